Background: an optimization exercise with open tools, aiming at small area and a short achievable clock period. Do not read the settings as production practice. At most, simulation tests tie the RTL to the original design; equivalence was not proved. The runs stand in the order in which they began. Some may have run side by side, so a run need not build on the results above it, and the first need not be the original design. Not every run is shown, and edits may drop behaviour that the tests do not exercise. The RTL of runs 2 to 4, 6, 7, 9 to 15, 17 to 26, 30 and 42 was laid out without a check of its function. Power figures rest on the tool's default switching activity, not on a simulated workload.

File: flow/config.mk
export PLATFORM = sky130hd
export DESIGN_NAME = ChipLevel
export DESIGN_NICKNAME = ChipLevel
export VERILOG_FILES = /design/flow/design.v
export SDC_FILE = /design/flow/constraint.sdc
export NUM_CORES = 4
export LEC_CHECK = 0
export CAP_MARGIN = 20
export CORE_MARGIN = 2
export CORE_UTILIZATION = 40
export SLEW_MARGIN = 20
File: flow/constraint.sdc
create_clock -name core_clock -period 8.0 [get_ports {clk}]
set_input_delay 1.6000 -clock core_clock [delete_from_list [all_inputs] [get_ports {clk}]]
set_output_delay 1.6000 -clock core_clock [all_outputs]
set_load 0.01 [all_outputs]
File: flow/design.v
module Adder16 #(
  parameter DATA_WIDTH = 16
  ) (
  output logic [DATA_WIDTH-1:0] sout,
  output logic cout,
  input  logic [DATA_WIDTH-1:0] ain, bin,
  input  logic cin, clk
  );
  logic [DATA_WIDTH-1:0] s_ain,s_bin;
  logic s_cin;
  always_ff @(posedge clk) begin
    s_ain <= ain;
    s_bin <= bin;
    s_cin <= cin;
    {cout,sout} <= s_ain + s_bin + s_cin;
  end
endmodule
module Adder8 #(
  parameter DATA_WIDTH = 8
  ) (
  output logic [DATA_WIDTH-1:0] sout,
  output logic cout,
  input  logic [DATA_WIDTH-1:0] ain, bin,
  input  logic cin, clk
  );
  logic [DATA_WIDTH-1:0] s_ain,s_bin;
  logic s_cin;
  always_ff @(posedge clk) begin
    s_ain <= ain;
    s_bin <= bin;
    s_cin <= cin;
    {cout,sout} <= s_ain + s_bin + s_cin;
  end
endmodule
module Comparator (
  output logic cp_out,
  input  logic [15:0] ain, bin
  );
  assign cp_out = ain < bin;
endmodule
module Counter (
  input  logic clk,
  input  logic rst,
  input  logic start,
  output logic [15:0] count
);
  always_ff @(posedge clk) begin
    if (rst) begin
      count <= 16'd0;
    end else if (start) begin
      count <= 16'd1;
    end else begin
      count <= count + 1;
    end
  end
endmodule
module CascadeMod (
  input  logic [15:0] data1, data2,
  output logic [15:0] s, cnt,
  input  logic clk, cin, rst, start,
  output logic cout, comp_out
);
logic co;
Adder8 u10 (.ain(data1[7:0]), .bin(data2[7:0]), .cin(cin), .clk(clk), 
.sout(s[7:0]), .cout(co));
Adder8 u11 (.ain(data1[15:8]), .bin(data2[15:8]), .cin(co), .clk(clk), 
.sout(s[15:8]), .cout(cout));
Comparator u12 (.ain(s), .bin(cnt), .cp_out(comp_out));
Counter u13 (.count(cnt), .start(start), .clk(clk), .rst(rst));
endmodule
module Multiply8x8 #( 
  parameter DATA_WIDTH = 8
  ) (
  input  logic [DATA_WIDTH-1:0] op1, op2,
  input  logic clk,
  output logic [2*DATA_WIDTH-1:0] res
);
always_ff @(posedge clk) begin
  res <= op1*op2;
end
endmodule
module Multiply16x16 #( 
  parameter DATA_WIDTH = 16
  ) (
  input  logic [DATA_WIDTH-1:0] op1, op2,
  input  logic clk,
  output logic [2*DATA_WIDTH-1:0] res
);
always_ff @(posedge clk) begin
  res <= op1*op2;
end
endmodule
module  MuxMod (
   output logic [15:0] Y_IN,
   input  logic [ 1:0] MUX_CNT,
   input  logic [15:0] D, F, R, UPC
   );
   always_comb begin
    case(MUX_CNT)
      2'b00 : Y_IN = D;
      2'b01 : Y_IN = R;
      2'b10 : Y_IN = F;
      2'b11 : Y_IN = UPC;
    endcase
   end
endmodule
module PathSegment (
  input  logic [15:0] R1, R2, R3, R4,
  input  logic S2, S1, clk,
  input  logic OP,
  output logic [15:0] REGOUT
);
logic [15:0] ADATA, BDATA;
logic MODE;
logic [15:0] product;
always_ff @(posedge clk) begin
  case(S1)
    1'b0 : ADATA <= R1;
    1'b1 : BDATA <= R2;
  endcase
  case(S2)
    1'b0 : ADATA <= R3;
    1'b1 : BDATA <= R4;
  endcase
end
assign product = ADATA[7:0] * BDATA[7:0];
always_ff @(posedge clk) begin
  case(OP)
    1'b0 : REGOUT <= ADATA + BDATA;
    1'b1 : REGOUT <= product;
  endcase
end
endmodule
module ChipLevel (
   input  logic [15:0] data16_a, data16_b, data16_c, data16_d,
   input  logic [7:0] din_a, din_b,
   input  logic [1:0] sel,
   input  logic clk, cin, rst, start,
   input  logic s1, s2, op,
   output logic [15:0] mux_out, regout,
   output logic [31:0] m32_out,
   output logic cout1, cout2, comp_out1, comp_out2
);
logic [15:0] ad16_sout, ad8_sout, m16_out, cnt;
Adder16 u1 (.ain(data16_a), .bin(data16_b), .cin(cin), .cout(cout1),
            .sout(ad16_sout), .clk(clk));
CascadeMod u2 (.data1(data16_a), .data2(data16_b), .cin(cin), .s(ad8_sout),
               .cout(cout2), .clk(clk), .comp_out(comp_out1), .cnt(cnt),
               .rst(rst), .start(start) );
Comparator u3 (.ain(ad16_sout), .bin(ad8_sout), .cp_out(comp_out2));
Multiply8x8 u4 (.op1(din_a), .op2(din_b), .res(m16_out), .clk(clk));
Multiply16x16 u5 (.op1(data16_a), .op2(data16_b), .res(m32_out), .clk(clk));
MuxMod  u6 (.Y_IN(mux_out), .MUX_CNT(sel), .D(ad16_sout), .R(ad8_sout),
            .F(m16_out), .UPC(cnt));
PathSegment u7 (.R1(data16_a), .R2(data16_b), .R3(data16_c), .R4(data16_d),
                .S2(s2), .S1(s1), .OP(op), .REGOUT(regout), .clk(clk));
endmodule
File: flow/run.sh
#!/bin/bash
# synth_recipe.tcl (not shown) runs the flow's synth.tcl, then flattens the netlist and writes it again
# the make line also repeats each setting of config.mk as NAME=value (left out here)
make -C /OpenROAD-flow-scripts/flow DESIGN_CONFIG=/design/flow/config.mk WORK_HOME=/design/flow/orfs CLKGATE_MAP_FILE= SYNTH_SCRIPT=/design/flow/synth_recipe.tcl finish
==> impl_metrics.py, run 1 <==
metrics = {
    "timing": {
        "max_freq_mhz": 138.0,
        "worst_slew_pin_slew_ps": 1014,
        "finalCritPeriodShare": 0.9060,
        "timing.final.ws_setup_ps": 752.0,
        "layout_min_cycle_time_ps": 7248,
        "finalMaxSlewViolations": 0,
        "whs_ps": 331.8,
        "setup_viol": 0,
        "clock_skew_ps": 12.61,
        "rsz0062_at_grt": "no",
        "setup_tns_ps": 0,
        "relSlewSlack": 0.3218,
        "finalHoldViolations": 0,
    },
    "layout": {
        "instances_no_fill": 2945,
        "syn2layout_area_growth_pct": 15.77,
        "drive_gt1_frac": 0.05968,
        "nNetsFinal": 2856,
    },
    "logic_synthesis": {
        "ys.flop_type": "dfxtp_1",
        "synth-edff-count": 32,
        "synthesis.area_mm2": 0.01978,
        "avgSynthCellArea_um2": 9.434,
        "synth_common_cells": "370 x inv_1, 271 x fa_1, 245 x nand2_1",
        "synth_top_area_frac": 0.2742,
        "ys_seq_elements": 173,
        "synth_cell_type_count": 74,
        "synth_xor_area_frac": 0.03807,
        "synth_top_family_by_area": "adder cells",
        "synth_top_area_cell": "fa_1",
        "async_reset_ff_frac": 0,
        "synth.mux.area_fraction": 0.03453,
        "synth_fa_ha_area_frac": 0.4197,
        "yosys_warnings": 7,
        "synthTopCellsByArea": "fa_1 27%, ha_1 15%, dfxtp_1 14%, inv_1 7.0%, and2_1 6.2%",
        "post-synth-top-count-cell": "inv_1",
        "ys_seq_area_frac": 0.1912,
        "synth_compound_gate_area_share": 0.08361,
        "yosys.area_share.simple": 0.1509,
        "netlist_instances": 2097,
    },
    "floorplan": {
        "dieArea_mm2": 0.05125,
        "die_height_um": 226.4,
        "initial_core_util": 0.4050,
        "coreArea_mm2": 0.04885,
        "core.rowCount": 81,
        "die_x_um": 226.4,
        "num_io_pins": 157,
    },
    "clocking": {
        "insertion_delay_ps": 500,
        "ctsResizeCount": 0,
        "clkTransAtPathRegs_ps": 80,
        "cts_buffer_depth": 2,
        "cts_tree": "built",
        "cts_sinks": 173,
        "cts_setup_buffers": 0,
        "h-tree-depth": 4,
        "ctsHoldBuffers": 0,
        "cts_root_buf": "clkbuf_16",
        "cts_buffers": 17,
    },
    "worst_setup_path": {
        "reg2reg_from": "u7.ADATA[4]",
        "arrival_ps": 7640,
        "start_kind": "input port",
        "end_kind": "flop",
        "criticalPathCategory": "in2reg",
        "rr_endpoint": "u7.REGOUT[14]",
        "reg2reg_depth": 15,
        "critPathMaxFanout": 8,
        "r2r_setup_slack_ps": 2870,
        "critPathRequiredTime_ps": 8400,
    },
    "placed_design": {
        "place_ws_ps": 239.2,
        "hpwl_mm": 39.54,
        "gp_congestion": 0.8695,
        "io_buffers": 156,
        "dpl.cell_count": 2911,
    },
    "power": {
        "seq_power_share": 0.146,
        "p_sw_frac": 0.4847,
        "p_clk_frac": 0.095,
        "leakagePower_nw": 11.01,
        "p_switching_mw": 4.258,
        "p_int_mw": 4.528,
        "pwr-share-comb": 0.759,
        "p_per_area_mw_per_mm2": 383.6,
        "peakVddDrop_mv": 0.3791,
    },
    "grt": {
        "grt_usage": 0.1989,
        "antenna_found_initial": 2,
        "grt_max_degree": 35,
        "globalRoute.totalOverflow": 0,
        "grt_pass1_wl_mm": 79.93,
        "grt_pass1_vias": 15650,
    },
    "hold_path": {
        "min_to": "u2.u11.s_cin",
        "holdPathStages": 0,
        "min-delay-start": "u2.u10.cout",
        "min_path_type": "reg2reg",
    },
    "status": {
        "outcome": "no timing/DRC/antenna violations",
    },
    "route": {
        "viasPerCell": 4.875,
        "vias": 14360,
        "finalWirelength_mm": 47.13,
        "wl_per_cell_um": 16.00,
        "dr.first_iter.drc_count": 667,
        "firstDrtPassIters": 5,
        "drc": 0,
        "postRouteAntennaNets": 0,
    },
    "job": {
        "max-cap-violations": 0,
    },
}
[logic make-up after synthesis]
logic type      after synthesis
buf+inv                     427
xor+xnor                     86
fa+ha+maj                   501
compound gates              245
simple gates                611
flops                       173
mux                          54
[power by group through the flow]
stage / logic (mW) / clock network [mW] / registers (mW)
detailed placement: 6.64 / 0 / 1.30
CTS: 6.77 / 0.869 / 1.28
global placement: 6.62 / 0 / 1.30
floorplan: 4.96 / 0 / 1.32
finish: 6.67 / 0.839 / 1.28
global route: 7.65 / 0.907 / 1.30
[layout make-up]
cell class | count | area (um^2)
Multi-Input combinational cell | 1497 | 14380
Sequential cell | 173 | 3784
Clock buffer | 18 | 439.2
Clock inverter | 14 | 123.9
Fill cell | 4664 | 25950
Antenna cell | 2 | 5.005
Tap cell | 664 | 830.8
Inverter | 371 | 1393
Timing Repair Buffer | 206 | 1949
[registers in the layout, indices dropped and copies added (netlist names), 7 cells and up]
register	cells
u2.u10.s_ain	7
u2.u10.sout	7
u2.u11.sout	8
u2.u11.s_bin	7
u2.u13.count	16
u1.sout	9
u2.u11.s_ain	7
u2.u10.s_bin	7
u7.REGOUT	16
u7.BDATA	16
u7.ADATA	16
u4.res	16
u5.res	32
[critical path, stage by stage]
cell,delay (ps)
clkdlybuf4s50_1,650
and2_1,310
fa_1,530
inv_1,50
fa_1,450
fa_1,520
inv_1,60
fa_1,540
fa_1,500
inv_1,50
fa_1,470
inv_1,40
ha_1,360
and3_2,240
a221oi_2,250
o21a_2,170
a21oi_2,90
o311ai_4,290
mux2i_1,130
a2111oi_2,340
[through the flow]
step | instance area, um^2 | power [mW] | util
final | 22900 | 8.786 | 0.4689
after global routing | 22900 | 9.863 | 0.4689
after CTS | 22900 | 8.923 | 0.4688
after detailed placement | 22340 | 7.939 | 0.4572
after global placement | 22340 | 7.922 | 0.4572
after floorplan | 19780 | 6.282 | -
[worst max path at each step]
stage                  from          to  slack, ps  depth (start not counted)
2_1_floorplan  data16_a[12]  u5.res[31]       1120                         19
3_3_place_gp   data16_a[10]  u5.res[31]        310                         20
3_5_place_dp    data16_b[2]  u5.res[31]        240                         18
4_1_cts        data16_a[11]  u5.res[31]        760                         19
5_1_grt         data16_b[2]  u5.res[31]        450                         19
6_report       data16_a[10]  u5.res[31]        750                         20
[routing by layer]
layer	vias up	track usage	part of all wire
met3	56	0.03395	0.027
met5	-	0	0
li1	7019	-	-
met4	0	0.06685	0.025
met2	192	0.3380	0.49
met1	7091	0.2563	0.46
[cell usage in the layout (no fill, tap or decap), types with 12 or more instances in the layout]
cell type and instances:
clkbuf_16 17, dfxtp_1 141, a21o_1 39, and2_1 195, clkdlybuf4s50_1 156, buf_4 49
nor3_1 14, mux2_2 34, nand2_1 245, edfxtp_1 32, o21ai_0 35, xor2_1 21
mux2i_1 12, fa_1 271, inv_1 370, nor2_1 80, ha_1 230, xnor2_1 65
nand3_1 23, a21oi_1 73
==> run 2, diff against run 1 <==
==> flow/design.v (replaced) <==
module AdderPair (
  input  logic        clk,
  input  logic [15:0] ain, bin,
  input  logic        cin,
  output logic [15:0] ad16,    
  output logic        cout1,
  output logic [15:0] s,       
  output logic        cout2,
  output logic        lt       
);
  logic [8:0] lo1, hi1;        
  logic [7:0] lo2;             
  logic [8:0] hi2;
  logic       c1, c2, c3;      
  always_ff @(posedge clk) begin
    lo1 <= {1'b0, ain[7:0]}  + {1'b0, bin[7:0]} + {8'd0, cin};
    hi1 <= {1'b0, ain[15:8]} + {1'b0, bin[15:8]};
    lo2 <= lo1[7:0];
    hi2 <= hi1;
    c1  <= lo1[8];
    c2  <= c1;
    c3  <= c2;
  end
  assign {cout1, ad16} = {hi2 + {8'd0, c1}, lo2};
  assign {cout2, s}    = {hi2 + {8'd0, c3}, lo2};
  assign lt = (c3 & ~c1 & ~&hi2[7:0]) | (c1 & ~c3 & &hi2[7:0]);
endmodule
module Comparator (
  output logic cp_out,
  input  logic [15:0] ain, bin
  );
  assign cp_out = ain < bin;
endmodule
module Counter (
  input  logic clk,
  input  logic rst,
  input  logic start,
  output logic [15:0] count
);
  always_ff @(posedge clk) begin
    if (rst) begin
      count <= 16'd0;
    end else if (start) begin
      count <= 16'd1;
    end else begin
      count <= count + 1;
    end
  end
endmodule
module Multiply8x8 #(
  parameter DATA_WIDTH = 8
  ) (
  input  logic [DATA_WIDTH-1:0] op1, op2,
  input  logic clk,
  output logic [2*DATA_WIDTH-1:0] res
);
always_ff @(posedge clk) begin
  res <= op1*op2;
end
endmodule
module Multiply16x16 #(
  parameter DATA_WIDTH = 16
  ) (
  input  logic [DATA_WIDTH-1:0] op1, op2,
  input  logic clk,
  output logic [2*DATA_WIDTH-1:0] res
);
always_ff @(posedge clk) begin
  res <= op1*op2;
end
endmodule
module  MuxMod (
   output logic [15:0] Y_IN,
   input  logic [ 1:0] MUX_CNT,
   input  logic [15:0] D, F, R, UPC
   );
   always_comb begin
    case(MUX_CNT)
      2'b00 : Y_IN = D;
      2'b01 : Y_IN = R;
      2'b10 : Y_IN = F;
      2'b11 : Y_IN = UPC;
    endcase
   end
endmodule
module PathSegment (
  input  logic [15:0] R1, R2, R3, R4,
  input  logic S2, S1, clk,
  input  logic OP,
  output logic [15:0] REGOUT
);
logic [15:0] ADATA, BDATA;
always_ff @(posedge clk) begin
  if (!S2)      ADATA <= R3;
  else if (!S1) ADATA <= R1;
  if (S2)       BDATA <= R4;
  else if (S1)  BDATA <= R2;
end
always_ff @(posedge clk) begin
  if (OP) REGOUT <= ADATA[7:0] * BDATA[7:0];
  else    REGOUT <= ADATA + BDATA;
end
endmodule
module ChipLevel (
   input  logic [15:0] data16_a, data16_b, data16_c, data16_d,
   input  logic [7:0] din_a, din_b,
   input  logic [1:0] sel,
   input  logic clk, cin, rst, start,
   input  logic s1, s2, op,
   output logic [15:0] mux_out, regout,
   output logic [31:0] m32_out,
   output logic cout1, cout2, comp_out1, comp_out2
);
logic [15:0] ad16_sout, ad8_sout, m16_out, cnt;
AdderPair u1 (.clk(clk), .ain(data16_a), .bin(data16_b), .cin(cin),
              .ad16(ad16_sout), .cout1(cout1), .s(ad8_sout), .cout2(cout2),
              .lt(comp_out2));
Counter u13 (.count(cnt), .start(start), .clk(clk), .rst(rst));
Comparator u12 (.ain(ad8_sout), .bin(cnt), .cp_out(comp_out1));
Multiply8x8 u4 (.op1(din_a), .op2(din_b), .res(m16_out), .clk(clk));
Multiply16x16 u5 (.op1(data16_a), .op2(data16_b), .res(m32_out), .clk(clk));
MuxMod  u6 (.Y_IN(mux_out), .MUX_CNT(sel), .D(ad16_sout), .R(ad8_sout),
            .F(m16_out), .UPC(cnt));
PathSegment u7 (.R1(data16_a), .R2(data16_b), .R3(data16_c), .R4(data16_d),
                .S2(s2), .S1(s1), .OP(op), .REGOUT(regout), .clk(clk));
endmodule
==> impl_metrics.py, run 2 <==
metrics = {
    "clocking": {
        "cts_buffers": 17,
        "cts_tree": "built",
        "h-tree-depth": 4,
        "insertion_delay_ps": 480,
        "cts_sinks": 150,
        "cts_setup_buffers": 0,
        "cts_buffer_depth": 2,
        "ctsResizeCount": 0,
        "ctsHoldBuffers": 0,
        "cts_root_buf": "clkbuf_16",
        "clkTransAtPathRegs_ps": 70,
    },
    "placed_design": {
        "dpl-instance-area_mm2": 0.02147,
        "hpwl_mm": 39.97,
        "place_ws_ps": 247.3,
        "gp_congestion": 0.8774,
        "io_buffers": 156,
    },
    "layout": {
        "syn2layout_area_growth_pct": 16.38,
        "fillers": 4469,
        "multi_input_area_mm2": 0.01403,
        "drive_gt1_frac": 0.06149,
        "final_common_cell": "inv_1",
        "largest_reg_flops": 32,
        "register_area_mm2": 0.003323,
        "top_register": "u5.res",
        "final_cell_mix": "369 x inv_1, 270 x fa_1, 227 x ha_1, 226 x nand2_1, 183 x and2_1",
        "nNetsFinal": 2801,
        "stdcell_area_mm2": 0.02208,
    },
    "logic_synthesis": {
        "synthTopCellsByArea": "fa_1 28%, ha_1 15%, dfxtp_1 12%, inv_1 7.3%, and2_1 6.0%",
        "async_reset_ff_frac": 0,
        "yosys_warnings": 6,
        "ys_seq_area_frac": 0.1752,
        "post-synth-top-count-cell": "inv_1",
        "netlist_instances": 2044,
        "ys.flop_type": "dfxtp_1",
        "synth_cell_type_count": 64,
        "ys_seq_elements": 150,
        "synth_common_cells": "369 x inv_1, 270 x fa_1, 227 x ha_1",
        "synth-edff-count": 32,
        "avgSynthCellArea_um2": 9.281,
        "synth_top_area_frac": 0.2849,
        "synth_top_area_cell": "fa_1",
        "synthesis.area_mm2": 0.01897,
    },
    "floorplan": {
        "dieArea_mm2": 0.04918,
        "core.rowCount": 79,
        "num_io_pins": 157,
        "die_x_um": 221.8,
        "initial_core_util": 0.4066,
        "coreArea_mm2": 0.04665,
        "die_height_um": 221.8,
    },
    "timing": {
        "finalHoldViolations": 0,
        "setup_tns_ps": 0,
        "clock_skew_ps": 12.60,
        "timing.final.ws_setup_ps": 656.0,
        "finalMaxSlewViolations": 0,
        "whs_ps": 323.4,
        "rsz0062_at_grt": "no",
        "worst_slew_pin_slew_ps": 941.5,
        "setup_viol": 0,
        "relSlewSlack": 0.3704,
        "layout_min_cycle_time_ps": 7344,
        "finalCritPeriodShare": 0.9180,
        "max_freq_mhz": 136.2,
    },
    "route": {
        "wl_per_cell_um": 16.81,
        "firstDrtPassIters": 18,
        "dr.first_iter.drc_count": 647,
        "drc": 0,
        "vias": 14120,
        "postRouteAntennaNets": 0,
        "viasPerCell": 4.980,
        "finalWirelength_mm": 47.66,
    },
    "grt": {
        "use_met3": 0.04214,
        "grt_busiest_layer": "met2",
        "grt_use_met2": 0.3432,
        "grt_pass1_vias": 15300,
        "globalRoute.totalOverflow": 0,
        "grt_use_met1": 0.2710,
        "grt_pass1_wl_mm": 80.47,
        "antenna_found_initial": 1,
        "grt_usage": 0.2081,
        "grt_max_degree": 37,
    },
    "power": {
        "leakagePower_nw": 10.60,
        "p_per_area_mw_per_mm2": 404.0,
        "peakVddDrop_mv": 0.4838,
    },
    "worst_setup_path": {
        "critPathRequiredTime_ps": 8430,
        "arrival_ps": 7770,
        "reg2reg_depth": 15,
        "r2r_setup_slack_ps": 3360,
        "setup.worst_path.end": "u5.res[31]",
        "reg2reg_from": "u7.BDATA[4]",
        "critPathMaxFanout": 11,
        "start_kind": "input port",
        "end_kind": "flop",
        "crit_start": "data16_b[9]",
        "criticalPathCategory": "in2reg",
        "rr_endpoint": "u7.REGOUT[12]",
    },
    "job": {
        "max-cap-violations": 0,
    },
    "hold_path": {
        "min_path_type": "reg2reg",
    },
    "status": {
        "outcome": "no timing/DRC/antenna violations",
    },
}
## run 2: cell count changes in the layout (fill, tap and decap cells not counted), moves of 9 or more
cell	before	now
a21o_1	39	27
a21oi_1	73	90
and2_1	195	183
dfxtp_1	141	118
mux2i_1	12	22
nand2_1	245	226
o21ai_0	35	44
xor2_1	21	32
## run 2: kinds of logic after synthesis
family,count (synthesis),synth area share
buffers and inverters,428,0.08515
muxes,56,0.03298
adders and majority gates,497,0.4347
AOI/OAI and AO/OA,224,0.07229
and+or+nand+nor,590,0.1540
DFF,150,0.1752
xor gates and xnor gates,99,0.04571
## run 2: worst max-delay path, stage by stage
cell	delay [ps]
clkdlybuf4s50_1	900
nand2_1	150
fa_1	510
inv_1	60
fa_1	510
inv_1	60
fa_1	560
inv_1	70
fa_1	470
fa_1	500
inv_1	50
fa_1	480
inv_1	40
ha_1	290
a21oi_1	200
o21ai_0	170
a21oi_1	140
a21bo_2	260
o31ai_4	390
mux2i_1	220
and3_1	150
## run 2: layer usage
layer | wire length (um) | vias up | share of wire
met5 | 0 | - | 0
met4 | 1343 | 0 | 0.028
met3 | 2121 | 76 | 0.044
met2 | 22810 | 319 | 0.48
met1 | 21390 | 6958 | 0.45
li1 | - | 6770 | -
## run 2: layout make-up
cell class,count,share of cell area
antenna,1,0.0001134
clock buffer,21,0.02182
clock inverter,11,0.005724
sequential,150,0.1505
multi-input combinational,1466,0.6356
timing repair buffer,209,0.08876
tap,607,0.03440
inverter,371,0.06308
## run 2: power by group
group          switching, mW  internal [mW]  total, mW
registers              0.106           1.06       1.17
logic                   3.82           3.08       6.90
clock network          0.372          0.474      0.846
total                   4.30           4.62       8.92
## run 2: how the worst min path moves through the flow
stage / start / to / slack (ps) / depth (start not counted)
final: u1.c2 / u1.c3 / 320 / 0
after global placement: u1.c2 / u1.c3 / 310 / 0
after floorplan: u1.lo1[8] / u1.c1 / 310 / 0
after detailed placement: u1.hi1[7] / u1.hi2[7] / 310 / 0
after CTS: u1.c2 / u1.c3 / 330 / 0
after global routing: u1.hi1[7] / u1.hi2[7] / 340 / 0
## run 2: through the flow
stage	utilization	instances	total power, mW
finish	0.4732	2836	8.920
global route	0.4732	2836	9.961
CTS	0.4731	2835	9.074
detailed placement	0.4601	2803	8.116
global placement	0.4601	2803	8.109
floorplan	-	2044	6.132
==> run 3: too many edits to list; what changed since run 2 <==
flow/design.v: 126 -> 2074 lines; modules unchanged: 5
  Multiply16x16: edited, 11 -> 1565 lines, shown in part
  Multiply8x8: edited, 11 -> 405 lines, not shown
  ChipLevel: edited, 23 -> 23 lines
==> module Multiply16x16, changes in run 3, first 117 of 1572 lines <==
@@ -1,11 +1,1565 @@
-module Multiply16x16 #(
-  parameter DATA_WIDTH = 16
-  ) (
-  input  logic [DATA_WIDTH-1:0] op1, op2,
+module Multiply16x16 (
   input  logic clk,
-  output logic [2*DATA_WIDTH-1:0] res
+  input  logic [15:0] a,
+  input  logic [15:0] b,
+  output logic [31:0] p
 );
+logic pp0_0;
+logic pp0_1;
+logic pp0_2;
+logic pp0_3;
+logic pp0_4;
+logic pp0_5;
+logic pp0_6;
+logic pp0_7;
+logic pp0_8;
+logic pp0_9;
+logic pp0_10;
+logic pp0_11;
+logic pp0_12;
+logic pp0_13;
+logic pp0_14;
+logic pp0_15;
+logic pp1_0;
+logic pp1_1;
+logic pp1_2;
+logic pp1_3;
+logic pp1_4;
+logic pp1_5;
+logic pp1_6;
+logic pp1_7;
+logic pp1_8;
+logic pp1_9;
+logic pp1_10;
+logic pp1_11;
+logic pp1_12;
+logic pp1_13;
+logic pp1_14;
+logic pp1_15;
+logic pp2_0;
+logic pp2_1;
+logic pp2_2;
+logic pp2_3;
+logic pp2_4;
+logic pp2_5;
+logic pp2_6;
+logic pp2_7;
+logic pp2_8;
+logic pp2_9;
+logic pp2_10;
+logic pp2_11;
+logic pp2_12;
+logic pp2_13;
+logic pp2_14;
+logic pp2_15;
+logic pp3_0;
+logic pp3_1;
+logic pp3_2;
+logic pp3_3;
+logic pp3_4;
+logic pp3_5;
+logic pp3_6;
+logic pp3_7;
+logic pp3_8;
+logic pp3_9;
+logic pp3_10;
+logic pp3_11;
+logic pp3_12;
+logic pp3_13;
+logic pp3_14;
+logic pp3_15;
+logic pp4_0;
+logic pp4_1;
+logic pp4_2;
+logic pp4_3;
+logic pp4_4;
+logic pp4_5;
+logic pp4_6;
+logic pp4_7;
+logic pp4_8;
+logic pp4_9;
+logic pp4_10;
+logic pp4_11;
+logic pp4_12;
+logic pp4_13;
+logic pp4_14;
+logic pp4_15;
+logic pp5_0;
+logic pp5_1;
+logic pp5_2;
+logic pp5_3;
+logic pp5_4;
+logic pp5_5;
+logic pp5_6;
+logic pp5_7;
+logic pp5_8;
+logic pp5_9;
+logic pp5_10;
+logic pp5_11;
+logic pp5_12;
+logic pp5_13;
+logic pp5_14;
+logic pp5_15;
+logic pp6_0;
+logic pp6_1;
+logic pp6_2;
+logic pp6_3;
+logic pp6_4;
+logic pp6_5;
+logic pp6_6;
+logic pp6_7;
+logic pp6_8;
==> module ChipLevel, changes in run 3 <==
@@ -16,4 +16,4 @@
 Comparator u12 (.ain(ad8_sout), .bin(cnt), .cp_out(comp_out1));
-Multiply8x8 u4 (.op1(din_a), .op2(din_b), .res(m16_out), .clk(clk));
-Multiply16x16 u5 (.op1(data16_a), .op2(data16_b), .res(m32_out), .clk(clk));
+Multiply8x8 u4 (.a(din_a), .b(din_b), .p(m16_out), .clk(clk));
+Multiply16x16 u5 (.a(data16_a), .b(data16_b), .p(m32_out), .clk(clk));
 MuxMod  u6 (.Y_IN(mux_out), .MUX_CNT(sel), .D(ad16_sout), .R(ad8_sout),
--- a/flow/config.mk
+++ b/flow/config.mk
@@ -9,3 +9,4 @@
 export CORE_MARGIN = 2
-export CORE_UTILIZATION = 40
+export CORE_UTILIZATION = 60
+export SETUP_SLACK_MARGIN = 4.0
 export SLEW_MARGIN = 20
==> impl_metrics.py, run 3 <==
metrics = {
    "grt": {
        "grt_pass1_vias": 15500,
        "grt_max_degree": 37,
        "grt_usage": 0.3279,
        "grt_pass1_wl_mm": 79.13,
        "globalRoute.totalOverflow": 0,
        "antenna_found_initial": 1,
    },
    "route": {
        "finalWirelength_mm": 51.54,
        "firstDrtPassIters": 6,
        "drc": 0,
        "dr.first_iter.drc_count": 1222,
        "wl_per_cell_um": 20.17,
        "vias": 14730,
        "viasPerCell": 5.763,
        "postRouteAntennaNets": 0,
    },
    "logic_synthesis": {
        "synth_top_area_cell": "fa_1",
        "synth_cell_type_count": 73,
        "synth-edff-count": 32,
        "synthTopCellsByArea": "fa_1 31%, dfxtp_1 16%, ha_1 9.8%, inv_1 5.9%, and2_1 5.4%",
        "async_reset_ff_frac": 0,
        "ys_seq_area_frac": 0.2166,
        "ys.flop_type": "dfxtp_1",
        "synth_common_cells": "287 x inv_1, 282 x fa_1, 254 x nand2_1",
        "post-synth-top-count-cell": "inv_1",
        "netlist_instances": 1879,
        "synthesis.area_mm2": 0.01830,
        "ys_seq_elements": 182,
        "yosys_warnings": 6,
        "synth_top_area_frac": 0.3085,
        "avgSynthCellArea_um2": 9.739,
    },
    "timing": {
        "finalHoldViolations": 0,
        "clock_skew_ps": 10.94,
        "finalMaxSlewViolations": 0,
        "worst_slew_pin_slew_ps": 869.4,
        "layout_min_cycle_time_ps": 4579,
        "rsz0062_at_grt": "yes",
        "relSlewSlack": 0.4190,
        "setup_tns_ps": 0,
        "setup_viol": 0,
        "max_freq_mhz": 218.4,
        "finalCritPeriodShare": 0.5724,
    },
    "layout": {
        "fillers": 1898,
        "drive_gt1_frac": 0.3144,
        "final_common_cell": "inv_1",
        "nNetsFinal": 2667,
        "instances_no_fill": 2556,
        "syn2layout_area_growth_pct": 30.77,
        "final_cell_mix": "231 x inv_1, 212 x nand2_1, 177 x fa_1, 132 x dfxtp_1, 120 x and2_1",
        "n_antenna_cell": 0,
    },
    "power": {
        "peakVddDrop_mv": 0.3785,
        "p_switching_mw": 3.014,
        "p_per_area_mw_per_mm2": 292.8,
        "pwr-share-comb": 0.689,
        "p_clk_frac": 0.118,
        "leakagePower_nw": 10.48,
        "seq_power_share": 0.193,
        "p_int_mw": 3.992,
        "p_sw_frac": 0.4302,
    },
    "hold_path": {
        "min_path_type": "reg2reg",
        "holdPathStages": 0,
    },
    "floorplan": {
        "initial_core_util": 0.6141,
        "num_io_pins": 157,
        "coreArea_mm2": 0.02980,
        "core.rowCount": 63,
        "die_x_um": 178.6,
        "die_height_um": 178.6,
        "dieArea_mm2": 0.03191,
    },
    "worst_setup_path": {
        "critPathMaxFanout": 7,
        "r2r_setup_slack_ps": 3690,
        "reg2reg_from": "u7.ADATA[4]",
        "slowest_stage": "fa_1",
        "setup.worst_path.end": "u5.q1_17",
        "rr_endpoint": "u7.REGOUT[15]",
        "critPathRequiredTime_ps": 8340,
        "crit_path_max_incr_delay_ps": 500,
        "reg2reg_depth": 15,
        "cp_num_buf_inv": 7,
        "worstSetupPathDepth": 14,
        "crit_family": "adder cells",
        "end_kind": "flop",
        "criticalPathCategory": "in2reg",
        "crit_start": "data16_b[13]",
        "start_kind": "input port",
        "path_cells": "buf_6 > buf_12 > buf_8 > and2_4 > fa_2 > inv_2 > fa_2 > fa_2 > fa_1 > inv_1 > fa_1 > inv_1 > fa_1 > inv_1",
        "arrival_ps": 4920,
    },
    "clocking": {
        "cts_root_buf": "clkbuf_16",
        "cts_tree": "built",
        "ctsHoldBuffers": 0,
        "insertion_delay_ps": 440,
        "cts_buffers": 17,
        "cts_buffer_depth": 2,
        "cts_sinks": 182,
        "clkTransAtPathRegs_ps": 70,
        "h-tree-depth": 4,
    },
    "status": {
        "outcome": "no timing/DRC/antenna violations",
    },
    "placed_design": {
        "dpl.cell_count": 2380,
        "hpwl_mm": 35.93,
        "io_buffers": 156,
        "gp_congestion": 0.9477,
    },
    "job": {
        "max-cap-violations": 0,
    },
}
[run 3: cell types whose count changed in the layout (fill, tap and decap cells not counted), sizes merged, moves of 13 or more]
cell           previous run  this run
and2                    183       157
nand2                   226       254
buf                      53       222
inv                     378       293
a21oi                    91        64
nor2                     77        61
ha                      227       143
dfxtp                   118       150
xnor2                    67        54
clkdlybuf4s50           156        71
[run 3: cells by family (layout without fill, tap and decap cells)]
group,after synthesis,count (layout),synth area share
buffers and inverters,347,634,0.07309
AO/OA/AOI/OAI,216,216,0.07952
AND/OR/NAND/NOR,580,580,0.1547
XOR/XNOR,77,77,0.03685
flip-flops,182,182,0.2166
adder cells (fa/ha/maj),425,425,0.4063
multiplexers,52,52,0.03289
[run 3: final cells by class]
type,instances,area [um^2],share of cell area
clock inverter,14,136.4,0.005699
tap,390,488.0,0.02039
multi-input combinational,1350,14430,0.6030
inverter,287,1085,0.04533
sequential,182,3996,0.1670
clock buffer,18,439.2,0.01835
timing repair buffer,315,3354,0.1402
[run 3: timing repair]
action | CTS | global route
buffers inserted | 105 | 35
resized for setup | 657 | 134
pin swaps | 154 | 115
gates cloned | 2 | 2
endpoints found under the setup margin | 98 | 85
[run 3: how the worst min path moves through the flow]
stage	start	to	slack [ps]
after CTS	u1.hi1[3]	u1.hi2[3]	330
after global placement	u1.lo1[2]	u1.lo2[2]	310
final	u1.hi1[3]	u1.hi2[3]	320
after global routing	u1.lo1[0]	u1.lo2[0]	330
after floorplan	u1.lo1[8]	u1.c1	310
after detailed placement	u1.lo1[3]	u1.lo2[3]	310
[run 3: power by group through the flow]
| stage | clock network (mW) | registers, mW | logic [mW] |
|---|---|---|---|
| 6_report | 0.827 | 1.35 | 4.82 |
| 3_5_place_dp | 0 | 1.35 | 4.07 |
| 3_3_place_gp | 0 | 1.35 | 4.01 |
| 5_1_grt | 0.879 | 1.38 | 5.32 |
| 2_1_floorplan | 0 | 1.32 | 2.74 |
| 4_1_cts | 0.841 | 1.35 | 4.51 |
[run 3: worst register-to-register path, stage by stage, from the launching register on]
cell	delay (ps)
edfxtp_1	560
nand2_2	110
fa_1	490
fa_1	520
inv_2	50
fa_1	470
inv_1	50
fa_1	490
inv_2	50
ha_4	210
o21a_1	100
o31a_1	140
o31ai_4	320
a21oi_2	100
or4b_1	510
o221ai_1	90
[run 3: metal layers]
metal | vias to the layer above | share of wire | track usage
met5 | - | 0 | 0
met3 | 217 | 0.064 | 0.04284
li1 | 6529 | - | -
met1 | 7339 | 0.37 | 0.4012
met4 | 0 | 0.060 | 0.1792
met2 | 645 | 0.50 | 0.5634
[run 3: through the flow]
step | total power [mW] | worst slack, ps | hold WS, ps | util | area [um^2]
final | 7.007 | 3421 | 322.1 | 0.8031 | 23930
after global routing | 7.577 | 3361 | 332.8 | 0.8031 | 23930
after CTS | 6.699 | 3439 | 328.5 | 0.7769 | 23150
after detailed placement | 5.417 | 1952 | 312.1 | 0.6939 | 20680
after global placement | 5.356 | 2016 | 311.2 | 0.6939 | 20680
after floorplan | 4.063 | 3177 | 309.6 | - | 19280
==> run 4, diff against run 3 <==
--- a/flow/config.mk
+++ b/flow/config.mk
@@ -10,3 +10,2 @@
 export CORE_UTILIZATION = 60
-export SETUP_SLACK_MARGIN = 4.0
 export SLEW_MARGIN = 20
==> impl_metrics.py, run 4 <==
metrics = {
    "route": {
        "postRouteAntennaNets": 0,
        "viasPerCell": 5.614,
        "firstDrtPassIters": 5,
        "dr.first_iter.drc_count": 981,
        "wl_per_cell_um": 18.52,
        "finalWirelength_mm": 44.68,
        "vias": 13550,
        "drc": 0,
    },
    "layout": {
        "final_common_cell": "inv_1",
        "nNetsFinal": 2520,
        "syn2layout_area_growth_pct": 13.84,
        "fillers": 2371,
        "stdcell_area_mm2": 0.02083,
        "final_cell_mix": "287 x inv_1, 282 x fa_1, 254 x nand2_1, 157 x and2_1, 156 x clkdlybuf4s50_1",
        "drive_gt1_frac": 0.05052,
    },
    "grt": {
        "grt_pass1_wl_mm": 73.35,
        "grt_max_degree": 37,
        "globalRoute.totalOverflow": 0,
        "antenna_found_initial": 3,
        "grt_pass1_vias": 14190,
        "grt_usage": 0.3003,
    },
    "logic_synthesis": {
        "ys_seq_elements": 182,
        "ys_seq_area_frac": 0.2166,
        "async_reset_ff_frac": 0,
        "yosys_warnings": 6,
        "synth_top_area_cell": "fa_1",
        "ys.flop_type": "dfxtp_1",
        "synth-edff-count": 32,
        "synth_top_area_frac": 0.3085,
        "synthesis.area_mm2": 0.01830,
        "netlist_instances": 1879,
        "post-synth-top-count-cell": "inv_1",
        "avgSynthCellArea_um2": 9.739,
        "synth_common_cells": "287 x inv_1, 282 x fa_1, 254 x nand2_1",
        "synthTopCellsByArea": "fa_1 31%, dfxtp_1 16%, ha_1 9.8%, inv_1 5.9%, and2_1 5.4%",
        "synth_cell_type_count": 73,
    },
    "timing": {
        "setup_tns_ps": 0,
        "finalMaxSlewViolations": 0,
        "setup_viol": 0,
        "whs_ps": 330.6,
        "clock_skew_ps": 7.635,
        "finalCritPeriodShare": 0.7449,
        "finalHoldViolations": 0,
        "max_freq_mhz": 167.8,
        "relSlewSlack": 0.3012,
        "layout_min_cycle_time_ps": 5959,
        "rsz0062_at_grt": "no",
        "worst_slew_pin_slew_ps": 1045,
    },
    "placed_design": {
        "hpwl_mm": 34.39,
        "dpl-instance-area_mm2": 0.02018,
        "gp_congestion": 0.8661,
        "io_buffers": 156,
    },
    "clocking": {
        "cts_root_buf": "clkbuf_16",
        "cts_sinks": 182,
        "h-tree-depth": 4,
        "cts_setup_buffers": 0,
        "ctsResizeCount": 0,
        "ctsHoldBuffers": 0,
        "cts_buffer_depth": 2,
        "cts_buffers": 17,
        "clkTransAtPathRegs_ps": 80,
        "cts_tree": "built",
        "insertion_delay_ps": 460,
    },
    "worst_setup_path": {
        "arrival_ps": 4360,
        "end_kind": "output pin",
        "start_kind": "input port",
        "critPathRequiredTime_ps": 6400,
        "criticalPathCategory": "in2out",
        "reg2reg_depth": 14,
        "critPathMaxFanout": 21,
    },
    "hold_path": {
        "min_path_type": "reg2reg",
        "holdPathStages": 0,
    },
    "floorplan": {
        "die_height_um": 178.6,
        "initial_core_util": 0.6141,
        "dieArea_mm2": 0.03191,
        "die_x_um": 178.6,
        "coreArea_mm2": 0.02980,
        "num_io_pins": 157,
        "core.rowCount": 63,
    },
    "job": {
        "max-cap-violations": 0,
    },
    "status": {
        "outcome": "no timing/DRC/antenna violations",
    },
    "power": {
        "peakVddDrop_mv": 0.3273,
        "p_per_area_mw_per_mm2": 292.9,
        "leakagePower_nw": 9.250,
    },
}
-- run 4: cell types whose count changed in the layout (fill, tap and decap cells not counted), sizes merged --
| cell | change |
|---|---|
| buf | -210 |
| clkdlybuf4s50 | +85 |
| dlygate4sd2 | -10 |
| dlymetal6s2s | -9 |
| clkbuf | -4 |
| diode | +4 |
| clkinvlp | -2 |
| inv | +2 |
| clkinv | +1 |
-- run 4: cell families (layout without fill, tap and decap cells) --
family | count (synthesis) | count (layout) | synth area share
xor+xnor | 77 | 77 | 0.03685
compound gates | 216 | 216 | 0.07952
simple gates | 580 | 580 | 0.1547
buf+inv | 347 | 487 | 0.07309
other cells | 0 | 4 | 0
flops | 182 | 182 | 0.2166
mux | 52 | 52 | 0.03289
fa+ha+maj | 425 | 425 | 0.4063
-- run 4: final cells by class --
| cell class | count | area [um^2] | area share |
|---|---|---|---|
| clock buffer | 17 | 425.4 | 0.02042 |
| timing repair buffer | 168 | 1652 | 0.07928 |
| inverter | 287 | 1077 | 0.05171 |
| multi-input combinational | 1350 | 13000 | 0.6239 |
| clock inverter | 15 | 217.7 | 0.01045 |
| antenna | 4 | 10.01 | 0.0004805 |
| sequential | 182 | 3964 | 0.1903 |
| tap | 390 | 488.0 | 0.02342 |
-- run 4: worst paths after layout --
kind	slack (ps)	start	endpoint
max	2040	sel[0]	mux_out[13]
min reg2reg	330	u1.hi1[2]	u1.hi2[2]
max reg2reg	3300	u7.ADATA[2]	u7.REGOUT[15]
min	330	u1.hi1[2]	u1.hi2[2]
-- run 4: metal layers --
metal	global-route usage	vias to the layer above	wire length [um]
li1	-	6229	-
met1	0.4030	6731	19090
met2	0.4973	487	21790
met3	0.04476	100	2404
met4	0.1084	0	1406
met5	0	-	0
-- run 4: metrics by stage --
stage	power, mW	utilization	setup slack (ps)	std cells
2_1_floorplan	3.907	-	2707	1879
3_3_place_gp	5.130	0.6772	1900	2377
3_5_place_dp	5.170	0.6772	1834	2377
4_1_cts	6.149	0.6988	2038	2409
5_1_grt	6.675	0.6990	1847	2412
6_report	6.101	0.6991	2041	2413
-- run 4: critical path, stage by stage --
cell and delay [ps]:
clkdlybuf4s50_1 1160, mux2_2 420, nand3_1 100, xnor2_1 120, nor2_1 60, a31oi_1 190
o211a_1 190, clkdlybuf4s50_1 530
-- run 4: power breakdown --
part	leakage [nW]	switching, mW	internal (mW)	total (mW)
logic	7.36	2.04	1.84	3.87
registers	1.58	0.117	1.21	1.32
clock network	0.308	0.466	0.439	0.905
## Run 5: large edit since run 4, in outline
flow/design.v: 2074 -> 2141 lines; modules unchanged: 4
  AdderPair: edited, 27 -> 24 lines, not shown
  FA: new, 7 lines, not shown
  Multiply16x16: edited, 1565 -> 1363 lines, not shown
  Multiply8x8: edited, 405 -> 369 lines, not shown
  Tree8x8: new, 299 lines, not shown
  PathSegment: edited, 18 -> 20 lines, not shown
removed: flow/run.sh
==> flow/flow/run.sh (new file) <==
#!/bin/bash
# Layout flow: the standard one, except that synthesis keeps the design's FA
# modules as the library's full-adder cell (flow/synth_fa.tcl) and leaves the
# remaining logic to ABC without re-extracting adders from it.  The
# registers must come out exactly as in the standard synthesis (same names
# and cell types); if they do not, the standard synthesis is used instead.
set -uo pipefail
R=orfs/results/$FLOW_PLATFORM/ChipLevel/base

bash standard.sh synth > std_synth.log 2>&1 || exit 1
cp $R/1_2_yosys.v std_1_2_yosys.v

# 2. the synthesis with full-adder cells, in a work folder of its own
MK=$(sed -n 's/^make -C \S* \(.*\) "\${@:-finish}"$/\1/p' standard.sh | sed 's|WORK_HOME=\S*||; s|SYNTH_SCRIPT=\S*||')
eval make -C "$FLOW_HOME" $MK WORK_HOME="$PWD/orfs_fa" SYNTH_SCRIPT="$PWD/flow/synth_fa.tcl" \
  "SYNTH_KEEP_MODULES=FA" "ADDER_MAP_FILE=" synth > fa_synth.log 2>&1
ok=$?
if [[ $ok -eq 0 ]] && python3 flow/same_regs.py std_1_2_yosys.v orfs_fa/results/$FLOW_PLATFORM/ChipLevel/base/1_2_yosys.v > regs_check.log 2>&1; then
  echo "using the full-adder synthesis" > synth_choice.log
  cp orfs_fa/results/$FLOW_PLATFORM/ChipLevel/base/1_2_yosys.v $R/1_2_yosys.v
  rm -f $R/1_synth.odb $R/1_synth.sdc
else
  echo "using the standard synthesis (fa synth exit $ok)" > synth_choice.log
fi

# 3. the rest of the standard flow
bash standard.sh finish > std_finish.log 2>&1
==> flow/flow/same_regs.py (new file) <==
"""Exit 0 if two netlists have the same flip-flops (instance names and cell types)."""
import re, sys

def regs(path):
    txt = open(path).read()
    return sorted(re.findall(r'(sky130_fd_sc_hd__(?:df|edf|sdf|dl)\w*)\s+(\S+)\s*\(', txt))

a, b = regs(sys.argv[1]), regs(sys.argv[2])
print(len(a), "registers in the standard synthesis,", len(b), "in the other")
if a != b or not a:
    print("differ:", sorted(set(a) ^ set(b))[:20])
    sys.exit(1)
print("same")
==> flow/flow/synth_fa.tcl (new file) <==
# synth_recipe.tcl with one change: the FA (and HA) modules, kept as hierarchy
# through SYNTH_KEEP_MODULES, become the library's full (and half) adder
# cells instead of being flattened and re-extracted.
proc synth {args} { yosys synth -nofsm -noshare {*}$args }
source $::env(SCRIPTS_DIR)/synth.tcl
foreach {m c} {FA sky130_fd_sc_hd__fa_1 HA sky130_fd_sc_hd__ha_1} {
  if {[lsearch -exact $::env(SYNTH_KEEP_MODULES) $m] >= 0} {
    chtype -set $c t:$m
    delete $m
  }
}
# left out here: clear keep_hierarchy, flatten, clean up, hide names made inside functions
tee -o $::env(REPORTS_DIR)/synth_stat_fa.txt stat {*}$lib_args
# left out here: write 1_2_yosys.v
==> flow/standard.sh (new file) <==
#!/bin/bash
# synth_recipe.tcl (not shown) runs the flow's synth.tcl, then flattens the netlist and writes it again
# the make line also repeats each setting of config.mk as NAME=value (left out here)
make -C /OpenROAD-flow-scripts/flow DESIGN_CONFIG=/design/flow/config.mk WORK_HOME=/design/flow/orfs CLKGATE_MAP_FILE= SYNTH_SCRIPT=/design/flow/synth_recipe.tcl "${@:-finish}"
--- a/flow/config.mk
+++ b/flow/config.mk
@@ -10,2 +10,3 @@
 export CORE_UTILIZATION = 60
+export SETUP_SLACK_MARGIN = 4.0
 export SLEW_MARGIN = 20
==> impl_metrics.py, run 5 <==
metrics = {
    "status": {
        "outcome": "no timing/DRC/antenna violations",
    },
    "route": {
        "dr.first_iter.drc_count": 1255,
        "viasPerCell": 5.886,
        "finalWirelength_mm": 51.27,
        "drc": 0,
        "postRouteAntennaNets": 0,
        "vias": 14070,
        "firstDrtPassIters": 9,
        "wl_per_cell_um": 21.44,
    },
    "timing": {
        "setup_tns_ps": 0,
        "worst_slew_pin_slew_ps": 769.9,
        "finalHoldViolations": 0,
        "clock_skew_ps": 8.293,
        "rsz0062_at_grt": "yes",
        "max_freq_mhz": 189.2,
        "finalCritPeriodShare": 0.6608,
        "finalMaxSlewViolations": 0,
        "relSlewSlack": 0.4855,
        "layout_min_cycle_time_ps": 5286,
        "setup_viol": 0,
        "timing.final.ws_setup_ps": 2714,
    },
    "worst_setup_path": {
        "worst_path_most_repeated_cell": "maj3_2",
        "critPathMaxFanout": 2,
        "reg2reg_depth": 17,
        "rr_endpoint": "u7.REGOUT[14]",
        "cp_num_buf_inv": 1,
        "reg2reg_from": "u7.ADATA[2]",
        "critPathRequiredTime_ps": 6400,
        "crit_family": "adder cells",
        "start_kind": "flop",
        "criticalPathCategory": "reg2out",
        "arrival_ps": 3690,
        "crit_path_max_incr_delay_ps": 490,
        "r2r_setup_slack_ps": 3780,
        "path_cells": "nor2_4 > a21oi_2 > maj3_2 > maj3_2 > maj3_2 > maj3_2 > maj3_2 > maj3_2 > xnor2_2 > mux4_2 > buf_6",
        "slowest_stage": "mux4_2",
        "end_kind": "output pin",
    },
    "logic_synthesis": {
        "yosys_warnings": 6,
        "netlist_instances": 1691,
        "synthesis.area_mm2": 0.01671,
        "avgSynthCellArea_um2": 9.880,
    },
    "hold_path": {
        "holdPathStages": 0,
        "min-delay-start": "u1.lo1[6]",
        "min_path_type": "reg2reg",
        "min_to": "u1.ad16[6]",
    },
    "clocking": {
        "cts_buffer_depth": 2,
        "cts_tree": "built",
        "insertion_delay_ps": 450,
        "ctsHoldBuffers": 0,
        "clkTransAtPathRegs_ps": 70,
        "cts_buffers": 17,
        "h-tree-depth": 4,
        "cts_sinks": 189,
        "cts_root_buf": "clkbuf_16",
    },
    "power": {
        "peakVddDrop_mv": 0.3228,
        "p_per_area_mw_per_mm2": 307.0,
        "leakagePower_nw": 8.514,
    },
    "placed_design": {
        "gp_congestion": 0.8671,
        "place_ws_ps": 2000,
        "hpwl_mm": 30.59,
        "io_buffers": 156,
    },
    "grt": {
        "grt_pass1_vias": 14400,
        "grt_usage": 0.3495,
        "grt_max_degree": 35,
        "grt_pass1_wl_mm": 77.29,
        "globalRoute.totalOverflow": 0,
        "antenna_found_initial": 1,
    },
    "layout": {
        "syn2layout_area_growth_pct": 34.90,
        "final_cell_mix": "385 x nand2_1, 172 x buf_4, 152 x fa_1, 144 x dfxtp_1, 125 x fa_2",
        "drive_gt1_frac": 0.3583,
        "nNetsFinal": 2365,
        "final_common_cell": "nand2_1",
    },
    "floorplan": {
        "dieArea_mm2": 0.02920,
        "initial_core_util": 0.6047,
        "num_io_pins": 157,
        "die_height_um": 170.9,
        "die_x_um": 170.9,
        "core.rowCount": 61,
        "coreArea_mm2": 0.02763,
    },
    "job": {
        "max-cap-violations": 0,
    },
}
run 5: routing by layer:
metal	vias up	routed length [um]	global-route usage
li1	6078	-	-
met3	213	4418	0.06893
met2	790	25080	0.5756
met5	-	0	0
met1	6993	19050	0.4437
met4	0	2720	0.1750
run 5: through the flow:
step	utilization	instances	area [um^2]	power, mW	hold WS, ps
after CTS	0.7838	2336	21660	6.423	330.0
after detailed placement	0.6843	2124	18910	5.160	312.1
after floorplan	-	1691	18040	4.043	309.6
after global routing	0.8157	2391	22540	7.353	332.6
final	0.8157	2391	22540	6.919	330.8
after global placement	0.6843	2124	18910	5.079	311.5
run 5: worst max path at each step:
| stage | slack, ps | startpoint | end | cells after the start |
|---|---|---|---|---|
| after floorplan | 3190 | data16_b[12] | u5.q1_17 | 9 |
| after global placement | 2120 | data16_b[3] | u5.q1_17 | 8 |
| after detailed placement | 2000 | data16_b[3] | u5.q1_17 | 8 |
| after CTS | 2710 | u4.q1_6 | mux_out[14] | 11 |
| after global routing | 2620 | u4.q0_6 | mux_out[14] | 11 |
| final | 2710 | u4.q0_6 | mux_out[14] | 11 |
run 5: cell type report:
cell class,instances,area (um^2)
inverter,29,108.9
clock inverter,13,138.9
fill,1678,5091
tap,378,473.0
antenna,1,2.502
timing repair buffer,416,4134
clock buffer,19,452.9
sequential,189,4135
multi-input combinational,1346,13090
run 5: timing repair:
item,in CTS,in global routing
pin swaps,140,129
cloned,2,1
resized for setup,547,134
setup buffers,178,53
setup endpoints to repair,102,87
run 5: power breakdown:
| part | internal (mW) | total (mW) | switching [mW] |
|---|---|---|---|
| registers | 1.26 | 1.52 | 0.251 |
| clock network | 0.435 | 0.864 | 0.429 |
| logic | 2.36 | 4.54 | 2.18 |
| total | 4.06 | 6.92 | 2.86 |
==> run 6, diff against run 5 <==
--- a/flow/design.v
+++ b/flow/design.v
@@ -13,5 +13,9 @@
   logic [7:0] s_hi;
+  logic [7:0] lo_s, hi_s;
+  logic       lo_c, hi_c;
+  PAdd #(.W(8)) u_lo (.a(ain[7:0]),  .b(bin[7:0]),  .ci(cin),  .s(lo_s), .co(lo_c));
+  PAdd #(.W(8)) u_hi (.a(ain[15:8]), .b(bin[15:8]), .ci(1'b0), .s(hi_s), .co(hi_c));
   always_ff @(posedge clk) begin
-    lo1 <= {1'b0, ain[7:0]}  + {1'b0, bin[7:0]} + {8'd0, cin};
-    hi1 <= {1'b0, ain[15:8]} + {1'b0, bin[15:8]};
+    lo1 <= {lo_c, lo_s};
+    hi1 <= {hi_c, hi_s};
     c1  <= lo1[8];
@@ -30,2 +34,32 @@
 endmodule
+module PAdd #(
+  parameter int W = 16
+  ) (
+  input  logic [W-1:0] a, b,
+  input  logic         ci,
+  output logic [W-1:0] s,
+  output logic         co
+  );
+  localparam int N = W + 1;           
+  localparam int L = $clog2(N);
+  logic [N*(L+1)-1:0] g, p;
+  assign g[N-1:0] = {a & b, ci};
+  assign p[N-1:0] = {a ^ b, 1'b0};
+  for (genvar l = 0; l < L; l++) begin : lvl
+    for (genvar i = 0; i < N; i++) begin : bit_
+      if ((i >> l) & 1) begin : merge
+        localparam int J = ((i >> l) << l) - 1;
+        assign g[(l+1)*N+i] = g[l*N+i] | (p[l*N+i] & g[l*N+J]);
+        assign p[(l+1)*N+i] = p[l*N+i] & p[l*N+J];
+      end else begin : pass
+        assign g[(l+1)*N+i] = g[l*N+i];
+        assign p[(l+1)*N+i] = p[l*N+i];
+      end
+    end
+  end
+  for (genvar i = 1; i < N; i++) begin : sum
+    assign s[i-1] = p[i] ^ g[L*N+i-1];
+  end
+  assign co = g[L*N+N-1];
+endmodule
 module Counter (
@@ -1413,3 +1447,3 @@
 logic [31:0] sum;
-assign sum = x + y;
+PAdd #(.W(32)) u_add (.a(x), .b(y), .ci(1'b0), .s(sum), .co());
 assign p = sum[31:0];
@@ -1782,3 +1816,3 @@
 logic [15:0] sum;
-assign sum = x + y;
+PAdd #(.W(16)) u_add (.a(x), .b(y), .ci(1'b0), .s(sum), .co());
 assign p = sum[15:0];
@@ -2105,3 +2139,3 @@
 logic [15:0] ADATA, BDATA;
-logic [15:0] px, py;
+logic [15:0] px, py, sa, sb, sum;
 always_ff @(posedge clk) begin
@@ -2113,5 +2147,7 @@
 Tree8x8 u_tree (.a(ADATA[7:0]), .b(BDATA[7:0]), .x(px), .y(py));
+assign sa = OP ? px : ADATA;
+assign sb = OP ? py : BDATA;
+PAdd #(.W(16)) u_add (.a(sa), .b(sb), .ci(1'b0), .s(sum), .co());
 always_ff @(posedge clk) begin
-  if (OP) REGOUT <= px + py;
-  else    REGOUT <= ADATA + BDATA;
+  REGOUT <= sum;
 end
==> impl_metrics.py, run 6 <==
metrics = {
    "status": {
        "outcome": "no timing/DRC/antenna violations",
    },
    "timing": {
        "max_freq_mhz": 187.7,
        "setup_viol": 0,
        "setup_tns_ps": 0,
        "layout_min_cycle_time_ps": 5327,
        "relSlewSlack": 0.4870,
        "rsz0062_at_grt": "yes",
        "clock_skew_ps": 8.202,
        "finalMaxSlewViolations": 0,
        "finalCritPeriodShare": 0.6659,
        "finalHoldViolations": 0,
        "worst_slew_pin_slew_ps": 767.6,
    },
    "floorplan": {
        "dieArea_mm2": 0.02822,
        "num_io_pins": 157,
        "initial_core_util": 0.6055,
        "die_x_um": 168,
        "die_height_um": 168,
        "core.rowCount": 60,
        "coreArea_mm2": 0.02665,
    },
    "logic_synthesis": {
        "yosys_warnings": 6,
        "netlist_instances": 1600,
        "synthesis.area_mm2": 0.01614,
        "avgSynthCellArea_um2": 10.09,
    },
    "grt": {
        "grt_pass1_wl_mm": 80.23,
        "grt_use_met2": 0.6125,
        "grt_pass1_vias": 14490,
        "use_met3": 0.08275,
        "antenna_found_initial": 1,
        "grt_max_degree": 35,
        "grt_busiest_layer": "met2",
        "grt_use_met1": 0.4610,
        "globalRoute.totalOverflow": 0,
        "grt_usage": 0.3750,
    },
    "layout": {
        "fillers": 1307,
        "final_cell_mix": "377 x nand2_1, 160 x buf_4, 150 x fa_1, 137 x dfxtp_1, 127 x fa_2",
        "final_common_cell": "nand2_1",
        "syn2layout_area_growth_pct": 41.43,
        "nNetsFinal": 2308,
        "register_area_mm2": 0.004141,
        "drive_gt1_frac": 0.4000,
        "multi_input_area_mm2": 0.01272,
    },
    "worst_setup_path": {
        "crit_path_max_incr_delay_ps": 450,
        "critPathMaxFanout": 4,
        "arrival_ps": 3730,
        "criticalPathCategory": "reg2out",
        "start_kind": "flop",
        "slowest_stage": "dfxtp_1",
        "path_cells": "xor2_1 > nand3_1 > nor2_2 > a31oi_4 > maj3_2 > a2bb2oi_2 > nor3_4 > a311oi_4 > maj3_2 > o21ai_2 > clkdlybuf4s15_1",
        "end_kind": "output pin",
        "worst_path_most_repeated_cell": "maj3_2",
        "critPathRequiredTime_ps": 6400,
    },
    "clocking": {
        "h-tree-depth": 4,
        "cts_buffer_depth": 2,
        "cts_tree": "built",
        "insertion_delay_ps": 440,
        "cts_sinks": 189,
        "cts_buffers": 17,
        "cts_root_buf": "clkbuf_16",
        "clkTransAtPathRegs_ps": 90,
    },
    "placed_design": {
        "io_buffers": 156,
        "hpwl_mm": 30.21,
        "gp_congestion": 0.8900,
    },
    "route": {
        "wl_per_cell_um": 25.15,
        "dr.first_iter.drc_count": 1573,
        "drc": 0,
        "viasPerCell": 6.163,
        "finalWirelength_mm": 57.79,
        "vias": 14160,
        "firstDrtPassIters": 6,
        "postRouteAntennaNets": 0,
    },
    "power": {
        "p_total_mw": 6.846,
        "peakVddDrop_mv": 0.3353,
        "p_per_area_mw_per_mm2": 299.9,
        "leakagePower_nw": 8.725,
    },
    "hold_path": {
        "min_path_type": "reg2reg",
    },
    "job": {
        "max-cap-violations": 0,
    },
}
run 6: worst max-delay path: cells and delay by family (launching register included):
kind / cells / cell delay [ps]
fa+ha+maj: 2 / 770
xor+xnor: 1 / 350
flops: 1 / 450
simple gates: 3 / 800
buf+inv: 1 / 280
compound gates: 4 / 610
run 6: layout make-up:
class	count	area share
Multi-Input combinational cell	1264	0.5572
Sequential cell	189	0.1814
Clock buffer	17	0.01864
Tap cell	341	0.01869
Clock inverter	15	0.008661
Timing Repair Buffer	441	0.2086
Inverter	29	0.006469
Antenna cell	2	0.0002193
run 6: timing repair:
| item | 4_1_cts | 5_1_grt |
|---|---|---|
| gates cloned | 11 | 0 |
| pin swaps | 129 | 142 |
| hold buffers | 0 | 0 |
| setup buffers | 171 | 72 |
| resized for setup | 617 | 195 |
| setup endpoints to repair | 106 | 80 |
run 6: power by group:
group / total [mW] / leakage, nW / internal (mW) / switching (mW)
combinational: 4.42 / 6.78 / 2.28 / 2.14
sequential: 1.52 / 1.64 / 1.27 / 0.248
clock: 0.909 / 0.304 / 0.455 / 0.454
run 6: stage by stage:
step	utilization	worst slack, ps	area [um^2]	hold WS, ps	instances
5_1_grt	0.8564	2617	22820	332.3	2298
3_3_place_gp	0.6894	2135	18370	310.1	2010
4_1_cts	0.8089	2783	21560	323.3	2224
2_1_floorplan	-	3162	17550	309.6	1600
6_report	0.8564	2673	22820	324.4	2298
3_5_place_dp	0.6894	2097	18370	312.1	2010
run 6: worst paths after layout:
path | cells after the start | start | endpoint | slack, ps
worst max register to register | 13 | u7.BDATA[6] | u7.REGOUT[12] | 3940
worst max-delay path | 11 | u5.q0_19 | m32_out[31] | 2670
worst min register to register | 0 | u1.lo1[5] | u1.ad16[5] | 320
worst min-delay path | 0 | u1.lo1[5] | u1.ad16[5] | 320
run 6: routing by layer:
layer  up-vias  wire length, um
met1      6971            20080
met4         0             4584
met2      1033            27350
met3       365             5775
li1       5793                -
met5         -                0
## Run 7: large edit since run 6, in outline
flow/design.v: 2177 -> 2224 lines; modules unchanged: 8
  Multiply16x16: edited, 1363 -> 1410 lines, shown in part
  Multiply8x8: edited, 369 -> 369 lines, not shown
  Tree8x8: edited, 299 -> 299 lines, not shown
==> module Multiply16x16 as of run 7, first 131 of 1410 lines <==
module Multiply16x16 (
  input  logic clk,
  input  logic [15:0] a,
  input  logic [15:0] b,
  output logic [31:0] p
);
logic pp0_0;
logic pp0_1;
logic pp0_2;
logic pp0_3;
logic pp0_4;
logic pp0_5;
logic pp0_6;
logic pp0_7;
logic pp0_8;
logic pp0_9;
logic pp0_10;
logic pp0_11;
logic pp0_12;
logic pp0_13;
logic pp0_14;
logic pp0_15;
logic pp1_0;
logic pp1_1;
logic pp1_2;
logic pp1_3;
logic pp1_4;
logic pp1_5;
logic pp1_6;
logic pp1_7;
logic pp1_8;
logic pp1_9;
logic pp1_10;
logic pp1_11;
logic pp1_12;
logic pp1_13;
logic pp1_14;
logic pp1_15;
logic pp2_0;
logic pp2_1;
logic pp2_2;
logic pp2_3;
logic pp2_4;
logic pp2_5;
logic pp2_6;
logic pp2_7;
logic pp2_8;
logic pp2_9;
logic pp2_10;
logic pp2_11;
logic pp2_12;
logic pp2_13;
logic pp2_14;
logic pp2_15;
logic pp3_0;
logic pp3_1;
logic pp3_2;
logic pp3_3;
logic pp3_4;
logic pp3_5;
logic pp3_6;
logic pp3_7;
logic pp3_8;
logic pp3_9;
logic pp3_10;
logic pp3_11;
logic pp3_12;
logic pp3_13;
logic pp3_14;
logic pp3_15;
logic pp4_0;
logic pp4_1;
logic pp4_2;
logic pp4_3;
logic pp4_4;
logic pp4_5;
logic pp4_6;
logic pp4_7;
logic pp4_8;
logic pp4_9;
logic pp4_10;
logic pp4_11;
logic pp4_12;
logic pp4_13;
logic pp4_14;
logic pp4_15;
logic pp5_0;
logic pp5_1;
logic pp5_2;
logic pp5_3;
logic pp5_4;
logic pp5_5;
logic pp5_6;
logic pp5_7;
logic pp5_8;
logic pp5_9;
logic pp5_10;
logic pp5_11;
logic pp5_12;
logic pp5_13;
logic pp5_14;
logic pp5_15;
logic pp6_0;
logic pp6_1;
logic pp6_2;
logic pp6_3;
logic pp6_4;
logic pp6_5;
logic pp6_6;
logic pp6_7;
logic pp6_8;
logic pp6_9;
logic pp6_10;
logic pp6_11;
logic pp6_12;
logic pp6_13;
logic pp6_14;
logic pp6_15;
logic pp7_0;
logic pp7_1;
logic pp7_2;
logic pp7_3;
logic pp7_4;
logic pp7_5;
logic pp7_6;
logic pp7_7;
logic pp7_8;
logic pp7_9;
logic pp7_10;
logic pp7_11;
logic pp7_12;
==> impl_metrics.py, run 7 <==
metrics = {
    "timing": {
        "relSlewSlack": 0.4367,
        "setup_tns_ps": 0,
        "finalMaxSlewViolations": 0,
        "max_freq_mhz": 176.4,
        "rsz0062_at_grt": "yes",
        "whs_ps": 326.1,
        "setup_viol": 0,
        "clock_skew_ps": 7.686,
        "finalCritPeriodShare": 0.7085,
        "worst_slew_pin_slew_ps": 842.8,
        "finalHoldViolations": 0,
        "layout_min_cycle_time_ps": 5668,
    },
    "floorplan": {
        "dieArea_mm2": 0.02956,
        "die_x_um": 171.9,
        "num_io_pins": 157,
        "coreArea_mm2": 0.02778,
        "initial_core_util": 0.6091,
        "die_height_um": 171.9,
        "core.rowCount": 61,
    },
    "route": {
        "viasPerCell": 5.848,
        "dr.first_iter.drc_count": 980,
        "finalWirelength_mm": 51.02,
        "firstDrtPassIters": 8,
        "postRouteAntennaNets": 0,
        "wl_per_cell_um": 21.73,
        "vias": 13730,
        "drc": 0,
    },
    "worst_setup_path": {
        "criticalPathCategory": "reg2out",
        "critPathMaxFanout": 4,
        "end_kind": "output pin",
        "arrival_ps": 4070,
        "critPathRequiredTime_ps": 6400,
        "start_kind": "flop",
    },
    "clocking": {
        "insertion_delay_ps": 550,
        "cts_sinks": 214,
        "cts_root_buf": "clkbuf_16",
        "cts_tree": "built",
        "h-tree-depth": 1,
        "cts_buffer_depth": 3,
        "cts_buffers": 26,
        "clkTransAtPathRegs_ps": 60,
        "ctsHoldBuffers": 0,
    },
    "layout": {
        "instances_no_fill": 2348,
        "final_cell_mix": "417 x nand2_1, 203 x fa_1, 169 x dfxtp_1, 136 x buf_4, 107 x xnor2_1",
        "drive_gt1_frac": 0.3106,
        "nNetsFinal": 2312,
        "final_common_cell": "nand2_1",
        "syn2layout_area_growth_pct": 32.47,
    },
    "logic_synthesis": {
        "netlist_instances": 1669,
        "yosys_warnings": 6,
        "synthesis.area_mm2": 0.01692,
        "avgSynthCellArea_um2": 10.14,
    },
    "job": {
        "max-cap-violations": 0,
    },
    "power": {
        "p_per_area_mw_per_mm2": 378.7,
        "p_sw_frac": 0.4003,
        "leakagePower_nw": 8.550,
        "p_int_mw": 5.092,
        "p_switching_mw": 3.398,
        "seq_power_share": 0.188,
        "p_clk_frac": 0.155,
        "peakVddDrop_mv": 0.4771,
        "pwr-share-comb": 0.657,
    },
    "grt": {
        "grt_pass1_wl_mm": 75.16,
        "grt_usage": 0.3361,
        "grt_max_degree": 47,
        "grt_pass1_vias": 14030,
        "globalRoute.totalOverflow": 0,
        "antenna_found_initial": 2,
    },
    "placed_design": {
        "io_buffers": 156,
        "gp_congestion": 0.8295,
        "dpl.cell_count": 2106,
        "hpwl_mm": 30.72,
    },
    "hold_path": {
        "min_path_type": "reg2reg",
    },
    "status": {
        "outcome": "no timing/DRC/antenna violations",
    },
}
run 7: metal layers:
layer / global-route usage / share of wire
met5: 0 / 0
met4: 0.1604 / 0.056
met3: 0.05333 / 0.075
met2: 0.5766 / 0.50
met1: 0.4185 / 0.37
run 7: power by group through the flow:
stage | registers [mW] | logic (mW) | clock network, mW
6_report | 1.60 | 5.58 | 1.32
5_1_grt | 1.63 | 5.91 | 1.37
4_1_cts | 1.59 | 5.04 | 1.33
3_5_place_dp | 1.62 | 4.48 | 0
3_3_place_gp | 1.61 | 4.43 | 0
2_1_floorplan | 1.56 | 2.96 | 0
run 7: what timing repair did:
action	4_1_cts	5_1_grt
buffers inserted	141	43
setup endpoints to repair	107	48
pin swaps	74	85
cloned	7	0
endpoints found under the hold margin	0	0
resized for setup	410	148
run 7: path summary, 6_finish.rpt:
path                                  start       endpoint  slack, ps  depth (start not counted)
worst max-delay path               u5.q2_15    m32_out[25]       2330                         14
worst min-delay path                  u1.c1          u1.c2        330                          0
worst max register to register  u7.ADATA[4]  u7.REGOUT[14]       3730                         16
worst min register to register        u1.c1          u1.c2        330                          0
run 7: per-stage QoR:
| stage | util | power, mW | worst slack [ps] | instance area (um^2) |
|---|---|---|---|---|
| 6_report | 0.8069 | 8.490 | 2332 | 22420 |
| 5_1_grt | 0.8068 | 8.904 | 2234 | 22420 |
| 4_1_cts | 0.7832 | 7.961 | 2427 | 21760 |
| 3_5_place_dp | 0.6860 | 6.103 | 2452 | 19060 |
| 3_3_place_gp | 0.6860 | 6.043 | 2534 | 19060 |
| 2_1_floorplan | - | 4.528 | 3353 | 18030 |
run 7: critical path: stages, from the launching register on:
cell,delay (ps)
dfxtp_1,390
fa_2,510
o21ai_2,230
a221oi_2,100
nand3b_1,270
a31oi_4,250
o21ai_4,110
maj3_2,350
buf_4,150
buf_6,110
buf_6,100
maj3_2,330
maj3_2,330
xnor2_2,130
buf_2,140
run 7: area by class of cell:
cell class	count	area [um^2]
clock inverters	18	275.3
fillers	1746	5364
well taps	378	473.0
multi-input cells	1302	12550
diodes	3	7.507
clock buffers	30	685.7
flip-flops and latches	214	4628
inverters	29	108.9
repair buffers	374	3690
==> run 8, diff against run 7 <==
==> flow/design.v: back to that of run 5 <==
==> flow/run.sh (new file) <==
#!/bin/bash
# synth_recipe.tcl (not shown) runs the flow's synth.tcl, then flattens the netlist and writes it again
# the make line also repeats each setting of config.mk as NAME=value (left out here)
make -C /OpenROAD-flow-scripts/flow DESIGN_CONFIG=/design/flow/config.mk WORK_HOME=/design/flow/orfs CLKGATE_MAP_FILE= SYNTH_SCRIPT=/design/flow/synth_recipe.tcl finish
removed: flow/flow/run.sh
removed: flow/flow/same_regs.py
removed: flow/flow/synth_fa.tcl
removed: flow/standard.sh
==> impl_metrics.py, run 8 <==
metrics = {
    "status": {
        "outcome": "no timing/DRC/antenna violations",
    },
    "worst_setup_path": {
        "path_cells": "buf_12 > and2_4 > fa_2 > fa_1 > inv_2 > fa_1 > inv_2 > fa_1 > inv_1 > fa_1 > inv_1 > fa_2 > inv_2",
        "arrival_ps": 4980,
        "end_kind": "flop",
        "crit_start": "data16_a[10]",
        "critPathRequiredTime_ps": 8360,
        "slowest_stage": "fa_1",
        "crit_path_max_incr_delay_ps": 520,
        "rr_endpoint": "u7.REGOUT[13]",
        "reg2reg_from": "u7.ADATA[4]",
        "r2r_setup_slack_ps": 3820,
        "critPathMaxFanout": 6,
        "reg2reg_depth": 13,
        "worst_path_most_repeated_cell": "fa_1",
        "start_kind": "input port",
        "criticalPathCategory": "in2reg",
    },
    "timing": {
        "timing.final.ws_setup_ps": 3376,
        "clock_skew_ps": 7.651,
        "worst_slew_pin_slew_ps": 713.7,
        "rsz0062_at_grt": "yes",
        "layout_min_cycle_time_ps": 4624,
        "finalMaxSlewViolations": 0,
        "max_freq_mhz": 216.3,
        "setup_viol": 0,
        "finalHoldViolations": 0,
        "setup_tns_ps": 0,
        "finalCritPeriodShare": 0.5779,
        "relSlewSlack": 0.5230,
    },
    "grt": {
        "grt_usage": 0.3099,
        "grt_pass1_vias": 15170,
        "grt_pass1_wl_mm": 78.48,
        "globalRoute.totalOverflow": 0,
        "antenna_found_initial": 6,
        "grt_max_degree": 37,
    },
    "logic_synthesis": {
        "ys_seq_area_frac": 0.2209,
        "post-synth-top-count-cell": "inv_1",
        "async_reset_ff_frac": 0,
        "ys_seq_elements": 189,
        "synthTopCellsByArea": "fa_1 30%, dfxtp_1 17%, and2_1 9.5%, ha_1 8.6%, inv_1 6.5%",
        "synthesis.area_mm2": 0.01858,
        "yosys_warnings": 6,
        "synth_top_area_cell": "fa_1",
        "synth_top_area_frac": 0.3050,
        "ys.flop_type": "dfxtp_1",
        "synth_common_cells": "322 x inv_1, 283 x fa_1, 281 x and2_1",
        "netlist_instances": 1884,
        "synth_cell_type_count": 64,
        "synth-edff-count": 32,
        "avgSynthCellArea_um2": 9.860,
    },
    "route": {
        "finalWirelength_mm": 48.77,
        "vias": 14010,
        "dr.first_iter.drc_count": 918,
        "drc": 0,
        "firstDrtPassIters": 6,
        "wl_per_cell_um": 19.11,
        "postRouteAntennaNets": 0,
        "viasPerCell": 5.488,
    },
    "power": {
        "pwr-share-comb": 0.673,
        "seq_power_share": 0.197,
        "p_clk_frac": 0.130,
        "leakagePower_nw": 10.81,
        "p_int_mw": 3.982,
        "p_per_area_mw_per_mm2": 297.9,
        "peakVddDrop_mv": 0.3480,
        "p_switching_mw": 3.034,
        "p_sw_frac": 0.4325,
        "p_total_mw": 7.016,
    },
    "job": {
        "max-cap-violations": 0,
    },
    "layout": {
        "final_common_cell": "inv_1",
        "stdcell_area_mm2": 0.02355,
        "drive_gt1_frac": 0.2873,
        "syn2layout_area_growth_pct": 26.79,
        "final_cell_mix": "260 x inv_1, 238 x and2_1, 182 x fa_1, 141 x dfxtp_1, 122 x nand2_1",
        "nNetsFinal": 2638,
    },
    "floorplan": {
        "coreArea_mm2": 0.03051,
        "dieArea_mm2": 0.03238,
        "core.rowCount": 64,
        "num_io_pins": 157,
        "die_x_um": 180.0,
        "die_height_um": 180.0,
        "initial_core_util": 0.6089,
    },
    "clocking": {
        "cts_buffer_depth": 2,
        "ctsHoldBuffers": 0,
        "h-tree-depth": 4,
        "cts_sinks": 189,
        "cts_tree": "built",
        "clkTransAtPathRegs_ps": 90,
        "cts_buffers": 17,
        "cts_root_buf": "clkbuf_16",
        "insertion_delay_ps": 450,
    },
    "hold_path": {
        "min-delay-start": "u1.lo1[7]",
        "holdPathStages": 0,
        "min_path_type": "reg2reg",
        "min_to": "u1.ad16[7]",
    },
    "placed_design": {
        "place_ws_ps": 1847,
        "io_buffers": 156,
        "hpwl_mm": 34.95,
        "dpl-instance-area_mm2": 0.02075,
        "gp_congestion": 0.8875,
    },
}
run 8: layout make-up:
| type | count | area, um^2 |
|---|---|---|
| Tap cell | 396 | 495.5 |
| Multi-Input combinational cell | 1320 | 14220 |
| Sequential cell | 189 | 4126 |
| Timing Repair Buffer | 287 | 2845 |
| Clock inverter | 15 | 211.5 |
| Inverter | 323 | 1215 |
| Fill cell | 2077 | 6955 |
| Antenna cell | 5 | 12.51 |
| Clock buffer | 17 | 425.4 |
run 8: power by group through the flow:
stage	Sequential, mW	Combinational [mW]	Clock, mW
after floorplan	1.37	2.66	0
after global placement	1.39	3.86	0
after detailed placement	1.40	3.94	0
after CTS	1.38	4.39	0.925
after global routing	1.40	5.28	0.961
final	1.38	4.72	0.911
run 8: stage by stage:
step	util	std cells	hold slack (ps)
after global routing	0.7720	2552	335.8
final	0.7720	2552	324.7
after global placement	0.6802	2390	310.9
after detailed placement	0.6802	2390	314.6
after CTS	0.7459	2503	327.1
after floorplan	-	1884	309.6
run 8: repair_timing:
item / CTS / global route
gates resized for setup: 570 / 175
setup endpoints to repair: 95 / 74
setup buffers: 79 / 43
pin swaps: 129 / 104
gates cloned: 2 / 1
run 8: per-layer routing:
metal / up-vias / routed length (um) / global-route usage
li1: 6445 / - / -
met1: 7008 / 19790 / 0.3926
met2: 444 / 24490 / 0.5255
met3: 106 / 2771 / 0.05470
met4: 2 / 1707 / 0.1317
met5: - / 13 / 0
run 8: worst max path at each step:
stage | slack [ps] | end
2_1_floorplan | 3070 | u5.q1_17
3_3_place_gp | 1950 | u5.q1_16
3_5_place_dp | 1850 | u5.q1_16
4_1_cts | 3360 | u5.q1_16
5_1_grt | 3300 | u5.q1_17
6_report | 3380 | u5.q1_17
run 8: cell families (layout without fill, tap and decap cells):
group,Yosys count,in the layout,synth area share
other,0,5,0
XOR/XNOR,84,84,0.03960
AO/OA/AOI/OAI,202,202,0.06938
AND/OR/NAND/NOR,568,568,0.1659
flip-flops,189,189,0.2209
adder cells (fa/ha/maj),411,411,0.3912
buffers and inverters,375,642,0.07591
multiplexers,55,55,0.03711
run 8: critical path: cells and delay by family:
kind	cells	cell delay (ps)
buffers and inverters	6	320
adder cells (fa/ha/maj)	6	2900
AND/OR/NAND/NOR	1	150
==> run 9: too many edits to list; what changed since run 8 <==
flow/design.v: 2141 -> 2264 lines; modules unchanged: 5
  AdderPair: edited, 24 -> 28 lines, not shown
  PAdd: new, 51 lines, not shown
  CellAO21: new, 3 lines, not shown
  CellAND2: new, 3 lines, not shown
  CellXOR2: new, 3 lines, not shown
  CellNOR2: new, 3 lines, not shown
  HA: new, 7 lines, not shown
  and 4 more new or edited modules, 0 of them shown
removed: flow/run.sh
==> flow/flow/run.sh (new file) <==
#!/bin/bash
# Layout flow: the standard one, except that synthesis keeps the design's FA
# modules as the library's full-adder cell (flow/synth_fa.tcl) and leaves the
# remaining logic to ABC without re-extracting adders from it.  The
# registers must come out exactly as in the standard synthesis (same names
# and cell types); if they do not, the standard synthesis is used instead.
set -uo pipefail
R=orfs/results/$FLOW_PLATFORM/ChipLevel/base

bash standard.sh synth > std_synth.log 2>&1 || exit 1
cp $R/1_2_yosys.v std_1_2_yosys.v

# 2. the synthesis with full-adder cells, in a work folder of its own
MK=$(sed -n 's/^make -C \S* \(.*\) "\${@:-finish}"$/\1/p' standard.sh | sed 's|WORK_HOME=\S*||; s|SYNTH_SCRIPT=\S*||')
eval make -C "$FLOW_HOME" $MK WORK_HOME="$PWD/orfs_fa" SYNTH_SCRIPT="$PWD/flow/synth_fa.tcl" \
  "SYNTH_KEEP_MODULES=FA HA CellAO21 CellAND2 CellXOR2 CellNOR2" "ADDER_MAP_FILE=" synth > fa_synth.log 2>&1
ok=$?
if [[ $ok -eq 0 ]] && python3 flow/same_regs.py std_1_2_yosys.v orfs_fa/results/$FLOW_PLATFORM/ChipLevel/base/1_2_yosys.v > regs_check.log 2>&1; then
  echo "using the full-adder synthesis" > synth_choice.log
  cp orfs_fa/results/$FLOW_PLATFORM/ChipLevel/base/1_2_yosys.v $R/1_2_yosys.v
  rm -f $R/1_synth.odb $R/1_synth.sdc
else
  echo "using the standard synthesis (fa synth exit $ok)" > synth_choice.log
fi

# 3. the rest of the standard flow, with the ORFS settings in flow/make_args.txt
EXTRA=()
if [[ -f flow/make_args.txt ]]; then
  while read -r line; do [[ -n "$line" && "$line" != \#* ]] && EXTRA+=("$line"); done < flow/make_args.txt
fi
bash standard.sh finish "${EXTRA[@]}" > std_finish.log 2>&1
==> flow/flow/same_regs.py (new file) <==
"""Exit 0 if two netlists have the same flip-flops (instance names and cell types)."""
import re, sys

def regs(path):
    txt = open(path).read()
    return sorted(re.findall(r'(sky130_fd_sc_hd__(?:df|edf|sdf|dl)\w*)\s+(\S+)\s*\(', txt))

a, b = regs(sys.argv[1]), regs(sys.argv[2])
print(len(a), "registers in the standard synthesis,", len(b), "in the other")
if a != b or not a:
    print("differ:", sorted(set(a) ^ set(b))[:20])
    sys.exit(1)
print("same")
==> flow/flow/synth_fa.tcl (new file) <==
# synth_recipe.tcl with one change: the small gate modules of the design (FA,
# HA and the Cell* gates), kept as hierarchy through SYNTH_KEEP_MODULES,
# become the library's matching cells instead of being flattened and
# re-synthesized, so the adders keep the structure the RTL gives them.
proc synth {args} { yosys synth -nofsm -noshare {*}$args }
source $::env(SCRIPTS_DIR)/synth.tcl
foreach {m c} {
  FA       sky130_fd_sc_hd__fa_1
  HA       sky130_fd_sc_hd__ha_1
  CellAO21 sky130_fd_sc_hd__a21o_1
  CellAND2 sky130_fd_sc_hd__and2_1
  CellXOR2 sky130_fd_sc_hd__xor2_1
  CellNOR2 sky130_fd_sc_hd__nor2_1
} {
  if {[lsearch -exact $::env(SYNTH_KEEP_MODULES) $m] >= 0} {
    chtype -set $c t:$m
    delete $m
  }
}
# left out here: clear keep_hierarchy, flatten, clean up, hide names made inside functions
tee -o $::env(REPORTS_DIR)/synth_stat_fa.txt stat {*}$lib_args
# left out here: write 1_2_yosys.v
==> flow/standard.sh (new file) <==
#!/bin/bash
# synth_recipe.tcl (not shown) runs the flow's synth.tcl, then flattens the netlist and writes it again
# the make line also repeats each setting of config.mk as NAME=value (left out here)
make -C /OpenROAD-flow-scripts/flow DESIGN_CONFIG=/design/flow/config.mk WORK_HOME=/design/flow/orfs CLKGATE_MAP_FILE= SYNTH_SCRIPT=/design/flow/synth_recipe.tcl "${@:-finish}"
==> impl_metrics.py, run 9 <==
metrics = {
    "status": {
        "outcome": "no timing/DRC/antenna violations",
    },
    "grt": {
        "grt_usage": 0.2949,
        "globalRoute.totalOverflow": 0,
        "grt_use_met1": 0.3824,
        "grt_max_degree": 37,
        "use_met3": 0.04801,
        "grt_busiest_layer": "met2",
        "antenna_found_initial": 6,
        "grt_pass1_vias": 14130,
        "grt_pass1_wl_mm": 74.68,
        "grt_use_met2": 0.5044,
    },
    "logic_synthesis": {
        "synth-edff-count": 32,
        "post-synth-top-count-cell": "inv_1",
        "ys_seq_area_frac": 0.2492,
        "synthTopCellsByArea": "fa_1 32%, dfxtp_1 20%, and2_1 9.8%, ha_1 7.5%, inv_1 6.9%",
        "synthesis.area_mm2": 0.01848,
        "async_reset_ff_frac": 0,
        "synth_top_area_cell": "fa_1",
        "yosys_warnings": 6,
        "synth_common_cells": "340 x inv_1, 291 x fa_1, 288 x and2_1",
        "synth_cell_type_count": 58,
        "ys_seq_elements": 214,
        "netlist_instances": 1799,
        "ys.flop_type": "dfxtp_1",
        "avgSynthCellArea_um2": 10.27,
        "synth_top_area_frac": 0.3153,
    },
    "clocking": {
        "clkTransAtPathRegs_ps": 60,
        "insertion_delay_ps": 550,
        "cts_buffers": 25,
        "cts_sinks": 214,
        "cts_tree": "built",
        "h-tree-depth": 1,
        "cts_root_buf": "clkbuf_16",
        "cts_buffer_depth": 3,
    },
    "power": {
        "p_clk_frac": 0.166,
        "seq_power_share": 0.205,
        "leakagePower_nw": 10.75,
        "p_int_mw": 4.583,
        "p_per_area_mw_per_mm2": 333.6,
        "pwr-share-comb": 0.630,
        "p_switching_mw": 3.038,
        "p_sw_frac": 0.3986,
        "peakVddDrop_mv": 0.7615,
    },
    "timing": {
        "clock_skew_ps": 14.60,
        "setup_viol": 0,
        "worst_slew_pin_slew_ps": 768.4,
        "relSlewSlack": 0.4865,
        "finalMaxSlewViolations": 0,
        "rsz0062_at_grt": "yes",
        "layout_min_cycle_time_ps": 4820,
        "finalHoldViolations": 0,
        "timing.final.ws_setup_ps": 3180,
        "finalCritPeriodShare": 0.6026,
        "max_freq_mhz": 207.5,
        "setup_tns_ps": 0,
    },
    "layout": {
        "nNetsFinal": 2503,
        "drive_gt1_frac": 0.2403,
        "final_cell_mix": "325 x inv_1, 259 x and2_1, 247 x fa_1, 174 x dfxtp_1, 100 x nand2_1",
        "final_common_cell": "inv_1",
        "syn2layout_area_growth_pct": 23.65,
    },
    "route": {
        "wl_per_cell_um": 18.96,
        "vias": 12870,
        "finalWirelength_mm": 46.13,
        "postRouteAntennaNets": 0,
        "dr.first_iter.drc_count": 788,
        "viasPerCell": 5.290,
        "drc": 0,
        "firstDrtPassIters": 7,
    },
    "floorplan": {
        "initial_core_util": 0.6072,
        "die_height_um": 179.5,
        "core.rowCount": 64,
        "coreArea_mm2": 0.03043,
        "dieArea_mm2": 0.03221,
        "num_io_pins": 157,
        "die_x_um": 179.5,
    },
    "worst_setup_path": {
        "slowest_stage": "fa_1",
        "crit_family": "compound AO/OA/AOI/OAI gates",
        "crit_path_max_incr_delay_ps": 540,
        "critPathMaxFanout": 6,
        "criticalPathCategory": "reg2out",
        "cp_num_buf_inv": 3,
        "path_cells": "fa_1 > inv_1 > ha_4 > a21oi_2 > o21a_1 > a2bb2oi_4 > o31ai_4 > buf_12 > a21o_4 > o31ai_4 > xnor2_1 > buf_2",
        "critPathRequiredTime_ps": 6400,
        "arrival_ps": 3220,
        "start_kind": "flop",
        "end_kind": "output pin",
        "worst_path_most_repeated_cell": "o31ai_4",
    },
    "placed_design": {
        "gp_congestion": 0.8614,
        "io_buffers": 156,
        "place_ws_ps": 2371,
        "hpwl_mm": 31.43,
    },
    "hold_path": {
        "min_path_type": "reg2reg",
    },
    "job": {
        "max-cap-violations": 0,
    },
}
## run 9: path summary, 6_finish.rpt
check	startpoint	to	slack, ps	cells past startpoint
hold reg to reg	u1.lo1[2]	u1.ad16[2]	320	0
setup / recovery	u5.q0_13	m32_out[30]	3180	12
hold / removal	u1.lo1[2]	u1.ad16[2]	320	0
setup reg to reg	u7.BDATA[6]	u7.REGOUT[15]	3500	16
## run 9: per-stage QoR
| step | util | area (um^2) | hold slack, ps | std cells | total power, mW |
|---|---|---|---|---|---|
| 2_1_floorplan | - | 18790 | 309.6 | 1799 | 4.691 |
| 3_3_place_gp | 0.6699 | 20390 | 310.5 | 2276 | 5.736 |
| 3_5_place_dp | 0.6699 | 20390 | 312.1 | 2276 | 5.796 |
| 4_1_cts | 0.7342 | 22340 | 323.0 | 2409 | 7.251 |
| 5_1_grt | 0.7508 | 22850 | 320.7 | 2433 | 8.235 |
| 6_report | 0.7508 | 22850 | 323.3 | 2433 | 7.621 |
## run 9: power by group through the flow
stage / logic (mW) / clock network, mW / registers, mW
6_report: 4.80 / 1.26 / 1.56
5_1_grt: 5.31 / 1.33 / 1.59
4_1_cts: 4.41 / 1.29 / 1.56
3_5_place_dp: 4.21 / 0 / 1.58
3_3_place_gp: 4.16 / 0 / 1.58
2_1_floorplan: 3.14 / 0 / 1.55
## run 9: per-layer routing
layer | routed length [um] | up-vias
met3 | 3149 | 89
met1 | 18360 | 6465
met4 | 1427 | 0
li1 | - | 5879
met5 | 0 | -
met2 | 23190 | 437
## run 9: layout make-up
cell class	count	area, um^2
multi-input cells	1157	12910
fillers	2118	7582
inverters	340	1279
flip-flops and latches	214	4614
repair buffers	274	2629
clock inverters	16	251.5
diodes	6	15.01
well taps	396	495.5
clock buffers	30	654.4
## run 9: logic make-up after synthesis
group | share of synthesized area
simple gates | 0.1495
flops | 0.2492
compound gates | 0.04537
xor+xnor | 0.03129
mux | 0.04070
fa+ha+maj | 0.3905
buf+inv | 0.09352
## run 9: timing repair
action	in CTS	in global routing
endpoints found under the hold margin	0	0
hold buffers	0	0
buffers inserted	82	18
cloned	5	0
endpoints found under the setup margin	102	58
resized for setup	461	129
pin swaps	55	56
==> run 10, diff against run 9 <==
==> flow/flow/make_args.txt (new file) <==
RECOVER_POWER=100
==> impl_metrics.py, run 10 <==
metrics = {
    "logic_synthesis": {
        "netlist_instances": 1799,
        "synth_top_family_by_area": "adder cells",
        "synth-edff-count": 32,
        "synth_common_cells": "340 x inv_1, 291 x fa_1, 288 x and2_1",
        "synth.mux.area_fraction": 0.04070,
        "ys_seq_area_frac": 0.2492,
        "synth_cell_type_count": 58,
        "synthesis.area_mm2": 0.01848,
        "ys.flop_type": "dfxtp_1",
        "synthTopCellsByArea": "fa_1 32%, dfxtp_1 20%, and2_1 9.8%, ha_1 7.5%, inv_1 6.9%",
        "synth_top_area_cell": "fa_1",
        "synth_fa_ha_area_frac": 0.3905,
        "ys_seq_elements": 214,
        "synth_xor_area_frac": 0.03129,
        "synth_compound_gate_area_share": 0.04537,
        "yosys.area_share.simple": 0.1495,
        "async_reset_ff_frac": 0,
        "post-synth-top-count-cell": "inv_1",
        "synth_top_area_frac": 0.3153,
        "yosys_warnings": 6,
        "avgSynthCellArea_um2": 10.27,
    },
    "hold_path": {
        "min_to": "u1.ad16[2]",
        "min-delay-start": "u1.lo1[2]",
        "holdPathStages": 0,
        "min_path_type": "reg2reg",
    },
    "grt": {
        "antenna_found_initial": 6,
        "grt_pass1_wl_mm": 74.68,
        "grt_pass1_vias": 14130,
        "globalRoute.totalOverflow": 0,
        "grt_max_degree": 37,
        "grt_usage": 0.2949,
    },
    "floorplan": {
        "initial_core_util": 0.6072,
        "coreArea_mm2": 0.03043,
        "core.rowCount": 64,
        "dieArea_mm2": 0.03221,
        "die_height_um": 179.5,
        "num_io_pins": 157,
        "die_x_um": 179.5,
    },
    "clocking": {
        "cts_tree": "built",
        "clkTransAtPathRegs_ps": 60,
        "h-tree-depth": 1,
        "cts_buffer_depth": 3,
        "cts_sinks": 214,
        "insertion_delay_ps": 550,
        "cts_buffers": 25,
        "cts_root_buf": "clkbuf_16",
    },
    "worst_setup_path": {
        "reg2reg_from": "u7.BDATA[6]",
        "critPathRequiredTime_ps": 6400,
        "r2r_setup_slack_ps": 3230,
        "reg2reg_depth": 16,
        "path_cells": "fa_1 > inv_2 > ha_4 > a211oi_1 > o21bai_1 > a21oi_1 > o31ai_4 > clkbuf_1 > clkdlybuf4s25_1 > clkbuf_1 > nor2_1 > dlygate4sd2_1",
        "end_kind": "output pin",
        "criticalPathCategory": "reg2out",
        "crit_path_max_incr_delay_ps": 570,
        "start_kind": "flop",
        "rr_endpoint": "u7.REGOUT[15]",
        "arrival_ps": 3790,
        "slowest_stage": "fa_1",
        "worst_path_most_repeated_cell": "clkbuf_1",
        "critPathMaxFanout": 6,
    },
    "timing": {
        "worst_slew_pin_slew_ps": 1892,
        "max_freq_mhz": 185.6,
        "relSlewSlack": -0.2610,
        "layout_min_cycle_time_ps": 5389,
        "timing.final.ws_setup_ps": 2611,
        "setup_tns_ps": 0,
        "rsz0062_at_grt": "yes",
        "setup_viol": 0,
        "finalHoldViolations": 0,
        "finalMaxSlewViolations": 37,
        "clock_skew_ps": 16.78,
        "finalCritPeriodShare": 0.6737,
    },
    "power": {
        "peakVddDrop_mv": 0.7421,
        "p_per_area_mw_per_mm2": 326.3,
        "leakagePower_nw": 10.51,
    },
    "route": {
        "vias": 12830,
        "finalWirelength_mm": 46.21,
        "wl_per_cell_um": 18.99,
        "postRouteAntennaNets": 0,
        "drc": 0,
        "viasPerCell": 5.273,
        "firstDrtPassIters": 5,
        "dr.first_iter.drc_count": 715,
    },
    "layout": {
        "nNetsFinal": 2503,
        "final_cell_mix": "325 x inv_1, 255 x fa_1, 238 x and2_1, 174 x dfxtp_1, 100 x nand2_1",
        "final_common_cell": "inv_1",
        "drive_gt1_frac": 0.2009,
        "syn2layout_area_growth_pct": 21.24,
    },
    "placed_design": {
        "io_buffers": 156,
        "place_ws_ps": 2371,
        "hpwl_mm": 31.43,
        "gp_congestion": 0.8614,
    },
    "job": {
        "max-cap-violations": 1,
    },
    "status": {
        "so_faults": "capacitance limit, slew limit",
        "outcome": "finished with violations",
    },
}
run 10: changes by cell type in the layout (fill, tap and decap cells not counted), moves of 4 or more:
cell	change
buf_2	-12
mux2_2	-6
dlygate4sd3_1	+31
clkdlybuf4s50_1	-31
and2_0	+23
fa_1	+8
buf_12	-5
mux2_1	+8
buf_6	-7
buf_4	-9
and2_1	-21
clkbuf_1	+42
fa_2	-8
a21oi_1	+4
run 10: how the worst max path moves through the flow:
stage | depth (start not counted) | endpoint | startpoint
after floorplan | 16 | u7.REGOUT[15] | u7.BDATA[7]
after global placement | 6 | mux_out[14] | sel[1]
after detailed placement | 5 | mux_out[14] | sel[1]
after CTS | 12 | m32_out[30] | u5.q0_8
after global routing | 12 | m32_out[20] | u5.q0_8
final | 12 | m32_out[20] | u5.q0_8
run 10: worst max-delay path: cells and delay by family (launching register included):
kind	cells	cell delay, ps
buffers and inverters	5	1280
DFF	1	320
and+or+nand+nor	1	70
adders and majority gates	2	830
AOI/OAI and AO/OA	4	750
run 10: final cells by class:
cell class | count | area, um^2
clock buffers | 30 | 654.4
diodes | 6 | 15.01
well taps | 396 | 495.5
fillers | 2197 | 8028
repair buffers | 274 | 2355
multi-input cells | 1157 | 12740
clock inverters | 16 | 251.5
flip-flops and latches | 214 | 4614
inverters | 340 | 1279
run 10: cells by family after synthesis:
logic type                 count (synthesis)
and+or+nand+nor                          509
buffers and inverters                    428
adders and majority gates                402
DFF                                      214
AOI/OAI and AO/OA                        119
xor gates and xnor gates                  66
muxes                                     61
run 10: through the flow:
step | hold slack [ps] | cells | instance area, um^2 | power, mW | utilization
2_1_floorplan | 309.6 | 1799 | 18790 | 4.691 | -
3_3_place_gp | 310.5 | 2276 | 20390 | 5.736 | 0.6699
3_5_place_dp | 312.1 | 2276 | 20390 | 5.796 | 0.6699
4_1_cts | 323.0 | 2409 | 22340 | 7.251 | 0.7342
5_1_grt | 320.7 | 2433 | 22400 | 7.919 | 0.7362
6_report | 323.3 | 2433 | 22400 | 7.310 | 0.7362
run 10: per-layer routing:
metal | vias up | routed length [um] | global-route usage
li1 | 5868 | - | -
met1 | 6485 | 18850 | 0.3824
met2 | 384 | 23160 | 0.5044
met3 | 91 | 2717 | 0.04801
met4 | 0 | 1479 | 0.1024
met5 | - | 0 | 0
run 10: repair_timing:
action                     in CTS  in global routing
setup endpoints to repair     102                 58
hold buffers                    0                  0
resized for setup             461                129
pin swaps                      55                 56
cloned                          5                  0
buffers inserted               82                 18
hold endpoints to repair        0                  0
run 10: where the power goes:
part / switching (mW) / internal (mW)
registers: 0.151 / 1.41
clock network: 0.481 / 0.782
logic: 2.32 / 2.17
==> run 11, diff against run 10 <==
--- a/flow/flow/run.sh
+++ b/flow/flow/run.sh
@@ -14,3 +14,4 @@
 MK=$(sed -n 's/^make -C \S* \(.*\) "\${@:-finish}"$/\1/p' standard.sh | sed 's|WORK_HOME=\S*||; s|SYNTH_SCRIPT=\S*||')
-eval make -C "$FLOW_HOME" $MK WORK_HOME="$PWD/orfs_fa" SYNTH_SCRIPT="$PWD/flow/synth_fa.tcl" \
+read -ra MKARGS <<< "$MK"
+make -C "$FLOW_HOME" "${MKARGS[@]}" WORK_HOME="$PWD/orfs_fa" SYNTH_SCRIPT="$PWD/flow/synth_fa.tcl" \
   "SYNTH_KEEP_MODULES=FA HA CellAO21 CellAND2 CellXOR2 CellNOR2" "ADDER_MAP_FILE=" synth > fa_synth.log 2>&1
removed: flow/flow/make_args.txt
==> impl_metrics.py, run 11 <==
metrics = {
    "timing": {
        "relSlewSlack": 0.5061,
        "layout_min_cycle_time_ps": 4582,
        "finalCritPeriodShare": 0.5728,
        "clock_skew_ps": 8.477,
        "setup_tns_ps": 0,
        "finalHoldViolations": 0,
        "setup_viol": 0,
        "rsz0062_at_grt": "yes",
        "finalMaxSlewViolations": 0,
        "max_freq_mhz": 218.2,
        "worst_slew_pin_slew_ps": 739.0,
    },
    "route": {
        "wl_per_cell_um": 19.54,
        "postRouteAntennaNets": 0,
        "firstDrtPassIters": 5,
        "vias": 13810,
        "drc": 0,
        "dr.first_iter.drc_count": 1077,
        "viasPerCell": 5.618,
        "finalWirelength_mm": 48.06,
    },
    "logic_synthesis": {
        "netlist_instances": 1751,
        "yosys_warnings": 6,
        "synthesis.area_mm2": 0.01779,
        "avgSynthCellArea_um2": 10.16,
    },
    "floorplan": {
        "core.rowCount": 63,
        "die_height_um": 176.2,
        "num_io_pins": 157,
        "initial_core_util": 0.6050,
        "dieArea_mm2": 0.03104,
        "coreArea_mm2": 0.02940,
        "die_x_um": 176.2,
    },
    "grt": {
        "antenna_found_initial": 0,
        "globalRoute.totalOverflow": 0,
        "grt_pass1_vias": 14660,
        "grt_max_degree": 40,
        "grt_pass1_wl_mm": 75.83,
        "grt_usage": 0.3160,
    },
    "clocking": {
        "clkTransAtPathRegs_ps": 60,
        "insertion_delay_ps": 530,
        "cts_tree": "built",
        "cts_root_buf": "clkbuf_16",
        "cts_sinks": 214,
        "h-tree-depth": 1,
        "ctsHoldBuffers": 0,
        "cts_buffers": 25,
        "cts_buffer_depth": 3,
    },
    "status": {
        "outcome": "no timing/DRC/antenna violations",
    },
    "layout": {
        "syn2layout_area_growth_pct": 27.41,
        "n_antenna_cell": 0,
        "final_cell_mix": "381 x nand2_1, 214 x fa_1, 171 x dfxtp_1, 161 x buf_4, 149 x a21o_1",
        "final_common_cell": "nand2_1",
        "nNetsFinal": 2450,
        "drive_gt1_frac": 0.2455,
    },
    "power": {
        "p_total_mw": 7.856,
        "p_per_area_mw_per_mm2": 346.6,
        "peakVddDrop_mv": 0.2182,
        "leakagePower_nw": 10.01,
    },
    "worst_setup_path": {
        "arrival_ps": 2980,
        "start_kind": "flop",
        "criticalPathCategory": "reg2out",
        "reg2reg_depth": 13,
        "critPathRequiredTime_ps": 6400,
        "end_kind": "output pin",
        "critPathMaxFanout": 4,
    },
    "hold_path": {
        "min_path_type": "reg2reg",
        "holdPathStages": 0,
    },
    "placed_design": {
        "gp_congestion": 0.8555,
        "hpwl_mm": 30.84,
        "io_buffers": 156,
    },
    "job": {
        "max-cap-violations": 0,
    },
}
[run 11: worst max-delay path, cell delays in order, from the launching register on]
cell     delay, ps
dfxtp_2        320
fa_1           520
xor2_2         180
a21o_1         200
a21o_1         200
a21o_4         240
a21o_4         210
buf_12         130
a21o_1         180
xor2_1         140
buf_2          140
[run 11: path summary, 6_finish.rpt]
kind               startpoint       endpoint  slack, ps
hold / removal      u1.lo1[4]     u1.ad16[4]        320
hold reg to reg     u1.lo1[4]     u1.ad16[4]        320
setup / recovery      u5.q0_9    m32_out[18]       3420
setup reg to reg  u7.BDATA[6]  u7.REGOUT[14]       3930
[run 11: where the power goes]
part | leakage (nW) | internal (mW) | total [mW] | switching (mW)
Combinational | 7.77 | 2.54 | 5.10 | 2.56
Clock | 0.396 | 0.701 | 1.15 | 0.452
Sequential | 1.85 | 1.41 | 1.60 | 0.188
[run 11: through the flow]
| stage | worst slack [ps] | util | hold WS [ps] | cell area [um^2] | instances |
|---|---|---|---|---|---|
| 2_1_floorplan | 3676 | - | 309.6 | 18660 | 1780 |
| 3_5_place_dp | 2461 | 0.6749 | 312.1 | 19840 | 2238 |
| 3_3_place_gp | 2503 | 0.6749 | 309.9 | 19840 | 2238 |
| 6_report | 3418 | 0.7708 | 324.0 | 22660 | 2459 |
| 5_1_grt | 3310 | 0.7708 | 332.9 | 22660 | 2459 |
| 4_1_cts | 3378 | 0.7630 | 325.4 | 22430 | 2442 |
[run 11: area by class of cell]
type / count / area (um^2)
clock buffer: 32 / 691.9
clock inverter: 11 / 133.9
fill: 1976 / 6740
inverter: 31 / 116.4
multi-input combinational: 1418 / 13220
sequential: 214 / 4618
tap: 390 / 488.0
timing repair buffer: 363 / 3390
[run 11: repair_timing]
item / CTS / global route
setup buffers: 159 / 17
pin swaps: 50 / 43
gates cloned: 2 / 0
setup endpoints to repair: 99 / 61
gates resized for setup: 394 / 83
[run 11: metal layers]
metal | vias up | GRT usage | wire length, um
met5 | - | 0 | 0
met4 | 0 | 0.1457 | 2484
met3 | 202 | 0.07730 | 4418
met2 | 644 | 0.5279 | 23160
met1 | 6851 | 0.3893 | 17990
li1 | 6117 | - | -
==> run 12, diff against run 11 <==
--- a/flow/config.mk
+++ b/flow/config.mk
@@ -10,3 +10,3 @@
 export CORE_UTILIZATION = 60
-export SETUP_SLACK_MARGIN = 4.0
+export SETUP_SLACK_MARGIN = 3.3
 export SLEW_MARGIN = 20
==> impl_metrics.py, run 12 <==
metrics = {
    "status": {
        "outcome": "no timing/DRC/antenna violations",
    },
    "grt": {
        "antenna_found_initial": 0,
        "grt_pass1_wl_mm": 67.44,
        "globalRoute.totalOverflow": 0,
        "grt_max_degree": 40,
        "grt_usage": 0.2740,
        "grt_pass1_vias": 13600,
    },
    "layout": {
        "fillers": 2240,
        "n_antenna_cell": 0,
        "nNetsFinal": 2274,
        "syn2layout_area_growth_pct": 16.33,
        "final_cell_mix": "395 x nand2_1, 275 x fa_1, 182 x dfxtp_1, 153 x a21o_1, 129 x xor2_1",
        "fin_util": 0.7038,
        "final_common_cell": "nand2_1",
        "stdcell_area_mm2": 0.02069,
        "drive_gt1_frac": 0.09172,
    },
    "route": {
        "dr.first_iter.drc_count": 789,
        "drc": 0,
        "postRouteAntennaNets": 0,
        "wl_per_cell_um": 17.79,
        "firstDrtPassIters": 5,
        "finalWirelength_mm": 40.69,
        "vias": 12660,
        "viasPerCell": 5.537,
    },
    "worst_setup_path": {
        "start_kind": "input port",
        "end_kind": "flop",
        "arrival_ps": 5060,
        "criticalPathCategory": "in2reg",
        "critPathMaxFanout": 18,
        "reg2reg_depth": 13,
        "critPathRequiredTime_ps": 8420,
    },
    "logic_synthesis": {
        "yosys_warnings": 6,
        "avgSynthCellArea_um2": 10.16,
        "synthesis.area_mm2": 0.01779,
        "netlist_instances": 1751,
    },
    "floorplan": {
        "core.rowCount": 63,
        "die_height_um": 176.2,
        "initial_core_util": 0.6050,
        "dieArea_mm2": 0.03104,
        "num_io_pins": 157,
        "die_x_um": 176.2,
        "coreArea_mm2": 0.02940,
    },
    "clocking": {
        "cts_root_buf": "clkbuf_16",
        "insertion_delay_ps": 550,
        "cts_buffer_depth": 3,
        "clkTransAtPathRegs_ps": 60,
        "ctsHoldBuffers": 0,
        "cts_sinks": 214,
        "h-tree-depth": 1,
        "cts_buffers": 26,
        "cts_tree": "built",
    },
    "placed_design": {
        "dpl-instance-area_mm2": 0.01962,
        "gp_congestion": 0.8415,
        "io_buffers": 156,
        "hpwl_mm": 29.41,
    },
    "power": {
        "leakagePower_nw": 8.967,
        "p_total_mw": 7.446,
        "peakVddDrop_mv": 0.2460,
        "p_per_area_mw_per_mm2": 359.8,
    },
    "timing": {
        "clock_skew_ps": 13.79,
        "relSlewSlack": 0.3079,
        "layout_min_cycle_time_ps": 4641,
        "finalHoldViolations": 0,
        "max_freq_mhz": 215.5,
        "whs_ps": 325.9,
        "worst_slew_pin_slew_ps": 1038,
        "setup_viol": 0,
        "setup_tns_ps": 0,
        "finalMaxSlewViolations": 0,
        "finalCritPeriodShare": 0.5802,
        "rsz0062_at_grt": "yes",
    },
    "hold_path": {
        "holdPathStages": 0,
        "min_path_type": "reg2reg",
    },
    "job": {
        "max-cap-violations": 0,
    },
}
==> run 12: cell types whose count changed in the layout (fill, tap and decap cells not counted), sizes merged <==
cell | before | now
a21o | 157 | 156
clkinv | 5 | 3
dlygate4sd2 | 16 | 12
clkdlybuf4s50 | 69 | 123
clkinvlp | 3 | 1
inv | 31 | 35
clkdlybuf4s15 | 6 | 1
buf | 249 | 44
clkbuf | 52 | 41
==> run 12: timing repair <==
action,in CTS,in global routing
buffers inserted,7,2
endpoints found under the hold margin,0,0
gates resized for setup,76,34
pin swaps,5,3
endpoints found under the setup margin,38,27
==> run 12: layout make-up <==
class | count | area, um^2 | area share
Tap cell | 390 | 488.0 | 0.02358
Inverter | 31 | 116.4 | 0.005623
Clock inverter | 11 | 158.9 | 0.007679
Timing Repair Buffer | 187 | 1717 | 0.08296
Sequential cell | 214 | 4604 | 0.2225
Clock buffer | 37 | 785.8 | 0.03797
Multi-Input combinational cell | 1417 | 12820 | 0.6197
==> run 12: per-stage QoR <==
| step | instances | worst slack [ps] |
|---|---|---|
| after CTS | 2285 | 3250 |
| after global placement | 2230 | 2469 |
| after global routing | 2287 | 3279 |
| after detailed placement | 2230 | 2456 |
| after floorplan | 1780 | 3311 |
| final | 2287 | 3359 |
==> run 12: worst max-delay path, stage by stage <==
cell,delay [ps]
dlygate4sd2_1,880
nand2_1,190
fa_1,480
fa_1,510
fa_1,500
fa_1,420
fa_1,470
==> run 12: routing by layer <==
metal	global-route usage	share of wire
met1	0.3574	0.41
met2	0.4768	0.51
met3	0.04780	0.065
met4	0.06990	0.023
met5	0	0
==> run 12: power breakdown <==
part / switching, mW / internal, mW
clock network: 0.482 / 0.788
registers: 0.186 / 1.41
logic: 2.27 / 2.31
total: 2.94 / 4.51
==> run 12: worst paths after layout <==
path                   end         from  slack, ps
max               u5.q2_17  data16_b[4]       3360
min             u1.ad16[6]    u1.lo1[6]        330
max reg2reg  u7.REGOUT[15]  u7.BDATA[6]       3670
min reg2reg     u1.ad16[6]    u1.lo1[6]        330
==> run 13, diff against run 12 <==
--- a/flow/config.mk
+++ b/flow/config.mk
@@ -10,3 +10,3 @@
 export CORE_UTILIZATION = 60
-export SETUP_SLACK_MARGIN = 3.3
+export SETUP_SLACK_MARGIN = 2.8
 export SLEW_MARGIN = 20
==> impl_metrics.py, run 13 <==
metrics = {
    "status": {
        "outcome": "no timing/DRC/antenna violations",
    },
    "logic_synthesis": {
        "avgSynthCellArea_um2": 10.16,
        "netlist_instances": 1751,
        "synthesis.area_mm2": 0.01779,
        "yosys_warnings": 6,
    },
    "timing": {
        "finalMaxSlewViolations": 0,
        "timing.final.ws_setup_ps": 2950,
        "finalCritPeriodShare": 0.6312,
        "clock_skew_ps": 16.06,
        "relSlewSlack": 0.3165,
        "rsz0062_at_grt": "yes",
        "setup_viol": 0,
        "setup_tns_ps": 0,
        "whs_ps": 325.9,
        "max_freq_mhz": 198.0,
        "layout_min_cycle_time_ps": 5050,
        "finalHoldViolations": 0,
        "worst_slew_pin_slew_ps": 1022,
    },
    "route": {
        "finalWirelength_mm": 40.41,
        "firstDrtPassIters": 5,
        "postRouteAntennaNets": 0,
        "wl_per_cell_um": 17.72,
        "drc": 0,
        "dr.first_iter.drc_count": 795,
        "viasPerCell": 5.550,
        "vias": 12650,
    },
    "grt": {
        "antenna_found_initial": 0,
        "grt_usage": 0.2732,
        "grt_pass1_vias": 13550,
        "grt_max_degree": 40,
        "grt_pass1_wl_mm": 67.26,
        "globalRoute.totalOverflow": 0,
    },
    "floorplan": {
        "initial_core_util": 0.6050,
        "die_x_um": 176.2,
        "dieArea_mm2": 0.03104,
        "num_io_pins": 157,
        "coreArea_mm2": 0.02940,
        "die_height_um": 176.2,
        "core.rowCount": 63,
    },
    "layout": {
        "nNetsFinal": 2267,
        "drive_gt1_frac": 0.07302,
        "fin_util": 0.7019,
        "syn2layout_area_growth_pct": 16.03,
        "stdcell_area_mm2": 0.02064,
        "instances_no_fill": 2280,
        "final_cell_mix": "395 x nand2_1, 276 x fa_1, 182 x dfxtp_1, 154 x clkdlybuf4s50_1, 154 x a21o_1",
        "fillers": 2252,
        "final_common_cell": "nand2_1",
        "n_antenna_cell": 0,
    },
    "power": {
        "leakagePower_nw": 8.868,
        "peakVddDrop_mv": 0.2459,
        "p_total_mw": 7.466,
        "p_per_area_mw_per_mm2": 361.7,
    },
    "hold_path": {
        "holdPathStages": 0,
        "min-delay-start": "u1.lo1[2]",
        "min_to": "u1.ad16[2]",
        "min_path_type": "reg2reg",
    },
    "placed_design": {
        "io_buffers": 156,
        "dpl-instance-area_mm2": 0.01962,
        "place_ws_ps": 2456,
        "hpwl_mm": 29.41,
        "dpl.cell_count": 2230,
        "gp_congestion": 0.8415,
    },
    "worst_setup_path": {
        "arrival_ps": 3450,
        "rr_endpoint": "u7.REGOUT[15]",
        "critPathRequiredTime_ps": 6400,
        "r2r_setup_slack_ps": 3670,
        "reg2reg_depth": 13,
        "critPathMaxFanout": 16,
        "start_kind": "flop",
        "criticalPathCategory": "reg2out",
        "reg2reg_from": "u7.ADATA[0]",
        "end_kind": "output pin",
    },
    "clocking": {
        "cts_buffers": 26,
        "clkTransAtPathRegs_ps": 60,
        "cts_root_buf": "clkbuf_16",
        "cts_sinks": 214,
        "insertion_delay_ps": 550,
        "cts_tree": "built",
        "cts_buffer_depth": 3,
        "ctsHoldBuffers": 0,
        "h-tree-depth": 1,
    },
    "job": {
        "max-cap-violations": 0,
    },
}
-- run 13: layout make-up --
type | instances | area (um^2) | area share
clock inverter | 11 | 158.9 | 0.007699
inverter | 31 | 116.4 | 0.005638
timing repair buffer | 180 | 1742 | 0.08439
sequential | 214 | 4604 | 0.2231
tap | 390 | 488.0 | 0.02364
clock buffer | 37 | 785.8 | 0.03807
multi-input combinational | 1417 | 12740 | 0.6175
-- run 13: worst max path at each step --
stage	from	end	slack [ps]	depth (start not counted)
after global placement	sel[0]	mux_out[13]	2470	3
after CTS	u5.q0_16	m32_out[30]	2830	9
after detailed placement	sel[0]	mux_out[12]	2460	3
after floorplan	data16_a[0]	u5.q2_17	3310	8
final	u5.q0_8	m32_out[17]	2950	9
after global routing	u5.q0_8	m32_out[17]	2770	9
-- run 13: layer usage --
| layer | wire length, um | vias to the layer above | GRT usage |
|---|---|---|---|
| li1 | - | 5784 | - |
| met1 | 16430 | 6351 | 0.3580 |
| met2 | 20350 | 452 | 0.4739 |
| met3 | 2760 | 67 | 0.04694 |
| met4 | 867 | 0 | 0.06956 |
| met5 | 0 | - | 0 |
-- run 13: report_power, final --
group | switching (mW) | internal (mW)
clock | 0.481 | 0.788
sequential | 0.186 | 1.41
combinational | 2.20 | 2.41
total | 2.86 | 4.60
-- run 13: what timing repair did --
item | CTS | global route
hold endpoints to repair | 0 | 0
pin swaps | 0 | 1
buffers inserted | 0 | 2
setup endpoints to repair | 32 | 12
gates resized for setup | 7 | 7
-- run 13: worst max-delay path, cell delays in order (launching register included) --
cell and delay, ps:
dfxtp_1 310, fa_1 560, xor2_1 240, and2_1 200
and2_1 200, and2_1 160, a21o_4 260, a21o_1 160
xor2_1 220, clkdlybuf4s50_1 580
==> run 14, diff against run 13 <==
--- a/flow/config.mk
+++ b/flow/config.mk
@@ -10,3 +10,3 @@
 export CORE_UTILIZATION = 60
-export SETUP_SLACK_MARGIN = 2.8
+export SETUP_SLACK_MARGIN = 3.6
 export SLEW_MARGIN = 20
==> impl_metrics.py, run 14 <==
metrics = {
    "status": {
        "outcome": "no timing/DRC/antenna violations",
    },
    "layout": {
        "instances_no_fill": 2313,
        "fin_util": 0.7177,
        "fillers": 2194,
        "final_common_cell": "nand2_1",
        "drive_gt1_frac": 0.1264,
        "stdcell_area_mm2": 0.02110,
        "register_area_mm2": 0.004609,
        "multi_input_area_mm2": 0.01294,
        "final_cell_mix": "395 x nand2_1, 269 x fa_1, 178 x dfxtp_1, 150 x a21o_1, 125 x xor2_1",
        "nNetsFinal": 2301,
        "syn2layout_area_growth_pct": 18.64,
        "n_antenna_cell": 0,
    },
    "worst_setup_path": {
        "start_kind": "flop",
        "reg2reg_depth": 13,
        "end_kind": "output pin",
        "arrival_ps": 3020,
        "crit_start": "u5.q2_11",
        "critPathMaxFanout": 8,
        "rr_endpoint": "u7.REGOUT[15]",
        "criticalPathCategory": "reg2out",
        "r2r_setup_slack_ps": 3780,
        "setup.worst_path.end": "m32_out[20]",
        "reg2reg_from": "u7.ADATA[2]",
        "critPathRequiredTime_ps": 6400,
    },
    "floorplan": {
        "die_x_um": 176.2,
        "coreArea_mm2": 0.02940,
        "dieArea_mm2": 0.03104,
        "num_io_pins": 157,
        "die_height_um": 176.2,
        "core.rowCount": 63,
        "initial_core_util": 0.6050,
    },
    "route": {
        "vias": 12840,
        "firstDrtPassIters": 5,
        "postRouteAntennaNets": 0,
        "top_layer_used": "met5",
        "drc": 0,
        "drt-met1-wl_mm": 17.06,
        "route.met3.wl_mm": 3.267,
        "dr_wl_met2_mm": 21.02,
        "wl_per_cell_um": 18.43,
        "finalWirelength_mm": 42.63,
        "viasPerCell": 5.551,
        "dr.first_iter.drc_count": 751,
    },
    "logic_synthesis": {
        "netlist_instances": 1751,
        "avgSynthCellArea_um2": 10.16,
        "synthesis.area_mm2": 0.01779,
        "yosys_warnings": 6,
    },
    "clocking": {
        "insertion_delay_ps": 530,
        "ctsHoldBuffers": 0,
        "cts_sinks": 214,
        "clkTransAtPathRegs_ps": 60,
        "cts_root_buf": "clkbuf_16",
        "cts_tree": "built",
        "h-tree-depth": 1,
        "cts_buffers": 25,
        "cts_buffer_depth": 3,
    },
    "timing": {
        "finalHoldViolations": 0,
        "relSlewSlack": 0.5051,
        "finalMaxSlewViolations": 0,
        "whs_ps": 323.1,
        "max_freq_mhz": 216.6,
        "clock_skew_ps": 5.117,
        "rsz0062_at_grt": "yes",
        "worst_slew_pin_slew_ps": 740.6,
        "setup_viol": 0,
        "layout_min_cycle_time_ps": 4617,
        "finalCritPeriodShare": 0.5772,
        "setup_tns_ps": 0,
    },
    "power": {
        "leakagePower_nw": 9.130,
        "p_per_area_mw_per_mm2": 357.2,
        "peakVddDrop_mv": 0.2303,
    },
    "placed_design": {
        "hpwl_mm": 30.12,
        "dpl.cell_count": 2229,
        "dpl-instance-area_mm2": 0.01962,
        "io_buffers": 156,
        "gp_congestion": 0.8284,
    },
    "grt": {
        "antenna_found_initial": 0,
        "grt_pass1_wl_mm": 67.72,
        "grt_usage": 0.2782,
        "globalRoute.totalOverflow": 0,
        "grt_max_degree": 40,
        "grt_pass1_vias": 13420,
    },
    "hold_path": {
        "min_path_type": "reg2reg",
    },
    "job": {
        "max-cap-violations": 0,
    },
}
[run 14: cell types whose count changed in the layout (fill, tap and decap cells not counted), sizes merged, moves of 4 or more]
| cell | change |
|---|---|
| clkinv | +4 |
| clkdlybuf4s50 | -44 |
| clkbuf | -5 |
| dlygate4sd2 | +6 |
| clkdlybuf4s15 | +14 |
| buf | +55 |
[run 14: worst min-delay path by stage]
stage / to / from / cells past startpoint / slack, ps
after floorplan: u1.ad16[0] / u1.lo1[0] / 0 / 310
after global placement: u1.c2 / u1.c1 / 0 / 310
after detailed placement: u1.ad16[6] / u1.lo1[6] / 0 / 310
after CTS: u1.ad16[5] / u1.lo1[5] / 0 / 330
after global routing: u1.ad16[7] / u1.lo1[7] / 0 / 330
final: u1.ad16[5] / u1.lo1[5] / 0 / 320
[run 14: area by class of cell]
cell class	instances	share of cell area
Inverter	31	0.005514
Clock buffer	31	0.03314
Sequential cell	214	0.2184
Timing Repair Buffer	214	0.09819
Clock inverter	15	0.008241
Multi-Input combinational cell	1418	0.6134
Tap cell	390	0.02312
[run 14: routing by layer]
metal / vias to the layer above / global-route usage
li1: 5837 / -
met1: 6379 / 0.3607
met2: 532 / 0.4747
met3: 89 / 0.05620
met4: 2 / 0.07851
met5: - / 0.02404
[run 14: through the flow]
| stage | worst slack [ps] | power [mW] |
|---|---|---|
| final | 3383 | 7.537 |
| after global routing | 3268 | 8.121 |
| after CTS | 3381 | 7.360 |
| after detailed placement | 2466 | 6.180 |
| after global placement | 2482 | 6.096 |
| after floorplan | 3556 | 4.529 |
[run 14: critical path, stage by stage, from the launching register on]
cell	delay (ps)
dfxtp_1	310
fa_1	530
xor2_2	210
a21o_1	160
a21o_1	190
a21o_4	270
a21o_4	250
a21o_1	230
xor2_2	170
buf_2	160
[run 14: report_power, final]
group	internal, mW	switching [mW]
clock	0.721	0.464
sequential	1.41	0.187
combinational	2.31	2.44
[run 14: repair_timing]
action	4_1_cts	5_1_grt
cloned	1	0
endpoints found under the setup margin	64	36
gates resized for setup	182	56
pin swaps	16	25
buffers inserted	6	31
hold endpoints to repair	0	0
==> run 15, diff against run 14 <==
==> flow/flow/make_args.txt (new file) <==
BUFFER_PORTS_ARGS=-buffer_cell sky130_fd_sc_hd__buf_1
--- a/flow/config.mk
+++ b/flow/config.mk
@@ -10,3 +10,3 @@
 export CORE_UTILIZATION = 60
-export SETUP_SLACK_MARGIN = 3.6
+export SETUP_SLACK_MARGIN = 3.3
 export SLEW_MARGIN = 20
==> impl_metrics.py, run 15 <==
metrics = {
    "floorplan": {
        "dieArea_mm2": 0.03104,
        "num_io_pins": 157,
        "core.rowCount": 63,
        "coreArea_mm2": 0.02940,
        "initial_core_util": 0.6050,
        "die_x_um": 176.2,
        "die_height_um": 176.2,
    },
    "placed_design": {
        "io_buffers": 156,
        "hpwl_mm": 29.56,
        "place_ws_ps": 2785,
        "gp_congestion": 0.8142,
    },
    "power": {
        "p_per_area_mw_per_mm2": 355.6,
        "p_clk_frac": 0.187,
        "p_switching_mw": 2.939,
        "leakagePower_nw": 8.563,
        "seq_power_share": 0.225,
        "peakVddDrop_mv": 0.2644,
        "p_int_mw": 4.129,
        "pwr-share-comb": 0.588,
        "p_sw_frac": 0.4158,
    },
    "layout": {
        "n_antenna_cell": 0,
        "nNetsFinal": 2277,
        "drive_gt1_frac": 0.09000,
        "syn2layout_area_growth_pct": 11.75,
        "fillers": 2347,
        "final_cell_mix": "395 x nand2_1, 276 x fa_1, 182 x dfxtp_1, 152 x a21o_1, 144 x buf_1",
        "final_common_cell": "nand2_1",
    },
    "route": {
        "viasPerCell": 5.520,
        "drc": 0,
        "finalWirelength_mm": 40.93,
        "dr.first_iter.drc_count": 625,
        "postRouteAntennaNets": 0,
        "firstDrtPassIters": 5,
        "vias": 12640,
        "wl_per_cell_um": 17.87,
    },
    "timing": {
        "finalMaxSlewViolations": 0,
        "rsz0062_at_grt": "yes",
        "finalHoldViolations": 0,
        "max_freq_mhz": 215.6,
        "worst_slew_pin_slew_ps": 1056,
        "timing.final.ws_setup_ps": 3361,
        "setup_viol": 0,
        "clock_skew_ps": 13.96,
        "layout_min_cycle_time_ps": 4639,
        "finalCritPeriodShare": 0.5799,
        "relSlewSlack": 0.2957,
        "setup_tns_ps": 0,
    },
    "clocking": {
        "insertion_delay_ps": 540,
        "ctsHoldBuffers": 0,
        "cts_buffer_depth": 3,
        "cts_buffers": 26,
        "cts_tree": "built",
        "cts_sinks": 214,
        "cts_root_buf": "clkbuf_16",
        "h-tree-depth": 1,
        "clkTransAtPathRegs_ps": 60,
    },
    "hold_path": {
        "min_to": "u1.ad16[3]",
        "min-delay-start": "u1.lo1[3]",
        "min_path_type": "reg2reg",
        "holdPathStages": 0,
    },
    "grt": {
        "grt_pass1_wl_mm": 66.47,
        "antenna_found_initial": 0,
        "globalRoute.totalOverflow": 0,
        "grt_usage": 0.2701,
        "grt_max_degree": 40,
        "grt_pass1_vias": 13450,
    },
    "logic_synthesis": {
        "yosys_warnings": 6,
        "netlist_instances": 1751,
        "synthesis.area_mm2": 0.01779,
        "avgSynthCellArea_um2": 10.16,
    },
    "worst_setup_path": {
        "end_kind": "output pin",
        "r2r_setup_slack_ps": 3610,
        "reg2reg_depth": 13,
        "start_kind": "flop",
        "arrival_ps": 3040,
        "criticalPathCategory": "reg2out",
        "reg2reg_from": "u7.BDATA[6]",
        "rr_endpoint": "u7.REGOUT[15]",
        "critPathRequiredTime_ps": 6400,
        "critPathMaxFanout": 8,
    },
    "status": {
        "outcome": "no timing/DRC/antenna violations",
    },
    "job": {
        "max-cap-violations": 0,
    },
}
run 15: cell types whose count changed in the layout (fill, tap and decap cells not counted), moves of 8 or more:
cell,change
buf_1,+144
buf_12,-8
buf_2,-12
buf_6,-8
clkdlybuf4s15_2,-13
clkdlybuf4s50_1,-110
run 15: final cells by class:
class | instances | area, um^2 | area share
multi-input cells | 1418 | 12820 | 0.6451
flip-flops and latches | 214 | 4604 | 0.2316
repair buffers | 189 | 853.3 | 0.04293
clock buffers | 34 | 773.2 | 0.03890
well taps | 390 | 488.0 | 0.02455
clock inverters | 14 | 220.2 | 0.01108
inverters | 31 | 116.4 | 0.005854
run 15: critical path: stages, from the launching register on:
cell and delay (ps):
dfxtp_1 310, fa_1 530, xor2_2 190, and2_1 180, a21o_1 240, a21o_4 270
a21o_4 260, a21o_1 200, xor2_1 170, buf_2 160
run 15: routing by layer:
metal  vias up  routed length, um  track usage
met5         -                  0            0
met4         0               1021      0.06990
met3        78               2537      0.03962
met2       375              20490       0.4766
met1      6389              16870       0.3506
li1       5798                  -            -
run 15: worst max path at each step:
stage / startpoint / to / slack, ps / cells past startpoint
finish: u5.q0_10 / m32_out[17] / 3360 / 9
floorplan: data16_a[0] / u5.q2_17 / 3310 / 8
detailed placement: data16_b[5] / u5.q2_17 / 2790 / 7
global route: u5.q0_10 / m32_out[17] / 3250 / 9
CTS: u5.q0_9 / m32_out[17] / 3290 / 9
global placement: data16_b[5] / u5.q2_17 / 2850 / 7
run 15: per-stage QoR:
stage / cell area [um^2] / std cells / power, mW / hold slack, ps / utilization
finish: 19880 / 2290 / 7.068 / 327.0 / 0.6761
global route: 19880 / 2290 / 7.663 / 334.1 / 0.6761
CTS: 19720 / 2287 / 6.873 / 328.4 / 0.6707
detailed placement: 18720 / 2239 / 5.511 / 313.5 / 0.6366
global placement: 18720 / 2239 / 5.436 / 310.1 / 0.6366
floorplan: 17900 / 1780 / 4.523 / 309.6 / -
run 15: power by group through the flow:
stage                     Sequential, mW  Clock [mW]  Combinational (mW)
final                               1.59        1.32                4.16
after global placement              1.61           0                3.83
after global routing                1.63        1.39                4.65
after floorplan                     1.57           0                2.95
after CTS                           1.59        1.35                3.93
after detailed placement            1.61           0                3.90
run 15: what timing repair did:
action / 4_1_cts / 5_1_grt
cloned: 0 / 1
endpoints found under the setup margin: 16 / 16
pin swaps: 0 / 4
setup buffers: 0 / 2
resized for setup: 3 / 39
==> run 16, diff against run 15 <==
--- a/flow/design.v
+++ b/flow/design.v
@@ -46,3 +46,3 @@
   localparam int N = W + OFF;
-  localparam int L = $clog2(N);
+  localparam int L = (N > 32) ? 6 : (N > 16) ? 5 : (N > 8) ? 4 : (N > 4) ? 3 : (N > 2) ? 2 : 1;
   logic [N*(L+1)-1:0] g, p;
removed: flow/flow/make_args.txt
==> impl_metrics.py, run 16 <==
metrics = {
    "status": {
        "outcome": "no timing/DRC/antenna violations",
    },
    "layout": {
        "instances_no_fill": 2287,
        "register_area_mm2": 0.004604,
        "n_antenna_cell": 0,
        "final_common_cell": "nand2_1",
        "syn2layout_area_growth_pct": 16.33,
        "multi_input_area_mm2": 0.01282,
        "drive_gt1_frac": 0.09172,
        "fin_util": 0.7038,
        "fillers": 2240,
        "nNetsFinal": 2274,
        "final_cell_mix": "395 x nand2_1, 275 x fa_1, 182 x dfxtp_1, 153 x a21o_1, 129 x xor2_1",
    },
    "worst_setup_path": {
        "setup.worst_path.end": "u5.q2_17",
        "critPathMaxFanout": 18,
        "end_kind": "flop",
        "reg2reg_depth": 13,
        "r2r_setup_slack_ps": 3670,
        "rr_endpoint": "u7.REGOUT[15]",
        "slowest_stage": "dlygate4sd2_1",
        "reg2reg_from": "u7.BDATA[6]",
        "worstSetupPathDepth": 7,
        "start_kind": "input port",
        "crit_family": "adder cells",
        "worst_path_most_repeated_cell": "fa_1",
        "cp_num_buf_inv": 1,
        "criticalPathCategory": "in2reg",
        "critPathRequiredTime_ps": 8420,
        "crit_start": "data16_b[4]",
        "crit_path_max_incr_delay_ps": 880,
        "path_cells": "dlygate4sd2_1 > nand2_1 > fa_1 > fa_1 > fa_1 > fa_1 > fa_1",
        "arrival_ps": 5060,
    },
    "power": {
        "peakVddDrop_mv": 0.2460,
        "leakagePower_nw": 8.967,
        "p_per_area_mw_per_mm2": 359.8,
    },
    "placed_design": {
        "hpwl_mm": 29.41,
        "gp_congestion": 0.8415,
        "dpl.cell_count": 2230,
        "io_buffers": 156,
        "place_ws_ps": 2456,
    },
    "timing": {
        "setup_viol": 0,
        "setup_tns_ps": 0,
        "rsz0062_at_grt": "yes",
        "finalCritPeriodShare": 0.5802,
        "finalMaxSlewViolations": 0,
        "layout_min_cycle_time_ps": 4641,
        "timing.final.ws_setup_ps": 3359,
        "relSlewSlack": 0.3079,
        "clock_skew_ps": 13.79,
        "finalHoldViolations": 0,
        "max_freq_mhz": 215.5,
        "worst_slew_pin_slew_ps": 1038,
    },
    "logic_synthesis": {
        "netlist_instances": 1751,
        "synthesis.area_mm2": 0.01779,
        "yosys_warnings": 6,
        "avgSynthCellArea_um2": 10.16,
    },
    "floorplan": {
        "coreArea_mm2": 0.02940,
        "core.rowCount": 63,
        "num_io_pins": 157,
        "dieArea_mm2": 0.03104,
        "die_x_um": 176.2,
        "die_height_um": 176.2,
        "initial_core_util": 0.6050,
    },
    "route": {
        "dr.first_iter.drc_count": 789,
        "drc": 0,
        "postRouteAntennaNets": 0,
        "vias": 12660,
        "viasPerCell": 5.537,
        "firstDrtPassIters": 5,
        "wl_per_cell_um": 17.79,
        "finalWirelength_mm": 40.69,
    },
    "grt": {
        "globalRoute.totalOverflow": 0,
        "antenna_found_initial": 0,
        "grt_pass1_vias": 13600,
        "grt_usage": 0.2740,
        "grt_pass1_wl_mm": 67.44,
        "grt_max_degree": 40,
    },
    "clocking": {
        "cts_buffer_depth": 3,
        "insertion_delay_ps": 550,
        "cts_buffers": 26,
        "h-tree-depth": 1,
        "cts_sinks": 214,
        "cts_root_buf": "clkbuf_16",
        "cts_tree": "built",
        "clkTransAtPathRegs_ps": 60,
    },
    "job": {
        "max-cap-violations": 0,
    },
    "hold_path": {
        "min_path_type": "reg2reg",
    },
}
[run 16: power by group]
part	switching, mW	internal (mW)	leakage, nW	total, mW
logic	2.27	2.31	6.66	4.58
registers	0.186	1.41	1.85	1.60
clock network	0.482	0.788	0.462	1.27
[run 16: layer usage]
metal	track usage	up-vias	share of wire
met1	0.3574	6376	0.41
li1	-	5783	-
met3	0.04780	76	0.065
met5	0	-	0
met2	0.4768	429	0.51
met4	0.06990	0	0.023
[run 16: repair_timing]
action	in CTS	in global routing
resized for setup	76	34
setup endpoints to repair	38	27
pin swaps	5	3
setup buffers	7	2
hold buffers	0	0
[run 16: worst min path at each step]
stage               cells after the start  slack (ps)      start          to
finish                                  0         330  u1.lo1[6]  u1.ad16[6]
global route                            0         330  u1.lo1[0]  u1.ad16[0]
CTS                                     0         330  u1.lo1[0]  u1.ad16[0]
detailed placement                      0         310  u1.lo1[6]  u1.ad16[6]
global placement                        0         310  u1.lo1[6]  u1.ad16[6]
floorplan                               0         310  u1.lo1[0]  u1.ad16[0]
[run 16: final cells by class]
cell class | instances | area share
repair buffers | 187 | 0.08296
inverters | 31 | 0.005623
well taps | 390 | 0.02358
multi-input cells | 1417 | 0.6197
flip-flops and latches | 214 | 0.2225
clock inverters | 11 | 0.007679
clock buffers | 37 | 0.03797
[run 16: stage by stage]
step | hold slack [ps] | total power [mW] | area [um^2]
final | 325.9 | 7.446 | 20690
after global routing | 331.0 | 8.064 | 20690
after CTS | 327.8 | 7.479 | 20650
after detailed placement | 313.8 | 6.149 | 19620
after global placement | 312.3 | 6.086 | 19620
after floorplan | 309.6 | 4.523 | 17900
[run 16: worst reg2reg max path: cells and delay by family, from the launching register on]
kind	cells	cell delay, ps
adders and majority gates	6	2500
AOI/OAI and AO/OA	4	800
DFF	1	570
and+or+nand+nor	1	140
xor gates and xnor gates	1	140
muxes	1	70
==> run 17, diff against run 16 <==
--- a/flow/design.v
+++ b/flow/design.v
@@ -1468,70 +1468,532 @@
 FA fa201 (.A(q0_29), .B(q1_29), .CIN(q2_29), .COUT(u48), .SUM(u47));
-logic [31:0] x, y;
-assign x[0] = q0_0;
-assign y[0] = 1'b1;
-assign x[1] = q0_1;
-assign y[1] = 1'b1;
-assign x[2] = q0_2;
-assign y[2] = 1'b1;
-assign x[3] = q0_3;
-assign y[3] = 1'b1;
-assign x[4] = q0_4;
-assign y[4] = 1'b1;
-assign x[5] = q0_5;
-assign y[5] = 1'b1;
-assign x[6] = u1;
-assign y[6] = 1'b1;
-assign x[7] = u2;
-assign y[7] = u3;
-assign x[8] = u4;
-assign y[8] = u5;
-assign x[9] = u6;
-assign y[9] = u7;
-assign x[10] = u8;
-assign y[10] = u9;
-assign x[11] = u10;
-assign y[11] = u11;
-assign x[12] = u12;
-assign y[12] = u13;
-assign x[13] = u14;
-assign y[13] = u15;
-assign x[14] = u16;
-assign y[14] = u17;
-assign x[15] = u18;
-assign y[15] = u19;
-assign x[16] = u20;
-assign y[16] = u21;
-assign x[17] = u22;
-assign y[17] = u23;
-assign x[18] = u24;
-assign y[18] = u25;
-assign x[19] = u26;
-assign y[19] = u27;
-assign x[20] = u28;
-assign y[20] = u29;
-assign x[21] = u30;
-assign y[21] = u31;
-assign x[22] = u32;
-assign y[22] = u33;
-assign x[23] = u34;
-assign y[23] = u35;
-assign x[24] = u36;
-assign y[24] = u37;
-assign x[25] = u38;
-assign y[25] = u39;
-assign x[26] = u40;
-assign y[26] = u41;
-assign x[27] = u42;
-assign y[27] = u43;
-assign x[28] = u44;
-assign y[28] = u45;
-assign x[29] = u46;
-assign y[29] = u47;
-assign x[30] = u48;
-assign y[30] = q0_30;
-assign x[31] = 1'b1;
-assign y[31] = 1'b1;
-logic [31:0] sum;
-PAdd #(.W(32), .INV(1), .HAS_CI(0)) u_add (.a(x), .b(y), .ci(1'b0), .s(sum), .co());
-assign p = sum[31:0];
+logic v1;
+logic v2;
+logic v3;
+logic v4;
+logic v5;
+logic v6;
+logic v7;
+logic v8;
+logic v9;
+logic v10;
+logic v11;
+logic v12;
+logic v13;
+logic v14;
+logic v15;
+logic v16;
+logic v17;
+logic v18;
+logic v19;
+logic v20;
+logic v21;
+logic v22;
+logic v23;
+logic v24;
+logic v25;
+logic v26;
+logic v27;
+logic v28;
+logic v29;
+logic v30;
+logic v31;
+logic v32;
+logic v33;
+logic v34;
+logic v35;
+logic v36;
+logic v37;
+logic v38;
+logic v39;
+logic v40;
+logic v41;
+logic v42;
+logic v43;
+logic v44;
+logic v45;
+logic v46;
+logic v47;
+logic v48;
+logic v49;
+logic v50;
+logic v51;
+logic v52;
+logic v53;
+logic v54;
+logic v55;
+logic v56;
+logic v57;
+logic v58;
+logic v59;
+logic v60;
+logic v61;
+logic v62;
+logic v63;
+logic v64;
+logic v65;
+logic v66;
+logic v67;
+logic v68;
+logic v69;
+logic v70;
+logic v71;
+logic v72;
+logic v73;
+logic v74;
+logic v75;
+logic v76;
+logic v77;
+logic v78;
+logic v79;
+logic v80;
+logic v81;
+logic v82;
+logic v83;
+logic v84;
+logic v85;
+logic v86;
+logic v87;
+logic v88;
+logic v89;
+logic v90;
+logic v91;
+logic v92;
+logic v93;
+logic v94;
+logic v95;
+logic v96;
+logic v97;
+logic v98;
+logic v99;
+logic v100;
+logic v101;
+logic v102;
+logic v103;
+logic v104;
+logic v105;
+logic v106;
+logic v107;
+logic v108;
+logic v109;
+logic v110;
+logic v111;
+logic v112;
+logic v113;
+logic v114;
+logic v115;
+logic v116;
+logic v117;
+logic v118;
+logic v119;
+logic v120;
+logic v121;
+logic v122;
+logic v123;
+logic v124;
+logic v125;
+logic v126;
+logic v127;
+logic v128;
+logic v129;
+logic v130;
+logic v131;
+logic v132;
+logic v133;
+logic v134;
+logic v135;
+logic v136;
+logic v137;
+logic v138;
+logic v139;
+logic v140;
+logic v141;
+logic v142;
+logic v143;
+logic v144;
+logic v145;
+logic v146;
+logic v147;
+logic v148;
+logic v149;
+logic v150;
+logic v151;
+logic v152;
+logic v153;
+logic v154;
+logic v155;
+logic v156;
+logic v157;
+logic v158;
+logic v159;
+logic v160;
+logic v161;
+logic v162;
+logic v163;
+logic v164;
+logic v165;
+logic v166;
+logic v167;
+logic v168;
+logic v169;
+logic v170;
+logic v171;
+logic v172;
+logic v173;
+logic v174;
+logic v175;
+logic v176;
+logic v177;
+logic v178;
+logic v179;
+logic v180;
+logic v181;
+logic v182;
+logic v183;
+logic v184;
+logic v185;
+logic v186;
+logic v187;
+logic v188;
+logic v189;
+logic v190;
+logic v191;
+logic v192;
+logic v193;
+logic v194;
+logic v195;
+logic v196;
+logic v197;
+logic v198;
+logic v199;
+logic v200;
+logic v201;
+logic v202;
+logic v203;
+logic v204;
+logic v205;
+logic v206;
+logic v207;
+logic v208;
+logic v209;
+logic v210;
+logic v211;
+logic v212;
+logic v213;
+logic v214;
+logic v215;
+logic v216;
+logic v217;
+logic v218;
+logic v219;
+logic v220;
+logic v221;
+logic v222;
+logic v223;
+logic v224;
+logic v225;
+logic v226;
+logic v227;
+logic v228;
+logic v229;
+logic v230;
+logic v231;
+logic v232;
+logic v233;
+logic v234;
+logic v235;
+logic v236;
+logic v237;
+logic v238;
+logic v239;
+logic v240;
+logic v241;
+logic v242;
+logic v243;
+logic v244;
+logic v245;
+logic v246;
+logic v247;
+logic v248;
+logic v249;
+assign v1 = ~q0_0;
+assign v2 = ~q0_1;
+assign v3 = ~q0_2;
+assign v4 = ~q0_3;
+assign v5 = ~q0_4;
+assign v6 = ~q0_5;
+assign v7 = ~u1;
+CellNOR2 cv8 (.A(u2), .B(u3), .Y(v8));
+CellXOR2 cv9 (.A(u2), .B(u3), .X(v9));
+CellNOR2 cv10 (.A(u4), .B(u5), .Y(v10));
+CellXOR2 cv11 (.A(u4), .B(u5), .X(v11));
+CellNOR2 cv12 (.A(u6), .B(u7), .Y(v12));
+CellXOR2 cv13 (.A(u6), .B(u7), .X(v13));
+CellNOR2 cv14 (.A(u8), .B(u9), .Y(v14));
+CellXOR2 cv15 (.A(u8), .B(u9), .X(v15));
+CellNOR2 cv16 (.A(u10), .B(u11), .Y(v16));
+CellXOR2 cv17 (.A(u10), .B(u11), .X(v17));
+CellNOR2 cv18 (.A(u12), .B(u13), .Y(v18));
+CellXOR2 cv19 (.A(u12), .B(u13), .X(v19));
+CellNOR2 cv20 (.A(u14), .B(u15), .Y(v20));
+CellXOR2 cv21 (.A(u14), .B(u15), .X(v21));
+CellNOR2 cv22 (.A(u16), .B(u17), .Y(v22));
+CellXOR2 cv23 (.A(u16), .B(u17), .X(v23));
+CellNOR2 cv24 (.A(u18), .B(u19), .Y(v24));
+CellXOR2 cv25 (.A(u18), .B(u19), .X(v25));
+CellNOR2 cv26 (.A(u20), .B(u21), .Y(v26));
+CellXOR2 cv27 (.A(u20), .B(u21), .X(v27));
+CellNOR2 cv28 (.A(u22), .B(u23), .Y(v28));
+CellXOR2 cv29 (.A(u22), .B(u23), .X(v29));
+CellNOR2 cv30 (.A(u24), .B(u25), .Y(v30));
+CellXOR2 cv31 (.A(u24), .B(u25), .X(v31));
+CellNOR2 cv32 (.A(u26), .B(u27), .Y(v32));
+CellXOR2 cv33 (.A(u26), .B(u27), .X(v33));
+CellNOR2 cv34 (.A(u28), .B(u29), .Y(v34));
+CellXOR2 cv35 (.A(u28), .B(u29), .X(v35));
+CellNOR2 cv36 (.A(u30), .B(u31), .Y(v36));
+CellXOR2 cv37 (.A(u30), .B(u31), .X(v37));
+CellNOR2 cv38 (.A(u32), .B(u33), .Y(v38));
+CellXOR2 cv39 (.A(u32), .B(u33), .X(v39));
+CellNOR2 cv40 (.A(u34), .B(u35), .Y(v40));
+CellXOR2 cv41 (.A(u34), .B(u35), .X(v41));
+CellNOR2 cv42 (.A(u36), .B(u37), .Y(v42));
+CellXOR2 cv43 (.A(u36), .B(u37), .X(v43));
+CellNOR2 cv44 (.A(u38), .B(u39), .Y(v44));
+CellXOR2 cv45 (.A(u38), .B(u39), .X(v45));
+CellNOR2 cv46 (.A(u40), .B(u41), .Y(v46));
+CellXOR2 cv47 (.A(u40), .B(u41), .X(v47));
+CellNOR2 cv48 (.A(u42), .B(u43), .Y(v48));
+CellXOR2 cv49 (.A(u42), .B(u43), .X(v49));
+CellNOR2 cv50 (.A(u44), .B(u45), .Y(v50));
+CellXOR2 cv51 (.A(u44), .B(u45), .X(v51));
+CellNOR2 cv52 (.A(u46), .B(u47), .Y(v52));
+CellXOR2 cv53 (.A(u46), .B(u47), .X(v53));
+CellNOR2 cv54 (.A(u48), .B(q0_30), .Y(v54));
+CellXOR2 cv55 (.A(u48), .B(q0_30), .X(v55));
+CellAND2 cv56 (.A(v4), .B(v3), .X(v56));
+CellAND2 cv57 (.A(v6), .B(v5), .X(v57));
+CellAND2 cv58 (.A(v9), .B(v7), .X(v58));
+CellAND2 cv59 (.A(v13), .B(v10), .X(v59));
+CellAO21 cv60 (.A1(v13), .A2(v10), .B1(v12), .X(v60));
+CellAND2 cv61 (.A(v13), .B(v11), .X(v61));
+CellAND2 cv62 (.A(v17), .B(v14), .X(v62));
+CellAO21 cv63 (.A1(v17), .A2(v14), .B1(v16), .X(v63));
+CellAND2 cv64 (.A(v17), .B(v15), .X(v64));
+CellAND2 cv65 (.A(v21), .B(v18), .X(v65));
+CellAO21 cv66 (.A1(v21), .A2(v18), .B1(v20), .X(v66));
+CellAND2 cv67 (.A(v21), .B(v19), .X(v67));
+CellAND2 cv68 (.A(v25), .B(v22), .X(v68));
+CellAO21 cv69 (.A1(v25), .A2(v22), .B1(v24), .X(v69));
+CellAND2 cv70 (.A(v25), .B(v23), .X(v70));
+CellAND2 cv71 (.A(v29), .B(v26), .X(v71));
+CellAO21 cv72 (.A1(v29), .A2(v26), .B1(v28), .X(v72));
+CellAND2 cv73 (.A(v29), .B(v27), .X(v73));
+CellAND2 cv74 (.A(v33), .B(v30), .X(v74));
+CellAO21 cv75 (.A1(v33), .A2(v30), .B1(v32), .X(v75));
+CellAND2 cv76 (.A(v33), .B(v31), .X(v76));
+CellAND2 cv77 (.A(v37), .B(v34), .X(v77));
+CellAO21 cv78 (.A1(v37), .A2(v34), .B1(v36), .X(v78));
+CellAND2 cv79 (.A(v37), .B(v35), .X(v79));
+CellAND2 cv80 (.A(v41), .B(v38), .X(v80));
+CellAO21 cv81 (.A1(v41), .A2(v38), .B1(v40), .X(v81));
+CellAND2 cv82 (.A(v41), .B(v39), .X(v82));
+CellAND2 cv83 (.A(v45), .B(v42), .X(v83));
+CellAO21 cv84 (.A1(v45), .A2(v42), .B1(v44), .X(v84));
+CellAND2 cv85 (.A(v45), .B(v43), .X(v85));
+CellAND2 cv86 (.A(v49), .B(v46), .X(v86));
+CellAO21 cv87 (.A1(v49), .A2(v46), .B1(v48), .X(v87));
+CellAND2 cv88 (.A(v49), .B(v47), .X(v88));
+CellAND2 cv89 (.A(v53), .B(v50), .X(v89));
+CellAO21 cv90 (.A1(v53), .A2(v50), .B1(v52), .X(v90));
+CellAND2 cv91 (.A(v53), .B(v51), .X(v91));
+CellAND2 cv92 (.A(v7), .B(v57), .X(v92));
+CellAND2 cv93 (.A(v58), .B(v57), .X(v93));
+CellAND2 cv94 (.A(v15), .B(v60), .X(v94));
+CellAO21 cv95 (.A1(v15), .A2(v60), .B1(v14), .X(v95));
+CellAND2 cv96 (.A(v15), .B(v61), .X(v96));
+CellAND2 cv97 (.A(v64), .B(v60), .X(v97));
+CellAO21 cv98 (.A1(v64), .A2(v60), .B1(v63), .X(v98));
+CellAND2 cv99 (.A(v64), .B(v61), .X(v99));
+CellAND2 cv100 (.A(v23), .B(v66), .X(v100));
+CellAO21 cv101 (.A1(v23), .A2(v66), .B1(v22), .X(v101));
+CellAND2 cv102 (.A(v23), .B(v67), .X(v102));
+CellAND2 cv103 (.A(v70), .B(v66), .X(v103));
+CellAO21 cv104 (.A1(v70), .A2(v66), .B1(v69), .X(v104));
+CellAND2 cv105 (.A(v70), .B(v67), .X(v105));
+CellAND2 cv106 (.A(v31), .B(v72), .X(v106));
+CellAO21 cv107 (.A1(v31), .A2(v72), .B1(v30), .X(v107));
+CellAND2 cv108 (.A(v31), .B(v73), .X(v108));
+CellAND2 cv109 (.A(v76), .B(v72), .X(v109));
+CellAO21 cv110 (.A1(v76), .A2(v72), .B1(v75), .X(v110));
+CellAND2 cv111 (.A(v76), .B(v73), .X(v111));
+CellAND2 cv112 (.A(v39), .B(v78), .X(v112));
+CellAO21 cv113 (.A1(v39), .A2(v78), .B1(v38), .X(v113));
+CellAND2 cv114 (.A(v39), .B(v79), .X(v114));
+CellAND2 cv115 (.A(v82), .B(v78), .X(v115));
+CellAO21 cv116 (.A1(v82), .A2(v78), .B1(v81), .X(v116));
+CellAND2 cv117 (.A(v82), .B(v79), .X(v117));
+CellAND2 cv118 (.A(v47), .B(v84), .X(v118));
+CellAO21 cv119 (.A1(v47), .A2(v84), .B1(v46), .X(v119));
+CellAND2 cv120 (.A(v47), .B(v85), .X(v120));
+CellAND2 cv121 (.A(v88), .B(v84), .X(v121));
+CellAO21 cv122 (.A1(v88), .A2(v84), .B1(v87), .X(v122));
+CellAND2 cv123 (.A(v88), .B(v85), .X(v123));
+CellAND2 cv124 (.A(v55), .B(v90), .X(v124));
+CellAO21 cv125 (.A1(v55), .A2(v90), .B1(v54), .X(v125));
+CellAND2 cv126 (.A(v55), .B(v91), .X(v126));
+CellAND2 cv127 (.A(v19), .B(v98), .X(v127));
+CellAO21 cv128 (.A1(v19), .A2(v98), .B1(v18), .X(v128));
+CellAND2 cv129 (.A(v19), .B(v99), .X(v129));
+CellAND2 cv130 (.A(v67), .B(v98), .X(v130));
+CellAO21 cv131 (.A1(v67), .A2(v98), .B1(v66), .X(v131));
+CellAND2 cv132 (.A(v67), .B(v99), .X(v132));
+CellAND2 cv133 (.A(v102), .B(v98), .X(v133));
+CellAO21 cv134 (.A1(v102), .A2(v98), .B1(v101), .X(v134));
+CellAND2 cv135 (.A(v102), .B(v99), .X(v135));
+CellAND2 cv136 (.A(v105), .B(v98), .X(v136));
+CellAO21 cv137 (.A1(v105), .A2(v98), .B1(v104), .X(v137));
+CellAND2 cv138 (.A(v105), .B(v99), .X(v138));
+CellAND2 cv139 (.A(v35), .B(v110), .X(v139));
+CellAO21 cv140 (.A1(v35), .A2(v110), .B1(v34), .X(v140));
+CellAND2 cv141 (.A(v35), .B(v111), .X(v141));
+CellAND2 cv142 (.A(v79), .B(v110), .X(v142));
+CellAO21 cv143 (.A1(v79), .A2(v110), .B1(v78), .X(v143));
+CellAND2 cv144 (.A(v79), .B(v111), .X(v144));
+CellAND2 cv145 (.A(v114), .B(v110), .X(v145));
+CellAO21 cv146 (.A1(v114), .A2(v110), .B1(v113), .X(v146));
+CellAND2 cv147 (.A(v114), .B(v111), .X(v147));
+CellAND2 cv148 (.A(v117), .B(v110), .X(v148));
+CellAO21 cv149 (.A1(v117), .A2(v110), .B1(v116), .X(v149));
+CellAND2 cv150 (.A(v117), .B(v111), .X(v150));
+CellAND2 cv151 (.A(v51), .B(v122), .X(v151));
+CellAO21 cv152 (.A1(v51), .A2(v122), .B1(v50), .X(v152));
+CellAND2 cv153 (.A(v51), .B(v123), .X(v153));
+CellAND2 cv154 (.A(v91), .B(v122), .X(v154));
+CellAO21 cv155 (.A1(v91), .A2(v122), .B1(v90), .X(v155));
+CellAND2 cv156 (.A(v91), .B(v123), .X(v156));
+CellAND2 cv157 (.A(v126), .B(v122), .X(v157));
+CellAO21 cv158 (.A1(v126), .A2(v122), .B1(v125), .X(v158));
+CellAND2 cv159 (.A(v126), .B(v123), .X(v159));
+CellAND2 cv160 (.A(v11), .B(v8), .X(v160));
+CellAO21 cv161 (.A1(v11), .A2(v8), .B1(v10), .X(v161));
+CellAND2 cv162 (.A(v61), .B(v8), .X(v162));
+CellAO21 cv163 (.A1(v61), .A2(v8), .B1(v60), .X(v163));
+CellAND2 cv164 (.A(v96), .B(v8), .X(v164));
+CellAO21 cv165 (.A1(v96), .A2(v8), .B1(v95), .X(v165));
+CellAND2 cv166 (.A(v99), .B(v8), .X(v166));
+CellAO21 cv167 (.A1(v99), .A2(v8), .B1(v98), .X(v167));
+CellAND2 cv168 (.A(v129), .B(v8), .X(v168));
+CellAO21 cv169 (.A1(v129), .A2(v8), .B1(v128), .X(v169));
+CellAND2 cv170 (.A(v132), .B(v8), .X(v170));
+CellAO21 cv171 (.A1(v132), .A2(v8), .B1(v131), .X(v171));
+CellAND2 cv172 (.A(v135), .B(v8), .X(v172));
+CellAO21 cv173 (.A1(v135), .A2(v8), .B1(v134), .X(v173));
+CellAND2 cv174 (.A(v138), .B(v8), .X(v174));
+CellAO21 cv175 (.A1(v138), .A2(v8), .B1(v137), .X(v175));
+CellAND2 cv176 (.A(v43), .B(v149), .X(v176));
+CellAO21 cv177 (.A1(v43), .A2(v149), .B1(v42), .X(v177));
+CellAND2 cv178 (.A(v43), .B(v150), .X(v178));
+CellAND2 cv179 (.A(v85), .B(v149), .X(v179));
+CellAO21 cv180 (.A1(v85), .A2(v149), .B1(v84), .X(v180));
+CellAND2 cv181 (.A(v85), .B(v150), .X(v181));
+CellAND2 cv182 (.A(v120), .B(v149), .X(v182));
+CellAO21 cv183 (.A1(v120), .A2(v149), .B1(v119), .X(v183));
+CellAND2 cv184 (.A(v120), .B(v150), .X(v184));
+CellAND2 cv185 (.A(v123), .B(v149), .X(v185));
+CellAO21 cv186 (.A1(v123), .A2(v149), .B1(v122), .X(v186));
+CellAND2 cv187 (.A(v123), .B(v150), .X(v187));
+CellAND2 cv188 (.A(v153), .B(v149), .X(v188));
+CellAO21 cv189 (.A1(v153), .A2(v149), .B1(v152), .X(v189));
+CellAND2 cv190 (.A(v153), .B(v150), .X(v190));
+CellAND2 cv191 (.A(v156), .B(v149), .X(v191));
+CellAO21 cv192 (.A1(v156), .A2(v149), .B1(v155), .X(v192));
+CellAND2 cv193 (.A(v156), .B(v150), .X(v193));
+CellAND2 cv194 (.A(v159), .B(v149), .X(v194));
+CellAO21 cv195 (.A1(v159), .A2(v149), .B1(v158), .X(v195));
+CellAND2 cv196 (.A(v159), .B(v150), .X(v196));
+CellAND2 cv197 (.A(v27), .B(v175), .X(v197));
+CellAO21 cv198 (.A1(v27), .A2(v175), .B1(v26), .X(v198));
+CellAND2 cv199 (.A(v73), .B(v175), .X(v199));
+CellAO21 cv200 (.A1(v73), .A2(v175), .B1(v72), .X(v200));
+CellAND2 cv201 (.A(v108), .B(v175), .X(v201));
+CellAO21 cv202 (.A1(v108), .A2(v175), .B1(v107), .X(v202));
+CellAND2 cv203 (.A(v111), .B(v175), .X(v203));
+CellAO21 cv204 (.A1(v111), .A2(v175), .B1(v110), .X(v204));
+CellAND2 cv205 (.A(v141), .B(v175), .X(v205));
+CellAO21 cv206 (.A1(v141), .A2(v175), .B1(v140), .X(v206));
+CellAND2 cv207 (.A(v144), .B(v175), .X(v207));
+CellAO21 cv208 (.A1(v144), .A2(v175), .B1(v143), .X(v208));
+CellAND2 cv209 (.A(v147), .B(v175), .X(v209));
+CellAO21 cv210 (.A1(v147), .A2(v175), .B1(v146), .X(v210));
+CellAND2 cv211 (.A(v150), .B(v175), .X(v211));
+CellAO21 cv212 (.A1(v150), .A2(v175), .B1(v149), .X(v212));
+CellAND2 cv213 (.A(v178), .B(v175), .X(v213));
+CellAO21 cv214 (.A1(v178), .A2(v175), .B1(v177), .X(v214));
+CellAND2 cv215 (.A(v181), .B(v175), .X(v215));
+CellAO21 cv216 (.A1(v181), .A2(v175), .B1(v180), .X(v216));
+CellAND2 cv217 (.A(v184), .B(v175), .X(v217));
+CellAO21 cv218 (.A1(v184), .A2(v175), .B1(v183), .X(v218));
+CellAND2 cv219 (.A(v187), .B(v175), .X(v219));
+CellAO21 cv220 (.A1(v187), .A2(v175), .B1(v186), .X(v220));
+CellAND2 cv221 (.A(v190), .B(v175), .X(v221));
+CellAO21 cv222 (.A1(v190), .A2(v175), .B1(v189), .X(v222));
+CellAND2 cv223 (.A(v193), .B(v175), .X(v223));
+CellAO21 cv224 (.A1(v193), .A2(v175), .B1(v192), .X(v224));
+CellAND2 cv225 (.A(v196), .B(v175), .X(v225));
+CellAO21 cv226 (.A1(v196), .A2(v175), .B1(v195), .X(v226));
+CellXOR2 cv227 (.A(v11), .B(v8), .X(v227));
+CellXOR2 cv228 (.A(v13), .B(v161), .X(v228));
+CellXOR2 cv229 (.A(v15), .B(v163), .X(v229));
+CellXOR2 cv230 (.A(v17), .B(v165), .X(v230));
+CellXOR2 cv231 (.A(v19), .B(v167), .X(v231));
+CellXOR2 cv232 (.A(v21), .B(v169), .X(v232));
+CellXOR2 cv233 (.A(v23), .B(v171), .X(v233));
+CellXOR2 cv234 (.A(v25), .B(v173), .X(v234));
+CellXOR2 cv235 (.A(v27), .B(v175), .X(v235));
+CellXOR2 cv236 (.A(v29), .B(v198), .X(v236));
+CellXOR2 cv237 (.A(v31), .B(v200), .X(v237));
+CellXOR2 cv238 (.A(v33), .B(v202), .X(v238));
+CellXOR2 cv239 (.A(v35), .B(v204), .X(v239));
+CellXOR2 cv240 (.A(v37), .B(v206), .X(v240));
+CellXOR2 cv241 (.A(v39), .B(v208), .X(v241));
+CellXOR2 cv242 (.A(v41), .B(v210), .X(v242));
+CellXOR2 cv243 (.A(v43), .B(v212), .X(v243));
+CellXOR2 cv244 (.A(v45), .B(v214), .X(v244));
+CellXOR2 cv245 (.A(v47), .B(v216), .X(v245));
+CellXOR2 cv246 (.A(v49), .B(v218), .X(v246));
+CellXOR2 cv247 (.A(v51), .B(v220), .X(v247));
+CellXOR2 cv248 (.A(v53), .B(v222), .X(v248));
+CellXOR2 cv249 (.A(v55), .B(v224), .X(v249));
+assign p[0] = v1;
+assign p[1] = v2;
+assign p[2] = v3;
+assign p[3] = v4;
+assign p[4] = v5;
+assign p[5] = v6;
+assign p[6] = v7;
+assign p[7] = v9;
+assign p[8] = v227;
+assign p[9] = v228;
+assign p[10] = v229;
+assign p[11] = v230;
+assign p[12] = v231;
+assign p[13] = v232;
+assign p[14] = v233;
+assign p[15] = v234;
+assign p[16] = v235;
+assign p[17] = v236;
+assign p[18] = v237;
+assign p[19] = v238;
+assign p[20] = v239;
+assign p[21] = v240;
+assign p[22] = v241;
+assign p[23] = v242;
+assign p[24] = v243;
+assign p[25] = v244;
+assign p[26] = v245;
+assign p[27] = v246;
+assign p[28] = v247;
+assign p[29] = v248;
+assign p[30] = v249;
+assign p[31] = v226;
 endmodule
@@ -1869,38 +2331,178 @@
 end
-logic [15:0] x, y;
-assign x[0] = q0_0;
-assign y[0] = 1'b1;
-assign x[1] = q0_1;
-assign y[1] = 1'b1;
-assign x[2] = q0_2;
-assign y[2] = 1'b1;
-assign x[3] = q0_3;
-assign y[3] = 1'b1;
-assign x[4] = q0_4;
-assign y[4] = 1'b1;
-assign x[5] = q0_5;
-assign y[5] = 1'b1;
-assign x[6] = q0_6;
-assign y[6] = q1_6;
-assign x[7] = q0_7;
-assign y[7] = q1_7;
-assign x[8] = q0_8;
-assign y[8] = q1_8;
-assign x[9] = q0_9;
-assign y[9] = q1_9;
-assign x[10] = q0_10;
-assign y[10] = q1_10;
-assign x[11] = q0_11;
-assign y[11] = q1_11;
-assign x[12] = q0_12;
-assign y[12] = q1_12;
-assign x[13] = q0_13;
-assign y[13] = q1_13;
-assign x[14] = q0_14;
-assign y[14] = q1_14;
-assign x[15] = 1'b1;
-assign y[15] = 1'b1;
-logic [15:0] sum;
-PAdd #(.W(16), .INV(1), .HAS_CI(0)) u_add (.a(x), .b(y), .ci(1'b0), .s(sum), .co());
-assign p = sum[15:0];
+logic v1;
+logic v2;
+logic v3;
+logic v4;
+logic v5;
+logic v6;
+logic v7;
+logic v8;
+logic v9;
+logic v10;
+logic v11;
+logic v12;
+logic v13;
+logic v14;
+logic v15;
+logic v16;
+logic v17;
+logic v18;
+logic v19;
+logic v20;
+logic v21;
+logic v22;
+logic v23;
+logic v24;
+logic v25;
+logic v26;
+logic v27;
+logic v28;
+logic v29;
+logic v30;
+logic v31;
+logic v32;
+logic v33;
+logic v34;
+logic v35;
+logic v36;
+logic v37;
+logic v38;
+logic v39;
+logic v40;
+logic v41;
+logic v42;
+logic v43;
+logic v44;
+logic v45;
+logic v46;
+logic v47;
+logic v48;
+logic v49;
+logic v50;
+logic v51;
+logic v52;
+logic v53;
+logic v54;
+logic v55;
+logic v56;
+logic v57;
+logic v58;
+logic v59;
+logic v60;
+logic v61;
+logic v62;
+logic v63;
+logic v64;
+logic v65;
+logic v66;
+logic v67;
+logic v68;
+logic v69;
+logic v70;
+logic v71;
+logic v72;
+logic v73;
+logic v74;
+logic v75;
+logic v76;
+logic v77;
+logic v78;
+logic v79;
+logic v80;
+assign v1 = ~q0_0;
+assign v2 = ~q0_1;
+assign v3 = ~q0_2;
+assign v4 = ~q0_3;
+assign v5 = ~q0_4;
+assign v6 = ~q0_5;
+CellNOR2 cv7 (.A(q0_6), .B(q1_6), .Y(v7));
+CellXOR2 cv8 (.A(q0_6), .B(q1_6), .X(v8));
+CellNOR2 cv9 (.A(q0_7), .B(q1_7), .Y(v9));
+CellXOR2 cv10 (.A(q0_7), .B(q1_7), .X(v10));
+CellNOR2 cv11 (.A(q0_8), .B(q1_8), .Y(v11));
+CellXOR2 cv12 (.A(q0_8), .B(q1_8), .X(v12));
+CellNOR2 cv13 (.A(q0_9), .B(q1_9), .Y(v13));
+CellXOR2 cv14 (.A(q0_9), .B(q1_9), .X(v14));
+CellNOR2 cv15 (.A(q0_10), .B(q1_10), .Y(v15));
+CellXOR2 cv16 (.A(q0_10), .B(q1_10), .X(v16));
+CellNOR2 cv17 (.A(q0_11), .B(q1_11), .Y(v17));
+CellXOR2 cv18 (.A(q0_11), .B(q1_11), .X(v18));
+CellNOR2 cv19 (.A(q0_12), .B(q1_12), .Y(v19));
+CellXOR2 cv20 (.A(q0_12), .B(q1_12), .X(v20));
+CellNOR2 cv21 (.A(q0_13), .B(q1_13), .Y(v21));
+CellXOR2 cv22 (.A(q0_13), .B(q1_13), .X(v22));
+CellNOR2 cv23 (.A(q0_14), .B(q1_14), .Y(v23));
+CellXOR2 cv24 (.A(q0_14), .B(q1_14), .X(v24));
+CellAND2 cv25 (.A(v4), .B(v3), .X(v25));
+CellAND2 cv26 (.A(v6), .B(v5), .X(v26));
+CellAND2 cv27 (.A(v10), .B(v7), .X(v27));
+CellAO21 cv28 (.A1(v10), .A2(v7), .B1(v9), .X(v28));
+CellAND2 cv29 (.A(v10), .B(v8), .X(v29));
+CellAND2 cv30 (.A(v14), .B(v11), .X(v30));
+CellAO21 cv31 (.A1(v14), .A2(v11), .B1(v13), .X(v31));
+CellAND2 cv32 (.A(v14), .B(v12), .X(v32));
+CellAND2 cv33 (.A(v18), .B(v15), .X(v33));
+CellAO21 cv34 (.A1(v18), .A2(v15), .B1(v17), .X(v34));
+CellAND2 cv35 (.A(v18), .B(v16), .X(v35));
+CellAND2 cv36 (.A(v22), .B(v19), .X(v36));
+CellAO21 cv37 (.A1(v22), .A2(v19), .B1(v21), .X(v37));
+CellAND2 cv38 (.A(v22), .B(v20), .X(v38));
+CellAND2 cv39 (.A(v8), .B(v26), .X(v39));
+CellAND2 cv40 (.A(v29), .B(v26), .X(v40));
+CellAND2 cv41 (.A(v16), .B(v31), .X(v41));
+CellAO21 cv42 (.A1(v16), .A2(v31), .B1(v15), .X(v42));
+CellAND2 cv43 (.A(v16), .B(v32), .X(v43));
+CellAND2 cv44 (.A(v35), .B(v31), .X(v44));
+CellAO21 cv45 (.A1(v35), .A2(v31), .B1(v34), .X(v45));
+CellAND2 cv46 (.A(v35), .B(v32), .X(v46));
+CellAND2 cv47 (.A(v24), .B(v37), .X(v47));
+CellAO21 cv48 (.A1(v24), .A2(v37), .B1(v23), .X(v48));
+CellAND2 cv49 (.A(v24), .B(v38), .X(v49));
+CellAND2 cv50 (.A(v20), .B(v45), .X(v50));
+CellAO21 cv51 (.A1(v20), .A2(v45), .B1(v19), .X(v51));
+CellAND2 cv52 (.A(v20), .B(v46), .X(v52));
+CellAND2 cv53 (.A(v38), .B(v45), .X(v53));
+CellAO21 cv54 (.A1(v38), .A2(v45), .B1(v37), .X(v54));
+CellAND2 cv55 (.A(v38), .B(v46), .X(v55));
+CellAND2 cv56 (.A(v49), .B(v45), .X(v56));
+CellAO21 cv57 (.A1(v49), .A2(v45), .B1(v48), .X(v57));
+CellAND2 cv58 (.A(v49), .B(v46), .X(v58));
+CellAND2 cv59 (.A(v12), .B(v28), .X(v59));
+CellAO21 cv60 (.A1(v12), .A2(v28), .B1(v11), .X(v60));
+CellAND2 cv61 (.A(v32), .B(v28), .X(v61));
+CellAO21 cv62 (.A1(v32), .A2(v28), .B1(v31), .X(v62));
+CellAND2 cv63 (.A(v43), .B(v28), .X(v63));
+CellAO21 cv64 (.A1(v43), .A2(v28), .B1(v42), .X(v64));
+CellAND2 cv65 (.A(v46), .B(v28), .X(v65));
+CellAO21 cv66 (.A1(v46), .A2(v28), .B1(v45), .X(v66));
+CellAND2 cv67 (.A(v52), .B(v28), .X(v67));
+CellAO21 cv68 (.A1(v52), .A2(v28), .B1(v51), .X(v68));
+CellAND2 cv69 (.A(v55), .B(v28), .X(v69));
+CellAO21 cv70 (.A1(v55), .A2(v28), .B1(v54), .X(v70));
+CellAND2 cv71 (.A(v58), .B(v28), .X(v71));
+CellAO21 cv72 (.A1(v58), .A2(v28), .B1(v57), .X(v72));
+CellXOR2 cv73 (.A(v10), .B(v7), .X(v73));
+CellXOR2 cv74 (.A(v12), .B(v28), .X(v74));
+CellXOR2 cv75 (.A(v14), .B(v60), .X(v75));
+CellXOR2 cv76 (.A(v16), .B(v62), .X(v76));
+CellXOR2 cv77 (.A(v18), .B(v64), .X(v77));
+CellXOR2 cv78 (.A(v20), .B(v66), .X(v78));
+CellXOR2 cv79 (.A(v22), .B(v68), .X(v79));
+CellXOR2 cv80 (.A(v24), .B(v70), .X(v80));
+assign p[0] = v1;
+assign p[1] = v2;
+assign p[2] = v3;
+assign p[3] = v4;
+assign p[4] = v5;
+assign p[5] = v6;
+assign p[6] = v8;
+assign p[7] = v73;
+assign p[8] = v74;
+assign p[9] = v75;
+assign p[10] = v76;
+assign p[11] = v77;
+assign p[12] = v78;
+assign p[13] = v79;
+assign p[14] = v80;
+assign p[15] = v72;
 endmodule
==> flow/flow/make_args.txt (new file) <==
BUFFER_PORTS_ARGS=-buffer_cell sky130_fd_sc_hd__buf_1
==> impl_metrics.py, run 17 <==
metrics = {
    "logic_synthesis": {
        "synthesis.area_mm2": 0.01751,
        "yosys_warnings": 6,
        "avgSynthCellArea_um2": 10.15,
        "netlist_instances": 1725,
    },
    "grt": {
        "grt_pass1_wl_mm": 65.36,
        "grt_use_met1": 0.3642,
        "grt_pass1_vias": 12880,
        "antenna_found_initial": 0,
        "grt_use_met2": 0.4600,
        "grt_max_degree": 40,
        "grt_usage": 0.2693,
        "grt_busiest_layer": "met2",
        "globalRoute.totalOverflow": 0,
        "use_met3": 0.03916,
    },
    "placed_design": {
        "gp_congestion": 0.8391,
        "dpl-instance-area_mm2": 0.01809,
        "hpwl_mm": 29.08,
        "dpl.cell_count": 2145,
        "io_buffers": 156,
    },
    "route": {
        "finalWirelength_mm": 39.75,
        "viasPerCell": 5.573,
        "postRouteAntennaNets": 0,
        "wl_per_cell_um": 18.15,
        "vias": 12210,
        "firstDrtPassIters": 5,
        "drc": 0,
        "dr.first_iter.drc_count": 712,
    },
    "clocking": {
        "cts_buffers": 25,
        "insertion_delay_ps": 520,
        "cts_sinks": 214,
        "cts_buffer_depth": 3,
        "cts_root_buf": "clkbuf_16",
        "clkTransAtPathRegs_ps": 60,
        "cts_tree": "built",
        "h-tree-depth": 1,
        "ctsHoldBuffers": 0,
    },
    "power": {
        "leakagePower_nw": 8.046,
        "peakVddDrop_mv": 0.1863,
        "p_per_area_mw_per_mm2": 349.3,
    },
    "timing": {
        "finalCritPeriodShare": 0.5830,
        "setup_viol": 0,
        "finalMaxSlewViolations": 0,
        "finalHoldViolations": 0,
        "setup_tns_ps": 0,
        "rsz0062_at_grt": "yes",
        "layout_min_cycle_time_ps": 4664,
        "worst_slew_pin_slew_ps": 952.0,
        "clock_skew_ps": 7.568,
        "max_freq_mhz": 214.4,
        "relSlewSlack": 0.3654,
    },
    "status": {
        "outcome": "no timing/DRC/antenna violations",
    },
    "hold_path": {
        "holdPathStages": 0,
        "min_to": "u1.ad16[5]",
        "min_path_type": "reg2reg",
        "min-delay-start": "u1.lo1[5]",
    },
    "layout": {
        "final_cell_mix": "408 x nand2_1, 276 x fa_1, 182 x dfxtp_1, 141 x buf_1, 130 x a21o_1",
        "fin_util": 0.6654,
        "drive_gt1_frac": 0.09468,
        "instances_no_fill": 2190,
        "final_common_cell": "nand2_1",
        "n_antenna_cell": 0,
        "syn2layout_area_growth_pct": 9.075,
        "fillers": 2312,
        "nNetsFinal": 2187,
        "stdcell_area_mm2": 0.01910,
    },
    "floorplan": {
        "dieArea_mm2": 0.03057,
        "die_height_um": 174.8,
        "die_x_um": 174.8,
        "core.rowCount": 62,
        "coreArea_mm2": 0.02870,
        "initial_core_util": 0.6101,
        "num_io_pins": 157,
    },
    "worst_setup_path": {
        "slowest_stage": "fa_1",
        "path_cells": "fa_1 > xor2_2 > a21o_1 > a21o_1 > a21o_1 > a21o_4 > buf_12 > a21o_1 > xor2_1 > buf_2",
        "start_kind": "flop",
        "reg2reg_depth": 13,
        "rr_endpoint": "u7.REGOUT[14]",
        "cp_num_buf_inv": 2,
        "critPathMaxFanout": 9,
        "r2r_setup_slack_ps": 3600,
        "end_kind": "output pin",
        "worst_path_most_repeated_cell": "a21o_1",
        "critPathRequiredTime_ps": 6400,
        "reg2reg_from": "u7.BDATA[6]",
        "crit_family": "compound AO/OA/AOI/OAI gates",
        "arrival_ps": 3060,
        "criticalPathCategory": "reg2out",
        "crit_path_max_incr_delay_ps": 530,
    },
    "job": {
        "max-cap-violations": 0,
    },
}
## run 17: changes by cell type in the layout (fill, tap and decap cells not counted), moves of 6 or more
cell             change
a21o_1              -23
and2_1               -6
buf_2                -6
nor2_1              -20
buf_1              +141
mux2i_1              -6
inv_1                +7
a21oi_1              -6
clkdlybuf4s50_1    -123
xor2_1              -28
nand2_1             +13
conb_1              -30
o21ai_0             +12
dlygate4sd2_1       -12
## run 17: layout make-up
type / instances / area (um^2) / share of cell area
Multi-Input combinational cell: 1321 / 12170 / 0.6374
Sequential cell: 214 / 4604 / 0.2411
Timing Repair Buffer: 190 / 872.1 / 0.04566
Clock buffer: 38 / 775.7 / 0.04062
Tap cell: 384 / 480.5 / 0.02516
Inverter: 38 / 142.6 / 0.007468
Clock inverter: 5 / 50.05 / 0.002620
## run 17: how the worst max path moves through the flow
stage                      startpoint          end  slack [ps]  depth (start not counted)
after global placement    data16_a[1]     u5.q2_17        2860                          7
final                         u5.q0_9  m32_out[29]        3340                         10
after detailed placement  data16_a[0]     u5.q2_17        2790                          7
after CTS                     u5.q2_9  m32_out[18]        3300                         10
after global routing         u5.q0_11  m32_out[26]        3200                         10
after floorplan           data16_a[0]     u5.q2_17        3310                          8
## run 17: per-layer routing
| metal | part of all wire | routed length [um] | vias up |
|---|---|---|---|
| met5 | 0 | 0 | - |
| met4 | 0.021 | 816 | 0 |
| met3 | 0.072 | 2871 | 80 |
| met2 | 0.50 | 19700 | 463 |
| met1 | 0.41 | 16370 | 6127 |
| li1 | - | - | 5535 |
## run 17: what timing repair did
item	CTS	global route
pin swaps	1	3
gates cloned	0	0
buffers inserted	2	0
endpoints found under the setup margin	16	17
gates resized for setup	13	24
## run 17: report_power, final
group	internal (mW)	leakage [nW]	switching, mW
registers	1.41	1.85	0.168
logic	1.79	5.78	2.17
clock network	0.694	0.412	0.444
## run 17: stage by stage
step / power [mW] / hold WS, ps / worst slack, ps
3_5_place_dp: 5.320 / 315.3 / 2792
2_1_floorplan: 4.841 / 309.6 / 3311
3_3_place_gp: 5.232 / 310.8 / 2862
5_1_grt: 7.235 / 333.9 / 3200
4_1_cts: 6.584 / 325.0 / 3301
6_report: 6.672 / 325.6 / 3336
==> run 18, diff against run 17 <==
==> flow/flow/make_args.txt (replaced) <==
BUFFER_PORTS_ARGS=-buffer_cell sky130_fd_sc_hd__buf_1
DONT_USE_CELLS=sky130_fd_sc_hd__probe_p_8 sky130_fd_sc_hd__probec_p_8 sky130_fd_sc_hd__lpflow_bleeder_1 sky130_fd_sc_hd__lpflow_clkbufkapwr_1 sky130_fd_sc_hd__lpflow_clkbufkapwr_16 sky130_fd_sc_hd__lpflow_clkbufkapwr_2 sky130_fd_sc_hd__lpflow_clkbufkapwr_4 sky130_fd_sc_hd__lpflow_clkbufkapwr_8 sky130_fd_sc_hd__lpflow_clkinvkapwr_1 sky130_fd_sc_hd__lpflow_clkinvkapwr_16 sky130_fd_sc_hd__lpflow_clkinvkapwr_2 sky130_fd_sc_hd__lpflow_clkinvkapwr_4 sky130_fd_sc_hd__lpflow_clkinvkapwr_8 sky130_fd_sc_hd__lpflow_decapkapwr_12 sky130_fd_sc_hd__lpflow_decapkapwr_3 sky130_fd_sc_hd__lpflow_decapkapwr_4 sky130_fd_sc_hd__lpflow_decapkapwr_6 sky130_fd_sc_hd__lpflow_decapkapwr_8 sky130_fd_sc_hd__lpflow_inputiso0n_1 sky130_fd_sc_hd__lpflow_inputiso0p_1 sky130_fd_sc_hd__lpflow_inputiso1n_1 sky130_fd_sc_hd__lpflow_inputiso1p_1 sky130_fd_sc_hd__lpflow_inputisolatch_1 sky130_fd_sc_hd__lpflow_isobufsrc_1 sky130_fd_sc_hd__lpflow_isobufsrc_16 sky130_fd_sc_hd__lpflow_isobufsrc_2 sky130_fd_sc_hd__lpflow_isobufsrc_4 sky130_fd_sc_hd__lpflow_isobufsrc_8 sky130_fd_sc_hd__lpflow_isobufsrckapwr_16 sky130_fd_sc_hd__lpflow_lsbuf_lh_hl_isowell_tap_1 sky130_fd_sc_hd__lpflow_lsbuf_lh_hl_isowell_tap_2 sky130_fd_sc_hd__lpflow_lsbuf_lh_hl_isowell_tap_4 sky130_fd_sc_hd__lpflow_lsbuf_lh_isowell_4 sky130_fd_sc_hd__lpflow_lsbuf_lh_isowell_tap_1 sky130_fd_sc_hd__lpflow_lsbuf_lh_isowell_tap_2 sky130_fd_sc_hd__lpflow_lsbuf_lh_isowell_tap_4  sky130_fd_sc_hd__clkdlybuf4s15_1 sky130_fd_sc_hd__clkdlybuf4s15_2 sky130_fd_sc_hd__clkdlybuf4s18_1 sky130_fd_sc_hd__clkdlybuf4s18_2 sky130_fd_sc_hd__clkdlybuf4s25_1 sky130_fd_sc_hd__clkdlybuf4s25_2 sky130_fd_sc_hd__clkdlybuf4s50_1 sky130_fd_sc_hd__clkdlybuf4s50_2
==> impl_metrics.py, run 18 <==
metrics = {
    "status": {
        "outcome": "no timing/DRC/antenna violations",
    },
    "worst_setup_path": {
        "criticalPathCategory": "in2reg",
        "arrival_ps": 5020,
        "critPathMaxFanout": 13,
        "cp_num_buf_inv": 2,
        "critPathRequiredTime_ps": 8390,
        "end_kind": "flop",
        "start_kind": "input port",
        "worst_path_most_repeated_cell": "fa_1",
        "crit_path_max_incr_delay_ps": 680,
        "slowest_stage": "buf_1",
        "path_cells": "buf_1 > buf_1 > nand2_1 > fa_1 > fa_1 > fa_1 > fa_1 > fa_1",
        "crit_family": "adder cells",
    },
    "floorplan": {
        "die_height_um": 174.8,
        "num_io_pins": 157,
        "initial_core_util": 0.6101,
        "core.rowCount": 62,
        "coreArea_mm2": 0.02870,
        "die_x_um": 174.8,
        "dieArea_mm2": 0.03057,
    },
    "timing": {
        "finalMaxSlewViolations": 0,
        "setup_viol": 0,
        "setup_tns_ps": 0,
        "finalCritPeriodShare": 0.5785,
        "max_freq_mhz": 216.1,
        "layout_min_cycle_time_ps": 4628,
        "worst_slew_pin_slew_ps": 1065,
        "clock_skew_ps": 4.894,
        "rsz0062_at_grt": "yes",
        "finalHoldViolations": 0,
        "relSlewSlack": 0.2901,
    },
    "route": {
        "firstDrtPassIters": 7,
        "dr.first_iter.drc_count": 700,
        "wl_per_cell_um": 18.67,
        "viasPerCell": 5.522,
        "finalWirelength_mm": 41.13,
        "vias": 12170,
        "postRouteAntennaNets": 0,
        "drc": 0,
    },
    "placed_design": {
        "io_buffers": 156,
        "dpl.cell_count": 2146,
        "hpwl_mm": 31.09,
        "gp_congestion": 0.8857,
        "dpl-instance-area_mm2": 0.01797,
    },
    "logic_synthesis": {
        "yosys_warnings": 6,
        "synthesis.area_mm2": 0.01751,
        "netlist_instances": 1725,
        "avgSynthCellArea_um2": 10.15,
    },
    "layout": {
        "syn2layout_area_growth_pct": 9.032,
        "final_common_cell": "nand2_1",
        "final_cell_mix": "408 x nand2_1, 272 x fa_1, 181 x dfxtp_1, 178 x buf_1, 128 x a21o_1",
        "register_area_mm2": 0.004606,
        "drive_gt1_frac": 0.08856,
        "stdcell_area_mm2": 0.01909,
        "nNetsFinal": 2197,
        "multi_input_area_mm2": 0.01227,
        "instances_no_fill": 2203,
        "fillers": 2364,
    },
    "job": {
        "max-cap-violations": 0,
    },
    "grt": {
        "grt_max_degree": 40,
        "antenna_found_initial": 1,
        "grt_usage": 0.2769,
        "grt_pass1_wl_mm": 66.68,
        "globalRoute.totalOverflow": 0,
        "grt_pass1_vias": 12890,
    },
    "clocking": {
        "cts_buffer_depth": 3,
        "cts_tree": "built",
        "h-tree-depth": 1,
        "cts_sinks": 214,
        "cts_buffers": 25,
        "ctsHoldBuffers": 0,
        "insertion_delay_ps": 510,
        "clkTransAtPathRegs_ps": 60,
        "cts_root_buf": "clkbuf_16",
    },
    "power": {
        "peakVddDrop_mv": 0.2120,
        "p_total_mw": 6.844,
        "p_per_area_mw_per_mm2": 358.4,
        "leakagePower_nw": 7.957,
    },
    "hold_path": {
        "min_path_type": "reg2reg",
    },
}
## run 18: cell count changes in the layout (fill, tap and decap cells not counted), sizes merged
cell,previous run,this run
clkbuf,47,44
clkinv,4,7
diode,0,1
clkinvlp,0,1
a21o,133,134
buf,181,191
## run 18: area by class of cell
type / count / area share
repair buffers: 199 / 0.04050
flip-flops and latches: 214 / 0.2412
diodes: 1 / 0.0001311
inverters: 38 / 0.007471
multi-input cells: 1322 / 0.6424
well taps: 384 / 0.02517
clock buffers: 36 / 0.03926
clock inverters: 9 / 0.003801
## run 18: per-layer routing
layer  share of wire  vias up  GRT usage  wire length, um
met2            0.48      421     0.4625            19940
li1                -     5566          -                -
met3           0.074       69    0.05352             3025
met1            0.42     6109     0.3759            17250
met4           0.022        0    0.06840              911
met5               0        -          0                0
## run 18: path summary, 6_finish.rpt
path	from	to	slack (ps)	cells past startpoint
setup / recovery	data16_b[4]	u5.q2_19	3370	8
setup reg to reg	u7.BDATA[6]	u7.REGOUT[15]	3620	13
hold / removal	u1.lo1[0]	u1.ad16[0]	330	0
hold reg to reg	u1.lo1[0]	u1.ad16[0]	330	0
## run 18: through the flow
stage | setup WS [ps] | hold WS [ps] | util
after detailed placement | 2804 | 312.1 | 0.6262
after global routing | 3266 | 330.5 | 0.6651
after floorplan | 3311 | 309.6 | -
final | 3372 | 327.8 | 0.6652
after global placement | 2857 | 310.2 | 0.6262
after CTS | 3265 | 325.2 | 0.6583
## run 18: power breakdown
| group | leakage [nW] | internal [mW] | total, mW | switching (mW) |
|---|---|---|---|---|
| clock network | 0.409 | 0.680 | 1.12 | 0.437 |
| registers | 1.85 | 1.41 | 1.58 | 0.171 |
| logic | 5.70 | 1.87 | 4.15 | 2.28 |
## run 18: timing repair
action                     4_1_cts  5_1_grt
setup endpoints to repair       31       19
buffers inserted                 2        8
gates cloned                     1        0
resized for setup               22       36
pin swaps                        2       13
==> run 19, diff against run 18 <==
--- a/flow/config.mk
+++ b/flow/config.mk
@@ -10,3 +10,3 @@
 export CORE_UTILIZATION = 60
-export SETUP_SLACK_MARGIN = 3.3
+export SETUP_SLACK_MARGIN = 3.6
 export SLEW_MARGIN = 20
==> impl_metrics.py, run 19 <==
metrics = {
    "layout": {
        "nNetsFinal": 2216,
        "instances_no_fill": 2221,
        "final_cell_mix": "408 x nand2_1, 273 x fa_1, 181 x dfxtp_1, 151 x buf_1, 129 x a21o_1",
        "final_common_cell": "nand2_1",
        "drive_gt1_frac": 0.1078,
        "n_antenna_cell": 0,
        "fin_util": 0.6677,
        "syn2layout_area_growth_pct": 9.439,
    },
    "power": {
        "leakagePower_nw": 8.080,
        "pwr-share-comb": 0.614,
        "seq_power_share": 0.231,
        "p_sw_frac": 0.4193,
        "p_per_area_mw_per_mm2": 355.7,
        "p_switching_mw": 2.858,
        "p_int_mw": 3.958,
        "peakVddDrop_mv": 0.1944,
        "p_clk_frac": 0.155,
    },
    "worst_setup_path": {
        "worstSetupPathDepth": 9,
        "reg2reg_depth": 13,
        "crit_path_max_incr_delay_ps": 520,
        "cp_num_buf_inv": 1,
        "critPathRequiredTime_ps": 6400,
        "crit_family": "compound AO/OA/AOI/OAI gates",
        "end_kind": "output pin",
        "worst_path_most_repeated_cell": "a21o_1",
        "slowest_stage": "fa_1",
        "arrival_ps": 3020,
        "critPathMaxFanout": 8,
        "start_kind": "flop",
        "criticalPathCategory": "reg2out",
        "path_cells": "fa_1 > xor2_2 > a21o_1 > a21o_1 > a21o_4 > a21o_4 > a21o_1 > xor2_1 > buf_2",
    },
    "route": {
        "wl_per_cell_um": 18.39,
        "vias": 12250,
        "drc": 0,
        "postRouteAntennaNets": 0,
        "finalWirelength_mm": 40.83,
        "firstDrtPassIters": 5,
        "viasPerCell": 5.517,
        "dr.first_iter.drc_count": 747,
    },
    "floorplan": {
        "dieArea_mm2": 0.03057,
        "die_height_um": 174.8,
        "initial_core_util": 0.6101,
        "num_io_pins": 157,
        "coreArea_mm2": 0.02870,
        "core.rowCount": 62,
        "die_x_um": 174.8,
    },
    "grt": {
        "grt_pass1_wl_mm": 66.35,
        "grt_max_degree": 40,
        "globalRoute.totalOverflow": 0,
        "grt_usage": 0.2754,
        "antenna_found_initial": 0,
        "grt_pass1_vias": 12960,
    },
    "placed_design": {
        "hpwl_mm": 30.88,
        "gp_congestion": 0.8790,
        "dpl.cell_count": 2145,
        "io_buffers": 156,
    },
    "hold_path": {
        "min_path_type": "reg2reg",
        "holdPathStages": 0,
    },
    "timing": {
        "whs_ps": 324.6,
        "worst_slew_pin_slew_ps": 956.8,
        "setup_viol": 0,
        "max_freq_mhz": 216.5,
        "finalMaxSlewViolations": 0,
        "rsz0062_at_grt": "yes",
        "layout_min_cycle_time_ps": 4618,
        "finalHoldViolations": 0,
        "finalCritPeriodShare": 0.5773,
        "clock_skew_ps": 11.58,
        "setup_tns_ps": 0,
        "relSlewSlack": 0.3621,
    },
    "clocking": {
        "cts_buffers": 24,
        "cts_buffer_depth": 3,
        "insertion_delay_ps": 520,
        "cts_sinks": 214,
        "cts_root_buf": "clkbuf_16",
        "cts_tree": "built",
        "clkTransAtPathRegs_ps": 60,
        "h-tree-depth": 1,
    },
    "job": {
        "max-cap-violations": 0,
    },
    "logic_synthesis": {
        "netlist_instances": 1725,
        "avgSynthCellArea_um2": 10.15,
        "yosys_warnings": 6,
        "synthesis.area_mm2": 0.01751,
    },
    "status": {
        "outcome": "no timing/DRC/antenna violations",
    },
}
## run 19: layout make-up
class	instances	area, um^2
multi-input combinational	1322	12250
timing repair buffer	219	927.1
tap	384	480.5
clock buffer	38	724.4
inverter	38	142.6
sequential	214	4606
clock inverter	6	32.53
fill	2378	9539
## run 19: what timing repair did
item / CTS / global route
cloned: 1 / 0
hold buffers: 0 / 0
pin swaps: 18 / 21
setup buffers: 9 / 22
setup endpoints to repair: 44 / 34
resized for setup: 62 / 38
## run 19: worst register-to-register path, stage by stage (launching register included)
cell      delay, ps
edfxtp_1        530
nand2_1         140
fa_1            460
fa_1            390
fa_1            450
fa_1            390
fa_1            480
mux2i_1          70
ha_1            350
a21o_1          200
a21o_1          230
a21o_1          180
a21o_1          150
xor2_1          140
## run 19: power groups by stage
stage	Sequential [mW]	Clock [mW]	Combinational, mW
detailed placement	1.60	0	3.68
global route	1.61	1.12	4.65
finish	1.58	1.05	4.19
floorplan	1.56	0	3.28
global placement	1.60	0	3.61
CTS	1.58	1.08	4.02
## run 19: final timing paths
| kind | from | to | slack (ps) |
|---|---|---|---|
| setup / recovery | u5.q0_9 | m32_out[21] | 3380 |
| hold / removal | u1.lo1[6] | u1.ad16[6] | 320 |
| setup reg to reg | u7.ADATA[0] | u7.REGOUT[14] | 3730 |
| hold reg to reg | u1.lo1[6] | u1.ad16[6] | 320 |
## run 19: metal layers
layer,vias up,share of wire,GRT usage
li1,5589,-,-
met3,80,0.068,0.04591
met1,6148,0.42,0.3710
met2,436,0.49,0.4676
met4,0,0.024,0.07049
met5,-,0,0
## run 19: through the flow
stage	power [mW]	instance area (um^2)	worst slack (ps)
after floorplan	4.848	17630	3556
after global placement	5.208	17970	2901
after detailed placement	5.281	17970	2860
after CTS	6.679	18950	3397
after global routing	7.380	19160	3287
final	6.816	19160	3382
==> run 20, diff against run 19 <==
--- a/flow/flow/run.sh
+++ b/flow/flow/run.sh
@@ -29,3 +29,3 @@
 if [[ -f flow/make_args.txt ]]; then
-  while read -r line; do [[ -n "$line" && "$line" != \#* ]] && EXTRA+=("$line"); done < flow/make_args.txt
+  while read -r line; do [[ -n "$line" && "$line" != \#* ]] && EXTRA+=("${line//@FLOW@/$PWD/flow}"); done < flow/make_args.txt
 fi
==> flow/flow/make_args.txt (replaced) <==
BUFFER_PORTS_ARGS=-outputs -buffer_cell sky130_fd_sc_hd__buf_1
PRE_GLOBAL_PLACE_TCL=@FLOW@/pre_gpl.tcl
DONT_USE_CELLS=sky130_fd_sc_hd__probe_p_8 sky130_fd_sc_hd__probec_p_8 sky130_fd_sc_hd__lpflow_bleeder_1 sky130_fd_sc_hd__lpflow_clkbufkapwr_1 sky130_fd_sc_hd__lpflow_clkbufkapwr_16 sky130_fd_sc_hd__lpflow_clkbufkapwr_2 sky130_fd_sc_hd__lpflow_clkbufkapwr_4 sky130_fd_sc_hd__lpflow_clkbufkapwr_8 sky130_fd_sc_hd__lpflow_clkinvkapwr_1 sky130_fd_sc_hd__lpflow_clkinvkapwr_16 sky130_fd_sc_hd__lpflow_clkinvkapwr_2 sky130_fd_sc_hd__lpflow_clkinvkapwr_4 sky130_fd_sc_hd__lpflow_clkinvkapwr_8 sky130_fd_sc_hd__lpflow_decapkapwr_12 sky130_fd_sc_hd__lpflow_decapkapwr_3 sky130_fd_sc_hd__lpflow_decapkapwr_4 sky130_fd_sc_hd__lpflow_decapkapwr_6 sky130_fd_sc_hd__lpflow_decapkapwr_8 sky130_fd_sc_hd__lpflow_inputiso0n_1 sky130_fd_sc_hd__lpflow_inputiso0p_1 sky130_fd_sc_hd__lpflow_inputiso1n_1 sky130_fd_sc_hd__lpflow_inputiso1p_1 sky130_fd_sc_hd__lpflow_inputisolatch_1 sky130_fd_sc_hd__lpflow_isobufsrc_1 sky130_fd_sc_hd__lpflow_isobufsrc_16 sky130_fd_sc_hd__lpflow_isobufsrc_2 sky130_fd_sc_hd__lpflow_isobufsrc_4 sky130_fd_sc_hd__lpflow_isobufsrc_8 sky130_fd_sc_hd__lpflow_isobufsrckapwr_16 sky130_fd_sc_hd__lpflow_lsbuf_lh_hl_isowell_tap_1 sky130_fd_sc_hd__lpflow_lsbuf_lh_hl_isowell_tap_2 sky130_fd_sc_hd__lpflow_lsbuf_lh_hl_isowell_tap_4 sky130_fd_sc_hd__lpflow_lsbuf_lh_isowell_4 sky130_fd_sc_hd__lpflow_lsbuf_lh_isowell_tap_1 sky130_fd_sc_hd__lpflow_lsbuf_lh_isowell_tap_2 sky130_fd_sc_hd__lpflow_lsbuf_lh_isowell_tap_4  sky130_fd_sc_hd__clkdlybuf4s15_1 sky130_fd_sc_hd__clkdlybuf4s15_2 sky130_fd_sc_hd__clkdlybuf4s18_1 sky130_fd_sc_hd__clkdlybuf4s18_2 sky130_fd_sc_hd__clkdlybuf4s25_1 sky130_fd_sc_hd__clkdlybuf4s25_2 sky130_fd_sc_hd__clkdlybuf4s50_1 sky130_fd_sc_hd__clkdlybuf4s50_2
==> flow/flow/pre_gpl.tcl (new file) <==
# Inputs get a buffer strong enough for their fanout; outputs get theirs from
# the standard buffer_ports call (BUFFER_PORTS_ARGS -outputs).
buffer_ports -inputs -buffer_cell sky130_fd_sc_hd__buf_4
--- a/flow/config.mk
+++ b/flow/config.mk
@@ -10,3 +10,3 @@
 export CORE_UTILIZATION = 60
-export SETUP_SLACK_MARGIN = 3.6
+export SETUP_SLACK_MARGIN = 3.3
 export SLEW_MARGIN = 20
==> impl_metrics.py, run 20 <==
metrics = {
    "status": {
        "outcome": "no timing/DRC/antenna violations",
    },
    "worst_setup_path": {
        "arrival_ps": 3020,
        "reg2reg_depth": 13,
        "critPathRequiredTime_ps": 6400,
        "r2r_setup_slack_ps": 3670,
        "start_kind": "flop",
        "end_kind": "output pin",
        "critPathMaxFanout": 8,
        "criticalPathCategory": "reg2out",
        "rr_endpoint": "u7.REGOUT[15]",
        "reg2reg_from": "u7.BDATA[6]",
    },
    "logic_synthesis": {
        "yosys_warnings": 6,
        "synthesis.area_mm2": 0.01751,
        "avgSynthCellArea_um2": 10.15,
        "netlist_instances": 1725,
    },
    "clocking": {
        "cts_sinks": 214,
        "insertion_delay_ps": 520,
        "clkTransAtPathRegs_ps": 60,
        "ctsHoldBuffers": 0,
        "cts_root_buf": "clkbuf_16",
        "cts_tree": "built",
        "cts_buffers": 25,
        "cts_buffer_depth": 3,
        "h-tree-depth": 1,
    },
    "floorplan": {
        "dieArea_mm2": 0.03057,
        "num_io_pins": 157,
        "core.rowCount": 62,
        "die_height_um": 174.8,
        "initial_core_util": 0.6101,
        "die_x_um": 174.8,
        "coreArea_mm2": 0.02870,
    },
    "layout": {
        "final_common_cell": "nand2_1",
        "nNetsFinal": 2074,
        "final_cell_mix": "408 x nand2_1, 276 x fa_1, 182 x dfxtp_1, 129 x a21o_1, 103 x xor2_1",
        "drive_gt1_frac": 0.07906,
        "stdcell_area_mm2": 0.01850,
        "syn2layout_area_growth_pct": 5.673,
    },
    "placed_design": {
        "io_buffers": 139,
        "dpl-instance-area_mm2": 0.01751,
        "place_ws_ps": 3542,
        "hpwl_mm": 28.99,
        "gp_congestion": 0.8457,
    },
    "timing": {
        "worst_slew_pin_slew_ps": 1028,
        "layout_min_cycle_time_ps": 4618,
        "rsz0062_at_grt": "yes",
        "setup_tns_ps": 0,
        "clock_skew_ps": 14.09,
        "finalCritPeriodShare": 0.5773,
        "timing.final.ws_setup_ps": 3382,
        "relSlewSlack": 0.3119,
        "setup_viol": 0,
        "finalMaxSlewViolations": 0,
        "max_freq_mhz": 216.5,
        "finalHoldViolations": 0,
    },
    "grt": {
        "grt_usage": 0.2682,
        "antenna_found_initial": 6,
        "grt_pass1_vias": 12380,
        "globalRoute.totalOverflow": 0,
        "grt_max_degree": 40,
        "grt_pass1_wl_mm": 64.80,
    },
    "route": {
        "viasPerCell": 5.657,
        "postRouteAntennaNets": 0,
        "wl_per_cell_um": 19.30,
        "drc": 0,
        "vias": 11790,
        "finalWirelength_mm": 40.24,
        "firstDrtPassIters": 5,
        "dr.first_iter.drc_count": 719,
    },
    "power": {
        "p_int_mw": 3.816,
        "seq_power_share": 0.241,
        "peakVddDrop_mv": 0.1871,
        "pwr-share-comb": 0.597,
        "p_switching_mw": 2.753,
        "p_clk_frac": 0.162,
        "p_per_area_mw_per_mm2": 355.0,
        "p_sw_frac": 0.4191,
        "p_total_mw": 6.568,
        "leakagePower_nw": 7.743,
    },
    "hold_path": {
        "min-delay-start": "u1.lo1[0]",
        "min_path_type": "reg2reg",
        "holdPathStages": 0,
        "min_to": "u1.ad16[0]",
    },
    "job": {
        "max-cap-violations": 0,
    },
}
==> run 20: critical path, cell delays in order (launching register included) <==
cell and delay, ps:
dfxtp_1 310, fa_1 530, xor2_2 190, and2_1 180, a21o_1 250, a21o_4 270
a21o_4 260, a21o_1 200, xor2_1 140, clkbuf_2 150
==> run 20: power groups by stage <==
| stage | Clock, mW | Combinational [mW] | Sequential [mW] |
|---|---|---|---|
| after global routing | 1.13 | 4.37 | 1.62 |
| after floorplan | 0 | 3.28 | 1.56 |
| final | 1.07 | 3.92 | 1.58 |
| after CTS | 1.09 | 3.65 | 1.58 |
| after global placement | 0 | 3.56 | 1.59 |
| after detailed placement | 0 | 3.62 | 1.61 |
==> run 20: how the worst max path moves through the flow <==
stage / from / endpoint / slack (ps) / cells past startpoint
4_1_cts: u5.q0_19 / m32_out[25] / 3360 / 9
2_1_floorplan: data16_a[0] / u5.q2_17 / 3310 / 8
3_3_place_gp: u5.q0_8 / m32_out[29] / 3630 / 9
6_report: u5.q2_10 / m32_out[22] / 3380 / 9
3_5_place_dp: u5.q0_9 / m32_out[22] / 3540 / 9
5_1_grt: u5.q2_10 / m32_out[25] / 3270 / 9
==> run 20: what timing repair did <==
| action | 4_1_cts | 5_1_grt |
|---|---|---|
| resized for setup | 6 | 28 |
| gates cloned | 0 | 1 |
| setup endpoints to repair | 16 | 15 |
| pin swaps | 0 | 4 |
| buffers inserted | 0 | 8 |
==> run 20: final cells by class <==
type | instances | area [um^2]
Multi-Input combinational cell | 1322 | 12190
Sequential cell | 214 | 4604
Clock buffer | 36 | 716.9
Clock inverter | 9 | 53.80
Inverter | 38 | 142.6
Tap cell | 384 | 480.5
Fill cell | 2407 | 10200
Antenna cell | 6 | 15.01
Timing Repair Buffer | 76 | 301.5
==> run 20: metrics by stage <==
step	utilization	instances	hold WS, ps
2_1_floorplan	-	1725	309.6
4_1_cts	0.6375	2070	328.2
5_1_grt	0.6447	2085	335.3
6_report	0.6447	2085	326.0
3_3_place_gp	0.6102	2025	310.8
3_5_place_dp	0.6102	2025	316.1
==> run 20: per-layer routing <==
metal	part of all wire	up-vias	global-route usage	routed length, um
met1	0.41	6009	0.3571	16600
li1	-	5324	-	-
met3	0.070	67	0.04569	2812
met5	0	-	0	0
met4	0.023	0	0.07708	941
met2	0.49	394	0.4549	19880
## Run 21: large edit since run 20, in outline
flow/design.v: 2866 -> 2783 lines; modules unchanged: 13
  Multiply16x16: edited, 1872 -> 1789 lines, shown in part
  Multiply8x8: edited, 509 -> 509 lines, not shown
  Tree8x8: edited, 299 -> 299 lines, not shown
==> module Multiply16x16, changes in run 21, first 48 of 1221 lines <==
@@ -646,2 +646,52 @@
 logic t384;
+logic t385;
+logic t386;
+logic t387;
+logic t388;
+logic t389;
+logic t390;
+logic t391;
+logic t392;
+logic t393;
+logic t394;
+logic t395;
+logic t396;
+logic t397;
+logic t398;
+logic t399;
+logic t400;
+logic t401;
+logic t402;
+logic t403;
+logic t404;
+logic t405;
+logic t406;
+logic t407;
+logic t408;
+logic t409;
+logic t410;
+logic t411;
+logic t412;
+logic t413;
+logic t414;
+logic t415;
+logic t416;
+logic t417;
+logic t418;
+logic t419;
+logic t420;
+logic t421;
+logic t422;
+logic t423;
+logic t424;
+logic t425;
+logic t426;
+logic t427;
+logic t428;
+logic t429;
+logic t430;
removed: flow/flow/pre_gpl.tcl
==> flow/flow/make_args.txt (replaced) <==
BUFFER_PORTS_ARGS=-buffer_cell sky130_fd_sc_hd__buf_1
POST_GLOBAL_PLACE_TCL=@FLOW@/post_gpl.tcl
DONT_USE_CELLS=sky130_fd_sc_hd__probe_p_8 sky130_fd_sc_hd__probec_p_8 sky130_fd_sc_hd__lpflow_bleeder_1 sky130_fd_sc_hd__lpflow_clkbufkapwr_1 sky130_fd_sc_hd__lpflow_clkbufkapwr_16 sky130_fd_sc_hd__lpflow_clkbufkapwr_2 sky130_fd_sc_hd__lpflow_clkbufkapwr_4 sky130_fd_sc_hd__lpflow_clkbufkapwr_8 sky130_fd_sc_hd__lpflow_clkinvkapwr_1 sky130_fd_sc_hd__lpflow_clkinvkapwr_16 sky130_fd_sc_hd__lpflow_clkinvkapwr_2 sky130_fd_sc_hd__lpflow_clkinvkapwr_4 sky130_fd_sc_hd__lpflow_clkinvkapwr_8 sky130_fd_sc_hd__lpflow_decapkapwr_12 sky130_fd_sc_hd__lpflow_decapkapwr_3 sky130_fd_sc_hd__lpflow_decapkapwr_4 sky130_fd_sc_hd__lpflow_decapkapwr_6 sky130_fd_sc_hd__lpflow_decapkapwr_8 sky130_fd_sc_hd__lpflow_inputiso0n_1 sky130_fd_sc_hd__lpflow_inputiso0p_1 sky130_fd_sc_hd__lpflow_inputiso1n_1 sky130_fd_sc_hd__lpflow_inputiso1p_1 sky130_fd_sc_hd__lpflow_inputisolatch_1 sky130_fd_sc_hd__lpflow_isobufsrc_1 sky130_fd_sc_hd__lpflow_isobufsrc_16 sky130_fd_sc_hd__lpflow_isobufsrc_2 sky130_fd_sc_hd__lpflow_isobufsrc_4 sky130_fd_sc_hd__lpflow_isobufsrc_8 sky130_fd_sc_hd__lpflow_isobufsrckapwr_16 sky130_fd_sc_hd__lpflow_lsbuf_lh_hl_isowell_tap_1 sky130_fd_sc_hd__lpflow_lsbuf_lh_hl_isowell_tap_2 sky130_fd_sc_hd__lpflow_lsbuf_lh_hl_isowell_tap_4 sky130_fd_sc_hd__lpflow_lsbuf_lh_isowell_4 sky130_fd_sc_hd__lpflow_lsbuf_lh_isowell_tap_1 sky130_fd_sc_hd__lpflow_lsbuf_lh_isowell_tap_2 sky130_fd_sc_hd__lpflow_lsbuf_lh_isowell_tap_4  sky130_fd_sc_hd__clkdlybuf4s15_1 sky130_fd_sc_hd__clkdlybuf4s15_2 sky130_fd_sc_hd__clkdlybuf4s18_1 sky130_fd_sc_hd__clkdlybuf4s18_2 sky130_fd_sc_hd__clkdlybuf4s25_1 sky130_fd_sc_hd__clkdlybuf4s25_2 sky130_fd_sc_hd__clkdlybuf4s50_1 sky130_fd_sc_hd__clkdlybuf4s50_2
==> flow/flow/post_gpl.tcl (new file) <==
# The standard port buffering gives every port a buf_1 (BUFFER_PORTS_ARGS);
# input ports fan out to many cells, so their buffers become buf_4.
foreach inst [get_cells input*] {
  if {[get_property $inst ref_name] eq "sky130_fd_sc_hd__buf_1"} {
    replace_cell $inst sky130_fd_sc_hd__buf_4
  }
}
==> impl_metrics.py, run 21 <==
metrics = {
    "status": {
        "outcome": "no timing/DRC/antenna violations",
    },
    "clocking": {
        "cts_buffer_depth": 2,
        "insertion_delay_ps": 450,
        "cts_root_buf": "clkbuf_16",
        "clkTransAtPathRegs_ps": 80,
        "cts_tree": "built",
        "cts_sinks": 189,
        "cts_buffers": 17,
        "h-tree-depth": 4,
    },
    "route": {
        "postRouteAntennaNets": 0,
        "vias": 11870,
        "drc": 0,
        "finalWirelength_mm": 38.62,
        "wl_per_cell_um": 18.20,
        "dr.first_iter.drc_count": 593,
        "firstDrtPassIters": 8,
        "viasPerCell": 5.594,
    },
    "grt": {
        "grt_pass1_vias": 12490,
        "grt_max_degree": 40,
        "globalRoute.totalOverflow": 0,
        "grt_pass1_wl_mm": 63.35,
        "grt_usage": 0.2805,
        "antenna_found_initial": 0,
    },
    "floorplan": {
        "num_io_pins": 157,
        "initial_core_util": 0.6097,
        "core.rowCount": 61,
        "coreArea_mm2": 0.02778,
        "die_x_um": 172.0,
        "die_height_um": 172.0,
        "dieArea_mm2": 0.02959,
    },
    "worst_setup_path": {
        "r2r_setup_slack_ps": 3510,
        "crit_path_max_incr_delay_ps": 570,
        "critPathRequiredTime_ps": 8330,
        "end_kind": "flop",
        "reg2reg_from": "u7.BDATA[6]",
        "worst_path_most_repeated_cell": "fa_1",
        "start_kind": "input port",
        "critPathMaxFanout": 10,
        "reg2reg_depth": 13,
        "arrival_ps": 4940,
        "path_cells": "buf_4 > buf_1 > nand2_1 > fa_1 > fa_1 > fa_1 > fa_1 > fa_1",
        "rr_endpoint": "u7.REGOUT[15]",
        "slowest_stage": "fa_1",
        "criticalPathCategory": "in2reg",
    },
    "timing": {
        "finalCritPeriodShare": 0.5767,
        "setup_viol": 0,
        "layout_min_cycle_time_ps": 4614,
        "max_freq_mhz": 216.8,
        "setup_tns_ps": 0,
        "clock_skew_ps": 11.96,
        "finalMaxSlewViolations": 0,
        "finalHoldViolations": 0,
        "relSlewSlack": 0.3870,
        "rsz0062_at_grt": "no",
        "whs_ps": 328.1,
        "worst_slew_pin_slew_ps": 919.4,
    },
    "power": {
        "peakVddDrop_mv": 0.1388,
        "p_per_area_mw_per_mm2": 280.9,
        "leakagePower_nw": 7.772,
    },
    "job": {
        "max-cap-violations": 0,
    },
    "layout": {
        "n_antenna_cell": 0,
        "syn2layout_area_growth_pct": 8.960,
        "drive_gt1_frac": 0.1376,
        "final_common_cell": "nand2_1",
        "final_cell_mix": "398 x nand2_1, 244 x fa_1, 157 x dfxtp_1, 125 x a21o_1, 106 x xor2_1",
        "nNetsFinal": 2129,
    },
    "hold_path": {
        "min_to": "u1.ad16[3]",
        "min-delay-start": "u1.lo1[3]",
        "holdPathStages": 0,
        "min_path_type": "reg2reg",
    },
    "logic_synthesis": {
        "yosys_warnings": 6,
        "netlist_instances": 1675,
        "synthesis.area_mm2": 0.01694,
        "avgSynthCellArea_um2": 10.11,
    },
    "placed_design": {
        "io_buffers": 156,
        "hpwl_mm": 30.14,
    },
}
-- run 21: worst max path at each step --
stage	cells after the start	end	startpoint	slack, ps
floorplan	10	u5.q1_17	data16_a[10]	3170
global placement	10	u5.q1_8	data16_b[0]	2490
detailed placement	8	u5.q1_21	data16_a[15]	2840
CTS	8	u5.q1_21	data16_a[15]	3310
global route	8	u5.q1_17	data16_b[9]	3300
finish	8	u5.q1_18	data16_a[10]	3390
-- run 21: cell type report --
class / instances / area, um^2
clock buffers: 17 / 425.4
clock inverters: 15 / 203.9
fillers: 2309 / 9325
inverters: 37 / 138.9
multi-input cells: 1299 / 12070
flip-flops and latches: 189 / 4104
well taps: 378 / 473.0
repair buffers: 187 / 1046
-- run 21: repair_timing --
action,4_1_cts,5_1_grt
buffers inserted,0,0
hold buffers,0,0
endpoints found under the setup margin,12,12
gates resized for setup,1,9
-- run 21: routing by layer --
| metal | track usage | wire (um) | up-vias |
|---|---|---|---|
| met5 | 0 | 0 | - |
| met4 | 0.08769 | 847 | 0 |
| met3 | 0.04257 | 2091 | 67 |
| met2 | 0.4959 | 19860 | 357 |
| met1 | 0.3568 | 15820 | 6038 |
| li1 | - | - | 5409 |
-- run 21: through the flow --
step	area, um^2	power [mW]	util	setup slack, ps	std cells
floorplan	17680	3.904	-	3168	1675
global placement	17490	4.260	0.6296	2485	2090
detailed placement	17810	4.341	0.6412	2840	2090
CTS	18450	5.244	0.6639	3314	2122
global route	18460	5.699	0.6643	3301	2122
finish	18460	5.184	0.6643	3386	2122
-- run 21: critical path: cells and delay by family --
family | cells | cell delay, ps
buffers and inverters | 2 | 680
adders and majority gates | 5 | 2470
and+or+nand+nor | 1 | 180
-- run 21: report_power, final --
group / total [mW] / switching [mW] / internal [mW]
clock: 0.888 / 0.453 / 0.436
combinational: 2.87 / 1.54 / 1.33
sequential: 1.43 / 0.164 / 1.26
==> run 22, diff against run 21 <==
==> flow/design.v: back to that of run 17 <==
==> impl_metrics.py, run 22 <==
metrics = {
    "worst_setup_path": {
        "reg2reg_from": "u7.BDATA[6]",
        "path_cells": "fa_1 > xor2_2 > a21o_1 > a21o_4 > a21o_4 > a21o_4 > a21o_1 > xor2_1 > clkbuf_2",
        "critPathRequiredTime_ps": 6400,
        "worst_path_most_repeated_cell": "a21o_4",
        "end_kind": "output pin",
        "r2r_setup_slack_ps": 3650,
        "start_kind": "flop",
        "criticalPathCategory": "reg2out",
        "critPathMaxFanout": 8,
        "reg2reg_depth": 13,
        "slowest_stage": "fa_1",
        "rr_endpoint": "u7.REGOUT[14]",
        "arrival_ps": 3040,
        "crit_path_max_incr_delay_ps": 530,
    },
    "logic_synthesis": {
        "yosys_warnings": 6,
        "netlist_instances": 1725,
        "synthesis.area_mm2": 0.01751,
        "avgSynthCellArea_um2": 10.15,
    },
    "timing": {
        "finalCritPeriodShare": 0.5799,
        "finalMaxSlewViolations": 0,
        "rsz0062_at_grt": "yes",
        "max_freq_mhz": 215.6,
        "finalHoldViolations": 0,
        "clock_skew_ps": 6.957,
        "worst_slew_pin_slew_ps": 1076,
        "whs_ps": 322.3,
        "setup_viol": 0,
        "layout_min_cycle_time_ps": 4639,
        "timing.final.ws_setup_ps": 3361,
        "relSlewSlack": 0.2824,
        "setup_tns_ps": 0,
    },
    "placed_design": {
        "hpwl_mm": 31.20,
        "dpl-instance-area_mm2": 0.01830,
        "dpl.cell_count": 2146,
        "place_ws_ps": 3053,
        "io_buffers": 156,
    },
    "clocking": {
        "ctsHoldBuffers": 0,
        "cts_sinks": 214,
        "insertion_delay_ps": 520,
        "cts_root_buf": "clkbuf_16",
        "clkTransAtPathRegs_ps": 60,
        "cts_buffers": 25,
        "h-tree-depth": 1,
        "cts_buffer_depth": 3,
        "cts_tree": "built",
    },
    "power": {
        "leakagePower_nw": 8.223,
        "p_total_mw": 6.775,
        "p_per_area_mw_per_mm2": 350.7,
        "peakVddDrop_mv": 0.1949,
    },
    "route": {
        "postRouteAntennaNets": 0,
        "drc": 0,
        "viasPerCell": 5.507,
        "firstDrtPassIters": 7,
        "wl_per_cell_um": 18.80,
        "dr.first_iter.drc_count": 684,
        "finalWirelength_mm": 41.34,
        "vias": 12110,
    },
    "layout": {
        "fin_util": 0.6731,
        "final_common_cell": "nand2_1",
        "stdcell_area_mm2": 0.01932,
        "drive_gt1_frac": 0.1267,
        "n_antenna_cell": 0,
        "final_cell_mix": "408 x nand2_1, 275 x fa_1, 182 x dfxtp_1, 128 x a21o_1, 101 x xor2_1",
        "nNetsFinal": 2195,
        "instances_no_fill": 2199,
        "fillers": 2288,
        "syn2layout_area_growth_pct": 10.34,
    },
    "hold_path": {
        "min_to": "u1.ad16[7]",
        "holdPathStages": 0,
        "min_path_type": "reg2reg",
        "min-delay-start": "u1.lo1[7]",
    },
    "floorplan": {
        "coreArea_mm2": 0.02870,
        "dieArea_mm2": 0.03057,
        "num_io_pins": 157,
        "core.rowCount": 62,
        "die_height_um": 174.8,
        "die_x_um": 174.8,
        "initial_core_util": 0.6101,
    },
    "grt": {
        "antenna_found_initial": 0,
        "grt_pass1_wl_mm": 67.15,
        "grt_max_degree": 40,
        "grt_usage": 0.2793,
        "grt_pass1_vias": 12940,
        "globalRoute.totalOverflow": 0,
    },
    "status": {
        "outcome": "no timing/DRC/antenna violations",
    },
    "job": {
        "max-cap-violations": 0,
    },
}
run 22: cell types whose count changed in the layout (fill, tap and decap cells not counted), sizes merged, moves of 5 or more:
cell | previous run | this run
o21ai | 18 | 25
dfxtp | 157 | 182
a21o | 125 | 134
and2 | 71 | 78
inv | 46 | 38
mux2 | 43 | 38
buf | 176 | 190
xor2 | 106 | 116
clkbuf | 28 | 41
run 22: power breakdown:
| group | total [mW] | internal (mW) | switching (mW) |
|---|---|---|---|
| Clock | 1.12 | 0.667 | 0.453 |
| Combinational | 4.08 | 1.84 | 2.24 |
| Sequential | 1.58 | 1.41 | 0.171 |
run 22: area by class of cell:
| cell class | count | area [um^2] | share of cell area |
|---|---|---|---|
| flip-flops and latches | 214 | 4604 | 0.2383 |
| well taps | 384 | 480.5 | 0.02487 |
| clock buffers | 34 | 690.7 | 0.03575 |
| inverters | 38 | 142.6 | 0.007382 |
| repair buffers | 197 | 1085 | 0.05615 |
| clock inverters | 10 | 107.6 | 0.005569 |
| multi-input cells | 1322 | 12210 | 0.6320 |
run 22: per-layer routing:
layer  vias up  wire length [um]  global-route usage
met5         -                 0                   0
met4         0              1098             0.08021
met3        80              3187             0.05374
met2       448             19890              0.4648
met1      6023             17170              0.3761
li1       5559                 -                   -
run 22: worst max-delay path by stage:
stage	start	end	slack, ps
finish	u5.q2_9	m32_out[25]	3360
global route	u5.q2_9	m32_out[25]	3260
CTS	u5.q0_9	m32_out[23]	3270
detailed placement	sel[0]	mux_out[10]	3050
global placement	data16_a[1]	u5.q2_17	2860
floorplan	data16_a[0]	u5.q2_17	3310
run 22: timing repair:
action | CTS | global route
buffers inserted | 2 | 6
setup endpoints to repair | 31 | 16
cloned | 1 | 0
resized for setup | 20 | 27
hold endpoints to repair | 0 | 0
pin swaps | 2 | 8
run 22: critical path, delay by kind of cell (launching register included):
| family | cells | cell delay, ps |
|---|---|---|
| DFF | 1 | 310 |
| AOI/OAI and AO/OA | 5 | 1120 |
| adders and majority gates | 1 | 530 |
| buffers and inverters | 1 | 170 |
| xor gates and xnor gates | 2 | 390 |
==> run 23, diff against run 22 <==
==> flow/design.v: back to that of run 21 <==
--- a/flow/config.mk
+++ b/flow/config.mk
@@ -10,3 +10,3 @@
 export CORE_UTILIZATION = 60
-export SETUP_SLACK_MARGIN = 3.3
+export SETUP_SLACK_MARGIN = 3.6
 export SLEW_MARGIN = 20
==> impl_metrics.py, run 23 <==
metrics = {
    "clocking": {
        "cts_buffer_depth": 2,
        "cts_root_buf": "clkbuf_16",
        "ctsHoldBuffers": 0,
        "cts_buffers": 17,
        "cts_tree": "built",
        "insertion_delay_ps": 450,
        "cts_sinks": 189,
        "clkTransAtPathRegs_ps": 80,
        "h-tree-depth": 4,
    },
    "grt": {
        "globalRoute.totalOverflow": 0,
        "grt_max_degree": 40,
        "grt_usage": 0.2812,
        "grt_pass1_wl_mm": 63.69,
        "antenna_found_initial": 0,
        "grt_pass1_vias": 12510,
    },
    "timing": {
        "rsz0062_at_grt": "yes",
        "finalCritPeriodShare": 0.5503,
        "worst_slew_pin_slew_ps": 915.0,
        "finalHoldViolations": 0,
        "setup_viol": 0,
        "max_freq_mhz": 227.1,
        "setup_tns_ps": 0,
        "relSlewSlack": 0.3900,
        "clock_skew_ps": 12.09,
        "finalMaxSlewViolations": 0,
        "layout_min_cycle_time_ps": 4403,
        "timing.final.ws_setup_ps": 3597,
    },
    "hold_path": {
        "min_path_type": "reg2reg",
    },
    "floorplan": {
        "initial_core_util": 0.6097,
        "coreArea_mm2": 0.02778,
        "num_io_pins": 157,
        "die_height_um": 172.0,
        "dieArea_mm2": 0.02959,
        "core.rowCount": 61,
        "die_x_um": 172.0,
    },
    "worst_setup_path": {
        "crit_family": "adder cells",
        "cp_num_buf_inv": 1,
        "end_kind": "flop",
        "path_cells": "buf_8 > nand2_1 > fa_2 > fa_1 > fa_1 > fa_1 > fa_1 > fa_2",
        "worst_path_most_repeated_cell": "fa_1",
        "slowest_stage": "fa_1",
        "criticalPathCategory": "in2reg",
        "start_kind": "input port",
        "critPathRequiredTime_ps": 8320,
        "arrival_ps": 4730,
        "critPathMaxFanout": 15,
        "crit_path_max_incr_delay_ps": 540,
    },
    "logic_synthesis": {
        "avgSynthCellArea_um2": 10.11,
        "synthesis.area_mm2": 0.01694,
        "yosys_warnings": 6,
        "netlist_instances": 1675,
    },
    "route": {
        "dr_wl_met2_mm": 19.77,
        "firstDrtPassIters": 5,
        "viasPerCell": 5.534,
        "top_layer_used": "met4",
        "finalWirelength_mm": 39.17,
        "dr.first_iter.drc_count": 606,
        "drc": 0,
        "drt-met1-wl_mm": 16.10,
        "postRouteAntennaNets": 0,
        "route.met3.wl_mm": 2.318,
        "vias": 11850,
        "wl_per_cell_um": 18.29,
    },
    "layout": {
        "drive_gt1_frac": 0.1668,
        "final_common_cell": "nand2_1",
        "instances_no_fill": 2141,
        "final_cell_mix": "386 x nand2_1, 221 x fa_1, 157 x dfxtp_1, 124 x a21o_1, 106 x xor2_1",
        "nNetsFinal": 2148,
        "syn2layout_area_growth_pct": 11.25,
        "stdcell_area_mm2": 0.01884,
        "n_antenna_cell": 0,
    },
    "placed_design": {
        "dpl.cell_count": 2092,
        "place_ws_ps": 2818,
        "io_buffers": 156,
        "dpl-instance-area_mm2": 0.01793,
        "hpwl_mm": 30.41,
    },
    "power": {
        "p_clk_frac": 0.170,
        "pwr-share-comb": 0.560,
        "peakVddDrop_mv": 0.1434,
        "p_sw_frac": 0.4147,
        "p_per_area_mw_per_mm2": 279.5,
        "p_switching_mw": 2.184,
        "leakagePower_nw": 7.924,
        "p_int_mw": 3.083,
        "seq_power_share": 0.270,
    },
    "status": {
        "outcome": "no timing/DRC/antenna violations",
    },
    "job": {
        "max-cap-violations": 0,
    },
}
## run 23: changes by cell type in the layout (fill, tap and decap cells not counted), sizes merged, moves of 3 or more
cell      delta
inv         +10
nor4         -3
buf          +9
a21o         -9
mux2         +5
clkinvlp     -3
dfxtp       -25
o21ai        -7
or2          -4
xor2        -10
nor3         +4
clkbuf      -17
and2         -7
## run 23: timing repair
item                       CTS  global route
pin swaps                    0             2
gates resized for setup     48            27
setup buffers                0            17
setup endpoints to repair   40            33
## run 23: power by group through the flow
stage	clock [mW]	sequential, mW	combinational [mW]
detailed placement	0	1.45	2.94
floorplan	0	1.41	2.54
finish	0.896	1.42	2.95
CTS	0.917	1.43	2.96
global placement	0	1.45	2.86
global route	0.956	1.46	3.36
## run 23: final timing paths
check | start | end | slack, ps | cells past startpoint
setup / recovery | data16_a[4] | u5.q1_17 | 3600 | 8
hold / removal | u1.lo1[4] | u1.ad16[4] | 330 | 0
setup reg to reg | u7.BDATA[7] | u7.REGOUT[15] | 3780 | 12
hold reg to reg | u1.lo1[4] | u1.ad16[4] | 330 | 0
## run 23: layout make-up
class | instances | area [um^2]
flip-flops and latches | 189 | 4104
clock buffers | 17 | 425.4
well taps | 378 | 473.0
multi-input cells | 1299 | 12180
clock inverters | 15 | 198.9
inverters | 37 | 138.9
repair buffers | 206 | 1320
fillers | 2293 | 8937
## run 23: metal layers
metal | vias up | GRT usage
met4 | 0 | 0.09061
li1 | 5440 | -
met3 | 77 | 0.05402
met5 | - | 0
met1 | 5961 | 0.3542
met2 | 370 | 0.4910
## run 23: stage by stage
| stage | total power, mW | hold slack [ps] | utilization |
|---|---|---|---|
| floorplan | 3.953 | 309.6 | - |
| finish | 5.267 | 329.8 | 0.6783 |
| global route | 5.773 | 336.8 | 0.6783 |
| CTS | 5.307 | 329.4 | 0.6726 |
| detailed placement | 4.390 | 314.3 | 0.6454 |
| global placement | 4.306 | 311.5 | 0.6338 |
==> run 24, diff against run 23 <==
--- a/flow/config.mk
+++ b/flow/config.mk
@@ -10,3 +10,3 @@
 export CORE_UTILIZATION = 60
-export SETUP_SLACK_MARGIN = 3.6
+export SETUP_SLACK_MARGIN = 3.9
 export SLEW_MARGIN = 20
==> impl_metrics.py, run 24 <==
metrics = {
    "timing": {
        "rsz0062_at_grt": "yes",
        "finalHoldViolations": 0,
        "max_freq_mhz": 227.6,
        "relSlewSlack": 0.3659,
        "finalMaxSlewViolations": 0,
        "worst_slew_pin_slew_ps": 951.1,
        "setup_viol": 0,
        "layout_min_cycle_time_ps": 4394,
        "setup_tns_ps": 0,
        "clock_skew_ps": 13.71,
        "finalCritPeriodShare": 0.5492,
    },
    "route": {
        "wl_per_cell_um": 18.57,
        "drt-met1-wl_mm": 16.78,
        "dr_wl_met2_mm": 20.99,
        "viasPerCell": 5.555,
        "postRouteAntennaNets": 0,
        "top_layer_used": "met4",
        "vias": 12460,
        "dr.first_iter.drc_count": 769,
        "drc": 0,
        "finalWirelength_mm": 41.65,
        "route.met3.wl_mm": 2.765,
        "firstDrtPassIters": 5,
    },
    "worst_setup_path": {
        "crit_start": "data16_a[10]",
        "reg2reg_from": "u7.BDATA[6]",
        "setup.worst_path.end": "u5.q1_17",
        "critPathRequiredTime_ps": 8400,
        "critPathMaxFanout": 8,
        "start_kind": "input port",
        "criticalPathCategory": "in2reg",
        "r2r_setup_slack_ps": 3900,
        "rr_endpoint": "u7.REGOUT[9]",
        "reg2reg_depth": 18,
        "end_kind": "flop",
        "arrival_ps": 4790,
    },
    "layout": {
        "instances_no_fill": 2243,
        "drive_gt1_frac": 0.2418,
        "multi_input_area_mm2": 0.01251,
        "n_antenna_cell": 0,
        "fillers": 2078,
        "syn2layout_area_growth_pct": 19.38,
        "nNetsFinal": 2250,
        "final_cell_mix": "364 x nand2_1, 174 x fa_1, 156 x dfxtp_1, 121 x a21o_1, 119 x buf_1",
        "fin_util": 0.7279,
        "register_area_mm2": 0.004105,
        "final_common_cell": "nand2_1",
    },
    "floorplan": {
        "coreArea_mm2": 0.02778,
        "core.rowCount": 61,
        "die_height_um": 172.0,
        "dieArea_mm2": 0.02959,
        "die_x_um": 172.0,
        "num_io_pins": 157,
        "initial_core_util": 0.6097,
    },
    "grt": {
        "globalRoute.totalOverflow": 0,
        "antenna_found_initial": 0,
        "grt_pass1_vias": 13040,
        "grt_max_degree": 40,
        "grt_pass1_wl_mm": 66.43,
        "grt_usage": 0.2962,
    },
    "power": {
        "p_clk_frac": 0.165,
        "p_sw_frac": 0.4119,
        "seq_power_share": 0.257,
        "p_switching_mw": 2.294,
        "p_per_area_mw_per_mm2": 275.4,
        "pwr-share-comb": 0.579,
        "peakVddDrop_mv": 0.1467,
        "p_total_mw": 5.569,
        "leakagePower_nw": 8.540,
        "p_int_mw": 3.275,
    },
    "logic_synthesis": {
        "avgSynthCellArea_um2": 10.11,
        "synthesis.area_mm2": 0.01694,
        "netlist_instances": 1675,
        "yosys_warnings": 6,
    },
    "placed_design": {
        "hpwl_mm": 30.39,
        "dpl.cell_count": 2092,
        "io_buffers": 156,
    },
    "clocking": {
        "cts_root_buf": "clkbuf_16",
        "cts_sinks": 189,
        "cts_tree": "built",
        "insertion_delay_ps": 460,
        "h-tree-depth": 4,
        "cts_buffers": 17,
        "clkTransAtPathRegs_ps": 90,
        "cts_buffer_depth": 2,
        "ctsHoldBuffers": 0,
    },
    "status": {
        "outcome": "no timing/DRC/antenna violations",
    },
    "hold_path": {
        "holdPathStages": 0,
        "min_path_type": "reg2reg",
    },
    "job": {
        "max-cap-violations": 0,
    },
}
run 24: worst min-delay path by stage:
| stage | from | end | slack (ps) |
|---|---|---|---|
| after floorplan | u1.lo1[0] | u1.ad16[0] | 310 |
| after global placement | u1.lo1[1] | u1.ad16[1] | 310 |
| after detailed placement | u1.lo1[6] | u1.ad16[6] | 310 |
| after CTS | u1.lo1[0] | u1.ad16[0] | 330 |
| after global routing | u1.lo1[0] | u1.ad16[0] | 330 |
| final | u1.lo1[0] | u1.ad16[0] | 330 |
run 24: what timing repair did:
item                                    in CTS  in global routing
pin swaps                                   46                 49
gates cloned                                 1                  0
resized for setup                          202                 98
endpoints found under the setup margin      70                 57
buffers inserted                            61                 57
run 24: power groups by stage:
| stage | Clock (mW) | Combinational, mW | Sequential, mW |
|---|---|---|---|
| after floorplan | 0 | 2.56 | 1.41 |
| final | 0.918 | 3.22 | 1.43 |
| after CTS | 0.932 | 3.12 | 1.42 |
| after global placement | 0 | 2.87 | 1.45 |
| after global routing | 0.973 | 3.65 | 1.46 |
| after detailed placement | 0 | 2.96 | 1.45 |
run 24: area by class of cell:
class	instances	share of cell area
Multi-Input combinational cell	1299	0.6188
Inverter	37	0.006868
Tap cell	378	0.02339
Timing Repair Buffer	308	0.1164
Sequential cell	189	0.2030
Clock inverter	15	0.01046
Clock buffer	17	0.02104
run 24: critical path, cell delays in order:
cell and delay [ps]:
buf_6 80, buf_12 130, nand2_2 70, fa_2 360, fa_1 490, fa_2 370, fa_2 350, fa_1 460
fa_2 350, fa_2 530
run 24: metal layers:
| metal | global-route usage | up-vias |
|---|---|---|
| li1 | - | 5641 |
| met1 | 0.3766 | 6287 |
| met2 | 0.5123 | 451 |
| met3 | 0.05447 | 80 |
| met4 | 0.1016 | 0 |
| met5 | 0 | - |
run 24: through the flow:
stage,hold WS [ps],area [um^2],setup slack [ps]
3_5_place_dp,313.5,18010,2818
6_report,332.6,20220,3606
2_1_floorplan,309.6,18210,3178
5_1_grt,333.0,20220,3591
4_1_cts,334.4,19650,3611
3_3_place_gp,310.4,17690,2461
## Run 25: large edit since run 24, in outline
flow/design.v: 2783 -> 3139 lines; modules unchanged: 9
  AdderPair: edited, 28 -> 28 lines, not shown
  Multiply16x16: edited, 1789 -> 1763 lines, not shown
  Multiply8x8: edited, 509 -> 499 lines, not shown
  Add8c: new, 106 lines, not shown
  Add8: new, 99 lines, not shown
  Add16: new, 231 lines, not shown
  CellAOI21: new, 3 lines
  CellOAI21: new, 3 lines
  CellNAND2: new, 3 lines
  CellXNOR2: new, 3 lines
  PathSegment: edited, 22 -> 23 lines, not shown
  removed: PAdd, CellAO21, CellAND2
==> module CellAOI21 as of run 25 <==
module CellAOI21 (input logic A1, A2, B1, output logic Y);
  assign Y = ~((A1 & A2) | B1);
endmodule
==> module CellOAI21 as of run 25 <==
module CellOAI21 (input logic A1, A2, B1, output logic Y);
  assign Y = ~((A1 | A2) & B1);
endmodule
==> module CellNAND2 as of run 25 <==
module CellNAND2 (input logic A, B, output logic Y);
  assign Y = ~(A & B);
endmodule
==> module CellXNOR2 as of run 25 <==
module CellXNOR2 (input logic A, B, output logic Y);
  assign Y = ~(A ^ B);
endmodule
--- a/flow/flow/run.sh
+++ b/flow/flow/run.sh
@@ -16,3 +16,3 @@
 make -C "$FLOW_HOME" "${MKARGS[@]}" WORK_HOME="$PWD/orfs_fa" SYNTH_SCRIPT="$PWD/flow/synth_fa.tcl" \
-  "SYNTH_KEEP_MODULES=FA HA CellAO21 CellAND2 CellXOR2 CellNOR2" "ADDER_MAP_FILE=" synth > fa_synth.log 2>&1
+  "SYNTH_KEEP_MODULES=FA HA CellAOI21 CellOAI21 CellNAND2 CellNOR2 CellXOR2 CellXNOR2" "ADDER_MAP_FILE=" synth > fa_synth.log 2>&1
 ok=$?
--- a/flow/flow/synth_fa.tcl
+++ b/flow/flow/synth_fa.tcl
@@ -7,8 +7,10 @@
 foreach {m c} {
-  FA       sky130_fd_sc_hd__fa_1
-  HA       sky130_fd_sc_hd__ha_1
-  CellAO21 sky130_fd_sc_hd__a21o_1
-  CellAND2 sky130_fd_sc_hd__and2_1
-  CellXOR2 sky130_fd_sc_hd__xor2_1
-  CellNOR2 sky130_fd_sc_hd__nor2_1
+  FA        sky130_fd_sc_hd__fa_1
+  HA        sky130_fd_sc_hd__ha_1
+  CellAOI21 sky130_fd_sc_hd__a21oi_1
+  CellOAI21 sky130_fd_sc_hd__o21ai_1
+  CellNAND2 sky130_fd_sc_hd__nand2_1
+  CellNOR2  sky130_fd_sc_hd__nor2_1
+  CellXOR2  sky130_fd_sc_hd__xor2_1
+  CellXNOR2 sky130_fd_sc_hd__xnor2_1
 } {
@@ -19,3 +21,6 @@
 }
-# left out here: clear keep_hierarchy, flatten, clean up, hide names made inside functions
+# left out here: clear keep_hierarchy, flatten, clean up
+# a gate module whose ports do not match its cell would leave nets undriven
+check -assert
+# left out here: hide names made inside functions
 tee -o $::env(REPORTS_DIR)/synth_stat_fa.txt stat {*}$lib_args
--- a/flow/config.mk
+++ b/flow/config.mk
@@ -10,3 +10,3 @@
 export CORE_UTILIZATION = 60
-export SETUP_SLACK_MARGIN = 3.9
+export SETUP_SLACK_MARGIN = 3.6
 export SLEW_MARGIN = 20
==> impl_metrics.py, run 25 <==
metrics = {
    "grt": {
        "antenna_found_initial": 0,
        "globalRoute.totalOverflow": 0,
        "grt_pass1_wl_mm": 66.08,
        "grt_max_degree": 39,
        "grt_pass1_vias": 12770,
        "grt_usage": 0.2779,
    },
    "worst_setup_path": {
        "crit_path_max_incr_delay_ps": 550,
        "arrival_ps": 4760,
        "slowest_stage": "fa_1",
        "reg2reg_depth": 7,
        "path_cells": "buf_4 > nand2_1 > fa_1 > fa_1 > fa_1 > fa_1 > fa_1 > fa_2",
        "end_kind": "flop",
        "critPathMaxFanout": 10,
        "critPathRequiredTime_ps": 8400,
        "crit_family": "adder cells",
        "r2r_setup_slack_ps": 4880,
        "cp_num_buf_inv": 1,
        "criticalPathCategory": "in2reg",
        "worst_path_most_repeated_cell": "fa_1",
        "start_kind": "input port",
        "worstSetupPathDepth": 8,
    },
    "layout": {
        "fillers": 2262,
        "drive_gt1_frac": 0.1631,
        "nNetsFinal": 2226,
        "final_cell_mix": "419 x nand2_1, 222 x fa_1, 173 x dfxtp_1, 102 x inv_1, 90 x a21oi_1",
        "n_antenna_cell": 0,
        "final_common_cell": "nand2_1",
        "stdcell_area_mm2": 0.01909,
        "syn2layout_area_growth_pct": 11.50,
        "fin_util": 0.6836,
    },
    "timing": {
        "setup_tns_ps": 0,
        "finalHoldViolations": 0,
        "setup_viol": 0,
        "worst_slew_pin_slew_ps": 974.3,
        "max_freq_mhz": 229.2,
        "relSlewSlack": 0.3505,
        "clock_skew_ps": 8.803,
        "finalMaxSlewViolations": 0,
        "whs_ps": 322.7,
        "finalCritPeriodShare": 0.5454,
        "rsz0062_at_grt": "yes",
        "layout_min_cycle_time_ps": 4363,
    },
    "logic_synthesis": {
        "netlist_instances": 1770,
        "avgSynthCellArea_um2": 9.675,
        "yosys_warnings": 6,
        "synthesis.area_mm2": 0.01713,
    },
    "power": {
        "leakagePower_nw": 7.332,
        "p_total_mw": 5.564,
        "p_per_area_mw_per_mm2": 291.4,
        "peakVddDrop_mv": 0.2645,
    },
    "job": {
        "max-cap-violations": 0,
    },
    "clocking": {
        "cts_root_buf": "clkbuf_16",
        "insertion_delay_ps": 520,
        "cts_buffers": 23,
        "cts_sinks": 205,
        "h-tree-depth": 1,
        "cts_tree": "built",
        "clkTransAtPathRegs_ps": 60,
        "cts_buffer_depth": 3,
    },
    "floorplan": {
        "core.rowCount": 61,
        "initial_core_util": 0.6131,
        "num_io_pins": 157,
        "die_height_um": 172.9,
        "die_x_um": 172.9,
        "dieArea_mm2": 0.02991,
        "coreArea_mm2": 0.02793,
    },
    "route": {
        "postRouteAntennaNets": 0,
        "wl_per_cell_um": 18.18,
        "viasPerCell": 5.477,
        "drc": 0,
        "finalWirelength_mm": 40.41,
        "firstDrtPassIters": 7,
        "vias": 12180,
        "dr.first_iter.drc_count": 756,
    },
    "hold_path": {
        "min_path_type": "reg2reg",
        "holdPathStages": 0,
    },
    "placed_design": {
        "dpl-instance-area_mm2": 0.01800,
        "hpwl_mm": 31.27,
        "io_buffers": 156,
    },
    "status": {
        "outcome": "no timing/DRC/antenna violations",
    },
}
-- run 25: cell count changes in the layout (fill, tap and decap cells not counted), moves of 32 or more --
cell / delta
nand2_1: +55
and2_1: -62
a21oi_1: +79
inv_1: +65
xnor2_1: +32
fa_1: +48
o21ai_1: +37
buf_1: -40
fa_2: -48
a21o_1: -121
-- run 25: final cells by class --
class	count	area (um^2)	area share
sequential	205	4424	0.2317
tap	378	473.0	0.02477
timing repair buffer	199	1315	0.06887
inverter	103	390.4	0.02044
clock buffer	36	695.7	0.03643
multi-input combinational	1296	11740	0.6146
clock inverter	6	60.06	0.003145
-- run 25: layer usage --
layer,vias up,global-route usage,wire (um)
met5,-,0,0
met4,0,0.07345,1107
met3,78,0.03606,2413
li1,5593,-,-
met2,410,0.4733,19740
met1,6094,0.3787,17150
-- run 25: path summary, 6_finish.rpt --
path,from,endpoint
worst max-delay path,data16_b[8],u5.q1_17
worst min-delay path,u1.lo1[3],u1.ad16[3]
worst max register to register,u7.BDATA[6],u7.rb[9]
worst min register to register,u1.lo1[3],u1.ad16[3]
-- run 25: stage by stage --
| step | setup slack, ps | instances |
|---|---|---|
| finish | 3637 | 2223 |
| detailed placement | 2759 | 2171 |
| CTS | 3603 | 2216 |
| global route | 3600 | 2223 |
| floorplan | 3174 | 1770 |
| global placement | 2449 | 2171 |
-- run 25: what timing repair did --
action | CTS | global route
endpoints found under the hold margin | 0 | 0
endpoints found under the setup margin | 48 | 30
resized for setup | 28 | 63
pin swaps | 0 | 7
hold buffers | 0 | 0
setup buffers | 3 | 7
-- run 25: report_power, final --
part,leakage [nW],total (mW),internal (mW),switching [mW]
logic,5.18,3.00,1.32,1.68
clock network,0.375,1.05,0.629,0.417
registers,1.77,1.52,1.35,0.172
## Run 26: large edit since run 25, in outline
flow/design.v: 3139 -> 3212 lines; modules unchanged: 17
  Multiply16x16: edited, 1763 -> 1836 lines, shown in part
  Multiply8x8: edited, 499 -> 499 lines, not shown
  Tree8x8: edited, 299 -> 299 lines, not shown
==> module Multiply16x16 as of run 26, first 131 of 1836 lines <==
module Multiply16x16 (
  input  logic clk,
  input  logic [15:0] a,
  input  logic [15:0] b,
  output logic [31:0] p
);
logic pp0_0;
logic pp0_1;
logic pp0_2;
logic pp0_3;
logic pp0_4;
logic pp0_5;
logic pp0_6;
logic pp0_7;
logic pp0_8;
logic pp0_9;
logic pp0_10;
logic pp0_11;
logic pp0_12;
logic pp0_13;
logic pp0_14;
logic pp0_15;
logic pp1_0;
logic pp1_1;
logic pp1_2;
logic pp1_3;
logic pp1_4;
logic pp1_5;
logic pp1_6;
logic pp1_7;
logic pp1_8;
logic pp1_9;
logic pp1_10;
logic pp1_11;
logic pp1_12;
logic pp1_13;
logic pp1_14;
logic pp1_15;
logic pp2_0;
logic pp2_1;
logic pp2_2;
logic pp2_3;
logic pp2_4;
logic pp2_5;
logic pp2_6;
logic pp2_7;
logic pp2_8;
logic pp2_9;
logic pp2_10;
logic pp2_11;
logic pp2_12;
logic pp2_13;
logic pp2_14;
logic pp2_15;
logic pp3_0;
logic pp3_1;
logic pp3_2;
logic pp3_3;
logic pp3_4;
logic pp3_5;
logic pp3_6;
logic pp3_7;
logic pp3_8;
logic pp3_9;
logic pp3_10;
logic pp3_11;
logic pp3_12;
logic pp3_13;
logic pp3_14;
logic pp3_15;
logic pp4_0;
logic pp4_1;
logic pp4_2;
logic pp4_3;
logic pp4_4;
logic pp4_5;
logic pp4_6;
logic pp4_7;
logic pp4_8;
logic pp4_9;
logic pp4_10;
logic pp4_11;
logic pp4_12;
logic pp4_13;
logic pp4_14;
logic pp4_15;
logic pp5_0;
logic pp5_1;
logic pp5_2;
logic pp5_3;
logic pp5_4;
logic pp5_5;
logic pp5_6;
logic pp5_7;
logic pp5_8;
logic pp5_9;
logic pp5_10;
logic pp5_11;
logic pp5_12;
logic pp5_13;
logic pp5_14;
logic pp5_15;
logic pp6_0;
logic pp6_1;
logic pp6_2;
logic pp6_3;
logic pp6_4;
logic pp6_5;
logic pp6_6;
logic pp6_7;
logic pp6_8;
logic pp6_9;
logic pp6_10;
logic pp6_11;
logic pp6_12;
logic pp6_13;
logic pp6_14;
logic pp6_15;
logic pp7_0;
logic pp7_1;
logic pp7_2;
logic pp7_3;
logic pp7_4;
logic pp7_5;
logic pp7_6;
logic pp7_7;
logic pp7_8;
logic pp7_9;
logic pp7_10;
logic pp7_11;
logic pp7_12;
--- a/flow/config.mk
+++ b/flow/config.mk
@@ -10,3 +10,3 @@
 export CORE_UTILIZATION = 60
-export SETUP_SLACK_MARGIN = 3.6
+export SETUP_SLACK_MARGIN = 3.9
 export SLEW_MARGIN = 20
==> impl_metrics.py, run 26 <==
metrics = {
    "status": {
        "outcome": "no timing/DRC/antenna violations",
    },
    "timing": {
        "setup_tns_ps": 0,
        "clock_skew_ps": 11.27,
        "finalHoldViolations": 0,
        "layout_min_cycle_time_ps": 4567,
        "finalCritPeriodShare": 0.5708,
        "whs_ps": 318.4,
        "timing.final.ws_setup_ps": 3433,
        "setup_viol": 0,
        "worst_slew_pin_slew_ps": 950.1,
        "max_freq_mhz": 219.0,
        "rsz0062_at_grt": "yes",
        "relSlewSlack": 0.3666,
        "finalMaxSlewViolations": 0,
    },
    "clocking": {
        "cts_sinks": 230,
        "insertion_delay_ps": 530,
        "cts_tree": "built",
        "h-tree-depth": 1,
        "ctsHoldBuffers": 0,
        "cts_root_buf": "clkbuf_16",
        "clkTransAtPathRegs_ps": 60,
        "cts_buffers": 26,
        "cts_buffer_depth": 3,
    },
    "grt": {
        "grt_max_degree": 39,
        "grt_usage": 0.2827,
        "globalRoute.totalOverflow": 0,
        "antenna_found_initial": 0,
        "grt_pass1_vias": 13190,
        "grt_pass1_wl_mm": 68.30,
    },
    "placed_design": {
        "hpwl_mm": 31.55,
        "dpl.cell_count": 2217,
        "dpl-instance-area_mm2": 0.01846,
        "place_ws_ps": 3051,
        "io_buffers": 156,
    },
    "layout": {
        "n_antenna_cell": 0,
        "stdcell_area_mm2": 0.02042,
        "final_cell_mix": "423 x nand2_1, 242 x fa_1, 192 x dfxtp_1, 104 x inv_1, 88 x buf_4",
        "fin_util": 0.7076,
        "drive_gt1_frac": 0.2114,
        "instances_no_fill": 2314,
        "syn2layout_area_growth_pct": 15.41,
        "fillers": 2197,
        "final_common_cell": "nand2_1",
        "nNetsFinal": 2307,
    },
    "floorplan": {
        "die_height_um": 175.7,
        "num_io_pins": 157,
        "die_x_um": 175.7,
        "initial_core_util": 0.6132,
        "dieArea_mm2": 0.03088,
        "core.rowCount": 62,
        "coreArea_mm2": 0.02886,
    },
    "worst_setup_path": {
        "criticalPathCategory": "reg2out",
        "critPathMaxFanout": 4,
        "critPathRequiredTime_ps": 6400,
        "arrival_ps": 2970,
        "path_cells": "fa_2 > xor2_4 > nand2_2 > nor2_4 > nand2_2 > o21ai_4 > buf_6 > buf_6 > buf_8 > a21oi_2 > xnor2_1 > buf_2",
        "end_kind": "output pin",
        "crit_path_max_incr_delay_ps": 640,
        "slowest_stage": "fa_2",
        "start_kind": "flop",
    },
    "power": {
        "pwr-share-comb": 0.625,
        "p_int_mw": 4.398,
        "p_sw_frac": 0.4392,
        "peakVddDrop_mv": 0.2143,
        "p_clk_frac": 0.160,
        "leakagePower_nw": 7.924,
        "p_per_area_mw_per_mm2": 384.1,
        "p_total_mw": 7.843,
        "p_switching_mw": 3.445,
        "seq_power_share": 0.215,
    },
    "job": {
        "max-cap-violations": 0,
    },
    "logic_synthesis": {
        "netlist_instances": 1815,
        "synthesis.area_mm2": 0.01769,
        "avgSynthCellArea_um2": 9.749,
        "yosys_warnings": 6,
    },
    "route": {
        "postRouteAntennaNets": 0,
        "firstDrtPassIters": 9,
        "vias": 12700,
        "viasPerCell": 5.487,
        "dr.first_iter.drc_count": 896,
        "wl_per_cell_um": 18.26,
        "drc": 0,
        "finalWirelength_mm": 42.26,
    },
    "hold_path": {
        "min_path_type": "reg2reg",
    },
}
-- run 26: changes by cell type in the layout (fill, tap and decap cells not counted), sizes merged, moves of 2 or more --
cell      change
clkinvlp      +2
or2           +4
nor2          +5
clkinv        +2
dfxtp        +25
buf          +33
nand2b        -3
nand2         +3
inv           +4
clkbuf        +2
xnor2         +5
o21ai         -3
a21oi         +8
-- run 26: layout make-up --
class	count	area, um^2	share of cell area
timing repair buffer	233	1431	0.07009
clock buffer	37	837.1	0.04099
inverter	106	400.4	0.01961
tap	384	480.5	0.02353
clock inverter	11	103.9	0.005086
multi-input combinational	1313	12240	0.5992
sequential	230	4932	0.2415
-- run 26: final timing paths --
check                                  from          end  slack [ps]  cells after the start
worst max-delay path                u5.q1_9  m32_out[27]        3430                     12
worst min-delay path              u1.lo1[2]   u1.ad16[2]         320                      0
worst max register to register  u7.BDATA[6]     u7.rb[9]        4880                      7
worst min register to register    u1.lo1[2]   u1.ad16[2]         320                      0
-- run 26: per-layer routing --
metal  up-vias  wire [um]  track usage
met3        76       2724      0.03701
met5         -         86      0.02083
met1      6312      17400       0.3797
met2       505      21010       0.4862
li1       5801          -            -
met4         3       1029      0.07369
-- run 26: timing repair --
action | 4_1_cts | 5_1_grt
cloned | 1 | 0
endpoints found under the setup margin | 54 | 49
pin swaps | 33 | 32
gates resized for setup | 122 | 90
setup buffers | 30 | 18
-- run 26: critical path, delay by kind of cell, from the launching register on --
family / cells / cell delay (ps)
XOR/XNOR: 2 / 370
flip-flops: 1 / 320
buffers and inverters: 4 / 540
AND/OR/NAND/NOR: 3 / 310
adder cells (fa/ha/maj): 1 / 640
AO/OA/AOI/OAI: 2 / 230
-- run 26: power by group through the flow --
| stage | clock network, mW | logic, mW | registers [mW] |
|---|---|---|---|
| 3_3_place_gp | 0 | 3.63 | 1.69 |
| 6_report | 1.26 | 4.90 | 1.68 |
| 2_1_floorplan | 0 | 3.41 | 1.63 |
| 4_1_cts | 1.28 | 4.50 | 1.67 |
| 5_1_grt | 1.33 | 5.39 | 1.72 |
| 3_5_place_dp | 0 | 3.74 | 1.69 |
--- run 27: outline of the changes from run 26 ---
flow/design.v: 3212 -> 3164 lines; modules unchanged: 16
  Multiply16x16: edited, 1836 -> 1789 lines, shown in part
  Multiply8x8: edited, 499 -> 499 lines, not shown
  Tree8x8: edited, 299 -> 299 lines, not shown
  PathSegment: edited, 23 -> 22 lines
==> module Multiply16x16, changes in run 27, first 69 of 1189 lines <==
@@ -646,2 +646,48 @@
 logic t384;
+logic t385;
+logic t386;
+logic t387;
+logic t388;
+logic t389;
+logic t390;
+logic t391;
+logic t392;
+logic t393;
+logic t394;
+logic t395;
+logic t396;
+logic t397;
+logic t398;
+logic t399;
+logic t400;
+logic t401;
+logic t402;
+logic t403;
+logic t404;
+logic t405;
+logic t406;
+logic t407;
+logic t408;
+logic t409;
+logic t410;
+logic t411;
+logic t412;
+logic t413;
+logic t414;
+logic t415;
+logic t416;
+logic t417;
+logic t418;
+logic t419;
+logic t420;
+logic t421;
+logic t422;
+logic t423;
+logic t424;
+logic t425;
+logic t426;
+logic t427;
+logic t428;
+logic t429;
+logic t430;
 assign pp0_0 = ~(a[0] & b[0]);
@@ -926,185 +972,208 @@
 FA fa14 (.A(t31), .B(t33), .CIN(t35), .COUT(t38), .SUM(t37));
-assign t39 = ~(t26 ^ t37);
-assign t40 = t26 | t37;
-FA fa15 (.A(pp0_7), .B(pp1_6), .CIN(pp2_5), .COUT(t42), .SUM(t41));
-FA fa16 (.A(pp3_4), .B(pp4_3), .CIN(pp5_2), .COUT(t44), .SUM(t43));
-FA fa17 (.A(pp6_1), .B(pp7_0), .CIN(t32), .COUT(t46), .SUM(t45));
-FA fa18 (.A(t34), .B(t41), .CIN(t43), .COUT(t48), .SUM(t47));
-FA fa19 (.A(t36), .B(t45), .CIN(t47), .COUT(t50), .SUM(t49));
-FA fa20 (.A(pp0_8), .B(pp1_7), .CIN(pp2_6), .COUT(t52), .SUM(t51));
-FA fa21 (.A(pp3_5), .B(pp4_4), .CIN(pp5_3), .COUT(t54), .SUM(t53));
-FA fa22 (.A(pp6_2), .B(pp7_1), .CIN(pp8_0), .COUT(t56), .SUM(t55));
-FA fa23 (.A(t42), .B(t44), .CIN(t51), .COUT(t58), .SUM(t57));
-FA fa24 (.A(t53), .B(t55), .CIN(t46), .COUT(t60), .SUM(t59));
-assign t61 = ~(t48 ^ t57);
-assign t62 = t48 | t57;
-FA fa25 (.A(pp0_9), .B(pp1_8), .CIN(pp2_7), .COUT(t64), .SUM(t63));
-FA fa26 (.A(pp3_6), .B(pp4_5), .CIN(pp5_4), .COUT(t66), .SUM(t65));
-FA fa27 (.A(pp6_3), .B(pp7_2), .CIN(pp8_1), .COUT(t68), .SUM(t67));
-FA fa28 (.A(pp9_0), .B(t52), .CIN(t54), .COUT(t70), .SUM(t69));
==> module PathSegment, changes in run 27 <==
@@ -7,3 +7,3 @@
 logic [15:0] ADATA, BDATA;
-logic [15:0] px, py, sa, sb, ra, rb;
+logic [15:0] px, py, sa, sb, sum;
 always_ff @(posedge clk) begin
@@ -17,7 +17,6 @@
 assign sb = OP ? py : BDATA;
+Add16 u_add (.a(sa), .b(sb), .s(sum), .co());
 always_ff @(posedge clk) begin
-  ra <= sa;
-  rb <= sb;
+  REGOUT <= sum;
 end
-Add16 u_add (.a(ra), .b(rb), .s(REGOUT), .co());
 endmodule
--- a/flow/config.mk
+++ b/flow/config.mk
@@ -10,3 +10,3 @@
 export CORE_UTILIZATION = 60
-export SETUP_SLACK_MARGIN = 3.9
+export SETUP_SLACK_MARGIN = 3.8
 export SLEW_MARGIN = 20
==> impl_metrics.py, run 27 <==
metrics = {
    "timing": {
        "max_freq_mhz": 229.7,
        "worst_slew_pin_slew_ps": 966.1,
        "finalHoldViolations": 0,
        "relSlewSlack": 0.3559,
        "clock_skew_ps": 12.21,
        "layout_min_cycle_time_ps": 4354,
        "finalMaxSlewViolations": 0,
        "rsz0062_at_grt": "yes",
        "setup_viol": 0,
        "setup_tns_ps": 0,
        "finalCritPeriodShare": 0.5443,
    },
    "clocking": {
        "cts_sinks": 191,
        "h-tree-depth": 4,
        "cts_buffer_depth": 2,
        "cts_tree": "built",
        "ctsHoldBuffers": 0,
        "insertion_delay_ps": 450,
        "clkTransAtPathRegs_ps": 80,
        "cts_root_buf": "clkbuf_16",
        "cts_buffers": 17,
    },
    "grt": {
        "grt_pass1_vias": 12770,
        "grt_max_degree": 40,
        "grt_pass1_wl_mm": 64.98,
        "grt_use_met1": 0.3839,
        "grt_busiest_layer": "met2",
        "antenna_found_initial": 0,
        "globalRoute.totalOverflow": 0,
        "grt_use_met2": 0.4860,
        "use_met3": 0.04487,
        "grt_usage": 0.2904,
    },
    "power": {
        "p_total_mw": 5.494,
        "seq_power_share": 0.264,
        "p_sw_frac": 0.4324,
        "p_int_mw": 3.118,
        "leakagePower_nw": 7.559,
        "p_switching_mw": 2.376,
        "p_clk_frac": 0.158,
        "p_per_area_mw_per_mm2": 281.0,
        "pwr-share-comb": 0.578,
        "peakVddDrop_mv": 0.1538,
    },
    "layout": {
        "register_area_mm2": 0.004144,
        "fin_util": 0.7077,
        "multi_input_area_mm2": 0.01199,
        "nNetsFinal": 2291,
        "syn2layout_area_growth_pct": 16.51,
        "drive_gt1_frac": 0.2028,
        "fillers": 2213,
        "final_cell_mix": "418 x nand2_1, 207 x fa_1, 159 x dfxtp_1, 104 x inv_1, 100 x buf_1",
        "n_antenna_cell": 0,
        "final_common_cell": "nand2_1",
    },
    "route": {
        "firstDrtPassIters": 5,
        "vias": 12570,
        "drc": 0,
        "postRouteAntennaNets": 0,
        "wl_per_cell_um": 17.92,
        "finalWirelength_mm": 40.97,
        "dr.first_iter.drc_count": 957,
        "viasPerCell": 5.497,
    },
    "job": {
        "max-cap-violations": 0,
    },
    "floorplan": {
        "dieArea_mm2": 0.02933,
        "die_height_um": 171.3,
        "initial_core_util": 0.6075,
        "num_io_pins": 157,
        "core.rowCount": 61,
        "die_x_um": 171.3,
        "coreArea_mm2": 0.02763,
    },
    "status": {
        "outcome": "no timing/DRC/antenna violations",
    },
    "hold_path": {
        "min_path_type": "reg2reg",
    },
    "worst_setup_path": {
        "criticalPathCategory": "in2reg",
        "end_kind": "flop",
        "critPathRequiredTime_ps": 8330,
        "start_kind": "input port",
        "critPathMaxFanout": 7,
        "arrival_ps": 4680,
    },
    "logic_synthesis": {
        "avgSynthCellArea_um2": 9.536,
        "netlist_instances": 1760,
        "synthesis.area_mm2": 0.01678,
        "yosys_warnings": 6,
    },
    "placed_design": {
        "hpwl_mm": 30.88,
        "io_buffers": 156,
    },
}
-- run 27: layer usage --
layer | up-vias | routed length, um
li1 | 5752 | -
met1 | 6249 | 17060
met2 | 474 | 20040
met3 | 92 | 2602
met4 | 0 | 1261
met5 | - | 0
-- run 27: final timing paths --
path | from | cells after the start | endpoint | slack (ps)
worst max register to register | u7.ADATA[0] | 13 | u7.REGOUT[15] | 3970
worst min-delay path | u1.lo1[1] | 0 | u1.ad16[1] | 330
worst min register to register | u1.lo1[1] | 0 | u1.ad16[1] | 330
worst max-delay path | data16_b[4] | 10 | u5.q0_17 | 3650
-- run 27: cell type report --
class / instances / share of cell area
Sequential cell: 191 / 0.2119
Timing Repair Buffer: 266 / 0.09924
Clock inverter: 15 / 0.009662
Clock buffer: 17 / 0.02176
Tap cell: 378 / 0.02419
Inverter: 104 / 0.01996
Multi-Input combinational cell: 1315 / 0.6133
-- run 27: worst max-delay path, cell delays in order --
cell	delay (ps)
buf_12	80
buf_12	120
buf_6	110
nand2_4	40
fa_2	550
fa_2	450
fa_2	370
fa_1	530
fa_1	430
or3_1	400
-- run 27: power by group through the flow --
stage               combinational [mW]  clock, mW  sequential, mW
floorplan                         2.55          0            1.43
global placement                  2.87          0            1.46
detailed placement                2.95          0            1.47
CTS                               3.07      0.889            1.45
global route                      3.59      0.922            1.49
finish                            3.17      0.869            1.45
-- run 27: what timing repair did --
item                                    4_1_cts  5_1_grt
endpoints found under the setup margin       67       51
resized for setup                           145       74
pin swaps                                    36       29
buffers inserted                             34       41
-- run 27: stage by stage --
| step | hold slack, ps | cell area (um^2) | worst slack (ps) | cells |
|---|---|---|---|---|
| after floorplan | 309.6 | 17820 | 3182 | 1760 |
| after global placement | 311.5 | 17480 | 2491 | 2179 |
| after detailed placement | 314.4 | 17800 | 2829 | 2179 |
| after CTS | 320.7 | 19070 | 3640 | 2245 |
| after global routing | 329.9 | 19550 | 3588 | 2286 |
| final | 325.4 | 19550 | 3646 | 2286 |
==> run 28, diff against run 27 <==
--- a/flow/config.mk
+++ b/flow/config.mk
@@ -10,3 +10,3 @@
 export CORE_UTILIZATION = 60
-export SETUP_SLACK_MARGIN = 3.8
+export SETUP_SLACK_MARGIN = 3.6
 export SLEW_MARGIN = 20
==> impl_metrics.py, run 28 <==
metrics = {
    "status": {
        "outcome": "no timing/DRC/antenna violations",
    },
    "timing": {
        "relSlewSlack": 0.3585,
        "whs_ps": 325.9,
        "clock_skew_ps": 12.48,
        "layout_min_cycle_time_ps": 4406,
        "finalCritPeriodShare": 0.5507,
        "max_freq_mhz": 227.0,
        "setup_viol": 0,
        "finalHoldViolations": 0,
        "finalMaxSlewViolations": 0,
        "worst_slew_pin_slew_ps": 962.3,
        "setup_tns_ps": 0,
        "rsz0062_at_grt": "yes",
        "timing.final.ws_setup_ps": 3594,
    },
    "placed_design": {
        "hpwl_mm": 30.71,
        "io_buffers": 156,
        "place_ws_ps": 2884,
    },
    "worst_setup_path": {
        "rr_endpoint": "u7.REGOUT[15]",
        "end_kind": "flop",
        "start_kind": "input port",
        "r2r_setup_slack_ps": 3840,
        "arrival_ps": 4740,
        "reg2reg_depth": 13,
        "criticalPathCategory": "in2reg",
        "reg2reg_from": "u7.ADATA[0]",
        "critPathRequiredTime_ps": 8330,
        "critPathMaxFanout": 7,
    },
    "route": {
        "vias": 12250,
        "dr.first_iter.drc_count": 902,
        "wl_per_cell_um": 18.05,
        "drc": 0,
        "viasPerCell": 5.464,
        "postRouteAntennaNets": 0,
        "finalWirelength_mm": 40.47,
        "firstDrtPassIters": 5,
    },
    "clocking": {
        "cts_tree": "built",
        "cts_buffer_depth": 2,
        "cts_sinks": 191,
        "clkTransAtPathRegs_ps": 80,
        "cts_buffers": 17,
        "ctsHoldBuffers": 0,
        "h-tree-depth": 4,
        "cts_root_buf": "clkbuf_16",
        "insertion_delay_ps": 450,
    },
    "grt": {
        "grt_pass1_wl_mm": 64.12,
        "grt_usage": 0.2873,
        "antenna_found_initial": 0,
        "grt_max_degree": 40,
        "globalRoute.totalOverflow": 0,
        "grt_pass1_vias": 12400,
    },
    "layout": {
        "drive_gt1_frac": 0.1738,
        "nNetsFinal": 2247,
        "final_cell_mix": "429 x nand2_1, 218 x fa_1, 159 x dfxtp_1, 104 x inv_1, 99 x a21oi_1",
        "syn2layout_area_growth_pct": 12.73,
        "final_common_cell": "nand2_1",
        "n_antenna_cell": 0,
    },
    "power": {
        "leakagePower_nw": 7.310,
        "p_per_area_mw_per_mm2": 285.2,
        "peakVddDrop_mv": 0.1381,
        "p_total_mw": 5.395,
    },
    "floorplan": {
        "num_io_pins": 157,
        "die_x_um": 171.3,
        "dieArea_mm2": 0.02933,
        "die_height_um": 171.3,
        "initial_core_util": 0.6075,
        "core.rowCount": 61,
        "coreArea_mm2": 0.02763,
    },
    "hold_path": {
        "min-delay-start": "u1.lo1[3]",
        "min_to": "u1.ad16[3]",
        "holdPathStages": 0,
        "min_path_type": "reg2reg",
    },
    "logic_synthesis": {
        "avgSynthCellArea_um2": 9.536,
        "yosys_warnings": 6,
        "synthesis.area_mm2": 0.01678,
        "netlist_instances": 1760,
    },
    "job": {
        "max-cap-violations": 0,
    },
}
==> run 28: cell count changes in the layout (fill, tap and decap cells not counted), moves of 6 or more <==
cell,before,now
nand2_1,418,429
buf_1,100,81
buf_12,13,4
fa_1,207,218
nand2_2,20,11
fa_2,68,57
buf_6,25,19
==> run 28: layout make-up <==
class / instances / area, um^2
Timing Repair Buffer: 222 / 1441
Clock inverter: 15 / 217.7
Clock buffer: 17 / 425.4
Multi-Input combinational cell: 1315 / 11830
Inverter: 104 / 390.4
Tap cell: 378 / 473.0
Sequential cell: 191 / 4144
Fill cell: 2267 / 8710
==> run 28: worst max-delay path by stage <==
stage	start	cells after the start	endpoint
after floorplan	data16_b[12]	10	u5.q1_17
after global placement	data16_b[3]	9	u5.q1_17
after detailed placement	data16_b[11]	8	u5.q1_21
after CTS	data16_b[14]	8	u5.q1_23
after global routing	data16_b[4]	11	u5.q1_16
final	data16_b[4]	9	u5.q1_17
==> run 28: report_power, final <==
group	internal [mW]	switching, mW
combinational	1.33	1.69
clock	0.486	0.434
sequential	1.28	0.174
total	3.10	2.30
==> run 28: per-stage QoR <==
| stage | std cells | cell area (um^2) | utilization |
|---|---|---|---|
| after global routing | 2242 | 18920 | 0.6848 |
| final | 2242 | 18920 | 0.6848 |
| after CTS | 2214 | 18550 | 0.6713 |
| after floorplan | 1760 | 17760 | - |
| after detailed placement | 2179 | 17770 | 0.6433 |
| after global placement | 2179 | 17450 | 0.6316 |
==> run 28: worst max-delay path, stage by stage <==
cell and delay (ps):
buf_12 80, buf_12 120, nand2_4 50, fa_2 380, fa_1 480, fa_1 590
fa_2 460, fa_2 550, fa_2 420
==> run 28: layer usage <==
| layer | routed length [um] | track usage | part of all wire |
|---|---|---|---|
| met4 | 1018 | 0.08217 | 0.025 |
| met3 | 2354 | 0.05154 | 0.058 |
| met1 | 17170 | 0.3844 | 0.42 |
| met2 | 19930 | 0.4837 | 0.49 |
| met5 | 0 | 0 | 0 |
==> run 28: what timing repair did <==
action                                 4_1_cts  5_1_grt
buffers inserted                             3       28
setup endpoints to repair                   40       27
pin swaps                                    4       13
endpoints found under the hold margin        0        0
gates resized for setup                     43       62
==> run 29, diff against run 28 <==
--- a/flow/config.mk
+++ b/flow/config.mk
@@ -10,2 +10,3 @@
 export CORE_UTILIZATION = 60
+export CTS_BUF_LIST = sky130_fd_sc_hd__clkbuf_4 sky130_fd_sc_hd__clkbuf_8
 export SETUP_SLACK_MARGIN = 3.6
==> impl_metrics.py, run 29 <==
metrics = {
    "logic_synthesis": {
        "async_reset_ff_frac": 0,
        "yosys_warnings": 6,
        "synth_cell_type_count": 47,
        "synth_top_area_frac": 0.3264,
        "synth_top_area_cell": "fa_1",
        "synthesis.area_mm2": 0.01785,
        "netlist_instances": 1748,
        "avgSynthCellArea_um2": 10.21,
        "ys.flop_type": "dfxtp_1",
        "synth-edff-count": 32,
        "ys_seq_area_frac": 0.2322,
        "ys_seq_elements": 191,
        "post-synth-top-count-cell": "inv_1",
        "synthTopCellsByArea": "fa_1 33%, dfxtp_1 18%, and2_1 10%, ha_1 7.8%, inv_1 6.8%",
        "synth_common_cells": "323 x inv_1, 292 x and2_1, 291 x fa_1",
    },
    "placed_design": {
        "hpwl_mm": 32.61,
        "dpl-instance-area_mm2": 0.01904,
        "place_ws_ps": 2566,
        "dpl.cell_count": 2237,
        "io_buffers": 156,
    },
    "layout": {
        "fillers": 2329,
        "final_common_cell": "inv_1",
        "fin_util": 0.7020,
        "n_antenna_cell": 0,
        "stdcell_area_mm2": 0.02069,
        "drive_gt1_frac": 0.2234,
        "instances_no_fill": 2355,
        "syn2layout_area_growth_pct": 15.94,
        "nNetsFinal": 2443,
        "final_cell_mix": "300 x inv_1, 265 x and2_1, 241 x fa_1, 152 x dfxtp_1, 94 x ha_1",
    },
    "power": {
        "peakVddDrop_mv": 0.3000,
        "p_clk_frac": 0.121,
        "leakagePower_nw": 9.891,
        "seq_power_share": 0.252,
        "pwr-share-comb": 0.627,
        "p_switching_mw": 2.335,
        "p_sw_frac": 0.4262,
        "p_int_mw": 3.143,
        "p_total_mw": 5.478,
        "p_per_area_mw_per_mm2": 264.7,
    },
    "route": {
        "viasPerCell": 5.287,
        "wl_per_cell_um": 18.42,
        "drc": 0,
        "postRouteAntennaNets": 0,
        "firstDrtPassIters": 5,
        "finalWirelength_mm": 43.39,
        "vias": 12450,
        "dr.first_iter.drc_count": 755,
    },
    "timing": {
        "rsz0062_at_grt": "yes",
        "timing.final.ws_setup_ps": 3330,
        "clock_skew_ps": 19.97,
        "setup_tns_ps": 0,
        "finalCritPeriodShare": 0.5837,
        "layout_min_cycle_time_ps": 4670,
        "max_freq_mhz": 214.1,
        "setup_viol": 0,
        "whs_ps": 317.9,
        "worst_slew_pin_slew_ps": 988.8,
        "relSlewSlack": 0.3408,
        "finalHoldViolations": 0,
        "finalMaxSlewViolations": 0,
    },
    "floorplan": {
        "dieArea_mm2": 0.03115,
        "die_height_um": 176.5,
        "die_x_um": 176.5,
        "core.rowCount": 63,
        "initial_core_util": 0.6055,
        "num_io_pins": 157,
        "coreArea_mm2": 0.02948,
    },
    "clocking": {
        "h-tree-depth": 4,
        "cts_tree": "built",
        "ctsHoldBuffers": 0,
        "cts_sinks": 191,
        "clkTransAtPathRegs_ps": 120,
        "cts_buffers": 17,
        "cts_buffer_depth": 2,
        "cts_root_buf": "clkbuf_8",
        "insertion_delay_ps": 520,
    },
    "worst_setup_path": {
        "crit_path_max_incr_delay_ps": 540,
        "criticalPathCategory": "in2reg",
        "start_kind": "input port",
        "slowest_stage": "fa_1",
        "crit_start": "data16_a[12]",
        "end_kind": "flop",
        "reg2reg_from": "u7.BDATA[6]",
        "rr_endpoint": "u7.REGOUT[15]",
        "critPathRequiredTime_ps": 8410,
        "arrival_ps": 5080,
        "reg2reg_depth": 16,
        "r2r_setup_slack_ps": 3700,
        "critPathMaxFanout": 3,
        "path_cells": "buf_12 > and2_4 > fa_2 > fa_1 > inv_2 > fa_1 > inv_2 > fa_1 > inv_2 > fa_2 > inv_2 > fa_2 > inv_1",
        "worst_path_most_repeated_cell": "inv_2",
    },
    "hold_path": {
        "min_path_type": "reg2reg",
        "min_to": "u1.c2",
        "holdPathStages": 0,
        "min-delay-start": "u1.c1",
    },
    "grt": {
        "globalRoute.totalOverflow": 0,
        "grt_max_degree": 37,
        "grt_usage": 0.2985,
        "grt_use_met1": 0.3889,
        "antenna_found_initial": 0,
        "grt_use_met2": 0.5060,
        "grt_pass1_wl_mm": 70.09,
        "grt_pass1_vias": 13340,
        "grt_busiest_layer": "met2",
        "use_met3": 0.04393,
    },
    "status": {
        "outcome": "no timing/DRC/antenna violations",
    },
    "job": {
        "max-cap-violations": 0,
    },
}
run 29: cell families (layout without fill, tap and decap cells):
family / Yosys count / in the layout / synth area share
simple gates: 502 / 502 / 0.1536
buf+inv: 405 / 622 / 0.09190
fa+ha+maj: 402 / 402 / 0.4042
flops: 191 / 191 / 0.2322
compound gates: 119 / 119 / 0.04157
mux: 65 / 65 / 0.04521
xor+xnor: 64 / 64 / 0.03140
run 29: worst max-delay path by stage:
stage	to	slack, ps
5_1_grt	mux_out[13]	3180
2_1_floorplan	u5.q1_17	3090
3_5_place_dp	u5.q1_17	2570
6_report	u5.q1_17	3330
3_3_place_gp	u5.q1_17	2260
4_1_cts	m32_out[30]	3340
run 29: layer usage:
layer  share of wire  vias to the layer above
met2            0.50                      361
met1            0.41                     6308
met4           0.033                        0
met5               0                        -
met3           0.058                       84
li1                -                     5698
run 29: layout make-up:
cell class | count | area, um^2 | share of cell area
Tap cell | 390 | 488.0 | 0.02358
Clock buffer | 18 | 247.7 | 0.01197
Timing Repair Buffer | 267 | 1809 | 0.08742
Multi-Input combinational cell | 1152 | 12630 | 0.6105
Sequential cell | 191 | 4153 | 0.2007
Inverter | 323 | 1212 | 0.05859
Clock inverter | 14 | 150.1 | 0.007255
run 29: power groups by stage:
stage / clock network [mW] / registers [mW] / logic [mW]
3_3_place_gp: 0 / 1.40 / 2.87
2_1_floorplan: 0 / 1.38 / 2.36
5_1_grt: 0.717 / 1.40 / 3.90
6_report: 0.661 / 1.38 / 3.44
3_5_place_dp: 0 / 1.41 / 2.94
4_1_cts: 0.673 / 1.38 / 3.26
run 29: critical path: cells and delay by family:
family        cells  cell delay [ps]
simple gates      1              150
fa+ha+maj         6             3000
buf+inv           6              310
run 29: repair_timing:
| action | 4_1_cts | 5_1_grt |
|---|---|---|
| endpoints found under the setup margin | 58 | 43 |
| pin swaps | 68 | 72 |
| setup buffers | 54 | 32 |
| resized for setup | 179 | 105 |
==> run 30, diff against run 29 <==
--- a/flow/design.v
+++ b/flow/design.v
@@ -1859,494 +1859,6 @@
 );
-logic pp0_0;
-logic pp0_1;
-logic pp0_2;
-logic pp0_3;
-logic pp0_4;
-logic pp0_5;
-logic pp0_6;
-logic pp0_7;
-logic pp1_0;
-logic pp1_1;
-logic pp1_2;
-logic pp1_3;
-logic pp1_4;
-logic pp1_5;
-logic pp1_6;
-logic pp1_7;
-logic pp2_0;
-logic pp2_1;
-logic pp2_2;
-logic pp2_3;
-logic pp2_4;
-logic pp2_5;
-logic pp2_6;
-logic pp2_7;
-logic pp3_0;
-logic pp3_1;
-logic pp3_2;
-logic pp3_3;
-logic pp3_4;
-logic pp3_5;
-logic pp3_6;
-logic pp3_7;
-logic pp4_0;
-logic pp4_1;
-logic pp4_2;
-logic pp4_3;
-logic pp4_4;
-logic pp4_5;
-logic pp4_6;
-logic pp4_7;
-logic pp5_0;
-logic pp5_1;
-logic pp5_2;
-logic pp5_3;
-logic pp5_4;
-logic pp5_5;
-logic pp5_6;
-logic pp5_7;
-logic pp6_0;
-logic pp6_1;
-logic pp6_2;
-logic pp6_3;
-logic pp6_4;
-logic pp6_5;
-logic pp6_6;
-logic pp6_7;
-logic pp7_0;
-logic pp7_1;
-logic pp7_2;
-logic pp7_3;
-logic pp7_4;
-logic pp7_5;
-logic pp7_6;
-logic pp7_7;
-logic t1;
-logic t2;
-logic t3;
-logic t4;
-logic t5;
-logic t6;
-logic t7;
-logic t8;
-logic t9;
-logic t10;
-logic t11;
-logic t12;
-logic t13;
-logic t14;
-logic t15;
-logic t16;
-logic t17;
-logic t18;
-logic t19;
-logic t20;
-logic t21;
-logic t22;
-logic t23;
-logic t24;
-logic t25;
-logic t26;
-logic t27;
-logic t28;
-logic t29;
-logic t30;
-logic t31;
-logic t32;
-logic t33;
-logic t34;
-logic t35;
-logic t36;
-logic t37;
-logic t38;
-logic t39;
-logic t40;
-logic t41;
-logic t42;
-logic t43;
-logic t44;
-logic t45;
-logic t46;
-logic t47;
-logic t48;
-logic t49;
-logic t50;
-logic t51;
-logic t52;
-logic t53;
-logic t54;
-logic t55;
-logic t56;
-logic t57;
-logic t58;
-logic t59;
-logic t60;
-logic t61;
-logic t62;
-logic t63;
-logic t64;
-logic t65;
-logic t66;
-logic t67;
-logic t68;
-logic t69;
-logic t70;
-logic t71;
-logic t72;
-logic t73;
-logic t74;
-logic t75;
-logic t76;
-logic t77;
-logic t78;
-logic t79;
-logic t80;
-logic t81;
-logic t82;
-logic t83;
-logic t84;
-logic t85;
-logic t86;
-logic t87;
-logic t88;
-logic t89;
-logic t90;
-logic t91;
-logic t92;
-logic t93;
-logic t94;
-assign pp0_0 = ~(a[0] & b[0]);
-assign pp0_1 = ~(a[0] & b[1]);
-assign pp0_2 = ~(a[0] & b[2]);
-assign pp0_3 = ~(a[0] & b[3]);
-assign pp0_4 = ~(a[0] & b[4]);
-assign pp0_5 = ~(a[0] & b[5]);
-assign pp0_6 = ~(a[0] & b[6]);
-assign pp0_7 = ~(a[0] & b[7]);
-assign pp1_0 = ~(a[1] & b[0]);
-assign pp1_1 = ~(a[1] & b[1]);
-assign pp1_2 = ~(a[1] & b[2]);
-assign pp1_3 = ~(a[1] & b[3]);
-assign pp1_4 = ~(a[1] & b[4]);
-assign pp1_5 = ~(a[1] & b[5]);
-assign pp1_6 = ~(a[1] & b[6]);
-assign pp1_7 = ~(a[1] & b[7]);
-assign pp2_0 = ~(a[2] & b[0]);
-assign pp2_1 = ~(a[2] & b[1]);
-assign pp2_2 = ~(a[2] & b[2]);
-assign pp2_3 = ~(a[2] & b[3]);
-assign pp2_4 = ~(a[2] & b[4]);
-assign pp2_5 = ~(a[2] & b[5]);
-assign pp2_6 = ~(a[2] & b[6]);
-assign pp2_7 = ~(a[2] & b[7]);
-assign pp3_0 = ~(a[3] & b[0]);
-assign pp3_1 = ~(a[3] & b[1]);
-assign pp3_2 = ~(a[3] & b[2]);
-assign pp3_3 = ~(a[3] & b[3]);
-assign pp3_4 = ~(a[3] & b[4]);
-assign pp3_5 = ~(a[3] & b[5]);
-assign pp3_6 = ~(a[3] & b[6]);
-assign pp3_7 = ~(a[3] & b[7]);
-assign pp4_0 = ~(a[4] & b[0]);
-assign pp4_1 = ~(a[4] & b[1]);
-assign pp4_2 = ~(a[4] & b[2]);
-assign pp4_3 = ~(a[4] & b[3]);
-assign pp4_4 = ~(a[4] & b[4]);
-assign pp4_5 = ~(a[4] & b[5]);
-assign pp4_6 = ~(a[4] & b[6]);
-assign pp4_7 = ~(a[4] & b[7]);
-assign pp5_0 = ~(a[5] & b[0]);
-assign pp5_1 = ~(a[5] & b[1]);
-assign pp5_2 = ~(a[5] & b[2]);
-assign pp5_3 = ~(a[5] & b[3]);
-assign pp5_4 = ~(a[5] & b[4]);
-assign pp5_5 = ~(a[5] & b[5]);
-assign pp5_6 = ~(a[5] & b[6]);
-assign pp5_7 = ~(a[5] & b[7]);
-assign pp6_0 = ~(a[6] & b[0]);
-assign pp6_1 = ~(a[6] & b[1]);
-assign pp6_2 = ~(a[6] & b[2]);
-assign pp6_3 = ~(a[6] & b[3]);
-assign pp6_4 = ~(a[6] & b[4]);
-assign pp6_5 = ~(a[6] & b[5]);
-assign pp6_6 = ~(a[6] & b[6]);
-assign pp6_7 = ~(a[6] & b[7]);
-assign pp7_0 = ~(a[7] & b[0]);
-assign pp7_1 = ~(a[7] & b[1]);
-assign pp7_2 = ~(a[7] & b[2]);
-assign pp7_3 = ~(a[7] & b[3]);
-assign pp7_4 = ~(a[7] & b[4]);
-assign pp7_5 = ~(a[7] & b[5]);
-assign pp7_6 = ~(a[7] & b[6]);
-assign pp7_7 = ~(a[7] & b[7]);
-assign t1 = ~(pp0_1 ^ pp1_0);
-assign t2 = pp0_1 | pp1_0;
-FA fa201 (.A(pp0_2), .B(pp1_1), .CIN(pp2_0), .COUT(t4), .SUM(t3));
-assign t5 = ~(t2 ^ t3);
-assign t6 = t2 | t3;
-FA fa202 (.A(pp0_3), .B(pp1_2), .CIN(pp2_1), .COUT(t8), .SUM(t7));
-FA fa203 (.A(pp3_0), .B(t4), .CIN(t7), .COUT(t10), .SUM(t9));
-assign t11 = ~(t6 ^ t9);
-assign t12 = t6 | t9;
-FA fa204 (.A(pp0_4), .B(pp1_3), .CIN(pp2_2), .COUT(t14), .SUM(t13));
-FA fa205 (.A(pp3_1), .B(pp4_0), .CIN(t8), .COUT(t16), .SUM(t15));
-FA fa206 (.A(t13), .B(t15), .CIN(t10), .COUT(t18), .SUM(t17));
-assign t19 = ~(t12 ^ t17);
-assign t20 = t12 | t17;
-FA fa207 (.A(pp0_5), .B(pp1_4), .CIN(pp2_3), .COUT(t22), .SUM(t21));
-FA fa208 (.A(pp3_2), .B(pp4_1), .CIN(pp5_0), .COUT(t24), .SUM(t23));
-FA fa209 (.A(t14), .B(t21), .CIN(t23), .COUT(t26), .SUM(t25));
-FA fa210 (.A(t16), .B(t25), .CIN(t18), .COUT(t28), .SUM(t27));
-assign t29 = ~(t20 ^ t27);
-assign t30 = t20 | t27;
-FA fa211 (.A(pp0_6), .B(pp1_5), .CIN(pp2_4), .COUT(t32), .SUM(t31));
-FA fa212 (.A(pp3_3), .B(pp4_2), .CIN(pp5_1), .COUT(t34), .SUM(t33));
-FA fa213 (.A(pp6_0), .B(t22), .CIN(t24), .COUT(t36), .SUM(t35));
-FA fa214 (.A(t31), .B(t33), .CIN(t35), .COUT(t38), .SUM(t37));
-FA fa215 (.A(t26), .B(t37), .CIN(t28), .COUT(t40), .SUM(t39));
-FA fa216 (.A(pp0_7), .B(pp1_6), .CIN(pp2_5), .COUT(t42), .SUM(t41));
-FA fa217 (.A(pp3_4), .B(pp4_3), .CIN(pp5_2), .COUT(t44), .SUM(t43));
-FA fa218 (.A(pp6_1), .B(pp7_0), .CIN(t32), .COUT(t46), .SUM(t45));
-FA fa219 (.A(t34), .B(t41), .CIN(t43), .COUT(t48), .SUM(t47));
-FA fa220 (.A(t36), .B(t45), .CIN(t47), .COUT(t50), .SUM(t49));
-assign t51 = ~(t38 ^ t49);
-assign t52 = t38 | t49;
-FA fa221 (.A(pp1_7), .B(pp2_6), .CIN(pp3_5), .COUT(t54), .SUM(t53));
-FA fa222 (.A(pp4_4), .B(pp5_3), .CIN(pp6_2), .COUT(t56), .SUM(t55));
-FA fa223 (.A(pp7_1), .B(t42), .CIN(t44), .COUT(t58), .SUM(t57));
-FA fa224 (.A(t53), .B(t55), .CIN(t46), .COUT(t60), .SUM(t59));
-FA fa225 (.A(t57), .B(t48), .CIN(t59), .COUT(t62), .SUM(t61));
-assign t63 = ~(t50 ^ t52);
-assign t64 = t50 | t52;
-FA fa226 (.A(pp2_7), .B(pp3_6), .CIN(pp4_5), .COUT(t66), .SUM(t65));
-FA fa227 (.A(pp5_4), .B(pp6_3), .CIN(pp7_2), .COUT(t68), .SUM(t67));
-FA fa228 (.A(t54), .B(t56), .CIN(t65), .COUT(t70), .SUM(t69));
-FA fa229 (.A(t67), .B(t58), .CIN(t69), .COUT(t72), .SUM(t71));
-FA fa230 (.A(t60), .B(t71), .CIN(t62), .COUT(t74), .SUM(t73));
-FA fa231 (.A(pp3_7), .B(pp4_6), .CIN(pp5_5), .COUT(t76), .SUM(t75));
-FA fa232 (.A(pp6_4), .B(pp7_3), .CIN(t66), .COUT(t78), .SUM(t77));
-FA fa233 (.A(t68), .B(t75), .CIN(t77), .COUT(t80), .SUM(t79));
-FA fa234 (.A(t70), .B(t79), .CIN(t72), .COUT(t82), .SUM(t81));
-FA fa235 (.A(pp4_7), .B(pp5_6), .CIN(pp6_5), .COUT(t84), .SUM(t83));
-FA fa236 (.A(pp7_4), .B(t76), .CIN(t83), .COUT(t86), .SUM(t85));
-FA fa237 (.A(t78), .B(t85), .CIN(t80), .COUT(t88), .SUM(t87));
-FA fa238 (.A(pp5_7), .B(pp6_6), .CIN(pp7_5), .COUT(t90), .SUM(t89));
-FA fa239 (.A(t84), .B(t89), .CIN(t86), .COUT(t92), .SUM(t91));
-FA fa240 (.A(pp6_7), .B(pp7_6), .CIN(t90), .COUT(t94), .SUM(t93));
-logic q0_0;
-logic q0_1;
-logic q0_2;
-logic q0_3;
-logic q0_4;
-logic q0_5;
-logic q0_6;
-logic q0_7;
-logic q0_8;
-logic q0_9;
-logic q0_10;
-logic q0_11;
-logic q0_12;
-logic q0_13;
-logic q0_14;
-logic q1_6;
-logic q1_7;
-logic q1_8;
-logic q1_9;
-logic q1_10;
-logic q1_11;
-logic q1_12;
-logic q1_13;
-logic q1_14;
-always_ff @(posedge clk) begin
-  q0_0 <= pp0_0;
-  q0_1 <= t1;
-  q0_2 <= t5;
-  q0_3 <= t11;
-  q0_4 <= t19;
-  q0_5 <= t29;
-  q0_6 <= t30;
-  q1_6 <= t39;
-  q0_7 <= t40;
-  q1_7 <= t51;
-  q0_8 <= t61;
-  q1_8 <= t63;
-  q0_9 <= t64;
-  q1_9 <= t73;
-  q0_10 <= t74;
-  q1_10 <= t81;
-  q0_11 <= t82;
-  q1_11 <= t87;
-  q0_12 <= t88;
-  q1_12 <= t91;
-  q0_13 <= t92;
-  q1_13 <= t93;
-  q0_14 <= pp7_7;
-  q1_14 <= t94;
-end
-logic v1;
-logic v2;
-logic v3;
-logic v4;
-logic v5;
-logic v6;
-logic v7;
-logic v8;
-logic v9;
-logic v10;
-logic v11;
-logic v12;
-logic v13;
-logic v14;
-logic v15;
-logic v16;
-logic v17;
-logic v18;
-logic v19;
-logic v20;
-logic v21;
-logic v22;
-logic v23;
-logic v24;
-logic v25;
-logic v26;
-logic v27;
-logic v28;
-logic v29;
-logic v30;
-logic v31;
-logic v32;
-logic v33;
-logic v34;
-logic v35;
-logic v36;
-logic v37;
-logic v38;
-logic v39;
-logic v40;
-logic v41;
-logic v42;
-logic v43;
-logic v44;
-logic v45;
-logic v46;
-logic v47;
-logic v48;
-logic v49;
-logic v50;
-logic v51;
-logic v52;
-logic v53;
-logic v54;
-logic v55;
-logic v56;
-logic v57;
-logic v58;
-logic v59;
-logic v60;
-logic v61;
-logic v62;
-logic v63;
-logic v64;
-logic v65;
-logic v66;
-logic v67;
-logic v68;
-logic v69;
-logic v70;
-logic v71;
-logic v72;
-logic v73;
-logic v74;
-logic v75;
-CellNOR2 cv1 (.A(q0_6), .B(q1_6), .Y(v1));
-CellXOR2 cv2 (.A(q0_6), .B(q1_6), .X(v2));
-CellNOR2 cv3 (.A(q0_7), .B(q1_7), .Y(v3));
-CellXOR2 cv4 (.A(q0_7), .B(q1_7), .X(v4));
-CellNOR2 cv5 (.A(q0_8), .B(q1_8), .Y(v5));
-CellXOR2 cv6 (.A(q0_8), .B(q1_8), .X(v6));
-CellNOR2 cv7 (.A(q0_9), .B(q1_9), .Y(v7));
-CellXOR2 cv8 (.A(q0_9), .B(q1_9), .X(v8));
-CellNOR2 cv9 (.A(q0_10), .B(q1_10), .Y(v9));
-CellXOR2 cv10 (.A(q0_10), .B(q1_10), .X(v10));
-CellNOR2 cv11 (.A(q0_11), .B(q1_11), .Y(v11));
-CellXOR2 cv12 (.A(q0_11), .B(q1_11), .X(v12));
-CellNOR2 cv13 (.A(q0_12), .B(q1_12), .Y(v13));
-CellXOR2 cv14 (.A(q0_12), .B(q1_12), .X(v14));
-CellNOR2 cv15 (.A(q0_13), .B(q1_13), .Y(v15));
-CellXOR2 cv16 (.A(q0_13), .B(q1_13), .X(v16));
-CellNOR2 cv17 (.A(q0_14), .B(q1_14), .Y(v17));
-CellXOR2 cv18 (.A(q0_14), .B(q1_14), .X(v18));
-CellNOR2 cv19 (.A(q0_3), .B(q0_2), .Y(v19));
-CellNOR2 cv20 (.A(q0_5), .B(q0_4), .Y(v20));
-CellAOI21 cv21 (.A1(v4), .A2(v1), .B1(v3), .Y(v21));
-CellNAND2 cv22 (.A(v4), .B(v2), .Y(v22));
-CellAOI21 cv23 (.A1(v8), .A2(v5), .B1(v7), .Y(v23));
-CellNAND2 cv24 (.A(v8), .B(v6), .Y(v24));
-CellAOI21 cv25 (.A1(v12), .A2(v9), .B1(v11), .Y(v25));
-CellNAND2 cv26 (.A(v12), .B(v10), .Y(v26));
-CellAOI21 cv27 (.A1(v16), .A2(v13), .B1(v15), .Y(v27));
-CellNAND2 cv28 (.A(v16), .B(v14), .Y(v28));
-CellNAND2 cv29 (.A(v2), .B(v20), .Y(v29));
-assign v30 = ~v20;
-CellNOR2 cv31 (.A(v22), .B(v30), .Y(v31));
-assign v32 = ~v23;
-CellAOI21 cv33 (.A1(v10), .A2(v32), .B1(v9), .Y(v33));
-assign v34 = ~v10;
-CellNOR2 cv35 (.A(v34), .B(v24), .Y(v35));
-CellOAI21 cv36 (.A1(v26), .A2(v23), .B1(v25), .Y(v36));
-CellNOR2 cv37 (.A(v26), .B(v24), .Y(v37));
-assign v38 = ~v27;
-CellAOI21 cv39 (.A1(v18), .A2(v38), .B1(v17), .Y(v39));
-assign v40 = ~v18;
-CellNOR2 cv41 (.A(v40), .B(v28), .Y(v41));
-CellAOI21 cv42 (.A1(v14), .A2(v36), .B1(v13), .Y(v42));
-CellNAND2 cv43 (.A(v14), .B(v37), .Y(v43));
-assign v44 = ~v36;
-CellOAI21 cv45 (.A1(v28), .A2(v44), .B1(v27), .Y(v45));
-assign v46 = ~v37;
-CellNOR2 cv47 (.A(v28), .B(v46), .Y(v47));
-assign v48 = ~v39;
-CellAOI21 cv49 (.A1(v41), .A2(v36), .B1(v48), .Y(v49));
-CellNAND2 cv50 (.A(v41), .B(v37), .Y(v50));
-assign v51 = ~v21;
-CellAOI21 cv52 (.A1(v6), .A2(v51), .B1(v5), .Y(v52));
-CellOAI21 cv53 (.A1(v24), .A2(v21), .B1(v23), .Y(v53));
-assign v54 = ~v35;
-CellOAI21 cv55 (.A1(v54), .A2(v21), .B1(v33), .Y(v55));
-assign v56 = ~v21;
-CellAOI21 cv57 (.A1(v37), .A2(v56), .B1(v36), .Y(v57));
-CellOAI21 cv58 (.A1(v43), .A2(v21), .B1(v42), .Y(v58));
-assign v59 = ~v21;
-CellAOI21 cv60 (.A1(v47), .A2(v59), .B1(v45), .Y(v60));
-CellOAI21 cv61 (.A1(v50), .A2(v21), .B1(v49), .Y(v61));
-assign v62 = ~q0_0;
-assign v63 = ~q0_1;
-assign v64 = ~q0_2;
-assign v65 = ~q0_3;
-assign v66 = ~q0_4;
-assign v67 = ~q0_5;
-CellXOR2 cv68 (.A(v4), .B(v1), .X(v68));
-CellXNOR2 cv69 (.A(v6), .B(v21), .Y(v69));
-CellXNOR2 cv70 (.A(v8), .B(v52), .Y(v70));
-CellXOR2 cv71 (.A(v10), .B(v53), .X(v71));
-CellXOR2 cv72 (.A(v12), .B(v55), .X(v72));
-CellXNOR2 cv73 (.A(v14), .B(v57), .Y(v73));
-CellXOR2 cv74 (.A(v16), .B(v58), .X(v74));
-CellXNOR2 cv75 (.A(v18), .B(v60), .Y(v75));
-assign p[0] = v62;
-assign p[1] = v63;
-assign p[2] = v64;
-assign p[3] = v65;
-assign p[4] = v66;
-assign p[5] = v67;
-assign p[6] = v2;
-assign p[7] = v68;
-assign p[8] = v69;
-assign p[9] = v70;
-assign p[10] = v71;
-assign p[11] = v72;
-assign p[12] = v73;
-assign p[13] = v74;
-assign p[14] = v75;
-assign p[15] = v61;
+logic [15:0] x, y, s;
+Tree8x8 u_tree (.a(a), .b(b), .x(x), .y(y));
+Add16 u_add (.a(x), .b(y), .s(s), .co());
+always_ff @(posedge clk) p <= s;
 endmodule
@@ -2571,49 +2083,49 @@
 assign t2 = pp0_2 | pp1_1;
-FA fa241 (.A(pp0_3), .B(pp1_2), .CIN(pp2_1), .COUT(t4), .SUM(t3));
+FA fa201 (.A(pp0_3), .B(pp1_2), .CIN(pp2_1), .COUT(t4), .SUM(t3));
 assign t5 = ~(pp3_0 ^ t2);
 assign t6 = pp3_0 | t2;
-FA fa242 (.A(pp0_4), .B(pp1_3), .CIN(pp2_2), .COUT(t8), .SUM(t7));
-FA fa243 (.A(pp3_1), .B(pp4_0), .CIN(t4), .COUT(t10), .SUM(t9));
+FA fa202 (.A(pp0_4), .B(pp1_3), .CIN(pp2_2), .COUT(t8), .SUM(t7));
+FA fa203 (.A(pp3_1), .B(pp4_0), .CIN(t4), .COUT(t10), .SUM(t9));
 assign t11 = ~(t6 ^ t7);
 assign t12 = t6 | t7;
-FA fa244 (.A(pp0_5), .B(pp1_4), .CIN(pp2_3), .COUT(t14), .SUM(t13));
-FA fa245 (.A(pp3_2), .B(pp4_1), .CIN(pp5_0), .COUT(t16), .SUM(t15));
-FA fa246 (.A(t8), .B(t13), .CIN(t15), .COUT(t18), .SUM(t17));
+FA fa204 (.A(pp0_5), .B(pp1_4), .CIN(pp2_3), .COUT(t14), .SUM(t13));
+FA fa205 (.A(pp3_2), .B(pp4_1), .CIN(pp5_0), .COUT(t16), .SUM(t15));
+FA fa206 (.A(t8), .B(t13), .CIN(t15), .COUT(t18), .SUM(t17));
 assign t19 = ~(t12 ^ t10);
 assign t20 = t12 | t10;
-FA fa247 (.A(pp0_6), .B(pp1_5), .CIN(pp2_4), .COUT(t22), .SUM(t21));
-FA fa248 (.A(pp3_3), .B(pp4_2), .CIN(pp5_1), .COUT(t24), .SUM(t23));
-FA fa249 (.A(pp6_0), .B(t14), .CIN(t16), .COUT(t26), .SUM(t25));
-FA fa250 (.A(t21), .B(t23), .CIN(t25), .COUT(t28), .SUM(t27));
+FA fa207 (.A(pp0_6), .B(pp1_5), .CIN(pp2_4), .COUT(t22), .SUM(t21));
+FA fa208 (.A(pp3_3), .B(pp4_2), .CIN(pp5_1), .COUT(t24), .SUM(t23));
+FA fa209 (.A(pp6_0), .B(t14), .CIN(t16), .COUT(t26), .SUM(t25));
+FA fa210 (.A(t21), .B(t23), .CIN(t25), .COUT(t28), .SUM(t27));
 assign t29 = ~(t18 ^ t20);
 assign t30 = t18 | t20;
-FA fa251 (.A(pp0_7), .B(pp1_6), .CIN(pp2_5), .COUT(t32), .SUM(t31));
-FA fa252 (.A(pp3_4), .B(pp4_3), .CIN(pp5_2), .COUT(t34), .SUM(t33));
-FA fa253 (.A(pp6_1), .B(pp7_0), .CIN(t22), .COUT(t36), .SUM(t35));
-FA fa254 (.A(t24), .B(t31), .CIN(t33), .COUT(t38), .SUM(t37));
-FA fa255 (.A(t26), .B(t35), .CIN(t37), .COUT(t40), .SUM(t39));
+FA fa211 (.A(pp0_7), .B(pp1_6), .CIN(pp2_5), .COUT(t32), .SUM(t31));
+FA fa212 (.A(pp3_4), .B(pp4_3), .CIN(pp5_2), .COUT(t34), .SUM(t33));
+FA fa213 (.A(pp6_1), .B(pp7_0), .CIN(t22), .COUT(t36), .SUM(t35));
+FA fa214 (.A(t24), .B(t31), .CIN(t33), .COUT(t38), .SUM(t37));
+FA fa215 (.A(t26), .B(t35), .CIN(t37), .COUT(t40), .SUM(t39));
 assign t41 = ~(t28 ^ t30);
 assign t42 = t28 | t30;
-FA fa256 (.A(pp1_7), .B(pp2_6), .CIN(pp3_5), .COUT(t44), .SUM(t43));
-FA fa257 (.A(pp4_4), .B(pp5_3), .CIN(pp6_2), .COUT(t46), .SUM(t45));
-FA fa258 (.A(pp7_1), .B(t32), .CIN(t34), .COUT(t48), .SUM(t47));
-FA fa259 (.A(t43), .B(t45), .CIN(t36), .COUT(t50), .SUM(t49));
-FA fa260 (.A(t47), .B(t38), .CIN(t49), .COUT(t52), .SUM(t51));
+FA fa216 (.A(pp1_7), .B(pp2_6), .CIN(pp3_5), .COUT(t44), .SUM(t43));
+FA fa217 (.A(pp4_4), .B(pp5_3), .CIN(pp6_2), .COUT(t46), .SUM(t45));
+FA fa218 (.A(pp7_1), .B(t32), .CIN(t34), .COUT(t48), .SUM(t47));
+FA fa219 (.A(t43), .B(t45), .CIN(t36), .COUT(t50), .SUM(t49));
+FA fa220 (.A(t47), .B(t38), .CIN(t49), .COUT(t52), .SUM(t51));
 assign t53 = ~(t40 ^ t42);
 assign t54 = t40 | t42;
-FA fa261 (.A(pp2_7), .B(pp3_6), .CIN(pp4_5), .COUT(t56), .SUM(t55));
-FA fa262 (.A(pp5_4), .B(pp6_3), .CIN(pp7_2), .COUT(t58), .SUM(t57));
-FA fa263 (.A(t44), .B(t46), .CIN(t55), .COUT(t60), .SUM(t59));
-FA fa264 (.A(t57), .B(t48), .CIN(t59), .COUT(t62), .SUM(t61));
-FA fa265 (.A(t50), .B(t61), .CIN(t52), .COUT(t64), .SUM(t63));
-FA fa266 (.A(pp3_7), .B(pp4_6), .CIN(pp5_5), .COUT(t66), .SUM(t65));
-FA fa267 (.A(pp6_4), .B(pp7_3), .CIN(t56), .COUT(t68), .SUM(t67));
-FA fa268 (.A(t58), .B(t65), .CIN(t67), .COUT(t70), .SUM(t69));
-FA fa269 (.A(t60), .B(t69), .CIN(t62), .COUT(t72), .SUM(t71));
-FA fa270 (.A(pp4_7), .B(pp5_6), .CIN(pp6_5), .COUT(t74), .SUM(t73));
-FA fa271 (.A(pp7_4), .B(t66), .CIN(t73), .COUT(t76), .SUM(t75));
-FA fa272 (.A(t68), .B(t75), .CIN(t70), .COUT(t78), .SUM(t77));
-FA fa273 (.A(pp5_7), .B(pp6_6), .CIN(pp7_5), .COUT(t80), .SUM(t79));
-FA fa274 (.A(t74), .B(t79), .CIN(t76), .COUT(t82), .SUM(t81));
-FA fa275 (.A(pp6_7), .B(pp7_6), .CIN(t80), .COUT(t84), .SUM(t83));
+FA fa221 (.A(pp2_7), .B(pp3_6), .CIN(pp4_5), .COUT(t56), .SUM(t55));
+FA fa222 (.A(pp5_4), .B(pp6_3), .CIN(pp7_2), .COUT(t58), .SUM(t57));
+FA fa223 (.A(t44), .B(t46), .CIN(t55), .COUT(t60), .SUM(t59));
+FA fa224 (.A(t57), .B(t48), .CIN(t59), .COUT(t62), .SUM(t61));
+FA fa225 (.A(t50), .B(t61), .CIN(t52), .COUT(t64), .SUM(t63));
+FA fa226 (.A(pp3_7), .B(pp4_6), .CIN(pp5_5), .COUT(t66), .SUM(t65));
+FA fa227 (.A(pp6_4), .B(pp7_3), .CIN(t56), .COUT(t68), .SUM(t67));
+FA fa228 (.A(t58), .B(t65), .CIN(t67), .COUT(t70), .SUM(t69));
+FA fa229 (.A(t60), .B(t69), .CIN(t62), .COUT(t72), .SUM(t71));
+FA fa230 (.A(pp4_7), .B(pp5_6), .CIN(pp6_5), .COUT(t74), .SUM(t73));
+FA fa231 (.A(pp7_4), .B(t66), .CIN(t73), .COUT(t76), .SUM(t75));
+FA fa232 (.A(t68), .B(t75), .CIN(t70), .COUT(t78), .SUM(t77));
+FA fa233 (.A(pp5_7), .B(pp6_6), .CIN(pp7_5), .COUT(t80), .SUM(t79));
+FA fa234 (.A(t74), .B(t79), .CIN(t76), .COUT(t82), .SUM(t81));
+FA fa235 (.A(pp6_7), .B(pp7_6), .CIN(t80), .COUT(t84), .SUM(t83));
 assign x[0] = ~pp0_0;
--- a/flow/config.mk
+++ b/flow/config.mk
@@ -10,3 +10,2 @@
 export CORE_UTILIZATION = 60
-export CTS_BUF_LIST = sky130_fd_sc_hd__clkbuf_4 sky130_fd_sc_hd__clkbuf_8
 export SETUP_SLACK_MARGIN = 3.6
==> impl_metrics.py, run 30 <==
metrics = {
    "route": {
        "viasPerCell": 5.478,
        "wl_per_cell_um": 17.71,
        "firstDrtPassIters": 5,
        "vias": 12480,
        "dr.first_iter.drc_count": 850,
        "finalWirelength_mm": 40.33,
        "drc": 0,
        "postRouteAntennaNets": 0,
    },
    "timing": {
        "rsz0062_at_grt": "yes",
        "clock_skew_ps": 17.54,
        "relSlewSlack": 0.3925,
        "finalCritPeriodShare": 0.5551,
        "finalMaxSlewViolations": 0,
        "layout_min_cycle_time_ps": 4441,
        "setup_tns_ps": 0,
        "worst_slew_pin_slew_ps": 911.2,
        "finalHoldViolations": 0,
        "setup_viol": 0,
        "max_freq_mhz": 225.2,
    },
    "floorplan": {
        "die_height_um": 171.7,
        "die_x_um": 171.7,
        "coreArea_mm2": 0.02771,
        "num_io_pins": 157,
        "initial_core_util": 0.6089,
        "core.rowCount": 61,
        "dieArea_mm2": 0.02947,
    },
    "power": {
        "peakVddDrop_mv": 0.1441,
        "leakagePower_nw": 7.616,
        "p_per_area_mw_per_mm2": 279.3,
        "p_total_mw": 5.365,
    },
    "layout": {
        "drive_gt1_frac": 0.1816,
        "syn2layout_area_growth_pct": 13.89,
        "final_cell_mix": "407 x nand2_1, 208 x fa_1, 151 x dfxtp_1, 125 x inv_1, 110 x a21oi_1",
        "fin_util": 0.6934,
        "nNetsFinal": 2294,
        "final_common_cell": "nand2_1",
        "n_antenna_cell": 0,
    },
    "clocking": {
        "ctsHoldBuffers": 0,
        "cts_buffer_depth": 2,
        "h-tree-depth": 4,
        "cts_tree": "built",
        "cts_buffers": 17,
        "cts_root_buf": "clkbuf_16",
        "clkTransAtPathRegs_ps": 80,
        "cts_sinks": 183,
        "insertion_delay_ps": 460,
    },
    "status": {
        "outcome": "no timing/DRC/antenna violations",
    },
    "worst_setup_path": {
        "arrival_ps": 4770,
        "end_kind": "flop",
        "critPathMaxFanout": 9,
        "critPathRequiredTime_ps": 8330,
        "start_kind": "input port",
        "criticalPathCategory": "in2reg",
    },
    "grt": {
        "globalRoute.totalOverflow": 0,
        "grt_pass1_wl_mm": 64.40,
        "grt_max_degree": 40,
        "grt_usage": 0.2864,
        "grt_pass1_vias": 12590,
        "antenna_found_initial": 0,
    },
    "hold_path": {
        "min_path_type": "reg2reg",
    },
    "logic_synthesis": {
        "synthesis.area_mm2": 0.01687,
        "yosys_warnings": 6,
        "avgSynthCellArea_um2": 9.424,
        "netlist_instances": 1790,
    },
    "placed_design": {
        "hpwl_mm": 31.11,
        "io_buffers": 156,
    },
    "job": {
        "max-cap-violations": 0,
    },
}
## run 30: changes by cell type in the layout (fill, tap and decap cells not counted), sizes merged, moves of 21 or more
cell | before | now
nand2 | 94 | 432
and2 | 292 | 10
inv | 328 | 136
a21oi | 39 | 120
ha | 111 | 48
xor2 | 28 | 72
buf | 259 | 217
xnor2 | 36 | 78
nor2 | 56 | 94
o21ai | 33 | 60
a21o | 22 | 1
fa | 291 | 270
## run 30: stage by stage
stage	hold slack, ps	worst slack [ps]	cells	cell area [um^2]
4_1_cts	323.3	3571	2247	18680
6_report	320.6	3559	2278	19210
5_1_grt	320.0	3504	2278	19210
2_1_floorplan	309.6	3182	1792	18020
3_3_place_gp	311.3	2517	2213	17640
3_5_place_dp	313.5	2885	2213	17960
## run 30: what timing repair did
| item | 4_1_cts | 5_1_grt |
|---|---|---|
| pin swaps | 4 | 17 |
| setup buffers | 2 | 31 |
| endpoints found under the hold margin | 0 | 0 |
| gates resized for setup | 50 | 99 |
| setup endpoints to repair | 48 | 33 |
| gates cloned | 0 | 0 |
## run 30: path summary, 6_finish.rpt
kind / from / to / slack [ps] / cells after the start
worst min-delay path: u1.lo1[6] / u1.ad16[6] / 320 / 0
worst min register to register: u1.lo1[6] / u1.ad16[6] / 320 / 0
worst max register to register: u7.BDATA[4] / u7.REGOUT[15] / 3820 / 13
worst max-delay path: data16_a[1] / u5.q1_17 / 3560 / 8
## run 30: routing by layer
| layer | up-vias | share of wire | global-route usage |
|---|---|---|---|
| li1 | 5767 | - | - |
| met1 | 6237 | 0.42 | 0.3803 |
| met2 | 410 | 0.50 | 0.4879 |
| met3 | 64 | 0.054 | 0.04533 |
| met4 | 0 | 0.022 | 0.08327 |
| met5 | - | 0 | 0 |
## run 30: power by group
group          internal (mW)  switching [mW]  leakage [nW]
clock network          0.430           0.421         0.279
registers               1.24           0.156          1.59
logic                   1.38            1.74          5.75
total                   3.05            2.32          7.62
## run 30: worst max-delay path, cell delays in order
cell	delay [ps]
buf_6	140
nand2_2	80
fa_2	400
fa_1	510
fa_1	540
fa_2	470
fa_1	580
fa_2	430
## run 30: layout make-up
type	instances	area, um^2
clock buffer	20	457.9
clock inverter	12	107.6
fill	2232	8494
inverter	128	480.5
multi-input combinational	1333	12120
sequential	183	3984
tap	378	473.0
timing repair buffer	224	1589
==> run 31, diff against run 30 <==
==> flow/design.v: back to that of run 27 <==
--- a/flow/config.mk
+++ b/flow/config.mk
@@ -9,3 +9,3 @@
 export CORE_MARGIN = 2
-export CORE_UTILIZATION = 60
+export CORE_UTILIZATION = 72
 export SETUP_SLACK_MARGIN = 3.6
==> impl_metrics.py, run 31 <==
metrics = {
    "timing": {
        "rsz0062_at_grt": "yes",
        "finalMaxSlewViolations": 0,
        "setup_viol": 0,
        "finalCritPeriodShare": 0.5596,
        "layout_min_cycle_time_ps": 4477,
        "relSlewSlack": 0.3778,
        "max_freq_mhz": 223.4,
        "whs_ps": 332.5,
        "setup_tns_ps": 0,
        "worst_slew_pin_slew_ps": 933.3,
        "finalHoldViolations": 0,
        "clock_skew_ps": 9.788,
    },
    "grt": {
        "globalRoute.totalOverflow": 0,
        "grt_max_degree": 40,
        "grt_usage": 0.3458,
        "grt_pass1_vias": 13360,
        "antenna_found_initial": 0,
        "grt_pass1_wl_mm": 65.31,
    },
    "power": {
        "p_sw_frac": 0.4320,
        "p_per_area_mw_per_mm2": 292.3,
        "p_int_mw": 3.100,
        "peakVddDrop_mv": 0.1644,
        "p_clk_frac": 0.168,
        "p_total_mw": 5.457,
        "seq_power_share": 0.265,
        "leakagePower_nw": 7.229,
        "pwr-share-comb": 0.567,
        "p_switching_mw": 2.357,
    },
    "worst_setup_path": {
        "slowest_stage": "fa_2",
        "cp_num_buf_inv": 1,
        "path_cells": "buf_4 > nand2_1 > fa_2 > fa_1 > fa_2 > fa_2 > fa_1 > fa_2 > fa_2",
        "worstSetupPathDepth": 9,
        "critPathMaxFanout": 9,
        "setup.worst_path.end": "u5.q1_17",
        "r2r_setup_slack_ps": 3730,
        "crit_path_max_incr_delay_ps": 530,
        "worst_path_most_repeated_cell": "fa_2",
        "criticalPathCategory": "in2reg",
        "critPathRequiredTime_ps": 8380,
        "end_kind": "flop",
        "rr_endpoint": "u7.REGOUT[15]",
        "arrival_ps": 4860,
        "crit_family": "adder cells",
        "crit_start": "data16_a[10]",
        "reg2reg_depth": 13,
        "reg2reg_from": "u7.ADATA[1]",
        "start_kind": "input port",
    },
    "layout": {
        "n_antenna_cell": 0,
        "drive_gt1_frac": 0.1628,
        "fillers": 1417,
        "final_cell_mix": "431 x nand2_1, 221 x fa_1, 159 x dfxtp_1, 104 x inv_1, 98 x a21oi_1",
        "syn2layout_area_growth_pct": 11.22,
        "final_common_cell": "nand2_1",
        "nNetsFinal": 2238,
        "stdcell_area_mm2": 0.01867,
    },
    "clocking": {
        "cts_root_buf": "clkbuf_16",
        "cts_buffers": 17,
        "cts_tree": "built",
        "cts_buffer_depth": 2,
        "h-tree-depth": 4,
        "ctsHoldBuffers": 0,
        "cts_sinks": 191,
        "clkTransAtPathRegs_ps": 80,
        "insertion_delay_ps": 440,
    },
    "hold_path": {
        "min_path_type": "reg2reg",
        "min-delay-start": "u1.lo1[3]",
    },
    "job": {
        "max-cap-violations": 0,
    },
    "placed_design": {
        "hpwl_mm": 30.48,
        "io_buffers": 156,
        "dpl-instance-area_mm2": 0.01768,
    },
    "floorplan": {
        "num_io_pins": 157,
        "core.rowCount": 55,
        "coreArea_mm2": 0.02278,
        "dieArea_mm2": 0.02455,
        "initial_core_util": 0.7368,
        "die_x_um": 156.7,
        "die_height_um": 156.7,
    },
    "logic_synthesis": {
        "synthesis.area_mm2": 0.01678,
        "netlist_instances": 1760,
        "yosys_warnings": 6,
        "avgSynthCellArea_um2": 9.536,
    },
    "route": {
        "viasPerCell": 5.927,
        "vias": 12850,
        "dr.first_iter.drc_count": 1114,
        "firstDrtPassIters": 6,
        "wl_per_cell_um": 18.69,
        "drc": 0,
        "finalWirelength_mm": 40.51,
        "postRouteAntennaNets": 0,
    },
    "status": {
        "outcome": "no timing/DRC/antenna violations",
    },
}
## run 31: area by class of cell
cell class | instances | area [um^2] | area share
Timing Repair Buffer | 213 | 1325 | 0.07098
Clock inverter | 15 | 216.5 | 0.01160
Multi-Input combinational cell | 1315 | 11770 | 0.6307
Inverter | 104 | 390.4 | 0.02091
Clock buffer | 17 | 425.4 | 0.02279
Tap cell | 313 | 391.6 | 0.02098
Sequential cell | 191 | 4144 | 0.2220
## run 31: repair_timing
item	in CTS	in global routing
setup endpoints to repair	45	33
pin swaps	1	10
buffers inserted	0	23
resized for setup	32	51
## run 31: power by group through the flow
| stage | logic (mW) | registers [mW] | clock network [mW] |
|---|---|---|---|
| floorplan | 2.54 | 1.43 | 0 |
| global placement | 2.83 | 1.46 | 0 |
| detailed placement | 2.96 | 1.47 | 0 |
| CTS | 3.00 | 1.45 | 0.930 |
| global route | 3.47 | 1.48 | 0.971 |
| finish | 3.09 | 1.45 | 0.919 |
## run 31: worst register-to-register path: stages (launching register included)
cell and delay (ps):
edfxtp_1 570, nand2_1 130, fa_1 440, fa_1 410
fa_1 460, fa_1 390, fa_1 510, mux2i_1 90
ha_1 380, a21oi_2 200, o21ai_1 140, a21oi_1 170
o21ai_1 100, xor2_1 160
## run 31: how the worst min path moves through the flow
stage	end	slack [ps]	cells after the start
final	u1.ad16[3]	330	0
after global routing	u1.ad16[7]	350	0
after CTS	u1.ad16[3]	330	0
after detailed placement	u1.ad16[4]	310	0
after global placement	u1.ad16[0]	310	0
after floorplan	u1.ad16[0]	310	0
## run 31: stage by stage
step,utilization,setup slack [ps],std cells
after floorplan,-,3182,1760
after global placement,0.7620,2471,2113
after detailed placement,0.7762,2745,2113
after CTS,0.8073,3526,2145
after global routing,0.8195,3470,2168
final,0.8195,3523,2168
## run 31: per-layer routing
metal	GRT usage	up-vias	part of all wire
li1	-	5643	-
met3	0.06092	124	0.081
met4	0.1490	0	0.036
met5	0	-	0
met2	0.5928	697	0.50
met1	0.4349	6386	0.38
==> run 32, diff against run 31 <==
==> flow/flow/post_gpl.tcl (replaced) <==
# The standard port buffering gives every port a buf_1 (BUFFER_PORTS_ARGS);
# input ports fan out to many cells, so their buffers become buf_2.
foreach inst [get_cells input*] {
  if {[get_property $inst ref_name] eq "sky130_fd_sc_hd__buf_1"} {
    replace_cell $inst sky130_fd_sc_hd__buf_2
  }
}
--- a/flow/config.mk
+++ b/flow/config.mk
@@ -9,4 +9,4 @@
 export CORE_MARGIN = 2
-export CORE_UTILIZATION = 72
-export SETUP_SLACK_MARGIN = 3.6
+export CORE_UTILIZATION = 60
+export SETUP_SLACK_MARGIN = 3.5
 export SLEW_MARGIN = 20
==> impl_metrics.py, run 32 <==
metrics = {
    "floorplan": {
        "die_x_um": 171.3,
        "initial_core_util": 0.6075,
        "num_io_pins": 157,
        "dieArea_mm2": 0.02933,
        "coreArea_mm2": 0.02763,
        "core.rowCount": 61,
        "die_height_um": 171.3,
    },
    "clocking": {
        "cts_buffers": 17,
        "insertion_delay_ps": 440,
        "cts_tree": "built",
        "clkTransAtPathRegs_ps": 90,
        "cts_root_buf": "clkbuf_16",
        "cts_sinks": 191,
        "cts_buffer_depth": 2,
        "h-tree-depth": 4,
        "ctsHoldBuffers": 0,
    },
    "layout": {
        "nNetsFinal": 2220,
        "drive_gt1_frac": 0.1535,
        "multi_input_area_mm2": 0.01175,
        "register_area_mm2": 0.004144,
        "fin_util": 0.6652,
        "final_common_cell": "nand2_1",
        "fillers": 2346,
        "final_cell_mix": "432 x nand2_1, 225 x fa_1, 159 x dfxtp_1, 104 x inv_1, 99 x a21oi_1",
        "syn2layout_area_growth_pct": 9.497,
    },
    "grt": {
        "antenna_found_initial": 1,
        "grt_pass1_wl_mm": 63.69,
        "globalRoute.totalOverflow": 0,
        "grt_pass1_vias": 12500,
        "grt_usage": 0.2832,
        "grt_max_degree": 40,
    },
    "power": {
        "p_int_mw": 3.058,
        "p_switching_mw": 2.280,
        "pwr-share-comb": 0.556,
        "peakVddDrop_mv": 0.1658,
        "p_clk_frac": 0.172,
        "p_total_mw": 5.337,
        "p_per_area_mw_per_mm2": 290.4,
        "p_sw_frac": 0.4271,
        "leakagePower_nw": 7.076,
        "seq_power_share": 0.272,
    },
    "route": {
        "finalWirelength_mm": 39.63,
        "wl_per_cell_um": 17.88,
        "dr.first_iter.drc_count": 708,
        "postRouteAntennaNets": 0,
        "drc": 0,
        "vias": 12240,
        "firstDrtPassIters": 5,
        "viasPerCell": 5.524,
    },
    "placed_design": {
        "hpwl_mm": 30.30,
        "place_ws_ps": 2762,
        "io_buffers": 156,
    },
    "timing": {
        "worst_slew_pin_slew_ps": 913.1,
        "layout_min_cycle_time_ps": 4503,
        "finalCritPeriodShare": 0.5628,
        "relSlewSlack": 0.3913,
        "max_freq_mhz": 222.1,
        "timing.final.ws_setup_ps": 3497,
        "rsz0062_at_grt": "yes",
        "whs_ps": 324.6,
        "clock_skew_ps": 14.23,
        "setup_viol": 0,
        "finalHoldViolations": 0,
        "setup_tns_ps": 0,
        "finalMaxSlewViolations": 0,
    },
    "worst_setup_path": {
        "end_kind": "flop",
        "arrival_ps": 4880,
        "criticalPathCategory": "in2reg",
        "critPathRequiredTime_ps": 8380,
        "start_kind": "input port",
        "critPathMaxFanout": 8,
    },
    "hold_path": {
        "min_path_type": "reg2reg",
    },
    "job": {
        "max-cap-violations": 0,
    },
    "logic_synthesis": {
        "netlist_instances": 1760,
        "yosys_warnings": 6,
        "synthesis.area_mm2": 0.01678,
        "avgSynthCellArea_um2": 9.536,
    },
    "status": {
        "outcome": "no timing/DRC/antenna violations",
    },
}
-- run 32: path summary, 6_finish.rpt --
check | slack, ps | cells after the start | to | from
max | 3500 | 9 | u5.q1_17 | data16_a[2]
min | 320 | 0 | u1.ad16[3] | u1.lo1[3]
max reg2reg | 3720 | 13 | u7.REGOUT[15] | u7.ADATA[1]
min reg2reg | 320 | 0 | u1.ad16[3] | u1.lo1[3]
-- run 32: layer usage --
metal  share of wire  wire [um]  vias to the layer above  GRT usage
met1            0.43      17130                     6181     0.3880
li1                -          -                     5603          -
met2            0.49      19430                      412     0.4800
met5               0          0                        -          0
met4           0.019        743                        0    0.07074
met3           0.059       2329                       46    0.04004
-- run 32: through the flow --
stage	instance area, um^2	instances
after floorplan	17740	1760
after global placement	17450	2179
after detailed placement	17560	2179
after CTS	18280	2211
after global routing	18380	2215
final	18380	2216
-- run 32: power by group through the flow --
stage	clock [mW]	sequential [mW]	combinational, mW
3_3_place_gp	0	1.46	2.87
2_1_floorplan	0	1.43	2.54
4_1_cts	0.938	1.45	2.96
5_1_grt	0.973	1.49	3.37
3_5_place_dp	0	1.47	2.94
6_report	0.920	1.45	2.97
-- run 32: layout make-up --
class,instances,share of cell area
flip-flops and latches,191,0.2255
clock buffers,17,0.02315
repair buffers,195,0.05338
diodes,1,0.0001362
clock inverters,15,0.01151
inverters,104,0.02124
well taps,378,0.02574
multi-input cells,1315,0.6394
-- run 32: what timing repair did --
| action | in CTS | in global routing |
|---|---|---|
| hold endpoints to repair | 0 | 0 |
| buffers inserted | 0 | 4 |
| pin swaps | 0 | 1 |
| endpoints found under the setup margin | 42 | 21 |
| resized for setup | 39 | 22 |
-- run 32: worst max-delay path, stage by stage --
cell	delay, ps
buf_2	240
nand2_1	130
fa_2	400
fa_1	460
fa_2	360
fa_2	340
fa_1	460
fa_2	350
fa_2	530
==> run 33, diff against run 32 <==
--- a/flow/config.mk
+++ b/flow/config.mk
@@ -10,3 +10,4 @@
 export CORE_UTILIZATION = 60
-export SETUP_SLACK_MARGIN = 3.5
+export CTS_CLUSTER_SIZE = 50
+export SETUP_SLACK_MARGIN = 3.7
 export SLEW_MARGIN = 20
==> impl_metrics.py, run 33 <==
metrics = {
    "status": {
        "outcome": "no timing/DRC/antenna violations",
    },
    "worst_setup_path": {
        "reg2reg_from": "u7.BDATA[6]",
        "slowest_stage": "fa_1",
        "arrival_ps": 4750,
        "critPathRequiredTime_ps": 8390,
        "r2r_setup_slack_ps": 3890,
        "reg2reg_depth": 14,
        "cp_num_buf_inv": 1,
        "rr_endpoint": "u7.REGOUT[14]",
        "crit_start": "data16_b[11]",
        "worst_path_most_repeated_cell": "fa_2",
        "crit_family": "adder cells",
        "end_kind": "flop",
        "crit_path_max_incr_delay_ps": 520,
        "start_kind": "input port",
        "path_cells": "buf_8 > nand2_2 > fa_2 > fa_1 > fa_2 > fa_2 > fa_1 > fa_2 > fa_2",
        "critPathMaxFanout": 7,
        "criticalPathCategory": "in2reg",
    },
    "route": {
        "dr.first_iter.drc_count": 693,
        "vias": 12320,
        "dr_wl_met2_mm": 20.73,
        "firstDrtPassIters": 7,
        "drt-met1-wl_mm": 17.10,
        "route.met3.wl_mm": 1.978,
        "finalWirelength_mm": 40.67,
        "drc": 0,
        "top_layer_used": "met4",
        "viasPerCell": 5.471,
        "wl_per_cell_um": 18.07,
        "postRouteAntennaNets": 0,
    },
    "clocking": {
        "cts_sinks": 191,
        "cts_tree": "built",
        "insertion_delay_ps": 440,
        "ctsHoldBuffers": 0,
        "clkTransAtPathRegs_ps": 80,
        "cts_buffers": 17,
        "h-tree-depth": 4,
        "cts_buffer_depth": 2,
        "cts_root_buf": "clkbuf_16",
    },
    "hold_path": {
        "min-delay-start": "u1.lo1[1]",
        "min_to": "u1.ad16[1]",
        "min_path_type": "reg2reg",
        "holdPathStages": 0,
    },
    "timing": {
        "clock_skew_ps": 10.62,
        "setup_tns_ps": 0,
        "layout_min_cycle_time_ps": 4362,
        "finalHoldViolations": 0,
        "max_freq_mhz": 229.3,
        "finalMaxSlewViolations": 0,
        "rsz0062_at_grt": "yes",
        "worst_slew_pin_slew_ps": 921.0,
        "whs_ps": 329.0,
        "finalCritPeriodShare": 0.5452,
        "setup_viol": 0,
        "relSlewSlack": 0.3860,
        "timing.final.ws_setup_ps": 3638,
    },
    "logic_synthesis": {
        "yosys_warnings": 6,
        "netlist_instances": 1760,
        "avgSynthCellArea_um2": 9.536,
        "synthesis.area_mm2": 0.01678,
    },
    "power": {
        "p_int_mw": 3.059,
        "leakagePower_nw": 7.315,
        "peakVddDrop_mv": 0.1860,
        "seq_power_share": 0.267,
        "p_clk_frac": 0.162,
        "p_sw_frac": 0.4343,
        "p_total_mw": 5.408,
        "pwr-share-comb": 0.570,
        "p_switching_mw": 2.349,
        "p_per_area_mw_per_mm2": 284.9,
    },
    "layout": {
        "multi_input_area_mm2": 0.01185,
        "syn2layout_area_growth_pct": 13.11,
        "fillers": 2234,
        "final_common_cell": "nand2_1",
        "final_cell_mix": "421 x nand2_1, 220 x fa_1, 159 x dfxtp_1, 104 x inv_1, 97 x a21oi_1",
        "drive_gt1_frac": 0.1762,
        "nNetsFinal": 2256,
        "stdcell_area_mm2": 0.01898,
        "register_area_mm2": 0.004144,
        "n_antenna_cell": 0,
    },
    "job": {
        "max-cap-violations": 0,
    },
    "grt": {
        "grt_usage": 0.2877,
        "grt_pass1_vias": 12790,
        "antenna_found_initial": 0,
        "globalRoute.totalOverflow": 0,
        "grt_pass1_wl_mm": 64.60,
        "grt_max_degree": 40,
    },
    "floorplan": {
        "core.rowCount": 61,
        "coreArea_mm2": 0.02763,
        "die_height_um": 171.3,
        "die_x_um": 171.3,
        "dieArea_mm2": 0.02933,
        "initial_core_util": 0.6075,
        "num_io_pins": 157,
    },
    "placed_design": {
        "io_buffers": 156,
        "dpl-instance-area_mm2": 0.01757,
        "place_ws_ps": 2724,
        "hpwl_mm": 31.14,
    },
}
run 33: timing repair:
action                                  in CTS  in global routing
resized for setup                          122                 70
buffers inserted                             1                 38
pin swaps                                    8                 19
endpoints found under the setup margin      55                 35
run 33: how the worst max path moves through the flow:
stage                     endpoint  slack, ps  cells after the start
after global routing      u5.q1_17       3600                      9
after floorplan           u5.q1_17       3180                     10
after CTS                 u5.q1_17       3630                      9
final                     u5.q1_17       3640                      9
after global placement    u5.q1_17       2440                      9
after detailed placement  u5.q0_17       2720                      9
run 33: metal layers:
| layer | track usage | vias up |
|---|---|---|
| li1 | - | 5678 |
| met1 | 0.3726 | 6182 |
| met2 | 0.5128 | 399 |
| met3 | 0.03866 | 57 |
| met4 | 0.07222 | 0 |
| met5 | 0 | - |
run 33: power by group through the flow:
stage | sequential [mW] | clock [mW] | combinational [mW]
2_1_floorplan | 1.43 | 0 | 2.55
3_3_place_gp | 1.46 | 0 | 2.87
3_5_place_dp | 1.47 | 0 | 2.94
4_1_cts | 1.45 | 0.893 | 3.00
5_1_grt | 1.48 | 0.935 | 3.50
6_report | 1.45 | 0.879 | 3.08
run 33: layout make-up:
cell class              count  area share
well taps                 378     0.02491
repair buffers            231     0.07955
flip-flops and latches    191      0.2183
clock inverters            15     0.01002
inverters                 104     0.02056
multi-input cells        1315      0.6242
clock buffers              17     0.02241
run 33: through the flow:
step | std cells | utilization
5_1_grt | 2251 | 0.6871
3_5_place_dp | 2180 | 0.6360
4_1_cts | 2213 | 0.6715
3_3_place_gp | 2180 | 0.6321
2_1_floorplan | 1760 | -
6_report | 2251 | 0.6871
run 33: worst register-to-register path, cell delays in order, from the launching register on:
cell and delay [ps]:
edfxtp_1 470, nand2_1 120, fa_1 450, fa_1 390
fa_1 450, fa_1 390, fa_1 490, mux2i_1 70
ha_1 380, a21oi_2 90, o21ai_1 300, inv_1 80
o21ai_1 130, a21oi_1 70, xnor2_1 130
==> run 34, diff against run 33 <==
--- a/flow/config.mk
+++ b/flow/config.mk
@@ -10,3 +10,3 @@
 export CORE_UTILIZATION = 60
-export CTS_CLUSTER_SIZE = 50
+export CTS_CLUSTER_SIZE = 30
 export SETUP_SLACK_MARGIN = 3.7
==> impl_metrics.py, run 34 <==
metrics = {
    "timing": {
        "relSlewSlack": 0.3860,
        "layout_min_cycle_time_ps": 4362,
        "setup_viol": 0,
        "setup_tns_ps": 0,
        "worst_slew_pin_slew_ps": 921.0,
        "finalCritPeriodShare": 0.5452,
        "rsz0062_at_grt": "yes",
        "finalHoldViolations": 0,
        "finalMaxSlewViolations": 0,
        "clock_skew_ps": 10.62,
        "timing.final.ws_setup_ps": 3638,
        "max_freq_mhz": 229.3,
    },
    "logic_synthesis": {
        "netlist_instances": 1760,
        "synthesis.area_mm2": 0.01678,
        "avgSynthCellArea_um2": 9.536,
        "yosys_warnings": 6,
    },
    "worst_setup_path": {
        "arrival_ps": 4750,
        "path_cells": "buf_8 > nand2_2 > fa_2 > fa_1 > fa_2 > fa_2 > fa_1 > fa_2 > fa_2",
        "critPathMaxFanout": 7,
        "cp_num_buf_inv": 1,
        "end_kind": "flop",
        "critPathRequiredTime_ps": 8390,
        "start_kind": "input port",
        "slowest_stage": "fa_1",
        "worst_path_most_repeated_cell": "fa_2",
        "crit_path_max_incr_delay_ps": 520,
        "criticalPathCategory": "in2reg",
        "crit_family": "adder cells",
    },
    "grt": {
        "grt_usage": 0.2877,
        "grt_pass1_wl_mm": 64.60,
        "antenna_found_initial": 0,
        "grt_max_degree": 40,
        "globalRoute.totalOverflow": 0,
        "grt_pass1_vias": 12790,
    },
    "floorplan": {
        "die_height_um": 171.3,
        "num_io_pins": 157,
        "coreArea_mm2": 0.02763,
        "initial_core_util": 0.6075,
        "die_x_um": 171.3,
        "core.rowCount": 61,
        "dieArea_mm2": 0.02933,
    },
    "clocking": {
        "cts_sinks": 191,
        "clkTransAtPathRegs_ps": 80,
        "cts_buffer_depth": 2,
        "ctsHoldBuffers": 0,
        "cts_buffers": 17,
        "cts_root_buf": "clkbuf_16",
        "cts_tree": "built",
        "insertion_delay_ps": 440,
        "h-tree-depth": 4,
    },
    "hold_path": {
        "min_path_type": "reg2reg",
    },
    "placed_design": {
        "hpwl_mm": 31.14,
        "io_buffers": 156,
        "place_ws_ps": 2724,
    },
    "layout": {
        "n_antenna_cell": 0,
        "nNetsFinal": 2256,
        "syn2layout_area_growth_pct": 13.11,
        "final_common_cell": "nand2_1",
        "drive_gt1_frac": 0.1762,
        "final_cell_mix": "421 x nand2_1, 220 x fa_1, 159 x dfxtp_1, 104 x inv_1, 97 x a21oi_1",
        "fillers": 2234,
    },
    "route": {
        "vias": 12320,
        "dr.first_iter.drc_count": 693,
        "drc": 0,
        "firstDrtPassIters": 7,
        "postRouteAntennaNets": 0,
        "wl_per_cell_um": 18.07,
        "viasPerCell": 5.471,
        "finalWirelength_mm": 40.67,
    },
    "job": {
        "max-cap-violations": 0,
    },
    "power": {
        "leakagePower_nw": 7.315,
        "p_per_area_mw_per_mm2": 284.9,
        "peakVddDrop_mv": 0.1860,
    },
    "status": {
        "outcome": "no timing/DRC/antenna violations",
    },
}
[run 34: power by group]
| part | internal, mW | switching, mW | leakage (nW) |
|---|---|---|---|
| sequential | 1.28 | 0.169 | 1.66 |
| combinational | 1.35 | 1.73 | 5.36 |
| clock | 0.429 | 0.450 | 0.294 |
| total | 3.06 | 2.35 | 7.31 |
[run 34: through the flow]
| step | cell area [um^2] | hold WS [ps] | cells | utilization | total power [mW] |
|---|---|---|---|---|---|
| 4_1_cts | 18550 | 329.3 | 2213 | 0.6715 | 5.339 |
| 3_3_place_gp | 17460 | 310.7 | 2180 | 0.6321 | 4.329 |
| 3_5_place_dp | 17570 | 312.1 | 2180 | 0.6360 | 4.412 |
| 6_report | 18980 | 329.0 | 2251 | 0.6871 | 5.408 |
| 2_1_floorplan | 17800 | 309.6 | 1760 | - | 3.976 |
| 5_1_grt | 18980 | 332.0 | 2251 | 0.6871 | 5.912 |
[run 34: timing repair]
action / in CTS / in global routing
gates resized for setup: 122 / 70
setup endpoints to repair: 55 / 35
pin swaps: 8 / 19
setup buffers: 1 / 38
[run 34: routing by layer]
layer / vias up / track usage / routed length (um)
li1: 5678 / - / -
met1: 6182 / 0.3726 / 17100
met2: 399 / 0.5128 / 20730
met3: 57 / 0.03866 / 1978
met4: 0 / 0.07222 / 864
met5: - / 0 / 0
[run 34: worst paths after layout]
| check | endpoint | cells after the start | slack, ps | start |
|---|---|---|---|---|
| min reg2reg | u1.ad16[1] | 0 | 330 | u1.lo1[1] |
| max | u5.q1_17 | 9 | 3640 | data16_b[11] |
| max reg2reg | u7.REGOUT[14] | 14 | 3890 | u7.BDATA[6] |
| min | u1.ad16[1] | 0 | 330 | u1.lo1[1] |
[run 34: layout make-up]
class | instances | area, um^2 | share of cell area
timing repair buffer | 231 | 1510 | 0.07955
clock buffer | 17 | 425.4 | 0.02241
multi-input combinational | 1315 | 11850 | 0.6242
sequential | 191 | 4144 | 0.2183
clock inverter | 15 | 190.2 | 0.01002
inverter | 104 | 390.4 | 0.02056
tap | 378 | 473.0 | 0.02491
==> run 35, diff against run 34 <==
--- a/flow/config.mk
+++ b/flow/config.mk
@@ -10,3 +10,2 @@
 export CORE_UTILIZATION = 60
-export CTS_CLUSTER_SIZE = 30
 export SETUP_SLACK_MARGIN = 3.7
==> impl_metrics.py, run 35 <==
metrics = {
    "floorplan": {
        "die_height_um": 171.3,
        "coreArea_mm2": 0.02763,
        "initial_core_util": 0.6075,
        "dieArea_mm2": 0.02933,
        "core.rowCount": 61,
        "num_io_pins": 157,
        "die_x_um": 171.3,
    },
    "grt": {
        "grt_usage": 0.2877,
        "grt_pass1_vias": 12790,
        "grt_pass1_wl_mm": 64.60,
        "antenna_found_initial": 0,
        "globalRoute.totalOverflow": 0,
        "grt_max_degree": 40,
    },
    "timing": {
        "max_freq_mhz": 229.3,
        "clock_skew_ps": 10.62,
        "setup_tns_ps": 0,
        "worst_slew_pin_slew_ps": 921.0,
        "layout_min_cycle_time_ps": 4362,
        "timing.final.ws_setup_ps": 3638,
        "finalHoldViolations": 0,
        "whs_ps": 329.0,
        "finalMaxSlewViolations": 0,
        "rsz0062_at_grt": "yes",
        "finalCritPeriodShare": 0.5452,
        "relSlewSlack": 0.3860,
        "setup_viol": 0,
    },
    "route": {
        "drc": 0,
        "route.met3.wl_mm": 1.978,
        "finalWirelength_mm": 40.67,
        "firstDrtPassIters": 7,
        "postRouteAntennaNets": 0,
        "vias": 12320,
        "dr.first_iter.drc_count": 693,
        "drt-met1-wl_mm": 17.10,
        "top_layer_used": "met4",
        "wl_per_cell_um": 18.07,
        "viasPerCell": 5.471,
        "dr_wl_met2_mm": 20.73,
    },
    "worst_setup_path": {
        "critPathRequiredTime_ps": 8390,
        "critPathMaxFanout": 7,
        "crit_path_max_incr_delay_ps": 520,
        "criticalPathCategory": "in2reg",
        "path_cells": "buf_8 > nand2_2 > fa_2 > fa_1 > fa_2 > fa_2 > fa_1 > fa_2 > fa_2",
        "reg2reg_depth": 14,
        "end_kind": "flop",
        "worst_path_most_repeated_cell": "fa_2",
        "slowest_stage": "fa_1",
        "arrival_ps": 4750,
        "start_kind": "input port",
    },
    "clocking": {
        "cts_root_buf": "clkbuf_16",
        "cts_tree": "built",
        "cts_sinks": 191,
        "ctsHoldBuffers": 0,
        "h-tree-depth": 4,
        "cts_buffers": 17,
        "insertion_delay_ps": 440,
        "cts_buffer_depth": 2,
        "clkTransAtPathRegs_ps": 80,
    },
    "power": {
        "leakagePower_nw": 7.315,
        "p_per_area_mw_per_mm2": 284.9,
        "peakVddDrop_mv": 0.1860,
    },
    "layout": {
        "drive_gt1_frac": 0.1762,
        "nNetsFinal": 2256,
        "final_cell_mix": "421 x nand2_1, 220 x fa_1, 159 x dfxtp_1, 104 x inv_1, 97 x a21oi_1",
        "syn2layout_area_growth_pct": 13.11,
        "n_antenna_cell": 0,
        "final_common_cell": "nand2_1",
        "instances_no_fill": 2251,
        "fillers": 2234,
    },
    "hold_path": {
        "min_path_type": "reg2reg",
        "holdPathStages": 0,
    },
    "placed_design": {
        "place_ws_ps": 2724,
        "dpl.cell_count": 2180,
        "hpwl_mm": 31.14,
        "io_buffers": 156,
    },
    "logic_synthesis": {
        "avgSynthCellArea_um2": 9.536,
        "netlist_instances": 1760,
        "synthesis.area_mm2": 0.01678,
        "yosys_warnings": 6,
    },
    "job": {
        "max-cap-violations": 0,
    },
    "status": {
        "outcome": "no timing/DRC/antenna violations",
    },
}
-- run 35: layout make-up --
cell class              instances  area [um^2]  area share
well taps                     378        473.0     0.02491
multi-input cells            1315        11850      0.6242
clock buffers                  17        425.4     0.02241
clock inverters                15        190.2     0.01002
repair buffers                231         1510     0.07955
inverters                     104        390.4     0.02056
flip-flops and latches        191         4144      0.2183
-- run 35: routing by layer --
layer	GRT usage	up-vias
met5	0	-
met1	0.3726	6182
met2	0.5128	399
met4	0.07222	0
li1	-	5678
met3	0.03866	57
-- run 35: critical path, delay by kind of cell --
family                     cells  cell delay [ps]
buffers and inverters          1              120
adders and majority gates      7             2950
and+or+nand+nor                1               70
-- run 35: worst paths after layout --
path                 from       endpoint  slack [ps]
max          data16_b[11]       u5.q1_17        3640
min             u1.lo1[1]     u1.ad16[1]         330
max reg2reg   u7.BDATA[6]  u7.REGOUT[14]        3890
min reg2reg     u1.lo1[1]     u1.ad16[1]         330
-- run 35: where the power goes --
| group | leakage (nW) | switching, mW | internal, mW |
|---|---|---|---|
| Sequential | 1.66 | 0.169 | 1.28 |
| Clock | 0.294 | 0.450 | 0.429 |
| Combinational | 5.36 | 1.73 | 1.35 |
-- run 35: metrics by stage --
stage          total power, mW  cell area [um^2]  utilization
4_1_cts                  5.339             18550       0.6715
3_5_place_dp             4.412             17570       0.6360
6_report                 5.408             18980       0.6871
5_1_grt                  5.912             18980       0.6871
2_1_floorplan            3.976             17800            -
3_3_place_gp             4.329             17460       0.6321
-- run 35: timing repair --
item,4_1_cts,5_1_grt
pin swaps,8,19
endpoints found under the hold margin,0,0
setup endpoints to repair,55,35
buffers inserted,1,38
gates resized for setup,122,70
==> run 36, diff against run 35 <==
--- a/flow/config.mk
+++ b/flow/config.mk
@@ -10,3 +10,3 @@
 export CORE_UTILIZATION = 60
-export SETUP_SLACK_MARGIN = 3.7
+export SETUP_SLACK_MARGIN = 3.65
 export SLEW_MARGIN = 20
==> impl_metrics.py, run 36 <==
metrics = {
    "timing": {
        "finalCritPeriodShare": 0.5472,
        "finalHoldViolations": 0,
        "worst_slew_pin_slew_ps": 931.1,
        "timing.final.ws_setup_ps": 3623,
        "setup_tns_ps": 0,
        "clock_skew_ps": 17.00,
        "rsz0062_at_grt": "yes",
        "whs_ps": 326.2,
        "max_freq_mhz": 228.4,
        "finalMaxSlewViolations": 0,
        "setup_viol": 0,
        "layout_min_cycle_time_ps": 4377,
        "relSlewSlack": 0.3792,
    },
    "power": {
        "peakVddDrop_mv": 0.1643,
        "leakagePower_nw": 7.384,
        "p_per_area_mw_per_mm2": 279.2,
    },
    "route": {
        "viasPerCell": 5.473,
        "vias": 12360,
        "dr.first_iter.drc_count": 905,
        "finalWirelength_mm": 40.54,
        "postRouteAntennaNets": 0,
        "firstDrtPassIters": 5,
        "drc": 0,
        "wl_per_cell_um": 17.95,
    },
    "clocking": {
        "cts_buffers": 17,
        "clkTransAtPathRegs_ps": 80,
        "cts_buffer_depth": 2,
        "cts_tree": "built",
        "cts_sinks": 191,
        "cts_root_buf": "clkbuf_16",
        "insertion_delay_ps": 450,
        "h-tree-depth": 4,
    },
    "floorplan": {
        "core.rowCount": 61,
        "coreArea_mm2": 0.02763,
        "die_height_um": 171.3,
        "die_x_um": 171.3,
        "initial_core_util": 0.6075,
        "dieArea_mm2": 0.02933,
        "num_io_pins": 157,
    },
    "worst_setup_path": {
        "arrival_ps": 4690,
        "critPathMaxFanout": 3,
        "crit_path_max_incr_delay_ps": 560,
        "worst_path_most_repeated_cell": "fa_1",
        "end_kind": "flop",
        "crit_family": "adder cells",
        "criticalPathCategory": "in2reg",
        "cp_num_buf_inv": 2,
        "path_cells": "buf_16 > buf_6 > nand2_1 > fa_2 > fa_1 > fa_1 > fa_1 > fa_1 > fa_2",
        "slowest_stage": "fa_1",
        "start_kind": "input port",
        "critPathRequiredTime_ps": 8320,
    },
    "status": {
        "outcome": "no timing/DRC/antenna violations",
    },
    "logic_synthesis": {
        "netlist_instances": 1760,
        "synthesis.area_mm2": 0.01678,
        "yosys_warnings": 6,
        "avgSynthCellArea_um2": 9.536,
    },
    "layout": {
        "fillers": 2228,
        "nNetsFinal": 2265,
        "syn2layout_area_growth_pct": 13.61,
        "final_cell_mix": "421 x nand2_1, 222 x fa_1, 159 x dfxtp_1, 104 x inv_1, 98 x a21oi_1",
        "n_antenna_cell": 0,
        "final_common_cell": "nand2_1",
        "drive_gt1_frac": 0.1786,
        "stdcell_area_mm2": 0.01907,
    },
    "placed_design": {
        "dpl-instance-area_mm2": 0.01757,
        "place_ws_ps": 2774,
        "io_buffers": 156,
        "hpwl_mm": 30.77,
    },
    "grt": {
        "grt_pass1_wl_mm": 65.58,
        "globalRoute.totalOverflow": 0,
        "grt_max_degree": 40,
        "antenna_found_initial": 0,
        "grt_pass1_vias": 12800,
        "grt_usage": 0.2912,
    },
    "job": {
        "max-cap-violations": 0,
    },
    "hold_path": {
        "min_path_type": "reg2reg",
    },
}
==> run 36: layout make-up <==
cell class | count | area [um^2] | share of cell area
multi-input cells | 1315 | 11840 | 0.6211
repair buffers | 240 | 1658 | 0.08694
well taps | 378 | 473.0 | 0.02480
inverters | 104 | 390.4 | 0.02047
clock inverters | 12 | 116.4 | 0.006102
flip-flops and latches | 191 | 4144 | 0.2173
clock buffers | 19 | 442.9 | 0.02323
==> run 36: per-stage QoR <==
stage / utilization / cells / total power, mW
after floorplan: - / 1760 / 3.974
after global placement: 0.6319 / 2179 / 4.331
after detailed placement: 0.6358 / 2179 / 4.400
after CTS: 0.6755 / 2230 / 5.279
after global routing: 0.6902 / 2259 / 5.827
final: 0.6902 / 2259 / 5.324
==> run 36: repair_timing <==
action,CTS,global route
setup endpoints to repair,50,36
hold buffers,0,0
resized for setup,133,68
buffers inserted,20,29
pin swaps,10,25
==> run 36: worst paths after layout <==
path | start | endpoint | slack, ps | cells after the start
worst max-delay path | data16_a[4] | u5.q1_17 | 3620 | 9
worst max register to register | u7.BDATA[4] | u7.REGOUT[15] | 3830 | 13
worst min-delay path | u1.lo1[1] | u1.ad16[1] | 330 | 0
worst min register to register | u1.lo1[1] | u1.ad16[1] | 330 | 0
==> run 36: layer usage <==
metal | up-vias | global-route usage | share of wire
met2 | 417 | 0.4961 | 0.49
met5 | - | 0 | 0
met1 | 6196 | 0.3847 | 0.42
li1 | 5684 | - | -
met4 | 0 | 0.08143 | 0.023
met3 | 66 | 0.05292 | 0.063
==> run 36: power breakdown <==
group / internal (mW) / switching [mW]
Combinational: 1.35 / 1.69
Sequential: 1.28 / 0.173
Clock: 0.420 / 0.411
Total: 3.05 / 2.28
==> run 37, diff against run 36 <==
--- a/flow/config.mk
+++ b/flow/config.mk
@@ -10,3 +10,4 @@
 export CORE_UTILIZATION = 60
-export SETUP_SLACK_MARGIN = 3.65
+export SETUP_SLACK_MARGIN = 3.7
 export SLEW_MARGIN = 20
+export TNS_END_PERCENT = 20
==> impl_metrics.py, run 37 <==
metrics = {
    "timing": {
        "finalCritPeriodShare": 0.5474,
        "worst_slew_pin_slew_ps": 917.4,
        "max_freq_mhz": 228.4,
        "layout_min_cycle_time_ps": 4379,
        "setup_viol": 0,
        "setup_tns_ps": 0,
        "finalHoldViolations": 0,
        "clock_skew_ps": 19.35,
        "relSlewSlack": 0.3884,
        "finalMaxSlewViolations": 0,
        "whs_ps": 330.1,
        "rsz0062_at_grt": "yes",
    },
    "floorplan": {
        "initial_core_util": 0.6075,
        "core.rowCount": 61,
        "num_io_pins": 157,
        "dieArea_mm2": 0.02933,
        "die_height_um": 171.3,
        "coreArea_mm2": 0.02763,
        "die_x_um": 171.3,
    },
    "placed_design": {
        "hpwl_mm": 30.36,
        "io_buffers": 156,
    },
    "power": {
        "leakagePower_nw": 7.323,
        "p_total_mw": 5.275,
        "p_per_area_mw_per_mm2": 279.8,
        "peakVddDrop_mv": 0.1398,
    },
    "route": {
        "viasPerCell": 5.427,
        "postRouteAntennaNets": 0,
        "finalWirelength_mm": 39.61,
        "firstDrtPassIters": 5,
        "drc": 0,
        "dr.first_iter.drc_count": 690,
        "vias": 12280,
        "wl_per_cell_um": 17.51,
    },
    "worst_setup_path": {
        "worst_path_most_repeated_cell": "fa_2",
        "rr_endpoint": "u7.REGOUT[13]",
        "end_kind": "flop",
        "path_cells": "buf_6 > nand2_2 > fa_2 > fa_1 > fa_2 > fa_2 > fa_1 > fa_2 > fa_2",
        "critPathMaxFanout": 9,
        "r2r_setup_slack_ps": 3850,
        "criticalPathCategory": "in2reg",
        "crit_path_max_incr_delay_ps": 520,
        "slowest_stage": "fa_2",
        "critPathRequiredTime_ps": 8390,
        "start_kind": "input port",
        "reg2reg_from": "u7.BDATA[6]",
        "reg2reg_depth": 13,
        "arrival_ps": 4770,
    },
    "clocking": {
        "cts_tree": "built",
        "cts_buffer_depth": 2,
        "cts_sinks": 191,
        "cts_root_buf": "clkbuf_16",
        "ctsHoldBuffers": 0,
        "h-tree-depth": 4,
        "clkTransAtPathRegs_ps": 80,
        "insertion_delay_ps": 450,
        "cts_buffers": 17,
    },
    "grt": {
        "antenna_found_initial": 0,
        "globalRoute.totalOverflow": 0,
        "grt_max_degree": 40,
        "grt_pass1_wl_mm": 63.56,
        "grt_pass1_vias": 12640,
        "grt_usage": 0.2836,
    },
    "logic_synthesis": {
        "yosys_warnings": 6,
        "avgSynthCellArea_um2": 9.536,
        "netlist_instances": 1760,
        "synthesis.area_mm2": 0.01678,
    },
    "layout": {
        "final_cell_mix": "434 x nand2_1, 239 x fa_1, 159 x dfxtp_1, 104 x inv_1, 102 x buf_2",
        "drive_gt1_frac": 0.1598,
        "fillers": 2251,
        "fin_util": 0.6825,
        "n_antenna_cell": 0,
        "syn2layout_area_growth_pct": 12.35,
        "final_common_cell": "nand2_1",
        "nNetsFinal": 2267,
    },
    "hold_path": {
        "min-delay-start": "u1.lo1[4]",
        "min_to": "u1.ad16[4]",
        "min_path_type": "reg2reg",
        "holdPathStages": 0,
    },
    "job": {
        "max-cap-violations": 0,
    },
    "status": {
        "outcome": "no timing/DRC/antenna violations",
    },
}
-- run 37: through the flow --
| stage | instances | worst slack (ps) | area [um^2] |
|---|---|---|---|
| 3_3_place_gp | 2179 | 2426 | 17380 |
| 5_1_grt | 2262 | 3551 | 18860 |
| 3_5_place_dp | 2179 | 2759 | 17490 |
| 2_1_floorplan | 1760 | 3179 | 17480 |
| 4_1_cts | 2218 | 3644 | 18530 |
| 6_report | 2262 | 3621 | 18860 |
-- run 37: per-layer routing --
layer | up-vias | GRT usage | wire length, um
met5 | - | 0 | 0
met4 | 0 | 0.08880 | 946
met3 | 75 | 0.04510 | 2406
met2 | 428 | 0.4741 | 19670
met1 | 6075 | 0.3836 | 16590
li1 | 5697 | - | -
-- run 37: worst max-delay path by stage --
| stage | slack [ps] | endpoint | cells past startpoint | startpoint |
|---|---|---|---|---|
| after floorplan | 3180 | u5.q1_17 | 10 | data16_b[13] |
| after global placement | 2430 | u5.q1_17 | 9 | data16_b[6] |
| after detailed placement | 2760 | u5.q1_17 | 9 | data16_b[6] |
| after CTS | 3640 | u5.q1_17 | 9 | data16_b[11] |
| after global routing | 3550 | u5.q1_16 | 10 | data16_a[10] |
| final | 3620 | u5.q1_17 | 9 | data16_b[13] |
-- run 37: layout make-up --
type                            instances  area, um^2  share of cell area
Inverter                              104       390.4             0.02070
Clock buffer                           17       425.4             0.02256
Tap cell                              378       473.0             0.02508
Timing Repair Buffer                  242        1519             0.08056
Sequential cell                       191        4144              0.2198
Clock inverter                         15       195.2             0.01035
Multi-Input combinational cell       1315       11710              0.6210
-- run 37: worst max-delay path, delay by kind of cell --
| kind | cells | cell delay, ps |
|---|---|---|
| AND/OR/NAND/NOR | 1 | 70 |
| buffers and inverters | 1 | 140 |
| adder cells (fa/ha/maj) | 7 | 2950 |
-- run 37: where the power goes --
| part | total, mW | internal (mW) | switching [mW] | leakage (nW) |
|---|---|---|---|---|
| registers | 1.44 | 1.28 | 0.165 | 1.66 |
| logic | 2.97 | 1.30 | 1.67 | 5.37 |
| clock network | 0.866 | 0.427 | 0.439 | 0.294 |
-- run 37: timing repair --
item | CTS | global route
buffers inserted | 7 | 44
pin swaps | 10 | 5
gates resized for setup | 121 | 20
endpoints found under the setup margin | 61 | 50
endpoints found under the hold margin | 0 | 0
==> run 38, diff against run 37 <==
--- a/flow/config.mk
+++ b/flow/config.mk
@@ -12,2 +12,2 @@
 export SLEW_MARGIN = 20
-export TNS_END_PERCENT = 20
+export TNS_END_PERCENT = 0
==> impl_metrics.py, run 38 <==
metrics = {
    "layout": {
        "instances_no_fill": 2228,
        "fin_util": 0.6663,
        "fillers": 2324,
        "n_antenna_cell": 0,
        "drive_gt1_frac": 0.1373,
        "final_cell_mix": "443 x nand2_1, 253 x fa_1, 159 x dfxtp_1, 104 x inv_1, 99 x a21oi_1",
        "nNetsFinal": 2233,
        "final_common_cell": "nand2_1",
        "syn2layout_area_growth_pct": 9.692,
    },
    "timing": {
        "rsz0062_at_grt": "yes",
        "layout_min_cycle_time_ps": 4455,
        "setup_viol": 0,
        "timing.final.ws_setup_ps": 3545,
        "setup_tns_ps": 0,
        "finalHoldViolations": 0,
        "worst_slew_pin_slew_ps": 926.9,
        "clock_skew_ps": 10.79,
        "max_freq_mhz": 224.5,
        "relSlewSlack": 0.3821,
        "finalCritPeriodShare": 0.5569,
        "finalMaxSlewViolations": 0,
    },
    "worst_setup_path": {
        "criticalPathCategory": "in2reg",
        "cp_num_buf_inv": 1,
        "end_kind": "flop",
        "path_cells": "buf_12 > nand2_1 > fa_2 > fa_1 > fa_1 > fa_1 > fa_1 > fa_1",
        "start_kind": "input port",
        "worst_path_most_repeated_cell": "fa_1",
        "reg2reg_from": "u7.BDATA[4]",
        "slowest_stage": "fa_1",
        "crit_path_max_incr_delay_ps": 600,
        "crit_start": "data16_a[3]",
        "crit_family": "adder cells",
        "critPathMaxFanout": 14,
        "arrival_ps": 4760,
        "critPathRequiredTime_ps": 8310,
    },
    "floorplan": {
        "die_x_um": 171.3,
        "core.rowCount": 61,
        "num_io_pins": 157,
        "initial_core_util": 0.6075,
        "dieArea_mm2": 0.02933,
        "coreArea_mm2": 0.02763,
        "die_height_um": 171.3,
    },
    "route": {
        "finalWirelength_mm": 39.55,
        "vias": 12130,
        "firstDrtPassIters": 6,
        "viasPerCell": 5.445,
        "wl_per_cell_um": 17.75,
        "dr.first_iter.drc_count": 754,
        "postRouteAntennaNets": 0,
        "drc": 0,
    },
    "hold_path": {
        "min_path_type": "reg2reg",
        "min-delay-start": "u1.lo1[1]",
    },
    "power": {
        "p_per_area_mw_per_mm2": 285.4,
        "peakVddDrop_mv": 0.1587,
        "leakagePower_nw": 7.123,
    },
    "grt": {
        "globalRoute.totalOverflow": 0,
        "grt_pass1_vias": 12670,
        "grt_pass1_wl_mm": 64.23,
        "grt_usage": 0.2866,
        "grt_max_degree": 40,
        "antenna_found_initial": 0,
    },
    "status": {
        "outcome": "no timing/DRC/antenna violations",
    },
    "clocking": {
        "cts_buffer_depth": 2,
        "cts_root_buf": "clkbuf_16",
        "cts_sinks": 191,
        "clkTransAtPathRegs_ps": 80,
        "insertion_delay_ps": 440,
        "cts_tree": "built",
        "cts_buffers": 17,
        "ctsHoldBuffers": 0,
        "h-tree-depth": 4,
    },
    "logic_synthesis": {
        "synthesis.area_mm2": 0.01678,
        "yosys_warnings": 6,
        "avgSynthCellArea_um2": 9.536,
        "netlist_instances": 1760,
    },
    "placed_design": {
        "io_buffers": 156,
        "hpwl_mm": 30.75,
        "dpl.cell_count": 2180,
        "place_ws_ps": 2624,
    },
    "job": {
        "max-cap-violations": 0,
    },
}
## run 38: stage by stage
| step | area [um^2] | hold slack (ps) | power, mW |
|---|---|---|---|
| 2_1_floorplan | 17140 | 309.6 | 3.914 |
| 3_3_place_gp | 17290 | 310.9 | 4.286 |
| 3_5_place_dp | 17400 | 314.6 | 4.358 |
| 4_1_cts | 18270 | 325.7 | 5.268 |
| 5_1_grt | 18410 | 331.6 | 5.755 |
| 6_report | 18410 | 326.2 | 5.255 |
## run 38: where the power goes
group / internal [mW] / switching (mW) / total (mW)
combinational: 1.28 / 1.66 / 2.94
sequential: 1.28 / 0.172 / 1.45
clock: 0.432 / 0.429 / 0.861
total: 2.99 / 2.26 / 5.25
## run 38: worst paths after layout
check	cells after the start	endpoint	slack, ps
setup reg to reg	13	u7.REGOUT[15]	3790
hold / removal	0	u1.ad16[1]	330
hold reg to reg	0	u1.ad16[1]	330
setup / recovery	8	u5.q1_17	3550
## run 38: per-layer routing
metal | part of all wire | up-vias | global-route usage
met2 | 0.50 | 374 | 0.4862
li1 | - | 5630 | -
met5 | 0 | - | 0
met3 | 0.058 | 59 | 0.04970
met4 | 0.022 | 0 | 0.08954
met1 | 0.42 | 6069 | 0.3786
## run 38: repair_timing
action | in CTS | in global routing
buffers inserted | 1 | 15
resized for setup | 97 | 19
pin swaps | 6 | 5
setup endpoints to repair | 64 | 59
## run 38: layout make-up
cell class	instances	area, um^2	share of cell area
clock buffers	18	439.2	0.02385
clock inverters	14	158.9	0.008631
inverters	104	390.4	0.02120
multi-input cells	1315	11630	0.6317
flip-flops and latches	191	4144	0.2251
well taps	378	473.0	0.02569
repair buffers	208	1175	0.06382
==> run 39, diff against run 38 <==
--- a/flow/config.mk
+++ b/flow/config.mk
@@ -10,3 +10,3 @@
 export CORE_UTILIZATION = 60
-export SETUP_SLACK_MARGIN = 3.7
+export SETUP_SLACK_MARGIN = 4.2
 export SLEW_MARGIN = 20
==> impl_metrics.py, run 39 <==
metrics = {
    "timing": {
        "timing.final.ws_setup_ps": 3578,
        "setup_viol": 0,
        "finalHoldViolations": 0,
        "relSlewSlack": 0.3831,
        "setup_tns_ps": 0,
        "clock_skew_ps": 10.92,
        "max_freq_mhz": 226.1,
        "worst_slew_pin_slew_ps": 925.3,
        "finalCritPeriodShare": 0.5527,
        "whs_ps": 326.9,
        "finalMaxSlewViolations": 0,
        "layout_min_cycle_time_ps": 4422,
        "rsz0062_at_grt": "yes",
    },
    "logic_synthesis": {
        "synthesis.area_mm2": 0.01678,
        "avgSynthCellArea_um2": 9.536,
        "yosys_warnings": 6,
        "netlist_instances": 1760,
    },
    "status": {
        "outcome": "no timing/DRC/antenna violations",
    },
    "placed_design": {
        "dpl-instance-area_mm2": 0.01740,
        "io_buffers": 156,
        "hpwl_mm": 30.75,
        "place_ws_ps": 2624,
        "dpl.cell_count": 2180,
    },
    "hold_path": {
        "min_path_type": "reg2reg",
    },
    "worst_setup_path": {
        "start_kind": "input port",
        "end_kind": "flop",
        "crit_path_max_incr_delay_ps": 590,
        "worst_path_most_repeated_cell": "fa_1",
        "cp_num_buf_inv": 1,
        "arrival_ps": 4730,
        "slowest_stage": "fa_1",
        "critPathRequiredTime_ps": 8310,
        "critPathMaxFanout": 10,
        "path_cells": "buf_8 > nand2_1 > fa_2 > fa_1 > fa_1 > fa_1 > fa_1 > fa_1",
        "crit_family": "adder cells",
        "criticalPathCategory": "in2reg",
    },
    "floorplan": {
        "core.rowCount": 61,
        "die_height_um": 171.3,
        "dieArea_mm2": 0.02933,
        "num_io_pins": 157,
        "die_x_um": 171.3,
        "initial_core_util": 0.6075,
        "coreArea_mm2": 0.02763,
    },
    "route": {
        "firstDrtPassIters": 5,
        "dr.first_iter.drc_count": 818,
        "drc": 0,
        "finalWirelength_mm": 39.65,
        "postRouteAntennaNets": 0,
        "wl_per_cell_um": 17.77,
        "vias": 12090,
        "viasPerCell": 5.420,
    },
    "grt": {
        "grt_use_met1": 0.3786,
        "use_met3": 0.04970,
        "antenna_found_initial": 0,
        "globalRoute.totalOverflow": 0,
        "grt_pass1_wl_mm": 64.23,
        "grt_max_degree": 40,
        "grt_busiest_layer": "met2",
        "grt_pass1_vias": 12670,
        "grt_usage": 0.2866,
        "grt_use_met2": 0.4862,
    },
    "clocking": {
        "cts_sinks": 191,
        "clkTransAtPathRegs_ps": 80,
        "cts_buffer_depth": 2,
        "cts_buffers": 17,
        "h-tree-depth": 4,
        "cts_tree": "built",
        "cts_root_buf": "clkbuf_16",
        "insertion_delay_ps": 440,
    },
    "layout": {
        "final_cell_mix": "441 x nand2_1, 252 x fa_1, 159 x dfxtp_1, 104 x inv_1, 99 x a21oi_1",
        "drive_gt1_frac": 0.1414,
        "instances_no_fill": 2231,
        "final_common_cell": "nand2_1",
        "syn2layout_area_growth_pct": 10.02,
        "n_antenna_cell": 0,
        "fin_util": 0.6683,
        "nNetsFinal": 2236,
        "stdcell_area_mm2": 0.01847,
    },
    "job": {
        "max-cap-violations": 0,
    },
    "power": {
        "p_total_mw": 5.264,
        "peakVddDrop_mv": 0.1588,
        "leakagePower_nw": 7.148,
        "p_per_area_mw_per_mm2": 285.1,
    },
}
==> run 39: cell types whose count changed in the layout (fill, tap and decap cells not counted), moves of 2 or more <==
cell	previous run	this run
nand2_2	3	5
nand2_1	443	441
clkbuf_2	6	9
buf_8	7	10
==> run 39: cell type report <==
type,instances,area (um^2)
tap,378,473.0
multi-input combinational,1315,11640
clock buffer,18,439.2
clock inverter,14,158.9
timing repair buffer,211,1215
inverter,104,390.4
fill,2315,9164
sequential,191,4144
==> run 39: final timing paths <==
kind / from / to / slack [ps] / cells after the start
max reg2reg: u7.BDATA[4] / u7.REGOUT[15] / 3800 / 13
max: data16_b[3] / u5.q1_17 / 3580 / 8
min reg2reg: u1.lo1[1] / u1.ad16[1] / 330 / 0
min: u1.lo1[1] / u1.ad16[1] / 330 / 0
==> run 39: power breakdown <==
part           internal [mW]  switching [mW]
registers               1.28           0.173
logic                   1.29            1.67
clock network          0.432           0.430
==> run 39: per-layer routing <==
metal / vias to the layer above / routed length, um
met5: - / 0
met4: 0 / 900
met3: 62 / 2171
met2: 382 / 19740
li1: 5634 / -
met1: 6015 / 16840
==> run 39: repair_timing <==
action / in CTS / in global routing
pin swaps: 6 / 10
resized for setup: 97 / 32
buffers inserted: 1 / 18
endpoints found under the setup margin: 85 / 92
cloned: 0 / 0
hold buffers: 0 / 0
==> run 40, diff against run 39 <==
--- a/flow/config.mk
+++ b/flow/config.mk
@@ -10,3 +10,3 @@
 export CORE_UTILIZATION = 60
-export SETUP_SLACK_MARGIN = 4.2
+export SETUP_SLACK_MARGIN = 3.9
 export SLEW_MARGIN = 20
==> impl_metrics.py, run 40 <==
metrics = {
    "status": {
        "outcome": "no timing/DRC/antenna violations",
    },
    "logic_synthesis": {
        "yosys_warnings": 6,
        "synthesis.area_mm2": 0.01678,
        "avgSynthCellArea_um2": 9.536,
        "netlist_instances": 1760,
    },
    "timing": {
        "setup_viol": 0,
        "relSlewSlack": 0.3831,
        "layout_min_cycle_time_ps": 4422,
        "finalHoldViolations": 0,
        "finalCritPeriodShare": 0.5527,
        "timing.final.ws_setup_ps": 3578,
        "setup_tns_ps": 0,
        "max_freq_mhz": 226.1,
        "clock_skew_ps": 10.92,
        "rsz0062_at_grt": "yes",
        "worst_slew_pin_slew_ps": 925.3,
        "finalMaxSlewViolations": 0,
    },
    "clocking": {
        "clkTransAtPathRegs_ps": 80,
        "ctsHoldBuffers": 0,
        "cts_tree": "built",
        "cts_buffer_depth": 2,
        "h-tree-depth": 4,
        "cts_root_buf": "clkbuf_16",
        "insertion_delay_ps": 440,
        "cts_sinks": 191,
        "cts_buffers": 17,
    },
    "floorplan": {
        "die_x_um": 171.3,
        "num_io_pins": 157,
        "dieArea_mm2": 0.02933,
        "coreArea_mm2": 0.02763,
        "core.rowCount": 61,
        "die_height_um": 171.3,
        "initial_core_util": 0.6075,
    },
    "worst_setup_path": {
        "end_kind": "flop",
        "reg2reg_from": "u7.BDATA[4]",
        "rr_endpoint": "u7.REGOUT[15]",
        "arrival_ps": 4730,
        "worst_path_most_repeated_cell": "fa_1",
        "worstSetupPathDepth": 8,
        "path_cells": "buf_8 > nand2_1 > fa_2 > fa_1 > fa_1 > fa_1 > fa_1 > fa_1",
        "r2r_setup_slack_ps": 3800,
        "start_kind": "input port",
        "crit_path_max_incr_delay_ps": 590,
        "critPathRequiredTime_ps": 8310,
        "cp_num_buf_inv": 1,
        "criticalPathCategory": "in2reg",
        "slowest_stage": "fa_1",
        "reg2reg_depth": 13,
        "critPathMaxFanout": 10,
        "crit_family": "adder cells",
    },
    "layout": {
        "drive_gt1_frac": 0.1414,
        "final_common_cell": "nand2_1",
        "syn2layout_area_growth_pct": 10.02,
        "n_antenna_cell": 0,
        "final_cell_mix": "441 x nand2_1, 252 x fa_1, 159 x dfxtp_1, 104 x inv_1, 99 x a21oi_1",
        "nNetsFinal": 2236,
    },
    "grt": {
        "grt_pass1_wl_mm": 64.23,
        "globalRoute.totalOverflow": 0,
        "antenna_found_initial": 0,
        "grt_usage": 0.2866,
        "grt_pass1_vias": 12670,
        "grt_max_degree": 40,
    },
    "power": {
        "p_sw_frac": 0.4310,
        "p_clk_frac": 0.164,
        "p_per_area_mw_per_mm2": 285.1,
        "p_switching_mw": 2.269,
        "pwr-share-comb": 0.561,
        "peakVddDrop_mv": 0.1588,
        "p_int_mw": 2.995,
        "seq_power_share": 0.276,
        "leakagePower_nw": 7.148,
    },
    "placed_design": {
        "io_buffers": 156,
        "hpwl_mm": 30.75,
        "place_ws_ps": 2624,
    },
    "route": {
        "drc": 0,
        "vias": 12090,
        "viasPerCell": 5.420,
        "firstDrtPassIters": 5,
        "finalWirelength_mm": 39.65,
        "dr.first_iter.drc_count": 818,
        "postRouteAntennaNets": 0,
        "wl_per_cell_um": 17.77,
    },
    "job": {
        "max-cap-violations": 0,
    },
    "hold_path": {
        "min_to": "u1.ad16[1]",
        "min-delay-start": "u1.lo1[1]",
        "min_path_type": "reg2reg",
        "holdPathStages": 0,
    },
}
[run 40: per-stage QoR]
step	hold WS (ps)	cells	utilization	cell area (um^2)	power [mW]
6_report	326.9	2231	0.6683	18470	5.264
5_1_grt	331.6	2231	0.6683	18470	5.760
4_1_cts	325.7	2213	0.6614	18270	5.268
3_5_place_dp	314.6	2180	0.6298	17400	4.358
3_3_place_gp	310.9	2180	0.6259	17290	4.286
2_1_floorplan	309.6	1760	-	17140	3.914
[run 40: worst max path at each step]
stage | from | endpoint | slack (ps)
finish | data16_b[3] | u5.q1_17 | 3580
global route | u5.q1_9 | m32_out[18] | 3530
CTS | data16_a[3] | u5.q1_17 | 3590
detailed placement | data16_b[6] | u5.q1_17 | 2620
global placement | data16_b[6] | u5.q1_17 | 2480
floorplan | data16_a[10] | u5.q1_17 | 3150
[run 40: layout make-up]
cell class,count,area (um^2)
well taps,378,473.0
fillers,2315,9164
clock inverters,14,158.9
repair buffers,211,1215
flip-flops and latches,191,4144
inverters,104,390.4
multi-input cells,1315,11640
clock buffers,18,439.2
[run 40: power groups by stage]
stage | registers, mW | logic (mW) | clock network (mW)
floorplan | 1.43 | 2.48 | 0
global placement | 1.46 | 2.82 | 0
detailed placement | 1.47 | 2.89 | 0
CTS | 1.45 | 2.94 | 0.882
global route | 1.48 | 3.36 | 0.920
finish | 1.45 | 2.95 | 0.862
[run 40: layer usage]
layer,global-route usage,part of all wire
met5,0,0
met4,0.08954,0.023
met3,0.04970,0.055
met2,0.4862,0.50
met1,0.3786,0.42
[run 40: worst reg2reg max path, delay by kind of cell, from the launching register on]
kind / cells / cell delay, ps
adder cells (fa/ha/maj): 6 / 2500
AO/OA/AOI/OAI: 4 / 670
multiplexers: 1 / 80
flip-flops: 1 / 570
XOR/XNOR: 1 / 150
AND/OR/NAND/NOR: 1 / 120
[run 40: what timing repair did]
item | in CTS | in global routing
pin swaps | 6 | 10
endpoints found under the setup margin | 77 | 76
setup buffers | 1 | 18
gates resized for setup | 97 | 32
==> run 41, diff against run 40 <==
--- a/flow/config.mk
+++ b/flow/config.mk
@@ -9,3 +9,3 @@
 export CORE_MARGIN = 2
-export CORE_UTILIZATION = 60
+export CORE_UTILIZATION = 70
 export SETUP_SLACK_MARGIN = 3.9
==> impl_metrics.py, run 41 <==
metrics = {
    "placed_design": {
        "dpl-instance-area_mm2": 0.01731,
        "place_ws_ps": 2699,
        "hpwl_mm": 29.63,
        "io_buffers": 156,
    },
    "timing": {
        "setup_viol": 0,
        "clock_skew_ps": 9.616,
        "timing.final.ws_setup_ps": 3603,
        "rsz0062_at_grt": "yes",
        "finalCritPeriodShare": 0.5497,
        "setup_tns_ps": 0,
        "max_freq_mhz": 227.4,
        "whs_ps": 329.8,
        "layout_min_cycle_time_ps": 4397,
        "finalHoldViolations": 0,
        "relSlewSlack": 0.3877,
        "finalMaxSlewViolations": 0,
        "worst_slew_pin_slew_ps": 918.4,
    },
    "route": {
        "postRouteAntennaNets": 0,
        "firstDrtPassIters": 6,
        "viasPerCell": 5.794,
        "drc": 0,
        "vias": 12540,
        "wl_per_cell_um": 18.41,
        "dr.first_iter.drc_count": 963,
        "finalWirelength_mm": 39.86,
    },
    "grt": {
        "grt_usage": 0.3257,
        "grt_pass1_wl_mm": 64.98,
        "globalRoute.totalOverflow": 0,
        "antenna_found_initial": 0,
        "grt_max_degree": 40,
        "grt_pass1_vias": 13200,
    },
    "hold_path": {
        "min_path_type": "reg2reg",
        "holdPathStages": 0,
        "min_to": "u1.ad16[3]",
        "min-delay-start": "u1.lo1[3]",
    },
    "logic_synthesis": {
        "yosys_warnings": 6,
        "netlist_instances": 1760,
        "synthesis.area_mm2": 0.01678,
        "avgSynthCellArea_um2": 9.536,
    },
    "layout": {
        "final_cell_mix": "442 x nand2_1, 254 x fa_1, 159 x dfxtp_1, 104 x inv_1, 99 x a21oi_1",
        "register_area_mm2": 0.004144,
        "n_antenna_cell": 0,
        "fillers": 1592,
        "syn2layout_area_growth_pct": 9.915,
        "stdcell_area_mm2": 0.01845,
        "multi_input_area_mm2": 0.01162,
        "nNetsFinal": 2229,
        "final_common_cell": "nand2_1",
        "drive_gt1_frac": 0.1381,
    },
    "worst_setup_path": {
        "reg2reg_from": "u7.BDATA[4]",
        "end_kind": "flop",
        "crit_path_max_incr_delay_ps": 560,
        "start_kind": "input port",
        "critPathMaxFanout": 5,
        "criticalPathCategory": "in2reg",
        "critPathRequiredTime_ps": 8310,
        "path_cells": "buf_4 > nand2_1 > fa_1 > fa_1 > fa_1 > fa_1 > fa_1 > or3_1",
        "rr_endpoint": "u7.REGOUT[15]",
        "cp_num_buf_inv": 1,
        "arrival_ps": 4710,
        "crit_family": "adder cells",
        "slowest_stage": "fa_1",
        "r2r_setup_slack_ps": 3760,
        "reg2reg_depth": 13,
        "worst_path_most_repeated_cell": "fa_1",
    },
    "power": {
        "p_total_mw": 5.363,
        "leakagePower_nw": 7.176,
        "peakVddDrop_mv": 0.1871,
        "p_per_area_mw_per_mm2": 290.7,
    },
    "floorplan": {
        "die_height_um": 158.8,
        "coreArea_mm2": 0.02347,
        "dieArea_mm2": 0.02523,
        "initial_core_util": 0.7150,
        "die_x_um": 158.8,
        "num_io_pins": 157,
        "core.rowCount": 56,
    },
    "clocking": {
        "cts_tree": "built",
        "clkTransAtPathRegs_ps": 80,
        "cts_sinks": 191,
        "ctsHoldBuffers": 0,
        "cts_buffer_depth": 2,
        "h-tree-depth": 4,
        "cts_root_buf": "clkbuf_16",
        "insertion_delay_ps": 440,
        "cts_buffers": 17,
    },
    "job": {
        "max-cap-violations": 0,
    },
    "status": {
        "outcome": "no timing/DRC/antenna violations",
    },
}
## run 41: cell types whose count changed in the layout (fill, tap and decap cells not counted), moves of 3 or more
cell,before,now
buf_12,2,6
buf_6,18,9
clkbuf_2,9,4
buf_4,7,12
buf_8,10,13
buf_1,83,77
## run 41: what timing repair did
item | 4_1_cts | 5_1_grt
resized for setup | 108 | 24
buffers inserted | 2 | 16
endpoints found under the setup margin | 76 | 74
pin swaps | 5 | 6
## run 41: final cells by class
class / count / share of cell area
inverters: 104 / 0.02116
multi-input cells: 1315 / 0.6299
repair buffers: 204 / 0.06687
flip-flops and latches: 191 / 0.2246
well taps: 319 / 0.02164
clock buffers: 18 / 0.02442
clock inverters: 14 / 0.01139
## run 41: routing by layer
layer  share of wire  up-vias  GRT usage
li1                -     5631          -
met1            0.39     6236     0.4094
met2            0.50      563     0.5639
met3           0.075      114    0.05982
met4           0.033        0     0.1234
met5               0        -          0
## run 41: worst max path at each step
| stage | startpoint | endpoint | slack, ps | cells past startpoint |
|---|---|---|---|---|
| 2_1_floorplan | data16_a[10] | u5.q1_17 | 3150 | 9 |
| 3_3_place_gp | data16_b[10] | u5.q1_17 | 2450 | 9 |
| 3_5_place_dp | data16_a[6] | u5.q1_17 | 2700 | 10 |
| 4_1_cts | data16_a[0] | u5.q1_17 | 3620 | 9 |
| 5_1_grt | data16_a[13] | u5.q1_17 | 3560 | 8 |
| 6_report | data16_b[14] | u5.q0_17 | 3600 | 8 |
## run 41: report_power, final
| part | switching (mW) | total [mW] | internal [mW] |
|---|---|---|---|
| logic | 1.69 | 2.97 | 1.29 |
| clock network | 0.434 | 0.940 | 0.506 |
| registers | 0.172 | 1.45 | 1.28 |
| total | 2.29 | 5.36 | 3.07 |
## run 41: through the flow
step | cells | util
after floorplan | 1760 | -
after CTS | 2149 | 0.7791
after global routing | 2165 | 0.7859
after global placement | 2115 | 0.7327
final | 2165 | 0.7859
after detailed placement | 2115 | 0.7373
==> run 42, diff against run 41 <==
--- a/flow/design.v
+++ b/flow/design.v
@@ -1035,4 +1035,4 @@
 FA fa13 (.A(pp6_0), .B(t22), .CIN(t24), .COUT(t36), .SUM(t35));
-FA fa14 (.A(t31), .B(t33), .CIN(t35), .COUT(t38), .SUM(t37));
-FA fa15 (.A(t26), .B(t37), .CIN(t28), .COUT(t40), .SUM(t39));
+FA fa14 (.A(t31), .B(t33), .CIN(t26), .COUT(t38), .SUM(t37));
+FA fa15 (.A(t35), .B(t37), .CIN(t28), .COUT(t40), .SUM(t39));
 FA fa16 (.A(pp0_7), .B(pp1_6), .CIN(pp2_5), .COUT(t42), .SUM(t41));
@@ -1050,4 +1050,4 @@
 FA fa26 (.A(t48), .B(t59), .CIN(t61), .COUT(t64), .SUM(t63));
-assign t65 = ~(t50 ^ t52);
-assign t66 = t50 | t52;
+assign t65 = ~(t50 ^ t63);
+assign t66 = t50 | t63;
 FA fa27 (.A(pp0_9), .B(pp1_8), .CIN(pp2_7), .COUT(t68), .SUM(t67));
@@ -1057,3 +1057,3 @@
 FA fa31 (.A(t58), .B(t67), .CIN(t69), .COUT(t76), .SUM(t75));
-FA fa32 (.A(t71), .B(t73), .CIN(t60), .COUT(t78), .SUM(t77));
+FA fa32 (.A(t71), .B(t60), .CIN(t73), .COUT(t78), .SUM(t77));
 FA fa33 (.A(t75), .B(t62), .CIN(t77), .COUT(t80), .SUM(t79));
@@ -1068,3 +1068,3 @@
 FA fa40 (.A(t89), .B(t76), .CIN(t91), .COUT(t96), .SUM(t95));
-FA fa41 (.A(t78), .B(t93), .CIN(t95), .COUT(t98), .SUM(t97));
+FA fa41 (.A(t93), .B(t78), .CIN(t95), .COUT(t98), .SUM(t97));
 assign t99 = ~(t80 ^ t97);
@@ -1077,4 +1077,4 @@
 FA fa47 (.A(t101), .B(t103), .CIN(t105), .COUT(t112), .SUM(t111));
-FA fa48 (.A(t107), .B(t90), .CIN(t109), .COUT(t114), .SUM(t113));
-FA fa49 (.A(t92), .B(t111), .CIN(t94), .COUT(t116), .SUM(t115));
+FA fa48 (.A(t107), .B(t90), .CIN(t92), .COUT(t114), .SUM(t113));
+FA fa49 (.A(t109), .B(t111), .CIN(t94), .COUT(t116), .SUM(t115));
 FA fa50 (.A(t113), .B(t96), .CIN(t115), .COUT(t118), .SUM(t117));
@@ -1089,3 +1089,3 @@
 FA fa57 (.A(t123), .B(t125), .CIN(t127), .COUT(t134), .SUM(t133));
-FA fa58 (.A(t110), .B(t129), .CIN(t112), .COUT(t136), .SUM(t135));
+FA fa58 (.A(t110), .B(t112), .CIN(t129), .COUT(t136), .SUM(t135));
 FA fa59 (.A(t131), .B(t133), .CIN(t114), .COUT(t138), .SUM(t137));
@@ -1102,3 +1102,3 @@
 FA fa68 (.A(t149), .B(t130), .CIN(t151), .COUT(t158), .SUM(t157));
-FA fa69 (.A(t153), .B(t132), .CIN(t134), .COUT(t160), .SUM(t159));
+FA fa69 (.A(t132), .B(t134), .CIN(t153), .COUT(t160), .SUM(t159));
 FA fa70 (.A(t155), .B(t136), .CIN(t157), .COUT(t162), .SUM(t161));
@@ -1115,4 +1115,4 @@
 FA fa79 (.A(t171), .B(t173), .CIN(t175), .COUT(t182), .SUM(t181));
-FA fa80 (.A(t152), .B(t154), .CIN(t177), .COUT(t184), .SUM(t183));
-FA fa81 (.A(t156), .B(t179), .CIN(t181), .COUT(t186), .SUM(t185));
+FA fa80 (.A(t152), .B(t154), .CIN(t156), .COUT(t184), .SUM(t183));
+FA fa81 (.A(t177), .B(t179), .CIN(t181), .COUT(t186), .SUM(t185));
 FA fa82 (.A(t158), .B(t160), .CIN(t183), .COUT(t188), .SUM(t187));
@@ -1130,6 +1130,6 @@
 FA fa92 (.A(t199), .B(t201), .CIN(t178), .COUT(t210), .SUM(t209));
-FA fa93 (.A(t203), .B(t205), .CIN(t180), .COUT(t212), .SUM(t211));
-FA fa94 (.A(t182), .B(t207), .CIN(t184), .COUT(t214), .SUM(t213));
-FA fa95 (.A(t209), .B(t186), .CIN(t211), .COUT(t216), .SUM(t215));
-FA fa96 (.A(t188), .B(t213), .CIN(t215), .COUT(t218), .SUM(t217));
+FA fa93 (.A(t180), .B(t182), .CIN(t203), .COUT(t212), .SUM(t211));
+FA fa94 (.A(t205), .B(t207), .CIN(t209), .COUT(t214), .SUM(t213));
+FA fa95 (.A(t184), .B(t186), .CIN(t211), .COUT(t216), .SUM(t215));
+FA fa96 (.A(t213), .B(t188), .CIN(t215), .COUT(t218), .SUM(t217));
 assign t219 = ~(t190 ^ t217);
@@ -1145,8 +1145,8 @@
 FA fa105 (.A(t229), .B(t204), .CIN(t206), .COUT(t238), .SUM(t237));
-FA fa106 (.A(t231), .B(t208), .CIN(t233), .COUT(t240), .SUM(t239));
+FA fa106 (.A(t208), .B(t231), .CIN(t233), .COUT(t240), .SUM(t239));
 FA fa107 (.A(t235), .B(t210), .CIN(t212), .COUT(t242), .SUM(t241));
 FA fa108 (.A(t237), .B(t239), .CIN(t214), .COUT(t244), .SUM(t243));
-FA fa109 (.A(t216), .B(t241), .CIN(t243), .COUT(t246), .SUM(t245));
-assign t247 = ~(t218 ^ t220);
-assign t248 = t218 | t220;
+FA fa109 (.A(t241), .B(t216), .CIN(t243), .COUT(t246), .SUM(t245));
+assign t247 = ~(t218 ^ t245);
+assign t248 = t218 | t245;
 FA fa110 (.A(pp10_7), .B(pp11_6), .CIN(pp12_5), .COUT(t250), .SUM(t249));
@@ -1159,6 +1159,6 @@
 FA fa117 (.A(t253), .B(t255), .CIN(t232), .COUT(t264), .SUM(t263));
-FA fa118 (.A(t257), .B(t259), .CIN(t234), .COUT(t266), .SUM(t265));
-FA fa119 (.A(t236), .B(t261), .CIN(t238), .COUT(t268), .SUM(t267));
+FA fa118 (.A(t257), .B(t234), .CIN(t236), .COUT(t266), .SUM(t265));
+FA fa119 (.A(t259), .B(t261), .CIN(t238), .COUT(t268), .SUM(t267));
 FA fa120 (.A(t263), .B(t240), .CIN(t265), .COUT(t270), .SUM(t269));
-FA fa121 (.A(t242), .B(t267), .CIN(t269), .COUT(t272), .SUM(t271));
+FA fa121 (.A(t267), .B(t242), .CIN(t269), .COUT(t272), .SUM(t271));
 FA fa122 (.A(t244), .B(t271), .CIN(t246), .COUT(t274), .SUM(t273));
@@ -1171,7 +1171,7 @@
 FA fa129 (.A(t277), .B(t279), .CIN(t281), .COUT(t288), .SUM(t287));
-FA fa130 (.A(t258), .B(t260), .CIN(t283), .COUT(t290), .SUM(t289));
-FA fa131 (.A(t262), .B(t285), .CIN(t287), .COUT(t292), .SUM(t291));
+FA fa130 (.A(t258), .B(t260), .CIN(t262), .COUT(t290), .SUM(t289));
+FA fa131 (.A(t283), .B(t285), .CIN(t287), .COUT(t292), .SUM(t291));
 FA fa132 (.A(t264), .B(t266), .CIN(t289), .COUT(t294), .SUM(t293));
 FA fa133 (.A(t291), .B(t268), .CIN(t270), .COUT(t296), .SUM(t295));
-FA fa134 (.A(t293), .B(t272), .CIN(t295), .COUT(t298), .SUM(t297));
+FA fa134 (.A(t293), .B(t295), .CIN(t272), .COUT(t298), .SUM(t297));
 FA fa135 (.A(pp10_9), .B(pp11_8), .CIN(pp12_7), .COUT(t300), .SUM(t299));
@@ -1183,4 +1183,4 @@
 FA fa141 (.A(t303), .B(t305), .CIN(t284), .COUT(t312), .SUM(t311));
-FA fa142 (.A(t307), .B(t286), .CIN(t288), .COUT(t314), .SUM(t313));
-FA fa143 (.A(t309), .B(t290), .CIN(t311), .COUT(t316), .SUM(t315));
+FA fa142 (.A(t286), .B(t288), .CIN(t307), .COUT(t314), .SUM(t313));
+FA fa143 (.A(t309), .B(t311), .CIN(t290), .COUT(t316), .SUM(t315));
 FA fa144 (.A(t292), .B(t313), .CIN(t294), .COUT(t318), .SUM(t317));
@@ -1193,6 +1193,6 @@
 FA fa151 (.A(t321), .B(t323), .CIN(t325), .COUT(t332), .SUM(t331));
-FA fa152 (.A(t308), .B(t327), .CIN(t329), .COUT(t334), .SUM(t333));
-FA fa153 (.A(t310), .B(t331), .CIN(t312), .COUT(t336), .SUM(t335));
-FA fa154 (.A(t314), .B(t333), .CIN(t316), .COUT(t338), .SUM(t337));
-FA fa155 (.A(t335), .B(t318), .CIN(t337), .COUT(t340), .SUM(t339));
+FA fa152 (.A(t308), .B(t327), .CIN(t310), .COUT(t334), .SUM(t333));
+FA fa153 (.A(t329), .B(t331), .CIN(t312), .COUT(t336), .SUM(t335));
+FA fa154 (.A(t314), .B(t333), .CIN(t335), .COUT(t338), .SUM(t337));
+FA fa155 (.A(t316), .B(t337), .CIN(t318), .COUT(t340), .SUM(t339));
 FA fa156 (.A(pp10_11), .B(pp11_10), .CIN(pp12_9), .COUT(t342), .SUM(t341));
@@ -1203,4 +1203,4 @@
 FA fa161 (.A(t345), .B(t328), .CIN(t330), .COUT(t352), .SUM(t351));
-FA fa162 (.A(t347), .B(t332), .CIN(t349), .COUT(t354), .SUM(t353));
-FA fa163 (.A(t334), .B(t351), .CIN(t353), .COUT(t356), .SUM(t355));
+FA fa162 (.A(t332), .B(t347), .CIN(t349), .COUT(t354), .SUM(t353));
+FA fa163 (.A(t351), .B(t334), .CIN(t353), .COUT(t356), .SUM(t355));
 FA fa164 (.A(t336), .B(t355), .CIN(t338), .COUT(t358), .SUM(t357));
@@ -1211,3 +1211,3 @@
 FA fa169 (.A(t359), .B(t361), .CIN(t363), .COUT(t368), .SUM(t367));
-FA fa170 (.A(t348), .B(t365), .CIN(t350), .COUT(t370), .SUM(t369));
+FA fa170 (.A(t348), .B(t350), .CIN(t365), .COUT(t370), .SUM(t369));
 FA fa171 (.A(t367), .B(t352), .CIN(t354), .COUT(t372), .SUM(t371));
@@ -1225,4 +1225,4 @@
 FA fa183 (.A(t389), .B(t391), .CIN(t380), .COUT(t396), .SUM(t395));
-FA fa184 (.A(t393), .B(t382), .CIN(t384), .COUT(t398), .SUM(t397));
-FA fa185 (.A(t395), .B(t386), .CIN(t397), .COUT(t400), .SUM(t399));
+FA fa184 (.A(t382), .B(t393), .CIN(t395), .COUT(t398), .SUM(t397));
+FA fa185 (.A(t384), .B(t397), .CIN(t386), .COUT(t400), .SUM(t399));
 FA fa186 (.A(pp10_15), .B(pp11_14), .CIN(pp12_13), .COUT(t402), .SUM(t401));
@@ -1309,3 +1309,3 @@
   q1_7 <= t51;
-  q0_8 <= t63;
+  q0_8 <= t52;
   q1_8 <= t65;
@@ -1325,3 +1325,3 @@
   q1_15 <= t219;
-  q0_16 <= t245;
+  q0_16 <= t220;
   q1_16 <= t247;
@@ -2104,4 +2104,4 @@
 FA fa213 (.A(pp6_0), .B(t22), .CIN(t24), .COUT(t36), .SUM(t35));
-FA fa214 (.A(t31), .B(t33), .CIN(t35), .COUT(t38), .SUM(t37));
-FA fa215 (.A(t26), .B(t37), .CIN(t28), .COUT(t40), .SUM(t39));
+FA fa214 (.A(t31), .B(t33), .CIN(t26), .COUT(t38), .SUM(t37));
+FA fa215 (.A(t35), .B(t37), .CIN(t28), .COUT(t40), .SUM(t39));
 FA fa216 (.A(pp0_7), .B(pp1_6), .CIN(pp2_5), .COUT(t42), .SUM(t41));
@@ -2117,5 +2117,5 @@
 FA fa224 (.A(t53), .B(t55), .CIN(t46), .COUT(t60), .SUM(t59));
-FA fa225 (.A(t57), .B(t48), .CIN(t59), .COUT(t62), .SUM(t61));
-assign t63 = ~(t50 ^ t52);
-assign t64 = t50 | t52;
+FA fa225 (.A(t48), .B(t57), .CIN(t59), .COUT(t62), .SUM(t61));
+assign t63 = ~(t50 ^ t61);
+assign t64 = t50 | t61;
 FA fa226 (.A(pp2_7), .B(pp3_6), .CIN(pp4_5), .COUT(t66), .SUM(t65));
@@ -2170,3 +2170,3 @@
   q1_7 <= t51;
-  q0_8 <= t61;
+  q0_8 <= t52;
   q1_8 <= t63;
@@ -2581,4 +2581,4 @@
 FA fa246 (.A(t8), .B(t13), .CIN(t15), .COUT(t18), .SUM(t17));
-assign t19 = ~(t12 ^ t10);
-assign t20 = t12 | t10;
+assign t19 = ~(t10 ^ t12);
+assign t20 = t10 | t12;
 FA fa247 (.A(pp0_6), .B(pp1_5), .CIN(pp2_4), .COUT(t22), .SUM(t21));
@@ -2586,5 +2586,5 @@
 FA fa249 (.A(pp6_0), .B(t14), .CIN(t16), .COUT(t26), .SUM(t25));
-FA fa250 (.A(t21), .B(t23), .CIN(t25), .COUT(t28), .SUM(t27));
-assign t29 = ~(t18 ^ t20);
-assign t30 = t18 | t20;
+FA fa250 (.A(t21), .B(t23), .CIN(t18), .COUT(t28), .SUM(t27));
+assign t29 = ~(t25 ^ t20);
+assign t30 = t25 | t20;
 FA fa251 (.A(pp0_7), .B(pp1_6), .CIN(pp2_5), .COUT(t32), .SUM(t31));
@@ -2594,4 +2594,4 @@
 FA fa255 (.A(t26), .B(t35), .CIN(t37), .COUT(t40), .SUM(t39));
-assign t41 = ~(t28 ^ t30);
-assign t42 = t28 | t30;
+assign t41 = ~(t30 ^ t28);
+assign t42 = t30 | t28;
 FA fa256 (.A(pp1_7), .B(pp2_6), .CIN(pp3_5), .COUT(t44), .SUM(t43));
@@ -2600,3 +2600,3 @@
 FA fa259 (.A(t43), .B(t45), .CIN(t36), .COUT(t50), .SUM(t49));
-FA fa260 (.A(t47), .B(t38), .CIN(t49), .COUT(t52), .SUM(t51));
+FA fa260 (.A(t38), .B(t47), .CIN(t49), .COUT(t52), .SUM(t51));
 assign t53 = ~(t40 ^ t42);
--- a/flow/config.mk
+++ b/flow/config.mk
@@ -9,3 +9,3 @@
 export CORE_MARGIN = 2
-export CORE_UTILIZATION = 70
+export CORE_UTILIZATION = 60
 export SETUP_SLACK_MARGIN = 3.9
==> impl_metrics.py, run 42 <==
metrics = {
    "grt": {
        "grt_max_degree": 40,
        "grt_pass1_wl_mm": 63.61,
        "use_met3": 0.05522,
        "grt_use_met1": 0.3681,
        "globalRoute.totalOverflow": 0,
        "grt_busiest_layer": "met2",
        "antenna_found_initial": 1,
        "grt_pass1_vias": 12610,
        "grt_use_met2": 0.4772,
        "grt_usage": 0.2824,
    },
    "route": {
        "dr.first_iter.drc_count": 660,
        "wl_per_cell_um": 17.57,
        "viasPerCell": 5.459,
        "finalWirelength_mm": 39.06,
        "postRouteAntennaNets": 0,
        "drc": 0,
        "vias": 12140,
        "firstDrtPassIters": 5,
    },
    "floorplan": {
        "dieArea_mm2": 0.02937,
        "die_x_um": 171.4,
        "core.rowCount": 61,
        "coreArea_mm2": 0.02771,
        "num_io_pins": 157,
        "die_height_um": 171.4,
        "initial_core_util": 0.6066,
    },
    "worst_setup_path": {
        "crit_path_max_incr_delay_ps": 550,
        "worst_path_most_repeated_cell": "fa_1",
        "critPathMaxFanout": 11,
        "criticalPathCategory": "in2reg",
        "slowest_stage": "fa_1",
        "critPathRequiredTime_ps": 8330,
        "arrival_ps": 4760,
        "start_kind": "input port",
        "path_cells": "buf_4 > nand2_1 > fa_2 > fa_1 > fa_1 > fa_1 > fa_1 > fa_1",
        "end_kind": "flop",
    },
    "status": {
        "outcome": "no timing/DRC/antenna violations",
    },
    "hold_path": {
        "min_path_type": "reg2reg",
    },
    "placed_design": {
        "io_buffers": 156,
        "dpl.cell_count": 2190,
        "hpwl_mm": 30.42,
    },
    "logic_synthesis": {
        "synthesis.area_mm2": 0.01681,
        "avgSynthCellArea_um2": 9.485,
        "yosys_warnings": 6,
        "netlist_instances": 1772,
    },
    "power": {
        "leakagePower_nw": 7.122,
        "p_per_area_mw_per_mm2": 287.7,
        "p_int_mw": 3.015,
        "seq_power_share": 0.273,
        "p_switching_mw": 2.278,
        "peakVddDrop_mv": 0.2039,
        "pwr-share-comb": 0.557,
        "p_sw_frac": 0.4303,
        "p_clk_frac": 0.170,
    },
    "layout": {
        "nNetsFinal": 2227,
        "fin_util": 0.6641,
        "final_common_cell": "nand2_1",
        "instances_no_fill": 2223,
        "final_cell_mix": "441 x nand2_1, 258 x fa_1, 159 x dfxtp_1, 105 x inv_1, 100 x a21oi_1",
        "syn2layout_area_growth_pct": 9.469,
        "drive_gt1_frac": 0.1264,
    },
    "timing": {
        "finalCritPeriodShare": 0.5534,
        "setup_tns_ps": 0,
        "layout_min_cycle_time_ps": 4427,
        "finalMaxSlewViolations": 0,
        "max_freq_mhz": 225.9,
        "worst_slew_pin_slew_ps": 909.8,
        "finalHoldViolations": 0,
        "clock_skew_ps": 13.74,
        "relSlewSlack": 0.3934,
        "setup_viol": 0,
        "whs_ps": 329.9,
        "rsz0062_at_grt": "yes",
    },
    "clocking": {
        "cts_buffer_depth": 2,
        "cts_buffers": 17,
        "cts_tree": "built",
        "cts_root_buf": "clkbuf_16",
        "cts_sinks": 191,
        "h-tree-depth": 4,
        "clkTransAtPathRegs_ps": 80,
        "insertion_delay_ps": 460,
    },
    "job": {
        "max-cap-violations": 0,
    },
}
[run 42: cell types whose count changed in the layout (fill, tap and decap cells not counted), sizes merged, moves of 3 or more]
cell,delta
o21ai,+6
or2,+6
mux2,-5
buf,-11
inv,+4
xnor2,-5
xor2,+11
clkbuf,-3
[run 42: what timing repair did]
action | 4_1_cts | 5_1_grt
pin swaps | 1 | 12
gates resized for setup | 88 | 36
hold buffers | 0 | 0
endpoints found under the setup margin | 78 | 80
buffers inserted | 0 | 0
[run 42: area by class of cell]
cell class,instances,area (um^2)
Clock buffer,17,425.4
Inverter,105,394.1
Tap cell,378,473.0
Timing Repair Buffer,191,1125
Fill cell,2283,9306
Multi-Input combinational cell,1325,11620
Antenna cell,1,2.502
Sequential cell,191,4144
Clock inverter,15,211.5
[run 42: per-stage QoR]
step	total power, mW	setup WS (ps)	instance area (um^2)
after floorplan	3.945	3139	17080
after global placement	4.312	2466	17290
after detailed placement	4.390	2698	17400
after CTS	5.329	3583	18280
after global routing	5.825	3490	18400
final	5.293	3573	18400
[run 42: metal layers]
| metal | vias to the layer above | part of all wire |
|---|---|---|
| met1 | 5965 | 0.41 |
| met3 | 74 | 0.068 |
| met2 | 470 | 0.49 |
| met5 | - | 0 |
| met4 | 0 | 0.027 |
| li1 | 5627 | - |
[run 42: worst max-delay path: cells and delay by family]
family                   cells  cell delay [ps]
adder cells (fa/ha/maj)      6             2850
AND/OR/NAND/NOR              1              110
buffers and inverters        1              190
[run 42: final timing paths]
path | startpoint | end | slack, ps | cells past startpoint
max | data16_b[12] | u5.q1_17 | 3570 | 8
min | u1.lo1[0] | u1.ad16[0] | 330 | 0
max reg2reg | u7.BDATA[6] | u7.REGOUT[15] | 3760 | 13
min reg2reg | u1.lo1[0] | u1.ad16[0] | 330 | 0
[run 42: power groups by stage]
stage / Clock (mW) / Sequential, mW / Combinational, mW
after global placement: 0 / 1.46 / 2.85
final: 0.898 / 1.44 / 2.95
after detailed placement: 0 / 1.47 / 2.92
after CTS: 0.920 / 1.44 / 2.96
after floorplan: 0 / 1.43 / 2.51
after global routing: 0.954 / 1.48 / 3.39
==> run 43, diff against run 42 <==
==> flow/design.v: back to that of run 27 <==
--- a/flow/flow/make_args.txt
+++ b/flow/flow/make_args.txt
@@ -3 +3,2 @@
 DONT_USE_CELLS=sky130_fd_sc_hd__probe_p_8 sky130_fd_sc_hd__probec_p_8 sky130_fd_sc_hd__lpflow_bleeder_1 sky130_fd_sc_hd__lpflow_clkbufkapwr_1 sky130_fd_sc_hd__lpflow_clkbufkapwr_16 sky130_fd_sc_hd__lpflow_clkbufkapwr_2 sky130_fd_sc_hd__lpflow_clkbufkapwr_4 sky130_fd_sc_hd__lpflow_clkbufkapwr_8 sky130_fd_sc_hd__lpflow_clkinvkapwr_1 sky130_fd_sc_hd__lpflow_clkinvkapwr_16 sky130_fd_sc_hd__lpflow_clkinvkapwr_2 sky130_fd_sc_hd__lpflow_clkinvkapwr_4 sky130_fd_sc_hd__lpflow_clkinvkapwr_8 sky130_fd_sc_hd__lpflow_decapkapwr_12 sky130_fd_sc_hd__lpflow_decapkapwr_3 sky130_fd_sc_hd__lpflow_decapkapwr_4 sky130_fd_sc_hd__lpflow_decapkapwr_6 sky130_fd_sc_hd__lpflow_decapkapwr_8 sky130_fd_sc_hd__lpflow_inputiso0n_1 sky130_fd_sc_hd__lpflow_inputiso0p_1 sky130_fd_sc_hd__lpflow_inputiso1n_1 sky130_fd_sc_hd__lpflow_inputiso1p_1 sky130_fd_sc_hd__lpflow_inputisolatch_1 sky130_fd_sc_hd__lpflow_isobufsrc_1 sky130_fd_sc_hd__lpflow_isobufsrc_16 sky130_fd_sc_hd__lpflow_isobufsrc_2 sky130_fd_sc_hd__lpflow_isobufsrc_4 sky130_fd_sc_hd__lpflow_isobufsrc_8 sky130_fd_sc_hd__lpflow_isobufsrckapwr_16 sky130_fd_sc_hd__lpflow_lsbuf_lh_hl_isowell_tap_1 sky130_fd_sc_hd__lpflow_lsbuf_lh_hl_isowell_tap_2 sky130_fd_sc_hd__lpflow_lsbuf_lh_hl_isowell_tap_4 sky130_fd_sc_hd__lpflow_lsbuf_lh_isowell_4 sky130_fd_sc_hd__lpflow_lsbuf_lh_isowell_tap_1 sky130_fd_sc_hd__lpflow_lsbuf_lh_isowell_tap_2 sky130_fd_sc_hd__lpflow_lsbuf_lh_isowell_tap_4  sky130_fd_sc_hd__clkdlybuf4s15_1 sky130_fd_sc_hd__clkdlybuf4s15_2 sky130_fd_sc_hd__clkdlybuf4s18_1 sky130_fd_sc_hd__clkdlybuf4s18_2 sky130_fd_sc_hd__clkdlybuf4s25_1 sky130_fd_sc_hd__clkdlybuf4s25_2 sky130_fd_sc_hd__clkdlybuf4s50_1 sky130_fd_sc_hd__clkdlybuf4s50_2
+RECOVER_POWER=50
==> impl_metrics.py, run 43 <==
metrics = {
    "layout": {
        "final_common_cell": "nand2_1",
        "final_cell_mix": "441 x nand2_1, 252 x fa_1, 159 x dfxtp_1, 104 x inv_1, 99 x a21oi_1",
        "drive_gt1_frac": 0.1344,
        "n_antenna_cell": 0,
        "nNetsFinal": 2236,
        "fillers": 2325,
        "fin_util": 0.6672,
        "instances_no_fill": 2231,
        "syn2layout_area_growth_pct": 9.833,
    },
    "worst_setup_path": {
        "path_cells": "clkbuf_1 > clkbuf_1 > nand2_1 > fa_2 > fa_2 > fa_2 > fa_2 > fa_1 > fa_2 > fa_1",
        "reg2reg_depth": 13,
        "criticalPathCategory": "in2reg",
        "end_kind": "flop",
        "critPathRequiredTime_ps": 8300,
        "arrival_ps": 5490,
        "start_kind": "input port",
        "crit_path_max_incr_delay_ps": 520,
        "worst_path_most_repeated_cell": "fa_2",
        "slowest_stage": "clkbuf_1",
        "critPathMaxFanout": 10,
    },
    "hold_path": {
        "min_path_type": "reg2reg",
        "holdPathStages": 0,
    },
    "power": {
        "peakVddDrop_mv": 0.1587,
        "leakagePower_nw": 7.114,
        "p_per_area_mw_per_mm2": 285.2,
    },
    "timing": {
        "clock_skew_ps": 10.33,
        "setup_tns_ps": 0,
        "finalMaxSlewViolations": 75,
        "relSlewSlack": -0.3244,
        "timing.final.ws_setup_ps": 2812,
        "max_freq_mhz": 192.7,
        "rsz0062_at_grt": "yes",
        "worst_slew_pin_slew_ps": 1987,
        "setup_viol": 0,
        "layout_min_cycle_time_ps": 5188,
        "finalHoldViolations": 0,
        "finalCritPeriodShare": 0.6485,
    },
    "grt": {
        "grt_pass1_vias": 12670,
        "grt_max_degree": 40,
        "antenna_found_initial": 0,
        "use_met3": 0.04970,
        "grt_use_met1": 0.3786,
        "globalRoute.totalOverflow": 0,
        "grt_use_met2": 0.4862,
        "grt_busiest_layer": "met2",
        "grt_pass1_wl_mm": 64.23,
        "grt_usage": 0.2866,
    },
    "floorplan": {
        "die_x_um": 171.3,
        "num_io_pins": 157,
        "core.rowCount": 61,
        "initial_core_util": 0.6075,
        "dieArea_mm2": 0.02933,
        "coreArea_mm2": 0.02763,
        "die_height_um": 171.3,
    },
    "job": {
        "max-cap-violations": 2,
    },
    "clocking": {
        "cts_tree": "built",
        "cts_sinks": 191,
        "h-tree-depth": 4,
        "insertion_delay_ps": 440,
        "cts_buffer_depth": 2,
        "clkTransAtPathRegs_ps": 80,
        "cts_buffers": 17,
        "cts_root_buf": "clkbuf_16",
    },
    "route": {
        "finalWirelength_mm": 39.63,
        "drc": 0,
        "wl_per_cell_um": 17.76,
        "firstDrtPassIters": 5,
        "postRouteAntennaNets": 0,
        "dr.first_iter.drc_count": 751,
        "vias": 12130,
        "viasPerCell": 5.438,
    },
    "logic_synthesis": {
        "yosys_warnings": 6,
        "synthesis.area_mm2": 0.01678,
        "avgSynthCellArea_um2": 9.536,
        "netlist_instances": 1760,
    },
    "placed_design": {
        "place_ws_ps": 2624,
        "hpwl_mm": 30.75,
        "io_buffers": 156,
        "dpl.cell_count": 2180,
    },
    "status": {
        "outcome": "finished with violations",
        "so_faults": "capacitance limit, slew limit",
    },
}
==> run 43: repair_timing <==
item | in CTS | in global routing
gates resized for setup | 97 | 32
buffers inserted | 1 | 18
setup endpoints to repair | 77 | 76
cloned | 0 | 0
hold endpoints to repair | 0 | 0
pin swaps | 6 | 10
hold buffers | 0 | 0
==> run 43: cell type report <==
cell class | instances | area, um^2 | share of cell area
inverter | 104 | 390.4 | 0.02118
timing repair buffer | 211 | 1184 | 0.06421
clock buffer | 18 | 439.2 | 0.02382
clock inverter | 14 | 158.9 | 0.008620
tap | 378 | 473.0 | 0.02566
sequential | 191 | 4144 | 0.2248
multi-input combinational | 1315 | 11640 | 0.6317
==> run 43: power breakdown <==
part | internal [mW] | switching (mW)
logic | 1.28 | 1.66
registers | 1.28 | 0.173
clock network | 0.432 | 0.429
total | 2.99 | 2.27
==> run 43: path summary, 6_finish.rpt <==
path,start,to,slack [ps]
min,u1.lo1[1],u1.ad16[1],330
max,data16_a[8],u5.q1_17,2810
max reg2reg,u7.ADATA[0],u7.REGOUT[15],3770
min reg2reg,u1.lo1[1],u1.ad16[1],330
==> run 43: critical path, delay by kind of cell <==
kind / cells / cell delay (ps)
adder cells (fa/ha/maj): 7 / 2710
buffers and inverters: 2 / 1020
AND/OR/NAND/NOR: 1 / 150
==> run 43: metrics by stage <==
stage | total power, mW | area [um^2] | hold slack (ps)
after floorplan | 3.914 | 17140 | 309.6
after global placement | 4.286 | 17290 | 310.9
after detailed placement | 4.358 | 17400 | 314.6
after CTS | 5.268 | 18270 | 325.7
after global routing | 5.758 | 18430 | 331.6
final | 5.258 | 18430 | 326.3
==> run 43: layer usage <==
layer | share of wire | vias to the layer above | wire length [um]
met2 | 0.50 | 387 | 19660
met5 | 0 | - | 0
met1 | 0.42 | 6047 | 16730
met3 | 0.058 | 67 | 2305
met4 | 0.024 | 0 | 937
li1 | - | 5631 | -

## afterwards: timing with drivers on the ports
In the flow no input, the clock included, has a driving cell. The finished layouts below were timed again as built, in two steps. Step 1 (the two cells are an assumption about what drives the block):
set clk [get_ports {clk}]
set_driving_cell -lib_cell sky130_fd_sc_hd__clkbuf_16 $clk
set_driving_cell -lib_cell sky130_fd_sc_hd__buf_2 [delete_from_list [all_inputs] $clk]
Step 2 adds t to the input delays and takes it off the output delays; t is the mean of the earliest and latest rising clock arrival at the registers after step 1. Input paths then give back, and output paths get back, about the clock's delay inside the block. Slacks: ideal ports / drivers / drivers and shift; pairs: ideal ports / drivers.
| run | t (ns) | setup WS [ns] | clock arrival spread, ns | worst slew at a driven data input, ns | cell pins on the clock port's net |
|---|---|---|---|---|---|
| run 1 | 0.544 | 0.752 / 0.781 / 0.237 | 0.017 / 0.018 | 0.10 | 1 |
| run 2 | 0.530 | 0.656 / 0.692 / 0.162 | 0.013 / 0.013 | 0.12 | 1 |
| run 3 | 0.490 | 3.421 / 3.415 / 2.925 | 0.013 / 0.013 | 0.16 | 1 |
| run 4 | 0.499 | 2.041 / 2.016 / 1.786 | 0.013 / 0.013 | 0.11 | 1 |
| run 5 | 0.499 | 2.714 / 2.659 / 2.957 | 0.014 / 0.014 | 0.17 | 1 |
| run 6 | 0.489 | 2.673 / 2.625 / 2.803 | 0.013 / 0.014 | 0.10 | 1 |
| run 7 | 0.599 | 2.332 / 2.280 / 2.879 | 0.012 / 0.012 | 0.17 | 1 |
| run 8 | 0.510 | 3.376 / 3.346 / 2.836 | 0.012 / 0.012 | 0.17 | 1 |
| run 9 | 0.588 | 3.180 / 3.127 / 3.471 | 0.020 / 0.020 | 0.09 | 1 |
| run 10 | 0.589 | 2.611 / 2.558 / 2.633 | 0.022 / 0.022 | 0.09 | 1 |
| run 11 | 0.575 | 3.418 / 3.365 / 3.458 | 0.015 / 0.016 | 0.09 | 1 |
| run 12 | 0.588 | 3.359 / 3.356 / 2.804 | 0.020 / 0.020 | 0.07 | 1 |
| run 13 | 0.586 | 2.950 / 2.898 / 2.558 | 0.022 / 0.022 | 0.07 | 1 |
| run 14 | 0.573 | 3.383 / 3.333 / 3.039 | 0.009 / 0.009 | 0.06 | 1 |
| run 15 | 0.583 | 3.361 / 3.311 / 2.871 | 0.019 / 0.019 | 0.04 | 1 |
| run 16 | 0.588 | 3.359 / 3.356 / 2.804 | 0.020 / 0.020 | 0.07 | 1 |
| run 17 | 0.572 | 3.336 / 3.284 / 3.216 | 0.010 / 0.010 | 0.04 | 1 |
| run 18 | 0.566 | 3.372 / 3.339 / 2.829 | 0.015 / 0.014 | 0.08 | 1 |
| run 19 | 0.566 | 3.382 / 3.331 / 3.074 | 0.016 / 0.016 | 0.05 | 1 |
| run 20 | 0.567 | 3.382 / 3.332 / 3.314 | 0.014 / 0.014 | 0.84 | 1 |
| run 21 | 0.497 | 3.386 / 3.404 / 2.906 | 0.015 / 0.015 | 0.05 | 1 |
| run 22 | 0.571 | 3.361 / 3.311 / 3.053 | 0.010 / 0.009 | 0.07 | 1 |
| run 23 | 0.496 | 3.597 / 3.597 / 3.101 | 0.015 / 0.016 | 0.07 | 1 |
| run 24 | 0.503 | 3.606 / 3.586 / 3.083 | 0.019 / 0.018 | 0.10 | 1 |
| run 25 | 0.563 | 3.637 / 3.633 / 3.070 | 0.010 / 0.010 | 0.07 | 1 |
| run 26 | 0.582 | 3.433 / 3.382 / 3.402 | 0.017 / 0.018 | 0.07 | 1 |
| run 27 | 0.496 | 3.646 / 3.604 / 3.108 | 0.014 / 0.014 | 0.09 | 1 |
| run 28 | 0.495 | 3.594 / 3.564 / 3.068 | 0.013 / 0.013 | 0.08 | 1 |
| run 29 | 0.551 | 3.330 / 3.285 / 2.781 | 0.027 / 0.027 | 0.08 | 1 |
| run 30 | 0.496 | 3.559 / 3.554 / 3.058 | 0.027 / 0.027 | 0.10 | 1 |
| run 31 | 0.486 | 3.523 / 3.520 / 3.034 | 0.013 / 0.013 | 0.08 | 1 |
| run 32 | 0.486 | 3.497 / 3.487 / 3.000 | 0.019 / 0.019 | 0.06 | 1 |
| run 33 | 0.487 | 3.638 / 3.636 / 3.148 | 0.013 / 0.013 | 0.08 | 1 |
| run 34 | 0.487 | 3.638 / 3.636 / 3.148 | 0.013 / 0.013 | 0.08 | 1 |
| run 35 | 0.487 | 3.638 / 3.636 / 3.148 | 0.013 / 0.013 | 0.08 | 1 |
| run 36 | 0.484 | 3.623 / 3.575 / 3.091 | 0.019 / 0.019 | 0.09 | 1 |
| run 37 | 0.491 | 3.621 / 3.597 / 3.106 | 0.020 / 0.020 | 0.10 | 1 |
| run 38 | 0.487 | 3.545 / 3.537 / 3.049 | 0.015 / 0.015 | 0.06 | 1 |
| run 39 | 0.486 | 3.578 / 3.575 / 3.089 | 0.014 / 0.014 | 0.07 | 1 |
| run 40 | 0.486 | 3.578 / 3.575 / 3.089 | 0.014 / 0.014 | 0.07 | 1 |
| run 41 | 0.485 | 3.603 / 3.592 / 3.107 | 0.018 / 0.018 | 0.07 | 1 |
| run 42 | 0.501 | 3.573 / 3.556 / 3.055 | 0.016 / 0.016 | 0.08 | 1 |
| run 43 | 0.485 | 2.812 / 2.808 / 2.323 | 0.014 / 0.014 | 0.07 | 1 |
The setup slack of run 25, which loses most, moves by -0.004 ns with the drivers and by -0.567 ns with both steps.
